What follows belongs to an exercise in optimizing a design on an open flow for small area; a production flow would make more cautious choices.
Where RTL was checked, it was by simulation tests only, not by an equivalence proof against the original.
Runs are listed by start time; runs that overlapped did not see each other's results, and the first one shown may already differ from the original design.
The series may have gaps, and a smaller design here may also do less where the tests do not look.
Only the layout flow was run in runs 2, 36 and 37; the RTL was not checked for function there.
No activity file was given, so power comes from the tool's default toggle rates.

==> design.v <==
module fpadd_top (
    input  wire        clk,
    input  wire [31:0] a,
    input  wire [31:0] b,
    output reg  [31:0] y
);
    reg  [31:0] a_q, b_q;
    wire        s_w;
    wire [7:0]  e_w;
    wire [22:0] f_w;
    fp_adder u_add (
        .sign1(a_q[31]), .sign2(b_q[31]),
        .exp1(a_q[30:23]), .exp2(b_q[30:23]),
        .frac1(a_q[22:0]), .frac2(b_q[22:0]),
        .sign_out(s_w), .exp_out(e_w), .frac_out(f_w)
    );
    always @(posedge clk) begin
        a_q <= a;
        b_q <= b;
        y   <= {s_w, e_w, f_w};
    end
endmodule

module fp_adder(
    input wire sign1,sign2,
    input wire[7:0] exp1,exp2,
    input wire [22:0] frac1,frac2,
    output reg sign_out,
    output reg [7:0] exp_out,
    output reg [22:0] frac_out
);
reg signb,signs;
reg [7:0] expb,exps,expn,exp_diff;
reg[23:0] fracb,fracs,fraca;
reg [22:0]fracn;
reg[24:0] sum;
reg [23:0]sum_norm;
reg [4:0]leading;
integer i;
always@*
begin
    if({exp1,frac1}>{exp2,frac2})
        begin
            signb=sign1;
            signs=sign2;
            expb=exp1;
            exps=exp2;
            fracb={1'b1,frac1};
            fracs={1'b1,frac2};
        end
    else 
        begin
            signb=sign2;
            signs=sign1;
            expb=exp2;
            exps=exp1;
            fracb={1'b1,frac2};
            fracs={1'b1,frac1};
        end
    exp_diff=expb-exps;
    fraca=fracs >> exp_diff;
    if(signb==signs)
        sum={1'b0,fracb}+{1'b0,fraca};
    else
        sum={1'b0,fracb}-{1'b0,fraca};
    leading=23;
        for(i=0;i<24;i=i+1)begin
            if(sum[i])begin
                leading=23-i;
            end
            else begin
                leading=leading;
            end
        end
    sum_norm=sum<<leading;
    if(sum[24])begin
        expn=expb+1;
        fracn=sum[23:1];
    end
    else if(sum[23:0]==24'd0)begin
        expn=0;
        fracn=0;
    end
    else if(leading>expb)begin
        expn=0;
        fracn=0;
    end
    else begin
        expn=expb-leading;
        fracn=sum_norm[22:0];
    end
    sign_out=(sum==25'd0)?1'b0:signb;
    exp_out=expn;
    frac_out=fracn;
end
endmodule
==> run.sh <==
#!/bin/bash
# synth_recipe.tcl (not shown) runs the flow's synth.tcl, then flattens the netlist and writes it again
# the make line also repeats each setting of config.mk as NAME=value (left out here)
make -C /OpenROAD-flow-scripts/flow DESIGN_CONFIG=/design/flow/config.mk WORK_HOME=/design/flow/orfs CLKGATE_MAP_FILE= SYNTH_SCRIPT=/design/flow/synth_recipe.tcl finish
==> config.mk <==
export PLATFORM = sky130hd
export DESIGN_NAME = fpadd_top
export DESIGN_NICKNAME = fpadd_top
export VERILOG_FILES = /design/flow/design.v
export SDC_FILE = /design/flow/constraint.sdc
export NUM_CORES = 4
export LEC_CHECK = 0
export CAP_MARGIN = 20
export CORE_MARGIN = 2
export CORE_UTILIZATION = 40
export SLEW_MARGIN = 20
==> constraint.sdc <==
create_clock -name core_clock -period 11.0 [get_ports {clk}]
set_input_delay 2.2000 -clock core_clock [delete_from_list [all_inputs] [get_ports {clk}]]
set_output_delay 2.2000 -clock core_clock [all_outputs]
set_load 0.01 [all_outputs]
==> results of run 1 <==
## area by class of cell
| cell class | instances | share of cell area (%) |
|---|---|---|
| clock buffer | 10 | 1.864 |
| clock inverter | 6 | 0.6010 |
| inverter | 69 | 2.129 |
| multi-input combinational | 1051 | 62.16 |
| sequential | 96 | 15.65 |
| tap | 324 | 3.300 |
| timing repair buffer | 202 | 14.30 |
## placed cells by master, fill, tap and decap left out, drive strengths merged, types with 11 or more instances in the layout
cell type      netlist  layout
o211ai              26      26
o21ai              101     101
a21boi              11      11
or2                 17      17
buf                 30     106
a21oi               83      83
xor2                16      16
nand2b              13      13
and3                12      12
mux2i               68      68
nor3                38      38
inv                 69      72
o31ai               13      13
nor2b               13      13
mux4                12      12
mux2                20      20
o22ai               21      21
nand3               31      31
nand2              123     123
o221ai              13      13
a21o                16      16
ha                  62      62
clkdlybuf4s50        0      96
a211oi              36      36
nand4               11      11
xnor2               38      38
and2                13      13
dfxtp               96      96
nor2                88      88
a31oi               15      15
## stage by stage
| step | TNS, ps | area [sq um] | worst slack (ps) |
|---|---|---|---|
| after floorplan | 0 | 9993 | 15.96 |
| after global placement | -79.82 | 11800 | -38.09 |
| after detailed placement | -1803 | 11800 | -220.4 |
| after CTS | 0 | 12110 | 42.07 |
| after global routing | -63.98 | 12280 | -32.39 |
| final | 0 | 12280 | 610.5 |
## flip-flops by register name, indices dropped and copies added (netlist names)
| register | cells |
|---|---|
| y | 32 |
| a_q | 32 |
| b_q | 32 |
## timing repair
| action | CTS | global route |
|---|---|---|
| buffers inserted | 1 | 8 |
| endpoints found under the setup margin | 16 | 31 |
| hold endpoints to repair | 0 | 0 |
| gates cloned | 0 | 0 |
| pin swaps | 1 | 8 |
| resized for setup | 4 | 31 |
| hold buffers | 0 | 0 |
## power groups by stage
stage,sequential (uW),clock [uW],combinational (uW)
6_report,459,343,2200
5_1_grt,466,367,2340
4_1_cts,460,352,2110
3_5_place_dp,468,0,2100
3_3_place_gp,467,0,2130
2_1_floorplan,492,0,1290
## kinds of logic (layout without fill, tap and decap cells)
| group | Yosys count | after routing | synth area share (%) |
|---|---|---|---|
| AOI/OAI and AO/OA | 445 | 445 | 31.40 |
| DFF | 96 | 96 | 19.25 |
| buffers and inverters | 132 | 287 | 5.590 |
| muxes | 100 | 100 | 12.06 |
| and+or+nand+nor | 388 | 388 | 18.80 |
| xor gates and xnor gates | 54 | 54 | 4.737 |
| adders and majority gates | 64 | 64 | 8.171 |
## layer usage
layer	part of all wire, %	GRT usage (%)	up-vias
li1	-	-	5110
met1	42	37.40	5075
met2	47	49.07	459
met3	6.1	4.111	106
met4	4.5	13.40	0
met5	0	0	-
## worst min path at each step
stage,endpoint,slack (ps),cells past startpoint,from
after floorplan,y[31]$_SDFF_PN0_,530,2,b_q[31]$_DFF_P_
after global placement,y[28]$_DFF_P_,770,3,b_q[28]$_DFF_P_
after detailed placement,y[28]$_DFF_P_,780,3,b_q[28]$_DFF_P_
after CTS,y[28]$_DFF_P_,800,3,b_q[28]$_DFF_P_
after global routing,y[31]$_SDFF_PN0_,860,2,a_q[31]$_DFF_P_
final,y[28]$_DFF_P_,790,3,b_q[28]$_DFF_P_
## worst register-to-register path, delay by kind of cell, from the launching register on
kind | cells | cell delay (ps)
AO/OA/AOI/OAI | 23 | 4440
XOR/XNOR | 2 | 180
adder cells (fa/ha/maj) | 4 | 1060
buffers and inverters | 5 | 700
flip-flops | 1 | 410
AND/OR/NAND/NOR | 15 | 3550
==> run_results.csv, run 1 <==
group,metric,value,unit
outcome,status,"timing/DRC/antenna clean",
cts,clockBufferDepth,2,
run,maxCapViolations,0,
critical_path,reg2reg_from,"b_q[22]$_DFF_P_",
final_layout,num_antenna_cells,0,
placement,placedCellCount,1733,
floorplan,die_x,162.0,um
pwr,pwr-share-comb,73.3,%
critical_path,reg2reg_to,"y[17]$_DFF_P_",
critical_path,start_kind,"flop",
synthesis,synth-edff-count,0,
synthesis,syn-instance-count,1279,
detailed_routing,route.vias.total,10750,
critical_path,critPathRequiredTime,11260,ps
cts,cts-root-buf,"clkbuf_16",
synthesis,async_flop_share,0,%
timing,maxSlewHeadroom,34.31,%
timing,finClkSkew,23.06,ps
detailed_routing,ant_nets,0,
critical_path,startpoint,"b_q[22]$_DFF_P_",
final_layout,stdcell_count,1758,
timing,fmax,96.25,MHz
floorplan,fp.dieH,162.0,um
timing,max_slew.worst_pin.slew,976.3,ps
cts,clk_latency,370,ps
pwr,power_frac_seq,15.3,%
timing,hold_viol,0,
cts,clk_pin_slew_worst_paths,80,ps
cts,htreeDepth,3,
synthesis,yosysUniqueCellTypes,106,
timing,finalCriticalPeriod,10390,ps
synthesis,synth_seq_cells,96,
critical_path,r2r_slack,610,ps
synthesis,synth_ff_type,"dfxtp_1",
final_layout,drive_gt1_share,15.76,%
synthesis,synth_warnings,2,
global_routing,grt_util_all_layers,29.31,%
floorplan,rows,57,
detailed_routing,wl_per_cell,22.33,um
critical_path,slowest_stage,"or4_1",
cts,numCtsBuffers,9,
pwr,swShare,50.68,%
critical_path,crit_cells,49,
floorplan,io_pins,97,
final_layout,final_nets,1558,
critical_path,crit_type,"reg -> reg",
synthesis,synthTopCellsByCount,"nand2_1 (122), o21ai_0 (97), dfxtp_1 (96)",
pwr,p_leak,0.005104,uW
pwr,p_clk_share,11.4,%
floorplan,start_util,40.93,%
detailed_routing,drt_wl_total,39250,um
cts,cts.sinks,96,
final_layout,area_growth,23.04,%
final_layout,multiInputGateArea,7635,sq um
global_routing,grt_max_degree,44,
timing,fin_crit_sh,94.45,%
critical_path,crit_path_max_incr_delay,560,ps
pwr,max-vdd-ir-drop,0.1008,mV
global_routing,grt_pass1_vias,10170,
global_routing,antenna_found_initial,0,
synthesis,synth_top_cell_by_area,"dfxtp_1",
synthesis,synth_nets,1408,
detailed_routing,drcViolationCount,0,
detailed_routing,drt-vias-per-instance,6.115,
hold_path,hold_class,"reg -> reg",
synthesis,seq_area_frac_synth,19.25,%
detailed_routing,dr.pass1.iters,5,
synthesis,avgSynthCellArea,7.806,sq um
critical_path,end_kind,"flop",
critical_path,r2r_cells,49,
final_layout,fill_cells,2431,
synthesis,synthTopCellsByArea,"dfxtp_1 (19%), ha_1 (7.8%), mux2i_1 (6.6%)",
critical_path,critPathTopFamily,"compound AO/OA/AOI/OAI gates",
global_routing,grt_pass1_wl,59450,um
synthesis,netlist_area,9983,sq um
timing,setup_viol,0,
cts,cts_tree,"done",
placement,hpwl,31710,um
floorplan,design.die.area,26240,sq um
pwr,power.switching,1520,uW
timing,slew_viol_final,0,
placement,globalplace.congestion,0.9919,
global_routing,grt_remaining_overflow,0,
pwr,intPower,1479,uW
critical_path,endpoint,"y[17]$_DFF_P_",
critical_path,worstPathArrival,10650,ps
final_layout,regArea,1922,sq um
pwr,p_total,2999,uW
synthesis,synth_top_cell_area_share,19.25,%
detailed_routing,drt-initial-drc-count,839,
timing,hold_ws,791.8,ps
placement,io_buffers,96,
critical_path,path_max_fanout,8,
critical_path,timing.critical_path.buf_inv,5,
synthesis,synthMostInstantiatedCell,"nand2_1",
final_layout,final_core_util,50.36,%
pwr,p_per_area,244.1,nW/um^2
floorplan,core,24390,sq um
==> inputs of run 2 (changes only) <==
==> design.v (replaced) <==
module fpadd_top (
    input  wire        clk,
    input  wire [31:0] a,
    input  wire [31:0] b,
    output reg  [31:0] y
);
    reg  [31:0] a_q, b_q;
    wire        s_w;
    wire [7:0]  e_w;
    wire [22:0] f_w;
    fp_adder u_add (
        .sign1(a_q[31]), .sign2(b_q[31]),
        .exp1(a_q[30:23]), .exp2(b_q[30:23]),
        .frac1(a_q[22:0]), .frac2(b_q[22:0]),
        .sign_out(s_w), .exp_out(e_w), .frac_out(f_w)
    );
    always @(posedge clk) begin
        a_q <= a;
        b_q <= b;
        y   <= {s_w, e_w, f_w};
    end
endmodule

module fp_adder(
    input wire sign1,sign2,
    input wire[7:0] exp1,exp2,
    input wire [22:0] frac1,frac2,
    output wire sign_out,
    output wire [7:0] exp_out,
    output wire [22:0] frac_out
);
    wire [8:0] ed  = {1'b0,exp1} - {1'b0,exp2};
    wire       elt = ed[8];                  
    wire       eeq = (exp1 == exp2);
    wire       fgt = frac1 > frac2;
    wire       gt  = eeq ? fgt : ~elt;       
    wire [7:0] eb  = elt ? exp2 : exp1;
    wire [7:0] d   = elt ? (exp2 - exp1) : ed[7:0];
    wire       hi  = |d[7:5];
    wire        sb = gt ? sign1 : sign2;
    wire [23:0] fb = gt ? {1'b1,frac1} : {1'b1,frac2};
    wire [23:0] fs = gt ? {1'b1,frac2} : {1'b1,frac1};
    wire [23:0] r0 = (d[4] | hi) ? {16'd0, fs[23:16]} : fs;
    wire [23:0] r1 = (d[3] | hi) ? {8'd0, r0[23:8]} : r0;
    wire [23:0] r2 = d[2] ? {4'd0, r1[23:4]} : r1;
    wire [23:0] r3 = d[1] ? {2'd0, r2[23:2]} : r2;
    wire [23:0] fa = d[0] ? {1'd0, r3[23:1]} : r3;
    wire [24:0] sum = (sign1 ^ sign2) ? ({1'b0,fb} - {1'b0,fa}) : ({1'b0,fb} + {1'b0,fa});
    wire z4 = ~|sum[24:9];
    wire [24:0] n0 = z4 ? {sum[8:0], 16'd0} : sum;
    wire z3 = ~|n0[24:17];
    wire [24:0] n1 = z3 ? {n0[16:0], 8'd0} : n0;
    wire z2 = ~|n1[24:21];
    wire [24:0] n2 = z2 ? {n1[20:0], 4'd0} : n1;
    wire z1 = ~|n2[24:23];
    wire [24:0] n3 = z1 ? {n2[22:0], 2'd0} : n2;
    wire z0 = ~n3[24];
    wire [24:0] n4 = z0 ? {n3[23:0], 1'd0} : n3;
    wire zero = ~n4[24];
    wire [4:0] z = {z4,z3,z2,z1,z0};
    wire [9:0] re = {2'b0,eb} + 10'd1 - {5'b0,z};
    wire flush = re[9] | zero;
    assign sign_out = sb & ~zero;
    assign exp_out  = flush ? 8'd0 : re[7:0];
    assign frac_out = flush ? 23'd0 : n4[23:1];
endmodule
--- a/config.mk
+++ b/config.mk
@@ -6,6 +6,7 @@
 export NUM_CORES = 4
 export LEC_CHECK = 0
+export ABC_AREA = 1
 export CAP_MARGIN = 20
 export CORE_MARGIN = 2
-export CORE_UTILIZATION = 40
+export CORE_UTILIZATION = 60
 export SLEW_MARGIN = 20
==> run 2 against run 1 <==
Highest routed layer unchanged. Non-clock buffer count down 100. Critical endpoint is now y[6]$_SDFF_PP0_. Critical path depth up 20. Clock power up 6.4%. Synthesized cell count up 9.5%. Setup slack better by 340 ps. Largest power group unchanged. Fmax up 3.4%. Wire length down 38%. Still clean on timing, DRC and antenna. Power down 17%. Largest cell class unchanged.
==> run_results.csv, run 2 <==
group,metric,value,unit
timing,finalCriticalPeriod,10050,ps
placement,io_buffers,96,
pwr,power.switching,1225,uW
synthesis,synth_warnings,1,
floorplan,die_x,124.6,um
critical_path,critPathRequiredTime,11240,ps
critical_path,slowest_stage,"fa_1",
pwr,p_total,2485,uW
placement,globalplace.congestion,1.066,
critical_path,end_kind,"flop",
global_routing,grt_pass1_vias,8308,
synthesis,synth-edff-count,0,
timing,finClkSkew,10.33,ps
final_layout,reg_top3,"a_q: 32 flops, b_q: 32 flops, y: 32 flops",
floorplan,rows,44,
detailed_routing,ant_nets,0,
timing,maxSlewHeadroom,41.37,%
global_routing,grt_pass1_wl,39410,um
timing,slew_viol_final,0,
hold_path,hold_class,"reg -> reg",
critical_path,r2r_cells,69,
critical_path,path_common_cell,"nand2_1",
placement,hpwl,19100,um
hold_path,hold-path-endpoint,"y[30]$_SDFF_PP0_",
pwr,pwr-share-comb,67.1,%
synthesis,synth_top_cell_area_share,22.03,%
floorplan,fp.dieH,124.6,um
cts,clk_latency,360,ps
detailed_routing,drcViolationCount,0,
critical_path,reg2reg_from,"a_q[23]$_DFF_P_",
run,maxCapViolations,0,
synthesis,syn-instance-count,1401,
critical_path,crit_type,"reg -> reg",
critical_path,reg2reg_to,"y[6]$_SDFF_PP0_",
detailed_routing,wl_per_cell,14.75,um
synthesis,synthTopCellsByCount,"nand2_1 (399), nand3_1 (212), inv_1 (156)",
synthesis,synthTopCellsByArea,"dfxtp_1 (22%), nand2_1 (17%), nand3_1 (12%)",
floorplan,core,14370,sq um
pwr,intPower,1260,uW
pwr,swShare,49.31,%
synthesis,async_flop_share,0,%
detailed_routing,route.vias.total,9417,
pwr,p_per_area,244.9,nW/um^2
final_layout,layout_commonest_cell,"nand2_1",
global_routing,grt_remaining_overflow,0,
critical_path,path_max_fanout,27,
cts,cts.sinks,96,
hold_path,holdPathStages,4,
cts,htreeDepth,3,
cts,postCtsHoldBufs,0,
floorplan,io_pins,97,
critical_path,start_kind,"flop",
critical_path,worstPathArrival,10290,ps
floorplan,design.die.area,15520,sq um
timing,setup_viol,0,
floorplan,start_util,60.70,%
cts,clockBufferDepth,2,
final_layout,area_growth,16.35,%
pwr,power_frac_seq,18.2,%
cts,numCtsBuffers,9,
timing,fin_crit_sh,91.33,%
hold_path,hp-start,"a_q[30]$_DFF_P_",
final_layout,final_nets,1611,
pwr,max-vdd-ir-drop,0.1362,mV
global_routing,antenna_found_initial,0,
critical_path,crit_path_max_incr_delay,440,ps
timing,hold_viol,0,
timing,fmax,99.54,MHz
detailed_routing,dr.pass1.iters,9,
pwr,p_clk_share,14.7,%
final_layout,num_antenna_cells,0,
synthesis,avgSynthCellArea,6.226,sq um
global_routing,grt_util_all_layers,30.80,%
synthesis,yosysUniqueCellTypes,51,
detailed_routing,drt-initial-drc-count,967,
cts,clk_pin_slew_worst_paths,70,ps
synthesis,synthMostInstantiatedCell,"nand2_1",
final_layout,drive_gt1_share,7.032,%
synthesis,synth_top_cell_by_area,"dfxtp_1",
cts,cts_tree,"done",
timing,hold_ws,796.6,ps
placement,placedCellCount,1640,
detailed_routing,drt-vias-per-instance,5.663,
synthesis,synth_seq_cells,96,
global_routing,grt_max_degree,79,
critical_path,r2r_slack,950,ps
detailed_routing,drt_wl_total,24520,um
synthesis,netlist_area,8722,sq um
final_layout,final_cell_mix,"nand2_1 (399), nand3_1 (211), inv_1 (156)",
synthesis,synth_nets,1538,
synthesis,seq_area_frac_synth,22.03,%
pwr,p_leak,0.005149,uW
synthesis,synth_ff_type,"dfxtp_1",
outcome,status,"timing/DRC/antenna clean",
timing,max_slew.worst_pin.slew,870.2,ps
final_layout,stdcell_count,1663,
timing,tns,0,ps
cts,cts-root-buf,"clkbuf_16",
-- run 2: layout make-up --
cell class | instances | area (sq um)
clock buffers | 9 | 225.2
inverters | 167 | 626.9
clock inverters | 7 | 123.9
well taps | 184 | 230.2
fillers | 1266 | 4220
flip-flops and latches | 96 | 1922
repair buffers | 102 | 1010
multi-input cells | 1098 | 6011
-- run 2: worst max-delay path, delay by kind of cell (launching register included) --
kind | cells | cell delay, ps
AOI/OAI and AO/OA | 8 | 1580
xor gates and xnor gates | 2 | 420
adders and majority gates | 5 | 1360
buffers and inverters | 11 | 1180
DFF | 1 | 330
and+or+nand+nor | 43 | 5000
-- run 2: worst max-delay path by stage --
| stage | start | endpoint | slack (ps) | cells after the start |
|---|---|---|---|---|
| floorplan | a_q[23]$_DFF_P_ | y[0]$_SDFF_PP0_ | 2630 | 68 |
| global placement | a_q[25]$_DFF_P_ | y[9]$_SDFF_PP0_ | 820 | 65 |
| detailed placement | a_q[23]$_DFF_P_ | y[6]$_SDFF_PP0_ | 380 | 62 |
| CTS | a_q[23]$_DFF_P_ | y[6]$_SDFF_PP0_ | 360 | 62 |
| global route | a_q[23]$_DFF_P_ | y[6]$_SDFF_PP0_ | -40 | 68 |
| finish | a_q[23]$_DFF_P_ | y[6]$_SDFF_PP0_ | 950 | 69 |
-- run 2: layer usage --
layer,vias to the layer above,wire length (um),track usage (%)
met1,4167,10100,37.98
met4,0,1428,18.24
met5,-,0,0
li1,4695,-,-
met2,460,11180,50.24
met3,95,1816,5.541
-- run 2: cell families after synthesis --
kind of cell	after synthesis	synth area share, %
adders and majority gates	72	10.67
buffers and inverters	212	10.10
xor gates and xnor gates	51	5.121
AOI/OAI and AO/OA	187	11.58
DFF	96	22.03
and+or+nand+nor	783	40.50
-- run 2: power groups by stage --
| stage | registers, uW | logic [uW] | clock network (uW) |
|---|---|---|---|
| finish | 453 | 1670 | 365 |
| global placement | 459 | 1580 | 0 |
| global route | 462 | 1860 | 387 |
| detailed placement | 461 | 1590 | 0 |
| CTS | 454 | 1600 | 371 |
| floorplan | 489 | 1150 | 0 |
-- run 2: through the flow --
stage                     setup slack [ps]  utilization [%]  cell area (sq um)
after floorplan                       2631                -               8722
after global placement               818.4            67.43               9689
after detailed placement             379.0            67.45               9692
after CTS                            360.4            69.88              10040
after global routing                -39.56            70.63              10150
final                                953.7            70.63              10150
-- run 2: timing repair --
item                                    4_1_cts  5_1_grt
endpoints found under the setup margin        0       31
setup buffers                                 0        2
resized for setup                             0       15
==> inputs of run 3 (changes only) <==
==> design.v (replaced) <==
module fpadd_top (
    input  wire        clk,
    input  wire [31:0] a,
    input  wire [31:0] b,
    output reg  [31:0] y
);
    reg  [31:0] a_q, b_q;
    wire        s_w;
    wire [7:0]  e_w;
    wire [22:0] f_w;
    fp_adder u_add (
        .sign1(a_q[31]), .sign2(b_q[31]),
        .exp1(a_q[30:23]), .exp2(b_q[30:23]),
        .frac1(a_q[22:0]), .frac2(b_q[22:0]),
        .sign_out(s_w), .exp_out(e_w), .frac_out(f_w)
    );
    always @(posedge clk) begin
        a_q <= a;
        b_q <= b;
        y   <= {s_w, e_w, f_w};
    end
endmodule

module fp_adder(
    input wire sign1,sign2,
    input wire[7:0] exp1,exp2,
    input wire [22:0] frac1,frac2,
    output reg sign_out,
    output reg [7:0] exp_out,
    output reg [22:0] frac_out
);
reg signb,signs;
reg [7:0] expb,exps,expn,exp_diff;
reg[23:0] fracb,fracs,fraca;
reg [22:0]fracn;
reg[24:0] sum;
reg [23:0]sum_norm;
reg [4:0]leading;
integer i;
always@*
begin
    if({exp1,frac1}>{exp2,frac2})
        begin
            signb=sign1;
            signs=sign2;
            expb=exp1;
            exps=exp2;
            fracb={1'b1,frac1};
            fracs={1'b1,frac2};
        end
    else 
        begin
            signb=sign2;
            signs=sign1;
            expb=exp2;
            exps=exp1;
            fracb={1'b1,frac2};
            fracs={1'b1,frac1};
        end
    exp_diff=expb-exps;
    fraca=fracs >> exp_diff;
    if(signb==signs)
        sum={1'b0,fracb}+{1'b0,fraca};
    else
        sum={1'b0,fracb}-{1'b0,fraca};
    leading=23;
        for(i=0;i<24;i=i+1)begin
            if(sum[i])begin
                leading=23-i;
            end
            else begin
                leading=leading;
            end
        end
    sum_norm=sum<<leading;
    if(sum[24])begin
        expn=expb+1;
        fracn=sum[23:1];
    end
    else if(sum[23:0]==24'd0)begin
        expn=0;
        fracn=0;
    end
    else if(leading>expb)begin
        expn=0;
        fracn=0;
    end
    else begin
        expn=expb-leading;
        fracn=sum_norm[22:0];
    end
    sign_out=(sum==25'd0)?1'b0:signb;
    exp_out=expn;
    frac_out=fracn;
end
endmodule
==> run 3 against run 2 <==
Wire length rose by 12%. Clock skew barely moved. Power rose by 38%. Critical endpoint is now y[22]$_DFF_P_. Clock power fell by 15%. Via count rose by 2.6%. Combinational power rose by about 60%. Sequential share of layout area rose by 0.070 points. First-iteration DRC count rose by 32%.
==> run_results.csv, run 3 <==
group,metric,value,unit
cts,clockBufferDepth,2,
synthesis,synthTopCellsByArea,"dfxtp_1 (22%), nand2_1 (19%), nand3_1 (13%)",
critical_path,reg2reg_from,"b_q[28]$_DFF_P_",
global_routing,grt_util_all_layers,34.12,%
synthesis,synth_top_cell_by_area,"dfxtp_1",
synthesis,synth_top_cell_area_share,22.09,%
outcome,status,"timing/DRC/antenna clean",
global_routing,grt_pass1_wl,43240,um
critical_path,crit_type,"reg -> reg",
detailed_routing,route.vias.total,9664,
cts,htreeDepth,3,
detailed_routing,dr.pass1.iters,6,
final_layout,reg_top3,"a_q: 32 flops, b_q: 32 flops, y: 32 flops",
timing,setup_viol,0,
critical_path,end_kind,"flop",
timing,tns,0,ps
timing,maxSlewHeadroom,44.84,%
synthesis,synth_nets,1531,
global_routing,grt_util_met3,7.302,%
timing,max_slew.worst_pin.slew,826.6,ps
global_routing,use_met2,55.29,%
hold_path,hold_class,"reg -> reg",
detailed_routing,drcViolationCount,0,
final_layout,multiInputGateArea,6027,sq um
cts,cts_tree,"done",
synthesis,avgSynthCellArea,6.206,sq um
timing,finalCriticalPeriod,9984,ps
timing,hold_ws,559.8,ps
synthesis,seq_area_frac_synth,22.09,%
synthesis,netlist_area,8701,sq um
placement,io_buffers,96,
synthesis,synth-edff-count,0,
detailed_routing,drt_wl_total,27560,um
synthesis,synth_seq_cells,96,
placement,globalplace.congestion,0.9878,
floorplan,start_util,60.55,%
floorplan,rows,44,
timing,fin_crit_sh,90.76,%
detailed_routing,drt-initial-drc-count,1277,
critical_path,r2r_cells,73,
cts,clk_pin_slew_worst_paths,70,ps
global_routing,top_usage_layer,"met2",
final_layout,final_nets,1606,
detailed_routing,drt-vias-per-instance,5.804,
timing,finClkSkew,9.955,ps
timing,finalWorstSetupSlack,1016,ps
pwr,p_total,3440,uW
critical_path,worstPathArrival,10220,ps
final_layout,drive_gt1_share,7.495,%
global_routing,grt_remaining_overflow,0,
floorplan,core,14370,sq um
final_layout,regArea,1922,sq um
run,maxCapViolations,0,
timing,slew_viol_final,0,
synthesis,syn-instance-count,1402,
cts,clk_latency,350,ps
cts,cts-root-buf,"clkbuf_16",
detailed_routing,wl_per_cell,16.55,um
synthesis,synthTopCellsByCount,"nand2_1 (431), nand3_1 (222), inv_1 (140)",
global_routing,antenna_found_initial,0,
synthesis,synthMostInstantiatedCell,"nand2_1",
placement,place_ws,399.5,ps
synthesis,synth_warnings,2,
critical_path,critPathRequiredTime,11240,ps
critical_path,path_max_fanout,37,
final_layout,layout_commonest_cell,"nand2_1",
critical_path,slowest_stage,"fa_1",
hold_path,hold-path-endpoint,"y[31]$_SDFF_PN0_",
final_layout,num_antenna_cells,0,
global_routing,gr-usage-met1,45.59,%
floorplan,design.die.area,15480,sq um
final_layout,final_cell_mix,"nand2_1 (431), nand3_1 (221), inv_1 (139)",
floorplan,fp.dieH,124.4,um
critical_path,r2r_slack,1020,ps
floorplan,io_pins,97,
global_routing,grt_pass1_vias,8656,
critical_path,path_common_cell,"nand2_1",
floorplan,die_x,124.4,um
hold_path,holdPathStages,2,
critical_path,crit_path_max_incr_delay,460,ps
final_layout,fill_cells,1306,
timing,fmax,100.2,MHz
cts,numCtsBuffers,9,
final_layout,area_growth,16.21,%
cts,cts.sinks,96,
pwr,max-vdd-ir-drop,0.1545,mV
global_routing,grt_max_degree,74,
placement,hpwl,21020,um
critical_path,reg2reg_to,"y[22]$_DFF_P_",
synthesis,async_flop_share,0,%
final_layout,final_core_util,70.37,%
pwr,p_per_area,340.2,nW/um^2
synthesis,yosysUniqueCellTypes,48,
timing,hold_viol,0,
synthesis,synth_ff_type,"dfxtp_1",
critical_path,start_kind,"flop",
pwr,p_leak,0.005159,uW
hold_path,hp-start,"a_q[31]$_DFF_P_",
detailed_routing,ant_nets,0,
[run 3: cell types whose count changed after synthesis, moves of 9 or more]
cell,change
nand4_1,+21
xnor2_1,-9
o22ai_1,+9
nor2_1,-23
inv_1,-16
clkbuf_1,+10
nand3_1,+10
nand2_2,-10
nand2_1,+32
[run 3: what timing repair did]
item                                    in CTS  in global routing
hold buffers                                 0                  0
gates resized for setup                      0                 12
hold endpoints to repair                     0                  0
setup buffers                                0                  1
endpoints found under the setup margin       0                 31
[run 3: critical path, delay by kind of cell, from the launching register on]
kind            cells  cell delay [ps]
buf+inv            12              920
flops               1              330
simple gates       50             5610
compound gates      5             1050
fa+ha+maj           6             1920
[run 3: final cells by class]
cell class	instances	share of cell area [%]
Multi-Input combinational cell	1108	59.61
Sequential cell	96	19.01
Timing Repair Buffer	108	10.39
Inverter	153	5.767
Tap cell	184	2.277
Clock buffer	9	2.227
Clock inverter	6	0.6682
Timing Repair inverter	1	0.04950
[run 3: logic make-up after synthesis]
family / count (synthesis) / share of synthesized area (%)
adders and majority gates: 64 / 9.376
DFF: 96 / 22.09
buffers and inverters: 206 / 9.850
and+or+nand+nor: 803 / 41.90
AOI/OAI and AO/OA: 185 / 11.63
xor gates and xnor gates: 47 / 5.033
muxes: 1 / 0.1150
[run 3: power by group]
group          total [uW]  internal (uW)  leakage [uW]  switching (uW)
sequential            459            434      0.000810            24.8
clock                 312            176      0.000138             136
combinational        2670            881       0.00421            1790
[run 3: worst max-delay path by stage]
stage	startpoint	cells after the start	end	slack [ps]
after floorplan	b_q[28]$_DFF_P_	74	y[0]$_DFF_P_	2470
after global placement	b_q[28]$_DFF_P_	74	y[21]$_DFF_P_	670
after detailed placement	b_q[28]$_DFF_P_	74	y[21]$_DFF_P_	400
after CTS	b_q[25]$_DFF_P_	75	y[21]$_DFF_P_	370
after global routing	b_q[28]$_DFF_P_	77	y[21]$_DFF_P_	-70
final	b_q[28]$_DFF_P_	73	y[22]$_DFF_P_	1020
[run 3: routing by layer]
metal  part of all wire (%)  up-vias
met5                      0        -
met4                    3.0        0
met3                    8.9       77
met2                     46      503
met1                     42     4311
li1                       -     4773
[run 3: per-stage QoR]
step                      cell area [sq um]  instances
final                                 10110       1665
after CTS                              9987       1655
after global routing                  10110       1665
after detailed placement               9694       1640
after floorplan                        8701       1402
after global placement                 9694       1640
==> inputs of run 4 (changes only) <==
==> design.v (replaced) <==
module fpadd_top (
    input  wire        clk,
    input  wire [31:0] a,
    input  wire [31:0] b,
    output reg  [31:0] y
);
    reg  [31:0] a_q, b_q;
    wire        s_w;
    wire [7:0]  e_w;
    wire [22:0] f_w;
    fp_adder u_add (
        .sign1(a_q[31]), .sign2(b_q[31]),
        .exp1(a_q[30:23]), .exp2(b_q[30:23]),
        .frac1(a_q[22:0]), .frac2(b_q[22:0]),
        .sign_out(s_w), .exp_out(e_w), .frac_out(f_w)
    );
    always @(posedge clk) begin
        a_q <= a;
        b_q <= b;
        y   <= {s_w, e_w, f_w};
    end
endmodule

module fp_adder(
    input wire sign1,sign2,
    input wire[7:0] exp1,exp2,
    input wire [22:0] frac1,frac2,
    output wire sign_out,
    output wire [7:0] exp_out,
    output wire [22:0] frac_out
);
    wire [8:0] ed  = {1'b0,exp1} - {1'b0,exp2};
    wire       elt = ed[8];                  
    wire       eeq = ~|ed[7:0];
    wire       fgt = frac1 > frac2;
    wire       gt  = eeq ? fgt : ~elt;       
    wire [7:0] eb  = elt ? exp2 : exp1;
    wire [7:0] d   = elt ? (exp2 - exp1) : ed[7:0];
    wire       hi  = |d[7:5];
    wire        sb = gt ? sign1 : sign2;
    wire [23:0] fb = gt ? {1'b1,frac1} : {1'b1,frac2};
    wire [23:0] fs = gt ? {1'b1,frac2} : {1'b1,frac1};
    wire [23:0] r0 = (d[4] | hi) ? {16'd0, fs[23:16]} : fs;
    wire [23:0] r1 = (d[3] | hi) ? {8'd0, r0[23:8]} : r0;
    wire [23:0] r2 = d[2] ? {4'd0, r1[23:4]} : r1;
    wire [23:0] r3 = d[1] ? {2'd0, r2[23:2]} : r2;
    wire [23:0] fa = d[0] ? {1'd0, r3[23:1]} : r3;
    wire        sub = sign1 ^ sign2;
    wire [24:0] sum = {1'b0,fb} + {sub,fa ^ {24{sub}}} + {24'd0,sub};
    wire [31:0] x = {sum, 7'h7f};
    wire [15:0] v1; wire [15:0] c1;
    genvar i;
    for (i=0;i<16;i=i+1) begin: l1
        assign v1[i] = x[2*i+1] | x[2*i];
        assign c1[i] = ~x[2*i+1];
    end
    wire [7:0] v2; wire [15:0] c2;
    for (i=0;i<8;i=i+1) begin: l2
        assign v2[i] = v1[2*i+1] | v1[2*i];
        assign c2[2*i+1:2*i] = v1[2*i+1] ? {1'b0, c1[2*i+1]} : {1'b1, c1[2*i]};
    end
    wire [3:0] v3; wire [11:0] c3;
    for (i=0;i<4;i=i+1) begin: l3
        assign v3[i] = v2[2*i+1] | v2[2*i];
        assign c3[3*i+2:3*i] = v2[2*i+1] ? {1'b0, c2[4*i+3:4*i+2]} : {1'b1, c2[4*i+1:4*i]};
    end
    wire [1:0] v4; wire [7:0] c4;
    for (i=0;i<2;i=i+1) begin: l4
        assign v4[i] = v3[2*i+1] | v3[2*i];
        assign c4[4*i+3:4*i] = v3[2*i+1] ? {1'b0, c3[6*i+5:6*i+3]} : {1'b1, c3[6*i+2:6*i]};
    end
    wire [4:0] z = v4[1] ? {1'b0, c4[7:4]} : {1'b1, c4[3:0]};
    wire [24:0] n0 = z[4] ? {sum[8:0], 16'd0} : sum;
    wire [24:0] n1 = z[3] ? {n0[16:0], 8'd0} : n0;
    wire [24:0] n2 = z[2] ? {n1[20:0], 4'd0} : n1;
    wire [24:0] n3 = z[1] ? {n2[22:0], 2'd0} : n2;
    wire [24:0] n4 = z[0] ? {n3[23:0], 1'd0} : n3;
    wire zero = ~|sum;
    wire [23:0] m = (eb >= 8'd23) ? 24'hffffff : ~(24'h7fffff >> eb[4:0]);
    wire flush = ~sum[24] & ~|(sum[23:0] & m);
    wire [7:0] re = eb + 8'd1 - {3'b0,z};
    assign sign_out = sb & ~zero;
    assign exp_out  = flush ? 8'd0 : re;
    assign frac_out = flush ? 23'd0 : n4[23:1];
endmodule
==> flow/run.sh (new file) <==
#!/bin/bash
# Own layout flow: the standard ORFS flow, with three changes:
#  - synthesis maps the combinational logic with an area-oriented ABC script (flow/area.abc),
#    without the Kogge-Stone adder map and without full-adder extraction;
#  - port buffers use sky130_fd_sc_hd__buf_1;
#  - everything else (floorplan, tapcells, PDN, placement, CTS, routing) is the standard flow.
set -euo pipefail
W=$(pwd)
FLOWDIR=$W/flow
# synthesis script: ORFS synth.tcl with the abc call using our script
sed -e "s|log_cmd abc {\*}\$abc_args|log_cmd abc {*}[lreplace \$abc_args 1 1 $FLOWDIR/area.abc]|" \
  "$FLOW_HOME/scripts/synth.tcl" > "$W/own_synth_core.tcl"
grep -q "$FLOWDIR/area.abc" "$W/own_synth_core.tcl"
sed -e "s|source \$::env(SCRIPTS_DIR)/synth.tcl|source $W/own_synth_core.tcl|" \
  "$W/synth_recipe.tcl" > "$W/own_synth.tcl"
grep -q own_synth_core "$W/own_synth.tcl"
BUF="-buffer_cell sky130_fd_sc_hd__buf_1"
bash "$W/standard.sh" SYNTH_SCRIPT="$W/own_synth.tcl" ADDER_MAP_FILE= \
  SYNTH_OPERATIONS_ARGS="-noshare" BUFFER_PORTS_ARGS="$BUF" $(cat "$FLOWDIR/extra.mk" 2>/dev/null) finish \
  > "$W/flow_make.log" 2>&1
==> flow/area.abc (new file) <==
strash
dch
amap
topo
stime -c
buffer -c
upsize -c
dnsize -c
==> standard.sh (new file) <==
#!/bin/bash
# synth_recipe.tcl (not shown) runs the flow's synth.tcl, then flattens the netlist and writes it again
# the make line also repeats each setting of config.mk as NAME=value (left out here)
make -C /OpenROAD-flow-scripts/flow DESIGN_CONFIG=/design/flow/config.mk WORK_HOME=/design/flow/orfs CLKGATE_MAP_FILE= SYNTH_SCRIPT=/design/flow/synth_recipe.tcl "${@:-finish}"
--- a/config.mk
+++ b/config.mk
@@ -6,7 +6,6 @@
 export NUM_CORES = 4
 export LEC_CHECK = 0
-export ABC_AREA = 1
 export CAP_MARGIN = 20
 export CORE_MARGIN = 2
-export CORE_UTILIZATION = 60
+export CORE_UTILIZATION = 55
 export SLEW_MARGIN = 20
removed: run.sh
==> run 4 against run 3 <==
Fmax shrank 1.3%. Cell area shrank 22%. Sequential share of layout area grew 5.3 points. Clock power grew 4%. Global-route usage shrank 4.7 points. Synthesized cell count shrank 31%. Wire length shrank 29%. Still clean. Flip-flop and latch count is the same. Core utilization shrank 5.4 points. Clock skew shrank 2.5 ps.
==> run_results.csv, run 4 <==
group,metric,value,unit
outcome,status,"timing/DRC/antenna clean",
timing,tns,0,ps
synthesis,yosysUniqueCellTypes,68,
synthesis,syn-instance-count,973,
critical_path,path_common_cell,"nor2_1",
global_routing,grt_remaining_overflow,0,
detailed_routing,route.vias.total,7559,
final_layout,multiInputGateArea,4479,sq um
timing,rsz0062_at_grt,"false",
global_routing,antenna_found_initial,0,
final_layout,area_growth,14.04,%
placement,io_buffers,96,
timing,fmax,98.84,MHz
floorplan,die_x,116.2,um
final_layout,final_cell_mix,"nor2_1 (165), o22ai_1 (111), a21oi_1 (108)",
critical_path,reg2reg_from,"a_q[25]$_DFF_P_",
synthesis,synth_nets,1038,
critical_path,start_kind,"flop",
final_layout,regArea,1922,sq um
floorplan,design.die.area,13510,sq um
cts,cts-root-buf,"clkbuf_16",
cts,htreeDepth,3,
critical_path,worstPathArrival,10370,ps
critical_path,critPathRequiredTime,11250,ps
floorplan,rows,40,
synthesis,synthMostInstantiatedCell,"nor2_1",
synthesis,synth-edff-count,0,
hold_path,hp-start,"b_q[30]$_DFF_P_",
synthesis,seq_area_frac_synth,27.75,%
run,maxCapViolations,0,
pwr,max-vdd-ir-drop,0.1067,mV
critical_path,crit_type,"reg -> reg",
detailed_routing,ant_nets,0,
timing,max_slew.worst_pin.slew,907.8,ps
hold_path,hold_class,"reg -> reg",
global_routing,gr-usage-met1,40.77,%
detailed_routing,wl_per_cell,15.92,um
timing,finalCriticalPeriod,10120,ps
timing,maxSlewHeadroom,37.91,%
cts,clk_pin_slew_worst_paths,70,ps
cts,clockBufferDepth,2,
synthesis,synth_warnings,1,
pwr,p_leak,0.003118,uW
timing,finalWorstSetupSlack,882.9,ps
cts,cts_tree,"done",
global_routing,grt_pass1_wl,31400,um
timing,finClkSkew,7.439,ps
global_routing,use_met2,44.50,%
global_routing,grt_max_degree,49,
synthesis,synth_top_cell_by_area,"dfxtp_1",
critical_path,r2r_cells,53,
floorplan,io_pins,97,
cts,numCtsBuffers,9,
final_layout,layout_commonest_cell,"nor2_1",
critical_path,end_kind,"flop",
floorplan,fp.dieH,116.2,um
synthesis,avgSynthCellArea,7.119,sq um
cts,clk_latency,360,ps
final_layout,fill_cells,1112,
floorplan,core,12160,sq um
hold_path,hold-path-endpoint,"y[30]$_SDFF_PP0_",
detailed_routing,dr.pass1.iters,6,
detailed_routing,drcViolationCount,0,
detailed_routing,drt-initial-drc-count,848,
synthesis,async_flop_share,0,%
floorplan,start_util,56.95,%
timing,slew_viol_final,0,
cts,cts.sinks,96,
detailed_routing,drt_wl_total,19660,um
global_routing,top_usage_layer,"met2",
global_routing,grt_util_all_layers,29.38,%
critical_path,slowest_stage,"a2111oi_0",
critical_path,path_max_fanout,35,
synthesis,synthTopCellsByCount,"nor2_1 (165), o22ai_1 (113), a21oi_1 (109)",
critical_path,reg2reg_to,"y[22]$_SDFF_PP0_",
synthesis,synth_ff_type,"dfxtp_1",
final_layout,reg_top3,"a_q: 32 flops, b_q: 32 flops, y: 32 flops",
critical_path,r2r_slack,880,ps
placement,globalplace.congestion,1.029,
hold_path,holdPathStages,3,
detailed_routing,drt-vias-per-instance,6.121,
critical_path,crit_path_max_incr_delay,720,ps
placement,hpwl,15140,um
synthesis,netlist_area,6927,sq um
synthesis,synth_top_cell_area_share,27.75,%
timing,setup_viol,0,
global_routing,grt_util_met3,8.770,%
final_layout,drive_gt1_share,13.03,%
synthesis,synth_seq_cells,96,
final_layout,final_nets,1127,
pwr,p_per_area,229.4,nW/um^2
placement,place_ws,445.0,ps
synthesis,synthTopCellsByArea,"dfxtp_1 (28%), o22ai_1 (10%), nor2_1 (8.9%)",
final_layout,num_antenna_cells,0,
critical_path,startpoint,"a_q[25]$_DFF_P_",
timing,fin_crit_sh,91.97,%
global_routing,grt_pass1_vias,6417,
timing,hold_viol,0,
==> run 4: cell type report <==
cell class | count | share of cell area, %
Clock buffer | 10 | 3.025
Clock inverter | 6 | 0.9346
Inverter | 94 | 4.689
Multi-Input combinational cell | 733 | 56.71
Sequential cell | 96 | 24.33
Tap cell | 168 | 2.661
Timing Repair Buffer | 128 | 7.651
==> run 4: worst max-delay path by stage <==
stage / endpoint / cells past startpoint
after detailed placement: y[30]$_SDFF_PP0_ / 60
after global placement: y[30]$_SDFF_PP0_ / 57
after floorplan: y[30]$_SDFF_PP0_ / 59
after global routing: y[30]$_SDFF_PP0_ / 61
after CTS: y[30]$_SDFF_PP0_ / 60
final: y[22]$_SDFF_PP0_ / 53
==> run 4: layer usage <==
metal	vias to the layer above	wire length [um]
met1	3374	9089
met5	-	0
li1	3847	-
met2	310	8384
met4	0	312
met3	28	1874
==> run 4: kinds of logic after synthesis <==
logic type             synth area share (%)
AO/OA/AOI/OAI                         46.30
AND/OR/NAND/NOR                       17.70
buffers and inverters                 8.255
flip-flops                            27.75
==> run 4: where the power goes <==
group	total [uW]	internal [uW]	switching [uW]
Clock	326	186	141
Combinational	1040	397	642
Sequential	447	423	23.9
==> run 4: worst max-delay path: cells and delay by family, from the launching register on <==
| family | cells | cell delay (ps) |
|---|---|---|
| buffers and inverters | 9 | 1110 |
| AOI/OAI and AO/OA | 26 | 5730 |
| and+or+nand+nor | 18 | 2750 |
| DFF | 1 | 400 |
==> run 4: what timing repair did <==
item / 4_1_cts / 5_1_grt
endpoints found under the setup margin: 0 / 26
setup buffers: 0 / 9
hold endpoints to repair: 0 / 0
hold buffers: 0 / 0
gates resized for setup: 0 / 11
==> run 4: stage by stage <==
step           total power, uW  cell area [sq um]  std cells  hold WS, ps  util (%)
6_report                  1812               7899       1235        790.2     64.95
5_1_grt                   1950               7899       1235        820.5     64.95
4_1_cts                   1792               7777       1226        787.2     63.95
3_5_place_dp              1456               7465       1210        780.3     61.38
3_3_place_gp              1459               7465       1210        774.6     61.38
2_1_floorplan             1209               6927        973        513.2         -
==> inputs of run 5 (changes only) <==
--- a/flow/run.sh
+++ b/flow/run.sh
@@ -15,6 +15,8 @@
   "$W/synth_recipe.tcl" > "$W/own_synth.tcl"
 grep -q own_synth_core "$W/own_synth.tcl"
-BUF="-buffer_cell sky130_fd_sc_hd__buf_1"
+# further make variables, one NAME=value per line
+EXTRA=()
+if [[ -f "$FLOWDIR/extra.mk" ]]; then mapfile -t EXTRA < <(grep -v '^#' "$FLOWDIR/extra.mk" | grep .); fi
 bash "$W/standard.sh" SYNTH_SCRIPT="$W/own_synth.tcl" ADDER_MAP_FILE= \
-  SYNTH_OPERATIONS_ARGS="-noshare" BUFFER_PORTS_ARGS="$BUF" $(cat "$FLOWDIR/extra.mk" 2>/dev/null) finish \
-  > "$W/flow_make.log" 2>&1
+  SYNTH_OPERATIONS_ARGS="-noshare" BUFFER_PORTS_ARGS="-buffer_cell sky130_fd_sc_hd__buf_1" \
+  "${EXTRA[@]}" finish > "$W/flow_make.log" 2>&1
==> run 5 against run 4 <==
Still clean on timing, DRC and antenna. Power did not move. Final cell count is the same. Area after synthesis unchanged. Critical path depth is the same. Setup slack unchanged. Sequential power about the same. Critical endpoint unchanged. Largest cell class unchanged. Largest power group unchanged. Highest routed layer unchanged.
==> run_results.csv, run 5 <==
group,metric,value,unit
detailed_routing,route.vias.total,7559,
final_layout,layout_commonest_cell,"nor2_1",
synthesis,avgSynthCellArea,7.119,sq um
final_layout,drive_gt1_share,13.03,%
global_routing,grt_remaining_overflow,0,
final_layout,stdcell_count,1235,
floorplan,fp.dieH,116.2,um
timing,max_slew.worst_pin.slew,907.8,ps
pwr,p_leak,0.003118,uW
timing,finClkSkew,7.439,ps
run,maxCapViolations,0,
synthesis,synthTopCellsByArea,"dfxtp_1 (28%), o22ai_1 (10%), nor2_1 (8.9%)",
synthesis,syn-instance-count,973,
cts,clk_latency,360,ps
critical_path,crit_path_max_incr_delay,720,ps
placement,io_buffers,96,
placement,placed_area,7465,sq um
detailed_routing,ant_nets,0,
cts,cts.sinks,96,
synthesis,synth_warnings,1,
pwr,max-vdd-ir-drop,0.1067,mV
floorplan,rows,40,
timing,setup_viol,0,
synthesis,yosysUniqueCellTypes,68,
global_routing,grt_pass1_vias,6417,
synthesis,synth_ff_type,"dfxtp_1",
detailed_routing,drt-vias-per-instance,6.121,
detailed_routing,drt_wl_total,19660,um
synthesis,synthTopCellsByCount,"nor2_1 (165), o22ai_1 (113), a21oi_1 (109)",
synthesis,synth_top_cell_by_area,"dfxtp_1",
cts,clockBufferDepth,2,
cts,numCtsBuffers,9,
final_layout,area_growth,14.04,%
synthesis,synth_top_cell_area_share,27.75,%
placement,placedCellCount,1210,
critical_path,path_max_fanout,35,
synthesis,synth_nets,1038,
timing,fmax,98.84,MHz
final_layout,final_core_util,64.95,%
timing,finalCriticalPeriod,10120,ps
synthesis,netlist_area,6927,sq um
timing,hold_viol,0,
global_routing,antenna_found_initial,0,
placement,hpwl,15140,um
timing,fin_crit_sh,91.97,%
timing,slew_viol_final,0,
detailed_routing,wl_per_cell,15.92,um
critical_path,worstPathArrival,10370,ps
critical_path,slowest_stage,"a2111oi_0",
global_routing,grt_util_all_layers,29.38,%
critical_path,crit_type,"reg -> reg",
floorplan,core,12160,sq um
floorplan,io_pins,97,
cts,htreeDepth,3,
final_layout,fill_cells,1112,
synthesis,seq_area_frac_synth,27.75,%
critical_path,end_kind,"flop",
outcome,status,"timing/DRC/antenna clean",
timing,maxSlewHeadroom,37.91,%
final_layout,num_antenna_cells,0,
detailed_routing,dr.pass1.iters,6,
final_layout,final_nets,1127,
synthesis,synth-edff-count,0,
synthesis,synth_seq_cells,96,
floorplan,start_util,56.95,%
placement,globalplace.congestion,1.029,
final_layout,design_area,7899,sq um
critical_path,start_kind,"flop",
timing,tns,0,ps
cts,cts-root-buf,"clkbuf_16",
synthesis,synthMostInstantiatedCell,"nor2_1",
cts,cts_tree,"done",
global_routing,grt_max_degree,49,
floorplan,die_x,116.2,um
detailed_routing,drt-initial-drc-count,848,
critical_path,critPathRequiredTime,11250,ps
cts,postCtsHoldBufs,0,
detailed_routing,drcViolationCount,0,
synthesis,async_flop_share,0,%
final_layout,reg_top3,"a_q: 32 flops, b_q: 32 flops, y: 32 flops",
critical_path,path_common_cell,"nor2_1",
timing,rsz0062_at_grt,"false",
floorplan,design.die.area,13510,sq um
hold_path,hold_class,"reg -> reg",
cts,clk_pin_slew_worst_paths,70,ps
final_layout,final_cell_mix,"nor2_1 (165), o22ai_1 (111), a21oi_1 (108)",
global_routing,grt_pass1_wl,31400,um
pwr,p_per_area,229.4,nW/um^2
## run 5: cell counts after synthesis
No cell type changed its count.
## run 5: repair_timing
action | CTS | global route
setup buffers | 0 | 9
setup endpoints to repair | 0 | 26
gates resized for setup | 0 | 11
## run 5: path summary, 6_finish.rpt
path                   start                to  slack (ps)  depth (start not counted)
max reg2reg  a_q[25]$_DFF_P_  y[22]$_SDFF_PP0_         880                         53
min          b_q[30]$_DFF_P_  y[30]$_SDFF_PP0_         790                          3
max          a_q[25]$_DFF_P_  y[22]$_SDFF_PP0_         880                         53
min reg2reg  b_q[30]$_DFF_P_  y[30]$_SDFF_PP0_         790                          3
## run 5: per-stage QoR
stage	total power (uW)	worst slack, ps	hold WS [ps]
floorplan	1209	2696	513.2
global placement	1459	753.9	774.6
detailed placement	1456	445.0	780.3
CTS	1792	404.6	787.2
global route	1950	8.323	820.5
finish	1812	882.9	790.2
## run 5: cells by family (layout without fill, tap and decap cells)
logic type	after synthesis	count (layout)	share of synthesized area, %
AO/OA/AOI/OAI	450	450	46.30
AND/OR/NAND/NOR	283	283	17.70
buffers and inverters	144	238	8.255
flip-flops	96	96	27.75
## run 5: power by group
| part | switching [uW] | internal (uW) | leakage (uW) |
|---|---|---|---|
| Sequential | 23.9 | 423 | 0.000810 |
| Clock | 141 | 186 | 0.000154 |
| Combinational | 642 | 397 | 0.00215 |
## run 5: metal layers
metal / GRT usage (%) / routed length (um)
met2: 44.50 / 8384
met4: 7.857 / 312
met3: 8.770 / 1874
met5: 0 / 0
met1: 40.77 / 9089
## run 5: area by class of cell
cell class	instances	area (sq um)	area share, %
multi-input cells	733	4479	56.71
flip-flops and latches	96	1922	24.33
repair buffers	128	604.3	7.651
inverters	94	370.4	4.689
clock buffers	10	239.0	3.025
well taps	168	210.2	2.661
clock inverters	6	73.82	0.9346
## run 5: worst max-delay path: cells and delay by family, from the launching register on
kind,cells,cell delay (ps)
buffers and inverters,9,1110
AOI/OAI and AO/OA,26,5730
DFF,1,400
and+or+nand+nor,18,2750
==> inputs of run 6 (changes only) <==
==> flow/extra.mk (new file) <==
CTS_ARGS=-sink_clustering_enable -repair_clock_nets -dont_use_dummy_load -buf_list {sky130_fd_sc_hd__clkbuf_4 sky130_fd_sc_hd__clkbuf_8}
--- a/config.mk
+++ b/config.mk
@@ -9,3 +9,4 @@
 export CORE_MARGIN = 2
 export CORE_UTILIZATION = 55
+export CTS_BUF_LIST = sky130_fd_sc_hd__clkbuf_4 sky130_fd_sc_hd__clkbuf_8
 export SLEW_MARGIN = 20
==> run 6 against run 5 <==
Hold slack lost 5.7 ps. Register-to-register slack gained 30 ps. Critical path depth is the same. Setup slack gained 25 ps. Non-clock buffer count is the same. Flip-flop and latch count is the same. Via count shrank 0.36%. Combinational power is essentially flat. Largest cell class unchanged. Fmax grew 0.25%. Die area is the same. Area after synthesis is the same.
==> run_results.csv, run 6 <==
group,metric,value,unit
timing,fmax,99.09,MHz
global_routing,grt_remaining_overflow,0,
synthesis,synth_top_cell_area_share,27.75,%
final_layout,final_nets,1127,
critical_path,slowest_stage,"a2111oi_0",
critical_path,start_kind,"flop",
placement,io_buffers,96,
final_layout,regArea,1922,sq um
timing,finalCriticalPeriod,10090,ps
synthesis,async_flop_share,0,%
run,maxCapViolations,0,
synthesis,avgSynthCellArea,7.119,sq um
detailed_routing,drcViolationCount,0,
synthesis,synth_ff_type,"dfxtp_1",
synthesis,synth_top_cell_by_area,"dfxtp_1",
final_layout,multiInputGateArea,4478,sq um
placement,hpwl,15140,um
detailed_routing,drt-vias-per-instance,6.134,
floorplan,core,12160,sq um
synthesis,synthTopCellsByCount,"nor2_1 (165), o22ai_1 (113), a21oi_1 (109)",
global_routing,grt_pass1_vias,6376,
floorplan,io_pins,97,
final_layout,final_core_util,63.38,%
global_routing,grt_max_degree,49,
synthesis,netlist_area,6927,sq um
timing,setup_viol,0,
critical_path,crit_path_max_incr_delay,660,ps
synthesis,synth-edff-count,0,
floorplan,die_x,116.2,um
hold_path,hp-start,"a_q[23]$_DFF_P_",
synthesis,seq_area_frac_synth,27.75,%
final_layout,fill_cells,1127,
floorplan,rows,40,
synthesis,yosysUniqueCellTypes,68,
timing,max_slew.worst_pin.slew,893.9,ps
detailed_routing,dr.pass1.iters,5,
final_layout,num_antenna_cells,0,
synthesis,synthTopCellsByArea,"dfxtp_1 (28%), o22ai_1 (10%), nor2_1 (8.9%)",
timing,slew_viol_final,0,
global_routing,antenna_found_initial,0,
pwr,p_per_area,215.4,nW/um^2
pwr,max-vdd-ir-drop,0.1010,mV
timing,fin_crit_sh,91.75,%
final_layout,area_growth,11.29,%
placement,globalplace.congestion,1.029,
hold_path,hold_class,"reg -> reg",
final_layout,drive_gt1_share,12.64,%
global_routing,grt_util_all_layers,29.22,%
cts,clockBufferDepth,2,
critical_path,critPathRequiredTime,11270,ps
cts,htreeDepth,3,
global_routing,grt_pass1_wl,31200,um
outcome,status,"timing/DRC/antenna clean",
critical_path,crit_type,"reg -> reg",
final_layout,layout_commonest_cell,"nor2_1",
detailed_routing,wl_per_cell,15.94,um
critical_path,startpoint,"a_q[25]$_DFF_P_",
floorplan,start_util,56.95,%
cts,clk_pin_slew_worst_paths,80,ps
detailed_routing,drt_wl_total,19570,um
detailed_routing,ant_nets,0,
detailed_routing,drt-initial-drc-count,828,
cts,clk_latency,380,ps
critical_path,worstPathArrival,10360,ps
pwr,p_total,1660,uW
synthesis,synthMostInstantiatedCell,"nor2_1",
synthesis,synth_nets,1038,
timing,maxSlewHeadroom,39.78,%
floorplan,fp.dieH,116.2,um
cts,cts-root-buf,"clkbuf_8",
critical_path,path_max_fanout,35,
final_layout,reg_top3,"a_q: 32 flops, b_q: 32 flops, y: 32 flops",
cts,cts.sinks,96,
cts,numCtsBuffers,9,
cts,cts_tree,"done",
critical_path,end_kind,"flop",
detailed_routing,route.vias.total,7532,
critical_path,path_common_cell,"nor2_1",
synthesis,synth_warnings,1,
final_layout,final_cell_mix,"nor2_1 (165), o22ai_1 (111), a21oi_1 (107)",
floorplan,design.die.area,13510,sq um
pwr,p_leak,0.003030,uW
critical_path,reg2reg_from,"a_q[25]$_DFF_P_",
synthesis,synth_seq_cells,96,
timing,hold_viol,0,
timing,finClkSkew,18.31,ps
synthesis,syn-instance-count,973,
-- run 6: cell counts after synthesis --
No cell type changed its count.
-- run 6: layout make-up --
cell class	instances	area share, %
multi-input combinational	733	58.09
timing repair buffer	128	7.840
clock buffer	9	1.607
tap	168	2.727
sequential	96	24.93
inverter	94	4.804
-- run 6: per-layer routing --
metal	track usage, %	vias to the layer above	part of all wire [%]
met5	0	-	0
met4	7.857	0	1.1
met3	8.926	21	9.8
met2	44.07	319	43
met1	40.55	3358	46
li1	-	3834	-
-- run 6: power by group --
group | internal, uW | switching, uW | total (uW)
Sequential | 423 | 23.9 | 447
Combinational | 396 | 639 | 1040
Clock | 73.3 | 105 | 178
-- run 6: final timing paths --
| check | end | slack (ps) | depth (start not counted) |
|---|---|---|---|
| setup / recovery | y[22]$_SDFF_PP0_ | 910 | 53 |
| hold / removal | y[23]$_SDFF_PP0_ | 780 | 4 |
| setup reg to reg | y[22]$_SDFF_PP0_ | 910 | 53 |
| hold reg to reg | y[23]$_SDFF_PP0_ | 780 | 4 |
-- run 6: critical path, delay by kind of cell (launching register included) --
family                 cells  cell delay [ps]
flip-flops                 1              400
AO/OA/AOI/OAI             26             5760
AND/OR/NAND/NOR           18             2690
buffers and inverters      9             1110
-- run 6: cells by family after synthesis --
| family | share of synthesized area (%) |
|---|---|
| flip-flops | 27.75 |
| AO/OA/AOI/OAI | 46.30 |
| buffers and inverters | 8.255 |
| AND/OR/NAND/NOR | 17.70 |
-- run 6: timing repair --
action,in CTS,in global routing
hold endpoints to repair,0,0
hold buffers,0,0
setup endpoints to repair,0,25
gates resized for setup,0,12
buffers inserted,0,9
-- run 6: through the flow --
stage / std cells / setup slack [ps] / instance area, sq um / hold slack, ps / setup TNS, ps
floorplan: 973 / 2696 / 6927 / 513.2 / 0
global placement: 1210 / 753.9 / 7465 / 774.6 / 0
detailed placement: 1210 / 445.0 / 7465 / 780.3 / 0
CTS: 1219 / 412.4 / 7589 / 785.2 / 0
global route: 1228 / -10.75 / 7709 / 822.3 / -13.74
finish: 1228 / 908.0 / 7709 / 784.6 / 0
==> inputs of run 7 (changes only) <==
--- a/design.v
+++ b/design.v
@@ -48,5 +48,5 @@
     wire        sub = sign1 ^ sign2;
     wire [24:0] sum = {1'b0,fb} + {sub,fa ^ {24{sub}}} + {24'd0,sub};
-    wire [31:0] x = {sum, 7'h7f};
+    wire [31:0] x = {sum, 7'h00};
     wire [15:0] v1; wire [15:0] c1;
     genvar i;
@@ -76,8 +76,8 @@
     wire [24:0] n3 = z[1] ? {n2[22:0], 2'd0} : n2;
     wire [24:0] n4 = z[0] ? {n3[23:0], 1'd0} : n3;
-    wire zero = ~|sum;
-    wire [23:0] m = (eb >= 8'd23) ? 24'hffffff : ~(24'h7fffff >> eb[4:0]);
-    wire flush = ~sum[24] & ~|(sum[23:0] & m);
-    wire [7:0] re = eb + 8'd1 - {3'b0,z};
+    wire zero = ~(v4[1] | v4[0]);
+    wire [9:0] re9 = {2'b0,eb} + 10'd1 - {5'b0,z};
+    wire [7:0] re = re9[7:0];
+    wire flush = zero | re9[9];
     assign sign_out = sb & ~zero;
     assign exp_out  = flush ? 8'd0 : re;
==> run 7 against run 6 <==
Core utilization increased by 2.8 points. Register-to-register slack got worse by 250 ps. Flip-flop and latch count unchanged. Final cell count decreased by 4.4%. Cell area decreased by 0.76%. Largest power group unchanged.
==> run_results.csv, run 7 <==
group,metric,value,unit
detailed_routing,drt-vias-per-instance,6.332,
floorplan,rows,39,
cts,cts.sinks,96,
pwr,max-vdd-ir-drop,0.1756,mV
synthesis,syn-instance-count,930,
critical_path,critPathRequiredTime,11260,ps
placement,globalplace.congestion,1.003,
timing,finalCriticalPeriod,10340,ps
final_layout,num_antenna_cells,0,
synthesis,synth_ff_type,"dfxtp_1",
pwr,power_frac_seq,28.4,%
placement,place_ws,178.7,ps
timing,setup_viol,0,
pwr,power.switching,711.0,uW
final_layout,final_cell_mix,"nor2_1 (179), buf_1 (96), a21oi_1 (95)",
synthesis,synth-edff-count,0,
critical_path,crit_type,"reg -> reg",
pwr,intPower,857.3,uW
timing,finClkSkew,32.31,ps
detailed_routing,dr.pass1.iters,5,
global_routing,grt_util_all_layers,30.18,%
final_layout,layout_commonest_cell,"nor2_1",
final_layout,design_area,7650,sq um
pwr,swShare,45.33,%
synthesis,synth_top_cell_by_area,"dfxtp_1",
critical_path,start_kind,"flop",
timing,finalWorstSetupSlack,661.1,ps
outcome,status,"timing/DRC/antenna clean",
critical_path,slowest_stage,"dfxtp_2",
global_routing,grt_pass1_vias,6796,
synthesis,async_flop_share,0,%
synthesis,synthTopCellsByArea,"dfxtp_1 (29%), nor2_1 (11%), o22a_1 (10%)",
timing,maxSlewHeadroom,13.63,%
synthesis,synth_warnings,1,
pwr,p_leak,0.003050,uW
synthesis,synth_top_cell_area_share,29.18,%
timing,tns,0,ps
floorplan,io_pins,97,
placement,hpwl,15100,um
cts,clockBufferDepth,2,
floorplan,core,11560,sq um
timing,slew_viol_final,0,
pwr,p_per_area,205.0,nW/um^2
critical_path,path_max_fanout,25,
cts,postCtsHoldBufs,0,
critical_path,crit_path_max_incr_delay,390,ps
critical_path,path_common_cell,"a21oi_2",
final_layout,drive_gt1_share,12.80,%
floorplan,start_util,56.95,%
synthesis,netlist_area,6586,sq um
pwr,pwr-share-comb,59.8,%
floorplan,die_x,113.4,um
cts,cts-root-buf,"clkbuf_8",
critical_path,end_kind,"flop",
timing,max_slew.worst_pin.slew,1286,ps
synthesis,synth_seq_cells,96,
synthesis,synthMostInstantiatedCell,"nor2_1",
synthesis,seq_area_frac_synth,29.18,%
run,maxCapViolations,0,
critical_path,worstPathArrival,10600,ps
synthesis,avgSynthCellArea,7.082,sq um
detailed_routing,drt_wl_total,20510,um
detailed_routing,route.vias.total,7434,
detailed_routing,drt-initial-drc-count,614,
pwr,p_clk_share,11.8,%
synthesis,yosysUniqueCellTypes,62,
cts,clk_pin_slew_worst_paths,100,ps
hold_path,hold_class,"reg -> reg",
placement,io_buffers,96,
floorplan,design.die.area,12870,sq um
cts,clk_latency,390,ps
global_routing,grt_pass1_wl,31660,um
timing,hold_ws,599.3,ps
global_routing,antenna_found_initial,0,
timing,fmax,96.72,MHz
placement,placed_area,7147,sq um
synthesis,synth_nets,995,
synthesis,synthTopCellsByCount,"nor2_1 (185), a21oi_1 (106), dfxtp_1 (96)",
detailed_routing,ant_nets,0,
cts,cts_tree,"done",
timing,fin_crit_sh,93.99,%
global_routing,grt_remaining_overflow,0,
global_routing,grt_max_degree,47,
floorplan,fp.dieH,113.4,um
detailed_routing,wl_per_cell,17.47,um
cts,htreeDepth,3,
final_layout,area_growth,16.15,%
detailed_routing,drcViolationCount,0,
final_layout,reg_top3,"a_q: 32 flops, b_q: 32 flops, y: 32 flops",
cts,numCtsBuffers,9,
timing,hold_viol,0,
final_layout,final_nets,1098,
run 7: changes by cell type in the layout (fill, tap and decap cells not counted), sizes merged, moves of 4 or more:
cell,before,now
a22oi,9,5
o221a,27,1
a31oi,8,3
nor3,14,10
a31o,0,4
o22a,42,78
o22ai,118,91
a221oi,11,6
nor2,172,189
buf,128,135
inv,91,72
run 7: area by class of cell:
cell class / count / area, sq um
flip-flops and latches: 96 / 1924
multi-input cells: 716 / 4434
repair buffers: 136 / 698.2
fillers: 1022 / 3915
inverters: 74 / 290.3
clock buffers: 9 / 123.9
well taps: 143 / 178.9
run 7: what timing repair did:
action                                  in CTS  in global routing
endpoints found under the setup margin       0                 31
resized for setup                            0                 53
buffers inserted                             0                  9
run 7: critical path, delay by kind of cell (launching register included):
kind | cells | cell delay, ps
compound gates | 29 | 5440
simple gates | 20 | 3020
buf+inv | 10 | 1350
flops | 1 | 390
run 7: through the flow:
| step | instances | total power, uW | util, % |
|---|---|---|---|
| after floorplan | 930 | 1105 | - |
| after global placement | 1151 | 1306 | 61.80 |
| after detailed placement | 1151 | 1319 | 61.80 |
| after CTS | 1160 | 1507 | 62.87 |
| after global routing | 1174 | 1681 | 66.15 |
| final | 1174 | 1568 | 66.15 |
run 7: cells by family (layout without fill, tap and decap cells):
| logic type | after synthesis | after routing | share of synthesized area, % |
|---|---|---|---|
| and+or+nand+nor | 296 | 296 | 18.92 |
| DFF | 96 | 96 | 29.18 |
| buffers and inverters | 122 | 219 | 7.713 |
| AOI/OAI and AO/OA | 416 | 420 | 44.19 |
run 7: layer usage:
metal	track usage, %	share of wire (%)	wire, um	vias up
met5	0	0	0	-
li1	-	-	-	3656
met3	6.057	6.4	1304	66
met2	51.30	49	9964	323
met1	35.58	40	8299	3389
met4	17.07	4.6	938	0
run 7: power by group through the flow:
stage	sequential, uW	combinational, uW	clock [uW]
floorplan	475	630	0
global placement	449	857	0
detailed placement	449	870	0
CTS	444	876	188
global route	451	1030	201
finish	445	938	185
run 7: final timing paths:
kind / from / endpoint / slack (ps) / cells after the start
setup reg to reg: b_q[24]$_DFF_P_ / y[27]$_SDFF_PP0_ / 660 / 59
hold reg to reg: b_q[31]$_DFF_P_ / y[31]$_DFF_P_ / 600 / 2
hold / removal: b_q[31]$_DFF_P_ / y[31]$_DFF_P_ / 600 / 2
setup / recovery: b_q[24]$_DFF_P_ / y[27]$_SDFF_PP0_ / 660 / 59
==> inputs of run 8 (changes only) <==
--- a/design.v
+++ b/design.v
@@ -48,5 +48,5 @@
     wire        sub = sign1 ^ sign2;
     wire [24:0] sum = {1'b0,fb} + {sub,fa ^ {24{sub}}} + {24'd0,sub};
-    wire [31:0] x = {sum, 7'h00};
+    wire [31:0] x = {sum, 7'h7f};
     wire [15:0] v1; wire [15:0] c1;
     genvar i;
@@ -76,8 +76,8 @@
     wire [24:0] n3 = z[1] ? {n2[22:0], 2'd0} : n2;
     wire [24:0] n4 = z[0] ? {n3[23:0], 1'd0} : n3;
-    wire zero = ~(v4[1] | v4[0]);
-    wire [9:0] re9 = {2'b0,eb} + 10'd1 - {5'b0,z};
-    wire [7:0] re = re9[7:0];
-    wire flush = zero | re9[9];
+    wire zero = ~|sum;
+    wire [23:0] m = (eb >= 8'd23) ? 24'hffffff : ~(24'h7fffff >> eb[4:0]);
+    wire flush = ~sum[24] & ~|(sum[23:0] & m);
+    wire [7:0] re = eb + 8'd1 - {3'b0,z};
     assign sign_out = sb & ~zero;
     assign exp_out  = flush ? 8'd0 : re;
==> flow/area.abc (replaced) <==
strash
ifraig
dch
amap
topo
stime -c
buffer -c
upsize -c
dnsize -c
==> run 8 against run 7 <==
Still clean on timing, DRC and antenna. Clock power hardly changed. Register-to-register slack gained 100 ps. Die area rose by 5.3%. Non-clock buffer count down 13. Critical endpoint is now y[30]$_SDFF_PP0_. Largest power group unchanged. Highest routed layer unchanged.
==> run_results.csv, run 8 <==
group,metric,value,unit
detailed_routing,drt-initial-drc-count,677,
hold_path,hp-start,"b_q[31]$_DFF_P_",
pwr,max-vdd-ir-drop,0.1054,mV
critical_path,reg2reg_from,"a_q[24]$_DFF_P_",
timing,finClkSkew,16.37,ps
global_routing,grt_pass1_vias,6554,
final_layout,area_growth,11.58,%
cts,clk_pin_slew_worst_paths,80,ps
synthesis,synthTopCellsByArea,"dfxtp_1 (28%), o22ai_1 (9.2%), nor2_1 (9.2%)",
timing,fmax,97.66,MHz
final_layout,multiInputGateArea,4529,sq um
critical_path,reg2reg_to,"y[30]$_SDFF_PP0_",
final_layout,final_core_util,62.19,%
final_layout,drive_gt1_share,10.81,%
floorplan,io_pins,97,
synthesis,synth_nets,1059,
critical_path,path_max_fanout,47,
detailed_routing,drcViolationCount,0,
hold_path,hold_class,"reg -> reg",
synthesis,async_flop_share,0,%
detailed_routing,wl_per_cell,15.90,um
placement,io_buffers,96,
detailed_routing,drt-vias-per-instance,6.107,
timing,setup_viol,0,
placement,placed_area,7475,sq um
cts,cts-root-buf,"clkbuf_8",
placement,globalplace.congestion,1.000,
critical_path,slowest_stage,"or3_4",
cts,numCtsBuffers,9,
critical_path,path_common_cell,"nor2_1",
critical_path,r2r_cells,57,
pwr,p_leak,0.003040,uW
cts,clk_latency,380,ps
synthesis,synth-edff-count,0,
timing,max_slew.worst_pin.slew,1005,ps
synthesis,seq_area_frac_synth,27.66,%
cts,postCtsHoldBufs,0,
critical_path,start_kind,"flop",
timing,slew_viol_final,0,
floorplan,rows,41,
timing,tns,0,ps
final_layout,regArea,1922,sq um
placement,hpwl,15180,um
critical_path,r2r_slack,760,ps
final_layout,final_cell_mix,"nor2_1 (169), o22ai_1 (98), dfxtp_1 (96), buf_1 (96), a21oi_1 (91)",
critical_path,end_kind,"flop",
critical_path,crit_type,"reg -> reg",
timing,finalCriticalPeriod,10240,ps
run,maxCapViolations,0,
hold_path,holdPathStages,2,
floorplan,design.die.area,13550,sq um
floorplan,fp.dieH,116.4,um
cts,clockBufferDepth,2,
outcome,status,"timing/DRC/antenna clean",
floorplan,die_x,116.4,um
floorplan,core,12470,sq um
pwr,p_per_area,216.1,nW/um^2
synthesis,netlist_area,6948,sq um
final_layout,reg_top3,"a_q: 32 flops, b_q: 32 flops, y: 32 flops",
final_layout,stdcell_count,1245,
detailed_routing,dr.pass1.iters,5,
final_layout,fill_cells,1212,
global_routing,grt_pass1_wl,31790,um
synthesis,yosysUniqueCellTypes,66,
critical_path,critPathRequiredTime,11260,ps
final_layout,layout_commonest_cell,"nor2_1",
timing,fin_crit_sh,93.08,%
timing,hold_viol,0,
synthesis,synth_top_cell_by_area,"dfxtp_1",
placement,placedCellCount,1228,
synthesis,synth_top_cell_area_share,27.66,%
cts,htreeDepth,3,
final_layout,design_area,7752,sq um
synthesis,synthTopCellsByCount,"nor2_1 (170), o22ai_1 (102), dfxtp_1 (96)",
detailed_routing,drt_wl_total,19800,um
timing,maxSlewHeadroom,32.86,%
detailed_routing,ant_nets,0,
synthesis,synth_warnings,1,
cts,cts_tree,"done",
synthesis,syn-instance-count,994,
critical_path,crit_path_max_incr_delay,430,ps
synthesis,synthMostInstantiatedCell,"nor2_1",
floorplan,start_util,55.74,%
critical_path,worstPathArrival,10500,ps
synthesis,avgSynthCellArea,6.990,sq um
global_routing,grt_max_degree,48,
global_routing,antenna_found_initial,0,
hold_path,hold-path-endpoint,"y[31]$_DFF_P_",
final_layout,final_nets,1140,
global_routing,grt_remaining_overflow,0,
cts,cts.sinks,96,
synthesis,synth_ff_type,"dfxtp_1",
global_routing,grt_util_all_layers,29.48,%
final_layout,num_antenna_cells,0,
detailed_routing,route.vias.total,7603,
synthesis,synth_seq_cells,96,
## run 8: report_power, final
group / internal (uW) / total (uW) / switching, uW / leakage (uW)
sequential: 422 / 446 / 23.7 / 0.000810
clock: 73.3 / 182 / 109 / 0.0000647
combinational: 402 / 1050 / 645 / 0.00217
total: 898 / 1680 / 778 / 0.00304
## run 8: layer usage
metal | routed length (um) | global-route usage [%]
met4 | 337 | 9.048
met3 | 1604 | 7.058
met1 | 9241 | 41.43
met2 | 8617 | 44.73
met5 | 0 | 0
## run 8: worst max path at each step
stage                       end             from
6_report       y[30]$_SDFF_PP0_  a_q[24]$_DFF_P_
5_1_grt        y[30]$_SDFF_PP0_  b_q[25]$_DFF_P_
4_1_cts        y[30]$_SDFF_PP0_  b_q[24]$_DFF_P_
3_5_place_dp   y[30]$_SDFF_PP0_  b_q[24]$_DFF_P_
3_3_place_gp   y[30]$_SDFF_PP0_  b_q[24]$_DFF_P_
2_1_floorplan  y[30]$_SDFF_PP0_  b_q[24]$_DFF_P_
## run 8: logic make-up after synthesis
| kind of cell | count (synthesis) | share of synthesized area (%) |
|---|---|---|
| buffers and inverters | 153 | 8.428 |
| DFF | 96 | 27.66 |
| AOI/OAI and AO/OA | 447 | 45.44 |
| and+or+nand+nor | 298 | 18.48 |
## run 8: area by class of cell
class | count | share of cell area [%]
Multi-Input combinational cell | 745 | 58.42
Sequential cell | 96 | 24.79
Timing Repair Buffer | 123 | 7.408
Inverter | 100 | 5.003
Tap cell | 172 | 2.776
Clock buffer | 9 | 1.598
## run 8: critical path, delay by kind of cell, from the launching register on
family	cells	cell delay, ps
DFF	1	340
buffers and inverters	8	1100
and+or+nand+nor	17	3130
AOI/OAI and AO/OA	32	5500
## run 8: per-stage QoR
step	power [uW]	worst slack (ps)	hold slack, ps
after floorplan	1215	2163	512.3
after global placement	1457	518.8	757.4
after detailed placement	1461	303.9	746.3
after CTS	1646	220.1	774.2
after global routing	1817	-80.96	807.1
final	1675	760.9	792.0
## run 8: repair_timing
| item | 4_1_cts | 5_1_grt |
|---|---|---|
| resized for setup | 0 | 28 |
| endpoints found under the setup margin | 0 | 30 |
| buffers inserted | 0 | 8 |
==> inputs of run 9 (changes only) <==
--- a/design.v
+++ b/design.v
@@ -48,5 +48,5 @@
     wire        sub = sign1 ^ sign2;
     wire [24:0] sum = {1'b0,fb} + {sub,fa ^ {24{sub}}} + {24'd0,sub};
-    wire [31:0] x = {sum, 7'h7f};
+    wire [31:0] x = {sum, 7'h00};
     wire [15:0] v1; wire [15:0] c1;
     genvar i;
@@ -76,8 +76,8 @@
     wire [24:0] n3 = z[1] ? {n2[22:0], 2'd0} : n2;
     wire [24:0] n4 = z[0] ? {n3[23:0], 1'd0} : n3;
-    wire zero = ~|sum;
-    wire [23:0] m = (eb >= 8'd23) ? 24'hffffff : ~(24'h7fffff >> eb[4:0]);
-    wire flush = ~sum[24] & ~|(sum[23:0] & m);
-    wire [7:0] re = eb + 8'd1 - {3'b0,z};
+    wire zero = ~(v4[1] | v4[0]);
+    wire [9:0] re9 = {2'b0,eb} + 10'd1 - {5'b0,z};
+    wire [7:0] re = re9[7:0];
+    wire flush = zero | re9[9];
     assign sign_out = sb & ~zero;
     assign exp_out  = flush ? 8'd0 : re;
==> flow/area.abc (replaced) <==
strash
ifraig
dch
amap
topo
stime -c
buffer -c
upsize -c
dnsize -c
upsize -c
dnsize -c
==> run 9 against run 8 <==
Setup slack gained 120 ps. First-iteration DRC count shrank 35%. Die area shrank 3.6%. Via count shrank 5.1%. Global-route usage shrank 0.13 points. Fmax grew 1.2%. Cell area shrank 4.1%. Core utilization is essentially flat. Combinational power shrank 6%. Sequential power is essentially flat. Clock skew grew 7.8 ps. Critical path type unchanged. Largest power group unchanged. Highest routed layer unchanged.
==> run_results.csv, run 9 <==
group,metric,value,unit
critical_path,end_kind,"flop",
floorplan,core,11960,sq um
cts,clockBufferDepth,2,
hold_path,hold_class,"reg -> reg",
timing,finalWorstSetupSlack,881.8,ps
synthesis,synth_warnings,1,
synthesis,synthMostInstantiatedCell,"nor2_1",
timing,hold_viol,0,
synthesis,synth_top_cell_area_share,28.73,%
synthesis,synth_ff_type,"dfxtp_1",
synthesis,yosysUniqueCellTypes,63,
synthesis,seq_area_frac_synth,28.73,%
timing,slew_viol_final,0,
placement,io_buffers,96,
pwr,max-vdd-ir-drop,0.1667,mV
floorplan,die_x,114.3,um
final_layout,stdcell_count,1168,
global_routing,grt_pass1_wl,30640,um
critical_path,r2r_cells,59,
timing,setup_viol,0,
floorplan,rows,40,
timing,tns,0,ps
global_routing,antenna_found_initial,0,
placement,place_ws,154.4,ps
hold_path,hp-start,"b_q[31]$_DFF_P_",
placement,placedCellCount,1147,
cts,numCtsBuffers,9,
final_layout,drive_gt1_share,9.207,%
timing,fin_crit_sh,91.98,%
outcome,status,"timing/DRC/antenna clean",
critical_path,crit_type,"reg -> reg",
cts,htreeDepth,3,
floorplan,fp.dieH,114.3,um
timing,finClkSkew,24.20,ps
detailed_routing,ant_nets,0,
cts,clk_latency,390,ps
cts,cts-root-buf,"clkbuf_8",
hold_path,holdPathStages,2,
synthesis,syn-instance-count,943,
placement,hpwl,14930,um
synthesis,synth-edff-count,0,
timing,maxSlewHeadroom,41.00,%
detailed_routing,wl_per_cell,16.85,um
critical_path,path_max_fanout,46,
detailed_routing,drt_wl_total,19680,um
cts,cts_tree,"done",
synthesis,avgSynthCellArea,7.093,sq um
detailed_routing,drt-initial-drc-count,437,
global_routing,grt_util_all_layers,29.35,%
floorplan,start_util,55.92,%
pwr,p_leak,0.002993,uW
timing,finalCriticalPeriod,10120,ps
timing,rsz0062_at_grt,"false",
critical_path,slowest_stage,"or3_1",
timing,hold_ws,583.8,ps
run,maxCapViolations,0,
placement,globalplace.congestion,0.9733,
detailed_routing,route.vias.total,7217,
global_routing,grt_max_degree,49,
synthesis,netlist_area,6689,sq um
final_layout,num_antenna_cells,0,
cts,cts.sinks,96,
critical_path,critPathRequiredTime,11280,ps
critical_path,start_kind,"flop",
final_layout,final_cell_mix,"nor2_1 (183), a21oi_1 (105), dfxtp_1 (96), buf_1 (96), o22a_1 (82)",
detailed_routing,drt-vias-per-instance,6.179,
critical_path,reg2reg_from,"b_q[24]$_DFF_P_",
synthesis,synth_nets,1008,
detailed_routing,drcViolationCount,0,
floorplan,io_pins,97,
critical_path,worstPathArrival,10400,ps
timing,max_slew.worst_pin.slew,878.3,ps
synthesis,async_flop_share,0,%
global_routing,grt_remaining_overflow,0,
synthesis,synthTopCellsByArea,"dfxtp_1 (29%), o22a_1 (11%), nor2_1 (10%)",
synthesis,synth_seq_cells,96,
final_layout,final_nets,1088,
critical_path,startpoint,"b_q[24]$_DFF_P_",
final_layout,layout_commonest_cell,"nor2_1",
timing,fmax,98.83,MHz
global_routing,grt_pass1_vias,6480,
detailed_routing,dr.pass1.iters,5,
synthesis,synth_top_cell_by_area,"dfxtp_1",
critical_path,crit_path_max_incr_delay,450,ps
pwr,p_per_area,216.2,nW/um^2
critical_path,path_common_cell,"inv_2",
cts,clk_pin_slew_worst_paths,90,ps
synthesis,synthTopCellsByCount,"nor2_1 (184), a21oi_1 (109), dfxtp_1 (96)",
floorplan,design.die.area,13060,sq um
final_layout,area_growth,11.13,%
final_layout,reg_top3,"a_q: 32 flops, b_q: 32 flops, y: 32 flops",
cts,postCtsHoldBufs,0,
run 9: logic make-up after synthesis:
group,after synthesis,synth area share [%]
flip-flops,96,28.73
buffers and inverters,137,8.230
AO/OA/AOI/OAI,415,43.66
AND/OR/NAND/NOR,295,19.38
run 9: power by group:
group	total, uW	switching, uW	internal, uW
Combinational	982	597	385
Clock	180	107	73.3
Sequential	445	26.0	419
Total	1610	730	877
run 9: stage by stage:
stage          utilization, %  total power [uW]  instance area [sq um]
2_1_floorplan               -              1185                   6689
3_3_place_gp            59.41              1389                   7107
3_5_place_dp            59.41              1401                   7107
4_1_cts                 60.45              1586                   7231
5_1_grt                 62.14              1741                   7433
6_report                62.14              1607                   7433
run 9: path summary, 6_finish.rpt:
check / slack [ps] / endpoint
setup / recovery: 880 / y[24]$_SDFF_PP0_
hold / removal: 580 / y[31]$_DFF_P_
setup reg to reg: 880 / y[24]$_SDFF_PP0_
hold reg to reg: 580 / y[31]$_DFF_P_
run 9: metal layers:
| layer | GRT usage (%) | routed length, um | vias to the layer above |
|---|---|---|---|
| met2 | 49.88 | 9479 | 241 |
| met3 | 5.558 | 980 | 58 |
| li1 | - | - | 3651 |
| met4 | 15.37 | 773 | 0 |
| met1 | 35.19 | 8447 | 3267 |
| met5 | 0 | 0 | - |
run 9: what timing repair did:
action / 4_1_cts / 5_1_grt
endpoints found under the setup margin: 0 / 31
buffers inserted: 0 / 11
resized for setup: 0 / 24
run 9: area by class of cell:
type                    count  area, sq um
flip-flops and latches     96         1922
fillers                  1125         4528
repair buffers            120        576.8
inverters                  85        350.3
clock buffers               9        123.9
well taps                 147        183.9
multi-input cells         711         4277
run 9: critical path, delay by kind of cell, from the launching register on:
kind                   cells  cell delay [ps]
AO/OA/AOI/OAI             27             4740
buffers and inverters     14             1820
flip-flops                 1              410
AND/OR/NAND/NOR           18             3000
==> inputs of run 10 (changes only) <==
==> flow/area.abc (replaced) <==
strash
ifraig
dc2
ifraig
dch
amap
topo
stime -c
buffer -c
upsize -c
dnsize -c
==> run 10 against run 9 <==
Setup slack got worse by 410 ps. Global-route usage shrank 0.099 points. Fmax fell by 3.9%. Cell area grew 8.5%. Critical path type unchanged. Highest routed layer unchanged.
==> run_results.csv, run 10 <==
group,metric,value,unit
outcome,status,"timing/DRC/antenna clean",
synthesis,synth_warnings,1,
final_layout,fill_cells,984,
detailed_routing,drt-initial-drc-count,809,
timing,maxSlewHeadroom,39.52,%
detailed_routing,ant_nets,0,
timing,slew_viol_final,0,
critical_path,worstPathArrival,10740,ps
cts,clk_latency,390,ps
cts,cts_tree,"done",
timing,hold_viol,0,
synthesis,synth_top_cell_by_area,"dfxtp_1",
synthesis,async_flop_share,0,%
final_layout,layout_commonest_cell,"nor2_1",
pwr,p_per_area,182.0,nW/um^2
critical_path,critPathRequiredTime,11210,ps
critical_path,crit_path_max_incr_delay,470,ps
synthesis,synthTopCellsByCount,"nor2_1 (131), dfxtp_1 (96), o22ai_1 (86)",
timing,finalWorstSetupSlack,468.7,ps
floorplan,io_pins,97,
critical_path,reg2reg_to,"y[3]$_SDFF_PP0_",
final_layout,design_area,8064,sq um
floorplan,design.die.area,12840,sq um
synthesis,synth_ff_type,"dfxtp_1",
final_layout,reg_top3,"a_q: 32 flops, b_q: 32 flops, y: 32 flops",
hold_path,hold-path-endpoint,"y[31]$_DFF_P_",
detailed_routing,drt-vias-per-instance,6.270,
timing,max_slew.worst_pin.slew,897.7,ps
timing,setup_viol,0,
global_routing,grt_max_degree,45,
pwr,p_total,1468,uW
global_routing,antenna_found_initial,0,
final_layout,final_nets,1106,
hold_path,hp-start,"b_q[31]$_DFF_P_",
synthesis,yosysUniqueCellTypes,67,
final_layout,final_cell_mix,"nor2_1 (125), buf_1 (96), dfxtp_1 (88)",
detailed_routing,dr.pass1.iters,5,
final_layout,drive_gt1_share,24.54,%
timing,finClkSkew,23.45,ps
pwr,power.switching,647.9,uW
pwr,p_leak,0.003103,uW
pwr,p_clk_share,12.3,%
floorplan,die_x,113.3,um
pwr,pwr-share-comb,57.8,%
synthesis,seq_area_frac_synth,29.24,%
synthesis,syn-instance-count,893,
critical_path,end_kind,"flop",
critical_path,start_kind,"flop",
critical_path,reg2reg_from,"a_q[15]$_DFF_P_",
final_layout,regArea,1932,sq um
global_routing,grt_pass1_vias,6283,
final_layout,multiInputGateArea,4389,sq um
synthesis,netlist_area,6573,sq um
final_layout,num_antenna_cells,0,
cts,numCtsBuffers,9,
floorplan,fp.dieH,113.3,um
critical_path,crit_type,"reg -> reg",
timing,fin_crit_sh,95.74,%
global_routing,grt_remaining_overflow,0,
cts,clk_pin_slew_worst_paths,90,ps
critical_path,path_max_fanout,14,
floorplan,rows,39,
critical_path,path_common_cell,"nand2_2",
detailed_routing,drt_wl_total,20590,um
placement,globalplace.congestion,1.016,
floorplan,core,11520,sq um
pwr,power_frac_seq,29.9,%
critical_path,r2r_cells,81,
placement,placed_area,7084,sq um
hold_path,holdPathStages,2,
cts,clockBufferDepth,2,
final_layout,area_growth,22.69,%
synthesis,synth-edff-count,0,
placement,place_ws,-174.5,ps
cts,cts.sinks,96,
timing,tns,0,ps
floorplan,start_util,57.07,%
detailed_routing,drcViolationCount,0,
placement,io_buffers,96,
detailed_routing,wl_per_cell,17.42,um
synthesis,avgSynthCellArea,7.360,sq um
cts,htreeDepth,3,
detailed_routing,route.vias.total,7411,
critical_path,r2r_slack,470,ps
critical_path,slowest_stage,"a2111o_1",
pwr,swShare,44.14,%
global_routing,grt_pass1_wl,30230,um
hold_path,hold_class,"reg -> reg",
synthesis,synthMostInstantiatedCell,"nor2_1",
timing,finalCriticalPeriod,10530,ps
global_routing,grt_util_all_layers,29.25,%
synthesis,synthTopCellsByArea,"dfxtp_1 (29%), o22ai_1 (8.2%), nor2_1 (7.5%)",
synthesis,synth_seq_cells,96,
synthesis,synth_nets,958,
cts,cts-root-buf,"clkbuf_8",
run,maxCapViolations,0,
pwr,intPower,819.8,uW
pwr,max-vdd-ir-drop,0.1180,mV
placement,hpwl,14690,um
timing,fmax,94.96,MHz
synthesis,synth_top_cell_area_share,29.24,%
==> run 10: cell count changes in the layout (fill, tap and decap cells not counted), sizes merged, moves of 6 or more <==
| cell | before | now |
|---|---|---|
| nand2 | 57 | 98 |
| nor2 | 186 | 138 |
| o21a | 7 | 20 |
| a21oi | 116 | 67 |
| a221oi | 10 | 30 |
| buf | 120 | 178 |
| or3 | 9 | 2 |
| o22ai | 74 | 91 |
| o21ai | 51 | 88 |
| o221a | 7 | 1 |
| o22a | 82 | 40 |
==> run 10: worst max path at each step <==
stage / from / cells after the start / to
final: a_q[15]$_DFF_P_ / 81 / y[3]$_SDFF_PP0_
after global routing: a_q[15]$_DFF_P_ / 82 / y[3]$_SDFF_PP0_
after CTS: b_q[8]$_DFF_P_ / 82 / y[16]$_SDFF_PP0_
after detailed placement: b_q[25]$_DFF_P_ / 88 / y[16]$_SDFF_PP0_
after global placement: b_q[25]$_DFF_P_ / 88 / y[16]$_SDFF_PP0_
after floorplan: b_q[25]$_DFF_P_ / 86 / y[11]$_SDFF_PP0_
==> run 10: routing by layer <==
layer / routed length, um / share of wire [%] / global-route usage [%]
met5: 0 / 0 / 0
met4: 974 / 4.7 / 13.50
met3: 1467 / 7.1 / 5.678
met2: 9808 / 48 / 49.74
met1: 8336 / 40 / 35.73
==> run 10: cells by family after synthesis <==
kind of cell	after synthesis	share of synthesized area (%)
AND/OR/NAND/NOR	270	17.97
buffers and inverters	131	9.918
AO/OA/AOI/OAI	395	42.74
flip-flops	96	29.24
XOR/XNOR	1	0.1333
==> run 10: layout make-up <==
type	instances	share of cell area, %
repair buffers	181	13.58
repair inverters	2	0.1241
inverters	85	4.158
clock buffers	9	1.536
flip-flops and latches	96	23.96
well taps	143	2.219
multi-input cells	666	54.43
==> run 10: power by group through the flow <==
stage / clock [uW] / sequential, uW / combinational, uW
floorplan: 0 / 474 / 517
global placement: 0 / 445 / 717
detailed placement: 0 / 446 / 722
CTS: 183 / 438 / 729
global route: 197 / 446 / 922
finish: 180 / 439 / 848
==> run 10: critical path: cells and delay by family, from the launching register on <==
| family | cells | cell delay [ps] |
|---|---|---|
| flops | 1 | 340 |
| compound gates | 27 | 3950 |
| buf+inv | 9 | 1190 |
| simple gates | 45 | 4860 |
==> run 10: metrics by stage <==
step	utilization (%)	hold WS, ps	cells
floorplan	-	514.9	893
global placement	61.52	565.9	1123
detailed placement	61.52	546.3	1123
CTS	62.85	563.6	1134
global route	70.02	622.3	1182
finish	70.02	561.6	1182
==> run 10: repair_timing <==
item / CTS / global route
setup buffers: 2 / 42
endpoints found under the setup margin: 30 / 32
resized for setup: 2 / 103
pin swaps: 2 / 35
gates cloned: 0 / 6
hold buffers: 0 / 0
==> inputs of run 11 (changes only) <==
==> flow/area.abc (replaced) <==
strash
ifraig
dch
amap
topo
stime -c
buffer -c
upsize -c
dnsize -c
==> run 11 against run 10 <==
Still clean. Final cell count down 1.7%. Cell area decreased by 9.6%. Register-to-register slack better by 440 ps. Non-clock buffer count decreased by 66. Setup slack improved by 440 ps. Sequential share of layout area up 2.4 points. Fmax increased by 4.3%. Critical path type unchanged. Largest power group unchanged.
==> run_results.csv, run 11 <==
group,metric,value,unit
outcome,status,"timing/DRC/antenna clean",
synthesis,syn-instance-count,943,
floorplan,die_x,114,um
pwr,swShare,45.13,%
cts,cts_tree,"done",
cts,clk_latency,380,ps
floorplan,fp.dieH,114,um
critical_path,crit_type,"reg -> reg",
synthesis,synthTopCellsByCount,"nor2_1 (183), a21oi_1 (110), dfxtp_1 (96)",
timing,finClkSkew,17.09,ps
pwr,p_per_area,217.3,nW/um^2
cts,postCtsHoldBufs,0,
critical_path,start_kind,"flop",
pwr,pwr-share-comb,60.5,%
detailed_routing,wl_per_cell,16.08,um
critical_path,crit_path_max_incr_delay,430,ps
run,maxCapViolations,0,
global_routing,antenna_found_initial,0,
timing,max_slew.worst_pin.slew,737.6,ps
synthesis,synth_nets,1008,
timing,setup_viol,0,
synthesis,synthMostInstantiatedCell,"nor2_1",
synthesis,synth_warnings,1,
detailed_routing,drt_wl_total,18680,um
timing,slew_viol_final,0,
synthesis,synthTopCellsByArea,"dfxtp_1 (29%), o22a_1 (11%), nor2_1 (10%)",
timing,hold_viol,0,
placement,placedCellCount,1149,
synthesis,synth_top_cell_by_area,"dfxtp_1",
detailed_routing,route.vias.total,7093,
placement,io_buffers,96,
cts,numCtsBuffers,9,
pwr,power_frac_seq,28.1,%
global_routing,grt_util_all_layers,28.75,%
final_layout,reg_top3,"a_q: 32 flops, b_q: 32 flops, y: 32 flops",
hold_path,hold_class,"reg -> reg",
floorplan,core,11910,sq um
critical_path,critPathRequiredTime,11260,ps
detailed_routing,dr.pass1.iters,7,
detailed_routing,drt-vias-per-instance,6.104,
final_layout,layout_commonest_cell,"nor2_1",
final_layout,drive_gt1_share,7.980,%
timing,maxSlewHeadroom,50.31,%
floorplan,io_pins,97,
final_layout,multiInputGateArea,4212,sq um
synthesis,avgSynthCellArea,7.057,sq um
critical_path,worstPathArrival,10350,ps
synthesis,yosysUniqueCellTypes,62,
final_layout,final_cell_mix,"nor2_1 (183), a21oi_1 (107), dfxtp_1 (96), buf_1 (96), o22a_1 (82)",
final_layout,final_nets,1082,
synthesis,netlist_area,6655,sq um
placement,hpwl,14720,um
detailed_routing,ant_nets,0,
final_layout,design_area,7289,sq um
timing,finalCriticalPeriod,10100,ps
final_layout,fill_cells,1088,
critical_path,critPathTopFamily,"compound AO/OA/AOI/OAI gates",
cts,cts-root-buf,"clkbuf_8",
synthesis,async_flop_share,0,%
pwr,max-vdd-ir-drop,0.1940,mV
critical_path,timing.critical_path.buf_inv,12,
global_routing,grt_remaining_overflow,0,
global_routing,grt_pass1_vias,6402,
pwr,intPower,869.1,uW
final_layout,area_growth,9.532,%
critical_path,end_kind,"flop",
floorplan,design.die.area,13000,sq um
pwr,p_clk_share,11.4,%
detailed_routing,drcViolationCount,0,
synthesis,seq_area_frac_synth,28.88,%
synthesis,synth_top_cell_area_share,28.88,%
critical_path,slowest_stage,"nor4_1",
detailed_routing,drt-initial-drc-count,430,
critical_path,path_max_fanout,40,
global_routing,grt_max_degree,49,
cts,clk_pin_slew_worst_paths,90,ps
final_layout,stdcell_count,1162,
global_routing,grt_pass1_wl,30140,um
cts,cts.sinks,96,
final_layout,regArea,1922,sq um
synthesis,synth_ff_type,"dfxtp_1",
cts,htreeDepth,3,
timing,tns,0,ps
pwr,power.switching,714.7,uW
synthesis,synth_seq_cells,96,
timing,fin_crit_sh,91.77,%
synthesis,synth-edff-count,0,
floorplan,start_util,55.87,%
floorplan,rows,40,
timing,fmax,99.06,MHz
placement,globalplace.congestion,0.9430,
critical_path,r2r_slack,900,ps
pwr,p_leak,0.002936,uW
placement,placed_area,7092,sq um
final_layout,num_antenna_cells,0,
cts,clockBufferDepth,2,
==> run 11: cell count changes after synthesis, sizes merged, moves of 7 or more <==
cell	previous run	this run
o22a	40	82
or3	2	9
o21a	20	7
buf	21	11
nand2	98	57
a221oi	30	10
clkbuf	17	41
o21ai	88	51
a21oi	67	116
o22ai	91	74
nor2	138	186
==> run 11: logic make-up after synthesis <==
kind of cell	share of synthesized area (%)
buf+inv	8.216
flops	28.88
simple gates	19.33
compound gates	43.58
==> run 11: metrics by stage <==
| stage | setup WS [ps] | total power [uW] | hold WS [ps] | util [%] |
|---|---|---|---|---|
| final | 904.8 | 1584 | 592.1 | 61.20 |
| after global placement | 815.2 | 1375 | 574.9 | 59.54 |
| after global routing | -8.052 | 1713 | 621.3 | 61.20 |
| after detailed placement | 449.6 | 1387 | 578.8 | 59.54 |
| after CTS | 352.5 | 1574 | 590.8 | 60.58 |
| after floorplan | 2608 | 1181 | 514.9 | - |
==> run 11: tightest hold or removal path, delay by kind of cell (launching register included) <==
family / cells / cell delay [ps]
compound gates: 1 / 150
simple gates: 1 / 60
flops: 1 / 340
==> run 11: path summary, 6_finish.rpt <==
path                                 startpoint              end  depth (start not counted)
worst max-delay path            b_q[24]$_DFF_P_  y[6]$_SDFF_PP0_                         60
worst max register to register  b_q[24]$_DFF_P_  y[6]$_SDFF_PP0_                         60
worst min-delay path            b_q[31]$_DFF_P_    y[31]$_DFF_P_                          2
worst min register to register  b_q[31]$_DFF_P_    y[31]$_DFF_P_                          2
==> run 11: layout make-up <==
cell class / count / area share [%]
Clock buffer: 9 / 1.699
Multi-Input combinational cell: 710 / 57.78
Inverter: 85 / 4.514
Tap cell: 147 / 2.523
Timing Repair Buffer: 115 / 7.123
Sequential cell: 96 / 26.36
==> run 11: per-layer routing <==
metal / up-vias / routed length, um / global-route usage (%)
li1: 3647 / - / -
met1: 3143 / 8031 / 34.07
met2: 254 / 8909 / 50.60
met3: 49 / 1042 / 4.729
met4: 0 / 700 / 13.58
met5: - / 0 / 0
==> run 11: what timing repair did <==
item | 4_1_cts | 5_1_grt
setup buffers | 0 | 4
setup endpoints to repair | 0 | 30
resized for setup | 0 | 13
==> run 11: power by group through the flow <==
stage	logic, uW	clock network, uW	registers [uW]
2_1_floorplan	703	0	478
3_3_place_gp	924	0	450
3_5_place_dp	937	0	450
4_1_cts	943	186	445
5_1_grt	1060	198	451
6_report	958	181	445
==> inputs of run 12 (changes only) <==
--- a/config.mk
+++ b/config.mk
@@ -10,3 +10,4 @@
 export CORE_UTILIZATION = 55
 export CTS_BUF_LIST = sky130_fd_sc_hd__clkbuf_4 sky130_fd_sc_hd__clkbuf_8
+export PLACE_DENSITY = 0.8
 export SLEW_MARGIN = 20
==> run 12 against run 11 <==
Via count rose by 0.27%. Combinational power rose by 1%. Die area did not move. Clock power barely moved. Non-clock buffer count did not move. Area after synthesis did not move. Register-to-register slack improved by 60 ps. Highest routed layer unchanged.
==> run_results.csv, run 12 <==
group,metric,value,unit
critical_path,crit_type,"reg -> reg",
synthesis,seq_area_frac_synth,28.88,%
floorplan,core,11910,sq um
detailed_routing,drt_wl_total,18020,um
detailed_routing,ant_nets,0,
floorplan,design.die.area,13000,sq um
critical_path,crit_path_max_incr_delay,410,ps
timing,finalCriticalPeriod,10040,ps
global_routing,grt_remaining_overflow,0,
synthesis,synth-edff-count,0,
timing,finalWorstSetupSlack,960.3,ps
placement,place_ws,413.6,ps
floorplan,io_pins,97,
final_layout,drive_gt1_share,8.169,%
timing,slew_viol_final,0,
synthesis,synthTopCellsByCount,"nor2_1 (183), a21oi_1 (110), dfxtp_1 (96)",
synthesis,netlist_area,6655,sq um
global_routing,grt_pass1_wl,28500,um
synthesis,synth_seq_cells,96,
pwr,p_per_area,219.4,nW/um^2
critical_path,end_kind,"flop",
synthesis,yosysUniqueCellTypes,62,
cts,cts_tree,"done",
placement,globalplace.congestion,0.9967,
final_layout,num_antenna_cells,0,
cts,cts.sinks,96,
cts,htreeDepth,3,
detailed_routing,drt-initial-drc-count,613,
cts,postCtsHoldBufs,0,
timing,maxSlewHeadroom,49.01,%
floorplan,die_x,114,um
cts,clockBufferDepth,2,
cts,numCtsBuffers,9,
timing,setup_viol,0,
synthesis,synth_ff_type,"dfxtp_1",
timing,fmax,99.60,MHz
synthesis,synthTopCellsByArea,"dfxtp_1 (29%), o22a_1 (11%), nor2_1 (10%)",
critical_path,start_kind,"flop",
floorplan,rows,40,
timing,finClkSkew,34.03,ps
synthesis,synth_top_cell_area_share,28.88,%
timing,max_slew.worst_pin.slew,756.9,ps
global_routing,grt_pass1_vias,6076,
final_layout,final_cell_mix,"nor2_1 (183), a21oi_1 (106), dfxtp_1 (96), buf_1 (96), o22a_1 (82)",
synthesis,synthMostInstantiatedCell,"nor2_1",
synthesis,avgSynthCellArea,7.057,sq um
timing,hold_viol,0,
critical_path,critPathRequiredTime,11260,ps
outcome,status,"timing/DRC/antenna clean",
detailed_routing,drcViolationCount,0,
cts,cts-root-buf,"clkbuf_8",
hold_path,hold_class,"reg -> reg",
timing,fin_crit_sh,91.27,%
pwr,max-vdd-ir-drop,0.2592,mV
cts,clk_pin_slew_worst_paths,90,ps
detailed_routing,wl_per_cell,15.50,um
critical_path,path_max_fanout,33,
final_layout,reg_top3,"a_q: 32 flops, b_q: 32 flops, y: 32 flops",
global_routing,grt_max_degree,49,
detailed_routing,route.vias.total,7112,
final_layout,final_core_util,61.20,%
critical_path,r2r_slack,960,ps
floorplan,fp.dieH,114,um
synthesis,synth_nets,1008,
cts,clk_latency,390,ps
placement,io_buffers,96,
detailed_routing,drt-vias-per-instance,6.115,
global_routing,antenna_found_initial,0,
floorplan,start_util,55.87,%
final_layout,area_growth,9.532,%
placement,hpwl,13870,um
synthesis,async_flop_share,0,%
critical_path,worstPathArrival,10300,ps
critical_path,slowest_stage,"dfxtp_1",
final_layout,layout_commonest_cell,"nor2_1",
detailed_routing,dr.pass1.iters,6,
run,maxCapViolations,0,
synthesis,syn-instance-count,943,
global_routing,grt_util_all_layers,27.21,%
synthesis,synth_top_cell_by_area,"dfxtp_1",
final_layout,final_nets,1083,
synthesis,synth_warnings,1,
pwr,p_leak,0.002931,uW
==> run 12: changes by cell type in the layout (fill, tap and decap cells not counted), sizes merged <==
cell,before,now
o221ai,15,16
==> run 12: stage by stage <==
step	total power, uW	area, sq um	setup TNS, ps	hold slack, ps	instances
6_report	1599	7289	0	621.8	1163
5_1_grt	1719	7289	-28.40	634.9	1163
2_1_floorplan	1181	6655	0	514.9	943
4_1_cts	1568	7216	0	616.3	1158
3_5_place_dp	1381	7092	0	595.5	1149
3_3_place_gp	1375	7092	0	593.6	1149
==> run 12: repair_timing <==
action / CTS / global route
gates resized for setup: 0 / 10
setup endpoints to repair: 0 / 30
buffers inserted: 0 / 4
==> run 12: worst max-delay path, delay by kind of cell, from the launching register on <==
family	cells	cell delay, ps
AOI/OAI and AO/OA	30	5240
and+or+nand+nor	19	2690
buffers and inverters	12	1530
DFF	1	410
==> run 12: per-layer routing <==
metal | global-route usage (%) | wire length, um | share of wire (%)
met1 | 35.45 | 8009 | 44
met4 | 9.837 | 500 | 2.8
met2 | 45.24 | 8339 | 46
met5 | 0 | 0 | 0
met3 | 4.888 | 1172 | 6.5
==> run 12: area by class of cell <==
class / count / area [sq um]
Multi-Input combinational cell: 711 / 4223
Timing Repair Buffer: 115 / 510.5
Tap cell: 147 / 183.9
Inverter: 85 / 326.6
Fill cell: 1135 / 4622
Clock buffer: 9 / 123.9
Sequential cell: 96 / 1922
==> run 12: logic make-up after synthesis <==
| group | share of synthesized area, % |
|---|---|
| compound gates | 43.58 |
| buf+inv | 8.216 |
| flops | 28.88 |
| simple gates | 19.33 |
==> run 12: power breakdown <==
part / switching [uW] / internal [uW] / total, uW
logic: 591 / 380 / 971
registers: 28.1 / 419 / 447
clock network: 108 / 73.3 / 181
total: 727 / 872 / 1600
==> run 12: path summary, 6_finish.rpt <==
| kind | from | endpoint | depth (start not counted) |
|---|---|---|---|
| worst max-delay path | b_q[24]$_DFF_P_ | y[25]$_SDFF_PP0_ | 61 |
| worst min-delay path | b_q[31]$_DFF_P_ | y[31]$_DFF_P_ | 2 |
| worst max register to register | b_q[24]$_DFF_P_ | y[25]$_SDFF_PP0_ | 61 |
| worst min register to register | b_q[31]$_DFF_P_ | y[31]$_DFF_P_ | 2 |
==> inputs of run 13 (changes only) <==
--- a/config.mk
+++ b/config.mk
@@ -8,6 +8,6 @@
 export CAP_MARGIN = 20
 export CORE_MARGIN = 2
-export CORE_UTILIZATION = 55
+export CORE_UTILIZATION = 45
 export CTS_BUF_LIST = sky130_fd_sc_hd__clkbuf_4 sky130_fd_sc_hd__clkbuf_8
-export PLACE_DENSITY = 0.8
+export PLACE_DENSITY = 0.85
 export SLEW_MARGIN = 20
==> run 13 against run 12 <==
Still clean on timing, DRC and antenna. Power is 0.52% lower. Register-to-register slack got worse by 50 ps. Flip-flop and latch count did not move. Final cell count is 3.2% higher. Sequential power about the same. Critical path type unchanged.
==> run_results.csv, run 13 <==
group,metric,value,unit
cts,clockBufferDepth,2,
critical_path,endpoint,"y[25]$_SDFF_PP0_",
timing,finalWorstSetupSlack,914.3,ps
synthesis,syn-instance-count,943,
timing,fin_crit_sh,91.69,%
critical_path,crit_type,"reg -> reg",
global_routing,antenna_found_initial,0,
global_routing,top_usage_layer,"met2",
synthesis,synthMostInstantiatedCell,"nor2_1",
detailed_routing,drt-vias-per-instance,5.986,
pwr,power_frac_seq,28.1,%
critical_path,critPathTopFamily,"compound AO/OA/AOI/OAI gates",
global_routing,grt_pass1_wl,29180,um
placement,io_buffers,96,
detailed_routing,wl_per_cell,14.78,um
synthesis,async_flop_share,0,%
detailed_routing,drt_wl_total,17730,um
pwr,max-vdd-ir-drop,0.1420,mV
critical_path,end_kind,"flop",
global_routing,grt_util_all_layers,22.11,%
global_routing,gr-usage-met1,29.11,%
final_layout,area_growth,10.62,%
floorplan,die_x,125.6,um
final_layout,design_area,7362,sq um
timing,finalCriticalPeriod,10090,ps
synthesis,synthTopCellsByArea,"dfxtp_1 (29%), o22a_1 (11%), nor2_1 (10%)",
global_routing,grt_max_degree,49,
timing,hold_viol,0,
global_routing,grt_util_met3,5.055,%
synthesis,yosysUniqueCellTypes,62,
detailed_routing,dr.pass1.iters,7,
timing,maxSlewHeadroom,49.67,%
final_layout,final_cell_mix,"nor2_1 (183), a21oi_1 (106), dfxtp_1 (96), buf_1 (96), o22a_1 (82)",
floorplan,core,14480,sq um
critical_path,r2r_slack,910,ps
synthesis,seq_area_frac_synth,28.88,%
detailed_routing,drt-initial-drc-count,830,
detailed_routing,drcViolationCount,0,
synthesis,synth_nets,1008,
placement,placedCellCount,1184,
run,maxCapViolations,0,
synthesis,synthTopCellsByCount,"nor2_1 (183), a21oi_1 (110), dfxtp_1 (96)",
placement,hpwl,13580,um
critical_path,startpoint,"a_q[25]$_DFF_P_",
hold_path,hold_class,"reg -> reg",
cts,cts-root-buf,"clkbuf_8",
timing,finClkSkew,36.06,ps
synthesis,synth_top_cell_by_area,"dfxtp_1",
synthesis,synth_seq_cells,96,
critical_path,r2r_cells,60,
floorplan,rows,44,
synthesis,synth-edff-count,0,
critical_path,slowest_stage,"a221o_1",
floorplan,io_pins,97,
synthesis,synth_top_cell_area_share,28.88,%
detailed_routing,ant_nets,0,
synthesis,synth_warnings,1,
hold_path,hp-start,"b_q[31]$_DFF_P_",
cts,htreeDepth,3,
synthesis,netlist_area,6655,sq um
pwr,p_total,1591,uW
final_layout,num_antenna_cells,0,
synthesis,synth_ff_type,"dfxtp_1",
synthesis,avgSynthCellArea,7.057,sq um
pwr,power.switching,719.5,uW
floorplan,design.die.area,15780,sq um
critical_path,start_kind,"flop",
critical_path,reg2reg_from,"a_q[25]$_DFF_P_",
final_layout,drive_gt1_share,8.169,%
timing,hold_ws,634.5,ps
placement,globalplace.congestion,1.002,
critical_path,crit_cells,60,
global_routing,use_met2,35.83,%
cts,clk_latency,400,ps
critical_path,reg2reg_to,"y[25]$_SDFF_PP0_",
global_routing,grt_pass1_vias,6318,
timing,fmax,99.15,MHz
cts,clk_pin_slew_worst_paths,90,ps
floorplan,start_util,45.96,%
final_layout,layout_commonest_cell,"nor2_1",
critical_path,crit_path_max_incr_delay,370,ps
cts,cts.sinks,96,
timing,setup_viol,0,
cts,numCtsBuffers,9,
pwr,intPower,871.3,uW
pwr,p_per_area,216.1,nW/um^2
placement,place_ws,512.1,ps
final_layout,reg_top3,"a_q: 32 flops, b_q: 32 flops, y: 32 flops",
final_layout,stdcell_count,1200,
pwr,pwr-share-comb,60.5,%
final_layout,final_nets,1083,
critical_path,path_max_fanout,48,
outcome,status,"timing/DRC/antenna clean",
detailed_routing,route.vias.total,7183,
timing,slew_viol_final,0,
pwr,p_clk_share,11.4,%
critical_path,critPathRequiredTime,11270,ps
placement,placed_area,7123,sq um
critical_path,worstPathArrival,10350,ps
global_routing,grt_remaining_overflow,0,
floorplan,fp.dieH,125.6,um
cts,cts_tree,"done",
cts,postCtsHoldBufs,0,
pwr,swShare,45.23,%
pwr,p_leak,0.002949,uW
critical_path,timing.critical_path.buf_inv,13,
timing,max_slew.worst_pin.slew,747.1,ps
run 13: repair_timing:
item,4_1_cts,5_1_grt
buffers inserted,0,7
setup endpoints to repair,0,30
resized for setup,0,17
run 13: cell type report:
class | count | area [sq um]
Fill cell | 1410 | 7117
Multi-Input combinational cell | 710 | 4210
Sequential cell | 96 | 1922
Timing Repair Buffer | 116 | 525.5
Inverter | 85 | 350.3
Tap cell | 184 | 230.2
Clock buffer | 9 | 123.9
run 13: worst min-delay path: cells and delay by family (launching register included):
family | cells | cell delay [ps]
AND/OR/NAND/NOR | 1 | 80
flip-flops | 1 | 350
AO/OA/AOI/OAI | 1 | 150
run 13: how the worst min path moves through the flow:
stage	to	slack, ps	cells past startpoint
after global routing	y[31]$_DFF_P_	670	2
after detailed placement	y[31]$_DFF_P_	620	2
after CTS	y[31]$_DFF_P_	640	2
final	y[31]$_DFF_P_	630	2
after floorplan	y[31]$_DFF_P_	510	2
after global placement	y[31]$_DFF_P_	650	2
run 13: cells by family (layout without fill, tap and decap cells):
family	Yosys count	count (layout)	share of synthesized area (%)
simple gates	295	295	19.33
buf+inv	137	210	8.216
flops	96	96	28.88
compound gates	415	415	43.58
run 13: per-stage QoR:
step	setup TNS [ps]	util (%)
6_report	0	50.85
5_1_grt	-1148	50.85
4_1_cts	0	50.05
3_5_place_dp	0	49.20
3_3_place_gp	0	49.20
2_1_floorplan	0	-
run 13: power groups by stage:
stage | sequential [uW] | clock (uW) | combinational [uW]
floorplan | 478 | 0 | 703
global placement | 455 | 0 | 916
detailed placement | 453 | 0 | 930
CTS | 447 | 187 | 936
global route | 453 | 199 | 1070
finish | 447 | 181 | 963
run 13: layer usage:
layer	vias to the layer above	wire [um]
li1	3656	-
met4	0	415
met5	-	0
met1	3197	7847
met2	296	8031
met3	34	1439
==> inputs of run 14 (changes only) <==
==> flow/extra.mk (replaced) <==
CTS_ARGS=-sink_clustering_enable -repair_clock_nets -dont_use_dummy_load -sink_clustering_size 24 -sink_clustering_max_diameter 80 -buf_list {sky130_fd_sc_hd__clkbuf_4 sky130_fd_sc_hd__clkbuf_8}
--- a/config.mk
+++ b/config.mk
@@ -8,6 +8,5 @@
 export CAP_MARGIN = 20
 export CORE_MARGIN = 2
-export CORE_UTILIZATION = 45
+export CORE_UTILIZATION = 55
 export CTS_BUF_LIST = sky130_fd_sc_hd__clkbuf_4 sky130_fd_sc_hd__clkbuf_8
-export PLACE_DENSITY = 0.85
 export SLEW_MARGIN = 20
==> run 14 against run 13 <==
Critical path depth is the same. Fmax is essentially flat. Via count shrank 1.3%. Power shrank 0.44%. Synthesized cell count is the same. Flip-flop and latch count is the same. Cell area shrank 0.99%. Still clean. Area after synthesis is the same. Setup slack lost 9.5 ps. Critical path type unchanged. Sequential share of layout area grew 0.26 points.
==> run_results.csv, run 14 <==
group,metric,value,unit
outcome,status,"timing/DRC/antenna clean",
detailed_routing,drt_wl_total,18680,um
critical_path,reg2reg_from,"b_q[24]$_DFF_P_",
synthesis,synth-edff-count,0,
floorplan,io_pins,97,
final_layout,final_nets,1082,
global_routing,grt_remaining_overflow,0,
critical_path,critPathRequiredTime,11260,ps
floorplan,design.die.area,13000,sq um
detailed_routing,dr.pass1.iters,7,
timing,finClkSkew,17.09,ps
timing,tns,0,ps
hold_path,holdPathStages,2,
critical_path,r2r_cells,60,
critical_path,r2r_slack,900,ps
timing,hold_viol,0,
synthesis,synth_ff_type,"dfxtp_1",
critical_path,crit_type,"reg -> reg",
detailed_routing,wl_per_cell,16.08,um
critical_path,reg2reg_to,"y[6]$_SDFF_PP0_",
synthesis,netlist_area,6655,sq um
placement,io_buffers,96,
critical_path,start_kind,"flop",
detailed_routing,drcViolationCount,0,
placement,hpwl,14720,um
critical_path,worstPathArrival,10350,ps
synthesis,synth_top_cell_area_share,28.88,%
timing,slew_viol_final,0,
timing,finalCriticalPeriod,10100,ps
critical_path,end_kind,"flop",
global_routing,grt_pass1_wl,30140,um
cts,htreeDepth,3,
floorplan,rows,40,
critical_path,path_max_fanout,40,
cts,clk_latency,380,ps
cts,numCtsBuffers,9,
final_layout,num_antenna_cells,0,
timing,max_slew.worst_pin.slew,737.6,ps
detailed_routing,drt-vias-per-instance,6.104,
final_layout,area_growth,9.532,%
final_layout,layout_commonest_cell,"nor2_1",
cts,cts-root-buf,"clkbuf_8",
floorplan,fp.dieH,114,um
hold_path,hold-path-endpoint,"y[31]$_DFF_P_",
floorplan,die_x,114,um
floorplan,core,11910,sq um
detailed_routing,drt-initial-drc-count,430,
synthesis,synthMostInstantiatedCell,"nor2_1",
critical_path,slowest_stage,"nor4_1",
timing,setup_viol,0,
run,maxCapViolations,0,
synthesis,synth_seq_cells,96,
timing,maxSlewHeadroom,50.31,%
final_layout,reg_top3,"a_q: 32 flops, b_q: 32 flops, y: 32 flops",
critical_path,crit_path_max_incr_delay,430,ps
synthesis,synthTopCellsByArea,"dfxtp_1 (29%), o22a_1 (11%), nor2_1 (10%)",
synthesis,avgSynthCellArea,7.057,sq um
synthesis,synth_top_cell_by_area,"dfxtp_1",
pwr,p_leak,0.002936,uW
global_routing,grt_max_degree,49,
cts,cts.sinks,96,
hold_path,hold_class,"reg -> reg",
synthesis,yosysUniqueCellTypes,62,
cts,cts_tree,"done",
final_layout,final_cell_mix,"nor2_1 (183), a21oi_1 (107), dfxtp_1 (96), buf_1 (96), o22a_1 (82)",
cts,clockBufferDepth,2,
synthesis,synth_nets,1008,
synthesis,syn-instance-count,943,
timing,fmax,99.06,MHz
global_routing,grt_util_all_layers,28.75,%
pwr,p_total,1584,uW
global_routing,antenna_found_initial,0,
cts,clk_pin_slew_worst_paths,90,ps
pwr,p_per_area,217.3,nW/um^2
synthesis,synth_warnings,1,
floorplan,start_util,55.87,%
synthesis,async_flop_share,0,%
pwr,max-vdd-ir-drop,0.1940,mV
timing,fin_crit_sh,91.77,%
detailed_routing,route.vias.total,7093,
synthesis,seq_area_frac_synth,28.88,%
global_routing,grt_pass1_vias,6402,
placement,globalplace.congestion,0.9430,
detailed_routing,ant_nets,0,
hold_path,hp-start,"b_q[31]$_DFF_P_",
final_layout,drive_gt1_share,7.980,%
synthesis,synthTopCellsByCount,"nor2_1 (183), a21oi_1 (110), dfxtp_1 (96)",
-- run 14: cell counts after synthesis --
No cell type changed its count.
-- run 14: critical path, delay by kind of cell (launching register included) --
family          cells  cell delay (ps)
compound gates     26             4520
simple gates       22             3630
buf+inv            12             1340
flops               1              400
-- run 14: worst max path at each step --
stage,cells past startpoint,slack (ps),endpoint,start
final,60,900,y[6]$_SDFF_PP0_,b_q[24]$_DFF_P_
after global routing,59,-8,y[9]$_SDFF_PP0_,b_q[24]$_DFF_P_
after CTS,60,350,y[6]$_SDFF_PP0_,a_q[25]$_DFF_P_
after detailed placement,60,450,y[16]$_SDFF_PP0_,a_q[25]$_DFF_P_
after global placement,60,820,y[10]$_SDFF_PP0_,a_q[25]$_DFF_P_
after floorplan,62,2610,y[25]$_SDFF_PP0_,a_q[25]$_DFF_P_
-- run 14: where the power goes --
group	switching, uW	leakage, uW	internal [uW]
sequential	26.1	0.000810	419
combinational	581	0.00206	377
clock	107	0.0000647	73.3
-- run 14: per-stage QoR --
step	setup slack, ps	util, %	std cells	hold WS, ps	instance area (sq um)
global route	-8.052	61.20	1162	621.3	7289
floorplan	2608	-	943	514.9	6655
global placement	815.2	59.54	1149	574.9	7092
CTS	352.5	60.58	1158	590.8	7216
detailed placement	449.6	59.54	1149	578.8	7092
finish	904.8	61.20	1162	592.1	7289
-- run 14: timing repair --
action                     4_1_cts  5_1_grt
gates resized for setup          0       13
buffers inserted                 0        4
hold buffers                     0        0
setup endpoints to repair        0       30
-- run 14: kinds of logic after synthesis --
family	after synthesis	share of synthesized area, %
compound gates	415	43.58
flops	96	28.88
simple gates	295	19.33
buf+inv	137	8.216
-- run 14: layer usage --
| layer | track usage [%] | up-vias | wire length [um] |
|---|---|---|---|
| met5 | 0 | - | 0 |
| met4 | 13.58 | 0 | 700 |
| met3 | 4.729 | 49 | 1042 |
| met2 | 50.60 | 254 | 8909 |
| met1 | 34.07 | 3143 | 8031 |
| li1 | - | 3647 | - |
-- run 14: layout make-up --
type / instances / area, sq um
clock buffer: 9 / 123.9
fill: 1088 / 4622
inverter: 85 / 329.1
multi-input combinational: 710 / 4212
sequential: 96 / 1922
tap: 147 / 183.9
timing repair buffer: 115 / 519.2
==> inputs of run 15 (changes only) <==
==> flow/area.abc (replaced) <==
strash
ifraig
dch
amap
==> flow/extra.mk (replaced) <==
CTS_ARGS=-sink_clustering_enable -repair_clock_nets -dont_use_dummy_load -buf_list {sky130_fd_sc_hd__clkbuf_4 sky130_fd_sc_hd__clkbuf_8}
==> run 15 against run 14 <==
Critical path depth fell by 7. Power rose by 2.2%. Critical endpoint is now y[20]$_SDFF_PP0_. Largest cell class unchanged. Highest routed layer unchanged. Sequential share of layout area fell by 0.93 points.
==> run_results.csv, run 15 <==
group,metric,value,unit
outcome,status,"timing/DRC/antenna clean",
cts,clockBufferDepth,2,
critical_path,start_kind,"flop",
cts,cts.sinks,96,
pwr,p_total,1618,uW
cts,clk_pin_slew_worst_paths,80,ps
timing,hold_viol,0,
detailed_routing,drt_wl_total,19520,um
final_layout,fill_cells,950,
synthesis,synthTopCellsByCount,"nor2_1 (186), a21oi_1 (116), dfxtp_1 (96)",
synthesis,syn-instance-count,891,
timing,slew_viol_final,0,
global_routing,grt_util_all_layers,30.01,%
final_layout,final_core_util,68.81,%
timing,maxSlewHeadroom,52.39,%
synthesis,synthTopCellsByArea,"dfxtp_1 (31%), o22a_1 (11%), nor2_1 (11%)",
critical_path,crit_path_max_incr_delay,470,ps
synthesis,synth-edff-count,0,
critical_path,worstPathArrival,10650,ps
critical_path,path_max_fanout,30,
detailed_routing,drt-vias-per-instance,6.271,
global_routing,grt_max_degree,44,
global_routing,grt_pass1_vias,6728,
global_routing,antenna_found_initial,0,
detailed_routing,dr.pass1.iters,8,
synthesis,synth_warnings,1,
floorplan,rows,38,
synthesis,seq_area_frac_synth,30.68,%
synthesis,synth_nets,956,
placement,io_buffers,96,
synthesis,synth_ff_type,"dfxtp_1",
cts,cts_tree,"done",
critical_path,critPathTopFamily,"compound AO/OA/AOI/OAI gates",
critical_path,timing.critical_path.buf_inv,12,
pwr,max-vdd-ir-drop,0.2148,mV
final_layout,drive_gt1_share,9.275,%
synthesis,netlist_area,6265,sq um
floorplan,io_pins,97,
placement,globalplace.congestion,1.041,
detailed_routing,route.vias.total,7369,
timing,finalCriticalPeriod,10400,ps
cts,htreeDepth,3,
final_layout,final_nets,1102,
placement,hpwl,14670,um
floorplan,design.die.area,12260,sq um
final_layout,area_growth,20.63,%
synthesis,synth_seq_cells,96,
timing,finClkSkew,17.45,ps
floorplan,core,10980,sq um
final_layout,design_area,7557,sq um
final_layout,regArea,1922,sq um
final_layout,reg_top3,"a_q: 32 flops, b_q: 32 flops, y: 32 flops",
cts,cts-root-buf,"clkbuf_8",
detailed_routing,ant_nets,0,
cts,clk_latency,380,ps
critical_path,slowest_stage,"dfxtp_1",
floorplan,fp.dieH,110.7,um
floorplan,start_util,57.04,%
timing,max_slew.worst_pin.slew,706.7,ps
critical_path,end_kind,"flop",
synthesis,async_flop_share,0,%
final_layout,multiInputGateArea,4290,sq um
cts,numCtsBuffers,9,
timing,fin_crit_sh,94.51,%
synthesis,avgSynthCellArea,7.031,sq um
synthesis,synthMostInstantiatedCell,"nor2_1",
pwr,p_per_area,214.1,nW/um^2
synthesis,yosysUniqueCellTypes,38,
global_routing,grt_pass1_wl,30770,um
synthesis,synth_top_cell_by_area,"dfxtp_1",
pwr,p_leak,0.002727,uW
synthesis,synth_top_cell_area_share,30.68,%
critical_path,path_common_cell,"clkinv_1",
critical_path,crit_type,"reg -> reg",
global_routing,grt_remaining_overflow,0,
critical_path,critPathRequiredTime,11260,ps
floorplan,die_x,110.7,um
timing,fmax,96.19,MHz
final_layout,num_antenna_cells,0,
run,maxCapViolations,0,
timing,setup_viol,0,
detailed_routing,drcViolationCount,0,
detailed_routing,wl_per_cell,16.61,um
final_layout,layout_commonest_cell,"nor2_1",
final_layout,final_cell_mix,"nor2_1 (181), a21oi_1 (102), dfxtp_1 (96), buf_1 (96), o22a_1 (82)",
placement,placed_area,7117,sq um
hold_path,hold_class,"reg -> reg",
detailed_routing,drt-initial-drc-count,535,
## run 15: area by class of cell
type	instances	share of cell area (%)
inverters	85	4.685
flip-flops and latches	96	25.43
repair buffers	134	9.040
well taps	140	2.318
multi-input cells	710	56.77
clock buffers	9	1.639
repair inverters	1	0.1159
## run 15: logic make-up (layout without fill, tap and decap cells)
logic type,count (synthesis),after routing,synth area share [%]
flip-flops,96,96,30.68
buffers and inverters,85,229,5.093
AO/OA/AOI/OAI,415,415,44.74
AND/OR/NAND/NOR,295,295,19.49
## run 15: power by group
| part | switching [uW] | internal, uW |
|---|---|---|
| logic | 599 | 394 |
| registers | 28.0 | 419 |
| clock network | 105 | 73.3 |
| total | 732 | 886 |
## run 15: path summary, 6_finish.rpt
kind / from / endpoint / slack [ps] / cells past startpoint
setup / recovery: b_q[24]$_DFF_P_ / y[20]$_SDFF_PP0_ / 600 / 53
hold / removal: a_q[31]$_DFF_P_ / y[31]$_DFF_P_ / 600 / 2
setup reg to reg: b_q[24]$_DFF_P_ / y[20]$_SDFF_PP0_ / 600 / 53
hold reg to reg: a_q[31]$_DFF_P_ / y[31]$_DFF_P_ / 600 / 2
## run 15: what timing repair did
item	CTS	global route
cloned	0	2
hold buffers	0	0
pin swaps	2	7
endpoints found under the setup margin	30	31
setup buffers	4	11
resized for setup	2	39
## run 15: worst register-to-register path: cells and delay by family (launching register included)
family,cells,cell delay (ps)
buf+inv,12,2220
compound gates,25,4540
flops,1,470
simple gates,16,3090
## run 15: per-layer routing
metal / routed length (um) / share of wire [%] / global-route usage (%) / vias to the layer above
met4: 803 / 4.1 / 13.33 / 0
met5: 0 / 0 / 0 / -
li1: - / - / - / 3688
met3: 954 / 4.9 / 4.429 / 57
met1: 8164 / 42 / 35.92 / 3370
met2: 9598 / 49 / 53.21 / 254
## run 15: metrics by stage
step	TNS (ps)	hold WS (ps)	std cells	setup slack [ps]
6_report	0	595.1	1175	603.7
5_1_grt	-3398	633.3	1175	-136.8
4_1_cts	0	593.6	1162	21.01
3_5_place_dp	-9604	584.9	1149	-340.3
3_3_place_gp	0	614.2	1149	238.6
2_1_floorplan	0	513.8	891	3.146
==> inputs of run 16 (changes only) <==
--- a/design.v
+++ b/design.v
@@ -33,5 +33,6 @@
     wire       elt = ed[8];                  
     wire       eeq = ~|ed[7:0];
-    wire       fgt = frac1 > frac2;
+    wire [23:0] ca = {1'b0,frac1} + {1'b0,~frac2};
+    wire       fgt = ca[23];
     wire       gt  = eeq ? fgt : ~elt;       
     wire [7:0] eb  = elt ? exp2 : exp1;
==> flow/area.abc (replaced) <==
strash
ifraig
dch
amap
topo
stime -c
buffer -c
upsize -c
dnsize -c
==> run 16 against run 15 <==
Still clean. Hold slack got worse by 25 ps. Critical path depth rose by 1. Wire length fell by 0.25%. Fmax rose by 4.8%. First-iteration DRC count rose by 11%. Largest cell class unchanged.
==> run_results.csv, run 16 <==
group,metric,value,unit
placement,placed_area,7036,sq um
synthesis,synth_xor_xnor_area_share,0,%
placement,placedCellCount,1142,
detailed_routing,dr.pass1.iters,6,
global_routing,antenna_found_initial,0,
detailed_routing,drt_wl_total,19470,um
cts,numCtsBuffers,9,
pwr,p_clk_share,11.8,%
synthesis,synthMuxAreaShare,0,%
final_layout,multiInputGateArea,4156,sq um
synthesis,synthMostInstantiatedCell,"nor2_1",
global_routing,grt_util_all_layers,29.88,%
cts,postCtsHoldBufs,0,
synthesis,synth_top_cell_area_share,29.10,%
floorplan,rows,40,
timing,finalCriticalPeriod,9920,ps
timing,hold_viol,0,
hold_path,hp-start,"a_q[31]$_DFF_P_",
floorplan,io_pins,97,
timing,rsz0062_at_grt,"false",
final_layout,area_growth,10.06,%
synthesis,synth-edff-count,0,
outcome,status,"timing/DRC/antenna clean",
final_layout,fill_cells,1070,
cts,cts-root-buf,"clkbuf_8",
detailed_routing,ant_nets,0,
pwr,max-vdd-ir-drop,0.1872,mV
final_layout,design_area,7268,sq um
final_layout,num_antenna_cells,0,
floorplan,die_x,113.6,um
cts,clockBufferDepth,2,
final_layout,regArea,1922,sq um
detailed_routing,wl_per_cell,16.77,um
synthesis,seq_area_frac_synth,29.10,%
timing,tns,0,ps
critical_path,critPathRequiredTime,11260,ps
synthesis,yosysUniqueCellTypes,62,
detailed_routing,drt-initial-drc-count,592,
synthesis,synth_simple_gate_area_share,19.48,%
floorplan,core,11860,sq um
global_routing,grt_pass1_vias,6563,
timing,max_slew.worst_pin.slew,703.3,ps
floorplan,fp.dieH,113.6,um
synthesis,synth-compound-area-share,43.18,%
critical_path,crit_path_max_incr_delay,470,ps
pwr,power_frac_seq,28.7,%
detailed_routing,drcViolationCount,0,
placement,io_buffers,96,
global_routing,grt_remaining_overflow,0,
critical_path,reg2reg_to,"y[13]$_SDFF_PP0_",
timing,fmax,100.8,MHz
cts,htreeDepth,3,
critical_path,r2r_cells,54,
synthesis,synth_top_family_by_area,"compound AO/OA/AOI/OAI gates",
run,maxCapViolations,0,
final_layout,layout_commonest_cell,"nor2_1",
critical_path,reg2reg_from,"b_q[24]$_DFF_P_",
detailed_routing,route.vias.total,7270,
synthesis,synthTopCellsByCount,"nor2_1 (180), dfxtp_1 (96), a21oi_1 (95)",
timing,hold_ws,570.6,ps
pwr,p_per_area,213.5,nW/um^2
synthesis,netlist_area,6604,sq um
pwr,swShare,45.51,%
global_routing,grt_max_degree,47,
synthesis,synth_nets,999,
pwr,pwr-share-comb,59.5,%
cts,clk_latency,370,ps
timing,maxSlewHeadroom,52.62,%
placement,globalplace.congestion,0.9130,
synthesis,synth_seq_cells,96,
pwr,intPower,845.6,uW
final_layout,reg_top3,"a_q: 32 flops, b_q: 32 flops, y: 32 flops",
pwr,power.switching,706.3,uW
critical_path,path_common_cell,"nor2_1",
final_layout,final_nets,1081,
hold_path,hold_class,"reg -> reg",
critical_path,end_kind,"flop",
timing,finClkSkew,18.14,ps
critical_path,crit_type,"reg -> reg",
hold_path,holdPathStages,2,
critical_path,path_max_fanout,30,
cts,cts_tree,"done",
synthesis,syn-instance-count,934,
synthesis,async_flop_share,0,%
timing,setup_viol,0,
synthesis,synth_top_cell_by_area,"dfxtp_1",
synthesis,avgSynthCellArea,7.070,sq um
final_layout,final_cell_mix,"nor2_1 (180), dfxtp_1 (96), buf_1 (96)",
final_layout,drive_gt1_share,8.284,%
pwr,p_leak,0.002887,uW
critical_path,slowest_stage,"a221oi_4",
timing,slew_viol_final,0,
synthesis,synthTopCellsByArea,"dfxtp_1 (29%), nor2_1 (10%), o22a_1 (9.5%)",
hold_path,hold-path-endpoint,"y[31]$_DFF_P_",
critical_path,r2r_slack,1080,ps
floorplan,design.die.area,12900,sq um
cts,cts.sinks,96,
synthesis,synth-adder-area-share,0,%
cts,clk_pin_slew_worst_paths,80,ps
final_layout,stdcell_count,1161,
placement,hpwl,15090,um
pwr,p_total,1552,uW
synthesis,synth_ff_type,"dfxtp_1",
critical_path,worstPathArrival,10170,ps
critical_path,start_kind,"flop",
global_routing,grt_pass1_wl,31070,um
floorplan,start_util,55.68,%
detailed_routing,drt-vias-per-instance,6.262,
timing,fin_crit_sh,90.18,%
synthesis,synth_warnings,1,
-- run 16: changes by cell type after synthesis, moves of 12 or more --
| cell | previous run | this run |
|---|---|---|
| inv_1 | 0 | 70 |
| o22ai_1 | 74 | 87 |
| clkinv_1 | 85 | 1 |
| inv_2 | 0 | 17 |
| clkbuf_1 | 0 | 36 |
| a21oi_1 | 116 | 95 |
| o21ai_1 | 0 | 12 |
-- run 16: routing by layer --
| layer | global-route usage (%) | vias to the layer above | share of wire, % |
|---|---|---|---|
| met5 | 0 | - | 0 |
| met4 | 14.80 | 0 | 4.1 |
| met3 | 4.676 | 59 | 6.0 |
| met2 | 51.58 | 298 | 48 |
| met1 | 36.25 | 3292 | 42 |
| li1 | - | 3621 | - |
-- run 16: how the worst max path moves through the flow --
| stage | startpoint | depth (start not counted) | slack [ps] | end |
|---|---|---|---|---|
| 2_1_floorplan | a_q[25]$_DFF_P_ | 54 | 3150 | y[25]$_SDFF_PP0_ |
| 3_3_place_gp | b_q[1]$_DFF_P_ | 58 | 1120 | y[12]$_SDFF_PP0_ |
| 3_5_place_dp | b_q[24]$_DFF_P_ | 58 | 730 | y[5]$_SDFF_PP0_ |
| 4_1_cts | b_q[24]$_DFF_P_ | 58 | 670 | y[3]$_SDFF_PP0_ |
| 5_1_grt | b_q[24]$_DFF_P_ | 56 | 50 | y[1]$_SDFF_PP0_ |
| 6_report | b_q[24]$_DFF_P_ | 54 | 1080 | y[13]$_SDFF_PP0_ |
-- run 16: repair_timing --
item / CTS / global route
setup endpoints to repair: 0 / 30
setup buffers: 0 / 10
endpoints found under the hold margin: 0 / 0
resized for setup: 0 / 11
-- run 16: power groups by stage --
stage	clock [uW]	sequential, uW	combinational (uW)
final	183	446	923
after global placement	0	450	882
after floorplan	0	476	658
after detailed placement	0	451	893
after CTS	188	446	898
after global routing	200	451	1020
-- run 16: kinds of logic (layout without fill, tap and decap cells) --
group           count (synthesis)  after routing
compound gates                408            408
simple gates                  294            294
buf+inv                       136            216
flops                          96             96
-- run 16: stage by stage --
| step | utilization, % | setup WS, ps |
|---|---|---|
| global route | 61.28 | 48.73 |
| global placement | 59.31 | 1123 |
| finish | 61.28 | 1080 |
| floorplan | - | 3153 |
| detailed placement | 59.31 | 730.1 |
| CTS | 60.36 | 669.1 |
-- run 16: final cells by class --
class	count	share of cell area, %
inverters	88	4.579
repair buffers	119	7.557
well taps	147	2.531
flip-flops and latches	96	26.44
clock buffers	9	1.704
multi-input cells	702	57.19
-- run 16: critical path, delay by kind of cell (launching register included) --
kind | cells | cell delay (ps)
compound gates | 24 | 4790
buf+inv | 9 | 1660
flops | 1 | 410
simple gates | 21 | 2890
==> inputs of run 17 (changes only) <==
--- a/design.v
+++ b/design.v
@@ -33,6 +33,5 @@
     wire       elt = ed[8];                  
     wire       eeq = ~|ed[7:0];
-    wire [23:0] ca = {1'b0,frac1} + {1'b0,~frac2};
-    wire       fgt = ca[23];
+    wire       fgt = frac1 > frac2;
     wire       gt  = eeq ? fgt : ~elt;       
     wire [7:0] eb  = elt ? exp2 : exp1;
--- a/config.mk
+++ b/config.mk
@@ -10,3 +10,4 @@
 export CORE_UTILIZATION = 55
 export CTS_BUF_LIST = sky130_fd_sc_hd__clkbuf_4 sky130_fd_sc_hd__clkbuf_8
+export SETUP_SLACK_MARGIN = -0.3
 export SLEW_MARGIN = 20
==> run 17 against run 16 <==
First-iteration DRC count down 39%. Still clean on timing, DRC and antenna. Die area up 0.75%. Clock skew down 1.7 ps. Area after synthesis up 0.78%. Critical path depth up 6. Register-to-register slack worse by 500 ps. Count of clock-buffer cells in the layout unchanged.
==> run_results.csv, run 17 <==
group,metric,value,unit
outcome,status,"timing/DRC/antenna clean",
cts,cts.sinks,96,
detailed_routing,drt-initial-drc-count,360,
cts,htreeDepth,3,
pwr,p_per_area,218.1,nW/um^2
final_layout,drive_gt1_share,7.601,%
final_layout,design_area,7249,sq um
synthesis,netlist_area,6655,sq um
timing,hold_viol,0,
synthesis,synth_nets,1008,
cts,cts_tree,"done",
cts,clockBufferDepth,2,
synthesis,synth_top_cell_by_area,"dfxtp_1",
synthesis,seq_area_frac_synth,28.88,%
final_layout,final_nets,1080,
floorplan,die_x,114,um
critical_path,slowest_stage,"nor4_1",
floorplan,core,11910,sq um
detailed_routing,route.vias.total,7085,
critical_path,path_max_fanout,48,
hold_path,holdPathStages,2,
synthesis,synthTopCellsByArea,"dfxtp_1 (29%), o22a_1 (11%), nor2_1 (10%)",
pwr,p_clk_share,11.4,%
critical_path,critPathTopFamily,"compound AO/OA/AOI/OAI gates",
global_routing,antenna_found_initial,0,
detailed_routing,drcViolationCount,0,
detailed_routing,wl_per_cell,16.03,um
synthesis,synthTopCellsByCount,"nor2_1 (183), a21oi_1 (110), dfxtp_1 (96)",
synthesis,synth_warnings,1,
cts,numCtsBuffers,9,
synthesis,avgSynthCellArea,7.057,sq um
global_routing,grt_util_all_layers,28.75,%
floorplan,rows,40,
critical_path,startpoint,"b_q[24]$_DFF_P_",
timing,hold_ws,591.0,ps
detailed_routing,ant_nets,0,
final_layout,area_growth,8.930,%
synthesis,synth-edff-count,0,
final_layout,reg_top3,"a_q: 32 flops, b_q: 32 flops, y: 32 flops",
global_routing,grt_pass1_wl,30140,um
timing,max_slew.worst_pin.slew,712.6,ps
critical_path,crit_type,"reg -> reg",
hold_path,hold_class,"reg -> reg",
critical_path,crit_cells,60,
synthesis,synth_top_cell_area_share,28.88,%
timing,finClkSkew,16.48,ps
critical_path,r2r_slack,580,ps
placement,hpwl,14720,um
critical_path,worstPathArrival,10670,ps
pwr,p_total,1581,uW
floorplan,design.die.area,13000,sq um
floorplan,io_pins,97,
timing,setup_viol,0,
detailed_routing,drt-vias-per-instance,6.108,
pwr,max-vdd-ir-drop,0.1936,mV
final_layout,stdcell_count,1160,
global_routing,grt_pass1_vias,6402,
timing,maxSlewHeadroom,51.99,%
synthesis,async_flop_share,0,%
placement,globalplace.congestion,0.9430,
final_layout,layout_commonest_cell,"nor2_1",
cts,postCtsHoldBufs,0,
timing,fin_crit_sh,94.72,%
final_layout,final_cell_mix,"nor2_1 (183), a21oi_1 (107), dfxtp_1 (96), buf_1 (96), o22a_1 (82)",
cts,clk_pin_slew_worst_paths,90,ps
cts,cts-root-buf,"clkbuf_8",
critical_path,reg2reg_from,"b_q[24]$_DFF_P_",
synthesis,synth_ff_type,"dfxtp_1",
critical_path,path_common_cell,"inv_2",
critical_path,r2r_cells,60,
pwr,power.switching,713.2,uW
critical_path,start_kind,"flop",
floorplan,start_util,55.87,%
critical_path,endpoint,"y[15]$_SDFF_PP0_",
pwr,swShare,45.11,%
synthesis,yosysUniqueCellTypes,62,
detailed_routing,dr.pass1.iters,5,
placement,io_buffers,96,
synthesis,synthMostInstantiatedCell,"nor2_1",
pwr,intPower,867.8,uW
critical_path,crit_path_max_incr_delay,430,ps
pwr,pwr-share-comb,60.4,%
run,maxCapViolations,0,
synthesis,synth_seq_cells,96,
detailed_routing,drt_wl_total,18600,um
timing,slew_viol_final,0,
critical_path,critPathRequiredTime,11250,ps
floorplan,fp.dieH,114,um
pwr,p_leak,0.002915,uW
timing,tns,0,ps
cts,clk_latency,390,ps
timing,finalCriticalPeriod,10420,ps
critical_path,timing.critical_path.buf_inv,12,
synthesis,syn-instance-count,943,
timing,fmax,95.98,MHz
pwr,power_frac_seq,28.1,%
global_routing,grt_max_degree,49,
critical_path,reg2reg_to,"y[15]$_SDFF_PP0_",
final_layout,num_antenna_cells,0,
critical_path,end_kind,"flop",
placement,placedCellCount,1149,
global_routing,grt_remaining_overflow,0,
placement,placed_area,7092,sq um
## run 17: timing repair
item | in CTS | in global routing
setup endpoints to repair | 0 | 30
resized for setup | 0 | 7
buffers inserted | 0 | 2
## run 17: power groups by stage
stage | Combinational [uW] | Clock (uW) | Sequential (uW)
4_1_cts | 943 | 186 | 445
3_3_place_gp | 924 | 0 | 450
5_1_grt | 1060 | 198 | 451
3_5_place_dp | 937 | 0 | 450
2_1_floorplan | 703 | 0 | 478
6_report | 955 | 181 | 445
## run 17: cell type report
cell class | instances | area, sq um
fill | 1095 | 4662
clock buffer | 9 | 123.9
tap | 147 | 183.9
sequential | 96 | 1922
inverter | 85 | 326.6
multi-input combinational | 710 | 4198
timing repair buffer | 113 | 495.5
## run 17: worst min path at each step
stage	startpoint	to	slack, ps
6_report	b_q[31]$_DFF_P_	y[31]$_DFF_P_	590
5_1_grt	b_q[31]$_DFF_P_	y[31]$_DFF_P_	620
4_1_cts	b_q[31]$_DFF_P_	y[31]$_DFF_P_	590
3_5_place_dp	b_q[31]$_DFF_P_	y[31]$_DFF_P_	580
3_3_place_gp	b_q[31]$_DFF_P_	y[31]$_DFF_P_	570
2_1_floorplan	b_q[31]$_DFF_P_	y[31]$_DFF_P_	510
## run 17: layer usage
layer	part of all wire [%]	track usage, %	vias to the layer above
met2	48	50.60	236
met4	3.8	13.58	0
met1	43	34.07	3167
met5	0	0	-
li1	-	-	3636
met3	5.6	4.729	46
## run 17: kinds of logic (layout without fill, tap and decap cells)
logic type / Yosys count / after routing / share of synthesized area [%]
AO/OA/AOI/OAI: 415 / 415 / 43.58
AND/OR/NAND/NOR: 295 / 295 / 19.33
buffers and inverters: 137 / 207 / 8.216
flip-flops: 96 / 96 / 28.88
## run 17: stage by stage
stage | setup slack (ps) | util, %
CTS | 352.5 | 60.58
global placement | 815.2 | 59.54
floorplan | 2608 | -
global route | -276.8 | 60.86
detailed placement | 449.6 | 59.54
finish | 581.3 | 60.86
## run 17: worst register-to-register path: cells and delay by family (launching register included)
| family | cells | cell delay [ps] |
|---|---|---|
| AOI/OAI and AO/OA | 26 | 4420 |
| and+or+nand+nor | 22 | 3870 |
| buffers and inverters | 12 | 1600 |
| DFF | 1 | 400 |
==> inputs of run 18 (changes only) <==
--- a/flow/run.sh
+++ b/flow/run.sh
@@ -1,8 +1,12 @@
 #!/bin/bash
-# Own layout flow: the standard ORFS flow, with three changes:
-#  - synthesis maps the combinational logic with an area-oriented ABC script (flow/area.abc),
-#    without the Kogge-Stone adder map and without full-adder extraction;
+# Own layout flow: the standard ORFS flow (standard.sh), with these changes:
+#  - synthesis is ORFS's synth.tcl run through synth_recipe.tcl as usual (same passes, registers,
+#    flattening and renaming), except that the combinational logic is mapped with the
+#    area-oriented ABC script flow/area.abc, without the Kogge-Stone adder map and without
+#    full-adder extraction;
 #  - port buffers use sky130_fd_sc_hd__buf_1;
+#  - flow/extra.mk adds make variables (one NAME=value per line), e.g. the CTS arguments;
 #  - everything else (floorplan, tapcells, PDN, placement, CTS, routing) is the standard flow.
+# All tool output goes to flow_make.log here and to ORFS's own logs under orfs/logs.
 set -euo pipefail
 W=$(pwd)
==> flow/area.abc (replaced) <==
strash
ifraig
dch
amap
topo
stime -c
buffer -c
upsize -D 9000
dnsize -D 9000
==> run 18 against run 17 <==
Global-route usage is 1.2 points higher. Clock power hardly changed. Flip-flop and latch count stayed put. Wire length is 1.8% higher. Non-clock buffer count is 7 higher. Hold slack better by 36 ps. Still clean. Synthesized cell count stayed put. Die area is 2.6% lower. Register-to-register slack better by 130 ps. Largest cell class unchanged. Count of clock-buffer cells in the layout stayed put. First-iteration DRC count is 25% higher. Critical endpoint is now y[11]$_SDFF_PP0_. Clock skew is 6.3 ps higher.
==> run_results.csv, run 18 <==
group,metric,value,unit
cts,cts-root-buf,"clkbuf_8",
synthesis,synth_top_cell_area_share,29.67,%
final_layout,layout_commonest_cell,"nor2_1",
timing,finClkSkew,22.76,ps
pwr,max-vdd-ir-drop,0.1874,mV
floorplan,design.die.area,12660,sq um
final_layout,fill_cells,1104,
pwr,swShare,44.84,%
global_routing,grt_max_degree,49,
final_layout,final_cell_mix,"nor2_1 (184), a21oi_1 (111), dfxtp_1 (96), buf_1 (96), o22a_1 (82)",
timing,max_slew.worst_pin.slew,889.1,ps
global_routing,grt_pass1_wl,31020,um
timing,maxSlewHeadroom,39.89,%
timing,finalCriticalPeriod,10280,ps
final_layout,reg_top3,"a_q: 32 flops, b_q: 32 flops, y: 32 flops",
global_routing,grt_util_all_layers,29.99,%
floorplan,fp.dieH,112.5,um
detailed_routing,drt-initial-drc-count,451,
synthesis,syn-instance-count,943,
cts,cts_tree,"done",
synthesis,avgSynthCellArea,6.869,sq um
synthesis,synth_warnings,1,
detailed_routing,drt_wl_total,18930,um
pwr,p_total,1585,uW
floorplan,io_pins,97,
critical_path,crit_path_max_incr_delay,440,ps
detailed_routing,ant_nets,0,
critical_path,worstPathArrival,10550,ps
placement,place_ws,244.1,ps
synthesis,synthTopCellsByArea,"dfxtp_1 (30%), o22a_1 (11%), nor2_1 (11%)",
floorplan,start_util,56.49,%
pwr,power.switching,710.6,uW
timing,fmax,97.23,MHz
timing,setup_viol,0,
pwr,p_leak,0.002903,uW
hold_path,hp-start,"b_q[31]$_DFF_P_",
critical_path,crit_type,"reg -> reg",
timing,fin_crit_sh,93.50,%
critical_path,path_max_fanout,35,
run,maxCapViolations,0,
placement,hpwl,14730,um
synthesis,synth_ff_type,"dfxtp_1",
synthesis,synth-edff-count,0,
critical_path,start_kind,"flop",
critical_path,reg2reg_from,"b_q[24]$_DFF_P_",
synthesis,netlist_area,6477,sq um
floorplan,rows,39,
detailed_routing,dr.pass1.iters,5,
global_routing,grt_remaining_overflow,0,
critical_path,r2r_slack,720,ps
detailed_routing,wl_per_cell,16.27,um
cts,clk_pin_slew_worst_paths,80,ps
timing,hold_ws,626.6,ps
detailed_routing,route.vias.total,7106,
final_layout,drive_gt1_share,6.471,%
timing,slew_viol_final,0,
cts,htreeDepth,3,
outcome,status,"timing/DRC/antenna clean",
final_layout,area_growth,11.42,%
pwr,p_per_area,219.6,nW/um^2
cts,numCtsBuffers,9,
pwr,intPower,874.2,uW
synthesis,synth_top_cell_by_area,"dfxtp_1",
global_routing,antenna_found_initial,0,
global_routing,grt_pass1_vias,6588,
cts,cts.sinks,96,
final_layout,final_nets,1087,
synthesis,synth_nets,1008,
cts,clk_latency,390,ps
detailed_routing,drt-vias-per-instance,6.110,
synthesis,synth_seq_cells,96,
floorplan,die_x,112.5,um
hold_path,hold_class,"reg -> reg",
pwr,power_frac_seq,28.2,%
critical_path,end_kind,"flop",
synthesis,yosysUniqueCellTypes,49,
pwr,pwr-share-comb,60.4,%
timing,finalWorstSetupSlack,715.4,ps
synthesis,synthMostInstantiatedCell,"nor2_1",
synthesis,seq_area_frac_synth,29.67,%
floorplan,core,11470,sq um
critical_path,critPathRequiredTime,11260,ps
timing,hold_viol,0,
placement,io_buffers,96,
critical_path,path_common_cell,"a21oi_1",
pwr,p_clk_share,11.4,%
final_layout,num_antenna_cells,0,
detailed_routing,drcViolationCount,0,
synthesis,async_flop_share,0,%
cts,clockBufferDepth,2,
placement,globalplace.congestion,0.9511,
critical_path,startpoint,"b_q[24]$_DFF_P_",
synthesis,synthTopCellsByCount,"nor2_1 (185), a21oi_1 (116), dfxtp_1 (96)",
timing,tns,0,ps
critical_path,slowest_stage,"or3_1",
run 18: cell count changes in the layout (fill, tap and decap cells not counted), sizes merged:
cell,delta
inv,+1
buf,+7
clkinv,-1
run 18: worst max-delay path, delay by kind of cell, from the launching register on:
kind                   cells  cell delay [ps]
AO/OA/AOI/OAI             26             4790
buffers and inverters     13             1480
flip-flops                 1              330
AND/OR/NAND/NOR           20             3560
run 18: cell type report:
cell class / instances / area [sq um] / share of cell area [%]
inverter: 85 / 324.1 / 4.490
tap: 143 / 178.9 / 2.479
multi-input combinational: 710 / 4095 / 56.74
sequential: 96 / 1922 / 26.63
timing repair buffer: 120 / 573.1 / 7.940
clock buffer: 9 / 123.9 / 1.716
run 18: logic make-up (layout without fill, tap and decap cells):
logic type / count (synthesis) / after routing / share of synthesized area (%)
AO/OA/AOI/OAI: 415 / 415 / 43.27
AND/OR/NAND/NOR: 295 / 295 / 18.97
buffers and inverters: 137 / 214 / 8.093
flip-flops: 96 / 96 / 29.67
run 18: path summary, 6_finish.rpt:
path / cells past startpoint / endpoint
setup reg to reg: 59 / y[11]$_SDFF_PP0_
hold reg to reg: 2 / y[31]$_DFF_P_
setup / recovery: 59 / y[11]$_SDFF_PP0_
hold / removal: 2 / y[31]$_DFF_P_
run 18: layer usage:
layer / vias up / share of wire, % / GRT usage (%)
met4: 0 / 2.9 / 11.95
met3: 42 / 5.7 / 4.968
met2: 246 / 49 / 52.77
met5: - / 0 / 0
li1: 3645 / - / -
met1: 3173 / 43 / 36.51
run 18: stage by stage:
stage                     utilization (%)  instances  area [sq um]
after detailed placement            61.21       1153          7019
final                               62.94       1163          7217
after global routing                62.94       1163          7217
after CTS                           62.29       1162          7143
after floorplan                         -        943          6477
after global placement              61.21       1153          7019
run 18: power groups by stage:
stage | sequential (uW) | combinational (uW) | clock [uW]
5_1_grt | 452 | 1070 | 197
4_1_cts | 447 | 936 | 186
2_1_floorplan | 478 | 678 | 0
6_report | 447 | 958 | 180
3_5_place_dp | 452 | 930 | 0
3_3_place_gp | 451 | 915 | 0
run 18: repair_timing:
item / 4_1_cts / 5_1_grt
endpoints found under the hold margin: 0 / 0
hold buffers: 0 / 0
setup buffers: 0 / 1
endpoints found under the setup margin: 0 / 30
resized for setup: 0 / 16
==> inputs of run 19 (changes only) <==
==> flow/area.abc (replaced) <==
strash
ifraig
dch
amap
topo
stime -c
buffer -c
upsize -c
dnsize -c
==> flow/extra.mk (replaced) <==
CTS_ARGS=-sink_clustering_enable -repair_clock_nets -dont_use_dummy_load -root_buf sky130_fd_sc_hd__clkbuf_8 -buf_list {sky130_fd_sc_hd__clkbuf_4}
--- a/config.mk
+++ b/config.mk
@@ -10,4 +10,3 @@
 export CORE_UTILIZATION = 55
 export CTS_BUF_LIST = sky130_fd_sc_hd__clkbuf_4 sky130_fd_sc_hd__clkbuf_8
-export SETUP_SLACK_MARGIN = -0.3
 export SLEW_MARGIN = 20
==> run 19 against run 18 <==
Hold slack worse by 34 ps. Fmax increased by 1.9%. Power is essentially flat. Sequential share of layout area down 0.27 points. Clock skew is 5.7 ps lower. Non-clock buffer count fell by 5. Final cell count about the same. Flip-flop and latch count unchanged. Sequential power is essentially flat. Register-to-register slack improved by 190 ps. Count of clock-buffer cells in the layout is the same. Area after synthesis increased by 2.7%.
==> run_results.csv, run 19 <==
group,metric,value,unit
timing,hold_ws,592.1,ps
final_layout,design_area,7289,sq um
final_layout,drive_gt1_share,7.980,%
detailed_routing,route.vias.total,7093,
synthesis,synth-edff-count,0,
floorplan,design.die.area,13000,sq um
final_layout,multiInputGateArea,4212,sq um
critical_path,path_max_fanout,40,
cts,numCtsBuffers,9,
final_layout,final_cell_mix,"nor2_1 (183), a21oi_1 (107), dfxtp_1 (96), buf_1 (96), o22a_1 (82)",
floorplan,rows,40,
cts,cts_tree,"done",
critical_path,start_kind,"flop",
synthesis,seq_area_frac_synth,28.88,%
critical_path,reg2reg_to,"y[6]$_SDFF_PP0_",
run,maxCapViolations,0,
detailed_routing,dr.pass1.iters,7,
synthesis,netlist_area,6655,sq um
final_layout,num_antenna_cells,0,
global_routing,grt_util_all_layers,28.75,%
critical_path,worstPathArrival,10350,ps
outcome,status,"timing/DRC/antenna clean",
synthesis,synthTopCellsByCount,"nor2_1 (183), a21oi_1 (110), dfxtp_1 (96)",
synthesis,syn-instance-count,943,
pwr,p_leak,0.002936,uW
hold_path,hp-start,"b_q[31]$_DFF_P_",
critical_path,endpoint,"y[6]$_SDFF_PP0_",
hold_path,hold_class,"reg -> reg",
timing,max_slew.worst_pin.slew,737.6,ps
final_layout,layout_commonest_cell,"nor2_1",
timing,fmax,99.06,MHz
global_routing,grt_pass1_wl,30140,um
critical_path,reg2reg_from,"b_q[24]$_DFF_P_",
placement,globalplace.congestion,0.9430,
global_routing,grt_remaining_overflow,0,
floorplan,start_util,55.87,%
synthesis,synth_warnings,1,
cts,cts.sinks,96,
detailed_routing,wl_per_cell,16.08,um
placement,hpwl,14720,um
synthesis,synth_nets,1008,
placement,place_ws,449.6,ps
timing,fin_crit_sh,91.77,%
final_layout,area_growth,9.532,%
synthesis,synthMostInstantiatedCell,"nor2_1",
critical_path,startpoint,"b_q[24]$_DFF_P_",
floorplan,core,11910,sq um
critical_path,critPathRequiredTime,11260,ps
detailed_routing,drt-initial-drc-count,430,
timing,hold_viol,0,
cts,postCtsHoldBufs,0,
cts,htreeDepth,3,
timing,finalCriticalPeriod,10100,ps
detailed_routing,drt-vias-per-instance,6.104,
timing,finClkSkew,17.09,ps
placement,io_buffers,96,
critical_path,crit_type,"reg -> reg",
timing,finalWorstSetupSlack,904.8,ps
synthesis,synth_ff_type,"dfxtp_1",
global_routing,grt_pass1_vias,6402,
critical_path,critPathTopFamily,"compound AO/OA/AOI/OAI gates",
critical_path,crit_path_max_incr_delay,430,ps
floorplan,fp.dieH,114,um
synthesis,synth_top_cell_area_share,28.88,%
synthesis,async_flop_share,0,%
timing,slew_viol_final,0,
final_layout,reg_top3,"a_q: 32 flops, b_q: 32 flops, y: 32 flops",
critical_path,end_kind,"flop",
global_routing,grt_max_degree,49,
critical_path,crit_cells,60,
critical_path,r2r_slack,900,ps
critical_path,r2r_cells,60,
timing,setup_viol,0,
detailed_routing,drt_wl_total,18680,um
final_layout,final_nets,1082,
synthesis,synth_top_cell_by_area,"dfxtp_1",
pwr,max-vdd-ir-drop,0.1940,mV
synthesis,synthTopCellsByArea,"dfxtp_1 (29%), o22a_1 (11%), nor2_1 (10%)",
floorplan,io_pins,97,
timing,maxSlewHeadroom,50.31,%
cts,clk_latency,380,ps
final_layout,fill_cells,1088,
cts,cts-root-buf,"clkbuf_8",
detailed_routing,ant_nets,0,
critical_path,slowest_stage,"nor4_1",
global_routing,antenna_found_initial,0,
critical_path,timing.critical_path.buf_inv,12,
cts,clk_pin_slew_worst_paths,90,ps
final_layout,regArea,1922,sq um
placement,placed_area,7092,sq um
cts,clockBufferDepth,2,
synthesis,synth_seq_cells,96,
synthesis,yosysUniqueCellTypes,62,
synthesis,avgSynthCellArea,7.057,sq um
pwr,p_per_area,217.3,nW/um^2
floorplan,die_x,114,um
timing,tns,0,ps
detailed_routing,drcViolationCount,0,
[run 19: cell count changes after synthesis, sizes merged]
cell,previous run,this run
inv,82,81
clkinv,3,4
clkbuf,44,41
buf,8,11
[run 19: what timing repair did]
| item | in CTS | in global routing |
|---|---|---|
| buffers inserted | 0 | 4 |
| endpoints found under the setup margin | 0 | 30 |
| resized for setup | 0 | 13 |
[run 19: power breakdown]
part / total [uW] / switching, uW / internal (uW)
Combinational: 958 / 581 / 377
Sequential: 445 / 26.1 / 419
Clock: 181 / 107 / 73.3
[run 19: cells by family (layout without fill, tap and decap cells)]
group                  count (synthesis)  in the layout  synth area share, %
AOI/OAI and AO/OA                    415            415                43.58
and+or+nand+nor                      295            295                19.33
DFF                                   96             96                28.88
buffers and inverters                137            209                8.216
[run 19: how the worst min path moves through the flow]
stage	to	slack (ps)	depth (start not counted)
CTS	y[31]$_DFF_P_	590	2
global route	y[31]$_DFF_P_	620	2
detailed placement	y[31]$_DFF_P_	580	2
global placement	y[31]$_DFF_P_	570	2
floorplan	y[31]$_DFF_P_	510	2
finish	y[31]$_DFF_P_	590	2
[run 19: stage by stage]
step / utilization (%) / std cells / power (uW)
after floorplan: - / 943 / 1181
after CTS: 60.58 / 1158 / 1574
after detailed placement: 59.54 / 1149 / 1387
final: 61.20 / 1162 / 1584
after global placement: 59.54 / 1149 / 1375
after global routing: 61.20 / 1162 / 1713
[run 19: layer usage]
layer / routed length, um / vias to the layer above / global-route usage [%]
li1: - / 3647 / -
met3: 1042 / 49 / 4.729
met1: 8031 / 3143 / 34.07
met5: 0 / - / 0
met2: 8909 / 254 / 50.60
met4: 700 / 0 / 13.58
[run 19: final cells by class]
class	count	share of cell area, %
Sequential cell	96	26.36
Clock buffer	9	1.699
Timing Repair Buffer	115	7.123
Inverter	85	4.514
Multi-Input combinational cell	710	57.78
Tap cell	147	2.523
[run 19: worst register-to-register path, delay by kind of cell, from the launching register on]
family                 cells  cell delay (ps)
AO/OA/AOI/OAI             26             4530
buffers and inverters     12             1360
flip-flops                 1              400
AND/OR/NAND/NOR           22             3660
==> inputs of run 20 (changes only) <==
--- a/design.v
+++ b/design.v
@@ -33,5 +33,6 @@
     wire       elt = ed[8];                  
     wire       eeq = ~|ed[7:0];
-    wire       fgt = frac1 > frac2;
+    wire [23:0] ca = {1'b0,frac1} + {1'b0,~frac2};
+    wire       fgt = ca[23];
     wire       gt  = eeq ? fgt : ~elt;       
     wire [7:0] eb  = elt ? exp2 : exp1;
==> flow/extra.mk (replaced) <==
CTS_ARGS=-sink_clustering_enable -repair_clock_nets -dont_use_dummy_load -buf_list {sky130_fd_sc_hd__clkbuf_4 sky130_fd_sc_hd__clkbuf_8}
--- a/config.mk
+++ b/config.mk
@@ -10,3 +10,4 @@
 export CORE_UTILIZATION = 55
 export CTS_BUF_LIST = sky130_fd_sc_hd__clkbuf_4 sky130_fd_sc_hd__clkbuf_8
+export GPL_TIMING_DRIVEN = 0
 export SLEW_MARGIN = 20
==> run 20 against run 19 <==
Largest power group unchanged. Area after synthesis fell by 0.77%. Hold slack worse by 20 ps. Via count is 0.61% lower. Critical path type unchanged.
==> run_results.csv, run 20 <==
group,metric,value,unit
critical_path,path_common_cell,"nor2_1",
final_layout,layout_commonest_cell,"nor2_1",
detailed_routing,dr.pass1.iters,5,
critical_path,end_kind,"flop",
synthesis,synth_warnings,1,
timing,finalCriticalPeriod,9793,ps
global_routing,grt_pass1_vias,6400,
critical_path,crit_cells,58,
global_routing,grt_max_degree,17,
global_routing,use_met2,47.35,%
floorplan,start_util,55.68,%
cts,htreeDepth,3,
final_layout,final_nets,1106,
global_routing,grt_util_met3,6.376,%
detailed_routing,drcViolationCount,0,
critical_path,timing.critical_path.buf_inv,9,
floorplan,die_x,113.6,um
detailed_routing,route.vias.total,7050,
outcome,status,"timing/DRC/antenna clean",
synthesis,synthTopCellsByArea,"dfxtp_1 (29%), nor2_1 (10%), o22a_1 (9.5%)",
placement,place_ws,1255,ps
synthesis,yosysUniqueCellTypes,62,
cts,cts-root-buf,"clkbuf_8",
cts,clk_latency,400,ps
global_routing,grt_pass1_wl,30570,um
critical_path,critPathRequiredTime,11280,ps
timing,setup_viol,0,
cts,cts-resized-gates,0,
final_layout,final_core_util,61.31,%
cts,cts_tree,"done",
timing,slew_viol_final,0,
synthesis,synthTopCellsByCount,"nor2_1 (180), dfxtp_1 (96), a21oi_1 (95)",
floorplan,fp.dieH,113.6,um
synthesis,synth_top_cell_by_area,"dfxtp_1",
synthesis,synth_ff_type,"dfxtp_1",
critical_path,start_kind,"flop",
final_layout,drive_gt1_share,6.641,%
run,maxCapViolations,0,
critical_path,critPathTopFamily,"compound AO/OA/AOI/OAI gates",
timing,fin_crit_sh,89.02,%
floorplan,core,11860,sq um
detailed_routing,drt-initial-drc-count,542,
timing,max_slew.worst_pin.slew,683.3,ps
final_layout,num_antenna_cells,0,
floorplan,io_pins,97,
final_layout,area_growth,10.12,%
floorplan,rows,40,
timing,tns,0,ps
pwr,p_leak,0.002858,uW
cts,numCtsBuffers,9,
timing,rsz0062_at_grt,"false",
detailed_routing,ant_nets,0,
final_layout,multiInputGateArea,4138,sq um
critical_path,crit_path_max_incr_delay,560,ps
critical_path,r2r_cells,58,
detailed_routing,wl_per_cell,15.53,um
global_routing,top_usage_layer,"met2",
pwr,p_per_area,210.6,nW/um^2
synthesis,synth_top_cell_area_share,29.10,%
final_layout,fill_cells,1135,
placement,globalplace.congestion,1.065,
placement,hpwl,14600,um
synthesis,synth_nets,999,
synthesis,async_flop_share,0,%
synthesis,synth_seq_cells,96,
cts,postCtsHoldBufs,0,
synthesis,avgSynthCellArea,7.070,sq um
global_routing,gr-usage-met1,37.25,%
cts,postCtsSetupRepairBufs,0,
critical_path,slowest_stage,"a221oi_4",
hold_path,hold_class,"reg -> reg",
timing,fmax,102.1,MHz
timing,finClkSkew,24.85,ps
final_layout,final_cell_mix,"nor2_1 (180), buf_1 (97), dfxtp_1 (96)",
hold_path,holdPathStages,2,
timing,finalWorstSetupSlack,1207,ps
detailed_routing,drt_wl_total,18420,um
synthesis,synthMostInstantiatedCell,"nor2_1",
detailed_routing,drt-vias-per-instance,5.944,
critical_path,path_max_fanout,10,
timing,maxSlewHeadroom,54.45,%
final_layout,regArea,1922,sq um
final_layout,reg_top3,"a_q: 32 flops, b_q: 32 flops, y: 32 flops",
floorplan,design.die.area,12900,sq um
synthesis,netlist_area,6604,sq um
placement,io_buffers,96,
cts,clockBufferDepth,2,
timing,hold_viol,0,
critical_path,worstPathArrival,10070,ps
synthesis,syn-instance-count,934,
global_routing,grt_remaining_overflow,0,
synthesis,synth-edff-count,0,
pwr,max-vdd-ir-drop,0.1679,mV
global_routing,antenna_found_initial,0,
cts,cts.sinks,96,
cts,clk_pin_slew_worst_paths,90,ps
global_routing,grt_util_all_layers,29.44,%
critical_path,crit_type,"reg -> reg",
synthesis,seq_area_frac_synth,29.10,%
-- run 20: cell count changes after synthesis, sizes merged, moves of 4 or more --
cell,change
o22ai,+16
a21oi,-15
o22a,-10
inv,+6
o32a,+6
clkbuf,-5
nor3,+5
a22oi,+4
nor2,-4
o21ai,+4
o221ai,-4
-- run 20: logic make-up (layout without fill, tap and decap cells) --
kind of cell | after synthesis | after routing | share of synthesized area (%)
buf+inv | 136 | 241 | 8.242
simple gates | 294 | 294 | 19.48
compound gates | 408 | 408 | 43.18
flops | 96 | 96 | 29.10
-- run 20: cell type report --
type	count	area share (%)
clock buffer	9	1.703
inverter	88	4.542
sequential	96	26.43
timing repair buffer	96	4.955
buffer	48	2.942
tap	147	2.529
multi-input combinational	702	56.90
-- run 20: power breakdown --
| part | switching (uW) | internal (uW) |
|---|---|---|
| sequential | 25.2 | 418 |
| combinational | 554 | 351 |
| clock | 110 | 73.2 |
-- run 20: through the flow --
step | cell area, sq um | power [uW] | std cells | hold WS (ps)
after floorplan | 6604 | 1134 | 934 | 514.6
after global placement | 7148 | 1340 | 1177 | 564.1
after detailed placement | 7148 | 1334 | 1177 | 553.2
after CTS | 7272 | 1524 | 1186 | 569.2
after global routing | 7272 | 1661 | 1186 | 605.5
final | 7272 | 1531 | 1186 | 571.7
-- run 20: routing by layer --
layer  vias up  wire, um
met2       286      8235
met1      3035      8265
li1       3678         -
met5         -         0
met3        51      1142
met4         0       776
-- run 20: worst min-delay path, cell delays in order, from the launching register on --
cell and delay, ps:
dfxtp_1 350, o22ai_1 100, nor2_1 100
-- run 20: final timing paths --
| kind | start | end | slack [ps] |
|---|---|---|---|
| worst max-delay path | b_q[24]$_DFF_P_ | y[25]$_SDFF_PP0_ | 1210 |
| worst min-delay path | a_q[31]$_DFF_P_ | y[31]$_DFF_P_ | 570 |
| worst max register to register | b_q[24]$_DFF_P_ | y[25]$_SDFF_PP0_ | 1210 |
| worst min register to register | a_q[31]$_DFF_P_ | y[31]$_DFF_P_ | 570 |
==> inputs of run 21 (changes only) <==
==> flow/area.abc (replaced) <==
strash
ifraig
dch
amap
topo
stime -c
buffer -c
upsize -D 9000
dnsize -D 9000
--- a/config.mk
+++ b/config.mk
@@ -10,4 +10,4 @@
 export CORE_UTILIZATION = 55
 export CTS_BUF_LIST = sky130_fd_sc_hd__clkbuf_4 sky130_fd_sc_hd__clkbuf_8
-export GPL_TIMING_DRIVEN = 0
+export SETUP_SLACK_MARGIN = -0.4
 export SLEW_MARGIN = 20
==> run 21 against run 20 <==
First-iteration DRC count decreased by 5.0%. Sequential power about the same. Sequential share of layout area increased by 0.60 points. Core utilization increased by 1.2 points. Clock skew decreased by 4.8 ps. Combinational power decreased by 0.7%. Global-route usage increased by 1.3 points. Non-clock buffer count decreased by 27. Register-to-register slack got worse by 620 ps. Count of clock-buffer cells in the layout unchanged. Final cell count decreased by 2.6%. Cell area decreased by 2.2%. Largest cell class unchanged. Highest routed layer unchanged.
==> run_results.csv, run 21 <==
group,metric,value,unit
critical_path,crit_path_max_incr_delay,480,ps
synthesis,synth_nets,999,
placement,placedCellCount,1145,
floorplan,design.die.area,12520,sq um
synthesis,synthMostInstantiatedCell,"nor2_1",
placement,place_ws,-69.61,ps
critical_path,critPathRequiredTime,11270,ps
placement,placed_area,6925,sq um
run,maxCapViolations,0,
pwr,pwr-share-comb,58.7,%
floorplan,fp.dieH,111.9,um
synthesis,synth_top_cell_area_share,30.02,%
final_layout,drive_gt1_share,4.743,%
floorplan,rows,39,
cts,clockBufferDepth,2,
global_routing,grt_pass1_vias,6675,
final_layout,stdcell_count,1155,
final_layout,multiInputGateArea,4034,sq um
pwr,p_clk_share,12.2,%
final_layout,layout_commonest_cell,"nor2_1",
timing,finalCriticalPeriod,10410,ps
critical_path,path_common_cell,"inv_1",
cts,clk_latency,390,ps
timing,fin_crit_sh,94.67,%
pwr,p_leak,0.002847,uW
detailed_routing,wl_met1,8240,um
timing,hold_viol,0,
detailed_routing,drt-initial-drc-count,515,
global_routing,antenna_found_initial,0,
synthesis,synth-edff-count,0,
final_layout,area_growth,11.08,%
synthesis,synth_ff_type,"dfxtp_1",
global_routing,grt_max_degree,49,
detailed_routing,dr.pass1.iters,6,
synthesis,avgSynthCellArea,6.853,sq um
final_layout,design_area,7111,sq um
detailed_routing,drt-vias-per-instance,6.258,
pwr,max-vdd-ir-drop,0.1915,mV
timing,slew_viol_final,0,
placement,io_buffers,96,
detailed_routing,drcViolationCount,0,
detailed_routing,routed-wl-met2,9613,um
placement,hpwl,15070,um
detailed_routing,wl_per_cell,16.92,um
synthesis,synthTopCellsByArea,"dfxtp_1 (30%), nor2_1 (11%), o22a_1 (9.9%)",
final_layout,final_nets,1079,
timing,finalWorstSetupSlack,586.4,ps
final_layout,fill_cells,1077,
cts,cts_tree,"done",
pwr,p_total,1531,uW
final_layout,reg_top3,"a_q: 32 flops, b_q: 32 flops, y: 32 flops",
final_layout,num_antenna_cells,0,
timing,setup_viol,0,
synthesis,seq_area_frac_synth,30.02,%
detailed_routing,route.vias.total,7228,
pwr,power_frac_seq,29.1,%
floorplan,start_util,56.30,%
pwr,swShare,45.38,%
pwr,power.switching,694.7,uW
synthesis,syn-instance-count,934,
placement,globalplace.congestion,0.9484,
cts,cts.sinks,96,
synthesis,netlist_area,6401,sq um
synthesis,synthTopCellsByCount,"nor2_1 (182), a21oi_1 (101), dfxtp_1 (96)",
timing,maxSlewHeadroom,50.91,%
global_routing,grt_remaining_overflow,0,
detailed_routing,highest_layer,"met4",
timing,fmax,96.03,MHz
cts,htreeDepth,3,
floorplan,die_x,111.9,um
timing,max_slew.worst_pin.slew,728.6,ps
synthesis,yosysUniqueCellTypes,44,
synthesis,synth_top_cell_by_area,"dfxtp_1",
critical_path,path_max_fanout,48,
detailed_routing,ant_nets,0,
detailed_routing,drt_wl_total,19540,um
floorplan,io_pins,97,
hold_path,hold_class,"reg -> reg",
timing,finClkSkew,20.03,ps
critical_path,worstPathArrival,10680,ps
critical_path,start_kind,"flop",
cts,cts-root-buf,"clkbuf_8",
synthesis,synth_seq_cells,96,
cts,clk_pin_slew_worst_paths,80,ps
critical_path,slowest_stage,"o311ai_0",
cts,postCtsHoldBufs,0,
global_routing,grt_util_all_layers,30.70,%
final_layout,regArea,1922,sq um
detailed_routing,met3WireLength,1051,um
cts,numCtsBuffers,9,
pwr,p_per_area,215.3,nW/um^2
outcome,status,"timing/DRC/antenna clean",
synthesis,async_flop_share,0,%
final_layout,final_cell_mix,"nor2_1 (181), a21oi_1 (99), dfxtp_1 (96), buf_1 (96), o22ai_1 (89)",
timing,tns,0,ps
critical_path,crit_type,"reg -> reg",
floorplan,core,11370,sq um
synthesis,synth_warnings,1,
global_routing,grt_pass1_wl,31360,um
pwr,intPower,836.3,uW
critical_path,end_kind,"flop",
[run 21: kinds of logic after synthesis]
group           after synthesis  share of synthesized area (%)
simple gates                294                          19.04
compound gates              408                          42.96
flops                        96                          30.02
buf+inv                     136                          7.975
[run 21: layout make-up]
cell class | instances | area share (%)
multi-input cells | 702 | 56.73
repair buffers | 117 | 7.338
well taps | 143 | 2.516
inverters | 88 | 4.645
clock buffers | 9 | 1.742
flip-flops and latches | 96 | 27.03
[run 21: final timing paths]
kind / from / endpoint / slack (ps) / cells past startpoint
worst max register to register: a_q[25]$_DFF_P_ / y[2]$_SDFF_PP0_ / 590 / 53
worst min register to register: a_q[31]$_DFF_P_ / y[31]$_DFF_P_ / 580 / 2
worst min-delay path: a_q[31]$_DFF_P_ / y[31]$_DFF_P_ / 580 / 2
worst max-delay path: a_q[25]$_DFF_P_ / y[2]$_SDFF_PP0_ / 590 / 53
[run 21: what timing repair did]
| action | 4_1_cts | 5_1_grt |
|---|---|---|
| setup endpoints to repair | 0 | 31 |
| setup buffers | 0 | 1 |
| gates resized for setup | 0 | 11 |
[run 21: power groups by stage]
stage / clock [uW] / sequential (uW) / combinational, uW
floorplan: 0 / 476 / 633
global placement: 0 / 448 / 861
detailed placement: 0 / 450 / 874
CTS: 190 / 445 / 881
global route: 197 / 450 / 993
finish: 186 / 446 / 899
[run 21: routing by layer]
metal  vias up  track usage [%]
met5         -                0
met3        47            5.117
met2       264            54.63
li1       3613                -
met1      3304            36.45
met4         0            13.09
[run 21: metrics by stage]
stage          util (%)  hold WS, ps
6_report          62.54        579.7
5_1_grt           62.54        611.8
4_1_cts           62.00        582.2
3_5_place_dp      60.91        590.0
3_3_place_gp      60.91        557.5
2_1_floorplan         -        514.6
[run 21: worst max-delay path, delay by kind of cell (launching register included)]
kind / cells / cell delay [ps]
AOI/OAI and AO/OA: 25 / 5710
buffers and inverters: 12 / 1680
DFF: 1 / 340
and+or+nand+nor: 16 / 2490
==> inputs of run 22 (changes only) <==
==> flow/area.abc (replaced) <==
strash
ifraig
dch
amap
topo
stime -c
buffer -c
upsize -c
dnsize -c
==> run 22 against run 21 <==
Still clean. Area after synthesis rose by 3.2%. Final cell count about the same. Combinational power grew 2%. Via count down 0.93%. Sequential power is essentially flat. Largest power group unchanged.
==> run_results.csv, run 22 <==
group,metric,value,unit
outcome,status,"timing/DRC/antenna clean",
timing,max_slew.worst_pin.slew,702.8,ps
synthesis,synth_xor_xnor_area_share,0,%
pwr,intPower,838.7,uW
floorplan,rows,40,
synthesis,synth-adder-area-share,0,%
global_routing,grt_pass1_vias,6563,
synthesis,synthMuxAreaShare,0,%
final_layout,reg_top3,"a_q: 32 flops, b_q: 32 flops, y: 32 flops",
timing,finalCriticalPeriod,10190,ps
critical_path,crit_type,"reg -> reg",
critical_path,path_max_fanout,46,
synthesis,synth_warnings,1,
floorplan,fp.dieH,113.6,um
detailed_routing,drt_wl_total,19380,um
final_layout,layout_commonest_cell,"nor2_1",
critical_path,r2r_cells,57,
critical_path,end_kind,"flop",
placement,placed_area,7036,sq um
timing,finClkSkew,19.51,ps
floorplan,start_util,55.68,%
floorplan,core,11860,sq um
pwr,p_clk_share,11.8,%
placement,io_buffers,96,
run,maxCapViolations,0,
hold_path,hold_class,"reg -> reg",
global_routing,grt_max_degree,47,
cts,cts-root-buf,"clkbuf_8",
synthesis,seq_area_frac_synth,29.10,%
cts,cts.sinks,96,
final_layout,num_antenna_cells,0,
cts,clk_latency,370,ps
floorplan,design.die.area,12900,sq um
synthesis,synth-edff-count,0,
pwr,p_leak,0.002842,uW
final_layout,fill_cells,1073,
synthesis,synthTopCellsByCount,"nor2_1 (180), dfxtp_1 (96), a21oi_1 (95)",
critical_path,start_kind,"flop",
pwr,p_per_area,214.6,nW/um^2
synthesis,netlist_area,6604,sq um
hold_path,holdPathStages,2,
detailed_routing,drt-vias-per-instance,6.205,
synthesis,synth-compound-area-share,43.18,%
timing,slew_viol_final,0,
final_layout,design_area,7182,sq um
pwr,p_total,1541,uW
synthesis,synth_top_cell_by_area,"dfxtp_1",
final_layout,drive_gt1_share,7.448,%
detailed_routing,wl_per_cell,16.79,um
final_layout,final_nets,1074,
synthesis,synthTopCellsByArea,"dfxtp_1 (29%), nor2_1 (10%), o22a_1 (9.5%)",
pwr,pwr-share-comb,59.2,%
timing,fmax,98.18,MHz
timing,setup_viol,0,
floorplan,die_x,113.6,um
critical_path,worstPathArrival,10430,ps
global_routing,grt_pass1_wl,31070,um
timing,maxSlewHeadroom,52.65,%
synthesis,synth_seq_cells,96,
synthesis,synth_top_cell_area_share,29.10,%
synthesis,synth_simple_gate_area_share,19.48,%
critical_path,critPathRequiredTime,11250,ps
cts,cts_tree,"done",
placement,hpwl,15090,um
global_routing,grt_util_all_layers,29.88,%
critical_path,slowest_stage,"buf_4",
synthesis,yosysUniqueCellTypes,62,
synthesis,synth_nets,999,
cts,htreeDepth,3,
global_routing,antenna_found_initial,0,
synthesis,synthMostInstantiatedCell,"nor2_1",
timing,hold_viol,0,
final_layout,regArea,1922,sq um
cts,cts-resized-gates,0,
final_layout,multiInputGateArea,4141,sq um
synthesis,async_flop_share,0,%
detailed_routing,route.vias.total,7161,
timing,fin_crit_sh,92.59,%
pwr,power_frac_seq,28.9,%
pwr,power.switching,702.2,uW
final_layout,final_cell_mix,"nor2_1 (180), dfxtp_1 (96), buf_1 (96)",
detailed_routing,drt-initial-drc-count,589,
cts,clockBufferDepth,2,
global_routing,grt_remaining_overflow,0,
detailed_routing,drcViolationCount,0,
synthesis,synth_top_family_by_area,"compound AO/OA/AOI/OAI gates",
cts,numCtsBuffers,9,
detailed_routing,dr.pass1.iters,5,
detailed_routing,ant_nets,0,
pwr,max-vdd-ir-drop,0.1874,mV
cts,postCtsHoldBufs,0,
floorplan,io_pins,97,
pwr,swShare,45.57,%
critical_path,path_common_cell,"nor2_1",
synthesis,avgSynthCellArea,7.070,sq um
final_layout,area_growth,8.753,%
cts,clk_pin_slew_worst_paths,80,ps
critical_path,crit_path_max_incr_delay,420,ps
placement,globalplace.congestion,0.9130,
synthesis,synth_ff_type,"dfxtp_1",
synthesis,syn-instance-count,934,
-- run 22: stage by stage --
step / setup WS, ps / TNS, ps / utilization (%) / cells / hold WS (ps)
after floorplan: 3153 / 0 / - / 934 / 514.6
after global placement: 1123 / 0 / 59.31 / 1142 / 542.4
after detailed placement: 730.1 / 0 / 59.31 / 1142 / 560.9
after CTS: 669.1 / 0 / 60.36 / 1151 / 571.8
after global routing: -378.3 / -10420 / 60.55 / 1154 / 584.7
final: 815.0 / 0 / 60.55 / 1154 / 570.5
-- run 22: area by class of cell --
class / count / area share (%)
Clock buffer: 9 / 1.725
Inverter: 88 / 4.599
Multi-Input combinational cell: 702 / 57.67
Sequential cell: 96 / 26.76
Tap cell: 147 / 2.561
Timing Repair Buffer: 112 / 6.690
-- run 22: worst max-delay path: cells and delay by family, from the launching register on --
family	cells	cell delay [ps]
flops	1	320
compound gates	27	5110
buf+inv	9	1870
simple gates	21	2720
-- run 22: path summary, 6_finish.rpt --
path / startpoint / end / slack (ps)
worst max-delay path: a_q[25]$_DFF_P_ / y[13]$_SDFF_PP0_ / 810
worst min-delay path: a_q[31]$_DFF_P_ / y[31]$_DFF_P_ / 570
worst max register to register: a_q[25]$_DFF_P_ / y[13]$_SDFF_PP0_ / 810
worst min register to register: a_q[31]$_DFF_P_ / y[31]$_DFF_P_ / 570
-- run 22: timing repair --
item                                    in CTS  in global routing
setup buffers                                0                  3
endpoints found under the hold margin        0                  0
endpoints found under the setup margin       0                 30
-- run 22: kinds of logic after synthesis --
logic type / count (synthesis)
simple gates: 294
flops: 96
buf+inv: 136
compound gates: 408
-- run 22: per-layer routing --
metal,vias to the layer above,part of all wire [%],global-route usage (%)
met4,0,4.1,14.80
met1,3223,42,36.25
met2,276,48,51.58
met5,-,0,0
li1,3608,-,-
met3,54,6.0,4.676
-- run 22: power groups by stage --
stage	Clock (uW)	Combinational, uW	Sequential, uW
final	182	913	446
after global routing	200	1010	451
after CTS	188	898	446
after detailed placement	0	893	451
after global placement	0	882	450
after floorplan	0	658	476
==> inputs of run 23 (changes only) <==
--- a/config.mk
+++ b/config.mk
@@ -10,4 +10,5 @@
 export CORE_UTILIZATION = 55
 export CTS_BUF_LIST = sky130_fd_sc_hd__clkbuf_4 sky130_fd_sc_hd__clkbuf_8
+export GPL_TIMING_DRIVEN = 0
 export SETUP_SLACK_MARGIN = -0.4
 export SLEW_MARGIN = 20
==> run 23 against run 22 <==
Die area is the same. Clock power is essentially flat. Core utilization rose by 0.76 points. Setup slack better by 390 ps. First-iteration DRC count is 8.0% lower. Area after synthesis unchanged. Largest power group unchanged. Highest routed layer unchanged.
==> run_results.csv, run 23 <==
group,metric,value,unit
outcome,status,"timing/DRC/antenna clean",
synthesis,synthTopCellsByCount,"nor2_1 (180), dfxtp_1 (96), a21oi_1 (95)",
pwr,p_total,1531,uW
placement,hpwl,14600,um
pwr,power_frac_seq,28.9,%
critical_path,start_kind,"flop",
critical_path,end_kind,"flop",
synthesis,avgSynthCellArea,7.070,sq um
final_layout,num_antenna_cells,0,
final_layout,final_cell_mix,"nor2_1 (180), buf_1 (97), dfxtp_1 (96)",
synthesis,synthMostInstantiatedCell,"nor2_1",
global_routing,grt_util_all_layers,29.44,%
floorplan,start_util,55.68,%
pwr,p_leak,0.002858,uW
synthesis,synth_top_cell_area_share,29.10,%
global_routing,grt_pass1_vias,6400,
synthesis,synth_ff_type,"dfxtp_1",
hold_path,hold_class,"reg -> reg",
critical_path,startpoint,"b_q[24]$_DFF_P_",
pwr,pwr-share-comb,59.1,%
critical_path,reg2reg_from,"b_q[24]$_DFF_P_",
global_routing,grt_max_degree,17,
cts,clk_latency,400,ps
timing,hold_viol,0,
pwr,intPower,841.4,uW
global_routing,grt_remaining_overflow,0,
final_layout,drive_gt1_share,6.641,%
floorplan,die_x,113.6,um
timing,finalCriticalPeriod,9793,ps
critical_path,critPathRequiredTime,11280,ps
critical_path,crit_path_max_incr_delay,560,ps
hold_path,hp-start,"a_q[31]$_DFF_P_",
cts,cts_tree,"done",
global_routing,use_met2,47.35,%
cts,cts.sinks,96,
timing,fmax,102.1,MHz
detailed_routing,drcViolationCount,0,
synthesis,synth_top_cell_by_area,"dfxtp_1",
detailed_routing,drt-initial-drc-count,542,
global_routing,grt_util_met3,6.376,%
detailed_routing,wl_per_cell,15.53,um
critical_path,path_max_fanout,10,
placement,placed_area,7148,sq um
synthesis,synth_seq_cells,96,
cts,numCtsBuffers,9,
synthesis,synthTopCellsByArea,"dfxtp_1 (29%), nor2_1 (10%), o22a_1 (9.5%)",
global_routing,top_usage_layer,"met2",
synthesis,seq_area_frac_synth,29.10,%
critical_path,slowest_stage,"a221oi_4",
timing,slew_viol_final,0,
global_routing,gr-usage-met1,37.25,%
final_layout,area_growth,10.12,%
floorplan,rows,40,
synthesis,syn-instance-count,934,
synthesis,yosysUniqueCellTypes,62,
floorplan,design.die.area,12900,sq um
detailed_routing,drt-vias-per-instance,5.944,
cts,htreeDepth,3,
pwr,max-vdd-ir-drop,0.1679,mV
detailed_routing,route.vias.total,7050,
final_layout,final_core_util,61.31,%
synthesis,async_flop_share,0,%
cts,clk_pin_slew_worst_paths,90,ps
timing,max_slew.worst_pin.slew,683.3,ps
timing,setup_viol,0,
timing,tns,0,ps
synthesis,netlist_area,6604,sq um
placement,io_buffers,96,
critical_path,worstPathArrival,10070,ps
pwr,swShare,45.06,%
cts,cts-resized-gates,0,
final_layout,final_nets,1106,
timing,hold_ws,571.7,ps
detailed_routing,ant_nets,0,
timing,maxSlewHeadroom,54.45,%
synthesis,synth_warnings,1,
final_layout,reg_top3,"a_q: 32 flops, b_q: 32 flops, y: 32 flops",
global_routing,antenna_found_initial,0,
hold_path,holdPathStages,2,
placement,globalplace.congestion,1.065,
floorplan,fp.dieH,113.6,um
critical_path,r2r_cells,58,
cts,cts-root-buf,"clkbuf_8",
detailed_routing,dr.pass1.iters,5,
synthesis,synth-edff-count,0,
floorplan,io_pins,97,
critical_path,crit_type,"reg -> reg",
final_layout,design_area,7272,sq um
pwr,power.switching,690.1,uW
floorplan,core,11860,sq um
cts,postCtsSetupRepairBufs,0,
synthesis,synth_nets,999,
final_layout,layout_commonest_cell,"nor2_1",
timing,finClkSkew,24.85,ps
pwr,p_clk_share,12.0,%
critical_path,path_common_cell,"nor2_1",
cts,clockBufferDepth,2,
timing,rsz0062_at_grt,"false",
detailed_routing,drt_wl_total,18420,um
global_routing,grt_pass1_wl,30570,um
cts,postCtsHoldBufs,0,
run,maxCapViolations,0,
timing,fin_crit_sh,89.02,%
pwr,p_per_area,210.6,nW/um^2
[run 23: cell counts after synthesis]
No cell type changed its count.
[run 23: stage by stage]
stage,instances,worst slack (ps)
final,1186,1207
after global routing,1186,175.4
after CTS,1186,1213
after detailed placement,1177,1255
after global placement,1177,1262
after floorplan,934,3153
[run 23: power groups by stage]
stage          clock (uW)  combinational (uW)  sequential [uW]
2_1_floorplan           0                 658              476
3_3_place_gp            0                 890              450
3_5_place_dp            0                 886              448
4_1_cts               187                 894              443
5_1_grt               204                1010              449
6_report              184                 905              443
[run 23: worst paths after layout]
check | endpoint | slack [ps]
worst max-delay path | y[25]$_SDFF_PP0_ | 1210
worst min-delay path | y[31]$_DFF_P_ | 570
worst max register to register | y[25]$_SDFF_PP0_ | 1210
worst min register to register | y[31]$_DFF_P_ | 570
[run 23: metal layers]
layer  up-vias  part of all wire (%)
met3        51                   6.2
met2       286                    45
li1       3678                     -
met4         0                   4.2
met1      3035                    45
met5         -                     0
[run 23: worst max-delay path: cells and delay by family (launching register included)]
family / cells / cell delay (ps)
simple gates: 21 / 2800
compound gates: 28 / 5270
buf+inv: 9 / 1190
flops: 1 / 410
[run 23: cell families (layout without fill, tap and decap cells)]
kind of cell	after synthesis	in the layout	synth area share, %
flip-flops	96	96	29.10
AO/OA/AOI/OAI	408	408	43.18
buffers and inverters	136	241	8.242
AND/OR/NAND/NOR	294	294	19.48
[run 23: layout make-up]
type,count,area (sq um)
sequential,96,1922
inverter,88,330.3
multi-input combinational,702,4138
tap,147,183.9
clock buffer,9,123.9
timing repair buffer,96,360.3
fill,1135,4589
buffer,48,214.0
==> inputs of run 24 (changes only) <==
--- a/config.mk
+++ b/config.mk
@@ -10,5 +10,4 @@
 export CORE_UTILIZATION = 55
 export CTS_BUF_LIST = sky130_fd_sc_hd__clkbuf_4 sky130_fd_sc_hd__clkbuf_8
-export GPL_TIMING_DRIVEN = 0
-export SETUP_SLACK_MARGIN = -0.4
+export SETUP_SLACK_MARGIN = -0.6
 export SLEW_MARGIN = 20
==> run 24 against run 23 <==
Largest power group unchanged. Combinational power up 0.8%. Critical path type unchanged. Register-to-register slack worse by 650 ps. Power up 0.61%. Global-route usage up 0.44 points. Largest cell class unchanged. Highest routed layer unchanged.
==> run_results.csv, run 24 <==
group,metric,value,unit
synthesis,synth_ff_type,"dfxtp_1",
outcome,status,"timing/DRC/antenna clean",
hold_path,hold_class,"reg -> reg",
critical_path,path_max_fanout,30,
cts,cts_tree,"done",
pwr,p_clk_share,11.9,%
detailed_routing,ant_nets,0,
pwr,power.switching,703.6,uW
floorplan,fp.dieH,113.6,um
pwr,p_per_area,215.2,nW/um^2
detailed_routing,drt-vias-per-instance,6.204,
final_layout,layout_commonest_cell,"nor2_1",
final_layout,area_growth,8.412,%
synthesis,synthTopCellsByArea,"dfxtp_1 (29%), nor2_1 (10%), o22a_1 (9.5%)",
placement,hpwl,15090,um
synthesis,synth_top_cell_by_area,"dfxtp_1",
detailed_routing,wl_per_cell,16.85,um
critical_path,crit_type,"reg -> reg",
timing,finalCriticalPeriod,10450,ps
global_routing,antenna_found_initial,0,
synthesis,async_flop_share,0,%
floorplan,start_util,55.68,%
synthesis,syn-instance-count,934,
synthesis,seq_area_frac_synth,29.10,%
detailed_routing,drt_wl_total,19390,um
cts,clockBufferDepth,2,
final_layout,drive_gt1_share,7.171,%
floorplan,core,11860,sq um
critical_path,worstPathArrival,10700,ps
cts,cts-resized-gates,0,
cts,htreeDepth,3,
floorplan,design.die.area,12900,sq um
timing,tns,0,ps
pwr,intPower,837.1,uW
synthesis,netlist_area,6604,sq um
cts,postCtsSetupRepairBufs,0,
critical_path,critPathRequiredTime,11250,ps
global_routing,grt_pass1_vias,6563,
global_routing,grt_pass1_wl,31070,um
floorplan,rows,40,
timing,fmax,95.72,MHz
critical_path,start_kind,"flop",
global_routing,top_usage_layer,"met2",
synthesis,synth_warnings,1,
synthesis,synthMostInstantiatedCell,"nor2_1",
cts,postCtsHoldBufs,0,
critical_path,path_common_cell,"nor2_1",
timing,setup_viol,0,
cts,numCtsBuffers,9,
final_layout,final_cell_mix,"nor2_1 (180), dfxtp_1 (96), buf_1 (96)",
detailed_routing,route.vias.total,7141,
synthesis,synth_top_cell_area_share,29.10,%
global_routing,use_met2,51.58,%
timing,finClkSkew,19.11,ps
critical_path,crit_path_max_incr_delay,510,ps
timing,fin_crit_sh,94.97,%
placement,globalplace.congestion,0.9130,
synthesis,avgSynthCellArea,7.070,sq um
placement,io_buffers,96,
synthesis,synthTopCellsByCount,"nor2_1 (180), dfxtp_1 (96), a21oi_1 (95)",
cts,clk_latency,370,ps
cts,cts-root-buf,"clkbuf_8",
final_layout,final_nets,1071,
global_routing,grt_util_met3,4.676,%
timing,slew_viol_final,0,
synthesis,synth_nets,999,
timing,maxSlewHeadroom,51.12,%
critical_path,end_kind,"flop",
synthesis,synth_seq_cells,96,
placement,place_ws,730.1,ps
global_routing,grt_max_degree,47,
final_layout,num_antenna_cells,0,
pwr,max-vdd-ir-drop,0.1875,mV
timing,max_slew.worst_pin.slew,725.5,ps
final_layout,reg_top3,"a_q: 32 flops, b_q: 32 flops, y: 32 flops",
cts,clk_pin_slew_worst_paths,80,ps
timing,hold_viol,0,
pwr,pwr-share-comb,59.2,%
detailed_routing,drcViolationCount,0,
critical_path,slowest_stage,"a221oi_4",
run,maxCapViolations,0,
final_layout,final_core_util,60.36,%
cts,cts.sinks,96,
pwr,swShare,45.67,%
floorplan,die_x,113.6,um
timing,finalWorstSetupSlack,552.8,ps
detailed_routing,dr.pass1.iters,5,
synthesis,yosysUniqueCellTypes,62,
floorplan,io_pins,97,
global_routing,grt_util_all_layers,29.88,%
global_routing,grt_remaining_overflow,0,
detailed_routing,drt-initial-drc-count,631,
global_routing,gr-usage-met1,36.25,%
synthesis,synth-edff-count,0,
pwr,power_frac_seq,29.0,%
pwr,p_leak,0.002827,uW
## run 24: cell counts after synthesis
No cell type changed its count.
## run 24: cells by family (layout without fill, tap and decap cells)
family,count (synthesis),count (layout),share of synthesized area (%)
DFF,96,96,29.10
AOI/OAI and AO/OA,408,408,43.18
and+or+nand+nor,294,294,19.48
buffers and inverters,136,206,8.242
## run 24: area by class of cell
cell class,count,area [sq um]
repair buffers,109,457.9
multi-input cells,702,4141
flip-flops and latches,96,1922
clock buffers,9,123.9
fillers,1080,4702
well taps,147,183.9
inverters,88,330.3
## run 24: power by group through the flow
stage | sequential, uW | clock, uW | combinational, uW
detailed placement | 451 | 0 | 893
global placement | 450 | 0 | 882
global route | 451 | 200 | 1000
floorplan | 476 | 0 | 658
finish | 446 | 183 | 912
CTS | 446 | 188 | 898
## run 24: worst max-delay path, delay by kind of cell (launching register included)
kind	cells	cell delay (ps)
flip-flops	1	410
AND/OR/NAND/NOR	23	3150
buffers and inverters	10	1930
AO/OA/AOI/OAI	25	4820
## run 24: path summary, 6_finish.rpt
kind,from,endpoint,slack (ps),depth (start not counted)
setup / recovery,b_q[24]$_DFF_P_,y[13]$_SDFF_PP0_,550,58
hold / removal,a_q[31]$_DFF_P_,y[31]$_DFF_P_,570,2
setup reg to reg,b_q[24]$_DFF_P_,y[13]$_SDFF_PP0_,550,58
hold reg to reg,a_q[31]$_DFF_P_,y[31]$_DFF_P_,570,2
## run 24: through the flow
step	cells	cell area, sq um	power (uW)	hold WS [ps]
floorplan	934	6604	1134	514.6
global placement	1142	7036	1332	542.4
detailed placement	1142	7036	1344	560.9
CTS	1151	7159	1531	571.8
global route	1151	7159	1655	584.7
finish	1151	7159	1541	569.8
## run 24: per-layer routing
metal  vias up  wire length, um
met5         -                0
met4         0              790
met3        52             1043
met2       265             9281
met1      3224             8276
li1       3600                -
==> inputs of run 25 (changes only) <==
==> flow/area.abc (replaced) <==
strash
ifraig
dch
amap
topo
stime -c
buffer -c
upsize -D 8000
dnsize -D 8000
--- a/config.mk
+++ b/config.mk
@@ -10,4 +10,4 @@
 export CORE_UTILIZATION = 55
 export CTS_BUF_LIST = sky130_fd_sc_hd__clkbuf_4 sky130_fd_sc_hd__clkbuf_8
-export SETUP_SLACK_MARGIN = -0.6
+export SETUP_SLACK_MARGIN = -0.4
 export SLEW_MARGIN = 20
==> run 25 against run 24 <==
Largest cell class unchanged. First-iteration DRC count shrank 14%. Combinational power is essentially flat. Clock skew shrank 3.1 ps. Largest power group unchanged. Final cell count is essentially flat. Critical path depth shrank 7. Synthesized cell count is the same. Count of clock-buffer cells in the layout is the same. Clock power is essentially flat.
==> run_results.csv, run 25 <==
group,metric,value,unit
final_layout,layout_commonest_cell,"nor2_1",
detailed_routing,dr.pass1.iters,5,
timing,setup_viol,0,
pwr,max-vdd-ir-drop,0.1865,mV
cts,htreeDepth,3,
detailed_routing,wl_per_cell,16.99,um
detailed_routing,route.vias.total,7148,
hold_path,holdPathStages,2,
placement,place_ws,638.9,ps
synthesis,syn-instance-count,934,
pwr,p_per_area,216.6,nW/um^2
placement,placed_area,6947,sq um
critical_path,path_max_fanout,30,
critical_path,path_common_cell,"a21oi_1",
global_routing,use_met2,52.13,%
synthesis,synth_top_cell_by_area,"dfxtp_1",
synthesis,synth_warnings,1,
hold_path,hold_class,"reg -> reg",
global_routing,grt_remaining_overflow,0,
critical_path,start_kind,"flop",
final_layout,num_antenna_cells,0,
synthesis,seq_area_frac_synth,29.80,%
pwr,p_leak,0.002831,uW
cts,clk_pin_slew_worst_paths,80,ps
floorplan,io_pins,97,
placement,io_buffers,96,
timing,fmax,97.41,MHz
floorplan,fp.dieH,112.3,um
cts,clk_latency,380,ps
final_layout,final_cell_mix,"nor2_1 (182), a21oi_1 (98), dfxtp_1 (96), buf_1 (96), o22ai_1 (90)",
detailed_routing,drt_wl_total,19570,um
final_layout,final_core_util,62.33,%
detailed_routing,drt-vias-per-instance,6.205,
cts,cts-resized-gates,0,
synthesis,synth_seq_cells,96,
global_routing,antenna_found_initial,0,
final_layout,reg_top3,"a_q: 32 flops, b_q: 32 flops, y: 32 flops",
run,maxCapViolations,0,
pwr,p_total,1541,uW
synthesis,synthTopCellsByCount,"nor2_1 (182), a21oi_1 (101), dfxtp_1 (96)",
timing,maxSlewHeadroom,48.93,%
critical_path,timing.critical_path.buf_inv,10,
detailed_routing,drt-initial-drc-count,544,
synthesis,netlist_area,6450,sq um
timing,finalWorstSetupSlack,734.1,ps
floorplan,start_util,56.49,%
critical_path,slowest_stage,"nor3_1",
cts,cts.sinks,96,
floorplan,core,11420,sq um
final_layout,final_nets,1076,
global_routing,grt_pass1_vias,6603,
floorplan,design.die.area,12610,sq um
final_layout,area_growth,10.34,%
synthesis,avgSynthCellArea,6.906,sq um
synthesis,synthTopCellsByArea,"dfxtp_1 (30%), nor2_1 (11%), o22a_1 (9.8%)",
synthesis,yosysUniqueCellTypes,52,
timing,slew_viol_final,0,
critical_path,end_kind,"flop",
synthesis,synth_ff_type,"dfxtp_1",
synthesis,synthMostInstantiatedCell,"nor2_1",
timing,finalCriticalPeriod,10270,ps
placement,hpwl,15020,um
cts,cts_tree,"done",
final_layout,design_area,7117,sq um
detailed_routing,ant_nets,0,
critical_path,r2r_cells,51,
cts,numCtsBuffers,9,
cts,cts-root-buf,"clkbuf_8",
timing,hold_ws,598.1,ps
global_routing,grt_util_met3,5.508,%
global_routing,grt_pass1_wl,30960,um
floorplan,rows,39,
critical_path,worstPathArrival,10540,ps
critical_path,crit_path_max_incr_delay,430,ps
final_layout,drive_gt1_share,5.352,%
synthesis,synth-edff-count,0,
critical_path,crit_cells,51,
critical_path,crit_type,"reg -> reg",
timing,finClkSkew,15.99,ps
floorplan,die_x,112.3,um
global_routing,grt_max_degree,47,
outcome,status,"timing/DRC/antenna clean",
global_routing,gr-usage-met1,36.08,%
cts,clockBufferDepth,2,
placement,globalplace.congestion,0.9530,
critical_path,critPathTopFamily,"compound AO/OA/AOI/OAI gates",
timing,max_slew.worst_pin.slew,758.0,ps
global_routing,top_usage_layer,"met2",
synthesis,synth_top_cell_area_share,29.80,%
synthesis,async_flop_share,0,%
cts,postCtsSetupRepairBufs,0,
detailed_routing,drcViolationCount,0,
timing,hold_viol,0,
cts,postCtsHoldBufs,0,
timing,fin_crit_sh,93.33,%
global_routing,grt_util_all_layers,30.19,%
critical_path,critPathRequiredTime,11270,ps
synthesis,synth_nets,999,
## run 25: power by group
| group | internal [uW] | leakage [uW] | switching, uW |
|---|---|---|---|
| Combinational | 346 | 0.00196 | 565 |
| Clock | 73.4 | 0.0000647 | 113 |
| Sequential | 417 | 0.000810 | 27.1 |
| Total | 837 | 0.00283 | 704 |
## run 25: worst register-to-register path: cells and delay by family, from the launching register on
family	cells	cell delay [ps]
AOI/OAI and AO/OA	27	5600
buffers and inverters	10	1600
DFF	1	340
and+or+nand+nor	14	2590
## run 25: layout make-up
class / instances / area (sq um)
repair buffers: 113 / 495.5
inverters: 88 / 334.1
clock buffers: 9 / 123.9
flip-flops and latches: 96 / 1922
multi-input cells: 702 / 4058
fillers: 1037 / 4302
repair inverters: 1 / 5.005
well taps: 143 / 178.9
## run 25: logic make-up (layout without fill, tap and decap cells)
| family | Yosys count | in the layout | synth area share (%) |
|---|---|---|---|
| flops | 96 | 96 | 29.80 |
| simple gates | 294 | 294 | 19.30 |
| compound gates | 408 | 408 | 42.85 |
| buf+inv | 136 | 211 | 8.050 |
## run 25: per-stage QoR
stage | std cells | TNS, ps
6_report | 1152 | 0
5_1_grt | 1152 | -9899
4_1_cts | 1151 | 0
3_5_place_dp | 1142 | 0
3_3_place_gp | 1142 | 0
2_1_floorplan | 934 | 0
## run 25: layer usage
| layer | part of all wire, % | wire length, um | up-vias |
|---|---|---|---|
| li1 | - | - | 3621 |
| met1 | 42 | 8256 | 3211 |
| met2 | 48 | 9452 | 261 |
| met3 | 5.6 | 1100 | 55 |
| met4 | 3.9 | 764 | 0 |
| met5 | 0 | 0 | - |
## run 25: path summary, 6_finish.rpt
| check | start | endpoint | slack [ps] |
|---|---|---|---|
| max | b_q[24]$_DFF_P_ | y[5]$_SDFF_PP0_ | 730 |
| min reg2reg | a_q[31]$_DFF_P_ | y[31]$_DFF_P_ | 600 |
| min | a_q[31]$_DFF_P_ | y[31]$_DFF_P_ | 600 |
| max reg2reg | b_q[24]$_DFF_P_ | y[5]$_SDFF_PP0_ | 730 |
==> inputs of run 26 (changes only) <==
==> flow/area.abc (replaced) <==
strash
ifraig
dch
amap
topo
stime -c
buffer -c
upsize -D 9000
dnsize -D 9000
--- a/config.mk
+++ b/config.mk
@@ -10,4 +10,4 @@
 export CORE_UTILIZATION = 55
 export CTS_BUF_LIST = sky130_fd_sc_hd__clkbuf_4 sky130_fd_sc_hd__clkbuf_8
-export SETUP_SLACK_MARGIN = -0.4
+export SETUP_SLACK_MARGIN = -0.5
 export SLEW_MARGIN = 20
==> run 26 against run 25 <==
Synthesized cell count unchanged. Sequential power about the same. Final cell count up 0.26%. Sequential share of layout area about the same. Register-to-register slack worse by 280 ps. Clock power about the same. Still clean on timing, DRC and antenna. Area after synthesis down 0.76%. Flip-flop and latch count unchanged. Critical endpoint is now y[13]$_SDFF_PP0_. Via count up 0.56%. Non-clock buffer count up 4. Core utilization up 0.17 points. Die area down 0.73%.
==> run_results.csv, run 26 <==
group,metric,value,unit
synthesis,synth-edff-count,0,
final_layout,final_nets,1079,
synthesis,netlist_area,6401,sq um
outcome,status,"timing/DRC/antenna clean",
detailed_routing,ant_nets,0,
cts,clk_pin_slew_worst_paths,80,ps
final_layout,reg_top3,"a_q: 32 flops, b_q: 32 flops, y: 32 flops",
timing,hold_ws,576.1,ps
synthesis,async_flop_share,0,%
critical_path,path_max_fanout,48,
synthesis,synth-compound-area-share,42.96,%
critical_path,r2r_slack,460,ps
synthesis,synth-adder-area-share,0,%
detailed_routing,drt-vias-per-instance,6.223,
floorplan,design.die.area,12520,sq um
cts,htreeDepth,3,
global_routing,antenna_found_initial,0,
timing,fmax,94.84,MHz
synthesis,synth_simple_gate_area_share,19.04,%
synthesis,seq_area_frac_synth,30.02,%
critical_path,worstPathArrival,10810,ps
timing,maxSlewHeadroom,49.74,%
global_routing,grt_util_all_layers,30.70,%
critical_path,critPathRequiredTime,11270,ps
critical_path,crit_path_max_incr_delay,560,ps
floorplan,core,11370,sq um
hold_path,hp-start,"a_q[31]$_DFF_P_",
final_layout,drive_gt1_share,4.644,%
critical_path,start_kind,"flop",
cts,cts.sinks,96,
synthesis,synthTopCellsByCount,"nor2_1 (182), a21oi_1 (101), dfxtp_1 (96)",
global_routing,grt_pass1_wl,31360,um
final_layout,regArea,1922,sq um
detailed_routing,wl_per_cell,16.89,um
pwr,max-vdd-ir-drop,0.1917,mV
cts,clockBufferDepth,2,
timing,hold_viol,0,
placement,io_buffers,96,
final_layout,multiInputGateArea,4029,sq um
hold_path,holdPathStages,2,
synthesis,synth_warnings,1,
critical_path,crit_type,"reg -> reg",
synthesis,synth_xor_xnor_area_share,0,%
critical_path,startpoint,"a_q[25]$_DFF_P_",
critical_path,slowest_stage,"nor3b_1",
global_routing,grt_max_degree,49,
critical_path,end_kind,"flop",
synthesis,synthTopCellsByArea,"dfxtp_1 (30%), nor2_1 (11%), o22a_1 (9.9%)",
critical_path,reg2reg_to,"y[13]$_SDFF_PP0_",
timing,setup_viol,0,
synthesis,synthMostInstantiatedCell,"nor2_1",
pwr,p_leak,0.002845,uW
detailed_routing,dr.pass1.iters,5,
final_layout,area_growth,11.00,%
synthesis,synth_top_cell_by_area,"dfxtp_1",
detailed_routing,routed-wl-met2,9500,um
cts,clk_latency,390,ps
synthesis,synthMuxAreaShare,0,%
timing,finClkSkew,21.25,ps
critical_path,path_common_cell,"a21oi_1",
floorplan,start_util,56.30,%
synthesis,synth_top_cell_area_share,30.02,%
timing,max_slew.worst_pin.slew,746.0,ps
timing,fin_crit_sh,95.85,%
critical_path,endpoint,"y[13]$_SDFF_PP0_",
final_layout,layout_commonest_cell,"nor2_1",
critical_path,reg2reg_from,"a_q[25]$_DFF_P_",
timing,slew_viol_final,0,
synthesis,yosysUniqueCellTypes,44,
cts,cts-root-buf,"clkbuf_8",
detailed_routing,drt_wl_total,19510,um
floorplan,fp.dieH,111.9,um
detailed_routing,highest_layer,"met4",
floorplan,rows,39,
synthesis,synth_seq_cells,96,
detailed_routing,drt-initial-drc-count,468,
final_layout,num_antenna_cells,0,
floorplan,io_pins,97,
detailed_routing,wl_met1,8274,um
cts,postCtsHoldBufs,0,
cts,cts_tree,"done",
detailed_routing,drcViolationCount,0,
global_routing,grt_pass1_vias,6675,
placement,hpwl,15070,um
final_layout,fill_cells,1077,
detailed_routing,route.vias.total,7188,
synthesis,synth_ff_type,"dfxtp_1",
synthesis,synth_top_family_by_area,"compound AO/OA/AOI/OAI gates",
pwr,p_per_area,215.4,nW/um^2
timing,finalCriticalPeriod,10540,ps
critical_path,r2r_cells,51,
run,maxCapViolations,0,
hold_path,hold_class,"reg -> reg",
final_layout,final_cell_mix,"nor2_1 (181), a21oi_1 (99), dfxtp_1 (96), buf_1 (96), o22ai_1 (89)",
floorplan,die_x,111.9,um
global_routing,grt_remaining_overflow,0,
placement,globalplace.congestion,0.9484,
final_layout,final_core_util,62.50,%
detailed_routing,met3WireLength,1067,um
synthesis,syn-instance-count,934,
synthesis,synth_nets,999,
cts,numCtsBuffers,9,
synthesis,avgSynthCellArea,6.853,sq um
-- run 26: layout make-up --
type                       instances  share of cell area, %
multi-input combinational        702                  56.70
clock buffer                       9                  1.743
sequential                        96                  27.05
timing repair buffer             117                  7.343
inverter                          88                  4.649
tap                              143                  2.518
-- run 26: worst min-delay path by stage --
stage | to | slack, ps
CTS | y[31]$_DFF_P_ | 580
finish | y[31]$_DFF_P_ | 580
global route | y[31]$_DFF_P_ | 610
floorplan | y[31]$_DFF_P_ | 510
detailed placement | y[31]$_DFF_P_ | 590
global placement | y[31]$_DFF_P_ | 560
-- run 26: cell families after synthesis --
group / Yosys count
buffers and inverters: 136
flip-flops: 96
AND/OR/NAND/NOR: 294
AO/OA/AOI/OAI: 408
-- run 26: repair_timing --
item                                   in CTS  in global routing
resized for setup                           0                 10
setup endpoints to repair                   0                 30
endpoints found under the hold margin       0                  0
setup buffers                               0                  1
-- run 26: routing by layer --
layer | vias up | GRT usage [%]
met5 | - | 0
met4 | 0 | 13.09
met3 | 51 | 5.117
met2 | 267 | 54.63
met1 | 3259 | 36.45
li1 | 3611 | -
-- run 26: stage by stage --
step	setup WS (ps)	TNS, ps	area (sq um)	cells	power [uW]
after floorplan	1731	0	6401	934	1108
after global placement	550.0	0	6925	1145	1309
after detailed placement	-69.61	-1679	6925	1145	1325
after CTS	-180.9	-4914	7049	1154	1516
after global routing	-569.5	-16460	7106	1155	1640
final	456.0	0	7106	1155	1531
-- run 26: worst max-delay path: cells and delay by family (launching register included) --
kind	cells	cell delay, ps
flops	1	340
buf+inv	7	1100
compound gates	27	6230
simple gates	17	2700
-- run 26: report_power, final --
part	total [uW]	internal [uW]	switching, uW
Combinational	899	345	554
Sequential	446	418	28.1
Clock	186	73.4	112
==> inputs of run 27 (changes only) <==
==> flow/area.abc (replaced) <==
strash
ifraig
dch
amap -Q 0.1
topo
stime -c
buffer -c
upsize -D 8000
dnsize -D 8000
--- a/config.mk
+++ b/config.mk
@@ -10,4 +10,4 @@
 export CORE_UTILIZATION = 55
 export CTS_BUF_LIST = sky130_fd_sc_hd__clkbuf_4 sky130_fd_sc_hd__clkbuf_8
-export SETUP_SLACK_MARGIN = -0.5
+export SETUP_SLACK_MARGIN = -0.4
 export SLEW_MARGIN = 20
==> run 27 against run 26 <==
Still clean on timing, DRC and antenna. Final cell count down 4.5%. Wire length down 3.8%. Flip-flop and latch count unchanged. Power up 1.8%. First-iteration DRC count down 23%. Non-clock buffer count unchanged. Count of clock-buffer cells in the layout unchanged. Setup slack better by 110 ps. Largest power group unchanged. Highest routed layer unchanged.
==> run_results.csv, run 27 <==
group,metric,value,unit
detailed_routing,drt_wl_total,18770,um
critical_path,end_kind,"flop",
critical_path,path_max_fanout,26,
synthesis,avgSynthCellArea,7.398,sq um
final_layout,drive_gt1_share,6.250,%
synthesis,synthMostInstantiatedCell,"nor2_1",
floorplan,fp.dieH,113.0,um
timing,hold_viol,0,
critical_path,worstPathArrival,10690,ps
cts,postCtsHoldBufs,0,
synthesis,seq_area_frac_synth,29.42,%
detailed_routing,ant_nets,0,
cts,clk_latency,380,ps
synthesis,yosysUniqueCellTypes,58,
timing,maxSlewHeadroom,41.79,%
floorplan,io_pins,97,
detailed_routing,wl_per_cell,17.02,um
floorplan,design.die.area,12770,sq um
timing,finalWorstSetupSlack,566.0,ps
cts,htreeDepth,3,
floorplan,rows,39,
synthesis,synth_seq_cells,96,
synthesis,synth_nets,948,
detailed_routing,route.vias.total,7026,
run,maxCapViolations,0,
placement,hpwl,14510,um
critical_path,crit_path_max_incr_delay,370,ps
cts,cts-root-buf,"clkbuf_8",
timing,slew_viol_final,0,
timing,finClkSkew,20.59,ps
critical_path,crit_type,"reg -> reg",
final_layout,area_growth,10.96,%
timing,max_slew.worst_pin.slew,871.0,ps
detailed_routing,drt-vias-per-instance,6.370,
global_routing,grt_pass1_vias,6338,
timing,fmax,95.84,MHz
final_layout,layout_commonest_cell,"nor2_1",
detailed_routing,dr.pass1.iters,16,
synthesis,synth_top_cell_area_share,29.42,%
cts,cts.sinks,96,
detailed_routing,drcViolationCount,0,
cts,clockBufferDepth,2,
final_layout,design_area,7248,sq um
synthesis,synth_ff_type,"dfxtp_1",
synthesis,syn-instance-count,883,
timing,finalCriticalPeriod,10430,ps
synthesis,synthTopCellsByArea,"dfxtp_1 (29%), o22a_1 (11%), o22ai_1 (8.3%)",
floorplan,die_x,113.0,um
placement,placed_area,7015,sq um
cts,cts_tree,"done",
outcome,status,"timing/DRC/antenna clean",
hold_path,hold_class,"reg -> reg",
final_layout,final_nets,1027,
global_routing,grt_pass1_wl,30140,um
cts,numCtsBuffers,9,
synthesis,synthTopCellsByCount,"nor2_1 (140), dfxtp_1 (96), inv_1 (90)",
timing,fin_crit_sh,94.85,%
timing,tns,0,ps
global_routing,grt_util_all_layers,29.06,%
detailed_routing,drt-initial-drc-count,361,
critical_path,slowest_stage,"a211oi_1",
final_layout,final_cell_mix,"nor2_1 (140), dfxtp_1 (96), buf_1 (96)",
final_layout,num_antenna_cells,0,
pwr,p_leak,0.002883,uW
pwr,p_per_area,214.9,nW/um^2
global_routing,antenna_found_initial,0,
synthesis,synth_top_cell_by_area,"dfxtp_1",
critical_path,start_kind,"flop",
synthesis,synth_warnings,1,
placement,io_buffers,96,
global_routing,grt_max_degree,49,
final_layout,fill_cells,1047,
synthesis,netlist_area,6533,sq um
synthesis,async_flop_share,0,%
critical_path,timing.critical_path.buf_inv,12,
placement,place_ws,-144.5,ps
timing,setup_viol,0,
final_layout,final_core_util,62.94,%
critical_path,critPathRequiredTime,11260,ps
global_routing,grt_remaining_overflow,0,
placement,globalplace.congestion,1.016,
cts,clk_pin_slew_worst_paths,70,ps
critical_path,critPathTopFamily,"compound AO/OA/AOI/OAI gates",
synthesis,synth-edff-count,0,
floorplan,start_util,56.73,%
pwr,max-vdd-ir-drop,0.1874,mV
final_layout,reg_top3,"a_q: 32 flops, b_q: 32 flops, y: 32 flops",
floorplan,core,11520,sq um
run 27: layout make-up:
type,count,area (sq um),share of cell area (%)
timing repair inverter,2,10.01,0.1381
sequential,96,1922,26.51
tap,143,178.9,2.469
timing repair buffer,117,538.0,7.423
multi-input combinational,641,4111,56.72
clock buffer,9,123.9,1.709
inverter,95,364.1,5.023
run 27: kinds of logic after synthesis:
logic type / after synthesis / share of synthesized area (%)
xor+xnor: 3 / 0.4023
compound gates: 412 / 46.60
flops: 96 / 29.42
buf+inv: 146 / 8.676
simple gates: 226 / 14.90
run 27: worst paths after layout:
path | depth (start not counted) | end | slack, ps | from
max reg2reg | 52 | y[9]$_SDFF_PP0_ | 570 | a_q[24]$_DFF_P_
min reg2reg | 2 | y[31]$_DFF_P_ | 610 | a_q[31]$_DFF_P_
min | 2 | y[31]$_DFF_P_ | 610 | a_q[31]$_DFF_P_
max | 52 | y[9]$_SDFF_PP0_ | 570 | a_q[24]$_DFF_P_
run 27: routing by layer:
metal / global-route usage, % / wire [um]
met5: 0 / 0
met4: 13.58 / 671
met3: 4.339 / 1076
met2: 50.32 / 9006
met1: 35.63 / 8014
run 27: per-stage QoR:
stage	hold WS [ps]	cells	total power (uW)
2_1_floorplan	515.1	883	1139
6_report	605.0	1103	1558
3_5_place_dp	595.0	1086	1343
3_3_place_gp	580.3	1086	1334
4_1_cts	605.1	1095	1528
5_1_grt	630.6	1103	1676
run 27: what timing repair did:
action                     CTS  global route
setup endpoints to repair    0            30
resized for setup            0            11
setup buffers                0             6
run 27: worst reg2reg max path, delay by kind of cell (launching register included):
family | cells | cell delay, ps
and+or+nand+nor | 15 | 2670
DFF | 1 | 350
AOI/OAI and AO/OA | 25 | 5190
buffers and inverters | 12 | 2080
run 27: power breakdown:
group | switching, uW | leakage [uW] | internal, uW
logic | 559 | 0.00201 | 377
clock network | 105 | 0.0000647 | 73.3
registers | 25.5 | 0.000810 | 418
==> inputs of run 28 (changes only) <==
==> flow/area.abc (replaced) <==
strash
ifraig
dch
amap
topo
stime -c
buffer -c
upsize -c
dnsize -c
--- a/config.mk
+++ b/config.mk
@@ -8,5 +8,5 @@
 export CAP_MARGIN = 20
 export CORE_MARGIN = 2
-export CORE_UTILIZATION = 55
+export CORE_UTILIZATION = 62
 export CTS_BUF_LIST = sky130_fd_sc_hd__clkbuf_4 sky130_fd_sc_hd__clkbuf_8
 export SETUP_SLACK_MARGIN = -0.4
==> run 28 against run 27 <==
Still clean on timing, DRC and antenna. Flip-flop and latch count is the same. Critical path type unchanged. Global-route usage grew 6.3 points. Register-to-register slack gained 110 ps. Fmax grew 1.1%. Combinational power shrank 1%. Hold slack lost 14 ps. Clock power grew 8%.
==> run_results.csv, run 28 <==
group,metric,value,unit
final_layout,final_nets,1074,
cts,cts-root-buf,"clkbuf_8",
cts,clockBufferDepth,2,
pwr,p_total,1564,uW
floorplan,design.die.area,11490,sq um
global_routing,grt_pass1_vias,6788,
synthesis,netlist_area,6604,sq um
floorplan,fp.dieH,107.2,um
run,maxCapViolations,0,
pwr,p_leak,0.002843,uW
critical_path,critPathRequiredTime,11280,ps
final_layout,regArea,1922,sq um
global_routing,grt_util_all_layers,35.33,%
synthesis,synth_top_cell_by_area,"dfxtp_1",
global_routing,grt_remaining_overflow,0,
timing,hold_ws,591.0,ps
outcome,status,"timing/DRC/antenna clean",
synthesis,synth_seq_cells,96,
critical_path,path_max_fanout,39,
cts,htreeDepth,3,
placement,hpwl,15210,um
critical_path,crit_type,"reg -> reg",
detailed_routing,route.vias.total,7414,
global_routing,grt_util_met3,6.201,%
placement,io_buffers,96,
hold_path,hold_class,"reg -> reg",
final_layout,num_antenna_cells,0,
detailed_routing,drt_wl_total,20490,um
global_routing,gr-usage-met1,42.61,%
critical_path,worstPathArrival,10600,ps
synthesis,synthTopCellsByArea,"dfxtp_1 (29%), nor2_1 (10%), o22a_1 (9.5%)",
synthesis,avgSynthCellArea,7.070,sq um
floorplan,core,10320,sq um
detailed_routing,drt-vias-per-instance,6.486,
synthesis,synthMostInstantiatedCell,"nor2_1",
global_routing,use_met2,60.22,%
final_layout,drive_gt1_share,7.448,%
final_layout,area_growth,8.659,%
synthesis,synth_ff_type,"dfxtp_1",
synthesis,seq_area_frac_synth,29.10,%
detailed_routing,wl_per_cell,17.92,um
synthesis,async_flop_share,0,%
pwr,p_per_area,218.0,nW/um^2
synthesis,synth_top_cell_area_share,29.10,%
detailed_routing,drt-initial-drc-count,711,
floorplan,io_pins,97,
timing,fmax,96.90,MHz
global_routing,grt_max_degree,47,
final_layout,stdcell_count,1143,
cts,clk_pin_slew_worst_paths,100,ps
cts,cts_tree,"done",
synthesis,synth_warnings,1,
critical_path,slowest_stage,"inv_2",
pwr,max-vdd-ir-drop,0.2055,mV
final_layout,layout_commonest_cell,"nor2_1",
synthesis,synthTopCellsByCount,"nor2_1 (180), dfxtp_1 (96), a21oi_1 (95)",
timing,finClkSkew,19.77,ps
timing,fin_crit_sh,93.82,%
timing,finalCriticalPeriod,10320,ps
critical_path,start_kind,"flop",
timing,setup_viol,0,
global_routing,grt_pass1_wl,32370,um
global_routing,top_usage_layer,"met2",
cts,clk_latency,400,ps
critical_path,crit_path_max_incr_delay,500,ps
timing,max_slew.worst_pin.slew,680.5,ps
synthesis,synth-edff-count,0,
synthesis,yosysUniqueCellTypes,62,
placement,placedCellCount,1130,
synthesis,synth_nets,999,
timing,maxSlewHeadroom,54.16,%
timing,hold_viol,0,
global_routing,antenna_found_initial,0,
floorplan,start_util,63.97,%
timing,tns,0,ps
floorplan,die_x,107.2,um
final_layout,fill_cells,822,
final_layout,final_cell_mix,"nor2_1 (180), dfxtp_1 (96), buf_1 (96)",
critical_path,end_kind,"flop",
detailed_routing,drcViolationCount,0,
detailed_routing,ant_nets,0,
detailed_routing,dr.pass1.iters,7,
cts,numCtsBuffers,9,
cts,cts.sinks,96,
floorplan,rows,37,
timing,slew_viol_final,0,
final_layout,reg_top3,"a_q: 32 flops, b_q: 32 flops, y: 32 flops",
synthesis,syn-instance-count,934,
placement,globalplace.congestion,0.9676,
final_layout,multiInputGateArea,4141,sq um
## run 28: changes by cell type in the layout (fill, tap and decap cells not counted), moves of 11 or more
cell	delta
nor2_1	+40
inv_2	+14
a2bb2oi_1	-30
o22a_1	-11
o2bb2ai_1	-19
nand2_1	+20
o21ai_1	+11
inv_1	-18
a21oi_1	+33
## run 28: report_power, final
| part | switching (uW) | internal [uW] |
|---|---|---|
| logic | 576 | 349 |
| clock network | 120 | 73.6 |
| registers | 28.7 | 417 |
## run 28: layout make-up
cell class | instances | area share, %
multi-input combinational | 702 | 57.72
tap | 136 | 2.371
clock buffer | 9 | 1.726
timing repair buffer | 112 | 6.800
inverter | 88 | 4.603
sequential | 96 | 26.78
## run 28: layer usage
metal | vias to the layer above | wire [um] | part of all wire, %
li1 | 3608 | - | -
met1 | 3398 | 8611 | 42
met2 | 347 | 9747 | 48
met3 | 61 | 1253 | 6.1
met4 | 0 | 873 | 4.3
met5 | - | 0 | 0
## run 28: final timing paths
check        cells after the start  slack [ps]            start              end
min                              2         590  a_q[31]$_DFF_P_    y[31]$_DFF_P_
max                             54         680   b_q[6]$_DFF_P_  y[1]$_SDFF_PP0_
max reg2reg                     54         680   b_q[6]$_DFF_P_  y[1]$_SDFF_PP0_
min reg2reg                      2         590  a_q[31]$_DFF_P_    y[31]$_DFF_P_
## run 28: worst max-delay path: cells and delay by family, from the launching register on
family / cells / cell delay [ps]
buffers and inverters: 8 / 1800
DFF: 1 / 430
and+or+nand+nor: 23 / 3370
AOI/OAI and AO/OA: 23 / 4550
## run 28: per-stage QoR
step | cell area (sq um) | setup WS, ps | util (%)
after floorplan | 6604 | 3153 | -
after detailed placement | 7014 | 834.9 | 67.94
final | 7176 | 679.8 | 69.51
after global routing | 7176 | -398.1 | 69.51
after CTS | 7138 | 753.4 | 69.14
after global placement | 7014 | 1236 | 67.94
## run 28: what timing repair did
item / in CTS / in global routing
resized for setup: 0 / 2
endpoints found under the setup margin: 0 / 28
hold buffers: 0 / 0
setup buffers: 0 / 4
## run 28: kinds of logic (layout without fill, tap and decap cells)
kind of cell           after synthesis  after routing  synth area share, %
and+or+nand+nor                    294            294                19.48
AOI/OAI and AO/OA                  408            408                43.18
DFF                                 96             96                29.10
buffers and inverters              136            209                8.242
==> inputs of run 29 (changes only) <==
--- a/design.v
+++ b/design.v
@@ -33,5 +33,5 @@
     wire       elt = ed[8];                  
     wire       eeq = ~|ed[7:0];
-    wire [23:0] ca = {1'b0,frac1} + {1'b0,~frac2};
+    wire [23:0] ca = {1'b0,frac1} + {1'b0,~frac2};  
     wire       fgt = ca[23];
     wire       gt  = eeq ? fgt : ~elt;       
@@ -77,8 +77,8 @@
     wire [24:0] n3 = z[1] ? {n2[22:0], 2'd0} : n2;
     wire [24:0] n4 = z[0] ? {n3[23:0], 1'd0} : n3;
-    wire zero = ~(v4[1] | v4[0]);
+    wire zero = ~(v4[1] | v4[0]);               
     wire [9:0] re9 = {2'b0,eb} + 10'd1 - {5'b0,z};
     wire [7:0] re = re9[7:0];
-    wire flush = zero | re9[9];
+    wire flush = zero | re9[9];                 
     assign sign_out = sb & ~zero;
     assign exp_out  = flush ? 8'd0 : re;
==> flow/area.abc (replaced) <==
strash
ifraig
dch
amap
topo
stime -c
buffer -c
upsize -D 9000
dnsize -D 9000
--- a/config.mk
+++ b/config.mk
@@ -8,5 +8,5 @@
 export CAP_MARGIN = 20
 export CORE_MARGIN = 2
-export CORE_UTILIZATION = 62
+export CORE_UTILIZATION = 55
 export CTS_BUF_LIST = sky130_fd_sc_hd__clkbuf_4 sky130_fd_sc_hd__clkbuf_8
 export SETUP_SLACK_MARGIN = -0.4
==> run 29 against run 28 <==
Critical path type unchanged. Die area rose by 8.9%. Clock skew barely moved. Global-route usage fell by 4.6 points. Via count fell by 2.5%. Final cell count rose by 1.0%. Still clean on timing, DRC and antenna. Setup slack got worse by 93 ps.
==> run_results.csv, run 29 <==
group,metric,value,unit
outcome,status,"timing/DRC/antenna clean",
timing,finClkSkew,20.03,ps
synthesis,synth_nets,999,
timing,maxSlewHeadroom,50.91,%
synthesis,synth_top_cell_by_area,"dfxtp_1",
pwr,p_leak,0.002847,uW
cts,clk_latency,390,ps
global_routing,grt_remaining_overflow,0,
floorplan,fp.dieH,111.9,um
critical_path,path_max_fanout,48,
timing,finalCriticalPeriod,10410,ps
synthesis,synth-edff-count,0,
placement,place_ws,-69.61,ps
detailed_routing,drt_wl_total,19540,um
critical_path,crit_type,"reg -> reg",
floorplan,design.die.area,12520,sq um
cts,clockBufferDepth,2,
timing,max_slew.worst_pin.slew,728.6,ps
floorplan,start_util,56.30,%
synthesis,netlist_area,6401,sq um
critical_path,crit_path_max_incr_delay,480,ps
placement,hpwl,15070,um
timing,setup_viol,0,
final_layout,reg_top3,"a_q: 32 flops, b_q: 32 flops, y: 32 flops",
critical_path,end_kind,"flop",
synthesis,synth_top_cell_area_share,30.02,%
pwr,p_per_area,215.3,nW/um^2
placement,globalplace.congestion,0.9484,
detailed_routing,route.vias.total,7228,
critical_path,slowest_stage,"o311ai_0",
timing,hold_ws,579.7,ps
synthesis,avgSynthCellArea,6.853,sq um
timing,finalWorstSetupSlack,586.4,ps
timing,fmax,96.03,MHz
final_layout,final_nets,1079,
cts,cts.sinks,96,
critical_path,path_common_cell,"inv_1",
critical_path,critPathRequiredTime,11270,ps
cts,numCtsBuffers,9,
floorplan,io_pins,97,
synthesis,synthMostInstantiatedCell,"nor2_1",
detailed_routing,wl_per_cell,16.92,um
timing,hold_viol,0,
pwr,max-vdd-ir-drop,0.1915,mV
run,maxCapViolations,0,
timing,slew_viol_final,0,
detailed_routing,drcViolationCount,0,
final_layout,area_growth,11.08,%
critical_path,worstPathArrival,10680,ps
hold_path,hold_class,"reg -> reg",
synthesis,async_flop_share,0,%
cts,clk_pin_slew_worst_paths,80,ps
placement,io_buffers,96,
detailed_routing,drt-initial-drc-count,515,
detailed_routing,ant_nets,0,
critical_path,start_kind,"flop",
synthesis,synthTopCellsByCount,"nor2_1 (182), a21oi_1 (101), dfxtp_1 (96)",
floorplan,die_x,111.9,um
final_layout,num_antenna_cells,0,
floorplan,core,11370,sq um
synthesis,synthTopCellsByArea,"dfxtp_1 (30%), nor2_1 (11%), o22a_1 (9.9%)",
final_layout,drive_gt1_share,4.743,%
final_layout,final_cell_mix,"nor2_1 (181), a21oi_1 (99), dfxtp_1 (96), buf_1 (96), o22ai_1 (89)",
global_routing,grt_pass1_vias,6675,
synthesis,syn-instance-count,934,
detailed_routing,drt-vias-per-instance,6.258,
critical_path,r2r_slack,590,ps
synthesis,synth_ff_type,"dfxtp_1",
detailed_routing,dr.pass1.iters,6,
global_routing,grt_max_degree,49,
synthesis,seq_area_frac_synth,30.02,%
synthesis,synth_warnings,1,
global_routing,antenna_found_initial,0,
timing,fin_crit_sh,94.67,%
global_routing,grt_pass1_wl,31360,um
final_layout,layout_commonest_cell,"nor2_1",
synthesis,yosysUniqueCellTypes,44,
global_routing,grt_util_all_layers,30.70,%
cts,cts_tree,"done",
cts,cts-root-buf,"clkbuf_8",
synthesis,synth_seq_cells,96,
cts,htreeDepth,3,
floorplan,rows,39,
[run 29: repair_timing]
item	in CTS	in global routing
resized for setup	0	11
endpoints found under the setup margin	0	31
setup buffers	0	1
hold buffers	0	0
[run 29: area by class of cell]
cell class | instances | area [sq um]
clock buffer | 9 | 123.9
timing repair buffer | 117 | 521.8
tap | 143 | 178.9
sequential | 96 | 1922
fill | 1077 | 4259
multi-input combinational | 702 | 4034
inverter | 88 | 330.3
[run 29: per-layer routing]
metal / share of wire [%] / GRT usage [%] / vias to the layer above
li1: - / - / 3613
met1: 42 / 36.45 / 3304
met2: 49 / 54.63 / 264
met3: 5.4 / 5.117 / 47
met4: 3.3 / 13.09 / 0
met5: 0 / 0 / -
[run 29: metrics by stage]
stage / TNS, ps / cell area, sq um / util (%) / power, uW / cells
2_1_floorplan: 0 / 6401 / - / 1108 / 934
3_3_place_gp: 0 / 6925 / 60.91 / 1309 / 1145
3_5_place_dp: -1679 / 6925 / 60.91 / 1325 / 1145
4_1_cts: -4914 / 7049 / 62.00 / 1516 / 1154
5_1_grt: -10350 / 7111 / 62.54 / 1641 / 1155
6_report: 0 / 7111 / 62.54 / 1531 / 1155
[run 29: critical path, delay by kind of cell (launching register included)]
family / cells / cell delay (ps)
AOI/OAI and AO/OA: 25 / 5710
and+or+nand+nor: 16 / 2490
DFF: 1 / 340
buffers and inverters: 12 / 1680
[run 29: path summary, 6_finish.rpt]
| check | to | startpoint | cells past startpoint |
|---|---|---|---|
| worst max-delay path | y[2]$_SDFF_PP0_ | a_q[25]$_DFF_P_ | 53 |
| worst min-delay path | y[31]$_DFF_P_ | a_q[31]$_DFF_P_ | 2 |
| worst max register to register | y[2]$_SDFF_PP0_ | a_q[25]$_DFF_P_ | 53 |
| worst min register to register | y[31]$_DFF_P_ | a_q[31]$_DFF_P_ | 2 |
[run 29: cell families (layout without fill, tap and decap cells)]
| logic type | count (synthesis) | count (layout) | synth area share, % |
|---|---|---|---|
| compound gates | 408 | 408 | 42.96 |
| buf+inv | 136 | 214 | 7.975 |
| flops | 96 | 96 | 30.02 |
| simple gates | 294 | 294 | 19.04 |
[run 29: where the power goes]
part / internal (uW) / switching [uW]
Clock: 73.4 / 113
Combinational: 345 / 554
Sequential: 418 / 28.1
Total: 836 / 695
==> inputs of run 30 (changes only) <==
--- a/design.v
+++ b/design.v
@@ -33,5 +33,5 @@
     wire       elt = ed[8];                  
     wire       eeq = ~|ed[7:0];
-    wire [23:0] ca = {1'b0,frac1} + {1'b0,~frac2};  
+    wire [23:0] ca = {1'b0,frac1} + {1'b0,~frac2};
     wire       fgt = ca[23];
     wire       gt  = eeq ? fgt : ~elt;       
@@ -77,8 +77,8 @@
     wire [24:0] n3 = z[1] ? {n2[22:0], 2'd0} : n2;
     wire [24:0] n4 = z[0] ? {n3[23:0], 1'd0} : n3;
-    wire zero = ~(v4[1] | v4[0]);               
+    wire zero = ~(v4[1] | v4[0]);
     wire [9:0] re9 = {2'b0,eb} + 10'd1 - {5'b0,z};
     wire [7:0] re = re9[7:0];
-    wire flush = zero | re9[9];                 
+    wire flush = zero | re9[9];
     assign sign_out = sb & ~zero;
     assign exp_out  = flush ? 8'd0 : re;
==> flow/area.abc (replaced) <==
strash
ifraig
dch
amap
topo
stime -c
buffer -c
upsize -D 8000
dnsize -D 8000
==> flow/extra.mk (replaced) <==
CTS_ARGS=-sink_clustering_enable -repair_clock_nets -dont_use_dummy_load -buf_list {sky130_fd_sc_hd__clkbuf_4 sky130_fd_sc_hd__clkbuf_8}
DONT_USE_CELLS=sky130_fd_sc_hd__probe_p_8 sky130_fd_sc_hd__probec_p_8 sky130_fd_sc_hd__lpflow_bleeder_1 sky130_fd_sc_hd__lpflow_clkbufkapwr_1 sky130_fd_sc_hd__lpflow_clkbufkapwr_16 sky130_fd_sc_hd__lpflow_clkbufkapwr_2 sky130_fd_sc_hd__lpflow_clkbufkapwr_4 sky130_fd_sc_hd__lpflow_clkbufkapwr_8 sky130_fd_sc_hd__lpflow_clkinvkapwr_1 sky130_fd_sc_hd__lpflow_clkinvkapwr_16 sky130_fd_sc_hd__lpflow_clkinvkapwr_2 sky130_fd_sc_hd__lpflow_clkinvkapwr_4 sky130_fd_sc_hd__lpflow_clkinvkapwr_8 sky130_fd_sc_hd__lpflow_decapkapwr_12 sky130_fd_sc_hd__lpflow_decapkapwr_3 sky130_fd_sc_hd__lpflow_decapkapwr_4 sky130_fd_sc_hd__lpflow_decapkapwr_6 sky130_fd_sc_hd__lpflow_decapkapwr_8 sky130_fd_sc_hd__lpflow_inputiso0n_1 sky130_fd_sc_hd__lpflow_inputiso0p_1 sky130_fd_sc_hd__lpflow_inputiso1n_1 sky130_fd_sc_hd__lpflow_inputiso1p_1 sky130_fd_sc_hd__lpflow_inputisolatch_1 sky130_fd_sc_hd__lpflow_isobufsrc_1 sky130_fd_sc_hd__lpflow_isobufsrc_16 sky130_fd_sc_hd__lpflow_isobufsrc_2 sky130_fd_sc_hd__lpflow_isobufsrc_4 sky130_fd_sc_hd__lpflow_isobufsrc_8 sky130_fd_sc_hd__lpflow_isobufsrckapwr_16 sky130_fd_sc_hd__lpflow_lsbuf_lh_hl_isowell_tap_1 sky130_fd_sc_hd__lpflow_lsbuf_lh_hl_isowell_tap_2 sky130_fd_sc_hd__lpflow_lsbuf_lh_hl_isowell_tap_4 sky130_fd_sc_hd__lpflow_lsbuf_lh_isowell_4 sky130_fd_sc_hd__lpflow_lsbuf_lh_isowell_tap_1 sky130_fd_sc_hd__lpflow_lsbuf_lh_isowell_tap_2 sky130_fd_sc_hd__lpflow_lsbuf_lh_isowell_tap_4 sky130_fd_sc_hd__buf_4 sky130_fd_sc_hd__buf_6 sky130_fd_sc_hd__buf_8 sky130_fd_sc_hd__buf_12 sky130_fd_sc_hd__buf_16
==> run 30 against run 29 <==
Still clean. Non-clock buffer count up 27. Sequential share of layout area is 1.1 points lower. Via count up 1.3%. Critical path depth increased by 1. Final cell count is 2.3% higher. Clock power shrank 2%. Area after synthesis is 0.76% higher. Fmax grew 0.14%. Cell area up 4.3%. Count of clock-buffer cells in the layout did not move. Critical path type unchanged. Critical endpoint is now y[14]$_SDFF_PP0_. Highest routed layer unchanged.
==> run_results.csv, run 30 <==
group,metric,value,unit
detailed_routing,wl_per_cell,16.23,um
hold_path,holdPathStages,2,
cts,clockBufferDepth,2,
floorplan,start_util,56.49,%
timing,fmax,96.16,MHz
synthesis,synthMostInstantiatedCell,"nor2_1",
floorplan,rows,39,
timing,slew_viol_final,0,
placement,place_ws,5.310,ps
detailed_routing,route.vias.total,7321,
critical_path,r2r_slack,600,ps
timing,setup_viol,0,
synthesis,synth_top_cell_by_area,"dfxtp_1",
run,maxCapViolations,0,
critical_path,r2r_cells,54,
synthesis,synth-edff-count,0,
synthesis,yosysUniqueCellTypes,53,
pwr,p_leak,0.003027,uW
final_layout,reg_top3,"a_q: 32 flops, b_q: 32 flops, y: 32 flops",
floorplan,design.die.area,12610,sq um
synthesis,syn-instance-count,934,
placement,placed_area,7168,sq um
synthesis,synth_ff_type,"dfxtp_1",
detailed_routing,dr.pass1.iters,5,
synthesis,avgSynthCellArea,6.906,sq um
global_routing,grt_pass1_wl,31100,um
final_layout,final_nets,1106,
outcome,status,"timing/DRC/antenna clean",
pwr,p_per_area,209.1,nW/um^2
timing,finClkSkew,21.48,ps
pwr,max-vdd-ir-drop,0.1833,mV
final_layout,area_growth,14.94,%
cts,cts-root-buf,"clkbuf_8",
global_routing,grt_remaining_overflow,0,
critical_path,crit_path_max_incr_delay,380,ps
timing,hold_viol,0,
critical_path,reg2reg_from,"b_q[24]$_DFF_P_",
placement,io_buffers,96,
critical_path,path_max_fanout,18,
cts,numCtsBuffers,9,
critical_path,start_kind,"flop",
synthesis,netlist_area,6450,sq um
detailed_routing,ant_nets,0,
detailed_routing,drt-initial-drc-count,546,
critical_path,slowest_stage,"nor4b_2",
timing,max_slew.worst_pin.slew,770.5,ps
critical_path,end_kind,"flop",
synthesis,synthTopCellsByArea,"dfxtp_1 (30%), nor2_1 (11%), o22a_1 (9.8%)",
timing,maxSlewHeadroom,48.63,%
synthesis,synthTopCellsByCount,"nor2_1 (182), a21oi_1 (101), dfxtp_1 (96)",
detailed_routing,drcViolationCount,0,
synthesis,synth_nets,999,
placement,globalplace.congestion,1.005,
global_routing,antenna_found_initial,0,
critical_path,critPathRequiredTime,11260,ps
final_layout,design_area,7413,sq um
final_layout,drive_gt1_share,4.427,%
floorplan,die_x,112.3,um
detailed_routing,drt_wl_total,19190,um
synthesis,async_flop_share,0,%
synthesis,seq_area_frac_synth,29.80,%
placement,hpwl,14790,um
final_layout,layout_commonest_cell,"nor2_1",
final_layout,final_core_util,64.92,%
timing,fin_crit_sh,94.54,%
synthesis,synth_warnings,1,
hold_path,hp-start,"a_q[31]$_DFF_P_",
critical_path,path_common_cell,"a21oi_1",
hold_path,hold_class,"reg -> reg",
floorplan,io_pins,97,
timing,finalWorstSetupSlack,601.1,ps
critical_path,reg2reg_to,"y[14]$_SDFF_PP0_",
cts,cts_tree,"done",
global_routing,grt_util_all_layers,30.03,%
critical_path,crit_type,"reg -> reg",
floorplan,core,11420,sq um
pwr,p_total,1550,uW
hold_path,hold-path-endpoint,"y[31]$_DFF_P_",
final_layout,num_antenna_cells,0,
synthesis,synth_seq_cells,96,
cts,cts.sinks,96,
synthesis,synth_top_cell_area_share,29.80,%
detailed_routing,drt-vias-per-instance,6.194,
cts,clk_pin_slew_worst_paths,90,ps
critical_path,worstPathArrival,10650,ps
cts,htreeDepth,3,
global_routing,grt_max_degree,47,
global_routing,grt_pass1_vias,6790,
floorplan,fp.dieH,112.3,um
timing,finalCriticalPeriod,10400,ps
cts,clk_latency,380,ps
final_layout,final_cell_mix,"nor2_1 (182), a21oi_1 (100), dfxtp_1 (96), buf_1 (96), o22ai_1 (90)",
run 30: metrics by stage:
step	setup TNS (ps)	hold slack, ps	instances
after floorplan	0	514.6	934
after global placement	0	571.8	1163
after detailed placement	0	584.2	1163
after CTS	-540.9	598.5	1172
after global routing	-3007	641.6	1182
final	0	604.0	1182
run 30: worst max path at each step:
stage / start / end / slack [ps]
CTS: b_q[24]$_DFF_P_ / y[10]$_SDFF_PP0_ / -70
detailed placement: b_q[24]$_DFF_P_ / y[14]$_SDFF_PP0_ / 5
global placement: b_q[24]$_DFF_P_ / y[12]$_SDFF_PP0_ / 550
global route: b_q[24]$_DFF_P_ / y[8]$_SDFF_PP0_ / -390
finish: b_q[24]$_DFF_P_ / y[14]$_SDFF_PP0_ / 600
floorplan: b_q[24]$_DFF_P_ / y[25]$_SDFF_PP0_ / 2700
run 30: area by class of cell:
cell class	instances	area, sq um
clock buffer	9	123.9
fill	1063	4005
inverter	88	334.1
multi-input combinational	702	4061
sequential	96	1922
tap	143	178.9
timing repair buffer	144	793.3
run 30: repair_timing:
action                     CTS  global route
buffers inserted             0             9
gates resized for setup      0            10
hold endpoints to repair     0             0
hold buffers                 0             0
setup endpoints to repair    0            30
run 30: cells by family (layout without fill, tap and decap cells):
kind of cell    after synthesis  after routing  synth area share (%)
buf+inv                     136            241                 8.050
simple gates                294            294                 19.22
compound gates              408            408                 42.93
flops                        96             96                 29.80
run 30: metal layers:
layer	vias up	global-route usage, %	wire length [um]
li1	3685	-	-
met1	3278	36.38	8358
met2	288	50.24	8866
met3	70	5.184	1017
met4	0	17.48	945
met5	-	0	0
run 30: worst max-delay path, delay by kind of cell, from the launching register on:
family	cells	cell delay [ps]
AO/OA/AOI/OAI	28	5720
AND/OR/NAND/NOR	18	2560
buffers and inverters	8	1600
flip-flops	1	340
run 30: power by group:
part           switching, uW  internal (uW)
logic                    559            364
registers               27.3            418
clock network            108           73.3
total                    695            855
==> inputs of run 31 (changes only) <==
==> flow/area.abc (replaced) <==
strash
ifraig
dch
amap
topo
stime -c
buffer -c
upsize -D 9000
dnsize -D 9000
==> flow/extra.mk (replaced) <==
CTS_ARGS=-sink_clustering_enable -repair_clock_nets -dont_use_dummy_load -sink_clustering_size 40 -sink_clustering_max_diameter 200 -buf_list {sky130_fd_sc_hd__clkbuf_16}
--- a/config.mk
+++ b/config.mk
@@ -9,5 +9,5 @@
 export CORE_MARGIN = 2
 export CORE_UTILIZATION = 55
-export CTS_BUF_LIST = sky130_fd_sc_hd__clkbuf_4 sky130_fd_sc_hd__clkbuf_8
+export CTS_BUF_LIST = sky130_fd_sc_hd__clkbuf_16
 export SETUP_SLACK_MARGIN = -0.4
 export SLEW_MARGIN = 20
==> run 31 against run 30 <==
Hold slack got worse by 15 ps. Still clean on timing, DRC and antenna. Power grew 3.9%. Setup slack gained 47 ps. Cell area decreased by 2.7%. Final cell count shrank 2.3%. Flip-flop and latch count unchanged. Synthesized cell count stayed put. Via count shrank 1.9%. Non-clock buffer count is 27 lower. Critical path depth increased by 1. Global-route usage rose by 0.80 points. Critical path type unchanged.
==> run_results.csv, run 31 <==
group,metric,value,unit
final_layout,final_cell_mix,"nor2_1 (181), a21oi_1 (99), dfxtp_1 (96), buf_1 (96), o22ai_1 (89)",
detailed_routing,wl_per_cell,16.92,um
timing,fin_crit_sh,94.11,%
final_layout,reg_top3,"a_q: 32 flops, b_q: 32 flops, y: 32 flops",
timing,finalCriticalPeriod,10350,ps
floorplan,core,11370,sq um
synthesis,synth_nets,999,
synthesis,synth_simple_gate_area_share,19.04,%
critical_path,timing.critical_path.buf_inv,13,
detailed_routing,drt-vias-per-instance,6.220,
synthesis,synthMostInstantiatedCell,"nor2_1",
synthesis,synth-edff-count,0,
timing,fmax,96.60,MHz
detailed_routing,drcViolationCount,0,
synthesis,synth_ff_type,"dfxtp_1",
detailed_routing,drt_wl_total,19550,um
final_layout,final_core_util,63.46,%
synthesis,yosysUniqueCellTypes,44,
timing,slew_viol_final,0,
critical_path,start_kind,"flop",
floorplan,design.die.area,12520,sq um
synthesis,netlist_area,6401,sq um
final_layout,design_area,7216,sq um
final_layout,final_nets,1079,
critical_path,crit_type,"reg -> reg",
pwr,p_clk_share,16.5,%
synthesis,synthTopCellsByCount,"nor2_1 (182), a21oi_1 (101), dfxtp_1 (96)",
critical_path,worstPathArrival,10590,ps
global_routing,grt_max_degree,49,
global_routing,grt_remaining_overflow,0,
cts,clockBufferDepth,2,
floorplan,start_util,56.30,%
global_routing,antenna_found_initial,0,
synthesis,synth_seq_cells,96,
synthesis,synth_top_family_by_area,"compound AO/OA/AOI/OAI gates",
detailed_routing,route.vias.total,7184,
synthesis,synth_top_cell_area_share,30.02,%
placement,globalplace.congestion,0.9484,
critical_path,critPathRequiredTime,11230,ps
detailed_routing,ant_nets,0,
critical_path,critPathTopFamily,"compound AO/OA/AOI/OAI gates",
pwr,intPower,907.6,uW
global_routing,grt_pass1_vias,6692,
cts,clk_latency,350,ps
synthesis,synthMuxAreaShare,0,%
timing,max_slew.worst_pin.slew,723.3,ps
detailed_routing,met3WireLength,986,um
cts,numCtsBuffers,9,
pwr,swShare,43.65,%
final_layout,area_growth,12.72,%
cts,clk_pin_slew_worst_paths,60,ps
detailed_routing,wl_met1,8321,um
detailed_routing,drt-initial-drc-count,433,
critical_path,path_max_fanout,48,
critical_path,slowest_stage,"o311ai_0",
floorplan,die_x,111.9,um
pwr,p_total,1611,uW
synthesis,synth_xor_xnor_area_share,0,%
timing,maxSlewHeadroom,51.27,%
synthesis,synth_top_cell_by_area,"dfxtp_1",
placement,io_buffers,96,
final_layout,num_antenna_cells,0,
pwr,p_leak,0.002894,uW
timing,hold_viol,0,
pwr,p_per_area,223.2,nW/um^2
critical_path,crit_path_max_incr_delay,440,ps
outcome,status,"timing/DRC/antenna clean",
synthesis,synth_warnings,1,
floorplan,fp.dieH,111.9,um
cts,htreeDepth,3,
pwr,power_frac_seq,27.7,%
global_routing,grt_util_all_layers,30.83,%
final_layout,layout_commonest_cell,"nor2_1",
placement,placed_area,6925,sq um
critical_path,path_common_cell,"inv_1",
detailed_routing,routed-wl-met2,9530,um
final_layout,drive_gt1_share,4.743,%
synthesis,synth-compound-area-share,42.96,%
final_layout,fill_cells,1061,
synthesis,async_flop_share,0,%
cts,cts.sinks,96,
hold_path,hold_class,"reg -> reg",
synthesis,seq_area_frac_synth,30.02,%
synthesis,avgSynthCellArea,6.853,sq um
detailed_routing,highest_layer,"met4",
pwr,max-vdd-ir-drop,0.1922,mV
placement,hpwl,15070,um
critical_path,end_kind,"flop",
global_routing,grt_pass1_wl,31460,um
floorplan,rows,39,
pwr,pwr-share-comb,55.8,%
timing,finClkSkew,12.07,ps
synthesis,syn-instance-count,934,
cts,cts_tree,"done",
timing,setup_viol,0,
synthesis,synth-adder-area-share,0,%
synthesis,synthTopCellsByArea,"dfxtp_1 (30%), nor2_1 (11%), o22a_1 (9.9%)",
run,maxCapViolations,0,
floorplan,io_pins,97,
cts,cts-root-buf,"clkbuf_16",
pwr,power.switching,703.0,uW
detailed_routing,dr.pass1.iters,5,
-- run 31: changes by cell type after synthesis, moves of 2 or more --
cell      previous run  this run
buf_1                2         0
buf_2                7         0
clkbuf_1            39        48
clkinv_1             1         3
inv_1               78        84
inv_2                9         1
o21ai_0             49        55
o21ai_1              6         0
-- run 31: cell type report --
type	count	area (sq um)	area share [%]
Timing Repair Buffer	117	525.5	7.283
Tap cell	143	178.9	2.480
Inverter	88	330.3	4.578
Multi-Input combinational cell	702	4034	55.90
Sequential cell	96	1922	26.63
Clock buffer	9	225.2	3.121
-- run 31: worst register-to-register path, delay by kind of cell (launching register included) --
| family | cells | cell delay [ps] |
|---|---|---|
| compound gates | 25 | 5450 |
| simple gates | 17 | 2650 |
| buf+inv | 13 | 1800 |
| flops | 1 | 340 |
-- run 31: cell families (layout without fill, tap and decap cells) --
| family | after synthesis | count (layout) |
|---|---|---|
| buffers and inverters | 136 | 214 |
| DFF | 96 | 96 |
| AOI/OAI and AO/OA | 408 | 408 |
| and+or+nand+nor | 294 | 294 |
-- run 31: per-stage QoR --
step | hold slack [ps] | worst slack, ps | cells | setup TNS (ps)
3_3_place_gp | 557.5 | 550.0 | 1145 | 0
6_report | 588.6 | 648.4 | 1155 | 0
4_1_cts | 585.9 | -228.9 | 1154 | -6490
2_1_floorplan | 514.6 | 1731 | 934 | 0
3_5_place_dp | 590.0 | -69.61 | 1145 | -1679
5_1_grt | 616.8 | -379.6 | 1155 | -10730
-- run 31: worst paths after layout --
| kind | startpoint | end | slack [ps] | cells after the start |
|---|---|---|---|---|
| worst max-delay path | a_q[25]$_DFF_P_ | y[2]$_SDFF_PP0_ | 650 | 55 |
| worst min-delay path | a_q[31]$_DFF_P_ | y[31]$_DFF_P_ | 590 | 2 |
| worst max register to register | a_q[25]$_DFF_P_ | y[2]$_SDFF_PP0_ | 650 | 55 |
| worst min register to register | a_q[31]$_DFF_P_ | y[31]$_DFF_P_ | 590 | 2 |
-- run 31: power groups by stage --
stage	Clock, uW	Combinational, uW	Sequential (uW)
5_1_grt	279	994	451
4_1_cts	270	882	446
3_3_place_gp	0	861	448
2_1_floorplan	0	633	476
6_report	266	898	447
3_5_place_dp	0	874	450
-- run 31: timing repair --
action | 4_1_cts | 5_1_grt
hold buffers | 0 | 0
setup endpoints to repair | 0 | 31
hold endpoints to repair | 0 | 0
gates resized for setup | 0 | 12
setup buffers | 0 | 1
-- run 31: metal layers --
metal | vias to the layer above | track usage (%)
met1 | 3269 | 36.74
li1 | 3615 | -
met5 | - | 0
met2 | 248 | 54.14
met4 | 0 | 14.49
met3 | 52 | 5.008
==> inputs of run 32 (changes only) <==
==> flow/area.abc (replaced) <==
strash
ifraig
dc2
balance
dch
amap
topo
stime -c
buffer -c
upsize -D 8000
dnsize -D 8000
==> flow/extra.mk (replaced) <==
CTS_ARGS=-sink_clustering_enable -repair_clock_nets -dont_use_dummy_load -buf_list {sky130_fd_sc_hd__clkbuf_4 sky130_fd_sc_hd__clkbuf_8}
--- a/config.mk
+++ b/config.mk
@@ -9,5 +9,5 @@
 export CORE_MARGIN = 2
 export CORE_UTILIZATION = 55
-export CTS_BUF_LIST = sky130_fd_sc_hd__clkbuf_16
+export CTS_BUF_LIST = sky130_fd_sc_hd__clkbuf_4 sky130_fd_sc_hd__clkbuf_8
 export SETUP_SLACK_MARGIN = -0.4
 export SLEW_MARGIN = 20
==> run 32 against run 31 <==
The layout now fails its checks (negative setup slack). Flip-flop and latch count unchanged. Wire length rose by 1.5%. Setup slack lost 930 ps. Clock power down 33%. Largest cell class unchanged. Critical path depth is 31 higher. Count of clock-buffer cells in the layout is the same. Sequential share of layout area is 1.8 points lower. Largest power group unchanged.
==> run_results.csv, run 32 <==
group,metric,value,unit
placement,io_buffers,96,
synthesis,synth_top_cell_by_area,"dfxtp_1",
synthesis,synth_ff_type,"dfxtp_1",
pwr,intPower,799.6,uW
placement,placedCellCount,1133,
global_routing,antenna_found_initial,0,
global_routing,grt_pass1_wl,29100,um
hold_path,holdPathStages,2,
critical_path,crit_type,"reg -> reg",
hold_path,hold-path-endpoint,"y[31]$_DFF_P_",
global_routing,grt_max_degree,49,
placement,hpwl,14140,um
hold_path,hold_class,"reg -> reg",
critical_path,worstPathArrival,11550,ps
synthesis,netlist_area,6437,sq um
synthesis,avgSynthCellArea,7.074,sq um
pwr,p_leak,0.002966,uW
detailed_routing,dr.pass1.iters,5,
floorplan,core,11420,sq um
timing,finalWorstSetupSlack,-285.8,ps
cts,clk_pin_slew_worst_paths,100,ps
synthesis,async_flop_share,0,%
critical_path,end_kind,"flop",
final_layout,layout_commonest_cell,"nor2_1",
synthesis,yosysUniqueCellTypes,63,
critical_path,critPathRequiredTime,11270,ps
outcome,so.violations,"negative setup slack",
synthesis,synth_top_cell_area_share,29.85,%
final_layout,final_core_util,67.69,%
cts,cts.sinks,96,
critical_path,path_common_cell,"nand2_1",
pwr,max-vdd-ir-drop,0.1895,mV
critical_path,r2r_cells,86,
timing,setup_viol,30,
timing,tns,-6272,ps
synthesis,synthTopCellsByCount,"nor2_1 (143), nand2_1 (101), dfxtp_1 (96)",
critical_path,reg2reg_to,"y[8]$_SDFF_PP0_",
cts,postCtsHoldBufs,0,
floorplan,start_util,56.38,%
final_layout,num_antenna_cells,0,
cts,htreeDepth,3,
pwr,p_clk_share,12.6,%
global_routing,grt_util_all_layers,28.07,%
cts,clk_latency,390,ps
run,maxCapViolations,0,
critical_path,path_max_fanout,9,
timing,maxSlewHeadroom,41.98,%
synthesis,synth_seq_cells,96,
timing,finClkSkew,30.55,ps
detailed_routing,wl_per_cell,16.90,um
floorplan,design.die.area,12590,sq um
pwr,power_frac_seq,31.0,%
timing,hold_viol,0,
synthesis,seq_area_frac_synth,29.85,%
cts,cts-root-buf,"clkbuf_8",
cts,clockBufferDepth,2,
synthesis,synth_warnings,1,
floorplan,fp.dieH,112.2,um
timing,finalCriticalPeriod,11290,ps
synthesis,synth-edff-count,0,
final_layout,drive_gt1_share,16.88,%
final_layout,final_cell_mix,"nor2_1 (139), buf_1 (96), dfxtp_1 (95)",
final_layout,stdcell_count,1174,
pwr,p_total,1416,uW
timing,slew_viol_final,0,
pwr,pwr-share-comb,56.4,%
final_layout,reg_top3,"a_q: 32 flops, b_q: 32 flops, y: 32 flops",
critical_path,timing.critical_path.buf_inv,6,
timing,rsz0062_at_grt,"true",
final_layout,fill_cells,1033,
outcome,status,"finished with violations",
final_layout,final_nets,1098,
pwr,p_per_area,183.2,nW/um^2
critical_path,reg2reg_from,"b_q[1]$_DFF_P_",
detailed_routing,drcViolationCount,0,
critical_path,slowest_stage,"o22ai_1",
global_routing,grt_pass1_vias,6287,
timing,fmax,88.61,MHz
detailed_routing,drt-initial-drc-count,760,
floorplan,io_pins,97,
timing,fin_crit_sh,102.6,%
critical_path,crit_path_max_incr_delay,360,ps
synthesis,synth_nets,975,
hold_path,hp-start,"a_q[31]$_DFF_P_",
critical_path,critPathTopFamily,"compound AO/OA/AOI/OAI gates",
floorplan,die_x,112.2,um
pwr,swShare,43.53,%
synthesis,syn-instance-count,910,
pwr,power.switching,616.3,uW
critical_path,start_kind,"flop",
detailed_routing,drt-vias-per-instance,6.107,
cts,numCtsBuffers,9,
timing,max_slew.worst_pin.slew,861.2,ps
detailed_routing,ant_nets,0,
final_layout,area_growth,20.06,%
global_routing,grt_remaining_overflow,0,
detailed_routing,drt_wl_total,19840,um
critical_path,r2r_slack,-290,ps
detailed_routing,route.vias.total,7170,
synthesis,synthMostInstantiatedCell,"nor2_1",
synthesis,synthTopCellsByArea,"dfxtp_1 (30%), o22ai_1 (8.8%), nor2_1 (8.3%)",
placement,globalplace.congestion,0.9809,
floorplan,rows,39,
cts,cts_tree,"done",
-- run 32: cell families (layout without fill, tap and decap cells) --
family | after synthesis | in the layout | share of synthesized area (%)
AOI/OAI and AO/OA | 390 | 392 | 42.24
xor gates and xnor gates | 1 | 1 | 0.1361
buffers and inverters | 130 | 249 | 8.396
DFF | 96 | 96 | 29.85
and+or+nand+nor | 293 | 293 | 19.38
-- run 32: per-layer routing --
layer	GRT usage [%]	share of wire [%]	routed length, um
met5	0	0	0
met4	9.837	2.5	487
met3	6.587	8.1	1615
met2	46.02	46	9151
met1	36.37	43	8582
-- run 32: stage by stage --
step                instance area, sq um  hold WS, ps  worst slack, ps
floorplan                           6437        514.6             1265
global placement                    7013        557.3            112.7
detailed placement                  7013        572.2           -255.6
CTS                                 7137        586.9           -349.1
global route                        7729        617.8            -1156
finish                              7729        590.9           -285.8
-- run 32: worst max path at each step --
stage,slack [ps],from,to,depth (start not counted)
after floorplan,1260,b_q[1]$_DFF_P_,y[13]$_SDFF_PP0_,88
after global placement,110,b_q[1]$_DFF_P_,y[27]$_SDFF_PP0_,90
after detailed placement,-260,b_q[1]$_DFF_P_,y[20]$_SDFF_PP0_,86
after CTS,-350,b_q[1]$_DFF_P_,y[20]$_SDFF_PP0_,86
after global routing,-1160,b_q[1]$_DFF_P_,y[26]$_SDFF_PP0_,90
final,-290,b_q[1]$_DFF_P_,y[8]$_SDFF_PP0_,86
-- run 32: worst reg2reg max path, delay by kind of cell (launching register included) --
family	cells	cell delay (ps)
AND/OR/NAND/NOR	41	3720
flip-flops	1	350
AO/OA/AOI/OAI	39	6410
buffers and inverters	6	670
-- run 32: what timing repair did --
action                                  in CTS  in global routing
resized for setup                            0                 65
endpoints found under the setup margin       0                 31
setup buffers                                0                 23
-- run 32: power by group through the flow --
| stage | logic [uW] | registers (uW) | clock network [uW] |
|---|---|---|---|
| 6_report | 798 | 439 | 178 |
| 5_1_grt | 877 | 443 | 195 |
| 4_1_cts | 707 | 439 | 183 |
| 3_5_place_dp | 702 | 447 | 0 |
| 3_3_place_gp | 690 | 443 | 0 |
| 2_1_floorplan | 496 | 473 | 0 |
-- run 32: layout make-up --
cell class	instances	area (sq um)	area share, %
repair buffers	155	918.4	11.88
flip-flops and latches	96	1923	24.88
multi-input cells	686	4244	54.91
well taps	143	178.9	2.315
clock buffers	9	123.9	1.603
repair inverters	3	17.52	0.2266
inverters	82	322.8	4.177
==> inputs of run 33 (changes only) <==
==> flow/area.abc (replaced) <==
strash
ifraig
dc2
dch
amap
topo
stime -c
buffer -c
upsize -D 8000
dnsize -D 8000
==> run 33 against run 32 <==
Hold slack better by 3.4 ps. Fmax down 2.4%. Die area is 1.0% lower. Global-route usage up 1.0 points. The layout still fails its checks (negative setup slack). Sequential share of layout area fell by 1.7 points. Wire length rose by 2.9%.
==> run_results.csv, run 33 <==
group,metric,value,unit
detailed_routing,wl_per_cell,16.66,um
pwr,p_leak,0.003289,uW
cts,clk_pin_slew_worst_paths,80,ps
timing,fin_crit_sh,105.1,%
pwr,power_frac_seq,29.7,%
critical_path,worstPathArrival,11810,ps
final_layout,fill_cells,907,
global_routing,grt_util_all_layers,29.11,%
critical_path,crit_type,"reg -> reg",
global_routing,grt_remaining_overflow,0,
critical_path,path_max_fanout,8,
placement,hpwl,14330,um
synthesis,synth_ff_type,"dfxtp_1",
global_routing,grt_pass1_wl,30040,um
timing,finalWorstSetupSlack,-560.6,ps
synthesis,synth-edff-count,0,
floorplan,design.die.area,12460,sq um
cts,cts.sinks,96,
timing,finClkSkew,16.41,ps
synthesis,synth_warnings,1,
floorplan,rows,39,
floorplan,start_util,56.01,%
pwr,swShare,42.58,%
final_layout,final_nets,1149,
critical_path,start_kind,"flop",
placement,io_buffers,96,
timing,slew_viol_final,0,
critical_path,crit_path_max_incr_delay,620,ps
cts,cts-root-buf,"clkbuf_8",
final_layout,area_growth,30.94,%
synthesis,synth_seq_cells,96,
synthesis,seq_area_frac_synth,30.18,%
final_layout,final_core_util,73.35,%
cts,htreeDepth,3,
pwr,p_per_area,177.5,nW/um^2
cts,numCtsBuffers,9,
synthesis,yosysUniqueCellTypes,62,
timing,maxSlewHeadroom,37.54,%
critical_path,end_kind,"flop",
synthesis,netlist_area,6369,sq um
timing,hold_viol,0,
global_routing,grt_pass1_vias,6491,
run,maxCapViolations,0,
final_layout,final_cell_mix,"nor2_1 (137), buf_4 (114), buf_1 (96)",
final_layout,layout_commonest_cell,"nor2_1",
detailed_routing,ant_nets,0,
placement,placedCellCount,1176,
synthesis,synthTopCellsByCount,"nor2_1 (144), dfxtp_1 (96), o22ai_1 (91)",
timing,rsz0062_at_grt,"true",
final_layout,reg_top3,"a_q: 32 flops, b_q: 32 flops, y: 32 flops",
synthesis,synthMostInstantiatedCell,"nor2_1",
final_layout,num_antenna_cells,0,
floorplan,core,11370,sq um
floorplan,die_x,111.6,um
floorplan,fp.dieH,111.6,um
synthesis,synth_top_cell_by_area,"dfxtp_1",
pwr,p_clk_share,12.3,%
pwr,power.switching,630.1,uW
detailed_routing,route.vias.total,7466,
cts,clk_latency,380,ps
pwr,intPower,849.8,uW
timing,setup_viol,30,
final_layout,drive_gt1_share,25.14,%
placement,globalplace.congestion,0.9471,
global_routing,grt_max_degree,38,
detailed_routing,drcViolationCount,0,
detailed_routing,drt-vias-per-instance,6.095,
synthesis,synthTopCellsByArea,"dfxtp_1 (30%), o22ai_1 (8.9%), nor2_1 (8.5%)",
hold_path,hold_class,"reg -> reg",
outcome,status,"finished with violations",
critical_path,slowest_stage,"or4b_4",
final_layout,stdcell_count,1225,
global_routing,antenna_found_initial,0,
pwr,max-vdd-ir-drop,0.1495,mV
timing,finalCriticalPeriod,11560,ps
floorplan,io_pins,97,
synthesis,avgSynthCellArea,7.116,sq um
timing,fmax,86.50,MHz
cts,cts_tree,"done",
synthesis,async_flop_share,0,%
critical_path,critPathRequiredTime,11250,ps
detailed_routing,drt_wl_total,20410,um
detailed_routing,drt-initial-drc-count,651,
pwr,pwr-share-comb,58.0,%
cts,clockBufferDepth,2,
synthesis,synth_top_cell_area_share,30.18,%
outcome,so.violations,"negative setup slack",
synthesis,syn-instance-count,895,
timing,max_slew.worst_pin.slew,927.1,ps
synthesis,synth_nets,960,
placement,place_ws,-537.0,ps
detailed_routing,dr.pass1.iters,7,
-- run 33: path summary, 6_finish.rpt --
kind | startpoint | end | slack [ps] | cells after the start
worst max-delay path | a_q[23]$_DFF_P_ | y[26]$_SDFF_PP0_ | -560 | 96
worst min-delay path | a_q[31]$_DFF_P_ | y[31]$_DFF_P_ | 590 | 2
worst max register to register | a_q[23]$_DFF_P_ | y[26]$_SDFF_PP0_ | -560 | 96
worst min register to register | a_q[31]$_DFF_P_ | y[31]$_DFF_P_ | 590 | 2
-- run 33: through the flow --
stage,total power (uW),TNS [ps],instance area [sq um],hold slack (ps)
global placement,1167,-160.8,7398,558.3
global route,1568,-37470,8339,634.6
CTS,1372,-11140,7572,585.3
detailed placement,1184,-12870,7398,561.5
floorplan,956.0,0,6369,514.6
finish,1480,-15980,8339,594.4
-- run 33: cell type report --
type                    instances  area, sq um  share of cell area, %
repair buffers                225         1489                  17.85
clock buffers                   9        123.9                  1.485
flip-flops and latches         96         1931                  23.15
inverters                      78        304.0                  3.646
multi-input cells             674         4313                  51.72
well taps                     143        178.9                  2.146
-- run 33: power by group through the flow --
stage,Sequential (uW),Combinational [uW],Clock (uW)
after floorplan,474,482,0
after global placement,444,723,0
after detailed placement,447,737,0
after CTS,439,748,185
after global routing,444,928,196
final,440,858,182
-- run 33: kinds of logic after synthesis --
| group | after synthesis | synth area share [%] |
|---|---|---|
| buf+inv | 125 | 8.232 |
| simple gates | 281 | 18.90 |
| compound gates | 393 | 42.69 |
| flops | 96 | 30.18 |
-- run 33: what timing repair did --
action	in CTS	in global routing
setup buffers	1	33
hold buffers	0	0
pin swaps	2	76
cloned	0	6
resized for setup	6	92
setup endpoints to repair	30	31
-- run 33: metal layers --
layer,up-vias,share of wire [%],global-route usage [%]
li1,3686,-,-
met1,3381,43,38.01
met2,359,47,48.09
met3,40,8.6,6.151
met4,0,2.0,9.877
met5,-,0,0
-- run 33: critical path, delay by kind of cell (launching register included) --
family,cells,cell delay (ps)
AO/OA/AOI/OAI,39,5460
buffers and inverters,12,1210
flip-flops,1,350
AND/OR/NAND/NOR,45,4340
==> inputs of run 34 (changes only) <==
==> flow/area.abc (replaced) <==
strash
ifraig
dch
amap
topo
stime -c
buffer -c
upsize -D 9000
dnsize -D 9000
==> flow/extra.mk (replaced) <==
CTS_ARGS=-sink_clustering_enable -repair_clock_nets -dont_use_dummy_load -sink_clustering_size 8 -root_buf sky130_fd_sc_hd__clkbuf_8 -buf_list {sky130_fd_sc_hd__clkbuf_2}
--- a/config.mk
+++ b/config.mk
@@ -9,5 +9,5 @@
 export CORE_MARGIN = 2
 export CORE_UTILIZATION = 55
-export CTS_BUF_LIST = sky130_fd_sc_hd__clkbuf_4 sky130_fd_sc_hd__clkbuf_8
+export CTS_BUF_LIST = sky130_fd_sc_hd__clkbuf_2 sky130_fd_sc_hd__clkbuf_8
 export SETUP_SLACK_MARGIN = -0.4
 export SLEW_MARGIN = 20
==> run 34 against run 33 <==
Now clean on timing, DRC and antenna. Die area up 0.49%. Count of clock-buffer cells in the layout stayed put. Cell area down 15%. Critical path type unchanged. Highest routed layer unchanged. Combinational power rose by 4.8%. Wire length decreased by 4.2%. Sequential power up 1%. Synthesized cell count grew 4.4%. Clock power is 2% higher. Core utilization decreased by 11 points. Critical path depth decreased by 43. First-iteration DRC count fell by 21%.
==> run_results.csv, run 34 <==
group,metric,value,unit
final_layout,drive_gt1_share,4.743,%
critical_path,crit_type,"reg -> reg",
timing,maxSlewHeadroom,50.91,%
detailed_routing,drt-vias-per-instance,6.258,
synthesis,synthTopCellsByArea,"dfxtp_1 (30%), nor2_1 (11%), o22a_1 (9.9%)",
final_layout,area_growth,11.08,%
final_layout,fill_cells,1077,
cts,numCtsBuffers,9,
global_routing,grt_pass1_vias,6675,
hold_path,hold_class,"reg -> reg",
timing,hold_viol,0,
pwr,p_per_area,215.3,nW/um^2
floorplan,rows,39,
detailed_routing,route.vias.total,7228,
synthesis,synth-edff-count,0,
timing,finalCriticalPeriod,10410,ps
synthesis,seq_area_frac_synth,30.02,%
synthesis,synthMostInstantiatedCell,"nor2_1",
global_routing,use_met2,54.63,%
critical_path,end_kind,"flop",
final_layout,stdcell_count,1155,
synthesis,synthTopCellsByCount,"nor2_1 (182), a21oi_1 (101), dfxtp_1 (96)",
detailed_routing,drt_wl_total,19540,um
placement,io_buffers,96,
final_layout,layout_commonest_cell,"nor2_1",
floorplan,io_pins,97,
timing,max_slew.worst_pin.slew,728.6,ps
synthesis,async_flop_share,0,%
floorplan,start_util,56.30,%
outcome,status,"timing/DRC/antenna clean",
synthesis,syn-instance-count,934,
synthesis,synth_seq_cells,96,
detailed_routing,wl_per_cell,16.92,um
critical_path,path_max_fanout,48,
global_routing,grt_pass1_wl,31360,um
cts,clk_pin_slew_worst_paths,80,ps
timing,slew_viol_final,0,
cts,cts_tree,"done",
critical_path,worstPathArrival,10680,ps
critical_path,crit_path_max_incr_delay,480,ps
global_routing,grt_remaining_overflow,0,
synthesis,yosysUniqueCellTypes,44,
cts,cts.sinks,96,
pwr,pwr-share-comb,58.7,%
cts,clockBufferDepth,2,
global_routing,gr-usage-met1,36.45,%
placement,placedCellCount,1145,
pwr,power_frac_seq,29.1,%
final_layout,num_antenna_cells,0,
synthesis,synth_nets,999,
placement,globalplace.congestion,0.9484,
cts,clk_latency,390,ps
global_routing,grt_util_met3,5.117,%
detailed_routing,drcViolationCount,0,
global_routing,grt_util_all_layers,30.70,%
critical_path,critPathRequiredTime,11270,ps
pwr,p_leak,0.002847,uW
detailed_routing,dr.pass1.iters,6,
critical_path,start_kind,"flop",
timing,finClkSkew,20.03,ps
pwr,p_clk_share,12.2,%
pwr,intPower,836.3,uW
synthesis,synth_top_cell_area_share,30.02,%
floorplan,design.die.area,12520,sq um
synthesis,avgSynthCellArea,6.853,sq um
detailed_routing,ant_nets,0,
pwr,max-vdd-ir-drop,0.1915,mV
global_routing,top_usage_layer,"met2",
floorplan,core,11370,sq um
floorplan,die_x,111.9,um
synthesis,synth_ff_type,"dfxtp_1",
synthesis,synth_warnings,1,
global_routing,grt_max_degree,49,
pwr,swShare,45.38,%
timing,fmax,96.03,MHz
placement,hpwl,15070,um
timing,setup_viol,0,
critical_path,slowest_stage,"o311ai_0",
timing,hold_ws,579.7,ps
final_layout,reg_top3,"a_q: 32 flops, b_q: 32 flops, y: 32 flops",
global_routing,antenna_found_initial,0,
final_layout,final_nets,1079,
synthesis,netlist_area,6401,sq um
final_layout,final_core_util,62.54,%
cts,cts-root-buf,"clkbuf_8",
detailed_routing,drt-initial-drc-count,515,
synthesis,synth_top_cell_by_area,"dfxtp_1",
timing,fin_crit_sh,94.67,%
pwr,power.switching,694.7,uW
final_layout,final_cell_mix,"nor2_1 (181), a21oi_1 (99), dfxtp_1 (96), buf_1 (96), o22ai_1 (89)",
critical_path,path_common_cell,"inv_1",
floorplan,fp.dieH,111.9,um
run,maxCapViolations,0,
cts,htreeDepth,3,
pwr,p_total,1531,uW
==> run 34: changes by cell type in the layout (fill, tap and decap cells not counted), sizes merged, moves of 6 or more <==
cell	previous run	this run
buf	220	117
o21ai	89	55
nor2	150	182
nor3	6	18
inv	76	85
o32a	5	11
a21oi	67	101
nand2	90	57
o22a	58	72
o21a	15	7
or2	9	2
==> run 34: critical path, delay by kind of cell, from the launching register on <==
family / cells / cell delay (ps)
buffers and inverters: 12 / 1680
and+or+nand+nor: 16 / 2490
DFF: 1 / 340
AOI/OAI and AO/OA: 25 / 5710
==> run 34: power groups by stage <==
stage | Sequential, uW | Combinational, uW | Clock, uW
5_1_grt | 450 | 993 | 197
6_report | 446 | 899 | 186
2_1_floorplan | 476 | 633 | 0
3_5_place_dp | 450 | 874 | 0
3_3_place_gp | 448 | 861 | 0
4_1_cts | 445 | 881 | 190
==> run 34: final timing paths <==
| kind | start | endpoint | slack [ps] | depth (start not counted) |
|---|---|---|---|---|
| worst max-delay path | a_q[25]$_DFF_P_ | y[2]$_SDFF_PP0_ | 590 | 53 |
| worst min-delay path | a_q[31]$_DFF_P_ | y[31]$_DFF_P_ | 580 | 2 |
| worst max register to register | a_q[25]$_DFF_P_ | y[2]$_SDFF_PP0_ | 590 | 53 |
| worst min register to register | a_q[31]$_DFF_P_ | y[31]$_DFF_P_ | 580 | 2 |
==> run 34: through the flow <==
step	cell area [sq um]	TNS [ps]	worst slack [ps]
floorplan	6401	0	1731
global placement	6925	0	550.0
detailed placement	6925	-1679	-69.61
CTS	7049	-4914	-180.9
global route	7111	-10350	-365.8
finish	7111	0	586.4
==> run 34: kinds of logic after synthesis <==
kind of cell / count (synthesis) / share of synthesized area [%]
simple gates: 294 / 19.04
buf+inv: 136 / 7.975
flops: 96 / 30.02
compound gates: 408 / 42.96
==> run 34: layout make-up <==
class	instances	area, sq um	share of cell area (%)
multi-input cells	702	4034	56.73
flip-flops and latches	96	1922	27.03
repair buffers	117	521.8	7.338
inverters	88	330.3	4.645
well taps	143	178.9	2.516
clock buffers	9	123.9	1.742
==> run 34: timing repair <==
action | CTS | global route
buffers inserted | 0 | 1
hold buffers | 0 | 0
gates resized for setup | 0 | 11
setup endpoints to repair | 0 | 31
==> run 34: per-layer routing <==
metal	share of wire [%]	wire length (um)
met5	0	0
met4	3.3	637
met3	5.4	1051
met2	49	9613
met1	42	8240
==> inputs of run 35 (changes only) <==
==> flow/extra.mk (replaced) <==
CTS_ARGS=-sink_clustering_enable -repair_clock_nets -dont_use_dummy_load -buf_list {sky130_fd_sc_hd__clkbuf_4 sky130_fd_sc_hd__clkbuf_8}
--- a/config.mk
+++ b/config.mk
@@ -6,8 +6,8 @@
 export NUM_CORES = 4
 export LEC_CHECK = 0
-export CAP_MARGIN = 20
+export CAP_MARGIN = 0
 export CORE_MARGIN = 2
 export CORE_UTILIZATION = 55
-export CTS_BUF_LIST = sky130_fd_sc_hd__clkbuf_2 sky130_fd_sc_hd__clkbuf_8
+export CTS_BUF_LIST = sky130_fd_sc_hd__clkbuf_4 sky130_fd_sc_hd__clkbuf_8
 export SETUP_SLACK_MARGIN = -0.4
-export SLEW_MARGIN = 20
+export SLEW_MARGIN = 0
==> run 35 against run 34 <==
Critical path type unchanged. Clock power barely moved. Critical path depth did not move. First-iteration DRC count did not move. Via count did not move. Hold slack did not move. Non-clock buffer count did not move.
==> run_results.csv, run 35 <==
group,metric,value,unit
outcome,status,"timing/DRC/antenna clean",
timing,fmax,96.03,MHz
placement,place_ws,-69.61,ps
floorplan,fp.dieH,111.9,um
critical_path,worstPathArrival,10680,ps
cts,numCtsBuffers,9,
run,maxCapViolations,0,
global_routing,grt_pass1_vias,6675,
cts,clockBufferDepth,2,
synthesis,synth-edff-count,0,
timing,finalCriticalPeriod,10410,ps
synthesis,synth_nets,999,
placement,io_buffers,96,
timing,finClkSkew,20.03,ps
placement,hpwl,15070,um
critical_path,crit_type,"reg -> reg",
critical_path,critPathRequiredTime,11270,ps
cts,clk_pin_slew_worst_paths,80,ps
cts,cts_tree,"done",
synthesis,synth_xor_xnor_area_share,0,%
placement,globalplace.congestion,0.9484,
final_layout,drive_gt1_share,4.743,%
global_routing,grt_max_degree,49,
cts,postCtsHoldBufs,0,
synthesis,yosysUniqueCellTypes,44,
timing,max_slew.worst_pin.slew,728.6,ps
critical_path,end_kind,"flop",
pwr,p_leak,0.002847,uW
timing,finalWorstSetupSlack,586.4,ps
synthesis,synth_warnings,1,
synthesis,async_flop_share,0,%
detailed_routing,wl_per_cell,16.92,um
detailed_routing,drt_wl_total,19540,um
floorplan,design.die.area,12520,sq um
synthesis,synthMuxAreaShare,0,%
detailed_routing,drt-vias-per-instance,6.258,
final_layout,num_antenna_cells,0,
final_layout,final_cell_mix,"nor2_1 (181), a21oi_1 (99), dfxtp_1 (96), buf_1 (96), o22ai_1 (89)",
critical_path,crit_path_max_incr_delay,480,ps
synthesis,synth_top_cell_area_share,30.02,%
detailed_routing,drcViolationCount,0,
final_layout,final_core_util,62.54,%
timing,slew_viol_final,0,
critical_path,path_max_fanout,48,
synthesis,syn-instance-count,934,
critical_path,path_common_cell,"inv_1",
global_routing,grt_remaining_overflow,0,
synthesis,seq_area_frac_synth,30.02,%
pwr,max-vdd-ir-drop,0.1915,mV
cts,cts.sinks,96,
detailed_routing,drt-initial-drc-count,515,
synthesis,synth-adder-area-share,0,%
critical_path,slowest_stage,"o311ai_0",
pwr,p_per_area,215.3,nW/um^2
synthesis,synthTopCellsByArea,"dfxtp_1 (30%), nor2_1 (11%), o22a_1 (9.9%)",
synthesis,synth_ff_type,"dfxtp_1",
timing,maxSlewHeadroom,50.91,%
synthesis,synth_top_family_by_area,"compound AO/OA/AOI/OAI gates",
synthesis,synth_seq_cells,96,
final_layout,final_nets,1079,
synthesis,synth-compound-area-share,42.96,%
detailed_routing,dr.pass1.iters,6,
critical_path,r2r_slack,590,ps
hold_path,hold_class,"reg -> reg",
detailed_routing,ant_nets,0,
cts,htreeDepth,3,
cts,cts-root-buf,"clkbuf_8",
cts,clk_latency,390,ps
floorplan,start_util,56.30,%
floorplan,io_pins,97,
timing,fin_crit_sh,94.67,%
floorplan,core,11370,sq um
final_layout,layout_commonest_cell,"nor2_1",
timing,tns,0,ps
synthesis,synthMostInstantiatedCell,"nor2_1",
detailed_routing,route.vias.total,7228,
placement,placed_area,6925,sq um
synthesis,netlist_area,6401,sq um
final_layout,design_area,7111,sq um
critical_path,start_kind,"flop",
final_layout,area_growth,11.08,%
synthesis,synth_simple_gate_area_share,19.04,%
floorplan,rows,39,
global_routing,grt_util_all_layers,30.70,%
synthesis,synthTopCellsByCount,"nor2_1 (182), a21oi_1 (101), dfxtp_1 (96)",
timing,hold_viol,0,
global_routing,grt_pass1_wl,31360,um
global_routing,antenna_found_initial,0,
final_layout,reg_top3,"a_q: 32 flops, b_q: 32 flops, y: 32 flops",
timing,setup_viol,0,
synthesis,synth_top_cell_by_area,"dfxtp_1",
floorplan,die_x,111.9,um
final_layout,fill_cells,1077,
synthesis,avgSynthCellArea,6.853,sq um
-- run 35: metal layers --
metal | track usage [%] | vias to the layer above | wire, um
li1 | - | 3613 | -
met1 | 36.45 | 3304 | 8240
met2 | 54.63 | 264 | 9613
met3 | 5.117 | 47 | 1051
met4 | 13.09 | 0 | 637
met5 | 0 | - | 0
-- run 35: repair_timing --
| action | in CTS | in global routing |
|---|---|---|
| setup endpoints to repair | 0 | 31 |
| setup buffers | 0 | 1 |
| resized for setup | 0 | 11 |
-- run 35: cell type report --
class | count | area [sq um] | area share [%]
repair buffers | 117 | 521.8 | 7.338
inverters | 88 | 330.3 | 4.645
clock buffers | 9 | 123.9 | 1.742
flip-flops and latches | 96 | 1922 | 27.03
multi-input cells | 702 | 4034 | 56.73
well taps | 143 | 178.9 | 2.516
-- run 35: through the flow --
step           std cells  hold WS, ps  power (uW)
6_report            1155        579.7        1531
5_1_grt             1155        611.8        1641
4_1_cts             1154        582.2        1516
3_5_place_dp        1145        590.0        1325
3_3_place_gp        1145        557.5        1309
2_1_floorplan        934        514.6        1108
-- run 35: worst paths after layout --
kind | start | endpoint | cells past startpoint
hold reg to reg | a_q[31]$_DFF_P_ | y[31]$_DFF_P_ | 2
hold / removal | a_q[31]$_DFF_P_ | y[31]$_DFF_P_ | 2
setup reg to reg | a_q[25]$_DFF_P_ | y[2]$_SDFF_PP0_ | 53
setup / recovery | a_q[25]$_DFF_P_ | y[2]$_SDFF_PP0_ | 53
-- run 35: report_power, final --
| part | leakage (uW) | switching, uW | internal (uW) | total, uW |
|---|---|---|---|---|
| Clock | 0.0000647 | 113 | 73.4 | 186 |
| Combinational | 0.00197 | 554 | 345 | 899 |
| Sequential | 0.000810 | 28.1 | 418 | 446 |
-- run 35: logic make-up after synthesis --
group | count (synthesis)
AOI/OAI and AO/OA | 408
buffers and inverters | 136
DFF | 96
and+or+nand+nor | 294
-- run 35: worst max-delay path, delay by kind of cell (launching register included) --
kind,cells,cell delay [ps]
DFF,1,340
and+or+nand+nor,16,2490
buffers and inverters,12,1680
AOI/OAI and AO/OA,25,5710
==> inputs of run 36 (changes only) <==
--- a/design.v
+++ b/design.v
@@ -36,5 +36,5 @@
     wire       fgt = ca[23];
     wire       gt  = eeq ? fgt : ~elt;       
-    wire [7:0] eb  = elt ? exp2 : exp1;
+    wire [7:0] eb  = gt ? exp1 : exp2;
     wire [7:0] d   = elt ? (exp2 - exp1) : ed[7:0];
     wire       hi  = |d[7:5];
--- a/config.mk
+++ b/config.mk
@@ -6,8 +6,8 @@
 export NUM_CORES = 4
 export LEC_CHECK = 0
-export CAP_MARGIN = 0
+export CAP_MARGIN = 20
 export CORE_MARGIN = 2
 export CORE_UTILIZATION = 55
 export CTS_BUF_LIST = sky130_fd_sc_hd__clkbuf_4 sky130_fd_sc_hd__clkbuf_8
 export SETUP_SLACK_MARGIN = -0.4
-export SLEW_MARGIN = 0
+export SLEW_MARGIN = 20
==> run 36 against run 35 <==
Setup slack worse by 110 ps. Hold slack better by 14 ps. Largest power group unchanged. Final cell count fell by 0.17%. Power decreased by 1.4%. Wire length is 2.9% higher. Register-to-register slack got worse by 110 ps. Combinational power decreased by 2.3%. Critical path depth up 2.
==> run_results.csv, run 36 <==
group,metric,value,unit
floorplan,fp.dieH,111.7,um
timing,finalCriticalPeriod,10530,ps
cts,numCtsBuffers,9,
critical_path,end_kind,"flop",
cts,clockBufferDepth,2,
timing,setup_viol,0,
final_layout,drive_gt1_share,5.446,%
critical_path,reg2reg_to,"y[11]$_SDFF_PP0_",
global_routing,antenna_found_initial,0,
cts,htreeDepth,3,
synthesis,synth_top_cell_area_share,30.10,%
synthesis,avgSynthCellArea,6.836,sq um
global_routing,grt_max_degree,47,
timing,maxSlewHeadroom,50.17,%
final_layout,final_cell_mix,"nor2_1 (178), a21oi_1 (101), dfxtp_1 (96), buf_1 (96), o22ai_1 (94)",
cts,cts.sinks,96,
synthesis,synth_nets,999,
detailed_routing,ant_nets,0,
synthesis,seq_area_frac_synth,30.10,%
critical_path,path_common_cell,"inv_1",
cts,clk_latency,390,ps
critical_path,reg2reg_from,"b_q[24]$_DFF_P_",
hold_path,hold_class,"reg -> reg",
critical_path,worstPathArrival,10790,ps
cts,cts_tree,"done",
floorplan,design.die.area,12490,sq um
final_layout,regArea,1922,sq um
pwr,max-vdd-ir-drop,0.1781,mV
cts,cts-root-buf,"clkbuf_8",
pwr,p_per_area,211.6,nW/um^2
synthesis,synthMostInstantiatedCell,"nor2_1",
critical_path,r2r_slack,470,ps
global_routing,grt_pass1_vias,6850,
timing,fmax,94.99,MHz
timing,finClkSkew,22.79,ps
cts,clk_pin_slew_worst_paths,90,ps
final_layout,layout_commonest_cell,"nor2_1",
synthesis,async_flop_share,0,%
timing,fin_crit_sh,95.71,%
final_layout,area_growth,11.70,%
timing,slew_viol_final,0,
floorplan,io_pins,97,
critical_path,critPathRequiredTime,11260,ps
critical_path,crit_path_max_incr_delay,420,ps
synthesis,synth_seq_cells,96,
floorplan,start_util,56.16,%
run,maxCapViolations,0,
critical_path,r2r_cells,55,
floorplan,rows,39,
synthesis,synth_top_cell_by_area,"dfxtp_1",
critical_path,crit_type,"reg -> reg",
detailed_routing,route.vias.total,7349,
detailed_routing,drt-vias-per-instance,6.374,
synthesis,synth_warnings,1,
final_layout,final_nets,1077,
critical_path,startpoint,"b_q[24]$_DFF_P_",
global_routing,grt_remaining_overflow,0,
hold_path,hp-start,"a_q[31]$_DFF_P_",
cts,postCtsSetupRepairBufs,0,
final_layout,reg_top3,"a_q: 32 flops, b_q: 32 flops, y: 32 flops",
timing,tns,0,ps
floorplan,core,11370,sq um
final_layout,fill_cells,1059,
synthesis,synthTopCellsByCount,"nor2_1 (180), a21oi_1 (105), dfxtp_1 (96), o22ai_1 (96), inv_1 (82)",
detailed_routing,wl_per_cell,17.45,um
placement,hpwl,15150,um
critical_path,start_kind,"flop",
pwr,p_total,1509,uW
floorplan,die_x,111.7,um
placement,globalplace.congestion,1.007,
critical_path,path_max_fanout,30,
critical_path,slowest_stage,"o221ai_1",
synthesis,netlist_area,6385,sq um
global_routing,grt_pass1_wl,32200,um
synthesis,syn-instance-count,934,
detailed_routing,drt_wl_total,20120,um
placement,io_buffers,96,
detailed_routing,dr.pass1.iters,5,
synthesis,synth_ff_type,"dfxtp_1",
final_layout,multiInputGateArea,4054,sq um
final_layout,num_antenna_cells,0,
detailed_routing,drt-initial-drc-count,654,
critical_path,endpoint,"y[11]$_SDFF_PP0_",
pwr,p_leak,0.002862,uW
outcome,status,"timing/DRC/antenna clean",
synthesis,synth-edff-count,0,
timing,hold_viol,0,
synthesis,synthTopCellsByArea,"dfxtp_1 (30%), nor2_1 (11%), o22a_1 (10%)",
global_routing,grt_util_all_layers,31.31,%
detailed_routing,drcViolationCount,0,
synthesis,yosysUniqueCellTypes,42,
timing,max_slew.worst_pin.slew,747.4,ps
==> run 36: cell types whose count changed in the layout (fill, tap and decap cells not counted), moves of 3 or more <==
| cell | delta |
|---|---|
| o22a_1 | +4 |
| buf_4 | -3 |
| o22ai_1 | +5 |
| nor3_1 | -3 |
| inv_1 | -3 |
| nor2_1 | -3 |
| o32a_1 | -4 |
==> run 36: worst min-delay path by stage <==
stage                    end  slack, ps  cells after the start
2_1_floorplan  y[31]$_DFF_P_        510                      2
3_3_place_gp   y[31]$_DFF_P_        590                      2
3_5_place_dp   y[31]$_DFF_P_        570                      2
4_1_cts        y[31]$_DFF_P_        590                      2
5_1_grt        y[31]$_DFF_P_        630                      2
6_report       y[31]$_DFF_P_        590                      2
==> run 36: logic make-up (layout without fill, tap and decap cells) <==
| family | Yosys count | count (layout) | share of synthesized area [%] |
|---|---|---|---|
| flops | 96 | 96 | 30.10 |
| buf+inv | 134 | 210 | 7.878 |
| compound gates | 412 | 412 | 43.01 |
| simple gates | 292 | 292 | 19.01 |
==> run 36: report_power, final <==
| group | switching (uW) | internal (uW) | total [uW] |
|---|---|---|---|
| clock network | 112 | 73.4 | 186 |
| registers | 28.3 | 417 | 446 |
| logic | 543 | 334 | 878 |
| total | 684 | 825 | 1510 |
==> run 36: worst max-delay path: cells and delay by family (launching register included) <==
kind	cells	cell delay (ps)
DFF	1	370
AOI/OAI and AO/OA	25	5520
and+or+nand+nor	18	2550
buffers and inverters	12	1950
==> run 36: cell type report <==
type                            count  area share, %
Sequential cell                    96          26.95
Inverter                           86          4.684
Tap cell                          143          2.509
Clock buffer                        9          1.737
Timing Repair Buffer              115          7.281
Multi-Input combinational cell    704          56.84
==> run 36: metal layers <==
layer / vias to the layer above / wire, um / global-route usage (%)
met5: - / 0 / 0
met4: 0 / 848 / 17.28
met3: 55 / 1264 / 5.389
met2: 323 / 9406 / 52.28
met1: 3358 / 8597 / 38.36
li1: 3613 / - / -
==> run 36: stage by stage <==
step	std cells	utilization [%]	hold WS (ps)	cell area [sq um]	setup WS (ps)
2_1_floorplan	934	-	514.6	6385	1876
3_3_place_gp	1144	60.74	590.3	6905	202.3
3_5_place_dp	1144	60.74	573.1	6905	-180.9
4_1_cts	1153	61.82	594.2	7029	-251.3
5_1_grt	1153	62.73	631.4	7132	-439.9
6_report	1153	62.73	594.0	7132	472.4
==> run 36: timing repair <==
action,in CTS,in global routing
endpoints found under the setup margin,0,30
resized for setup,0,26
hold buffers,0,0
hold endpoints to repair,0,0
==> inputs of run 37 (changes only) <==
--- a/design.v
+++ b/design.v
@@ -36,6 +36,6 @@
     wire       fgt = ca[23];
     wire       gt  = eeq ? fgt : ~elt;       
-    wire [7:0] eb  = gt ? exp1 : exp2;
-    wire [7:0] d   = elt ? (exp2 - exp1) : ed[7:0];
+    wire [7:0] eb  = elt ? exp2 : exp1;
+    wire [7:0] d   = (ed[7:0] ^ {8{elt}}) + {7'd0,elt};
     wire       hi  = |d[7:5];
     wire        sb = gt ? sign1 : sign2;
==> run 37 against run 36 <==
Still clean. Count of clock-buffer cells in the layout unchanged. Non-clock buffer count is 4 higher. Final cell count decreased by 0.95%. Global-route usage shrank 1.6 points. Fmax up 0.41%. Clock power is essentially flat. Power fell by 2.5%. Critical endpoint is now y[25]$_SDFF_PP0_.
==> run_results.csv, run 37 <==
group,metric,value,unit
critical_path,critPathRequiredTime,11280,ps
floorplan,fp.dieH,111.4,um
synthesis,synth_top_cell_by_area,"dfxtp_1",
cts,numCtsBuffers,9,
cts,postCtsHoldBufs,0,
critical_path,crit_type,"reg -> reg",
critical_path,worstPathArrival,10770,ps
placement,hpwl,14570,um
critical_path,critPathTopFamily,"simple AND/OR/NAND/NOR gates",
floorplan,design.die.area,12420,sq um
final_layout,final_cell_mix,"nor2_1 (163), a21oi_1 (101), dfxtp_1 (96), buf_1 (96), o22ai_1 (86)",
placement,placed_area,6914,sq um
cts,cts-root-buf,"clkbuf_8",
final_layout,area_growth,11.59,%
synthesis,synth_top_cell_area_share,30.27,%
final_layout,final_nets,1066,
critical_path,timing.critical_path.buf_inv,9,
timing,fin_crit_sh,95.32,%
cts,postCtsSetupRepairBufs,0,
final_layout,num_antenna_cells,0,
timing,finClkSkew,25.64,ps
cts,cts.sinks,96,
timing,finalCriticalPeriod,10480,ps
pwr,p_leak,0.002807,uW
synthesis,async_flop_share,0,%
synthesis,netlist_area,6349,sq um
floorplan,core,11320,sq um
detailed_routing,drt-vias-per-instance,6.165,
synthesis,synthMostInstantiatedCell,"nor2_1",
final_layout,fill_cells,1034,
timing,slew_viol_final,0,
pwr,p_total,1471,uW
global_routing,grt_pass1_vias,6482,
synthesis,synthTopCellsByArea,"dfxtp_1 (30%), o22a_1 (10%), nor2_1 (9.6%)",
placement,globalplace.congestion,0.9225,
cts,clk_pin_slew_worst_paths,80,ps
final_layout,reg_top3,"a_q: 32 flops, b_q: 32 flops, y: 32 flops",
floorplan,die_x,111.4,um
cts,cts-resized-gates,0,
timing,hold_viol,0,
synthesis,synth-edff-count,0,
hold_path,hold_class,"reg -> reg",
pwr,p_per_area,207.6,nW/um^2
critical_path,slowest_stage,"or4b_1",
final_layout,design_area,7084,sq um
synthesis,syn-instance-count,920,
critical_path,crit_path_max_incr_delay,490,ps
final_layout,drive_gt1_share,5.506,%
timing,max_slew.worst_pin.slew,796.6,ps
synthesis,synth_nets,985,
pwr,max-vdd-ir-drop,0.1968,mV
detailed_routing,drt-initial-drc-count,476,
detailed_routing,drt_wl_total,18650,um
synthesis,synth_ff_type,"dfxtp_1",
cts,clk_latency,380,ps
outcome,status,"timing/DRC/antenna clean",
synthesis,synth_seq_cells,96,
cts,clockBufferDepth,2,
run,maxCapViolations,0,
detailed_routing,route.vias.total,7040,
synthesis,yosysUniqueCellTypes,55,
placement,io_buffers,96,
synthesis,seq_area_frac_synth,30.27,%
cts,cts_tree,"done",
synthesis,avgSynthCellArea,6.901,sq um
global_routing,grt_remaining_overflow,0,
critical_path,path_max_fanout,48,
final_layout,layout_commonest_cell,"nor2_1",
synthesis,synthTopCellsByCount,"nor2_1 (163), a21oi_1 (105), dfxtp_1 (96)",
critical_path,end_kind,"flop",
cts,htreeDepth,3,
timing,maxSlewHeadroom,46.84,%
detailed_routing,ant_nets,0,
timing,setup_viol,0,
detailed_routing,wl_per_cell,16.33,um
floorplan,io_pins,97,
global_routing,grt_max_degree,49,
global_routing,grt_util_all_layers,29.69,%
timing,fmax,95.38,MHz
global_routing,antenna_found_initial,0,
detailed_routing,drcViolationCount,0,
global_routing,grt_pass1_wl,30530,um
synthesis,synth_warnings,1,
floorplan,start_util,56.08,%
critical_path,start_kind,"flop",
floorplan,rows,39,
detailed_routing,dr.pass1.iters,5,
[run 37: cell types whose count changed in the layout (fill, tap and decap cells not counted), moves of 3 or more]
cell / previous run / this run
o221ai_1: 10 / 7
nor2b_1: 7 / 11
nor4b_1: 0 / 3
inv_1: 81 / 68
o22ai_1: 94 / 86
nor2_1: 178 / 163
o21ai_0: 51 / 54
o32ai_1: 7 / 1
buf_4: 17 / 21
nand2_1: 56 / 67
a22oi_1: 9 / 2
a31oi_1: 3 / 6
clkinv_1: 1 / 4
o21a_1: 7 / 11
[run 37: cell families after synthesis]
family                 Yosys count  synth area share, %
AO/OA/AOI/OAI                  402                42.14
AND/OR/NAND/NOR                295                19.81
buffers and inverters          125                7.509
flip-flops                      96                30.27
XOR/XNOR                         2               0.2760
[run 37: worst paths after layout]
check | from | to | slack (ps) | cells after the start
worst max-delay path | b_q[3]$_DFF_P_ | y[25]$_SDFF_PP0_ | 520 | 58
worst max register to register | b_q[3]$_DFF_P_ | y[25]$_SDFF_PP0_ | 520 | 58
worst min-delay path | a_q[31]$_DFF_P_ | y[31]$_DFF_P_ | 620 | 2
worst min register to register | a_q[31]$_DFF_P_ | y[31]$_DFF_P_ | 620 | 2
[run 37: tightest hold or removal path, cell delays in order (launching register included)]
cell     delay, ps
dfxtp_1        370
o22ai_1        120
nor2_1         100
[run 37: final cells by class]
cell class,count,area [sq um],share of cell area (%)
clock buffer,9,123.9,1.749
multi-input combinational,699,4013,56.64
inverter,76,289.0,4.080
tap,143,178.9,2.526
timing repair buffer,119,558.0,7.877
sequential,96,1922,27.13
[run 37: routing by layer]
| metal | GRT usage (%) | vias to the layer above | routed length [um] |
|---|---|---|---|
| li1 | - | 3566 | - |
| met1 | 35.71 | 3156 | 7788 |
| met2 | 51.99 | 274 | 8965 |
| met3 | 5.444 | 44 | 1280 |
| met4 | 12.76 | 0 | 616 |
| met5 | 0 | - | 0 |
[run 37: where the power goes]
part           switching, uW  internal [uW]
registers               25.7            416
clock network            110           73.4
logic                    516            330
total                    652            819
[run 37: stage by stage]
stage	hold slack, ps	util, %	setup slack (ps)	instances	TNS, ps
floorplan	514.6	-	1680	920	0
global placement	605.7	61.07	669.8	1133	0
detailed placement	598.5	61.07	461.6	1133	0
CTS	618.6	62.17	401.5	1142	0
global route	713.6	62.58	-429.5	1142	-11760
finish	619.8	62.58	515.1	1142	0
==> inputs of run 38 (changes only) <==
--- a/design.v
+++ b/design.v
@@ -33,9 +33,9 @@
     wire       elt = ed[8];                  
     wire       eeq = ~|ed[7:0];
-    wire [23:0] ca = {1'b0,frac1} + {1'b0,~frac2};
+    wire [23:0] ca = {1'b0,frac1} + {1'b0,~frac2};  
     wire       fgt = ca[23];
     wire       gt  = eeq ? fgt : ~elt;       
     wire [7:0] eb  = elt ? exp2 : exp1;
-    wire [7:0] d   = (ed[7:0] ^ {8{elt}}) + {7'd0,elt};
+    wire [7:0] d   = (ed[7:0] ^ {8{elt}}) + {7'd0,elt};  
     wire       hi  = |d[7:5];
     wire        sb = gt ? sign1 : sign2;
@@ -77,8 +77,8 @@
     wire [24:0] n3 = z[1] ? {n2[22:0], 2'd0} : n2;
     wire [24:0] n4 = z[0] ? {n3[23:0], 1'd0} : n3;
-    wire zero = ~(v4[1] | v4[0]);
+    wire zero = ~(v4[1] | v4[0]);               
     wire [9:0] re9 = {2'b0,eb} + 10'd1 - {5'b0,z};
     wire [7:0] re = re9[7:0];
-    wire flush = zero | re9[9];
+    wire flush = zero | re9[9];                 
     assign sign_out = sb & ~zero;
     assign exp_out  = flush ? 8'd0 : re;
==> run 38 against run 37 <==
Clock power about the same. Cell area unchanged. Flip-flop and latch count is the same. Sequential share of layout area is the same. Fmax is the same. Critical endpoint unchanged. Largest cell class unchanged.
==> run_results.csv, run 38 <==
group,metric,value,unit
outcome,status,"timing/DRC/antenna clean",
global_routing,antenna_found_initial,0,
cts,clockBufferDepth,2,
synthesis,synth_top_cell_area_share,30.27,%
detailed_routing,drt-initial-drc-count,476,
final_layout,num_antenna_cells,0,
global_routing,grt_max_degree,49,
synthesis,synth-edff-count,0,
synthesis,avgSynthCellArea,6.901,sq um
floorplan,rows,39,
critical_path,reg2reg_from,"b_q[3]$_DFF_P_",
cts,cts_tree,"done",
critical_path,end_kind,"flop",
synthesis,synth_warnings,1,
global_routing,grt_pass1_wl,30530,um
critical_path,reg2reg_to,"y[25]$_SDFF_PP0_",
timing,slew_viol_final,0,
final_layout,area_growth,11.59,%
timing,finalCriticalPeriod,10480,ps
global_routing,grt_pass1_vias,6482,
timing,fmax,95.38,MHz
hold_path,holdPathStages,2,
pwr,p_total,1471,uW
detailed_routing,drt-vias-per-instance,6.165,
critical_path,path_max_fanout,48,
cts,numCtsBuffers,9,
cts,postCtsSetupRepairBufs,0,
critical_path,worstPathArrival,10770,ps
final_layout,final_nets,1066,
synthesis,synthTopCellsByCount,"nor2_1 (163), a21oi_1 (105), dfxtp_1 (96)",
cts,htreeDepth,3,
critical_path,timing.critical_path.buf_inv,9,
pwr,p_per_area,207.6,nW/um^2
timing,hold_ws,619.8,ps
timing,fin_crit_sh,95.32,%
timing,maxSlewHeadroom,46.84,%
critical_path,crit_cells,58,
final_layout,reg_top3,"a_q: 32 flops, b_q: 32 flops, y: 32 flops",
floorplan,start_util,56.08,%
pwr,p_leak,0.002807,uW
synthesis,synth_nets,985,
final_layout,final_cell_mix,"nor2_1 (163), a21oi_1 (101), dfxtp_1 (96), buf_1 (96), o22ai_1 (86)",
final_layout,drive_gt1_share,5.506,%
synthesis,syn-instance-count,920,
final_layout,fill_cells,1034,
timing,hold_viol,0,
synthesis,seq_area_frac_synth,30.27,%
global_routing,grt_util_all_layers,29.69,%
floorplan,io_pins,97,
cts,cts-root-buf,"clkbuf_8",
placement,io_buffers,96,
placement,hpwl,14570,um
detailed_routing,ant_nets,0,
hold_path,hold-path-endpoint,"y[31]$_DFF_P_",
critical_path,crit_path_max_incr_delay,490,ps
critical_path,r2r_slack,520,ps
synthesis,async_flop_share,0,%
timing,finClkSkew,25.64,ps
hold_path,hp-start,"a_q[31]$_DFF_P_",
timing,max_slew.worst_pin.slew,796.6,ps
final_layout,stdcell_count,1142,
floorplan,die_x,111.4,um
critical_path,crit_type,"reg -> reg",
placement,placedCellCount,1133,
cts,clk_latency,380,ps
critical_path,critPathRequiredTime,11280,ps
cts,clk_pin_slew_worst_paths,80,ps
cts,postCtsHoldBufs,0,
detailed_routing,drt_wl_total,18650,um
run,maxCapViolations,0,
floorplan,core,11320,sq um
synthesis,synth_ff_type,"dfxtp_1",
synthesis,synthMostInstantiatedCell,"nor2_1",
synthesis,synth_seq_cells,96,
critical_path,critPathTopFamily,"simple AND/OR/NAND/NOR gates",
synthesis,synth_top_cell_by_area,"dfxtp_1",
placement,placed_area,6914,sq um
cts,cts-resized-gates,0,
hold_path,hold_class,"reg -> reg",
floorplan,fp.dieH,111.4,um
floorplan,design.die.area,12420,sq um
final_layout,layout_commonest_cell,"nor2_1",
detailed_routing,route.vias.total,7040,
critical_path,start_kind,"flop",
synthesis,yosysUniqueCellTypes,55,
synthesis,netlist_area,6349,sq um
pwr,max-vdd-ir-drop,0.1968,mV
detailed_routing,drcViolationCount,0,
cts,cts.sinks,96,
global_routing,grt_remaining_overflow,0,
critical_path,slowest_stage,"or4b_1",
timing,setup_viol,0,
detailed_routing,wl_per_cell,16.33,um
placement,globalplace.congestion,0.9225,
final_layout,design_area,7084,sq um
synthesis,synthTopCellsByArea,"dfxtp_1 (30%), o22a_1 (10%), nor2_1 (9.6%)",
critical_path,r2r_cells,58,
detailed_routing,dr.pass1.iters,5,
## run 38: cell counts in the layout (fill, tap and decap cells not counted)
No cell type changed its count.
## run 38: worst max path at each step
stage | startpoint | slack, ps | to
2_1_floorplan | b_q[3]$_DFF_P_ | 1680 | y[25]$_SDFF_PP0_
3_3_place_gp | b_q[24]$_DFF_P_ | 670 | y[25]$_SDFF_PP0_
3_5_place_dp | a_q[24]$_DFF_P_ | 460 | y[25]$_SDFF_PP0_
4_1_cts | a_q[24]$_DFF_P_ | 400 | y[8]$_SDFF_PP0_
5_1_grt | b_q[3]$_DFF_P_ | -430 | y[25]$_SDFF_PP0_
6_report | b_q[3]$_DFF_P_ | 520 | y[25]$_SDFF_PP0_
## run 38: cell families (layout without fill, tap and decap cells)
kind of cell,after synthesis,count (layout),synth area share (%)
compound gates,402,402,42.14
flops,96,96,30.27
xor+xnor,2,2,0.2760
simple gates,295,295,19.81
buf+inv,125,204,7.509
## run 38: worst register-to-register path: cells and delay by family (launching register included)
kind | cells | cell delay [ps]
buf+inv | 9 | 1130
simple gates | 24 | 4740
compound gates | 25 | 4190
flops | 1 | 350
## run 38: final cells by class
type / instances / area (sq um) / area share (%)
inverters: 76 / 289.0 / 4.080
well taps: 143 / 178.9 / 2.526
repair buffers: 119 / 558.0 / 7.877
flip-flops and latches: 96 / 1922 / 27.13
multi-input cells: 699 / 4013 / 56.64
clock buffers: 9 / 123.9 / 1.749
## run 38: metrics by stage
step,worst slack [ps],TNS [ps],util [%]
CTS,401.5,0,62.17
global route,-429.5,-11760,62.58
detailed placement,461.6,0,61.07
finish,515.1,0,62.58
global placement,669.8,0,61.07
floorplan,1680,0,-
## run 38: report_power, final
group | switching (uW) | internal (uW) | leakage (uW)
Combinational | 516 | 330 | 0.00193
Clock | 110 | 73.4 | 0.0000647
Sequential | 25.7 | 416 | 0.000810
Total | 652 | 819 | 0.00281
## run 38: metal layers
metal	track usage [%]	wire length [um]	up-vias
met1	35.71	7788	3156
met5	0	0	-
met2	51.99	8965	274
met4	12.76	616	0
met3	5.444	1280	44
li1	-	-	3566
==> inputs of run 39 (changes only) <==
--- a/flow/run.sh
+++ b/flow/run.sh
@@ -4,5 +4,6 @@
 #    flattening and renaming), except that the combinational logic is mapped with the
 #    area-oriented ABC script flow/area.abc, without the Kogge-Stone adder map and without
-#    full-adder extraction;
+#    full-adder extraction, and (flow/abc_dont_use.txt) without the non-inverting AND-OR cells,
+#    which leaves ABC's area mapper with better choices;
 #  - port buffers use sky130_fd_sc_hd__buf_1;
 #  - flow/extra.mk adds make variables (one NAME=value per line), e.g. the CTS arguments;
@@ -13,5 +14,11 @@
 FLOWDIR=$W/flow
 # synthesis script: ORFS synth.tcl with the abc call using our script
-sed -e "s|log_cmd abc {\*}\$abc_args|log_cmd abc {*}[lreplace \$abc_args 1 1 $FLOWDIR/area.abc]|" \
+# cells that ABC alone may not map to (flow/abc_dont_use.txt, one per line); the rest of the
+# flow may still use them
+XDU=""
+if [[ -f "$FLOWDIR/abc_dont_use.txt" ]]; then
+  for c in $(grep -v '^#' "$FLOWDIR/abc_dont_use.txt"); do XDU="$XDU -dont_use $c"; done
+fi
+sed -e "s|log_cmd abc {\*}\$abc_args|log_cmd abc {*}[lreplace \$abc_args 1 1 $FLOWDIR/area.abc]$XDU|" \
   "$FLOW_HOME/scripts/synth.tcl" > "$W/own_synth_core.tcl"
 grep -q "$FLOWDIR/area.abc" "$W/own_synth_core.tcl"
==> flow/abc_dont_use.txt (new file) <==
sky130_fd_sc_hd__a2111o_1
sky130_fd_sc_hd__a2111o_2
sky130_fd_sc_hd__a2111o_4
sky130_fd_sc_hd__a211o_1
sky130_fd_sc_hd__a211o_2
sky130_fd_sc_hd__a211o_4
sky130_fd_sc_hd__a21bo_1
sky130_fd_sc_hd__a21bo_2
sky130_fd_sc_hd__a21bo_4
sky130_fd_sc_hd__a21o_1
sky130_fd_sc_hd__a21o_2
sky130_fd_sc_hd__a21o_4
sky130_fd_sc_hd__a221o_1
sky130_fd_sc_hd__a221o_2
sky130_fd_sc_hd__a221o_4
sky130_fd_sc_hd__a22o_1
sky130_fd_sc_hd__a22o_2
sky130_fd_sc_hd__a22o_4
sky130_fd_sc_hd__a2bb2o_1
sky130_fd_sc_hd__a2bb2o_2
sky130_fd_sc_hd__a2bb2o_4
sky130_fd_sc_hd__a311o_1
sky130_fd_sc_hd__a311o_2
sky130_fd_sc_hd__a311o_4
sky130_fd_sc_hd__a31o_1
sky130_fd_sc_hd__a31o_2
sky130_fd_sc_hd__a31o_4
sky130_fd_sc_hd__a32o_1
sky130_fd_sc_hd__a32o_2
sky130_fd_sc_hd__a32o_4
sky130_fd_sc_hd__a41o_1
sky130_fd_sc_hd__a41o_2
sky130_fd_sc_hd__a41o_4
sky130_fd_sc_hd__and2_0
sky130_fd_sc_hd__and2_1
sky130_fd_sc_hd__and2_2
sky130_fd_sc_hd__and2_4
sky130_fd_sc_hd__and2b_1
sky130_fd_sc_hd__and2b_2
sky130_fd_sc_hd__and2b_4
sky130_fd_sc_hd__and3_1
sky130_fd_sc_hd__and3_2
sky130_fd_sc_hd__and3_4
sky130_fd_sc_hd__and3b_1
sky130_fd_sc_hd__and3b_2
sky130_fd_sc_hd__and3b_4
sky130_fd_sc_hd__and4_1
sky130_fd_sc_hd__and4_2
sky130_fd_sc_hd__and4_4
sky130_fd_sc_hd__and4b_1
sky130_fd_sc_hd__and4b_2
sky130_fd_sc_hd__and4b_4
sky130_fd_sc_hd__o2111a_1
sky130_fd_sc_hd__o2111a_2
sky130_fd_sc_hd__o2111a_4
sky130_fd_sc_hd__o211a_1
sky130_fd_sc_hd__o211a_2
sky130_fd_sc_hd__o211a_4
sky130_fd_sc_hd__o21a_1
sky130_fd_sc_hd__o21a_2
sky130_fd_sc_hd__o21a_4
sky130_fd_sc_hd__o21ba_1
sky130_fd_sc_hd__o21ba_2
sky130_fd_sc_hd__o21ba_4
sky130_fd_sc_hd__o221a_1
sky130_fd_sc_hd__o221a_2
sky130_fd_sc_hd__o221a_4
sky130_fd_sc_hd__o22a_1
sky130_fd_sc_hd__o22a_2
sky130_fd_sc_hd__o22a_4
sky130_fd_sc_hd__o2bb2a_1
sky130_fd_sc_hd__o2bb2a_2
sky130_fd_sc_hd__o2bb2a_4
sky130_fd_sc_hd__o311a_1
sky130_fd_sc_hd__o311a_2
sky130_fd_sc_hd__o311a_4
sky130_fd_sc_hd__o31a_1
sky130_fd_sc_hd__o31a_2
sky130_fd_sc_hd__o31a_4
sky130_fd_sc_hd__o32a_1
sky130_fd_sc_hd__o32a_2
sky130_fd_sc_hd__o32a_4
sky130_fd_sc_hd__o41a_1
sky130_fd_sc_hd__o41a_2
sky130_fd_sc_hd__o41a_4
sky130_fd_sc_hd__or2_0
sky130_fd_sc_hd__or2_1
sky130_fd_sc_hd__or2_2
sky130_fd_sc_hd__or2_4
sky130_fd_sc_hd__or2b_1
sky130_fd_sc_hd__or2b_2
sky130_fd_sc_hd__or2b_4
sky130_fd_sc_hd__or3_1
sky130_fd_sc_hd__or3_2
sky130_fd_sc_hd__or3_4
sky130_fd_sc_hd__or3b_1
sky130_fd_sc_hd__or3b_2
sky130_fd_sc_hd__or3b_4
sky130_fd_sc_hd__or4_1
sky130_fd_sc_hd__or4_2
sky130_fd_sc_hd__or4_4
sky130_fd_sc_hd__or4b_1
sky130_fd_sc_hd__or4b_2
sky130_fd_sc_hd__or4b_4
==> run 39 against run 38 <==
Sequential share of layout area increased by 0.067 points. Clock power down 3%. Combinational power fell by 5.7%. Die area down 0.68%. Flip-flop and latch count stayed put. Area after synthesis shrank 0.71%. Critical endpoint is now y[8]$_SDFF_PP0_. Largest cell class unchanged.
==> run_results.csv, run 39 <==
group,metric,value,unit
global_routing,grt_remaining_overflow,0,
synthesis,netlist_area,6304,sq um
synthesis,yosysUniqueCellTypes,40,
global_routing,grt_util_all_layers,27.21,%
critical_path,slowest_stage,"o311ai_0",
detailed_routing,drt-vias-per-instance,5.854,
cts,postCtsHoldBufs,0,
synthesis,synth_warnings,1,
final_layout,area_growth,12.11,%
placement,globalplace.congestion,1.054,
detailed_routing,dr.pass1.iters,9,
final_layout,final_nets,1121,
final_layout,stdcell_count,1197,
final_layout,final_cell_mix,"nor2_1 (165), o22ai_1 (149), a21oi_1 (126)",
synthesis,synth_top_cell_area_share,30.49,%
floorplan,io_pins,97,
detailed_routing,drt-initial-drc-count,712,
synthesis,synthMostInstantiatedCell,"nor2_1",
placement,place_ws,468.5,ps
cts,clk_pin_slew_worst_paths,90,ps
cts,clk_latency,380,ps
critical_path,reg2reg_from,"b_q[3]$_DFF_P_",
cts,clockBufferDepth,2,
critical_path,end_kind,"flop",
critical_path,crit_type,"reg -> reg",
timing,finalCriticalPeriod,10100,ps
critical_path,worstPathArrival,10360,ps
floorplan,core,11320,sq um
synthesis,synth_top_cell_by_area,"dfxtp_1",
synthesis,synthTopCellsByArea,"dfxtp_1 (30%), o22ai_1 (15%), a21oi_1 (10%)",
timing,hold_ws,706.2,ps
pwr,max-vdd-ir-drop,0.1802,mV
pwr,p_per_area,200.1,nW/um^2
timing,slew_viol_final,0,
placement,io_buffers,96,
synthesis,synth_nets,1041,
detailed_routing,route.vias.total,7007,
final_layout,layout_commonest_cell,"nor2_1",
critical_path,critPathRequiredTime,11260,ps
pwr,p_leak,0.002835,uW
critical_path,start_kind,"flop",
timing,fmax,99.00,MHz
outcome,status,"timing/DRC/antenna clean",
synthesis,synthTopCellsByCount,"nor2_1 (165), o22ai_1 (151), a21oi_1 (130)",
timing,setup_viol,0,
floorplan,rows,39,
global_routing,antenna_found_initial,0,
placement,placedCellCount,1187,
detailed_routing,routed-wl-met2,7080,um
global_routing,grt_pass1_vias,6106,
cts,htreeDepth,3,
critical_path,path_max_fanout,43,
hold_path,hp-start,"a_q[31]$_DFF_P_",
final_layout,regArea,1922,sq um
floorplan,fp.dieH,111.1,um
global_routing,grt_max_degree,48,
synthesis,synth_ff_type,"dfxtp_1",
detailed_routing,ant_nets,0,
floorplan,start_util,55.68,%
hold_path,hold_class,"reg -> reg",
floorplan,die_x,111.1,um
global_routing,grt_pass1_wl,28030,um
run,maxCapViolations,0,
timing,finClkSkew,16.46,ps
cts,numCtsBuffers,9,
synthesis,avgSynthCellArea,6.459,sq um
detailed_routing,wl_per_cell,13.90,um
timing,fin_crit_sh,91.82,%
synthesis,synth-edff-count,0,
final_layout,num_antenna_cells,0,
critical_path,startpoint,"b_q[3]$_DFF_P_",
timing,maxSlewHeadroom,52.97,%
cts,cts.sinks,96,
synthesis,async_flop_share,0,%
detailed_routing,met3WireLength,1450,um
timing,finalWorstSetupSlack,899.3,ps
detailed_routing,wl_met1,7761,um
final_layout,drive_gt1_share,4.364,%
cts,cts_tree,"done",
detailed_routing,highest_layer,"met4",
detailed_routing,drcViolationCount,0,
synthesis,syn-instance-count,976,
critical_path,path_common_cell,"inv_1",
final_layout,reg_top3,"a_q: 32 flops, b_q: 32 flops, y: 32 flops",
final_layout,fill_cells,1143,
placement,hpwl,13210,um
cts,cts-root-buf,"clkbuf_8",
timing,max_slew.worst_pin.slew,687.7,ps
critical_path,crit_path_max_incr_delay,350,ps
final_layout,multiInputGateArea,3886,sq um
floorplan,design.die.area,12330,sq um
timing,hold_viol,0,
synthesis,seq_area_frac_synth,30.49,%
synthesis,synth_seq_cells,96,
detailed_routing,drt_wl_total,16640,um
[run 39: cell types whose count changed after synthesis, sizes merged, moves of 11 or more]
cell / before / now
nor2b: 11 / 29
inv: 72 / 103
a21oi: 105 / 130
o22a: 76 / 0
o22ai: 88 / 151
o21a: 11 / 0
[run 39: what timing repair did]
item / CTS / global route
setup buffers: 0 / 1
endpoints found under the setup margin: 0 / 30
resized for setup: 0 / 17
[run 39: layer usage]
metal	global-route usage, %	vias up
li1	-	3676
met1	37.29	3041
met2	41.80	258
met3	7.381	32
met4	8.807	0
met5	0	-
[run 39: cells by family (layout without fill, tap and decap cells)]
group / Yosys count / in the layout / synth area share, %
flip-flops: 96 / 96 / 30.49
buffers and inverters: 156 / 234 / 9.289
XOR/XNOR: 2 / 2 / 0.2779
AND/OR/NAND/NOR: 312 / 312 / 21.26
AO/OA/AOI/OAI: 410 / 410 / 38.69
[run 39: where the power goes]
| part | internal [uW] | leakage (uW) | total (uW) | switching (uW) |
|---|---|---|---|---|
| logic | 290 | 0.00196 | 798 | 508 |
| registers | 417 | 0.000810 | 439 | 22.4 |
| clock network | 73.3 | 0.0000647 | 177 | 104 |
| total | 780 | 0.00283 | 1410 | 634 |
[run 39: final timing paths]
kind / endpoint / slack [ps] / cells past startpoint
setup / recovery: y[8]$_SDFF_PP0_ / 900 / 63
hold / removal: y[31]$_DFF_P_ / 710 / 2
setup reg to reg: y[8]$_SDFF_PP0_ / 900 / 63
hold reg to reg: y[31]$_DFF_P_ / 710 / 2
[run 39: layout make-up]
class,count,area share (%)
multi-input cells,724,54.99
flip-flops and latches,96,27.20
clock buffers,9,1.753
well taps,143,2.532
inverters,106,5.825
repair buffers,119,7.702
[run 39: stage by stage]
stage	power, uW	TNS, ps	instance area [sq um]	utilization, %
2_1_floorplan	1029	0	6304	-
3_3_place_gp	1211	0	6854	60.54
3_5_place_dp	1214	0	6854	60.54
4_1_cts	1392	0	6978	61.64
5_1_grt	1536	-10380	7067	62.42
6_report	1414	0	7067	62.42
[run 39: critical path: cells and delay by family (launching register included)]
| kind | cells | cell delay [ps] |
|---|---|---|
| buffers and inverters | 14 | 2160 |
| AND/OR/NAND/NOR | 23 | 2370 |
| AO/OA/AOI/OAI | 26 | 5090 |
| flip-flops | 1 | 310 |
==> inputs of run 40 (changes only) <==
--- a/flow/abc_dont_use.txt
+++ b/flow/abc_dont_use.txt
@@ -103,2 +103,17 @@
 sky130_fd_sc_hd__or4b_2
 sky130_fd_sc_hd__or4b_4
+sky130_fd_sc_hd__a2111oi_0
+sky130_fd_sc_hd__a2111oi_1
+sky130_fd_sc_hd__a2111oi_2
+sky130_fd_sc_hd__a2111oi_4
+sky130_fd_sc_hd__a222oi_1
+sky130_fd_sc_hd__a311oi_1
+sky130_fd_sc_hd__a311oi_2
+sky130_fd_sc_hd__a311oi_4
+sky130_fd_sc_hd__o2111ai_1
+sky130_fd_sc_hd__o2111ai_2
+sky130_fd_sc_hd__o2111ai_4
+sky130_fd_sc_hd__o311ai_0
+sky130_fd_sc_hd__o311ai_1
+sky130_fd_sc_hd__o311ai_2
+sky130_fd_sc_hd__o311ai_4
==> flow/area.abc (replaced) <==
strash
ifraig
dch
amap
topo
stime -c
buffer -c
upsize -D 8000
dnsize -D 8000
==> run 40 against run 39 <==
Core utilization decreased by 0.32 points. Power is 0.27% higher. Still clean on timing, DRC and antenna. Clock skew is 2.9 ps lower. Cell area fell by 0.51%. Critical path type unchanged. Critical endpoint is now y[19]$_SDFF_PP0_. Via count fell by 0.44%.
==> run_results.csv, run 40 <==
group,metric,value,unit
global_routing,grt_pass1_vias,6060,
outcome,status,"timing/DRC/antenna clean",
pwr,power.switching,642.3,uW
synthesis,seq_area_frac_synth,30.37,%
critical_path,worstPathArrival,10550,ps
pwr,intPower,775.7,uW
critical_path,reg2reg_to,"y[19]$_SDFF_PP0_",
synthesis,async_flop_share,0,%
global_routing,grt_util_all_layers,27.25,%
cts,numCtsBuffers,9,
hold_path,hold-path-endpoint,"y[31]$_DFF_P_",
timing,slew_viol_final,0,
final_layout,reg_top3,"a_q: 32 flops, b_q: 32 flops, y: 32 flops",
critical_path,end_kind,"flop",
cts,cts_tree,"done",
critical_path,path_max_fanout,30,
cts,clk_latency,380,ps
synthesis,netlist_area,6327,sq um
synthesis,avgSynthCellArea,6.483,sq um
detailed_routing,dr.pass1.iters,6,
timing,finalCriticalPeriod,10290,ps
final_layout,num_antenna_cells,0,
critical_path,path_common_cell,"a21oi_1",
critical_path,reg2reg_from,"b_q[24]$_DFF_P_",
placement,hpwl,13090,um
detailed_routing,ant_nets,0,
synthesis,synth_top_cell_area_share,30.37,%
global_routing,antenna_found_initial,0,
critical_path,slowest_stage,"a31oi_1",
critical_path,critPathRequiredTime,11260,ps
cts,cts.sinks,96,
synthesis,yosysUniqueCellTypes,42,
detailed_routing,drt-vias-per-instance,5.843,
detailed_routing,drt-initial-drc-count,580,
placement,io_buffers,96,
pwr,p_per_area,201.7,nW/um^2
detailed_routing,drt_wl_total,16940,um
global_routing,grt_pass1_wl,28060,um
final_layout,final_nets,1118,
detailed_routing,route.vias.total,6976,
pwr,power_frac_seq,30.9,%
detailed_routing,wl_per_cell,14.19,um
placement,placedCellCount,1183,
final_layout,layout_commonest_cell,"nor2_1",
cts,clk_pin_slew_worst_paths,80,ps
global_routing,grt_max_degree,48,
floorplan,io_pins,97,
critical_path,crit_path_max_incr_delay,450,ps
synthesis,synth_warnings,1,
critical_path,start_kind,"flop",
cts,htreeDepth,3,
synthesis,synth_nets,1041,
run,maxCapViolations,0,
global_routing,grt_remaining_overflow,0,
pwr,p_clk_share,12.8,%
synthesis,synth_top_cell_by_area,"dfxtp_1",
synthesis,synth-edff-count,0,
floorplan,core,11320,sq um
detailed_routing,drcViolationCount,0,
synthesis,synthTopCellsByCount,"nor2_1 (170), o22ai_1 (149), a21oi_1 (133)",
timing,fin_crit_sh,93.56,%
synthesis,synth_ff_type,"dfxtp_1",
final_layout,area_growth,11.11,%
pwr,pwr-share-comb,56.3,%
synthesis,syn-instance-count,976,
floorplan,start_util,55.89,%
critical_path,crit_type,"reg -> reg",
final_layout,stdcell_count,1194,
cts,postCtsHoldBufs,0,
critical_path,r2r_slack,710,ps
synthesis,synthMostInstantiatedCell,"nor2_1",
pwr,swShare,45.30,%
timing,fmax,97.16,MHz
critical_path,r2r_cells,57,
timing,max_slew.worst_pin.slew,626.9,ps
hold_path,holdPathStages,2,
final_layout,final_cell_mix,"nor2_1 (170), o22ai_1 (148), a21oi_1 (130)",
final_layout,drive_gt1_share,4.662,%
synthesis,synth_seq_cells,96,
timing,setup_viol,0,
pwr,max-vdd-ir-drop,0.1416,mV
floorplan,design.die.area,12380,sq um
timing,finClkSkew,13.51,ps
synthesis,synthTopCellsByArea,"dfxtp_1 (30%), o22ai_1 (15%), a21oi_1 (11%)",
hold_path,hp-start,"a_q[31]$_DFF_P_",
floorplan,rows,39,
cts,cts-root-buf,"clkbuf_8",
pwr,p_leak,0.002815,uW
final_layout,final_core_util,62.10,%
hold_path,hold_class,"reg -> reg",
floorplan,fp.dieH,111.3,um
cts,clockBufferDepth,2,
placement,globalplace.congestion,0.9968,
timing,maxSlewHeadroom,57.77,%
timing,hold_viol,0,
floorplan,die_x,111.3,um
## run 40: cell types whose count changed after synthesis, sizes merged, moves of 3 or more
cell     delta
o2111ai     -3
nor4        +3
nor3        -3
buf         +3
o221ai      +3
a221oi      +3
clkbuf      -3
a2111oi     -7
a21oi       +3
nor2        +7
inv         -3
nand2       -3
## run 40: stage by stage
step	TNS [ps]	hold WS, ps	setup WS (ps)	cell area, sq um	power, uW
finish	0	684.0	708.2	7030	1418
global route	-11090	694.7	-386.5	7030	1533
global placement	0	659.6	795.4	6849	1219
floorplan	0	514.6	2690	6327	1036
CTS	0	699.8	395.7	6973	1405
detailed placement	0	675.8	467.9	6849	1223
## run 40: worst max-delay path, delay by kind of cell, from the launching register on
family,cells,cell delay (ps)
AOI/OAI and AO/OA,26,5170
and+or+nand+nor,20,3110
buffers and inverters,11,1500
DFF,1,350
## run 40: layer usage
layer | global-route usage, % | part of all wire, %
met1 | 38.00 | 47
met2 | 42.07 | 43
met3 | 6.397 | 7.8
met4 | 8.066 | 2.0
met5 | 0 | 0
## run 40: timing repair
item,in CTS,in global routing
buffers inserted,0,2
endpoints found under the setup margin,0,30
resized for setup,0,7
## run 40: how the worst max path moves through the flow
stage                    startpoint               end  slack, ps  depth (start not counted)
CTS                 b_q[24]$_DFF_P_   y[6]$_SDFF_PP0_        400                         55
detailed placement  b_q[24]$_DFF_P_   y[6]$_SDFF_PP0_        470                         55
global placement    b_q[24]$_DFF_P_  y[12]$_SDFF_PP0_        800                         55
floorplan           b_q[24]$_DFF_P_  y[25]$_SDFF_PP0_       2690                         56
finish              b_q[24]$_DFF_P_  y[19]$_SDFF_PP0_        710                         57
global route        b_q[24]$_DFF_P_   y[3]$_SDFF_PP0_       -390                         57
## run 40: final cells by class
type                    instances  area [sq um]
fillers                      1098          4290
multi-input cells             727          3889
flip-flops and latches         96          1922
repair buffers                116         526.8
inverters                     103         390.4
well taps                     143         178.9
clock buffers                   9         123.9
## run 40: kinds of logic (layout without fill, tap and decap cells)
| family | Yosys count | in the layout | share of synthesized area (%) |
|---|---|---|---|
| AND/OR/NAND/NOR | 322 | 322 | 22.29 |
| flip-flops | 96 | 96 | 30.37 |
| AO/OA/AOI/OAI | 403 | 403 | 37.89 |
| buffers and inverters | 153 | 228 | 9.175 |
| XOR/XNOR | 2 | 2 | 0.2769 |
## run 40: power by group through the flow
stage                     clock network, uW  logic [uW]  registers, uW
after floorplan                           0         561            475
after CTS                               186         779            439
after global routing                    198         891            444
after global placement                    0         773            446
final                                   181         799            439
after detailed placement                  0         776            447
==> inputs of run 41 (changes only) <==
--- a/flow/abc_dont_use.txt
+++ b/flow/abc_dont_use.txt
@@ -111,4 +111,28 @@
 sky130_fd_sc_hd__a311oi_2
 sky130_fd_sc_hd__a311oi_4
+sky130_fd_sc_hd__a32oi_1
+sky130_fd_sc_hd__a32oi_2
+sky130_fd_sc_hd__a32oi_4
+sky130_fd_sc_hd__a41oi_1
+sky130_fd_sc_hd__a41oi_2
+sky130_fd_sc_hd__a41oi_4
+sky130_fd_sc_hd__nand4_1
+sky130_fd_sc_hd__nand4_2
+sky130_fd_sc_hd__nand4_4
+sky130_fd_sc_hd__nand4b_1
+sky130_fd_sc_hd__nand4b_2
+sky130_fd_sc_hd__nand4b_4
+sky130_fd_sc_hd__nand4bb_1
+sky130_fd_sc_hd__nand4bb_2
+sky130_fd_sc_hd__nand4bb_4
+sky130_fd_sc_hd__nor4_1
+sky130_fd_sc_hd__nor4_2
+sky130_fd_sc_hd__nor4_4
+sky130_fd_sc_hd__nor4b_1
+sky130_fd_sc_hd__nor4b_2
+sky130_fd_sc_hd__nor4b_4
+sky130_fd_sc_hd__nor4bb_1
+sky130_fd_sc_hd__nor4bb_2
+sky130_fd_sc_hd__nor4bb_4
 sky130_fd_sc_hd__o2111ai_1
 sky130_fd_sc_hd__o2111ai_2
@@ -118,2 +142,8 @@
 sky130_fd_sc_hd__o311ai_2
 sky130_fd_sc_hd__o311ai_4
+sky130_fd_sc_hd__o32ai_1
+sky130_fd_sc_hd__o32ai_2
+sky130_fd_sc_hd__o32ai_4
+sky130_fd_sc_hd__o41ai_1
+sky130_fd_sc_hd__o41ai_2
+sky130_fd_sc_hd__o41ai_4
==> flow/area.abc (replaced) <==
strash
ifraig
dch
amap
topo
stime -c
buffer -c
upsize -D 9000
dnsize -D 9000
==> run 41 against run 40 <==
Die area shrank 0.80%. Non-clock buffer count up 7. Fmax increased by 3.4%. Critical endpoint is now y[1]$_SDFF_PP0_.
==> run_results.csv, run 41 <==
group,metric,value,unit
hold_path,hold_class,"reg -> reg",
timing,hold_ws,612.8,ps
critical_path,crit_path_max_incr_delay,310,ps
placement,io_buffers,96,
final_layout,num_antenna_cells,0,
synthesis,async_flop_share,0,%
pwr,swShare,45.09,%
pwr,p_leak,0.002872,uW
timing,tns,0,ps
detailed_routing,drt-initial-drc-count,651,
pwr,p_clk_share,12.6,%
cts,htreeDepth,3,
synthesis,syn-instance-count,984,
cts,cts_tree,"done",
critical_path,path_common_cell,"inv_1",
critical_path,critPathRequiredTime,11250,ps
critical_path,worstPathArrival,10200,ps
timing,max_slew.worst_pin.slew,694.1,ps
detailed_routing,ant_nets,0,
synthesis,synth_nets,1049,
timing,finalCriticalPeriod,9950,ps
synthesis,synthMostInstantiatedCell,"nor2_1",
synthesis,synthTopCellsByArea,"dfxtp_1 (31%), o22ai_1 (15%), a21oi_1 (12%)",
global_routing,grt_pass1_vias,5946,
outcome,status,"timing/DRC/antenna clean",
synthesis,synth-edff-count,0,
pwr,p_per_area,200.4,nW/um^2
timing,hold_viol,0,
synthesis,yosysUniqueCellTypes,28,
pwr,intPower,776.6,uW
synthesis,avgSynthCellArea,6.377,sq um
final_layout,fill_cells,1140,
synthesis,synth_warnings,1,
cts,clk_latency,390,ps
floorplan,die_x,110.8,um
timing,setup_viol,0,
run,maxCapViolations,0,
final_layout,layout_commonest_cell,"nor2_1",
timing,finClkSkew,20.74,ps
cts,numCtsBuffers,9,
pwr,power_frac_seq,31.0,%
synthesis,synth_seq_cells,96,
cts,clk_pin_slew_worst_paths,90,ps
detailed_routing,wl_per_cell,13.75,um
synthesis,seq_area_frac_synth,30.63,%
cts,postCtsHoldBufs,0,
cts,cts.sinks,96,
synthesis,synth_top_cell_area_share,30.63,%
cts,clockBufferDepth,2,
final_layout,final_cell_mix,"nor2_1 (160), o22ai_1 (149), a21oi_1 (146)",
critical_path,crit_type,"reg -> reg",
pwr,pwr-share-comb,56.4,%
global_routing,grt_util_all_layers,27.17,%
timing,maxSlewHeadroom,53.23,%
placement,globalplace.congestion,0.9710,
timing,slew_viol_final,0,
critical_path,path_max_fanout,47,
detailed_routing,route.vias.total,7017,
detailed_routing,drcViolationCount,0,
floorplan,design.die.area,12280,sq um
floorplan,io_pins,97,
timing,fmax,100.5,MHz
timing,fin_crit_sh,90.46,%
synthesis,netlist_area,6275,sq um
floorplan,rows,39,
detailed_routing,drt-vias-per-instance,5.790,
global_routing,grt_max_degree,48,
final_layout,area_growth,12.44,%
synthesis,synth_top_cell_by_area,"dfxtp_1",
detailed_routing,drt_wl_total,16670,um
placement,hpwl,13120,um
final_layout,reg_top3,"a_q: 32 flops, b_q: 32 flops, y: 32 flops",
global_routing,antenna_found_initial,0,
final_layout,drive_gt1_share,4.397,%
final_layout,final_nets,1136,
cts,cts-root-buf,"clkbuf_8",
global_routing,grt_remaining_overflow,0,
critical_path,slowest_stage,"dfxtp_1",
synthesis,synth_ff_type,"dfxtp_1",
critical_path,start_kind,"flop",
floorplan,core,11270,sq um
synthesis,synthTopCellsByCount,"nor2_1 (160), o22ai_1 (151), a21oi_1 (148)",
detailed_routing,dr.pass1.iters,5,
floorplan,start_util,55.67,%
pwr,max-vdd-ir-drop,0.1630,mV
critical_path,end_kind,"flop",
global_routing,grt_pass1_wl,27620,um
pwr,power.switching,637.6,uW
floorplan,fp.dieH,110.8,um
## run 41: cell count changes after synthesis, sizes merged, moves of 5 or more
| cell | previous run | this run |
|---|---|---|
| a22oi | 9 | 3 |
| o211ai | 3 | 8 |
| a21oi | 133 | 148 |
| clkbuf | 40 | 46 |
| nor2b | 31 | 21 |
| inv | 100 | 95 |
| nand4 | 7 | 0 |
| o21ai | 63 | 69 |
| nor4 | 5 | 0 |
| nor2 | 172 | 160 |
| buf | 10 | 2 |
| nand2 | 64 | 85 |
## run 41: area by class of cell
class	count	area, sq um	share of cell area [%]
multi-input combinational	739	3847	54.53
sequential	96	1922	27.24
timing repair buffer	123	591.8	8.388
inverter	101	386.6	5.480
tap	143	178.9	2.536
clock buffer	9	123.9	1.756
timing repair inverter	1	5.005	0.07093
## run 41: kinds of logic after synthesis
group | Yosys count | share of synthesized area (%)
XOR/XNOR | 1 | 0.1396
buffers and inverters | 149 | 8.913
AO/OA/AOI/OAI | 423 | 39.10
AND/OR/NAND/NOR | 315 | 21.22
flip-flops | 96 | 30.63
## run 41: timing repair
action                     in CTS  in global routing
resized for setup               0                  7
buffers inserted                0                  1
setup endpoints to repair       0                 29
## run 41: per-layer routing
| layer | share of wire [%] | vias to the layer above | wire length (um) | track usage (%) |
|---|---|---|---|---|
| met3 | 8.6 | 23 | 1428 | 6.889 |
| met5 | 0 | - | 0 | 0 |
| li1 | - | 3724 | - | - |
| met4 | 1.8 | 0 | 301 | 6.667 |
| met1 | 48 | 3002 | 8011 | 39.16 |
| met2 | 42 | 268 | 6924 | 40.78 |
## run 41: path summary, 6_finish.rpt
kind | startpoint | to | slack [ps] | cells past startpoint
max | a_q[7]$_DFF_P_ | y[1]$_SDFF_PP0_ | 1050 | 63
min | a_q[31]$_DFF_P_ | y[31]$_DFF_P_ | 610 | 2
max reg2reg | a_q[7]$_DFF_P_ | y[1]$_SDFF_PP0_ | 1050 | 63
min reg2reg | a_q[31]$_DFF_P_ | y[31]$_DFF_P_ | 610 | 2
## run 41: stage by stage
stage	total power [uW]	setup slack, ps	instance area (sq um)	cells	util (%)
2_1_floorplan	1026	1850	6275	984	-
3_3_place_gp	1217	1185	6888	1201	61.11
3_5_place_dp	1221	1036	6888	1201	61.11
4_1_cts	1401	933.6	7012	1210	62.20
5_1_grt	1535	-345.9	7056	1212	62.59
6_report	1414	1050	7056	1212	62.59
## run 41: worst max-delay path, delay by kind of cell, from the launching register on
family | cells | cell delay, ps
buffers and inverters | 16 | 2280
AO/OA/AOI/OAI | 31 | 5230
flip-flops | 1 | 310
AND/OR/NAND/NOR | 16 | 2010
## run 41: power by group through the flow
| stage | Clock, uW | Sequential (uW) | Combinational [uW] |
|---|---|---|---|
| after floorplan | 0 | 474 | 551 |
| after global placement | 0 | 447 | 770 |
| after detailed placement | 0 | 447 | 773 |
| after CTS | 183 | 439 | 778 |
| after global routing | 193 | 444 | 898 |
| final | 178 | 439 | 797 |
==> inputs of run 42 (changes only) <==
--- a/flow/abc_dont_use.txt
+++ b/flow/abc_dont_use.txt
@@ -103,47 +103,2 @@
 sky130_fd_sc_hd__or4b_2
 sky130_fd_sc_hd__or4b_4
-sky130_fd_sc_hd__a2111oi_0
-sky130_fd_sc_hd__a2111oi_1
-sky130_fd_sc_hd__a2111oi_2
-sky130_fd_sc_hd__a2111oi_4
-sky130_fd_sc_hd__a222oi_1
-sky130_fd_sc_hd__a311oi_1
-sky130_fd_sc_hd__a311oi_2
-sky130_fd_sc_hd__a311oi_4
-sky130_fd_sc_hd__a32oi_1
-sky130_fd_sc_hd__a32oi_2
-sky130_fd_sc_hd__a32oi_4
-sky130_fd_sc_hd__a41oi_1
-sky130_fd_sc_hd__a41oi_2
-sky130_fd_sc_hd__a41oi_4
-sky130_fd_sc_hd__nand4_1
-sky130_fd_sc_hd__nand4_2
-sky130_fd_sc_hd__nand4_4
-sky130_fd_sc_hd__nand4b_1
-sky130_fd_sc_hd__nand4b_2
-sky130_fd_sc_hd__nand4b_4
-sky130_fd_sc_hd__nand4bb_1
-sky130_fd_sc_hd__nand4bb_2
-sky130_fd_sc_hd__nand4bb_4
-sky130_fd_sc_hd__nor4_1
-sky130_fd_sc_hd__nor4_2
-sky130_fd_sc_hd__nor4_4
-sky130_fd_sc_hd__nor4b_1
-sky130_fd_sc_hd__nor4b_2
-sky130_fd_sc_hd__nor4b_4
-sky130_fd_sc_hd__nor4bb_1
-sky130_fd_sc_hd__nor4bb_2
-sky130_fd_sc_hd__nor4bb_4
-sky130_fd_sc_hd__o2111ai_1
-sky130_fd_sc_hd__o2111ai_2
-sky130_fd_sc_hd__o2111ai_4
-sky130_fd_sc_hd__o311ai_0
-sky130_fd_sc_hd__o311ai_1
-sky130_fd_sc_hd__o311ai_2
-sky130_fd_sc_hd__o311ai_4
-sky130_fd_sc_hd__o32ai_1
-sky130_fd_sc_hd__o32ai_2
-sky130_fd_sc_hd__o32ai_4
-sky130_fd_sc_hd__o41ai_1
-sky130_fd_sc_hd__o41ai_2
-sky130_fd_sc_hd__o41ai_4
==> flow/area.abc (replaced) <==
strash
ifraig
dch
amap
topo
stime -c
buffer -c
upsize -D 8000
dnsize -D 8000
==> run 42 against run 41 <==
Combinational power about the same. Count of clock-buffer cells in the layout unchanged. Area after synthesis up 3.4%. Wire length up 3.4%. Clock skew down 5.8 ps. Setup slack worse by 210 ps. Cell area down 0.34%. Largest cell class unchanged.
==> run_results.csv, run 42 <==
group,metric,value,unit
timing,fin_crit_sh,92.35,%
floorplan,fp.dieH,112.6,um
run,maxCapViolations,0,
cts,cts_tree,"done",
timing,finClkSkew,14.91,ps
detailed_routing,wl_per_cell,14.43,um
floorplan,design.die.area,12680,sq um
cts,htreeDepth,3,
cts,cts.sinks,96,
outcome,status,"timing/DRC/antenna clean",
detailed_routing,drt_wl_total,17230,um
critical_path,worstPathArrival,10420,ps
detailed_routing,route.vias.total,7060,
hold_path,hold_class,"reg -> reg",
detailed_routing,drt-vias-per-instance,5.913,
synthesis,synth_warnings,1,
placement,io_buffers,96,
synthesis,synth_ff_type,"dfxtp_1",
timing,setup_viol,0,
synthesis,synth_top_cell_area_share,29.61,%
final_layout,layout_commonest_cell,"nor2_1",
floorplan,core,11470,sq um
synthesis,synth_top_cell_by_area,"dfxtp_1",
critical_path,end_kind,"flop",
synthesis,synth-edff-count,0,
synthesis,syn-instance-count,976,
synthesis,synthTopCellsByCount,"nor2_1 (163), o22ai_1 (151), a21oi_1 (129)",
floorplan,rows,39,
floorplan,die_x,112.6,um
cts,numCtsBuffers,9,
synthesis,synthTopCellsByArea,"dfxtp_1 (30%), o22ai_1 (15%), a21oi_1 (9.9%)",
placement,hpwl,13570,um
synthesis,synth_nets,1041,
timing,slew_viol_final,0,
timing,hold_viol,0,
global_routing,antenna_found_initial,0,
detailed_routing,drt-initial-drc-count,492,
detailed_routing,drcViolationCount,0,
final_layout,drive_gt1_share,5.043,%
placement,globalplace.congestion,1.010,
synthesis,synthMostInstantiatedCell,"nor2_1",
critical_path,critPathRequiredTime,11260,ps
critical_path,crit_type,"reg -> reg",
pwr,p_per_area,201.4,nW/um^2
critical_path,timing.critical_path.buf_inv,12,
cts,clk_latency,380,ps
timing,hold_ws,705.8,ps
final_layout,num_antenna_cells,0,
global_routing,grt_pass1_wl,28960,um
final_layout,fill_cells,1152,
global_routing,grt_util_all_layers,27.76,%
pwr,p_total,1416,uW
timing,maxSlewHeadroom,43.72,%
final_layout,final_core_util,61.32,%
global_routing,grt_remaining_overflow,0,
floorplan,io_pins,97,
global_routing,grt_pass1_vias,6184,
pwr,max-vdd-ir-drop,0.1850,mV
floorplan,start_util,56.60,%
cts,cts-root-buf,"clkbuf_8",
final_layout,reg_top3,"a_q: 32 flops, b_q: 32 flops, y: 32 flops",
cts,clk_pin_slew_worst_paths,90,ps
synthesis,avgSynthCellArea,6.650,sq um
critical_path,slowest_stage,"a2111oi_1",
critical_path,start_kind,"flop",
final_layout,final_cell_mix,"nor2_1 (163), o22ai_1 (150), a21oi_1 (127)",
critical_path,path_max_fanout,35,
detailed_routing,ant_nets,0,
final_layout,area_growth,8.348,%
pwr,p_leak,0.002799,uW
timing,tns,0,ps
cts,clockBufferDepth,2,
synthesis,async_flop_share,0,%
detailed_routing,dr.pass1.iters,6,
synthesis,netlist_area,6490,sq um
timing,fmax,98.44,MHz
synthesis,synth_seq_cells,96,
synthesis,seq_area_frac_synth,29.61,%
global_routing,grt_max_degree,45,
critical_path,critPathTopFamily,"compound AO/OA/AOI/OAI gates",
timing,max_slew.worst_pin.slew,843.2,ps
final_layout,final_nets,1118,
timing,finalCriticalPeriod,10160,ps
synthesis,yosysUniqueCellTypes,52,
critical_path,crit_path_max_incr_delay,380,ps
## run 42: cell types whose count changed after synthesis, moves of 7 or more
cell	change
buf_6	+13
nor2b_1	+8
buf_2	+7
nand2_1	-18
a21oi_1	-19
clkbuf_1	-29
o21ai_0	-7
## run 42: kinds of logic (layout without fill, tap and decap cells)
kind of cell	Yosys count	count (layout)	share of synthesized area [%]
buf+inv	156	231	11.20
simple gates	312	312	20.92
flops	96	96	29.61
compound gates	410	410	38.00
xor+xnor	2	2	0.2700
## run 42: power by group
| part | switching, uW | leakage (uW) | total, uW | internal, uW |
|---|---|---|---|---|
| clock network | 108 | 0.0000647 | 181 | 73.3 |
| registers | 22.7 | 0.000810 | 439 | 417 |
| logic | 510 | 0.00192 | 796 | 285 |
## run 42: final timing paths
kind                   start               end  slack, ps  cells after the start
max           a_q[3]$_DFF_P_  y[22]$_SDFF_PP0_        840                     63
min          a_q[31]$_DFF_P_     y[31]$_DFF_P_        710                      2
max reg2reg   a_q[3]$_DFF_P_  y[22]$_SDFF_PP0_        840                     63
min reg2reg  a_q[31]$_DFF_P_     y[31]$_DFF_P_        710                      2
## run 42: timing repair
| action | CTS | global route |
|---|---|---|
| hold buffers | 0 | 0 |
| setup endpoints to repair | 0 | 30 |
| buffers inserted | 0 | 0 |
| gates resized for setup | 0 | 10 |
## run 42: per-layer routing
metal	vias up	part of all wire (%)	wire length (um)	GRT usage, %
li1	3672	-	-	-
met1	3141	49	8375	39.39
met2	221	43	7332	42.12
met3	26	7.1	1221	6.587
met4	0	1.8	305	7.886
met5	-	0	0	0
## run 42: stage by stage
stage	instances	worst slack [ps]	area [sq um]
floorplan	976	2545	6490
global placement	1185	961.0	6875
detailed placement	1185	739.0	6875
CTS	1194	686.3	6999
global route	1194	-401.6	7032
finish	1194	841.1	7032
## run 42: worst reg2reg max path: cells and delay by family, from the launching register on
| family | cells | cell delay [ps] |
|---|---|---|
| compound gates | 27 | 5050 |
| simple gates | 24 | 3070 |
| buf+inv | 12 | 1560 |
| flops | 1 | 370 |
## run 42: final cells by class
type                       instances  area, sq um  share of cell area (%)
multi-input combinational        724         3891                   55.34
sequential                        96         1922                   27.33
clock buffer                       9        123.9                   1.762
timing repair buffer             116        514.2                   7.313
tap                              143        178.9                   2.544
inverter                         106        401.6                   5.712
==> inputs of run 43 (changes only) <==
--- a/flow/abc_dont_use.txt
+++ b/flow/abc_dont_use.txt
@@ -103,2 +103,8 @@
 sky130_fd_sc_hd__or4b_2
 sky130_fd_sc_hd__or4b_4
+sky130_fd_sc_hd__nand3_1
+sky130_fd_sc_hd__nand3_2
+sky130_fd_sc_hd__nand3_4
+sky130_fd_sc_hd__nor3_1
+sky130_fd_sc_hd__nor3_2
+sky130_fd_sc_hd__nor3_4
==> run 43 against run 42 <==
Still clean. Wire length is 5.1% lower. Count of clock-buffer cells in the layout stayed put. Clock skew is essentially flat. Clock power decreased by 2%. Register-to-register slack worse by 130 ps. Critical path depth decreased by 3. Final cell count is 0.67% lower. Largest cell class unchanged. Highest routed layer unchanged.
==> run_results.csv, run 43 <==
group,metric,value,unit
outcome,status,"timing/DRC/antenna clean",
cts,clk_latency,380,ps
floorplan,rows,39,
global_routing,gr-usage-met1,36.97,%
floorplan,die_x,111.1,um
timing,finClkSkew,14.96,ps
pwr,pwr-share-comb,56.6,%
floorplan,io_pins,97,
synthesis,syn-instance-count,968,
critical_path,reg2reg_to,"y[30]$_SDFF_PP0_",
synthesis,yosysUniqueCellTypes,48,
synthesis,seq_area_frac_synth,30.46,%
critical_path,critPathRequiredTime,11290,ps
detailed_routing,ant_nets,0,
hold_path,hold-path-endpoint,"y[31]$_DFF_P_",
pwr,power.switching,645.1,uW
detailed_routing,drt-vias-per-instance,5.853,
pwr,p_total,1418,uW
global_routing,grt_util_met3,5.194,%
synthesis,synth_warnings,1,
final_layout,fill_cells,1095,
pwr,p_clk_share,12.5,%
pwr,power_frac_seq,30.9,%
global_routing,antenna_found_initial,0,
timing,fmax,97.21,MHz
timing,finalCriticalPeriod,10290,ps
synthesis,async_flop_share,0,%
detailed_routing,drcViolationCount,0,
floorplan,design.die.area,12350,sq um
pwr,p_per_area,201.8,nW/um^2
timing,setup_viol,0,
final_layout,reg_top3,"a_q: 32 flops, b_q: 32 flops, y: 32 flops",
floorplan,start_util,55.74,%
final_layout,area_growth,11.34,%
final_layout,final_nets,1110,
synthesis,synthTopCellsByArea,"dfxtp_1 (30%), o22ai_1 (14%), a21oi_1 (11%)",
critical_path,startpoint,"b_q[3]$_DFF_P_",
hold_path,hold_class,"reg -> reg",
cts,cts.sinks,96,
placement,globalplace.congestion,0.9887,
pwr,max-vdd-ir-drop,0.1451,mV
synthesis,avgSynthCellArea,6.518,sq um
timing,maxSlewHeadroom,46.87,%
detailed_routing,wl_per_cell,13.79,um
synthesis,synth_nets,1033,
synthesis,netlist_area,6310,sq um
pwr,swShare,45.51,%
timing,slew_viol_final,0,
critical_path,end_kind,"flop",
cts,clk_pin_slew_worst_paths,90,ps
global_routing,top_usage_layer,"met2",
synthesis,synth_seq_cells,96,
global_routing,grt_pass1_vias,5799,
critical_path,crit_path_max_incr_delay,440,ps
run,maxCapViolations,0,
detailed_routing,drt-initial-drc-count,564,
placement,io_buffers,96,
global_routing,grt_max_degree,51,
cts,cts-root-buf,"clkbuf_8",
critical_path,worstPathArrival,10580,ps
final_layout,final_cell_mix,"nor2_1 (177), a21oi_1 (142), o22ai_1 (137)",
final_layout,drive_gt1_share,5.081,%
critical_path,start_kind,"flop",
global_routing,grt_remaining_overflow,0,
cts,clockBufferDepth,2,
cts,htreeDepth,3,
pwr,intPower,772.5,uW
hold_path,hp-start,"a_q[31]$_DFF_P_",
synthesis,synth_ff_type,"dfxtp_1",
critical_path,reg2reg_from,"b_q[3]$_DFF_P_",
critical_path,r2r_cells,60,
critical_path,r2r_slack,710,ps
detailed_routing,drt_wl_total,16360,um
synthesis,synth_top_cell_area_share,30.46,%
detailed_routing,route.vias.total,6942,
critical_path,crit_type,"reg -> reg",
pwr,p_leak,0.002819,uW
critical_path,slowest_stage,"a211oi_1",
timing,max_slew.worst_pin.slew,789.7,ps
final_layout,layout_commonest_cell,"nor2_1",
synthesis,synthTopCellsByCount,"nor2_1 (177), a21oi_1 (143), o22ai_1 (140)",
critical_path,path_max_fanout,50,
hold_path,holdPathStages,2,
cts,numCtsBuffers,9,
synthesis,synth_top_cell_by_area,"dfxtp_1",
cts,cts_tree,"done",
placement,placed_area,6778,sq um
global_routing,grt_util_all_layers,26.08,%
floorplan,core,11320,sq um
final_layout,design_area,7025,sq um
global_routing,grt_pass1_wl,26710,um
synthesis,synthMostInstantiatedCell,"nor2_1",
timing,fin_crit_sh,93.52,%
global_routing,use_met2,39.75,%
cts,postCtsHoldBufs,0,
detailed_routing,dr.pass1.iters,5,
final_layout,num_antenna_cells,0,
placement,hpwl,12560,um
floorplan,fp.dieH,111.1,um
synthesis,synth-edff-count,0,
timing,hold_viol,0,
[run 43: cell count changes after synthesis, sizes merged, moves of 14 or more]
| cell | change |
|---|---|
| a21oi | +14 |
| buf | -22 |
| clkbuf | +23 |
| nor2b | -16 |
| nor3 | -17 |
[run 43: repair_timing]
action | CTS | global route
setup buffers | 0 | 6
endpoints found under the setup margin | 0 | 30
resized for setup | 0 | 16
[run 43: power groups by stage]
| stage | Clock (uW) | Sequential, uW | Combinational (uW) |
|---|---|---|---|
| after global routing | 194 | 444 | 901 |
| final | 177 | 438 | 802 |
| after CTS | 183 | 438 | 775 |
| after floorplan | 0 | 474 | 563 |
| after detailed placement | 0 | 446 | 769 |
| after global placement | 0 | 446 | 768 |
[run 43: final cells by class]
| class | instances | area [sq um] | area share (%) |
|---|---|---|---|
| multi-input cells | 729 | 3940 | 56.08 |
| flip-flops and latches | 96 | 1922 | 27.36 |
| repair buffers | 115 | 503.0 | 7.159 |
| inverters | 94 | 357.8 | 5.093 |
| well taps | 143 | 178.9 | 2.547 |
| clock buffers | 9 | 123.9 | 1.763 |
[run 43: how the worst max path moves through the flow]
stage / end / cells past startpoint / slack, ps
2_1_floorplan: y[30]$_SDFF_PP0_ / 60 / 2740
3_3_place_gp: y[11]$_SDFF_PP0_ / 61 / 700
3_5_place_dp: y[11]$_SDFF_PP0_ / 57 / 360
4_1_cts: y[11]$_SDFF_PP0_ / 59 / 320
5_1_grt: y[30]$_SDFF_PP0_ / 60 / -460
6_report: y[30]$_SDFF_PP0_ / 60 / 710
[run 43: cells by family (layout without fill, tap and decap cells)]
kind of cell | after synthesis | count (layout) | synth area share [%]
xor+xnor | 2 | 2 | 0.2777
compound gates | 426 | 426 | 40.27
buf+inv | 143 | 218 | 8.646
simple gates | 301 | 301 | 20.35
flops | 96 | 96 | 30.46
[run 43: per-stage QoR]
stage	setup TNS [ps]	hold WS (ps)	worst slack, ps	instances	util (%)
floorplan	0	514.6	2741	968	-
global placement	0	582.7	702.3	1171	59.87
detailed placement	0	576.7	358.4	1171	59.87
CTS	0	594.5	324.4	1180	60.96
global route	-12040	617.3	-462.0	1186	62.06
finish	0	582.7	712.5	1186	62.06
[run 43: routing by layer]
layer,share of wire (%),vias up
met2,43,244
met5,0,-
li1,-,3652
met4,2.1,0
met3,6.7,25
met1,49,3021
[run 43: critical path: cells and delay by family, from the launching register on]
family	cells	cell delay, ps
AOI/OAI and AO/OA	31	5810
buffers and inverters	9	1220
DFF	1	350
and+or+nand+nor	20	2760
==> inputs of run 44 (changes only) <==
--- a/flow/abc_dont_use.txt
+++ b/flow/abc_dont_use.txt
@@ -103,8 +103,2 @@
 sky130_fd_sc_hd__or4b_2
 sky130_fd_sc_hd__or4b_4
-sky130_fd_sc_hd__nand3_1
-sky130_fd_sc_hd__nand3_2
-sky130_fd_sc_hd__nand3_4
-sky130_fd_sc_hd__nor3_1
-sky130_fd_sc_hd__nor3_2
-sky130_fd_sc_hd__nor3_4
--- a/config.mk
+++ b/config.mk
@@ -10,4 +10,5 @@
 export CORE_UTILIZATION = 55
 export CTS_BUF_LIST = sky130_fd_sc_hd__clkbuf_4 sky130_fd_sc_hd__clkbuf_8
+export GPL_ROUTABILITY_DRIVEN = 0
 export SETUP_SLACK_MARGIN = -0.4
 export SLEW_MARGIN = 20
==> run 44 against run 43 <==
Still clean on timing, DRC and antenna. Critical path depth is 2 higher. Fmax is 0.30% higher. Setup slack better by 30 ps. Register-to-register slack better by 30 ps. Power is 0.76% lower. Highest routed layer unchanged.
==> run_results.csv, run 44 <==
group,metric,value,unit
cts,postCtsSetupRepairBufs,0,
global_routing,gr-usage-met1,35.02,%
floorplan,fp.dieH,112.6,um
final_layout,final_core_util,61.43,%
synthesis,seq_area_frac_synth,29.61,%
detailed_routing,drcViolationCount,0,
pwr,swShare,44.81,%
timing,finClkSkew,23.84,ps
final_layout,layout_commonest_cell,"nor2_1",
placement,placed_area,6875,sq um
synthesis,synthMostInstantiatedCell,"nor2_1",
synthesis,yosysUniqueCellTypes,52,
global_routing,top_usage_layer,"met2",
critical_path,crit_path_max_incr_delay,350,ps
floorplan,start_util,56.60,%
timing,maxSlewHeadroom,44.54,%
synthesis,synth_warnings,1,
synthesis,synth_nets,1041,
outcome,status,"timing/DRC/antenna clean",
detailed_routing,drt-initial-drc-count,625,
final_layout,final_nets,1118,
run,maxCapViolations,0,
synthesis,synth_top_cell_by_area,"dfxtp_1",
detailed_routing,wl_per_cell,13.62,um
timing,hold_viol,0,
final_layout,reg_top3,"a_q: 32 flops, b_q: 32 flops, y: 32 flops",
timing,fmax,97.49,MHz
hold_path,hold_class,"reg -> reg",
timing,fin_crit_sh,93.25,%
floorplan,design.die.area,12680,sq um
cts,numCtsBuffers,9,
critical_path,crit_type,"reg -> reg",
cts,cts_tree,"done",
global_routing,grt_max_degree,48,
synthesis,synth_ff_type,"dfxtp_1",
final_layout,stdcell_count,1194,
synthesis,synthTopCellsByCount,"nor2_1 (163), o22ai_1 (151), a21oi_1 (129)",
critical_path,slowest_stage,"o22ai_1",
cts,cts-root-buf,"clkbuf_8",
critical_path,start_kind,"flop",
pwr,max-vdd-ir-drop,0.1661,mV
final_layout,final_cell_mix,"nor2_1 (163), o22ai_1 (149), a21oi_1 (125)",
floorplan,core,11470,sq um
pwr,power.switching,630.4,uW
critical_path,critPathTopFamily,"compound AO/OA/AOI/OAI gates",
global_routing,grt_pass1_vias,5873,
pwr,power_frac_seq,31.2,%
synthesis,synth_seq_cells,96,
critical_path,end_kind,"flop",
cts,clk_pin_slew_worst_paths,80,ps
floorplan,die_x,112.6,um
timing,hold_ws,702.9,ps
pwr,intPower,776.4,uW
global_routing,grt_util_all_layers,25.52,%
global_routing,grt_util_met3,4.860,%
synthesis,avgSynthCellArea,6.650,sq um
timing,setup_viol,0,
detailed_routing,ant_nets,0,
global_routing,antenna_found_initial,0,
timing,finalCriticalPeriod,10260,ps
detailed_routing,drt_wl_total,16260,um
pwr,p_leak,0.002810,uW
synthesis,netlist_area,6490,sq um
pwr,pwr-share-comb,56.3,%
global_routing,use_met2,40.44,%
critical_path,critPathRequiredTime,11240,ps
detailed_routing,route.vias.total,6948,
cts,cts.sinks,96,
placement,hpwl,12860,um
placement,io_buffers,96,
cts,clockBufferDepth,2,
final_layout,drive_gt1_share,5.043,%
synthesis,synth_top_cell_area_share,29.61,%
critical_path,path_common_cell,"a21oi_1",
timing,max_slew.worst_pin.slew,830.9,ps
synthesis,synthTopCellsByArea,"dfxtp_1 (30%), o22ai_1 (15%), a21oi_1 (9.9%)",
detailed_routing,dr.pass1.iters,6,
final_layout,num_antenna_cells,0,
detailed_routing,drt-vias-per-instance,5.819,
critical_path,timing.critical_path.buf_inv,11,
pwr,p_per_area,199.7,nW/um^2
final_layout,design_area,7044,sq um
timing,slew_viol_final,0,
placement,placedCellCount,1185,
critical_path,path_max_fanout,35,
floorplan,io_pins,97,
pwr,p_clk_share,12.5,%
cts,htreeDepth,3,
synthesis,async_flop_share,0,%
global_routing,grt_remaining_overflow,0,
floorplan,rows,39,
synthesis,synth-edff-count,0,
synthesis,syn-instance-count,976,
final_layout,area_growth,8.541,%
global_routing,grt_pass1_wl,26660,um
cts,clk_latency,390,ps
critical_path,worstPathArrival,10500,ps
-- run 44: cell count changes after synthesis, sizes merged, moves of 14 or more --
| cell | delta |
|---|---|
| clkbuf | -23 |
| buf | +22 |
| nor3 | +17 |
| nor2b | +16 |
| a21oi | -14 |
-- run 44: final cells by class --
class | instances | area, sq um
Clock buffer | 9 | 123.9
Fill cell | 1107 | 4423
Inverter | 106 | 400.4
Multi-Input combinational cell | 724 | 3901
Sequential cell | 96 | 1922
Tap cell | 143 | 178.9
Timing Repair Buffer | 116 | 518.0
-- run 44: tightest hold or removal path, cell delays in order, from the launching register on --
cell	delay (ps)
dfxtp_1	370
o22ai_1	140
nor2_1	140
-- run 44: metal layers --
layer  vias to the layer above  routed length, um  part of all wire [%]
met5                         -                  0                     0
met4                         0                252                   1.6
met3                        18               1172                   7.2
met2                       240               7065                    43
met1                      3010               7765                    48
li1                       3680                  -                     -
-- run 44: power by group through the flow --
| stage | clock, uW | combinational [uW] | sequential [uW] |
|---|---|---|---|
| after floorplan | 0 | 574 | 475 |
| after global placement | 0 | 770 | 446 |
| after detailed placement | 0 | 771 | 448 |
| after CTS | 183 | 775 | 440 |
| after global routing | 194 | 886 | 445 |
| final | 175 | 792 | 440 |
-- run 44: cell families (layout without fill, tap and decap cells) --
family / Yosys count / count (layout) / synth area share (%)
and+or+nand+nor: 312 / 312 / 20.92
AOI/OAI and AO/OA: 410 / 410 / 38.00
xor gates and xnor gates: 2 / 2 / 0.2700
DFF: 96 / 96 / 29.61
buffers and inverters: 156 / 231 / 11.20
-- run 44: final timing paths --
kind | start | endpoint | slack (ps) | cells past startpoint
worst max-delay path | b_q[3]$_DFF_P_ | y[25]$_SDFF_PP0_ | 740 | 62
worst min-delay path | a_q[31]$_DFF_P_ | y[31]$_DFF_P_ | 700 | 2
worst max register to register | b_q[3]$_DFF_P_ | y[25]$_SDFF_PP0_ | 740 | 62
worst min register to register | a_q[31]$_DFF_P_ | y[31]$_DFF_P_ | 700 | 2
-- run 44: repair_timing --
action,CTS,global route
endpoints found under the setup margin,0,30
hold buffers,0,0
gates resized for setup,0,12
-- run 44: stage by stage --
stage / worst slack, ps / power [uW] / setup TNS [ps]
2_1_floorplan: 2545 / 1049 / 0
3_3_place_gp: 650.5 / 1216 / 0
3_5_place_dp: 451.3 / 1219 / 0
4_1_cts: 388.0 / 1398 / 0
5_1_grt: -375.1 / 1526 / -10740
6_report: 742.8 / 1407 / 0
==> inputs of run 45 (changes only) <==
--- a/config.mk
+++ b/config.mk
@@ -10,5 +10,5 @@
 export CORE_UTILIZATION = 55
 export CTS_BUF_LIST = sky130_fd_sc_hd__clkbuf_4 sky130_fd_sc_hd__clkbuf_8
-export GPL_ROUTABILITY_DRIVEN = 0
 export SETUP_SLACK_MARGIN = -0.4
 export SLEW_MARGIN = 20
+export TNS_END_PERCENT = 0
==> run 45 against run 44 <==
Core utilization decreased by 0.11 points. Combinational power increased by 0.5%. Sequential power is essentially flat. First-iteration DRC count shrank 21%. Highest routed layer unchanged. Final cell count unchanged. Clock power is 3% higher. Synthesized cell count unchanged. Non-clock buffer count unchanged. Area after synthesis unchanged. Critical path depth rose by 1.
==> run_results.csv, run 45 <==
group,metric,value,unit
outcome,status,"timing/DRC/antenna clean",
synthesis,netlist_area,6490,sq um
synthesis,synthTopCellsByArea,"dfxtp_1 (30%), o22ai_1 (15%), a21oi_1 (9.9%)",
final_layout,reg_top3,"a_q: 32 flops, b_q: 32 flops, y: 32 flops",
synthesis,seq_area_frac_synth,29.61,%
hold_path,holdPathStages,2,
critical_path,start_kind,"flop",
critical_path,crit_path_max_incr_delay,380,ps
critical_path,reg2reg_to,"y[22]$_SDFF_PP0_",
floorplan,start_util,56.60,%
timing,slew_viol_final,0,
critical_path,critPathTopFamily,"compound AO/OA/AOI/OAI gates",
global_routing,grt_max_degree,45,
synthesis,synthMostInstantiatedCell,"nor2_1",
synthesis,synth_warnings,1,
cts,postCtsHoldBufs,0,
timing,max_slew.worst_pin.slew,843.2,ps
placement,globalplace.congestion,1.010,
synthesis,synth-edff-count,0,
detailed_routing,ant_nets,0,
timing,maxSlewHeadroom,43.72,%
pwr,p_per_area,201.4,nW/um^2
cts,clk_latency,380,ps
critical_path,critPathRequiredTime,11260,ps
detailed_routing,route.vias.total,7060,
final_layout,drive_gt1_share,5.043,%
global_routing,top_usage_layer,"met2",
final_layout,final_cell_mix,"nor2_1 (163), o22ai_1 (150), a21oi_1 (127)",
critical_path,worstPathArrival,10420,ps
synthesis,synth_top_cell_area_share,29.61,%
floorplan,core,11470,sq um
pwr,p_leak,0.002799,uW
placement,io_buffers,96,
global_routing,grt_remaining_overflow,0,
timing,hold_ws,705.8,ps
synthesis,synth_nets,1041,
global_routing,grt_util_all_layers,27.76,%
run,maxCapViolations,0,
critical_path,reg2reg_from,"a_q[3]$_DFF_P_",
cts,cts.sinks,96,
final_layout,regArea,1922,sq um
final_layout,area_growth,8.348,%
critical_path,timing.critical_path.buf_inv,12,
global_routing,use_met2,42.12,%
hold_path,hold-path-endpoint,"y[31]$_DFF_P_",
floorplan,die_x,112.6,um
cts,numCtsBuffers,9,
synthesis,syn-instance-count,976,
critical_path,end_kind,"flop",
placement,placedCellCount,1185,
floorplan,rows,39,
global_routing,gr-usage-met1,39.39,%
cts,cts-root-buf,"clkbuf_8",
global_routing,grt_pass1_vias,6184,
placement,hpwl,13570,um
final_layout,stdcell_count,1194,
final_layout,fill_cells,1152,
detailed_routing,drt_wl_total,17230,um
timing,setup_viol,0,
hold_path,hp-start,"a_q[31]$_DFF_P_",
global_routing,grt_pass1_wl,28960,um
synthesis,synth_top_cell_by_area,"dfxtp_1",
floorplan,design.die.area,12680,sq um
final_layout,layout_commonest_cell,"nor2_1",
synthesis,yosysUniqueCellTypes,52,
timing,finClkSkew,14.91,ps
final_layout,num_antenna_cells,0,
critical_path,crit_type,"reg -> reg",
detailed_routing,drcViolationCount,0,
timing,hold_viol,0,
global_routing,grt_util_met3,6.587,%
cts,clk_pin_slew_worst_paths,90,ps
timing,fmax,98.44,MHz
detailed_routing,dr.pass1.iters,6,
cts,clockBufferDepth,2,
final_layout,multiInputGateArea,3891,sq um
cts,htreeDepth,3,
final_layout,final_nets,1118,
timing,finalCriticalPeriod,10160,ps
final_layout,design_area,7032,sq um
detailed_routing,drt-initial-drc-count,492,
floorplan,fp.dieH,112.6,um
critical_path,r2r_slack,840,ps
synthesis,async_flop_share,0,%
timing,fin_crit_sh,92.35,%
global_routing,antenna_found_initial,0,
floorplan,io_pins,97,
detailed_routing,wl_per_cell,14.43,um
critical_path,path_max_fanout,35,
critical_path,r2r_cells,63,
critical_path,slowest_stage,"a2111oi_1",
detailed_routing,drt-vias-per-instance,5.913,
hold_path,hold_class,"reg -> reg",
synthesis,synth_ff_type,"dfxtp_1",
synthesis,synthTopCellsByCount,"nor2_1 (163), o22ai_1 (151), a21oi_1 (129)",
placement,placed_area,6875,sq um
synthesis,avgSynthCellArea,6.650,sq um
pwr,max-vdd-ir-drop,0.1850,mV
synthesis,synth_seq_cells,96,
cts,cts_tree,"done",
run 45: cell types whose count changed in the layout (fill, tap and decap cells not counted), sizes merged:
cell      delta
inv          -1
clkinvlp     +1
run 45: power breakdown:
group,switching (uW),internal [uW]
clock,108,73.3
sequential,22.7,417
combinational,510,285
total,640,775
run 45: repair_timing:
item,4_1_cts,5_1_grt
endpoints found under the hold margin,0,0
buffers inserted,0,0
setup endpoints to repair,0,30
gates resized for setup,0,10
run 45: cell type report:
cell class	count	share of cell area, %
clock buffer	9	1.762
inverter	106	5.712
multi-input combinational	724	55.34
sequential	96	27.33
tap	143	2.544
timing repair buffer	116	7.313
run 45: logic make-up after synthesis:
kind of cell              count (synthesis)  share of synthesized area (%)
DFF                                      96                          29.61
xor gates and xnor gates                  2                         0.2700
buffers and inverters                   156                          11.20
and+or+nand+nor                         312                          20.92
AOI/OAI and AO/OA                       410                          38.00
run 45: worst max path at each step:
stage	cells after the start	slack [ps]	to	start
final	63	840	y[22]$_SDFF_PP0_	a_q[3]$_DFF_P_
after global routing	58	-400	y[22]$_SDFF_PP0_	b_q[25]$_DFF_P_
after CTS	60	690	y[22]$_SDFF_PP0_	a_q[11]$_DFF_P_
after detailed placement	60	740	y[22]$_SDFF_PP0_	a_q[11]$_DFF_P_
after global placement	60	960	y[2]$_SDFF_PP0_	a_q[11]$_DFF_P_
after floorplan	63	2550	y[25]$_SDFF_PP0_	b_q[3]$_DFF_P_
run 45: metal layers:
layer  vias to the layer above  share of wire [%]
met1                      3141                 49
li1                       3672                  -
met5                         -                  0
met4                         0                1.8
met3                        26                7.1
met2                       221                 43
run 45: metrics by stage:
step	total power, uW	utilization (%)	setup TNS (ps)	worst slack [ps]
6_report	1416	61.32	0	841.1
5_1_grt	1546	61.32	-11380	-401.6
4_1_cts	1403	61.04	0	686.3
3_5_place_dp	1222	59.96	0	739.0
3_3_place_gp	1217	59.96	0	961.0
2_1_floorplan	1049	-	0	2545
run 45: worst reg2reg max path, delay by kind of cell (launching register included):
kind,cells,cell delay (ps)
and+or+nand+nor,24,3070
AOI/OAI and AO/OA,27,5050
buffers and inverters,12,1560
DFF,1,370

separate check: timing with driven ports:
In the flow no input, the clock included, has a driving cell. The finished layouts below were timed again as built, in two steps. Step 1 (the two cells are an assumption about what drives the block):
set clk [get_ports {clk}]
set_driving_cell -lib_cell sky130_fd_sc_hd__clkbuf_16 $clk
set_driving_cell -lib_cell sky130_fd_sc_hd__buf_2 [delete_from_list [all_inputs] $clk]
Step 2 times the ports against the registers' clock, not the clock port: input delays grow and output delays shrink by t, the midpoint of the rising clock arrivals with the driver on. Slacks: ideal / step 1 / step 2; pairs: ideal / step 1.
run | t, ns | slack for setup (ns) | slew at the worst register clock pin (ns) | worst slew at a driven data input, ns | cell pins on the clock port's net
run 1 | 0.411 | 0.611 / 0.611 / 0.611 | 0.10 / 0.10 | 0.07 | 1
run 2 | 0.401 | 0.954 / 0.954 / 0.954 | 0.07 / 0.07 | 0.04 | 1
run 3 | 0.392 | 1.016 / 1.016 / 1.016 | 0.07 / 0.07 | 0.05 | 1
run 4 | 0.398 | 0.883 / 0.883 / 0.883 | 0.07 / 0.07 | 0.03 | 1
run 5 | 0.398 | 0.883 / 0.883 / 0.883 | 0.07 / 0.07 | 0.03 | 1
run 6 | 0.408 | 0.908 / 0.908 / 0.908 | 0.10 / 0.10 | 0.03 | 1
run 7 | 0.409 | 0.661 / 0.661 / 0.661 | 0.10 / 0.10 | 0.03 | 1
run 8 | 0.412 | 0.761 / 0.761 / 0.761 | 0.08 / 0.08 | 0.03 | 1
run 9 | 0.415 | 0.882 / 0.882 / 0.882 | 0.09 / 0.09 | 0.04 | 1
run 10 | 0.415 | 0.469 / 0.469 / 0.469 | 0.09 / 0.09 | 0.04 | 1
run 11 | 0.412 | 0.905 / 0.905 / 0.905 | 0.09 / 0.09 | 0.04 | 1
run 12 | 0.413 | 0.960 / 0.960 / 0.960 | 0.10 / 0.10 | 0.04 | 1
run 13 | 0.414 | 0.914 / 0.914 / 0.914 | 0.10 / 0.10 | 0.04 | 1
run 14 | 0.412 | 0.905 / 0.905 / 0.905 | 0.09 / 0.09 | 0.04 | 1
run 15 | 0.404 | 0.604 / 0.604 / 0.604 | 0.09 / 0.09 | 0.04 | 1
run 16 | 0.399 | 1.080 / 1.080 / 1.080 | 0.09 / 0.09 | 0.04 | 1
run 17 | 0.414 | 0.581 / 0.581 / 0.581 | 0.09 / 0.09 | 0.04 | 1
run 18 | 0.410 | 0.715 / 0.715 / 0.715 | 0.09 / 0.09 | 0.04 | 1
run 19 | 0.412 | 0.905 / 0.905 / 0.905 | 0.09 / 0.09 | 0.04 | 1
run 20 | 0.422 | 1.207 / 1.207 / 1.207 | 0.09 / 0.09 | 0.04 | 1
run 21 | 0.417 | 0.586 / 0.586 / 0.586 | 0.09 / 0.09 | 0.04 | 1
run 22 | 0.397 | 0.815 / 0.815 / 0.815 | 0.09 / 0.09 | 0.04 | 1
run 23 | 0.422 | 1.207 / 1.207 / 1.207 | 0.09 / 0.09 | 0.04 | 1
run 24 | 0.401 | 0.553 / 0.553 / 0.553 | 0.09 / 0.09 | 0.04 | 1
run 25 | 0.412 | 0.734 / 0.734 / 0.734 | 0.09 / 0.09 | 0.04 | 1
run 26 | 0.413 | 0.456 / 0.456 / 0.456 | 0.09 / 0.09 | 0.04 | 1
run 27 | 0.406 | 0.566 / 0.566 / 0.566 | 0.09 / 0.09 | 0.04 | 1
run 28 | 0.426 | 0.680 / 0.680 / 0.680 | 0.10 / 0.10 | 0.04 | 1
run 29 | 0.417 | 0.586 / 0.586 / 0.586 | 0.09 / 0.09 | 0.04 | 1
run 30 | 0.409 | 0.601 / 0.601 / 0.601 | 0.09 / 0.09 | 0.04 | 1
run 31 | 0.395 | 0.648 / 0.648 / 0.648 | 0.06 / 0.06 | 0.04 | 1
run 32 | 0.413 | -0.286 / -0.286 / -0.286 | 0.10 / 0.10 | 0.04 | 1
run 33 | 0.411 | -0.561 / -0.561 / -0.561 | 0.09 / 0.09 | 0.03 | 1
run 34 | 0.417 | 0.586 / 0.586 / 0.586 | 0.09 / 0.09 | 0.04 | 1
run 35 | 0.417 | 0.586 / 0.586 / 0.586 | 0.09 / 0.09 | 0.04 | 1
run 36 | 0.411 | 0.472 / 0.472 / 0.472 | 0.09 / 0.09 | 0.04 | 1
run 37 | 0.406 | 0.515 / 0.515 / 0.515 | 0.09 / 0.09 | 0.04 | 1
run 38 | 0.406 | 0.515 / 0.515 / 0.515 | 0.09 / 0.09 | 0.04 | 1
run 39 | 0.406 | 0.899 / 0.899 / 0.899 | 0.09 / 0.09 | 0.03 | 1
run 40 | 0.412 | 0.708 / 0.708 / 0.708 | 0.08 / 0.08 | 0.04 | 1
run 41 | 0.416 | 1.050 / 1.050 / 1.050 | 0.09 / 0.09 | 0.04 | 1
run 42 | 0.417 | 0.841 / 0.841 / 0.841 | 0.09 / 0.09 | 0.04 | 1
run 43 | 0.407 | 0.713 / 0.713 / 0.713 | 0.09 / 0.09 | 0.03 | 1
run 44 | 0.411 | 0.743 / 0.743 / 0.743 | 0.09 / 0.09 | 0.03 | 1
run 45 | 0.417 | 0.841 / 0.841 / 0.841 | 0.09 / 0.09 | 0.04 | 1
